Context: an optimization exercise on an open-source flow, tuned for small area and a short achievable clock period. The choices shown serve that exercise and are no tape-out recipe.
RTL that was checked went through simulation tests only; none was proved equivalent to the original.
Runs are listed by start time; runs that overlapped did not see each other's results, and the first one shown may already differ from the original design.
Not every run is shown, and edits may drop behaviour that the tests do not exercise.
Function not checked in runs 2 to 15, 19, 24, 28 to 31, 33, 34, 36, 39, 40, 44 to 47, 49 to 52, 54 and 56 to 59: the RTL went through the layout flow alone.

$ cat flow/design.v
module ex2_1 (
	      input 		  clk, rst, validi,
	      input [31:0] 	  data_in,
	      output logic 	  valido, 
	      output logic [31:0] data_out
	      );
   enum 			  {S0, S1, S2} state, next;
   logic [31:0] 		  a;
   logic [31:0]                   b;
   always_ff @(posedge clk) begin
      a <= b;
      b <= data_in;
   end
   always_ff @(posedge clk or posedge rst) begin
      if (rst) begin
	 data_out <= 32'b0;
	 valido <= 1'b0;
	 state = S0;
	 next = S0;
      end
      else begin
	 case (state)
	   S0: begin
	      valido <= 1'b0;
	      if (validi) begin
		 next = S1;
	      end
	   end
	   S1: begin
	      if (validi) begin
		 next = S2;
	      end
	      else begin
		next = S0;
              end
	   end
	   S2: begin
	      if (validi) begin
		 data_out <= a * b + data_in;
		 valido <= 1'b1;
                 next = S2;
	      end
              else begin
                next = S0;
                valido <= 1'b0;
              end
	   end
	 endcase
	 state = next;
      end
   end
endmodule
$ cat flow/run.sh
#!/bin/bash
# synth_recipe.tcl (not shown) runs the flow's synth.tcl, then flattens the netlist and writes it again
# the make line also repeats each setting of config.mk as NAME=value (left out here)
make -C /OpenROAD-flow-scripts/flow DESIGN_CONFIG=/design/flow/config.mk WORK_HOME=/design/flow/orfs CLKGATE_MAP_FILE= SYNTH_SCRIPT=/design/flow/synth_recipe.tcl finish
$ cat flow/config.mk
export PLATFORM = sky130hd
export DESIGN_NAME = ex2_1
export DESIGN_NICKNAME = ex2_1
export VERILOG_FILES = /design/flow/design.v
export SDC_FILE = /design/flow/constraint.sdc
export NUM_CORES = 4
export LEC_CHECK = 0
export CAP_MARGIN = 20
export CORE_MARGIN = 2
export CORE_UTILIZATION = 40
export SLEW_MARGIN = 20
$ cat flow/constraint.sdc
create_clock -name core_clock -period 8.0 [get_ports {clk}]
set_input_delay 1.6000 -clock core_clock [delete_from_list [all_inputs] [get_ports {clk}]]
set_output_delay 1.6000 -clock core_clock [all_outputs]
set_load 0.01 [all_outputs]
==> results of run 1 <==
==> final cells by class <==
cell class	count	area share, %
inverter	488	8.41
clock buffer	11	1.21
sequential	99	9.90
clock inverter	5	0.178
tap	615	3.53
timing repair buffer	165	6.59
multi-input combinational	1381	70.2
==> through the flow <==
stage	setup WS [ns]	utilization, %	hold WS [ns]
2_1_floorplan	0.251	-	0.329
3_3_place_gp	-0.543	44.5	0.349
3_5_place_dp	-0.617	44.5	0.353
4_1_cts	0.0151	45.3	0.365
5_1_grt	0.00221	45.5	0.382
6_report	0.201	45.5	0.364
==> critical path: stages <==
cell             delay (ns)
clkdlybuf4s50_1        0.48
inv_1                  0.09
fa_1                   0.51
fa_1                   0.55
inv_1                  0.05
fa_1                   0.48
inv_1                  0.06
fa_1                   0.53
inv_1                  0.06
fa_1                   0.48
fa_1                   0.47
fa_1                   0.55
inv_1                  0.06
fa_1                   0.48
inv_1                  0.04
ha_2                   0.19
or3_4                  0.41
a311oi_4               0.29
buf_6                  0.16
o31ai_2                0.08
a2111oi_2              0.35
nand3b_1               0.15
==> cell families (layout without fill, tap and decap cells) <==
kind of cell | after synthesis | count (layout) | share of synthesized area [%]
and+or+nand+nor | 639 | 639 | 17.5
buffers and inverters | 580 | 669 | 11.2
adders and majority gates | 564 | 564 | 53.1
DFF | 99 | 99 | 11.1
AOI/OAI and AO/OA | 92 | 92 | 3.15
xor gates and xnor gates | 84 | 84 | 3.85
muxes | 2 | 2 | 0.109
==> cells in the final DEF (no fill, tap or decap), drive strengths merged, types with 3 or more instances in the layout <==
cell / n
nor3: 5
a21oi: 28
dfrtp: 35
dfxtp: 64
and2: 368
o21ai: 28
o21bai: 3
ha: 126
dlymetal6s2s: 5
nand3b: 3
xor2: 23
nand2: 222
nand2b: 3
buf: 98
xnor2: 60
clkbuf: 11
o22ai: 3
nand4: 3
a21o: 6
clkdlybuf4s50: 62
inv: 491
and3: 6
nor2: 12
nand3: 9
fa: 438
o31ai: 3
==> registers in the layout, indices dropped and copies added, names as in the netlist <==
register and count:
b 32, data_out 32, a 32, state 2
valido 1
==> how the worst min path moves through the flow <==
stage,startpoint,end
final,b[31],a[31]
after global placement,b[31],a[31]
after CTS,b[31],a[31]
after detailed placement,b[31],a[31]
after global routing,b[31],a[31]
after floorplan,b[22],a[22]
==> routing by layer <==
| layer | track usage (%) | up-vias |
|---|---|---|
| met5 | 0 | - |
| met4 | 6.62 | 0 |
| met3 | 4.17 | 73 |
| met2 | 36.3 | 426 |
| met1 | 32.8 | 7065 |
| li1 | - | 6093 |
==> timing repair <==
item | in CTS | in global routing
setup buffers | 1 | 1
gates resized for setup | 8 | 32
pin swaps | 7 | 18
endpoints found under the setup margin | 8 | 12
==> synthesized netlist by cell type, types with 2 or more instances <==
library cell  number  area [sq um]
o31ai_1            2          15.0
nor3_1             5          25.0
xnor2_1           60           526
a211oi_1           2          15.0
a221o_1            2          20.0
o2111ai_1          2          17.5
a21o_1             6          45.0
inv_1            488          1830
a31oi_1            2          12.5
o21bai_1           3          22.5
o21ai_0           26           130
clkbuf_1          91           342
nand3b_1           3          22.5
nor2_1            11          41.3
or4_1              2          15.0
o22ai_1            3          18.8
and2_1           366          2290
nand2_1          222           833
nand2b_1           3          18.8
or3_1              2          12.5
and3_1             6          37.5
nand4_1            3          18.8
a21oi_1           27           135
ha_1             126          1580
o211ai_1           2          15.0
nor2b_1            2          12.5
fa_1             438          8770
dfxtp_1           64          1280
nand3_1            9          45.0
xor2_1            23           201
o21a_1             2          15.0
dfrtp_1           35           876
==> impl_metrics.py, run 1 <==
metrics = {
    "cells_and_area": {
        "fill_cells": 4537,
        "final_cell_count_no_fill": 2764,
        "design_area_sq_um": 21800,
        "drive_above_1_share_pct": 7.17,
        "regArea_sq_um": 2160,
        "area_delta_synth_final_pct": 11.9,
        "fin_nets": 2743,
        "antenna_cells": 0,
        "multiInputGateArea_sq_um": 15300,
    },
    "global_route": {
        "grt_pass1_vias": 15451,
        "grt_use_total_pct": 23.1,
        "grt-ovfl-total": 0,
        "grt_first_pass_wirelength_mm": 87.7,
        "antenna_found_initial": 3,
        "grt_max_degree": 39,
    },
    "synth": {
        "synthFlopType": "dfxtp_1",
        "ys_ff_latch": 99,
        "syn-mean-instance-area_sq_um": 9.45,
        "ys_seq_area_share_pct": 11.1,
        "synth-edff-count": 0,
        "ys_warn_count": 1,
        "synthCells": 2060,
        "synthesis.area_sq_um": 19500,
        "yosysUniqueCellTypes": 54,
        "synth-async-reset-ratio_pct": 35.4,
    },
    "critical_path": {
        "reg2regPathDepth": 24,
        "critPathArrivalTime_ns": 8.12,
        "path_class": "in2reg",
        "required_ns": 8.32,
        "cp-endpoint": "data_out[26]",
        "crit_start": "data_in[22]",
        "cp-end-kind": "flop",
        "rr_startpoint": "b[2]",
        "r2r_slack_ns": 0.55,
        "r2r_end": "data_out[26]",
        "worstPathMaxFanout": 4,
        "crit_path_start_kind": "input port",
    },
    "timing": {
        "max-slew-margin-rel_pct": 27.2,
        "finalCritPeriodShare_pct": 97.5,
        "setup_viol": 0,
        "drv_slew": 0,
        "finalSetupTns_ns": 0,
        "max_freq_ghz": 0.128,
        "rsz0062_at_grt": "false",
        "hold_violations": 0,
        "period_minus_slack_ns": 7.80,
        "worst_pin_slew_ns": 1.09,
        "finClkSkew_ns": 0.00918,
    },
    "drt": {
        "routed.top_layer": "met4",
        "initialDrtViolationCount": 823,
        "drcViolationCount": 0,
        "via_count": 13657,
        "routedWlPerCell_um": 19.6,
        "dr_wl_met3_mm": 3.77,
        "ant_nets": 0,
        "vias_per_cell": 4.94,
        "dr.pass1.iters": 5,
        "wl_met1_mm": 24.2,
        "wl_mm": 54.0,
        "wl_met2_mm": 24.7,
    },
    "placement": {
        "port_buffers": 67,
        "dp_cells": 2746,
        "post_dp_cell_area_sq_um": 21300,
        "gp_congestion": 0.898,
        "dp_hpwl_mm": 44.1,
    },
    "clocking": {
        "clk_pin_slew_ns": 0.08,
        "numCtsBuffers": 9,
        "clockBufferDepth": 2,
        "htreeDepth": 3,
        "cts_root_buf": "clkbuf_16",
        "cts_hold_buf": 0,
        "cts_tree": "built",
        "clk_latency_ns": 0.39,
        "clock-sinks": 99,
    },
    "floorplan": {
        "initial_utilization_pct": 40.7,
        "die_area_sq_um": 50500,
        "core_area_sq_um": 47800,
        "die-width_um": 225,
        "pin_count": 68,
        "std_cell_rows": 80,
        "die_h_um": 225,
    },
    "hold_path": {
        "whs_path_depth": 0,
        "hold_path.class": "reg2reg",
    },
    "flow_run": {
        "cap_violations": 0,
    },
    "run_status": {
        "status": "finished clean",
    },
}
Power of run 1 is not shown: default switching activity piles up to over one toggle a cycle in this logic, so the estimate is an artifact.
## Run 2: large edit since run 1, in outline
flow/design.v: 52 -> 1692 lines; modules unchanged: 0
  ex2_1: edited, 52 -> 1692 lines, shown in part
==> module ex2_1, changes in run 2, first 46 of 1732 lines <==
@@ -1,52 +1,1692 @@
 module ex2_1 (
 	      input 		  clk, rst, validi,
 	      input [31:0] 	  data_in,
-	      output logic 	  valido, 
+	      output logic 	  valido,
 	      output logic [31:0] data_out
 	      );
-   enum 			  {S0, S1, S2} state, next;
-   logic [31:0] 		  a;
-   logic [31:0]                   b;
-   always_ff @(posedge clk) begin
-      a <= b;
-      b <= data_in;
-   end
+   logic [1:0] 			  cnt;
    always_ff @(posedge clk or posedge rst) begin
       if (rst) begin
-	 data_out <= 32'b0;
+	 cnt <= 2'b00;
 	 valido <= 1'b0;
-	 state = S0;
-	 next = S0;
       end
       else begin
-	 case (state)
-	   S0: begin
-	      valido <= 1'b0;
-	      if (validi) begin
-		 next = S1;
-	      end
-	   end
-	   S1: begin
-	      if (validi) begin
-		 next = S2;
-	      end
-	      else begin
-		next = S0;
-              end
-	   end
-	   S2: begin
-	      if (validi) begin
-		 data_out <= a * b + data_in;
-		 valido <= 1'b1;
-                 next = S2;
-	      end
==> run 2 against run 1 <==
Still clean on timing, DRC and antenna; hold slack better by 0.0039 ns; design area down 23%; global-route usage up 0.47 points; first-iteration DRC count grew 39%; clock-buffer cell count is 2 lower; clock skew is 0.0088 ns higher; die area is 22% lower; via count shrank 16%; final cell count decreased by 23%; fmax rose by 11%; critical endpoint is now data_out[31]; highest routed layer unchanged.
==> impl_metrics.py, run 2 <==
metrics = {
    "clocking": {
        "cts_root_buf": "clkbuf_16",
        "numCtsBuffers": 9,
        "cts_hold_buf": 0,
        "cts_resized": 0,
        "clk_pin_slew_ns": 0.09,
        "clk_latency_ns": 0.40,
        "cts_setup_buffers": 0,
        "clock-sinks": 99,
    },
    "cells_and_area": {
        "antenna_cells": 0,
        "reg_top3": "a (32), b (32), data_out (32)",
        "drive_above_1_share_pct": 6.20,
        "fin_nets": 1961,
    },
    "global_route": {
        "grt-ovfl-total": 0,
        "grt_max_degree": 48,
        "antenna_found_initial": 0,
        "grtUsageMet1_pct": 30.9,
        "top_usage_layer": "met2",
        "grt_first_pass_wirelength_mm": 69.7,
        "use_met2_pct": 38.1,
        "grt_use_met3_pct": 3.97,
        "grt_pass1_vias": 12133,
        "grt_use_total_pct": 23.6,
    },
    "synth": {
        "synth_top_area_cell": "fa_1",
        "yosysUniqueCellTypes": 53,
        "synthMuxAreaShare_pct": 0,
        "synthCells": 1617,
        "synth_common_cells": "260 x inv_1, 225 x a22oi_1, 225 x fa_1",
        "synth_compound_area_share_pct": 17.0,
        "synthFlopType": "dfxtp_1",
        "synthSimpleGateAreaFrac_pct": 4.25,
        "synth_area_leaders": "fa_1 30%, dfxtp_1 13%, xnor2_1 12%, a22oi_1 11%, xor2_1 7.6%",
        "synth_xor_area_share_pct": 19.4,
        "synth_top_family_by_area": "adder cells",
        "ys_warn_count": 1,
    },
    "flow_run": {
        "cap_violations": 0,
    },
    "critical_path": {
        "critPathArrivalTime_ns": 7.30,
        "required_ns": 8.27,
        "reg2regPathDepth": 23,
        "worstPathMaxFanout": 12,
        "crit_path_start_kind": "flop",
        "path_class": "reg2reg",
        "rr_startpoint": "a[9]",
        "r2r_slack_ns": 0.96,
    },
    "drt": {
        "via_count": 11480,
        "routedWlPerCell_um": 20.7,
        "initialDrtViolationCount": 1147,
        "ant_nets": 0,
        "dr.pass1.iters": 6,
    },
    "hold_path": {
        "holdPathEnd": "a[31]",
        "hold_path.class": "reg2reg",
        "hold_path.startpoint": "b[31]",
        "whs_path_depth": 0,
    },
    "timing": {
        "setup_viol": 0,
        "worst_pin_slew_ns": 0.990,
        "max-slew-margin-rel_pct": 33.9,
        "finalCritPeriodShare_pct": 88.0,
        "hold_ws_ns": 0.368,
        "worst_slack_ns": 0.961,
        "drv_slew": 0,
        "max_freq_ghz": 0.142,
        "finalSetupTns_ns": 0,
        "hold_violations": 0,
        "period_minus_slack_ns": 7.04,
        "finClkSkew_ns": 0.0180,
        "rsz0062_at_grt": "false",
    },
    "placement": {
        "dp_hpwl_mm": 34.2,
        "place_ws_ns": 0.975,
    },
    "run_status": {
        "status": "finished clean",
    },
    "floorplan": {
        "die_area_sq_um": 39400,
        "std_cell_rows": 71,
        "die_h_um": 199,
    },
}
==> run 2: how the worst max path moves through the flow <==
stage	startpoint	to	cells after the start
global placement	a[9]	data_out[31]	23
CTS	a[9]	data_out[31]	23
finish	a[9]	data_out[31]	23
global route	a[9]	data_out[31]	23
floorplan	a[1]	data_out[31]	23
detailed placement	a[9]	data_out[31]	23
==> run 2: kinds of logic after synthesis <==
| family | Yosys count |
|---|---|
| buf+inv | 395 |
| compound gates | 367 |
| flops | 99 |
| simple gates | 121 |
| fa+ha+maj | 302 |
| xor+xnor | 333 |
==> run 2: area by class of cell <==
cell class | count | area [sq um] | share of cell area, %
Timing Repair Buffer | 130 | 1140 | 6.84
Clock buffer | 9 | 225 | 1.35
Clock inverter | 7 | 78.8 | 0.472
Multi-Input combinational cell | 1123 | 11600 | 69.7
Inverter | 261 | 980 | 5.86
Sequential cell | 99 | 2000 | 12.0
Tap cell | 511 | 639 | 3.82
==> run 2: routing by layer <==
metal  up-vias  part of all wire (%)
met5         -                     0
met4         0                   4.1
met3        98                   7.2
met2       469                    47
met1      5673                    42
li1       5240                     -
==> run 2: critical path: stages (launching register included) <==
cell	delay, ns
dfxtp_1	0.42
ha_1	0.16
nand2b_1	0.55
inv_1	0.53
xnor2_1	0.30
fa_1	0.56
inv_1	0.06
fa_1	0.52
inv_1	0.05
fa_1	0.40
inv_1	0.08
fa_1	0.38
inv_1	0.08
fa_1	0.41
ha_1	0.29
ha_1	0.39
a21o_1	0.19
a21oi_1	0.18
o21ai_0	0.13
a21o_1	0.25
o41ai_2	0.40
o21ai_0	0.22
a31oi_1	0.24
xnor2_1	0.09
==> run 2: per-stage QoR <==
stage          cell area [sq um]  util [%]  cells
6_report                   16700      44.6   2140
3_5_place_dp               16400      43.8   2124
5_1_grt                    16700      44.6   2140
3_3_place_gp               16400      43.8   2124
2_1_floorplan              15100         -   1617
4_1_cts                    16700      44.6   2140
Power of run 2 is left out for the same reason.
## Run 3: large edit since run 2, in outline
flow/design.v: 1692 -> 1816 lines; modules unchanged: 0
  ex2_1: edited, 1692 -> 1816 lines, shown in part
==> module ex2_1, changes in run 3, first 68 of 1859 lines <==
@@ -16,7 +16,69 @@
       end
    end
    logic [31:0] a;
-   logic [31:0] b;
+   logic q0;
+   logic q1;
+   logic q2;
+   logic q3;
+   logic q4;
+   logic q5;
+   logic q6;
+   logic q7;
+   logic q8;
+   logic q9;
+   logic q10;
+   logic q11;
+   logic q12;
+   logic q13;
+   logic q14;
+   logic q15;
+   logic q16;
+   logic q17;
+   logic q18;
+   logic q19;
+   logic q20;
+   logic q21;
+   logic q22;
+   logic q23;
+   logic q24;
+   logic q25;
+   logic q26;
+   logic q27;
+   logic q28;
+   logic q29;
+   logic q30;
+   logic q31;
+   logic q32;
+   logic q33;
+   logic q34;
+   logic q35;
+   logic q36;
+   logic q37;
+   logic q38;
+   logic q39;
+   logic q40;
+   logic q41;
+   logic q42;
+   logic q43;
+   logic q44;
+   logic q45;
+   logic q46;
+   logic q47;
+   logic q48;
+   logic q49;
+   logic q50;
+   logic q51;
+   logic q52;
+   logic q53;
+   logic q54;
+   logic q55;
+   logic q56;
+   logic q57;
+   logic q58;
+   logic q59;
+   logic q60;
+   logic q61;
+   logic q62;
==> run 3 against run 2 <==
Hold slack gained 0.071 ns; clock-buffer cell count grew 10; routed wire length grew 11%; critical path depth shrank 9; worst setup slack gained 1.0 ns; non-clock buffer count shrank 11; die area grew 2.7%; sequential share of layout area grew 3.2 points; synthesized area grew 2.8%; via count grew 4.4%; critical endpoint is now q61; largest cell class unchanged.
==> impl_metrics.py, run 3 <==
metrics = {
    "timing": {
        "finClkSkew_ns": 0.0130,
        "worst_pin_slew_ns": 0.919,
        "rsz0062_at_grt": "false",
        "setup_viol": 0,
        "finalSetupTns_ns": 0,
        "hold_violations": 0,
        "worst_slack_ns": 1.97,
        "hold_ws_ns": 0.438,
        "period_minus_slack_ns": 6.03,
        "drv_slew": 0,
        "finalCritPeriodShare_pct": 75.4,
        "max_freq_ghz": 0.166,
    },
    "synth": {
        "synthCells": 1564,
        "synth_common_cells": "226 x fa_1, 223 x a22oi_1, 209 x xor2_1",
        "ys_warn_count": 1,
        "yosysMostFrequentCell": "fa_1",
        "ys_seq_area_share_pct": 16.8,
        "synth_top_area_share_pct": 29.1,
        "synth-async-reset-ratio_pct": 2.31,
        "synthesis.area_sq_um": 15600,
        "synth_top_area_cell": "fa_1",
        "synth_area_leaders": "fa_1 29%, dfxtp_1 16%, xor2_1 12%, a22oi_1 11%, xnor2_1 6.3%",
        "yosysUniqueCellTypes": 61,
    },
    "cells_and_area": {
        "final_core_util_pct": 45.0,
        "mostFrequentLayoutCell": "fa_1",
        "regArea_sq_um": 2620,
        "layout_common_cells": "226 x fa_1, 223 x a22oi_1, 209 x xor2_1, 129 x inv_1, 125 x dfxtp_1",
        "drive_above_1_share_pct": 7.05,
        "fin_nets": 1899,
        "design_area_sq_um": 17300,
        "area_delta_synth_final_pct": 11.2,
        "antenna_cells": 0,
        "multiInputGateArea_sq_um": 11900,
        "fill_cells": 3613,
    },
    "drt": {
        "dr.pass1.iters": 8,
        "via_count": 11986,
        "vias_per_cell": 5.73,
        "initialDrtViolationCount": 1316,
        "drcViolationCount": 0,
        "wl_mm": 49.4,
    },
    "flow_run": {
        "cap_violations": 0,
    },
    "hold_path": {
        "hold_path.class": "reg2reg",
        "whs_path_depth": 1,
        "holdPathEnd": "cnt[0]",
    },
    "critical_path": {
        "worstPathMaxFanout": 10,
        "required_ns": 8.33,
        "r2r_end": "q61",
        "crit_path_start_kind": "input port",
        "reg2regPathDepth": 17,
        "critPathArrivalTime_ns": 6.36,
    },
    "clocking": {
        "cts_setup_buffers": 0,
        "htreeDepth": 4,
        "cts_resized": 0,
        "cts_hold_buf": 0,
        "clockBufferDepth": 2,
        "clock-sinks": 130,
        "clk_latency_ns": 0.46,
    },
    "placement": {
        "dp_hpwl_mm": 35.8,
        "post_dp_cell_area_sq_um": 16700,
        "dp_cells": 2060,
        "gp_congestion": 0.922,
    },
    "floorplan": {
        "die_area_sq_um": 40500,
        "pin_count": 68,
        "std_cell_rows": 72,
        "die_h_um": 201,
    },
    "global_route": {
        "grt-ovfl-total": 0,
        "top_usage_layer": "met2",
        "grt_use_met3_pct": 5.51,
        "grt_first_pass_wirelength_mm": 75.9,
        "grt_pass1_vias": 12431,
    },
    "run_status": {
        "status": "finished clean",
    },
}
==> run 3: cell count changes after synthesis, moves of 5 or more <==
cell and delta:
o21ai_0 +9, o21bai_1 +5, nor2b_1 +7, xor2_1 +77, dfxtp_1 +31, nand3_1 +8, o211ai_1 +5, inv_1 -131
a21o_1 -7, nand3b_1 +6, xnor2_1 -87, nor2_1 +8
==> run 3: how the worst max path moves through the flow <==
stage,from,slack [ns],cells past startpoint,to
after floorplan,data_in[3],2.17,15,q61
after CTS,data_in[9],2.00,14,q61
final,data_in[9],1.97,14,q61
after global placement,data_in[9],1.53,14,q61
after detailed placement,data_in[9],1.54,14,q61
after global routing,data_in[9],1.79,14,q61
==> run 3: cell families (layout without fill, tap and decap cells) <==
group	after synthesis	in the layout	synth area share [%]
AOI/OAI and AO/OA	384	384	17.4
xor gates and xnor gates	323	323	18.4
adders and majority gates	303	303	35.3
buffers and inverters	271	281	6.77
and+or+nand+nor	152	152	5.28
DFF	130	130	16.8
muxes	1	1	0.0724
==> run 3: layout make-up <==
class | instances | area share, %
Multi-Input combinational cell | 1163 | 68.9
Sequential cell | 130 | 15.1
Timing Repair Buffer | 119 | 6.13
Tap cell | 518 | 3.75
Inverter | 130 | 2.82
Clock buffer | 19 | 2.50
Clock inverter | 13 | 0.745
==> run 3: per-layer routing <==
| layer | vias to the layer above | part of all wire (%) |
|---|---|---|
| met5 | - | 0 |
| met4 | 0 | 3.9 |
| met3 | 107 | 9.3 |
| met2 | 680 | 46 |
| met1 | 5961 | 41 |
| li1 | 5238 | - |
==> run 3: worst max-delay path, cell delays in order <==
cell and delay (ns):
clkdlybuf4s50_1 0.94, a22oi_1 0.21, xor2_1 0.21, fa_1 0.49, fa_1 0.48, fa_1 0.39, fa_1 0.39, fa_1 0.39
xnor2_1 0.22, xnor2_1 0.16, xnor2_1 0.16, xnor2_1 0.16, xnor2_1 0.14, xnor3_1 0.40
Power of run 3 is not shown: the default activity estimate is doubtful for this run.
==> run 4: changes to the inputs <==
==> flow/design.v: back to that of run 2 <==
--- a/flow/config.mk
+++ b/flow/config.mk
@@ -5,7 +5,9 @@
 export SDC_FILE = /design/flow/constraint.sdc
 export NUM_CORES = 4
 export LEC_CHECK = 0
+export ABC_CLOCK_PERIOD_IN_PS = 4000
 export CAP_MARGIN = 20
 export CORE_MARGIN = 2
 export CORE_UTILIZATION = 40
+export SETUP_SLACK_MARGIN = 3.5
 export SLEW_MARGIN = 20
==> run 4 against run 3 <==
Sequential share of layout area down 4.5 points; hold slack worse by 0.069 ns; fmax up 3.5%; design area up 13%; still clean; register-to-register slack worse by 0.24 ns.
==> impl_metrics.py, run 4 <==
metrics = {
    "run_status": {
        "status": "finished clean",
    },
    "floorplan": {
        "core_area_sq_um": 37500,
        "die_area_sq_um": 39400,
        "initial_utilization_pct": 40.4,
        "die-width_um": 199,
        "die_h_um": 199,
        "pin_count": 68,
        "std_cell_rows": 71,
    },
    "global_route": {
        "grt_pass1_vias": 13272,
        "grt-ovfl-total": 0,
        "grt_first_pass_wirelength_mm": 77.5,
        "grt_use_total_pct": 26.3,
        "grt_max_degree": 41,
        "antenna_found_initial": 0,
    },
    "drt": {
        "dr.pass1.iters": 6,
        "vias_per_cell": 5.51,
        "drcViolationCount": 0,
        "ant_nets": 0,
        "wl_mm": 50.2,
        "via_count": 12441,
        "initialDrtViolationCount": 1042,
        "routedWlPerCell_um": 22.3,
    },
    "synth": {
        "ys_warn_count": 1,
        "synth_top_area_share_pct": 29.8,
        "synth-async-reset-ratio_pct": 3.03,
        "synth_common_cells": "260 x inv_1, 225 x a22oi_1, 225 x fa_1",
        "yosysUniqueCellTypes": 53,
        "syn-mean-instance-area_sq_um": 9.36,
        "synth-edff-count": 0,
        "synthesis.area_sq_um": 15100,
        "synthCells": 1617,
        "synth_area_leaders": "fa_1 30%, dfxtp_1 13%, xnor2_1 12%, a22oi_1 11%, xor2_1 7.6%",
        "synth_top_area_cell": "fa_1",
        "ys_ff_latch": 99,
        "yosysMostFrequentCell": "inv_1",
        "synthFlopType": "dfxtp_1",
        "ys_seq_area_share_pct": 13.2,
    },
    "clocking": {
        "clk_pin_slew_ns": 0.07,
        "cts_root_buf": "clkbuf_16",
        "cts_tree": "built",
        "clk_latency_ns": 0.40,
        "clockBufferDepth": 2,
        "clock-sinks": 99,
        "numCtsBuffers": 9,
        "htreeDepth": 3,
    },
    "critical_path": {
        "path_class": "reg2reg",
        "worst-path-buf-inv": 7,
        "path_delay_family": "adder cells",
        "cp-end-kind": "flop",
        "critPathArrivalTime_ns": 6.10,
        "reg2regPathDepth": 25,
        "required_ns": 8.27,
        "worstPathMaxFanout": 5,
        "crit_path_start_kind": "flop",
        "cp_slowest_cell": "fa_2",
        "max_stage_delay_ns": 0.54,
        "crit_cells": 25,
    },
    "flow_run": {
        "cap_violations": 0,
    },
    "cells_and_area": {
        "area_delta_synth_final_pct": 28.6,
        "layout_common_cells": "232 x inv_1, 197 x a22oi_1, 192 x xnor2_1, 185 x fa_1, 128 x xor2_1",
        "mostFrequentLayoutCell": "inv_1",
        "drive_above_1_share_pct": 26.6,
        "fill_cells": 3364,
        "reg_top3": "a (32), b (32), data_out (32)",
        "antenna_cells": 0,
        "fin_nets": 2077,
    },
    "placement": {
        "dp_hpwl_mm": 33.3,
        "port_buffers": 67,
        "place_ws_ns": 1.16,
        "gp_congestion": 0.927,
    },
    "timing": {
        "finalSetupTns_ns": 0,
        "setup_viol": 0,
        "period_minus_slack_ns": 5.82,
        "max-slew-margin-rel_pct": 45.4,
        "hold_ws_ns": 0.369,
        "finClkSkew_ns": 0.0169,
        "hold_violations": 0,
        "rsz0062_at_grt": "true",
        "max_freq_ghz": 0.172,
        "worst_slack_ns": 2.18,
        "worst_pin_slew_ns": 0.818,
        "drv_slew": 0,
        "finalCritPeriodShare_pct": 72.8,
    },
    "hold_path": {
        "hold_path.class": "reg2reg",
        "whs_path_depth": 0,
    },
}
-- run 4: timing repair --
item	CTS	global route
buffers inserted	93	43
hold endpoints to repair	0	0
setup endpoints to repair	24	24
pin swaps	76	81
hold buffers	0	0
resized for setup	156	88
cloned	6	0
-- run 4: layer usage --
layer	vias to the layer above	wire length, um	global-route usage, %
li1	5483	-	-
met1	6313	20800	33.6
met2	512	23900	43.0
met3	133	3510	5.58
met4	0	2000	11.6
met5	-	0	0
-- run 4: cells by family after synthesis --
| group | synth area share [%] |
|---|---|
| XOR/XNOR | 19.4 |
| AO/OA/AOI/OAI | 17.0 |
| flip-flops | 13.2 |
| AND/OR/NAND/NOR | 4.25 |
| buffers and inverters | 9.97 |
| adder cells (fa/ha/maj) | 36.1 |
-- run 4: worst paths after layout --
path / startpoint / end / slack, ns
worst max register to register: a[3] / data_out[31] / 2.18
worst min register to register: b[31] / a[31] / 0.37
min in group asynchronous: rst / valido / 1.37
worst min-delay path: b[31] / a[31] / 0.37
worst max-delay path: a[3] / data_out[31] / 2.18
max in group asynchronous: rst / cnt[1] / 6.50
-- run 4: cell type report --
cell class                 count  area (sq um)  share of cell area, %
clock buffer                   9           225                   1.16
clock inverter                 7          63.8                  0.328
inverter                     261           983                   5.05
timing repair buffer         241          2310                   11.9
sequential                    99          2070                   10.6
tap                          511           639                   3.28
multi-input combinational   1128         13200                   67.7
-- run 4: through the flow --
stage               cells  cell area (sq um)  util (%)
finish               2256              19500      51.9
global route         2256              19500      51.9
CTS                  2213              18700      50.0
detailed placement   2098              16900      45.1
global placement     2098              16900      45.1
floorplan            1617              16100         -
Power of run 4 is left out: the tool's default activity adds up to more than one toggle a clock period on the data nets, which glitch-free logic cannot reach.
==> run 5: changes to the inputs <==
==> flow/design.v: back to that of run 3 <==
==> flow/config.mk (replaced) <==
export PLATFORM = sky130hd
export DESIGN_NAME = ex2_1
export DESIGN_NICKNAME = ex2_1
export VERILOG_FILES = /design/flow/design.v
export SDC_FILE = /design/flow/constraint.sdc
export NUM_CORES = 4
export LEC_CHECK = 0
export ABC_CLOCK_PERIOD_IN_PS = 3500
export CAP_MARGIN = 20
export CORE_MARGIN = 2
export CORE_UTILIZATION = 40
export SETUP_SLACK_MARGIN = 4.5
export SLEW_MARGIN = 20
==> run 5 against run 4 <==
Highest routed layer unchanged; largest cell class unchanged; design area is 4.1% higher; utilization is 0.73 points higher; fmax is 18% higher; critical path depth is 10 lower; synthesized cell count is 3.3% lower; final cell count is 2.7% lower; synthesized area is 2.8% higher; die area is 2.7% higher; non-clock buffer count is 18 lower; still clean on timing, DRC and antenna; sequential share of layout area is 2.3 points higher; first-iteration DRC count is 1.2% lower.
==> impl_metrics.py, run 5 <==
metrics = {
    "run_status": {
        "status": "finished clean",
    },
    "global_route": {
        "grt_first_pass_wirelength_mm": 79.1,
        "grt_use_met3_pct": 4.36,
        "grtUsageMet1_pct": 33.1,
        "grt_use_total_pct": 25.7,
        "grt_pass1_vias": 13287,
        "antenna_found_initial": 0,
        "grt_max_degree": 45,
        "grt-ovfl-total": 0,
        "use_met2_pct": 41.9,
    },
    "clocking": {
        "clk_pin_slew_ns": 0.06,
        "htreeDepth": 4,
        "clockBufferDepth": 2,
        "clk_latency_ns": 0.45,
        "cts_tree": "built",
        "clock-sinks": 130,
    },
    "synth": {
        "ys_seq_area_share_pct": 16.8,
        "synthesis.area_sq_um": 15600,
        "yosysMostFrequentCell": "fa_1",
        "synth_common_cells": "226 x fa_1, 223 x a22oi_1, 209 x xor2_1",
        "synthCells": 1564,
        "synth_top_area_cell": "fa_1",
        "synth-async-reset-ratio_pct": 2.31,
        "syn-mean-instance-area_sq_um": 9.94,
        "ys_ff_latch": 130,
        "yosysUniqueCellTypes": 61,
    },
    "cells_and_area": {
        "mostFrequentLayoutCell": "xor2_1",
        "reg_top3": "a (32), data_out (32), cnt (2)",
        "drive_above_1_share_pct": 33.0,
        "layout_common_cells": "188 x xor2_1, 151 x a22oi_1, 126 x fa_1, 125 x dfxtp_1, 107 x inv_1",
        "area_delta_synth_final_pct": 30.2,
        "antenna_cells": 0,
        "fill_cells": 3295,
    },
    "critical_path": {
        "path_delay_family": "adder cells",
        "worstPathMaxFanout": 7,
        "cp-end-kind": "flop",
        "path_cells": "buf_6 > buf_12 > a22oi_2 > xor2_1 > fa_1 > fa_2 > fa_2 > fa_2 > fa_2 > xnor2_2 > xnor2_2 > xnor2_2 > xnor2_2 > xnor2_1 > xnor3_1",
        "crit_cells": 15,
        "critPathArrivalTime_ns": 5.26,
        "path_class": "in2reg",
        "worst-path-buf-inv": 2,
    },
    "drt": {
        "via_count": 12471,
        "wl_mm": 51.0,
        "initialDrtViolationCount": 1029,
        "dr_wl_met3_mm": 3.81,
        "wl_met2_mm": 24.4,
        "dr.pass1.iters": 6,
        "routedWlPerCell_um": 23.2,
        "wl_met1_mm": 20.4,
        "vias_per_cell": 5.68,
        "drcViolationCount": 0,
    },
    "timing": {
        "worst_pin_slew_ns": 1.13,
        "hold_violations": 0,
        "period_minus_slack_ns": 4.93,
        "rsz0062_at_grt": "true",
        "setup_viol": 0,
        "max_freq_ghz": 0.203,
        "max-slew-margin-rel_pct": 24.7,
        "finalSetupTns_ns": 0,
        "drv_slew": 0,
        "finClkSkew_ns": 0.0104,
    },
    "placement": {
        "port_buffers": 67,
        "dp_hpwl_mm": 35.3,
        "gp_congestion": 0.923,
    },
    "floorplan": {
        "std_cell_rows": 72,
        "pin_count": 68,
        "core_area_sq_um": 38500,
        "die_area_sq_um": 40500,
        "die-width_um": 201,
        "die_h_um": 201,
    },
    "hold_path": {
        "hold_path.class": "reg2reg",
    },
}
run 5: what timing repair did:
action,CTS,global route
pin swaps,138,127
gates cloned,2,0
hold buffers,0,0
gates resized for setup,429,95
setup endpoints to repair,82,68
buffers inserted,68,29
run 5: final timing paths:
path | endpoint | start | slack (ns)
max | q61 | data_in[21] | 3.07
max in group asynchronous | cnt[0] | rst | 6.54
min reg2reg | cnt[0] | cnt[0] | 0.43
min | cnt[0] | cnt[0] | 0.43
min in group asynchronous | valido | rst | 1.33
max reg2reg | q61 | a[25] | 3.14
run 5: per-stage QoR:
stage	hold WS [ns]	cells	setup WS (ns)	instance area (sq um)	util, %
3_5_place_dp	0.425	2065	1.65	17300	45.0
4_1_cts	0.434	2167	3.15	19600	50.8
2_1_floorplan	0.353	1564	2.81	16400	-
5_1_grt	0.456	2196	2.96	20300	52.7
6_report	0.431	2196	3.07	20300	52.7
3_3_place_gp	0.418	2065	1.71	17300	45.0
run 5: worst register-to-register path, stage by stage, from the launching register on:
cell	delay, ns
dfxtp_1	0.36
ha_1	0.21
nor2b_1	0.86
xor2_2	0.24
fa_2	0.46
fa_2	0.41
fa_2	0.40
fa_2	0.35
fa_2	0.38
xnor2_2	0.16
xnor2_2	0.15
xnor2_2	0.22
xnor2_2	0.15
xnor2_1	0.15
xnor3_1	0.25
run 5: kinds of logic after synthesis:
logic type | Yosys count | synth area share, %
buffers and inverters | 271 | 6.77
xor gates and xnor gates | 323 | 18.4
AOI/OAI and AO/OA | 384 | 17.4
and+or+nand+nor | 152 | 5.28
adders and majority gates | 303 | 35.3
muxes | 1 | 0.0724
DFF | 130 | 16.8
run 5: area by class of cell:
cell class | count | area, sq um | area share (%)
flip-flops and latches | 130 | 2620 | 12.9
repair buffers | 223 | 2400 | 11.9
clock buffers | 18 | 439 | 2.17
inverters | 130 | 490 | 2.42
multi-input cells | 1163 | 13500 | 66.8
well taps | 518 | 648 | 3.20
clock inverters | 14 | 129 | 0.636
Power of run 5 is not shown: the default activity estimate is doubtful for this run.
==> run 6: too many edits to list; what changed since run 5 <==
flow/design.v: 1816 -> 1928 lines; modules unchanged: 0
  ex2_1: edited, 1816 -> 1928 lines, shown in part
==> module ex2_1, changes in run 6, first 65 of 1566 lines <==
@@ -79,6 +79,62 @@
    logic q60;
    logic q61;
    logic q62;
+   logic q63;
+   logic q64;
+   logic q65;
+   logic q66;
+   logic q67;
+   logic q68;
+   logic q69;
+   logic q70;
+   logic q71;
+   logic q72;
+   logic q73;
+   logic q74;
+   logic q75;
+   logic q76;
+   logic q77;
+   logic q78;
+   logic q79;
+   logic q80;
+   logic q81;
+   logic q82;
+   logic q83;
+   logic q84;
+   logic q85;
+   logic q86;
+   logic q87;
+   logic q88;
+   logic q89;
+   logic q90;
+   logic q91;
+   logic q92;
+   logic q93;
+   logic q94;
+   logic q95;
+   logic q96;
+   logic q97;
+   logic q98;
+   logic q99;
+   logic q100;
+   logic q101;
+   logic q102;
+   logic q103;
+   logic q104;
+   logic q105;
+   logic q106;
+   logic q107;
+   logic q108;
+   logic q109;
+   logic q110;
+   logic q111;
+   logic q112;
+   logic q113;
+   logic q114;
+   logic q115;
+   logic q116;
+   logic q117;
+   logic q118;
    wire bo0, bt0, bn0;
    wire pp1;
    wire pp2;
@@ -706,132 +762,132 @@
    wire s609;
==> run 6 against run 5 <==
First-iteration DRC count increased by 33%; clock-buffer cell count fell by 1; final cell count rose by 16%; utilization increased by 0.60 points; via count increased by 12%; critical path type unchanged; fmax grew 21%.
==> impl_metrics.py, run 6 <==
metrics = {
    "critical_path": {
        "crit_path_start_kind": "input port",
        "reg2regPathDepth": 14,
        "max_stage_delay_ns": 0.46,
        "r2r_slack_ns": 4.02,
        "cp_slowest_cell": "fa_2",
        "cp-endpoint": "q102",
        "path_cells": "buf_8 > buf_12 > buf_6 > buf_6 > buf_6 > buf_8 > buf_8 > a22oi_2 > xor2_2 > fa_2 > fa_2 > fa_2 > inv_2 > fa_1",
        "required_ns": 8.35,
        "critPathArrivalTime_ns": 4.43,
        "path_class": "in2reg",
    },
    "synth": {
        "synth_xor_area_share_pct": 16.6,
        "synthFlopType": "dfxtp_1",
        "synth-edff-count": 0,
        "ys_seq_area_share_pct": 21.5,
        "synth_compound_area_share_pct": 14.8,
        "ys_ff_latch": 186,
        "synth_top_family_by_area": "adder cells",
        "synth_top_area_share_pct": 26.0,
        "synthMuxAreaShare_pct": 0,
        "syn-mean-instance-area_sq_um": 9.48,
        "yosysUniqueCellTypes": 56,
        "ys_warn_count": 1,
        "synth_common_cells": "357 x inv_1, 226 x a22oi_1, 226 x fa_1",
        "synthesis.area_sq_um": 17400,
    },
    "clocking": {
        "clk_pin_slew_ns": 0.07,
        "clockBufferDepth": 2,
        "cts_hold_buf": 0,
        "numCtsBuffers": 17,
        "cts_tree": "built",
        "clk_latency_ns": 0.49,
        "clock-sinks": 186,
    },
    "cells_and_area": {
        "final_cell_count_no_fill": 2557,
        "mostFrequentLayoutCell": "inv_1",
        "drive_above_1_share_pct": 33.8,
        "fin_nets": 2296,
        "area_delta_synth_final_pct": 31.5,
    },
    "placement": {
        "dp_hpwl_mm": 37.4,
        "dp_cells": 2401,
    },
    "global_route": {
        "grt_first_pass_wirelength_mm": 89.1,
        "grt_pass1_vias": 14600,
        "grtUsageMet1_pct": 34.2,
        "grt_use_met3_pct": 6.10,
        "grt-ovfl-total": 0,
        "antenna_found_initial": 1,
        "grt_use_total_pct": 27.0,
        "use_met2_pct": 42.1,
        "top_usage_layer": "met2",
    },
    "flow_run": {
        "cap_violations": 0,
    },
    "run_status": {
        "status": "finished clean",
    },
    "floorplan": {
        "die_area_sq_um": 45200,
        "core_area_sq_um": 43000,
        "std_cell_rows": 76,
    },
    "timing": {
        "period_minus_slack_ns": 4.09,
        "worst_pin_slew_ns": 0.960,
        "finClkSkew_ns": 0.0268,
        "rsz0062_at_grt": "true",
        "hold_violations": 0,
        "drv_slew": 0,
        "max-slew-margin-rel_pct": 35.8,
        "finalCritPeriodShare_pct": 51.1,
        "setup_viol": 0,
    },
    "drt": {
        "vias_per_cell": 5.44,
        "via_count": 13907,
        "initialDrtViolationCount": 1365,
        "drcViolationCount": 0,
        "dr.pass1.iters": 6,
        "wl_mm": 58.9,
    },
    "hold_path": {
        "holdPathEnd": "cnt[0]",
        "hold_path.class": "reg2reg",
        "hold_path.startpoint": "cnt[0]",
        "whs_path_depth": 1,
    },
}
## run 6: cell types whose count changed in the layout (fill, tap and decap cells not counted), moves of 8 or more
| cell | previous run | this run |
|---|---|---|
| a22oi_2 | 72 | 89 |
| xnor2_1 | 97 | 170 |
| fa_1 | 126 | 146 |
| xnor2_2 | 14 | 22 |
| inv_2 | 22 | 84 |
| a21oi_1 | 57 | 39 |
| inv_1 | 107 | 273 |
| xor2_1 | 188 | 115 |
| a22oi_1 | 151 | 137 |
| fa_2 | 100 | 80 |
| dfxtp_1 | 125 | 173 |
| dfxtp_2 | 1 | 9 |
## run 6: final cells by class
type,instances,area [sq um]
clock inverter,15,220
antenna,1,2.50
multi-input combinational,1155,13700
sequential,186,3750
clock buffer,17,425
fill,3804,20100
tap,585,732
timing repair buffer,238,2710
inverter,360,1360
## run 6: cells by family (layout without fill, tap and decap cells)
logic type	count (synthesis)	after routing
buffers and inverters	495	630
AO/OA/AOI/OAI	370	370
XOR/XNOR	328	328
adder cells (fa/ha/maj)	303	303
flip-flops	186	186
AND/OR/NAND/NOR	154	154
other	0	1
## run 6: stage by stage
step	utilization, %	cell area [sq um]
after global routing	53.3	22900
after detailed placement	45.1	19400
after global placement	45.1	19400
after CTS	51.3	22100
final	53.3	22900
after floorplan	-	18700
## run 6: repair_timing
item,in CTS,in global routing
setup buffers,81,34
gates resized for setup,453,140
endpoints found under the setup margin,113,73
pin swaps,154,136
gates cloned,8,0
## run 6: layer usage
layer,vias up,share of wire [%]
met4,0,6.0
li1,6054,-
met3,179,9.0
met2,740,45
met1,6934,40
met5,-,0
## run 6: critical path: cells and delay by family
kind            cells  cell delay [ns]
buf+inv             8             0.86
xor+xnor            1             0.19
fa+ha+maj           4             1.58
compound gates      1             0.20
Power of run 6 is left out: the tool's default activity adds up to more than one toggle a clock period on the data nets, which glitch-free logic cannot reach.
--- run 7: outline of the changes from run 6 ---
flow/design.v: 1928 -> 1818 lines; modules unchanged: 0
  ex2_1: edited, 1928 -> 1818 lines, shown in part
==> module ex2_1, changes in run 7, first 65 of 2304 lines <==
@@ -80,61 +80,6 @@
    logic q61;
    logic q62;
    logic q63;
-   logic q64;
-   logic q65;
-   logic q66;
-   logic q67;
-   logic q68;
-   logic q69;
-   logic q70;
-   logic q71;
-   logic q72;
-   logic q73;
-   logic q74;
-   logic q75;
-   logic q76;
-   logic q77;
-   logic q78;
-   logic q79;
-   logic q80;
-   logic q81;
-   logic q82;
-   logic q83;
-   logic q84;
-   logic q85;
-   logic q86;
-   logic q87;
-   logic q88;
-   logic q89;
-   logic q90;
-   logic q91;
-   logic q92;
-   logic q93;
-   logic q94;
-   logic q95;
-   logic q96;
-   logic q97;
-   logic q98;
-   logic q99;
-   logic q100;
-   logic q101;
-   logic q102;
-   logic q103;
-   logic q104;
-   logic q105;
-   logic q106;
-   logic q107;
-   logic q108;
-   logic q109;
-   logic q110;
-   logic q111;
-   logic q112;
-   logic q113;
-   logic q114;
-   logic q115;
-   logic q116;
-   logic q117;
-   logic q118;
    wire bo0, bt0, bn0;
    wire pp1;
    wire pp2;
@@ -762,193 +707,193 @@
    wire s609;
    wire c610;
==> run 7 against run 6 <==
Critical path type unchanged; design area fell by 8.4%; fmax shrank 21%; register-to-register slack got worse by 0.62 ns; routed wire length shrank 15%; final cell count is 11% lower; utilization increased by 1.1 points; non-clock buffer count increased by 20; synthesized cell count decreased by 13%; worst setup slack worse by 1.1 ns; critical path depth rose by 5; via count fell by 10%; flip-flop and latch count decreased by 56.
==> impl_metrics.py, run 7 <==
metrics = {
    "critical_path": {
        "cp_slowest_cell": "fa_2",
        "path_cells": "buf_12 > nand3b_1 > o21ai_4 > buf_6 > buf_6 > buf_6 > buf_6 > buf_6 > buf_6 > a22oi_2 > xor2_2 > fa_2 > fa_2 > fa_2 > inv_2 > fa_2 > inv_2 > fa_2 > inv_1",
        "critPathArrivalTime_ns": 5.57,
        "path_delay_family": "adder cells",
        "cp-end-kind": "flop",
        "max_stage_delay_ns": 0.54,
        "worstPathMaxFanout": 7,
        "crit_path_start_kind": "input port",
        "required_ns": 8.36,
        "cp_common_cell": "buf_6",
        "worst-path-buf-inv": 10,
        "path_class": "in2reg",
    },
    "timing": {
        "finalCritPeriodShare_pct": 65.0,
        "worst_slack_ns": 2.80,
        "max-slew-margin-rel_pct": 33.1,
        "drv_slew": 0,
        "worst_pin_slew_ns": 1.00,
        "finalSetupTns_ns": 0,
        "max_freq_ghz": 0.192,
        "period_minus_slack_ns": 5.20,
        "hold_violations": 0,
        "rsz0062_at_grt": "true",
        "hold_ws_ns": 0.434,
        "finClkSkew_ns": 0.0139,
        "setup_viol": 0,
    },
    "clocking": {
        "clk_latency_ns": 0.47,
        "cts_root_buf": "clkbuf_16",
        "clockBufferDepth": 2,
        "cts_hold_buf": 0,
        "cts_tree": "built",
        "htreeDepth": 4,
        "clock-sinks": 130,
        "numCtsBuffers": 17,
        "clk_pin_slew_ns": 0.06,
    },
    "placement": {
        "port_buffers": 67,
        "dp_hpwl_mm": 34.5,
        "place_ws_ns": 1.34,
        "gp_congestion": 0.889,
        "dp_cells": 2094,
    },
    "cells_and_area": {
        "final_cell_count_no_fill": 2273,
        "mostFrequentLayoutCell": "xor2_1",
        "reg_top3": "a (32), data_out (32), cnt (2)",
        "layout_common_cells": "176 x xor2_1, 140 x a22oi_1, 136 x inv_1, 126 x dfxtp_1, 125 x xnor2_1",
        "drive_above_1_share_pct": 37.8,
        "area_delta_synth_final_pct": 34.7,
        "fin_nets": 2081,
    },
    "drt": {
        "dr.pass1.iters": 5,
        "vias_per_cell": 5.50,
        "wl_mm": 50.1,
        "ant_nets": 0,
        "initialDrtViolationCount": 1059,
        "via_count": 12512,
        "routedWlPerCell_um": 22.1,
        "drcViolationCount": 0,
    },
    "synth": {
        "syn-mean-instance-area_sq_um": 9.73,
        "synth_top_area_cell": "fa_1",
        "synthCells": 1601,
        "ys_ff_latch": 130,
        "synthFlopType": "dfxtp_1",
        "ys_warn_count": 1,
        "synth_top_area_share_pct": 29.1,
        "ys_seq_area_share_pct": 16.8,
        "synth_area_leaders": "fa_1 29%, dfxtp_1 16%, a22oi_1 11%, xor2_1 10%, xnor2_1 7.9%",
        "synth-async-reset-ratio_pct": 2.31,
        "yosysMostFrequentCell": "fa_1",
        "synth_common_cells": "226 x fa_1, 225 x a22oi_1, 191 x inv_1",
        "synth-edff-count": 0,
        "yosysUniqueCellTypes": 54,
        "synthesis.area_sq_um": 15600,
    },
    "run_status": {
        "status": "finished clean",
    },
    "flow_run": {
        "cap_violations": 0,
    },
    "global_route": {
        "grt_max_degree": 32,
        "grt-ovfl-total": 0,
        "grt_first_pass_wirelength_mm": 78.1,
        "antenna_found_initial": 0,
        "grt_use_total_pct": 25.5,
        "grt_pass1_vias": 12885,
    },
    "floorplan": {
        "initial_utilization_pct": 40.4,
        "die_h_um": 201,
        "die-width_um": 201,
        "std_cell_rows": 72,
        "pin_count": 68,
        "core_area_sq_um": 38600,
        "die_area_sq_um": 40500,
    },
    "hold_path": {
        "hold_path.class": "reg2reg",
    },
}
-- run 7: kinds of logic after synthesis --
group                    share of synthesized area [%]
XOR/XNOR                                          18.5
buffers and inverters                             7.95
flip-flops                                        16.8
AO/OA/AOI/OAI                                     16.7
AND/OR/NAND/NOR                                   4.82
adder cells (fa/ha/maj)                           35.2
-- run 7: per-stage QoR --
step	area (sq um)	util (%)
after global routing	21000	54.4
after detailed placement	17700	46.0
final	21000	54.4
after CTS	20600	53.4
after floorplan	17000	-
after global placement	17700	46.0
-- run 7: area by class of cell --
| class | instances | area, sq um |
|---|---|---|
| fillers | 3420 | 17600 |
| multi-input cells | 1143 | 13700 |
| repair buffers | 258 | 2660 |
| flip-flops and latches | 130 | 2620 |
| inverters | 192 | 726 |
| well taps | 518 | 648 |
| clock buffers | 20 | 478 |
| clock inverters | 10 | 124 |
| repair inverters | 1 | 5.00 |
| diodes | 1 | 2.50 |
-- run 7: path summary, 6_finish.rpt --
kind,start,end,slack (ns),cells after the start
max in group asynchronous,rst,valido,6.57,2
min in group asynchronous,rst,cnt[0],1.30,2
setup / recovery,data_in[5],q53,2.80,19
setup reg to reg,q3,data_out[29],3.40,17
hold / removal,cnt[0],cnt[0],0.43,1
hold reg to reg,cnt[0],cnt[0],0.43,1
-- run 7: per-layer routing --
metal / track usage, % / part of all wire, % / vias up / wire length [um]
li1: - / - / 5576 / -
met1: 35.0 / 44 / 6399 / 22000
met2: 41.3 / 47 / 448 / 23500
met3: 3.51 / 6.2 / 89 / 3120
met4: 9.11 / 3.1 / 0 / 1530
met5: 0 / 0 / - / 0
-- run 7: what timing repair did --
action                     CTS  global route
resized for setup          439            80
pin swaps                  153            69
buffers inserted           125            20
gates cloned                 3             0
setup endpoints to repair   79            72
Power of run 7 is not shown: the default activity estimate is doubtful for this run.
==> run 8: too many edits to list; what changed since run 7 <==
flow/design.v: 1818 -> 1876 lines; modules unchanged: 0
  ex2_1: edited, 1818 -> 1876 lines, shown in part
==> module ex2_1, changes in run 8, first 66 of 1617 lines <==
@@ -80,6 +80,35 @@
    logic q61;
    logic q62;
    logic q63;
+   logic q64;
+   logic q65;
+   logic q66;
+   logic q67;
+   logic q68;
+   logic q69;
+   logic q70;
+   logic q71;
+   logic q72;
+   logic q73;
+   logic q74;
+   logic q75;
+   logic q76;
+   logic q77;
+   logic q78;
+   logic q79;
+   logic q80;
+   logic q81;
+   logic q82;
+   logic q83;
+   logic q84;
+   logic q85;
+   logic q86;
+   logic q87;
+   logic q88;
+   logic q89;
+   logic q90;
+   logic q91;
+   logic q92;
    wire bo0, bt0, bn0;
    wire pp1;
    wire pp2;
@@ -707,193 +736,193 @@
    wire s609;
    wire c610;
    wire s611;
-   wire c612;
+   wire s612;
    wire s613;
-   wire c614;
+   wire s614;
    wire s615;
-   wire c616;
+   wire s616;
    wire s617;
-   wire c618;
+   wire s618;
    wire s619;
-   wire c620;
+   wire s620;
    wire s621;
-   wire c622;
+   wire s622;
    wire s623;
-   wire c624;
-   wire s625;
-   wire c626;
-   wire s627;
-   wire c628;
-   wire s629;
-   wire c630;
-   wire s631;
==> run 8 against run 7 <==
Flip-flop and latch count rose by 29; synthesized cell count rose by 5.2%; clock-buffer cell count fell by 1; critical path depth fell by 2; utilization rose by 1.2 points; synthesized area rose by 5.3%; clock skew rose by 0.0030 ns; routed wire length rose by 9.0%; global-route usage rose by 0.98 points; die area rose by 5.2%.
==> impl_metrics.py, run 8 <==
metrics = {
    "clocking": {
        "clk_pin_slew_ns": 0.07,
        "clk_latency_ns": 0.48,
        "clock-sinks": 159,
        "numCtsBuffers": 17,
        "cts_hold_buf": 0,
        "clockBufferDepth": 2,
    },
    "placement": {
        "dp_hpwl_mm": 35.5,
    },
    "flow_run": {
        "cap_violations": 0,
    },
    "critical_path": {
        "crit_cells": 17,
        "cp_common_cell": "xnor2_1",
        "reg2regPathDepth": 21,
        "worst-path-buf-inv": 3,
        "cp-end-kind": "flop",
        "crit_path_start_kind": "input port",
        "path_class": "in2reg",
        "r2r_slack_ns": 3.48,
        "path_cells": "buf_12 > nand2b_4 > o21ai_4 > a22oi_2 > xnor2_1 > fa_1 > inv_2 > fa_2 > inv_2 > fa_1 > fa_2 > xnor2_2 > xnor2_2 > xnor2_1 > xnor2_1 > xnor2_1 > xnor2_1",
        "worstPathMaxFanout": 4,
        "max_stage_delay_ns": 0.52,
        "critPathArrivalTime_ns": 5.16,
        "rr_startpoint": "q3",
        "path_delay_family": "adder cells",
        "cp-endpoint": "q92",
        "crit_start": "data_in[14]",
        "cp_slowest_cell": "fa_1",
    },
    "synth": {
        "syn-mean-instance-area_sq_um": 9.73,
        "synth_top_area_cell": "fa_1",
        "yosysMostFrequentCell": "inv_1",
        "synth_top_area_share_pct": 27.6,
        "synthFlopType": "dfxtp_1",
        "yosysUniqueCellTypes": 58,
        "ys_ff_latch": 159,
        "synthCells": 1685,
        "ys_warn_count": 1,
        "synth-edff-count": 0,
        "synth_area_leaders": "fa_1 28%, dfxtp_1 19%, xnor2_1 11%, a22oi_1 10%, xor2_1 6.6%",
        "synth-async-reset-ratio_pct": 1.89,
    },
    "timing": {
        "worst_pin_slew_ns": 0.996,
        "rsz0062_at_grt": "true",
        "max-slew-margin-rel_pct": 33.5,
        "finalCritPeriodShare_pct": 59.5,
        "hold_violations": 0,
        "finClkSkew_ns": 0.0169,
        "drv_slew": 0,
        "finalSetupTns_ns": 0,
        "period_minus_slack_ns": 4.76,
    },
    "run_status": {
        "status": "finished clean",
    },
    "drt": {
        "wl_mm": 54.7,
        "ant_nets": 0,
        "initialDrtViolationCount": 1192,
        "vias_per_cell": 5.53,
        "dr.pass1.iters": 5,
        "routedWlPerCell_um": 22.6,
    },
    "cells_and_area": {
        "antenna_cells": 0,
        "fin_nets": 2207,
        "fill_cells": 3422,
        "mostFrequentLayoutCell": "inv_1",
        "drive_above_1_share_pct": 38.0,
        "layout_common_cells": "181 x inv_1, 157 x xnor2_1, 154 x dfxtp_1, 130 x a22oi_1, 126 x buf_4",
    },
    "hold_path": {
        "whs_path_depth": 1,
        "hold_path.class": "reg2reg",
        "hold_path.startpoint": "cnt[0]",
    },
    "global_route": {
        "grt_use_total_pct": 26.5,
        "antenna_found_initial": 1,
        "grt_pass1_vias": 13602,
        "grt_first_pass_wirelength_mm": 83.2,
    },
    "floorplan": {
        "die_area_sq_um": 42600,
        "std_cell_rows": 74,
        "die_h_um": 206,
        "die-width_um": 206,
        "core_area_sq_um": 40600,
    },
}
-- run 8: cell types whose count changed in the layout (fill, tap and decap cells not counted), moves of 19 or more --
cell,previous run,this run
xnor2_2,16,41
dfxtp_1,126,154
inv_1,136,181
fa_1,106,125
fa_2,120,101
xor2_1,176,118
xnor2_1,125,157
-- run 8: routing by layer --
| layer | global-route usage [%] | share of wire, % |
|---|---|---|
| met1 | 35.7 | 41 |
| met2 | 41.7 | 47 |
| met3 | 4.49 | 7.5 |
| met4 | 11.9 | 4.4 |
| met5 | 0 | 0.016 |
-- run 8: metrics by stage --
step | setup WS (ns) | instance area, sq um | hold WS [ns] | util, % | std cells
after floorplan | 2.87 | 18000 | 0.409 | - | 1685
after global placement | 1.65 | 18600 | 0.419 | 45.7 | 2187
after detailed placement | 1.49 | 18600 | 0.422 | 45.7 | 2187
after CTS | 3.28 | 21900 | 0.442 | 53.8 | 2382
after global routing | 3.15 | 22600 | 0.493 | 55.6 | 2414
final | 3.24 | 22600 | 0.437 | 55.6 | 2414
-- run 8: layout make-up --
type / count / area [sq um] / share of cell area (%)
tap: 532 / 666 / 2.95
sequential: 159 / 3200 / 14.2
clock inverter: 13 / 129 / 0.571
timing repair buffer: 299 / 3280 / 14.5
multi-input combinational: 1156 / 14000 / 61.8
inverter: 236 / 912 / 4.04
clock buffer: 19 / 443 / 1.96
-- run 8: cell families after synthesis --
group	synth area share, %
AOI/OAI and AO/OA	15.8
muxes	0.0610
adders and majority gates	33.5
and+or+nand+nor	5.27
buffers and inverters	8.55
DFF	19.5
xor gates and xnor gates	17.4
-- run 8: repair_timing --
item	4_1_cts	5_1_grt
gates cloned	8	0
buffers inserted	155	32
gates resized for setup	484	104
endpoints found under the setup margin	100	91
pin swaps	205	91
Power of run 8 is left out: the tool's default activity adds up to more than one toggle a clock period on the data nets, which glitch-free logic cannot reach.
==> run 9: too many edits to list; what changed since run 8 <==
flow/design.v: 1876 -> 1930 lines; modules unchanged: 0
  ex2_1: edited, 1876 -> 1930 lines, shown in part
==> module ex2_1, changes in run 9, first 64 of 1686 lines <==
@@ -109,6 +109,33 @@
    logic q90;
    logic q91;
    logic q92;
+   logic q93;
+   logic q94;
+   logic q95;
+   logic q96;
+   logic q97;
+   logic q98;
+   logic q99;
+   logic q100;
+   logic q101;
+   logic q102;
+   logic q103;
+   logic q104;
+   logic q105;
+   logic q106;
+   logic q107;
+   logic q108;
+   logic q109;
+   logic q110;
+   logic q111;
+   logic q112;
+   logic q113;
+   logic q114;
+   logic q115;
+   logic q116;
+   logic q117;
+   logic q118;
+   logic q119;
    wire bo0, bt0, bn0;
    wire pp1;
    wire pp2;
@@ -686,17 +713,17 @@
    wire s559;
    wire c560;
    wire s561;
-   wire c562;
+   wire s562;
    wire s563;
-   wire c564;
+   wire s564;
    wire s565;
-   wire c566;
+   wire s566;
    wire s567;
-   wire c568;
+   wire s568;
    wire s569;
-   wire c570;
+   wire s570;
    wire s571;
-   wire c572;
+   wire s572;
    wire s573;
    wire c574;
    wire s575;
@@ -736,192 +763,192 @@
    wire s609;
    wire c610;
    wire s611;
-   wire s612;
+   wire c612;
==> run 9 against run 8 <==
Hold slack worse by 0.0070 ns; non-clock buffer count shrank 14; design area rose by 3.2%; largest cell class unchanged; critical path type is now reg2reg; final cell count increased by 3.3%; synthesized area is 4.8% higher; flip-flop and latch count rose by 27; register-to-register slack gained 0.21 ns.
==> impl_metrics.py, run 9 <==
metrics = {
    "floorplan": {
        "die-width_um": 211,
        "pin_count": 68,
        "core_area_sq_um": 42200,
        "std_cell_rows": 75,
    },
    "synth": {
        "synthCells": 1776,
        "synthesis.area_sq_um": 17200,
        "synth_fa_ha_area_share_pct": 31.9,
        "syn-mean-instance-area_sq_um": 9.68,
        "ys_ff_latch": 186,
        "synth_common_cells": "252 x inv_1, 226 x fa_1, 225 x a22oi_1",
        "synth_compound_area_share_pct": 15.1,
        "ys_seq_area_share_pct": 21.7,
        "synth_area_leaders": "fa_1 26%, dfxtp_1 21%, a22oi_1 9.8%, xnor2_1 9.1%, xor2_1 6.1%",
        "synthSimpleGateAreaFrac_pct": 6.54,
        "yosysMostFrequentCell": "inv_1",
        "synth_top_area_share_pct": 26.3,
        "synth_xor_area_share_pct": 15.3,
        "ys_warn_count": 1,
        "synthFlopType": "dfxtp_1",
    },
    "placement": {
        "gp_congestion": 0.842,
        "dp_cells": 2284,
    },
    "clocking": {
        "clockBufferDepth": 2,
        "cts_tree": "built",
        "clk_latency_ns": 0.48,
        "numCtsBuffers": 17,
        "htreeDepth": 4,
        "clk_pin_slew_ns": 0.07,
        "cts_hold_buf": 0,
        "cts_root_buf": "clkbuf_16",
    },
    "drt": {
        "drcViolationCount": 0,
        "routedWlPerCell_um": 23.0,
        "wl_mm": 57.3,
        "ant_nets": 0,
        "vias_per_cell": 5.53,
        "dr.pass1.iters": 5,
    },
    "critical_path": {
        "required_ns": 8.35,
        "path_cells": "inv_1 > fa_1 > inv_1 > fa_1 > fa_1 > ha_4 > ha_4 > or4_4 > a31oi_4 > o22ai_4 > o31a_1 > a221o_1 > xnor2_1",
        "path_delay_family": "adder cells",
        "worst-path-buf-inv": 2,
        "cp_slowest_cell": "fa_1",
        "critPathArrivalTime_ns": 4.65,
        "cp_common_cell": "fa_1",
        "cp-end-kind": "flop",
        "worstPathMaxFanout": 6,
    },
    "global_route": {
        "grt_use_met3_pct": 5.68,
        "grt_max_degree": 34,
        "grt_first_pass_wirelength_mm": 86.3,
        "grt-ovfl-total": 0,
        "antenna_found_initial": 1,
        "grtUsageMet1_pct": 32.5,
        "grt_pass1_vias": 14610,
        "use_met2_pct": 43.1,
    },
    "cells_and_area": {
        "final_cell_count_no_fill": 2494,
        "reg_top3": "a (32), data_out (32), cnt (2)",
        "final_core_util_pct": 55.2,
        "mostFrequentLayoutCell": "inv_1",
        "fill_cells": 3580,
        "fin_nets": 2280,
        "area_delta_synth_final_pct": 35.5,
        "antenna_cells": 0,
    },
    "timing": {
        "finClkSkew_ns": 0.0155,
        "max_freq_ghz": 0.232,
        "period_minus_slack_ns": 4.31,
        "hold_violations": 0,
        "finalSetupTns_ns": 0,
        "drv_slew": 0,
        "worst_pin_slew_ns": 0.957,
        "finalCritPeriodShare_pct": 53.9,
    },
    "flow_run": {
        "cap_violations": 0,
    },
    "run_status": {
        "status": "finished clean",
    },
    "hold_path": {
        "hold_path.class": "reg2reg",
    },
}
run 9: layout make-up:
| type | count | area, sq um | area share [%] |
|---|---|---|---|
| tap | 539 | 674 | 2.89 |
| timing repair buffer | 285 | 3140 | 13.5 |
| multi-input combinational | 1197 | 14200 | 61.0 |
| inverter | 254 | 971 | 4.17 |
| timing repair inverter | 1 | 11.3 | 0.0483 |
| clock inverter | 15 | 125 | 0.537 |
| sequential | 186 | 3740 | 16.1 |
| clock buffer | 17 | 425 | 1.83 |
run 9: cell families after synthesis:
group | Yosys count
AND/OR/NAND/NOR | 216
multiplexers | 8
XOR/XNOR | 298
flip-flops | 186
adder cells (fa/ha/maj) | 303
buffers and inverters | 393
AO/OA/AOI/OAI | 372
run 9: final timing paths:
kind | startpoint | to | slack, ns | depth (start not counted)
setup reg to reg | q68 | data_out[31] | 3.69 | 13
max in group asynchronous | rst | cnt[1] | 6.58 | 2
hold reg to reg | cnt[0] | cnt[0] | 0.43 | 1
min in group asynchronous | rst | cnt[0] | 1.29 | 2
hold / removal | cnt[0] | cnt[0] | 0.43 | 1
setup / recovery | q68 | data_out[31] | 3.69 | 13
run 9: through the flow:
| stage | cell area, sq um | setup slack (ns) | hold WS (ns) |
|---|---|---|---|
| final | 23300 | 3.69 | 0.430 |
| after global routing | 23300 | 3.58 | 0.449 |
| after CTS | 22500 | 3.67 | 0.434 |
| after detailed placement | 19100 | 2.25 | 0.424 |
| after global placement | 19100 | 2.26 | 0.418 |
| after floorplan | 18500 | 3.45 | 0.409 |
run 9: layer usage:
| metal | vias up | wire [um] |
|---|---|---|
| met5 | - | 0 |
| met4 | 0 | 2430 |
| met3 | 135 | 3960 |
| met2 | 510 | 27300 |
| met1 | 7025 | 23600 |
| li1 | 6112 | - |
run 9: timing repair:
action | CTS | global route
resized for setup | 532 | 111
buffers inserted | 139 | 31
cloned | 7 | 1
pin swaps | 194 | 105
endpoints found under the setup margin | 115 | 83
Power of run 9 is left out for the same reason.
--- run 10: outline of the changes from run 9 ---
flow/design.v: 1930 -> 1682 lines; modules unchanged: 0
  ex2_1: edited, 1930 -> 1674 lines, shown in part
  ex2_1_fa: new, 4 lines
  ex2_1_ha: new, 4 lines
==> module ex2_1 as of run 10, first 24 of 1674 lines <==
module ex2_1 (
	      input 		  clk, rst, validi,
	      input [31:0] 	  data_in,
	      output logic 	  valido,
	      output logic [31:0] data_out
	      );
   logic [1:0] 			  cnt;
   always_ff @(posedge clk or posedge rst) begin
      if (rst) begin
	 cnt <= 2'b00;
	 valido <= 1'b0;
      end
      else begin
	 cnt <= validi ? {cnt[1] | cnt[0], ~(cnt[1] | cnt[0])} : 2'b00;
	 valido <= validi & cnt[1];
      end
   end
   logic [31:0] a;
   logic q0;
   logic q1;
   logic q2;
   logic q3;
   logic q4;
   logic q5;
==> module ex2_1_fa as of run 10 <==
module ex2_1_fa (input a, b, c, output s, co);
   assign s = a ^ b ^ c;
   assign co = (a & b) | (c & (a ^ b));
endmodule
==> module ex2_1_ha as of run 10 <==
module ex2_1_ha (input a, b, output s, co);
   assign s = a ^ b;
   assign co = a & b;
endmodule
--- a/flow/config.mk
+++ b/flow/config.mk
@@ -11,3 +11,4 @@
 export CORE_UTILIZATION = 40
 export SETUP_SLACK_MARGIN = 4.5
 export SLEW_MARGIN = 20
+export SYNTH_HIERARCHICAL = 1
==> run 10 against run 9 <==
Still clean; register-to-register slack improved by 0.28 ns; routed wire length decreased by 3.8%; clock skew about the same; final cell count decreased by 11%; fmax about the same; global-route usage increased by 0.75 points; synthesized area decreased by 5.6%; first-iteration DRC count decreased by 10%; sequential share of layout area increased by 0.62 points; synthesized cell count decreased by 14%; critical path depth increased by 3.
==> impl_metrics.py, run 10 <==
metrics = {
    "cells_and_area": {
        "fin_nets": 2028,
        "final_cell_count_no_fill": 2228,
        "reg_top3": "a (32), data_out (32), cnt (2)",
        "mostFrequentLayoutCell": "xnor2_1",
        "area_delta_synth_final_pct": 38.1,
        "fill_cells": 3245,
        "layout_common_cells": "247 x xnor2_1, 181 x dfxtp_1, 141 x a22oi_1, 122 x buf_4, 115 x fa_2",
        "design_area_sq_um": 22400,
    },
    "drt": {
        "dr.pass1.iters": 5,
        "drcViolationCount": 0,
        "initialDrtViolationCount": 1045,
        "vias_per_cell": 5.71,
        "routedWlPerCell_um": 24.7,
        "wl_mm": 55.1,
    },
    "flow_run": {
        "cap_violations": 0,
    },
    "global_route": {
        "grt_use_total_pct": 26.8,
        "antenna_found_initial": 0,
        "grt-ovfl-total": 0,
        "grt_first_pass_wirelength_mm": 83.2,
        "grt_max_degree": 39,
    },
    "placement": {
        "post_dp_cell_area_sq_um": 18300,
        "gp_congestion": 0.875,
        "port_buffers": 67,
        "place_ws_ns": 2.04,
    },
    "synth": {
        "synthFlopType": "dfxtp_1",
        "synth-async-reset-ratio_pct": 1.61,
        "ys_warn_count": 7,
        "synth-edff-count": 0,
        "synth_top_area_share_pct": 27.9,
        "ys_ff_latch": 186,
        "syn-mean-instance-area_sq_um": 10.6,
        "ys_seq_area_share_pct": 23.0,
        "synth_top_area_cell": "fa_1",
    },
    "hold_path": {
        "hold_path.startpoint": "cnt[0]",
        "whs_path_depth": 1,
    },
    "timing": {
        "max-slew-margin-rel_pct": 32.2,
        "period_minus_slack_ns": 4.31,
        "setup_viol": 0,
        "hold_ws_ns": 0.437,
        "finalCritPeriodShare_pct": 53.9,
        "drv_slew": 0,
        "finClkSkew_ns": 0.0151,
        "rsz0062_at_grt": "true",
        "worst_slack_ns": 3.69,
        "hold_violations": 0,
        "max_freq_ghz": 0.232,
    },
    "clocking": {
        "clk_pin_slew_ns": 0.07,
        "cts_hold_buf": 0,
        "cts_root_buf": "clkbuf_16",
        "clock-sinks": 186,
        "clockBufferDepth": 2,
        "numCtsBuffers": 17,
        "cts_tree": "built",
        "clk_latency_ns": 0.48,
    },
    "critical_path": {
        "cp-end-kind": "flop",
        "critPathArrivalTime_ns": 4.71,
        "cp_common_cell": "xnor2_1",
        "required_ns": 8.40,
        "worst-path-buf-inv": 3,
        "path_cells": "buf_12 > nand3b_1 > o21ai_4 > buf_6 > buf_12 > a22oi_2 > xnor2_2 > fa_2 > fa_2 > fa_2 > xor2_1 > xnor2_1 > xnor2_1 > xnor2_1 > xnor2_1 > xnor2_1",
        "worstPathMaxFanout": 9,
        "path_class": "in2reg",
        "reg2regPathDepth": 14,
        "path_delay_family": "XOR/XNOR gates",
    },
    "floorplan": {
        "die_h_um": 205,
        "initial_utilization_pct": 40.7,
        "die-width_um": 205,
        "std_cell_rows": 73,
        "core_area_sq_um": 39900,
        "pin_count": 68,
    },
    "run_status": {
        "status": "finished clean",
    },
}
run 10: cell types whose count changed after synthesis, moves of 6 or more:
| cell | change |
|---|---|
| inv_1 | -210 |
| xnor2_1 | +122 |
| xor2_1 | -91 |
| a21oi_1 | +51 |
| nand3_1 | -32 |
| o21ai_0 | -28 |
| nand2_1 | -24 |
| nor2b_1 | -16 |
| nor2_1 | +12 |
| nand2b_1 | -11 |
| clkbuf_1 | -8 |
| inv_2 | +7 |
| mux2i_1 | -7 |
| buf_2 | -6 |
run 10: cell type report:
type / instances / area (sq um) / area share [%]
multi-input cells: 1170 / 14300 / 63.7
repair buffers: 260 / 2670 / 11.9
well taps: 525 / 657 / 2.93
repair inverters: 3 / 26.3 / 0.117
flip-flops and latches: 186 / 3740 / 16.7
clock inverters: 14 / 233 / 1.04
clock buffers: 18 / 439 / 1.96
inverters: 52 / 360 / 1.61
run 10: worst max path at each step:
stage               cells after the start   startpoint   end
finish                                 16   data_in[9]  q119
global route                           15  data_in[17]  q119
CTS                                    16   data_in[8]  q119
detailed placement                     14   data_in[3]  q119
global placement                       14   data_in[5]  q119
floorplan                              14  data_in[10]  q119
run 10: what timing repair did:
item / 4_1_cts / 5_1_grt
pin swaps: 179 / 105
endpoints found under the setup margin: 115 / 85
cloned: 7 / 1
gates resized for setup: 501 / 79
buffers inserted: 147 / 25
run 10: per-layer routing:
layer | vias to the layer above | track usage (%) | share of wire (%)
li1 | 5578 | - | -
met1 | 6515 | 35.7 | 42
met3 | 103 | 5.81 | 7.2
met5 | - | 0 | 0
met4 | 0 | 9.38 | 3.1
met2 | 528 | 43.2 | 47
run 10: cell families after synthesis:
logic type | share of synthesized area (%)
buf+inv | 4.09
mux | 0.131
fa+ha+maj | 33.8
simple gates | 4.33
xor+xnor | 17.7
flops | 23.0
compound gates | 16.9
Power of run 10 is left out for the same reason.
## Run 11: large edit since run 10, in outline
flow/design.v: 1682 -> 1628 lines; modules unchanged: 2
  ex2_1: edited, 1674 -> 1620 lines, shown in part
==> module ex2_1 as of run 11, first 59 of 1620 lines <==
module ex2_1 (
	      input 		  clk, rst, validi,
	      input [31:0] 	  data_in,
	      output logic 	  valido,
	      output logic [31:0] data_out
	      );
   logic [1:0] 			  cnt;
   always_ff @(posedge clk or posedge rst) begin
      if (rst) begin
	 cnt <= 2'b00;
	 valido <= 1'b0;
      end
      else begin
	 cnt <= validi ? {cnt[1] | cnt[0], ~(cnt[1] | cnt[0])} : 2'b00;
	 valido <= validi & cnt[1];
      end
   end
   logic [31:0] a;
   logic q0;
   logic q1;
   logic q2;
   logic q3;
   logic q4;
   logic q5;
   logic q6;
   logic q7;
   logic q8;
   logic q9;
   logic q10;
   logic q11;
   logic q12;
   logic q13;
   logic q14;
   logic q15;
   logic q16;
   logic q17;
   logic q18;
   logic q19;
   logic q20;
   logic q21;
   logic q22;
   logic q23;
   logic q24;
   logic q25;
   logic q26;
   logic q27;
   logic q28;
   logic q29;
   logic q30;
   logic q31;
   logic q32;
   logic q33;
   logic q34;
   logic q35;
   logic q36;
   logic q37;
   logic q38;
   logic q39;
   logic q40;
==> run 11 against run 10 <==
First-iteration DRC count up 8.9%; design area fell by 8.6%; largest cell class unchanged; hold slack got worse by 0.0025 ns; clock-buffer cell count decreased by 1; synthesized area fell by 2.8%; utilization shrank 3.3 points; flip-flop and latch count decreased by 26; routed wire length grew 2.0%; worst setup slack worse by 0.12 ns; non-clock buffer count decreased by 43; still clean on timing, DRC and antenna; fmax down 2.6%; critical path depth is 4 lower; critical path type unchanged.
==> impl_metrics.py, run 11 <==
metrics = {
    "clocking": {
        "cts_tree": "built",
        "numCtsBuffers": 17,
        "htreeDepth": 4,
        "clk_pin_slew_ns": 0.08,
        "cts_hold_buf": 0,
        "clock-sinks": 160,
        "clockBufferDepth": 2,
        "cts_root_buf": "clkbuf_16",
        "clk_latency_ns": 0.45,
    },
    "drt": {
        "wl_mm": 56.2,
        "initialDrtViolationCount": 1138,
        "dr.pass1.iters": 6,
        "routedWlPerCell_um": 26.2,
        "vias_per_cell": 5.94,
        "via_count": 12752,
        "drcViolationCount": 0,
        "ant_nets": 0,
    },
    "global_route": {
        "grt_pass1_vias": 13208,
        "grt_first_pass_wirelength_mm": 83.5,
        "antenna_found_initial": 0,
        "grt_max_degree": 39,
        "grt_use_total_pct": 27.4,
        "grt-ovfl-total": 0,
    },
    "timing": {
        "drv_slew": 0,
        "finalSetupTns_ns": 0,
        "finClkSkew_ns": 0.0150,
        "rsz0062_at_grt": "true",
        "period_minus_slack_ns": 4.43,
        "max-slew-margin-rel_pct": 36.0,
        "setup_viol": 0,
        "worst_pin_slew_ns": 0.954,
        "max_freq_ghz": 0.226,
        "hold_violations": 0,
        "finalCritPeriodShare_pct": 55.3,
    },
    "critical_path": {
        "path_cells": "buf_12 > a22oi_2 > xnor2_2 > fa_1 > fa_1 > fa_2 > fa_2 > xnor2_2 > xnor2_1 > xnor2_1 > xnor2_1 > xnor2_1",
        "path_class": "in2reg",
        "required_ns": 8.39,
        "cp_common_cell": "xnor2_1",
        "cp_slowest_cell": "fa_1",
        "crit_path_start_kind": "input port",
        "cp-end-kind": "flop",
        "max_stage_delay_ns": 0.58,
        "path_delay_family": "adder cells",
        "worstPathMaxFanout": 3,
        "r2r_slack_ns": 3.72,
        "worst-path-buf-inv": 1,
        "critPathArrivalTime_ns": 4.81,
    },
    "synth": {
        "yosysUniqueCellTypes": 58,
        "yosysMostFrequentCell": "xnor2_1",
        "synthFlopType": "dfxtp_1",
        "ys_warn_count": 7,
        "synthCells": 1510,
        "synth-async-reset-ratio_pct": 1.88,
        "synth_area_leaders": "fa_1 29%, dfxtp_1 20%, xnor2_1 16%, a22oi_1 11%, ha_1 6.1%",
        "synth_top_area_share_pct": 28.7,
        "ys_ff_latch": 160,
        "syn-mean-instance-area_sq_um": 10.4,
        "synthesis.area_sq_um": 15800,
        "synth-edff-count": 0,
        "synth_common_cells": "293 x xnor2_1, 226 x fa_1, 225 x a22oi_1",
        "synth_top_area_cell": "fa_1",
        "ys_seq_area_share_pct": 20.4,
    },
    "floorplan": {
        "core_area_sq_um": 38700,
        "pin_count": 68,
        "die-width_um": 203,
        "die_h_um": 203,
        "std_cell_rows": 72,
        "die_area_sq_um": 41000,
        "initial_utilization_pct": 40.7,
    },
    "cells_and_area": {
        "antenna_cells": 0,
        "drive_above_1_share_pct": 31.4,
        "layout_common_cells": "265 x xnor2_1, 154 x a22oi_1, 154 x dfxtp_1, 139 x fa_1, 98 x buf_4",
        "reg_top3": "a (32), data_out (32), cnt (2)",
        "fill_cells": 3289,
        "final_core_util_pct": 52.9,
        "mostFrequentLayoutCell": "xnor2_1",
        "fin_nets": 1954,
        "area_delta_synth_final_pct": 29.9,
    },
    "flow_run": {
        "cap_violations": 0,
    },
    "placement": {
        "gp_congestion": 0.887,
        "dp_hpwl_mm": 37.2,
        "port_buffers": 67,
    },
    "run_status": {
        "status": "finished clean",
    },
    "hold_path": {
        "hold_path.class": "reg2reg",
    },
}
-- run 11: repair_timing --
item,CTS,global route
gates resized for setup,389,102
pin swaps,88,86
setup buffers,62,37
endpoints found under the setup margin,99,73
cloned,7,0
-- run 11: layer usage --
layer	part of all wire, %	global-route usage, %	vias to the layer above
li1	-	-	5406
met1	40	36.3	6524
met2	46	43.2	674
met3	9.6	6.04	148
met4	4.3	12.0	0
met5	0	0	-
-- run 11: final timing paths --
kind                             startpoint  depth (start not counted)  endpoint
worst min register to register       cnt[0]                          1    cnt[0]
worst max register to register         a[3]                         13       q91
max in group asynchronous               rst                          2    valido
worst min-delay path                 cnt[0]                          1    cnt[0]
worst max-delay path            data_in[26]                         12       q91
min in group asynchronous               rst                          2    cnt[1]
-- run 11: per-module statistics from Yosys (local to each module, per instance) --
module    cells  cell area, sq um
ex2_1_fa      1              20.0
ex2_1      1254             10900
ex2_1_ha      1              12.5
-- run 11: kinds of logic (layout without fill, tap and decap cells) --
group,Yosys count,after routing,synth area share [%]
compound gates,410,410,17.7
xor+xnor,327,327,18.2
fa+ha+maj,303,303,34.8
buf+inv,186,304,4.51
flops,160,160,20.4
simple gates,124,124,4.29
-- run 11: cell type report --
type                       instances  area [sq um]  share of cell area, %
inverter                          56           231                   1.13
multi-input combinational       1164         13300                   65.0
tap                              518           648                   3.16
clock buffer                      17           425                   2.08
sequential                       160          3220                   15.7
clock inverter                    14           173                  0.843
timing repair buffer             217          2470                   12.1
-- run 11: through the flow --
stage	cell area [sq um]	setup slack [ns]	hold slack, ns	cells
after CTS	19700	3.57	0.433	2109
after global routing	20500	3.52	0.443	2146
after floorplan	16800	3.41	0.359	1510
after global placement	17500	2.38	0.421	2009
after detailed placement	17500	2.39	0.425	2009
final	20500	3.57	0.434	2146
Power of run 11 is left out for the same reason.
--- run 12: outline of the changes from run 11 ---
flow/design.v: 1628 -> 1682 lines; modules unchanged: 2
  ex2_1: edited, 1620 -> 1674 lines, shown in part
==> module ex2_1, changes in run 12, first 65 of 569 lines <==
@@ -109,6 +109,33 @@
    logic q90;
    logic q91;
    logic q92;
+   logic q93;
+   logic q94;
+   logic q95;
+   logic q96;
+   logic q97;
+   logic q98;
+   logic q99;
+   logic q100;
+   logic q101;
+   logic q102;
+   logic q103;
+   logic q104;
+   logic q105;
+   logic q106;
+   logic q107;
+   logic q108;
+   logic q109;
+   logic q110;
+   logic q111;
+   logic q112;
+   logic q113;
+   logic q114;
+   logic q115;
+   logic q116;
+   logic q117;
+   logic q118;
+   logic q119;
    wire bo0, bt0, bn0;
    wire pp1;
    wire pp2;
@@ -748,60 +775,60 @@
    wire s621;
    wire c622;
    wire s623;
-   wire s624;
-   wire c625;
-   wire s626;
-   wire c627;
-   wire s628;
-   wire c629;
-   wire s630;
-   wire c631;
-   wire s632;
-   wire c633;
-   wire s634;
-   wire c635;
-   wire s636;
-   wire c637;
-   wire s638;
-   wire c639;
-   wire s640;
-   wire c641;
-   wire s642;
-   wire c643;
-   wire s644;
-   wire c645;
-   wire s646;
-   wire c647;
-   wire s648;
-   wire c649;
-   wire s650;
==> run 12 against run 11 <==
Still clean on timing, DRC and antenna; clock skew up 0.0040 ns; flip-flop and latch count up 27; non-clock buffer count up 2; sequential share of layout area up 1.7 points.
==> impl_metrics.py, run 12 <==
metrics = {
    "clocking": {
        "cts_root_buf": "clkbuf_16",
        "clock-sinks": 187,
        "numCtsBuffers": 17,
        "clk_latency_ns": 0.47,
        "htreeDepth": 4,
        "cts_hold_buf": 0,
        "clk_pin_slew_ns": 0.07,
        "cts_tree": "built",
        "clockBufferDepth": 2,
    },
    "synth": {
        "synthMuxAreaShare_pct": 0.0610,
        "synthFlopType": "dfxtp_1",
        "yosysMostFrequentCell": "xnor2_1",
        "synthSimpleGateAreaFrac_pct": 4.44,
        "synth_common_cells": "291 x xnor2_1, 226 x fa_1, 225 x a22oi_1",
        "yosysUniqueCellTypes": 57,
        "synth-async-reset-ratio_pct": 1.60,
        "syn-mean-instance-area_sq_um": 10.6,
        "synth_compound_area_share_pct": 17.5,
        "synth_top_area_cell": "fa_1",
        "ys_seq_area_share_pct": 22.9,
        "ys_ff_latch": 187,
        "synth_top_area_share_pct": 27.6,
        "ys_warn_count": 7,
        "synthesis.area_sq_um": 16400,
        "synthCells": 1544,
        "synth_top_family_by_area": "adder cells",
        "synth_xor_area_share_pct": 17.4,
        "synth-edff-count": 0,
        "synth_area_leaders": "fa_1 28%, dfxtp_1 22%, xnor2_1 16%, a22oi_1 10%, ha_1 5.9%",
        "synth_fa_ha_area_share_pct": 33.4,
    },
    "placement": {
        "gp_congestion": 0.915,
        "post_dp_cell_area_sq_um": 18300,
        "dp_hpwl_mm": 37.0,
        "port_buffers": 67,
    },
    "timing": {
        "period_minus_slack_ns": 4.28,
        "finalSetupTns_ns": 0,
        "finClkSkew_ns": 0.0190,
        "max-slew-margin-rel_pct": 39.3,
        "rsz0062_at_grt": "true",
        "setup_viol": 0,
        "max_freq_ghz": 0.234,
        "hold_violations": 0,
        "finalCritPeriodShare_pct": 53.5,
        "worst_pin_slew_ns": 0.904,
        "drv_slew": 0,
    },
    "floorplan": {
        "core_area_sq_um": 40600,
        "die-width_um": 207,
        "initial_utilization_pct": 40.4,
        "std_cell_rows": 74,
        "pin_count": 68,
        "die_area_sq_um": 42700,
        "die_h_um": 207,
    },
    "hold_path": {
        "hold_path.class": "reg2reg",
    },
    "critical_path": {
        "crit_path_start_kind": "input port",
        "required_ns": 8.35,
        "path_class": "in2reg",
        "cp-end-kind": "flop",
        "critPathArrivalTime_ns": 4.63,
        "worstPathMaxFanout": 4,
    },
    "global_route": {
        "grt_max_degree": 41,
        "grt_first_pass_wirelength_mm": 87.1,
        "use_met2_pct": 44.5,
        "grt_use_total_pct": 28.2,
        "grt-ovfl-total": 0,
        "grt_use_met3_pct": 6.92,
        "antenna_found_initial": 0,
        "grtUsageMet1_pct": 37.2,
        "top_usage_layer": "met2",
        "grt_pass1_vias": 13449,
    },
    "cells_and_area": {
        "final_core_util_pct": 53.2,
        "design_area_sq_um": 21600,
        "mostFrequentLayoutCell": "xnor2_1",
        "area_delta_synth_final_pct": 31.9,
        "antenna_cells": 0,
        "fin_nets": 1989,
        "layout_common_cells": "242 x xnor2_1, 182 x dfxtp_1, 151 x fa_1, 137 x a22oi_1, 89 x buf_4",
        "reg_top3": "a (32), data_out (32), cnt (2)",
        "drive_above_1_share_pct": 32.6,
    },
    "drt": {
        "wl_mm": 58.9,
        "routed.top_layer": "met4",
        "dr.pass1.iters": 5,
        "routedWlPerCell_um": 26.8,
        "initialDrtViolationCount": 1300,
        "ant_nets": 0,
        "via_count": 12963,
        "wl_met2_mm": 27.1,
        "drcViolationCount": 0,
        "vias_per_cell": 5.90,
        "wl_met1_mm": 24.3,
        "dr_wl_met3_mm": 5.32,
    },
    "run_status": {
        "status": "finished clean",
    },
    "flow_run": {
        "cap_violations": 0,
    },
}
-- run 12: per-stage QoR --
step	worst slack [ns]	hold slack (ns)	std cells
2_1_floorplan	3.63	0.361	1544
3_3_place_gp	2.39	0.419	2056
3_5_place_dp	2.35	0.432	2056
4_1_cts	3.69	0.441	2171
5_1_grt	3.66	0.463	2196
6_report	3.72	0.439	2196
-- run 12: final cells by class --
type,count,area [sq um]
Fill cell,3450,19000
Multi-Input combinational cell,1174,13700
Sequential cell,187,3770
Timing Repair Buffer,219,2660
Tap cell,532,666
Clock buffer,19,443
Inverter,52,201
Clock inverter,13,190
-- run 12: timing repair --
item / CTS / global route
gates resized for setup: 410 / 95
cloned: 13 / 2
pin swaps: 176 / 146
endpoints found under the setup margin: 113 / 56
hold endpoints to repair: 0 / 0
setup buffers: 70 / 23
-- run 12: critical path, cell delays in order --
cell     delay (ns)
buf_8          0.10
buf_12         0.12
ha_4           0.15
fa_2           0.54
fa_1           0.45
ha_4           0.31
and3_4         0.20
and2_4         0.18
nand3_4        0.09
a211o_1        0.32
a31o_1         0.28
buf_4          0.15
xnor2_2        0.12
-- run 12: modules after synthesis, one instance, submodules excluded --
module    times used  cells inside  cell area (sq um)
ex2_1              1          1288              11500
ex2_1_ha          31             1               12.5
ex2_1_fa         225             1               20.0
-- run 12: path summary, 6_finish.rpt --
check | from | end | slack [ns] | cells past startpoint
setup / recovery | data_in[10] | data_out[26] | 3.72 | 13
hold / removal | cnt[0] | cnt[0] | 0.44 | 1
setup reg to reg | a[5] | q119 | 3.98 | 14
hold reg to reg | cnt[0] | cnt[0] | 0.44 | 1
max in group asynchronous | rst | valido | 6.57 | 2
min in group asynchronous | rst | cnt[1] | 1.31 | 2
Power of run 12 is left out for the same reason.
==> run 13: changes to the inputs <==
==> flow/config.mk (replaced) <==
export PLATFORM = sky130hd
export DESIGN_NAME = ex2_1
export DESIGN_NICKNAME = ex2_1
export VERILOG_FILES = /design/flow/design.v
export SDC_FILE = /design/flow/constraint.sdc
export NUM_CORES = 4
export LEC_CHECK = 0
export ABC_CLOCK_PERIOD_IN_PS = 4000
export CAP_MARGIN = 20
export CORE_MARGIN = 2
export CORE_UTILIZATION = 40
export SETUP_SLACK_MARGIN = 4.0
export SLEW_MARGIN = 20
export SYNTH_HIERARCHICAL = 1
==> run 13 against run 12 <==
Still clean; non-clock buffer count down 38; fmax down 0.94%; die area unchanged; critical endpoint is now data_out[27]; highest routed layer unchanged.
==> impl_metrics.py, run 13 <==
metrics = {
    "clocking": {
        "numCtsBuffers": 17,
        "clk_latency_ns": 0.47,
        "clk_pin_slew_ns": 0.06,
        "cts_tree": "built",
        "cts_root_buf": "clkbuf_16",
        "clockBufferDepth": 2,
        "htreeDepth": 4,
        "clock-sinks": 187,
    },
    "drt": {
        "routedWlPerCell_um": 27.0,
        "ant_nets": 0,
        "dr.pass1.iters": 6,
        "wl_mm": 58.3,
        "initialDrtViolationCount": 1235,
        "vias_per_cell": 5.93,
        "via_count": 12803,
        "drcViolationCount": 0,
    },
    "timing": {
        "setup_viol": 0,
        "finClkSkew_ns": 0.0178,
        "max_freq_ghz": 0.232,
        "worst_slack_ns": 3.68,
        "rsz0062_at_grt": "true",
        "max-slew-margin-rel_pct": 25.3,
        "finalSetupTns_ns": 0,
        "hold_violations": 0,
        "worst_pin_slew_ns": 1.12,
        "period_minus_slack_ns": 4.32,
        "drv_slew": 0,
        "finalCritPeriodShare_pct": 54.0,
        "hold_ws_ns": 0.432,
    },
    "placement": {
        "port_buffers": 67,
        "dp_cells": 2051,
        "dp_hpwl_mm": 36.7,
        "place_ws_ns": 2.44,
        "post_dp_cell_area_sq_um": 17900,
        "gp_congestion": 0.906,
    },
    "cells_and_area": {
        "reg_top3": "a (32), data_out (32), cnt (2)",
        "final_core_util_pct": 50.1,
        "mostFrequentLayoutCell": "xnor2_1",
        "design_area_sq_um": 20400,
        "area_delta_synth_final_pct": 24.1,
        "fin_nets": 1951,
        "drive_above_1_share_pct": 19.7,
        "layout_common_cells": "280 x xnor2_1, 216 x fa_1, 215 x a22oi_1, 182 x dfxtp_1, 75 x a21oi_1",
        "fill_cells": 3523,
        "final_cell_count_no_fill": 2158,
    },
    "critical_path": {
        "path_class": "in2reg",
        "cp_slowest_cell": "fa_1",
        "max_stage_delay_ns": 0.62,
        "crit_path_start_kind": "input port",
        "worstPathMaxFanout": 4,
        "critPathArrivalTime_ns": 4.63,
        "required_ns": 8.31,
        "cp-end-kind": "flop",
        "path_cells": "buf_12 > buf_12 > ha_4 > fa_1 > fa_1 > ha_4 > nand2_4 > nor3_4 > and3_4 > a221oi_4 > nand2_2 > a21oi_4 > a311oi_2",
    },
    "synth": {
        "synthFlopType": "dfxtp_1",
        "synth_area_leaders": "fa_1 28%, dfxtp_1 22%, xnor2_1 16%, a22oi_1 10%, ha_1 5.9%",
        "ys_warn_count": 7,
        "synthesis.area_sq_um": 16400,
        "yosysMostFrequentCell": "xnor2_1",
        "synth_top_area_cell": "fa_1",
        "synth-edff-count": 0,
        "synth-async-reset-ratio_pct": 1.60,
        "synthCells": 1544,
        "synth_top_area_share_pct": 27.6,
        "ys_seq_area_share_pct": 22.9,
        "syn-mean-instance-area_sq_um": 10.6,
        "synth_common_cells": "291 x xnor2_1, 226 x fa_1, 225 x a22oi_1",
        "ys_ff_latch": 187,
        "yosysUniqueCellTypes": 57,
    },
    "global_route": {
        "grt_use_total_pct": 28.3,
        "grt_pass1_vias": 13452,
        "grt-ovfl-total": 0,
        "antenna_found_initial": 1,
        "grt_first_pass_wirelength_mm": 87.0,
        "grt_max_degree": 34,
    },
    "floorplan": {
        "initial_utilization_pct": 40.4,
        "die_h_um": 207,
        "std_cell_rows": 74,
        "pin_count": 68,
        "core_area_sq_um": 40600,
        "die-width_um": 207,
        "die_area_sq_um": 42700,
    },
    "run_status": {
        "status": "finished clean",
    },
    "hold_path": {
        "hold_path.class": "reg2reg",
    },
    "flow_run": {
        "cap_violations": 0,
    },
}
[run 13: cells by family after synthesis]
family | after synthesis | synth area share [%]
AO/OA/AOI/OAI | 413 | 17.5
XOR/XNOR | 324 | 17.4
adder cells (fa/ha/maj) | 303 | 33.4
buffers and inverters | 183 | 4.23
flip-flops | 187 | 22.9
multiplexers | 1 | 0.0610
AND/OR/NAND/NOR | 133 | 4.44
[run 13: final timing paths]
kind	start	end	slack, ns	depth (start not counted)
setup reg to reg	a[3]	q119	3.96	13
hold / removal	cnt[0]	cnt[0]	0.43	1
max in group asynchronous	rst	valido	6.57	2
setup / recovery	data_in[13]	data_out[27]	3.68	13
hold reg to reg	cnt[0]	cnt[0]	0.43	1
min in group asynchronous	rst	cnt[1]	1.30	2
[run 13: per-module statistics from Yosys, one instance, submodules excluded]
module,flops+latches,area [sq um]
ex2_1_ha,0,12.5
ex2_1_fa,0,20.0
ex2_1,187,11500
[run 13: repair_timing]
action                     4_1_cts  5_1_grt
cloned                          13        0
resized for setup              295       57
pin swaps                       95       80
setup endpoints to repair       70       21
hold buffers                     0        0
buffers inserted                50       12
[run 13: area by class of cell]
type                       instances  area, sq um  share of cell area, %
antenna                            1         2.50                 0.0123
timing repair buffer             181         2160                   10.6
sequential                       187         3760                   18.5
tap                              532          666                   3.27
clock inverter                    13          214                   1.05
clock buffer                      18          429                   2.11
multi-input combinational       1174        12900                   63.5
inverter                          52          195                  0.958
[run 13: worst max-delay path: cells and delay by family]
kind                     cells  cell delay [ns]
AO/OA/AOI/OAI                3             0.83
adder cells (fa/ha/maj)      4             1.49
buffers and inverters        2             0.22
AND/OR/NAND/NOR              4             0.48
[run 13: metal layers]
metal  vias to the layer above  GRT usage [%]  share of wire (%)
li1                       5437              -                  -
met1                      6525           35.8                 39
met2                       701           46.7                 48
met3                       140           6.84                9.3
met4                         0           10.9                3.8
met5                         -              0                  0
Power of run 13 is left out for the same reason.
==> run 14: too many edits to list; what changed since run 13 <==
flow/design.v: 1682 -> 1648 lines; modules unchanged: 2
  ex2_1: edited, 1674 -> 1640 lines, shown in part
==> module ex2_1, changes in run 14, first 38 of 1354 lines <==
@@ -119,23 +119,6 @@
    logic q100;
    logic q101;
    logic q102;
-   logic q103;
-   logic q104;
-   logic q105;
-   logic q106;
-   logic q107;
-   logic q108;
-   logic q109;
-   logic q110;
-   logic q111;
-   logic q112;
-   logic q113;
-   logic q114;
-   logic q115;
-   logic q116;
-   logic q117;
-   logic q118;
-   logic q119;
    wire bo0, bt0, bn0;
    wire pp1;
    wire pp2;
@@ -443,197 +426,197 @@
    wire s289;
    wire c290;
    wire s291;
-   wire s292;
+   wire c292;
    wire s293;
-   wire s294;
-   wire c295;
-   wire s296;
-   wire c297;
-   wire s298;
-   wire c299;
-   wire s300;
==> flow/config.mk (replaced) <==
export PLATFORM = sky130hd
export DESIGN_NAME = ex2_1
export DESIGN_NICKNAME = ex2_1
export VERILOG_FILES = /design/flow/design.v
export SDC_FILE = /design/flow/constraint.sdc
export NUM_CORES = 4
export LEC_CHECK = 0
export ABC_CLOCK_PERIOD_IN_PS = 3500
export CAP_MARGIN = 20
export CORE_MARGIN = 2
export CORE_UTILIZATION = 40
export SETUP_SLACK_MARGIN = 4.5
export SLEW_MARGIN = 20
export SYNTH_HIERARCHICAL = 1
==> run 14 against run 13 <==
Critical path depth down 1; register-to-register slack got worse by 0.08 ns; highest routed layer unchanged; final cell count barely moved; die area decreased by 3.3%; largest cell class unchanged; design area is 5.2% higher; clock skew grew 0.0014 ns; non-clock buffer count up 42; hold slack better by 0.0050 ns; global-route usage grew 0.68 points; synthesized cell count shrank 2.1%; synthesized area down 3.4%; still clean; critical endpoint is now data_out[31].
==> impl_metrics.py, run 14 <==
metrics = {
    "run_status": {
        "status": "finished clean",
    },
    "critical_path": {
        "max_stage_delay_ns": 0.53,
        "crit_cells": 12,
        "crit_start": "data_in[13]",
        "cp-end-kind": "flop",
        "cp_slowest_cell": "fa_1",
        "r2r_end": "data_out[31]",
        "required_ns": 8.35,
        "critPathArrivalTime_ns": 4.52,
        "r2r_slack_ns": 3.88,
        "path_delay_family": "adder cells",
        "crit_path_start_kind": "input port",
        "worstPathMaxFanout": 5,
    },
    "synth": {
        "synth_area_leaders": "fa_1 29%, dfxtp_1 21%, xnor2_1 17%, a22oi_1 11%, ha_1 6.1%",
        "synthFlopType": "dfxtp_1",
        "synth_fa_ha_area_share_pct": 34.6,
        "synthesis.area_sq_um": 15900,
        "ys_ff_latch": 170,
        "synth_xor_area_share_pct": 18.3,
        "synth_common_cells": "303 x xnor2_1, 226 x fa_1, 225 x a22oi_1",
        "synth-async-reset-ratio_pct": 1.76,
        "synthCells": 1511,
        "synth_top_area_share_pct": 28.5,
        "ys_warn_count": 7,
        "yosysUniqueCellTypes": 54,
        "synth_top_family_by_area": "adder cells",
        "synth_compound_area_share_pct": 16.7,
        "ys_seq_area_share_pct": 21.6,
        "syn-mean-instance-area_sq_um": 10.5,
        "yosysMostFrequentCell": "xnor2_1",
        "synth_top_area_cell": "fa_1",
    },
    "placement": {
        "post_dp_cell_area_sq_um": 17700,
        "port_buffers": 67,
        "dp_hpwl_mm": 35.1,
        "place_ws_ns": 2.47,
        "gp_congestion": 0.900,
        "dp_cells": 2008,
    },
    "cells_and_area": {
        "final_cell_count_no_fill": 2157,
        "area_delta_synth_final_pct": 35.1,
        "design_area_sq_um": 21400,
        "drive_above_1_share_pct": 37.4,
        "reg_top3": "a (32), data_out (32), cnt (2)",
    },
    "hold_path": {
        "hold_path.class": "reg2reg",
        "hold_path.startpoint": "cnt[0]",
        "whs_path_depth": 1,
    },
    "floorplan": {
        "core_area_sq_um": 38900,
        "die-width_um": 203,
        "pin_count": 68,
    },
    "clocking": {
        "cts_tree": "built",
        "clk_pin_slew_ns": 0.07,
        "numCtsBuffers": 17,
        "htreeDepth": 4,
        "clock-sinks": 170,
    },
    "drt": {
        "ant_nets": 0,
        "vias_per_cell": 5.95,
        "wl_mm": 59.8,
        "via_count": 12840,
    },
    "timing": {
        "hold_ws_ns": 0.437,
        "drv_slew": 0,
        "finalSetupTns_ns": 0,
        "setup_viol": 0,
        "max-slew-margin-rel_pct": 37.2,
        "worst_pin_slew_ns": 0.936,
        "period_minus_slack_ns": 4.17,
        "rsz0062_at_grt": "true",
        "hold_violations": 0,
        "max_freq_ghz": 0.240,
        "worst_slack_ns": 3.83,
    },
    "global_route": {
        "grt_first_pass_wirelength_mm": 87.0,
        "grt_max_degree": 64,
        "grt_pass1_vias": 13298,
    },
}
run 14: changes by cell type after synthesis, sizes merged, moves of 6 or more:
cell | previous run | this run
nand2 | 34 | 42
and3 | 8 | 2
a21o | 22 | 6
clkbuf | 98 | 92
xnor2 | 291 | 303
inv | 50 | 57
dfxtp | 184 | 167
nor2 | 13 | 20
a211oi | 7 | 1
run 14: cells by family (layout without fill, tap and decap cells):
| group | count (synthesis) | after routing |
|---|---|---|
| AO/OA/AOI/OAI | 389 | 390 |
| flip-flops | 170 | 170 |
| AND/OR/NAND/NOR | 130 | 130 |
| XOR/XNOR | 331 | 331 |
| adder cells (fa/ha/maj) | 303 | 303 |
| other | 0 | 1 |
| buffers and inverters | 188 | 314 |
run 14: per-layer routing:
layer,global-route usage (%),wire length (um)
met3,7.56,6300
met2,45.4,27100
met1,38.1,23500
met5,0,0
met4,11.8,2870
run 14: cell type report:
| class | instances | area, sq um |
|---|---|---|
| diodes | 1 | 2.50 |
| clock buffers | 17 | 425 |
| clock inverters | 15 | 149 |
| fillers | 3233 | 17500 |
| inverters | 59 | 236 |
| multi-input cells | 1154 | 13800 |
| flip-flops and latches | 170 | 3430 |
| well taps | 518 | 648 |
| repair buffers | 223 | 2710 |
run 14: Yosys stat by module, one instance, submodules excluded:
| module | times used | flip-flops and latches | cell area (sq um) |
|---|---|---|---|
| ex2_1_ha | 31 | 0 | 12.5 |
| ex2_1 | 1 | 170 | 11000 |
| ex2_1_fa | 225 | 0 | 20.0 |
run 14: timing repair:
action / 4_1_cts / 5_1_grt
buffers inserted: 71 / 29
hold buffers: 0 / 0
endpoints found under the hold margin: 0 / 0
gates cloned: 14 / 2
pin swaps: 162 / 139
resized for setup: 421 / 140
endpoints found under the setup margin: 123 / 65
Power of run 14 is left out for the same reason.
==> run 15: too many edits to list; what changed since run 14 <==
flow/design.v: 1648 -> 1602 lines; modules unchanged: 2
  ex2_1: edited, 1640 -> 1594 lines, shown in part
==> module ex2_1, changes in run 15, first 65 of 803 lines <==
@@ -96,29 +96,6 @@
    logic q77;
    logic q78;
    logic q79;
-   logic q80;
-   logic q81;
-   logic q82;
-   logic q83;
-   logic q84;
-   logic q85;
-   logic q86;
-   logic q87;
-   logic q88;
-   logic q89;
-   logic q90;
-   logic q91;
-   logic q92;
-   logic q93;
-   logic q94;
-   logic q95;
-   logic q96;
-   logic q97;
-   logic q98;
-   logic q99;
-   logic q100;
-   logic q101;
-   logic q102;
    wire bo0, bt0, bn0;
    wire pp1;
    wire pp2;
@@ -738,15 +715,15 @@
    wire s601;
    wire c602;
    wire s603;
-   wire s604;
+   wire c604;
    wire s605;
-   wire s606;
+   wire c606;
    wire s607;
-   wire s608;
+   wire c608;
    wire s609;
-   wire s610;
+   wire c610;
    wire s611;
-   wire s612;
+   wire c612;
    wire s613;
    wire c614;
    wire s615;
@@ -776,17 +753,17 @@
    wire s639;
    wire c640;
    wire s641;
-   wire c642;
+   wire s642;
    wire s643;
-   wire c644;
+   wire s644;
    wire s645;
-   wire c646;
+   wire s646;
    wire s647;
-   wire c648;
==> run 15 against run 14 <==
Still clean on timing, DRC and antenna; design area decreased by 2.1%; routed wire length is 2.0% lower; via count fell by 0.56%; non-clock buffer count rose by 3; die area shrank 2.1%; highest routed layer unchanged.
==> impl_metrics.py, run 15 <==
metrics = {
    "timing": {
        "period_minus_slack_ns": 4.10,
        "rsz0062_at_grt": "true",
        "max_freq_ghz": 0.244,
        "finalSetupTns_ns": 0,
        "finClkSkew_ns": 0.0135,
        "finalCritPeriodShare_pct": 51.3,
        "worst_pin_slew_ns": 0.904,
        "setup_viol": 0,
        "drv_slew": 0,
        "max-slew-margin-rel_pct": 39.3,
        "hold_violations": 0,
    },
    "synth": {
        "synth_area_leaders": "fa_1 29%, dfxtp_1 19%, xnor2_1 17%, a22oi_1 11%, ha_1 6.2%",
        "yosysUniqueCellTypes": 59,
        "ys_ff_latch": 147,
        "synthesis.area_sq_um": 15500,
        "yosysMostFrequentCell": "xnor2_1",
        "ys_warn_count": 7,
        "synth-async-reset-ratio_pct": 2.04,
        "ys_seq_area_share_pct": 19.1,
        "synth_top_area_cell": "fa_1",
        "synth_top_area_share_pct": 29.2,
        "synth-edff-count": 0,
        "syn-mean-instance-area_sq_um": 10.4,
        "synthFlopType": "dfxtp_1",
        "synthCells": 1492,
        "synth_common_cells": "297 x xnor2_1, 226 x fa_1, 225 x a22oi_1",
    },
    "floorplan": {
        "pin_count": 68,
        "initial_utilization_pct": 40.3,
        "core_area_sq_um": 38500,
        "std_cell_rows": 72,
        "die_h_um": 201,
        "die-width_um": 201,
        "die_area_sq_um": 40400,
    },
    "hold_path": {
        "hold_path.class": "reg2reg",
        "hold_path.startpoint": "cnt[0]",
        "holdPathEnd": "cnt[0]",
        "whs_path_depth": 1,
    },
    "critical_path": {
        "crit_path_start_kind": "input port",
        "critPathArrivalTime_ns": 4.45,
        "r2r_end": "q79",
        "r2r_slack_ns": 3.94,
        "cp-endpoint": "q79",
        "path_class": "in2reg",
        "crit_start": "data_in[23]",
        "reg2regPathDepth": 13,
        "rr_startpoint": "a[7]",
        "cp-end-kind": "flop",
        "worstPathMaxFanout": 11,
        "required_ns": 8.35,
    },
    "cells_and_area": {
        "fin_nets": 1950,
        "reg_top3": "a (32), data_out (32), cnt (2)",
        "drive_above_1_share_pct": 39.0,
        "design_area_sq_um": 21000,
        "area_delta_synth_final_pct": 35.1,
        "layout_common_cells": "246 x xnor2_1, 148 x fa_2, 142 x dfxtp_1, 129 x a22oi_1, 96 x a22oi_2",
        "mostFrequentLayoutCell": "xnor2_1",
    },
    "drt": {
        "dr.pass1.iters": 5,
        "vias_per_cell": 5.96,
        "ant_nets": 0,
        "via_count": 12768,
        "drcViolationCount": 0,
        "routedWlPerCell_um": 27.3,
        "initialDrtViolationCount": 1330,
        "wl_mm": 58.6,
    },
    "flow_run": {
        "cap_violations": 0,
    },
    "clocking": {
        "numCtsBuffers": 17,
        "cts_setup_buffers": 83,
        "clk_latency_ns": 0.46,
        "cts_tree": "built",
        "cts_root_buf": "clkbuf_16",
        "clk_pin_slew_ns": 0.07,
        "htreeDepth": 4,
        "cts_hold_buf": 0,
        "cts_resized": 490,
        "clockBufferDepth": 2,
        "clock-sinks": 147,
    },
    "run_status": {
        "status": "finished clean",
    },
    "placement": {
        "post_dp_cell_area_sq_um": 17400,
        "port_buffers": 67,
        "gp_congestion": 0.905,
        "dp_hpwl_mm": 36.8,
    },
    "global_route": {
        "grt_max_degree": 64,
        "grt_pass1_vias": 13161,
        "grt_first_pass_wirelength_mm": 86.2,
        "grt-ovfl-total": 0,
        "grt_use_total_pct": 29.1,
        "antenna_found_initial": 0,
    },
}
run 15: cell types whose count changed after synthesis, moves of 8 or more:
| cell | before | now |
|---|---|---|
| inv_1 | 48 | 39 |
| a21o_1 | 6 | 16 |
| dfxtp_1 | 167 | 144 |
| a211oi_1 | 1 | 10 |
| nand2_1 | 42 | 34 |
| o21ai_0 | 22 | 12 |
run 15: worst max-delay path: stages:
cell and delay (ns):
buf_4 0.18, a22oi_2 0.24, xnor2_2 0.15, fa_2 0.48
fa_2 0.42, fa_2 0.41, xor2_2 0.16, xnor2_1 0.21
xnor2_1 0.17, xnor2_1 0.16, xnor2_1 0.16, xnor2_1 0.10
run 15: per-module statistics from Yosys (local to each module, per instance):
module    copies in the design  flops+latches  cells inside
ex2_1_fa                   225              0             1
ex2_1                        1            147          1236
ex2_1_ha                    31              0             1
run 15: cell type report:
cell class              count  area, sq um
diodes                      1         2.50
clock buffers              20          447
clock inverters            12          146
fillers                  3199        17500
inverters                  49          193
multi-input cells        1171        13800
flip-flops and latches    147         2960
well taps                 518          648
repair buffers            226         2740
run 15: cell families after synthesis:
group / Yosys count / synth area share, %
compound gates: 402 / 17.8
xor+xnor: 327 / 18.5
fa+ha+maj: 303 / 35.4
buf+inv: 174 / 4.34
flops: 147 / 19.1
mux: 1 / 0.0645
simple gates: 138 / 4.85
run 15: stage by stage:
stage / worst slack (ns) / util (%) / cells / hold WS [ns]
finish: 3.90 / 54.5 / 2144 / 0.433
global route: 3.82 / 54.5 / 2143 / 0.454
CTS: 3.99 / 53.0 / 2130 / 0.435
detailed placement: 2.52 / 45.3 / 2001 / 0.427
global placement: 2.47 / 45.3 / 2001 / 0.420
floorplan: 3.64 / - / 1492 / 0.361
run 15: per-layer routing:
layer	vias to the layer above	global-route usage, %	wire length [um]
met5	-	0	0
met4	0	15.6	3390
met2	791	45.6	26700
met1	6371	37.2	22700
met3	200	7.21	5870
li1	5406	-	-
Power of run 15 is not shown: the default activity estimate is doubtful for this run.
## Run 16: large edit since run 15, in outline
flow/design.v: 1602 -> 1682 lines; modules unchanged: 2
  ex2_1: edited, 1594 -> 1674 lines, shown in part
==> module ex2_1, changes in run 16, first 65 of 843 lines <==
@@ -96,6 +96,46 @@
    logic q77;
    logic q78;
    logic q79;
+   logic q80;
+   logic q81;
+   logic q82;
+   logic q83;
+   logic q84;
+   logic q85;
+   logic q86;
+   logic q87;
+   logic q88;
+   logic q89;
+   logic q90;
+   logic q91;
+   logic q92;
+   logic q93;
+   logic q94;
+   logic q95;
+   logic q96;
+   logic q97;
+   logic q98;
+   logic q99;
+   logic q100;
+   logic q101;
+   logic q102;
+   logic q103;
+   logic q104;
+   logic q105;
+   logic q106;
+   logic q107;
+   logic q108;
+   logic q109;
+   logic q110;
+   logic q111;
+   logic q112;
+   logic q113;
+   logic q114;
+   logic q115;
+   logic q116;
+   logic q117;
+   logic q118;
+   logic q119;
    wire bo0, bt0, bn0;
    wire pp1;
    wire pp2;
@@ -673,17 +713,17 @@
    wire s559;
    wire c560;
    wire s561;
-   wire c562;
+   wire s562;
    wire s563;
-   wire c564;
+   wire s564;
    wire s565;
-   wire c566;
+   wire s566;
    wire s567;
-   wire c568;
+   wire s568;
    wire s569;
-   wire c570;
+   wire s570;
==> run 16 against run 15 <==
Still clean on timing, DRC and antenna; die area grew 5.1%; via count fell by 0.94%; synthesized cell count is 2.7% higher; final cell count up 2.0%; non-clock buffer count decreased by 3; first-iteration DRC count is 13% lower; critical path depth grew 1; largest cell class unchanged; highest routed layer unchanged.
==> impl_metrics.py, run 16 <==
metrics = {
    "cells_and_area": {
        "final_core_util_pct": 53.3,
        "fill_cells": 3425,
        "drive_above_1_share_pct": 31.3,
        "mostFrequentLayoutCell": "xnor2_1",
        "antenna_cells": 0,
        "reg_top3": "a (32), data_out (32), cnt (2)",
        "final_cell_count_no_fill": 2187,
    },
    "timing": {
        "period_minus_slack_ns": 4.10,
        "finalCritPeriodShare_pct": 51.3,
        "worst_slack_ns": 3.90,
        "finClkSkew_ns": 0.0214,
        "max_freq_ghz": 0.244,
        "max-slew-margin-rel_pct": 39.4,
        "setup_viol": 0,
        "finalSetupTns_ns": 0,
        "worst_pin_slew_ns": 0.908,
    },
    "synth": {
        "synth_top_area_cell": "fa_1",
        "synth_area_leaders": "fa_1 28%, dfxtp_1 23%, xnor2_1 16%, a22oi_1 10%, ha_1 5.9%",
        "synthSimpleGateAreaFrac_pct": 4.61,
        "syn-mean-instance-area_sq_um": 10.7,
        "synthesis.area_sq_um": 16300,
        "synth_top_area_share_pct": 27.7,
        "synth-edff-count": 0,
        "synth_top_family_by_area": "adder cells",
        "yosysMostFrequentCell": "xnor2_1",
        "ys_ff_latch": 187,
        "synth_xor_area_share_pct": 17.6,
        "synth_compound_area_share_pct": 16.9,
        "ys_warn_count": 7,
        "yosysUniqueCellTypes": 59,
        "synth-async-reset-ratio_pct": 1.60,
    },
    "drt": {
        "via_count": 12648,
        "drcViolationCount": 0,
        "dr.pass1.iters": 5,
        "initialDrtViolationCount": 1153,
        "wl_mm": 54.0,
        "routedWlPerCell_um": 24.7,
    },
    "critical_path": {
        "cp-end-kind": "flop",
        "worstPathMaxFanout": 15,
        "cp_slowest_cell": "fa_1",
        "critPathArrivalTime_ns": 4.44,
        "worst-path-buf-inv": 3,
        "path_delay_family": "compound AO/OA/AOI/OAI gates",
        "path_cells": "buf_6 > buf_6 > fa_1 > ha_4 > ha_4 > a21o_1 > a2111oi_4 > a211oi_4 > o21ai_4 > buf_12 > a2bb2oi_4 > mux2i_1 > a211oi_2",
        "crit_path_start_kind": "input port",
        "required_ns": 8.34,
    },
    "clocking": {
        "htreeDepth": 4,
        "clk_latency_ns": 0.47,
        "clock-sinks": 187,
        "numCtsBuffers": 17,
        "cts_root_buf": "clkbuf_16",
        "cts_hold_buf": 0,
        "cts_tree": "built",
        "clk_pin_slew_ns": 0.07,
    },
    "global_route": {
        "grt_use_total_pct": 26.0,
        "grt_pass1_vias": 13128,
        "grt-ovfl-total": 0,
        "antenna_found_initial": 0,
    },
    "floorplan": {
        "die_h_um": 206,
        "pin_count": 68,
        "std_cell_rows": 73,
        "initial_utilization_pct": 40.8,
        "core_area_sq_um": 40000,
    },
    "placement": {
        "dp_hpwl_mm": 35.0,
        "dp_cells": 2044,
        "port_buffers": 67,
        "gp_congestion": 0.897,
        "post_dp_cell_area_sq_um": 18100,
        "place_ws_ns": 2.54,
    },
    "hold_path": {
        "hold_path.class": "reg2reg",
    },
    "run_status": {
        "status": "finished clean",
    },
}
[run 16: layout make-up]
| class | count | area (sq um) | area share [%] |
|---|---|---|---|
| multi-input combinational | 1171 | 13500 | 63.4 |
| sequential | 187 | 3770 | 17.7 |
| timing repair buffer | 223 | 2580 | 12.1 |
| tap | 525 | 657 | 3.08 |
| clock buffer | 20 | 478 | 2.24 |
| inverter | 49 | 188 | 0.880 |
| clock inverter | 12 | 148 | 0.692 |
[run 16: timing repair]
action | in CTS | in global routing
buffers inserted | 59 | 42
resized for setup | 403 | 99
cloned | 9 | 1
endpoints found under the setup margin | 99 | 53
pin swaps | 171 | 102
[run 16: modules after synthesis (local to each module, per instance)]
module | cells inside | flops+latches
ex2_1 | 1276 | 187
ex2_1_fa | 1 | 0
ex2_1_ha | 1 | 0
[run 16: logic make-up (layout without fill, tap and decap cells)]
kind of cell / count (synthesis) / count (layout)
simple gates: 138 / 138
fa+ha+maj: 303 / 303
compound gates: 402 / 402
flops: 187 / 187
xor+xnor: 327 / 327
buf+inv: 174 / 304
mux: 1 / 1
[run 16: per-layer routing]
layer	global-route usage, %	up-vias	wire length (um)
li1	-	5511	-
met1	35.4	6475	23100
met2	41.2	573	25000
met3	5.44	89	4600
met4	9.13	0	1330
met5	0	-	0
[run 16: path summary, 6_finish.rpt]
kind,slack (ns),cells after the start,start,end
worst max-delay path,3.90,13,data_in[9],data_out[24]
worst min-delay path,0.43,1,cnt[0],cnt[0]
worst max register to register,3.92,16,q3,data_out[24]
worst min register to register,0.43,1,cnt[0],cnt[0]
max in group asynchronous,6.58,2,rst,valido
min in group asynchronous,1.30,2,rst,cnt[0]
Power of run 16 is not shown: default switching activity piles up to over one toggle a cycle in this logic, so the estimate is an artifact.
==> run 17: changes to the inputs <==
--- a/flow/config.mk
+++ b/flow/config.mk
@@ -5,10 +5,10 @@
 export SDC_FILE = /design/flow/constraint.sdc
 export NUM_CORES = 4
 export LEC_CHECK = 0
-export ABC_CLOCK_PERIOD_IN_PS = 3500
 export CAP_MARGIN = 20
 export CORE_MARGIN = 2
 export CORE_UTILIZATION = 40
 export SETUP_SLACK_MARGIN = 4.5
 export SLEW_MARGIN = 20
 export SYNTH_HIERARCHICAL = 1
+export TNS_END_PERCENT = 0
==> run 17 against run 16 <==
Hold slack improved by 0.0062 ns; non-clock buffer count fell by 84; register-to-register slack got worse by 0.04 ns; largest cell class unchanged.
==> impl_metrics.py, run 17 <==
metrics = {
    "hold_path": {
        "hold_path.class": "reg2reg",
    },
    "synth": {
        "synthMuxAreaShare_pct": 0.0613,
        "ys_seq_area_share_pct": 23.0,
        "synthCells": 1532,
        "synth_compound_area_share_pct": 16.9,
        "synthesis.area_sq_um": 16300,
        "synth_top_area_share_pct": 27.7,
        "synthSimpleGateAreaFrac_pct": 4.61,
        "synthFlopType": "dfxtp_1",
        "synth-async-reset-ratio_pct": 1.60,
        "synth_xor_area_share_pct": 17.6,
        "yosysUniqueCellTypes": 59,
        "synth-edff-count": 0,
        "syn-mean-instance-area_sq_um": 10.7,
        "ys_warn_count": 7,
        "ys_ff_latch": 187,
        "synth_top_family_by_area": "adder cells",
        "synth_top_area_cell": "fa_1",
    },
    "cells_and_area": {
        "multi_input_area_share_pct": 65.0,
        "nonClkBufAreaFrac_pct": 7.83,
        "final_cell_count_no_fill": 2103,
        "area_delta_synth_final_pct": 16.5,
        "seq_cell_count": 187,
        "seq-cell-share_pct": 19.8,
        "n_all_inverters": 49,
        "mostFrequentLayoutCell": "xnor2_1",
        "antenna_cells": 0,
        "multi_input_cells": 1171,
        "layout_common_cells": "293 x xnor2_1, 214 x a22oi_1, 214 x fa_1, 181 x dfxtp_1, 88 x a21oi_1",
        "nNonClkBuffers": 139,
        "reg_top3": "a (32), data_out (32), cnt (2)",
        "largestClassByArea": "multi-input gates",
        "regArea_sq_um": 3760,
    },
    "timing": {
        "period_minus_slack_ns": 4.12,
        "hold_violations": 0,
        "setup_viol": 0,
        "max-slew-margin-rel_pct": 39.8,
        "drv_slew": 0,
        "max_freq_ghz": 0.243,
        "finalSetupTns_ns": 0,
        "finalCritPeriodShare_pct": 51.5,
        "worst_slack_ns": 3.88,
        "finClkSkew_ns": 0.0193,
    },
    "critical_path": {
        "crit_path_start_kind": "flop",
        "cp-end-kind": "flop",
        "r2r_slack_ns": 3.88,
        "worstPathMaxFanout": 7,
        "path_class": "reg2reg",
    },
    "floorplan": {
        "die_h_um": 206,
        "die_area_sq_um": 42400,
        "initial_utilization_pct": 40.8,
        "nWellTaps": 525,
        "pin_count": 68,
        "die-width_um": 206,
    },
    "placement": {
        "dp_hpwl_mm": 35.3,
        "port_buffers": 67,
        "place_ws_ns": 2.29,
    },
    "global_route": {
        "grt_max_degree": 41,
        "antenna_found_initial": 0,
        "grt_first_pass_wirelength_mm": 78.2,
        "grt-ovfl-total": 0,
    },
    "drt": {
        "initialDrtViolationCount": 1248,
        "drcViolationCount": 0,
        "ant_nets": 0,
        "via_count": 12171,
        "wl_mm": 51.1,
    },
    "clocking": {
        "cts_tree": "built",
        "cts_root_buf": "clkbuf_16",
        "numCtsBuffers": 17,
        "clockBufferDepth": 2,
    },
    "run_status": {
        "status": "finished clean",
    },
}
## run 17: logic make-up after synthesis
kind of cell / count (synthesis)
multiplexers: 1
buffers and inverters: 174
XOR/XNOR: 327
AND/OR/NAND/NOR: 138
AO/OA/AOI/OAI: 402
flip-flops: 187
adder cells (fa/ha/maj): 303
## run 17: critical path, cell delays in order (launching register included)
cell      delay [ns]
dfxtp_2         0.33
fa_2            0.39
fa_2            0.36
fa_1            0.44
ha_2            0.18
ha_1            0.17
ha_2            0.19
ha_4            0.30
ha_4            0.23
a211oi_2        0.19
o211a_1         0.22
a211oi_2        0.08
buf_4           0.16
o21ai_4         0.13
buf_12          0.14
o21ai_4         0.09
a311oi_2        0.30
xnor2_1         0.10
## run 17: Yosys stat by module, one instance, submodules excluded
module,times used,flops+latches
ex2_1,1,187
ex2_1_fa,225,0
ex2_1_ha,31,0
## run 17: worst paths after layout
check | from | endpoint | depth (start not counted)
max | q5 | data_out[30] | 17
min in group asynchronous | rst | cnt[0] | 2
min reg2reg | cnt[0] | cnt[0] | 1
max in group asynchronous | rst | valido | 2
max reg2reg | q5 | data_out[30] | 17
min | cnt[0] | cnt[0] | 1
## run 17: metrics by stage
step | hold WS (ns) | instance area, sq um
floorplan | 0.361 | 16500
global placement | 0.419 | 17500
detailed placement | 0.427 | 17500
CTS | 0.437 | 18900
global route | 0.473 | 19000
finish | 0.440 | 19000
## run 17: layer usage
metal  up-vias  wire length, um  global-route usage, %
li1       5325                -                      -
met1      6190            21500                   33.2
met2       564            24100                   40.3
met3        92             4090                   5.12
met4         0             1490                   8.42
met5         -                0                      0
## run 17: what timing repair did
action                                  CTS  global route
endpoints found under the setup margin  100            68
hold buffers                              0             0
cloned                                    7             0
buffers inserted                         23             0
pin swaps                                35            20
resized for setup                       225            26
Power of run 17 is left out for the same reason.
==> run 18: changes to the inputs <==
--- a/flow/config.mk
+++ b/flow/config.mk
@@ -8,7 +8,6 @@
 export CAP_MARGIN = 20
 export CORE_MARGIN = 2
 export CORE_UTILIZATION = 40
-export SETUP_SLACK_MARGIN = 4.5
+export SETUP_SLACK_MARGIN = 3.8
 export SLEW_MARGIN = 20
 export SYNTH_HIERARCHICAL = 1
-export TNS_END_PERCENT = 0
==> run 18 against run 17 <==
Still clean; register-to-register slack better by 0.03 ns; fmax down 0.30%; non-clock buffer count unchanged; sequential share of layout area about the same; die area unchanged; critical path depth down 3; first-iteration DRC count down 11%; synthesized area unchanged; clock-buffer cell count unchanged; worst setup slack worse by 0.012 ns; design area about the same; final cell count unchanged; critical endpoint unchanged; highest routed layer unchanged.
==> impl_metrics.py, run 18 <==
metrics = {
    "placement": {
        "dp_hpwl_mm": 35.3,
        "gp_congestion": 0.904,
    },
    "synth": {
        "ys_warn_count": 7,
        "synth_top_area_cell": "fa_1",
        "synth_top_family_by_area": "adder cells",
        "syn-mean-instance-area_sq_um": 10.7,
        "synthCells": 1532,
        "synth-async-reset-ratio_pct": 1.60,
        "yosysMostFrequentCell": "xnor2_1",
        "ys_ff_latch": 187,
        "synth_area_leaders": "fa_1 28%, dfxtp_1 23%, xnor2_1 16%, a22oi_1 10%, ha_1 5.9%",
        "synth-edff-count": 0,
        "synth_top_area_share_pct": 27.7,
        "synth_compound_area_share_pct": 16.9,
        "ys_seq_area_share_pct": 23.0,
        "synthSimpleGateAreaFrac_pct": 4.61,
        "synthesis.area_sq_um": 16300,
        "synthFlopType": "dfxtp_1",
    },
    "timing": {
        "period_minus_slack_ns": 4.13,
        "worst_pin_slew_ns": 0.917,
        "max_freq_ghz": 0.242,
        "drv_slew": 0,
        "finClkSkew_ns": 0.0157,
        "rsz0062_at_grt": "false",
        "max-slew-margin-rel_pct": 38.9,
        "hold_violations": 0,
    },
    "critical_path": {
        "r2r_slack_ns": 3.91,
        "critPathArrivalTime_ns": 4.49,
        "cp_slowest_cell": "fa_1",
        "r2r_end": "data_out[30]",
        "max_stage_delay_ns": 0.38,
        "cp_common_cell": "o21ai_4",
        "rr_startpoint": "q5",
        "cp-end-kind": "flop",
        "path_class": "in2reg",
        "reg2regPathDepth": 15,
        "path_cells": "buf_2 > buf_8 > fa_1 > ha_1 > ha_4 > a21o_1 > a2111oi_4 > a211oi_2 > buf_4 > o21ai_4 > buf_12 > o21ai_4 > a311oi_2 > xnor2_1",
    },
    "global_route": {
        "grtUsageMet1_pct": 32.8,
        "grt_use_total_pct": 24.7,
        "grt_use_met3_pct": 5.85,
        "grt_pass1_vias": 12632,
        "use_met2_pct": 40.0,
        "grt_first_pass_wirelength_mm": 77.6,
        "antenna_found_initial": 0,
        "top_usage_layer": "met2",
        "grt_max_degree": 41,
    },
    "hold_path": {
        "whs_path_depth": 1,
        "hold_path.startpoint": "cnt[0]",
        "hold_path.class": "reg2reg",
    },
    "floorplan": {
        "die_area_sq_um": 42400,
        "core_area_sq_um": 40000,
        "die_h_um": 206,
        "std_cell_rows": 73,
        "initial_utilization_pct": 40.8,
        "die-width_um": 206,
    },
    "drt": {
        "routedWlPerCell_um": 24.1,
        "drcViolationCount": 0,
        "vias_per_cell": 5.77,
        "ant_nets": 0,
        "via_count": 12135,
    },
    "clocking": {
        "clk_latency_ns": 0.47,
        "numCtsBuffers": 17,
        "clockBufferDepth": 2,
        "clk_pin_slew_ns": 0.07,
    },
    "cells_and_area": {
        "layout_common_cells": "292 x xnor2_1, 212 x fa_1, 211 x a22oi_1, 181 x dfxtp_1, 88 x a21oi_1",
        "design_area_sq_um": 19000,
        "mostFrequentLayoutCell": "xnor2_1",
        "area_delta_synth_final_pct": 16.6,
        "drive_above_1_share_pct": 14.3,
    },
    "run_status": {
        "status": "finished clean",
    },
    "flow_run": {
        "cap_violations": 0,
    },
}
==> run 18: cell counts after synthesis <==
Identical to the previous run, type by type.
==> run 18: layout make-up <==
type,instances,area [sq um],share of cell area (%)
Multi-Input combinational cell,1171,12400,65.1
Clock inverter,12,100,0.526
Sequential cell,187,3760,19.8
Inverter,49,190,1.00
Timing Repair Buffer,139,1480,7.77
Clock buffer,20,457,2.40
Tap cell,525,657,3.45
==> run 18: through the flow <==
stage | instances | hold WS (ns) | util (%) | setup slack (ns)
after CTS | 2095 | 0.437 | 47.1 | 3.81
after floorplan | 1532 | 0.361 | - | 3.64
after detailed placement | 2041 | 0.427 | 43.8 | 2.29
after global placement | 2041 | 0.419 | 43.8 | 2.34
after global routing | 2103 | 0.473 | 47.6 | 3.79
final | 2103 | 0.439 | 47.6 | 3.87
==> run 18: cells by family after synthesis <==
| family | Yosys count |
|---|---|
| xor+xnor | 327 |
| flops | 187 |
| buf+inv | 174 |
| compound gates | 402 |
| simple gates | 138 |
| fa+ha+maj | 303 |
| mux | 1 |
==> run 18: critical path: cells and delay by family <==
| family | cells | cell delay (ns) |
|---|---|---|
| adders and majority gates | 3 | 0.91 |
| buffers and inverters | 4 | 0.72 |
| AOI/OAI and AO/OA | 6 | 1.16 |
| xor gates and xnor gates | 1 | 0.10 |
==> run 18: Yosys stat by module, one instance, submodules excluded <==
module	copies in the design	flip-flops and latches	cell area [sq um]	cells inside
ex2_1	1	187	11400	1276
ex2_1_fa	225	0	20.0	1
ex2_1_ha	31	0	12.5	1
==> run 18: routing by layer <==
metal,vias up,part of all wire [%]
met5,-,0
met4,0,2.4
met3,82,8.4
met2,554,47
met1,6160,42
li1,5339,-
==> run 18: repair_timing <==
action / in CTS / in global routing
pin swaps: 22 / 35
endpoints found under the setup margin: 54 / 14
gates cloned: 7 / 0
gates resized for setup: 177 / 87
setup buffers: 15 / 8
Power of run 18 is left out for the same reason.
--- run 19: outline of the changes from run 18 ---
flow/design.v: 1682 -> 1602 lines; modules unchanged: 2
  ex2_1: edited, 1674 -> 1594 lines, shown in part
==> module ex2_1, changes in run 19, first 48 of 842 lines <==
@@ -96,46 +96,6 @@
    logic q77;
    logic q78;
    logic q79;
-   logic q80;
-   logic q81;
-   logic q82;
-   logic q83;
-   logic q84;
-   logic q85;
-   logic q86;
-   logic q87;
-   logic q88;
-   logic q89;
-   logic q90;
-   logic q91;
-   logic q92;
-   logic q93;
-   logic q94;
-   logic q95;
-   logic q96;
-   logic q97;
-   logic q98;
-   logic q99;
-   logic q100;
-   logic q101;
-   logic q102;
-   logic q103;
-   logic q104;
-   logic q105;
-   logic q106;
-   logic q107;
-   logic q108;
-   logic q109;
-   logic q110;
-   logic q111;
-   logic q112;
-   logic q113;
-   logic q114;
-   logic q115;
-   logic q116;
-   logic q117;
-   logic q118;
-   logic q119;
    wire bo0, bt0, bn0;
    wire pp1;
    wire pp2;
@@ -713,17 +673,17 @@
--- a/flow/config.mk
+++ b/flow/config.mk
@@ -8,6 +8,6 @@
 export CAP_MARGIN = 20
 export CORE_MARGIN = 2
 export CORE_UTILIZATION = 40
-export SETUP_SLACK_MARGIN = 3.8
+export SETUP_SLACK_MARGIN = 4.5
 export SLEW_MARGIN = 20
 export SYNTH_HIERARCHICAL = 1
==> run 19 against run 18 <==
Critical path type unchanged; critical endpoint is now q62; highest routed layer unchanged; still clean; hold slack worse by 0.0045 ns; clock skew down 0.00062 ns; die area down 4.4%; largest cell class unchanged.
==> impl_metrics.py, run 19 <==
metrics = {
    "floorplan": {
        "die_h_um": 201,
        "pin_count": 68,
        "die_area_sq_um": 40600,
        "std_cell_rows": 72,
        "die-width_um": 201,
        "core_area_sq_um": 38600,
        "initial_utilization_pct": 40.4,
    },
    "timing": {
        "drv_slew": 0,
        "finalCritPeriodShare_pct": 50.9,
        "hold_ws_ns": 0.435,
        "finClkSkew_ns": 0.0151,
        "max_freq_ghz": 0.246,
        "period_minus_slack_ns": 4.07,
        "rsz0062_at_grt": "true",
        "worst_pin_slew_ns": 0.919,
        "finalSetupTns_ns": 0,
        "setup_viol": 0,
        "hold_violations": 0,
        "max-slew-margin-rel_pct": 38.4,
    },
    "synth": {
        "synth_top_area_cell": "fa_1",
        "synth_area_leaders": "fa_1 29%, dfxtp_1 18%, xnor2_1 17%, a22oi_1 11%, ha_1 6.2%",
        "synthCells": 1494,
        "synth-async-reset-ratio_pct": 2.04,
        "ys_ff_latch": 147,
        "synthFlopType": "dfxtp_1",
        "yosysMostFrequentCell": "xnor2_1",
        "ys_seq_area_share_pct": 19.0,
        "synthesis.area_sq_um": 15600,
        "synth-edff-count": 0,
        "synth_common_cells": "294 x xnor2_1, 226 x fa_1, 225 x a22oi_1",
        "ys_warn_count": 7,
        "syn-mean-instance-area_sq_um": 10.4,
        "synth_top_area_share_pct": 29.0,
        "yosysUniqueCellTypes": 64,
    },
    "clocking": {
        "htreeDepth": 4,
        "clock-sinks": 147,
        "clk_latency_ns": 0.46,
        "cts_tree": "built",
        "cts_root_buf": "clkbuf_16",
        "clockBufferDepth": 2,
        "cts_hold_buf": 0,
        "numCtsBuffers": 17,
        "clk_pin_slew_ns": 0.07,
    },
    "cells_and_area": {
        "reg_top3": "a (32), data_out (32), cnt (2)",
        "multiInputGateArea_sq_um": 13900,
        "antenna_cells": 0,
        "area_delta_synth_final_pct": 34.7,
        "fin_nets": 1960,
        "drive_above_1_share_pct": 38.2,
        "mostFrequentLayoutCell": "xnor2_1",
        "fill_cells": 3240,
        "layout_common_cells": "249 x xnor2_1, 142 x dfxtp_1, 138 x a22oi_1, 130 x fa_2, 102 x buf_4",
        "regArea_sq_um": 2960,
    },
    "global_route": {
        "grt_pass1_vias": 13489,
        "grt_first_pass_wirelength_mm": 86.2,
        "grt-ovfl-total": 0,
        "antenna_found_initial": 0,
        "grt_max_degree": 64,
        "grt_use_total_pct": 28.5,
    },
    "critical_path": {
        "path_class": "in2reg",
        "worst-path-buf-inv": 3,
        "cp_common_cell": "fa_2",
        "required_ns": 8.33,
        "crit_path_start_kind": "input port",
        "max_stage_delay_ns": 0.56,
        "path_delay_family": "adder cells",
        "cp_slowest_cell": "fa_2",
        "cp-end-kind": "flop",
        "path_cells": "buf_12 > buf_8 > buf_4 > a22oi_2 > xnor2_1 > fa_2 > fa_2 > fa_2 > fa_2",
        "critPathArrivalTime_ns": 4.40,
        "worstPathMaxFanout": 7,
    },
    "drt": {
        "vias_per_cell": 6.01,
        "wl_mm": 58.0,
        "dr.pass1.iters": 5,
        "via_count": 12935,
        "routedWlPerCell_um": 26.9,
        "initialDrtViolationCount": 1290,
        "ant_nets": 0,
        "drcViolationCount": 0,
    },
    "placement": {
        "dp_hpwl_mm": 36.0,
        "port_buffers": 67,
        "gp_congestion": 0.890,
    },
    "flow_run": {
        "cap_violations": 0,
    },
    "run_status": {
        "status": "finished clean",
    },
    "hold_path": {
        "hold_path.class": "reg2reg",
    },
}
run 19: metrics by stage:
step	util (%)	instance area [sq um]	instances	setup slack (ns)
after floorplan	-	16500	1494	3.68
after global placement	44.6	17200	1995	2.48
after detailed placement	44.6	17200	1995	2.42
after CTS	52.2	20100	2120	4.02
after global routing	54.5	21000	2153	3.83
final	54.5	21000	2153	3.93
run 19: area by class of cell:
| cell class | instances | share of cell area (%) |
|---|---|---|
| clock buffer | 17 | 2.02 |
| clock inverter | 15 | 0.768 |
| multi-input combinational | 1164 | 66.0 |
| tap | 518 | 3.08 |
| inverter | 55 | 1.05 |
| timing repair buffer | 237 | 13.0 |
| sequential | 147 | 14.1 |
run 19: kinds of logic (layout without fill, tap and decap cells):
family | count (synthesis) | count (layout) | synth area share, %
compound gates | 391 | 391 | 17.8
xor+xnor | 330 | 330 | 18.6
fa+ha+maj | 303 | 303 | 35.2
buf+inv | 183 | 324 | 4.58
flops | 147 | 147 | 19.0
simple gates | 139 | 139 | 4.80
mux | 1 | 1 | 0.0642
run 19: path summary, 6_finish.rpt:
check,depth (start not counted),start,slack (ns),endpoint
worst max-delay path,9,data_in[11],3.93,q62
worst min-delay path,1,cnt[0],0.43,cnt[0]
worst max register to register,13,a[5],3.95,q78
worst min register to register,1,cnt[0],0.43,cnt[0]
max in group asynchronous,2,rst,6.56,cnt[1]
min in group asynchronous,2,rst,1.31,valido
run 19: routing by layer:
layer | global-route usage, % | share of wire (%) | wire length, um
met1 | 36.3 | 39 | 22600
met4 | 13.4 | 4.9 | 2830
met2 | 46.0 | 47 | 27100
met5 | 0 | 0 | 0
met3 | 6.30 | 9.2 | 5360
run 19: timing repair:
action                                  4_1_cts  5_1_grt
buffers inserted                             84       32
gates resized for setup                     481      131
gates cloned                                  9        1
endpoints found under the setup margin      104       74
pin swaps                                   184      128
Power of run 19 is not shown: the default activity estimate is doubtful for this run.
==> run 20: changes to the inputs <==
--- a/flow/design.v
+++ b/flow/design.v
@@ -847,70 +847,70 @@
    wire s733;
    wire c734;
    wire s735;
-   wire c736;
+   wire s736;
    wire s737;
-   wire c738;
-   wire s739;
-   wire c740;
-   wire s741;
-   wire c742;
-   wire s743;
-   wire c744;
-   wire s745;
-   wire c746;
-   wire s747;
-   wire c748;
-   wire s749;
-   wire c750;
-   wire s751;
-   wire c752;
-   wire s753;
-   wire c754;
-   wire s755;
-   wire c756;
-   wire s757;
-   wire c758;
-   wire s759;
-   wire c760;
-   wire s761;
-   wire c762;
-   wire s763;
-   wire c764;
-   wire s765;
-   wire c766;
-   wire s767;
-   wire c768;
-   wire s769;
-   wire c770;
-   wire s771;
-   wire c772;
-   wire s773;
-   wire c774;
-   wire s775;
-   wire c776;
-   wire s777;
-   wire c778;
-   wire s779;
-   wire c780;
-   wire s781;
-   wire c782;
-   wire s783;
-   wire c784;
-   wire s785;
-   wire c786;
-   wire s787;
-   wire c788;
-   wire s789;
-   wire c790;
-   wire s791;
-   wire c792;
-   wire s793;
-   wire c794;
-   wire s795;
-   wire c796;
-   wire s797;
+   wire s738;
+   wire c739;
+   wire s740;
+   wire c741;
+   wire s742;
+   wire c743;
+   wire s744;
+   wire c745;
+   wire s746;
+   wire c747;
+   wire s748;
+   wire c749;
+   wire s750;
+   wire c751;
+   wire s752;
+   wire c753;
+   wire s754;
+   wire c755;
+   wire s756;
+   wire c757;
+   wire s758;
+   wire c759;
+   wire s760;
+   wire c761;
+   wire s762;
+   wire c763;
+   wire s764;
+   wire c765;
+   wire s766;
+   wire c767;
+   wire s768;
+   wire c769;
+   wire s770;
+   wire c771;
+   wire s772;
+   wire c773;
+   wire s774;
+   wire c775;
+   wire s776;
+   wire c777;
+   wire s778;
+   wire c779;
+   wire s780;
+   wire c781;
+   wire s782;
+   wire c783;
+   wire s784;
+   wire c785;
+   wire s786;
+   wire c787;
+   wire s788;
+   wire c789;
+   wire s790;
+   wire c791;
+   wire s792;
+   wire c793;
+   wire s794;
+   wire c795;
+   wire s796;
+   wire c797;
    wire s798;
-   wire s799;
+   wire c799;
    wire s800;
    wire [31:0] ra, rb;
    always_ff @(posedge clk) begin
@@ -1513,84 +1513,84 @@
    assign s650 = c630 ^ s646 ^ s647;
    assign s651 = s648 ^ c632 ^ c634;
    assign s652 = s649 ^ s650 ^ c636;
-   ex2_1_ha us653 (.a(q0), .b(q1), .s(s653), .co(c654));
-   ex2_1_ha us655 (.a(q2), .b(c654), .s(s655), .co(c656));
-   ex2_1_ha us657 (.a(q3), .b(c656), .s(s657), .co(c658));
-   ex2_1_ha us659 (.a(q4), .b(c658), .s(s659), .co(c660));
-   ex2_1_ha us661 (.a(q5), .b(c660), .s(s661), .co(c662));
-   ex2_1_ha us663 (.a(q6), .b(c662), .s(s663), .co(c664));
-   ex2_1_fa us665 (.a(q7), .b(q8), .c(q9), .s(s665), .co(c666));
-   ex2_1_ha us667 (.a(s665), .b(data_in[6]), .s(s667), .co(c668));
-   ex2_1_fa us669 (.a(q10), .b(q11), .c(c666), .s(s669), .co(c670));
-   ex2_1_ha us671 (.a(s669), .b(data_in[7]), .s(s671), .co(c672));
-   ex2_1_fa us673 (.a(q12), .b(q13), .c(c670), .s(s673), .co(c674));
-   ex2_1_ha us675 (.a(data_in[8]), .b(c672), .s(s675), .co(c676));
-   ex2_1_fa us677 (.a(q14), .b(q15), .c(data_in[9]), .s(s677), .co(c678));
-   ex2_1_ha us679 (.a(c674), .b(c676), .s(s679), .co(c680));
-   ex2_1_fa us681 (.a(q16), .b(q17), .c(data_in[10]), .s(s681), .co(c682));
-   ex2_1_ha us683 (.a(c678), .b(s681), .s(s683), .co(c684));
-   ex2_1_fa us685 (.a(q18), .b(q19), .c(data_in[11]), .s(s685), .co(c686));
+   ex2_1_ha us653 (.a(q7), .b(q8), .s(s653), .co(c654));
+   ex2_1_ha us655 (.a(q10), .b(q11), .s(s655), .co(c656));
+   ex2_1_ha us657 (.a(q12), .b(q13), .s(s657), .co(c658));
+   ex2_1_ha us659 (.a(q14), .b(q15), .s(s659), .co(c660));
+   ex2_1_ha us661 (.a(q16), .b(q17), .s(s661), .co(c662));
+   ex2_1_ha us663 (.a(q18), .b(q19), .s(s663), .co(c664));
+   ex2_1_ha us665 (.a(q20), .b(q21), .s(s665), .co(c666));
+   ex2_1_ha us667 (.a(q22), .b(q23), .s(s667), .co(c668));
+   ex2_1_ha us669 (.a(q24), .b(q25), .s(s669), .co(c670));
+   ex2_1_ha us671 (.a(q26), .b(q27), .s(s671), .co(c672));
+   ex2_1_ha us673 (.a(q28), .b(q29), .s(s673), .co(c674));
+   ex2_1_ha us675 (.a(q30), .b(q31), .s(s675), .co(c676));
+   ex2_1_fa us677 (.a(q32), .b(q33), .c(q34), .s(s677), .co(c678));
+   ex2_1_ha us679 (.a(q35), .b(c676), .s(s679), .co(c680));
+   ex2_1_fa us681 (.a(q36), .b(q37), .c(q38), .s(s681), .co(c682));
+   ex2_1_ha us683 (.a(c680), .b(c678), .s(s683), .co(c684));
+   ex2_1_fa us685 (.a(q39), .b(q40), .c(q41), .s(s685), .co(c686));
    ex2_1_ha us687 (.a(c682), .b(s685), .s(s687), .co(c688));
-   ex2_1_fa us689 (.a(q20), .b(q21), .c(data_in[12]), .s(s689), .co(c690));
+   ex2_1_fa us689 (.a(q42), .b(q43), .c(q44), .s(s689), .co(c690));
    ex2_1_ha us691 (.a(c686), .b(s689), .s(s691), .co(c692));
-   ex2_1_fa us693 (.a(q22), .b(q23), .c(data_in[13]), .s(s693), .co(c694));
+   ex2_1_fa us693 (.a(q45), .b(q46), .c(q47), .s(s693), .co(c694));
    ex2_1_ha us695 (.a(c690), .b(s693), .s(s695), .co(c696));
-   ex2_1_fa us697 (.a(q24), .b(q25), .c(data_in[14]), .s(s697), .co(c698));
+   ex2_1_fa us697 (.a(q48), .b(q49), .c(q50), .s(s697), .co(c698));
    ex2_1_ha us699 (.a(c694), .b(s697), .s(s699), .co(c700));
-   ex2_1_fa us701 (.a(q26), .b(q27), .c(data_in[15]), .s(s701), .co(c702));
+   ex2_1_fa us701 (.a(q51), .b(q52), .c(q53), .s(s701), .co(c702));
    ex2_1_ha us703 (.a(c698), .b(s701), .s(s703), .co(c704));
-   ex2_1_fa us705 (.a(q28), .b(q29), .c(data_in[16]), .s(s705), .co(c706));
+   ex2_1_fa us705 (.a(q54), .b(q55), .c(q56), .s(s705), .co(c706));
    ex2_1_ha us707 (.a(c702), .b(s705), .s(s707), .co(c708));
-   ex2_1_fa us709 (.a(q30), .b(q31), .c(data_in[17]), .s(s709), .co(c710));
+   ex2_1_fa us709 (.a(q57), .b(q58), .c(q59), .s(s709), .co(c710));
    ex2_1_ha us711 (.a(c706), .b(s709), .s(s711), .co(c712));
-   ex2_1_fa us713 (.a(q32), .b(q33), .c(q34), .s(s713), .co(c714));
-   ex2_1_fa us715 (.a(q35), .b(s713), .c(data_in[18]), .s(s715), .co(c716));
-   ex2_1_ha us717 (.a(c710), .b(s715), .s(s717), .co(c718));
-   ex2_1_fa us719 (.a(q36), .b(q37), .c(q38), .s(s719), .co(c720));
-   ex2_1_fa us721 (.a(c714), .b(s719), .c(data_in[19]), .s(s721), .co(c722));
-   ex2_1_ha us723 (.a(c716), .b(s721), .s(s723), .co(c724));
-   ex2_1_fa us725 (.a(q39), .b(q40), .c(q41), .s(s725), .co(c726));
-   ex2_1_fa us727 (.a(c720), .b(s725), .c(data_in[20]), .s(s727), .co(c728));
-   ex2_1_ha us729 (.a(c722), .b(s727), .s(s729), .co(c730));
-   ex2_1_fa us731 (.a(q42), .b(q43), .c(q44), .s(s731), .co(c732));
-   ex2_1_fa us733 (.a(c726), .b(s731), .c(data_in[21]), .s(s733), .co(c734));
-   ex2_1_ha us735 (.a(c728), .b(s733), .s(s735), .co(c736));
-   ex2_1_fa us737 (.a(q45), .b(q46), .c(q47), .s(s737), .co(c738));
-   ex2_1_fa us739 (.a(c732), .b(s737), .c(data_in[22]), .s(s739), .co(c740));
-   ex2_1_ha us741 (.a(c734), .b(s739), .s(s741), .co(c742));
-   ex2_1_fa us743 (.a(q48), .b(q49), .c(q50), .s(s743), .co(c744));
-   ex2_1_fa us745 (.a(c738), .b(s743), .c(data_in[23]), .s(s745), .co(c746));
-   ex2_1_ha us747 (.a(c740), .b(s745), .s(s747), .co(c748));
-   ex2_1_fa us749 (.a(q51), .b(q52), .c(q53), .s(s749), .co(c750));
-   ex2_1_fa us751 (.a(c744), .b(s749), .c(data_in[24]), .s(s751), .co(c752));
-   ex2_1_ha us753 (.a(c746), .b(s751), .s(s753), .co(c754));
-   ex2_1_fa us755 (.a(q54), .b(q55), .c(q56), .s(s755), .co(c756));
-   ex2_1_fa us757 (.a(c750), .b(s755), .c(data_in[25]), .s(s757), .co(c758));
-   ex2_1_ha us759 (.a(c752), .b(s757), .s(s759), .co(c760));
-   ex2_1_fa us761 (.a(q57), .b(q58), .c(q59), .s(s761), .co(c762));
-   ex2_1_fa us763 (.a(c756), .b(s761), .c(data_in[26]), .s(s763), .co(c764));
-   ex2_1_ha us765 (.a(c758), .b(s763), .s(s765), .co(c766));
-   ex2_1_fa us767 (.a(q60), .b(q61), .c(q62), .s(s767), .co(c768));
-   ex2_1_fa us769 (.a(c762), .b(s767), .c(data_in[27]), .s(s769), .co(c770));
-   ex2_1_ha us771 (.a(c764), .b(s769), .s(s771), .co(c772));
-   ex2_1_fa us773 (.a(q63), .b(q64), .c(q65), .s(s773), .co(c774));
-   ex2_1_fa us775 (.a(q66), .b(q67), .c(c768), .s(s775), .co(c776));
-   ex2_1_fa us777 (.a(s773), .b(s775), .c(data_in[28]), .s(s777), .co(c778));
-   ex2_1_ha us779 (.a(c770), .b(s777), .s(s779), .co(c780));
-   ex2_1_fa us781 (.a(q68), .b(q69), .c(q70), .s(s781), .co(c782));
-   ex2_1_fa us783 (.a(q71), .b(c774), .c(s781), .s(s783), .co(c784));
-   ex2_1_fa us785 (.a(c776), .b(s783), .c(data_in[29]), .s(s785), .co(c786));
-   ex2_1_ha us787 (.a(c778), .b(s785), .s(s787), .co(c788));
-   ex2_1_fa us789 (.a(q72), .b(q73), .c(q74), .s(s789), .co(c790));
-   ex2_1_fa us791 (.a(q75), .b(c782), .c(s789), .s(s791), .co(c792));
-   ex2_1_fa us793 (.a(c784), .b(s791), .c(data_in[30]), .s(s793), .co(c794));
-   ex2_1_ha us795 (.a(c786), .b(s793), .s(s795), .co(c796));
-   assign s797 = q76 ^ q77 ^ q78;
-   assign s798 = q79 ^ c790 ^ s797;
-   assign s799 = s798 ^ c792 ^ data_in[31];
-   assign s800 = c794 ^ s799;
-   assign ra = {s800, c788, c780, c772, c766, c760, c754, c748, c742, c736, c730, c724, c718, c712, c708, c704, c700, c696, c692, c688, c684, c680, s677, s673, c668, c664, data_in[5], data_in[4], s659, s657, s655, s653};
-   assign rb = {c796, s795, s787, s779, s771, s765, s759, s753, s747, s741, s735, s729, s723, s717, s711, s707, s703, s699, s695, s691, s687, s683, s679, s675, s671, s667, s663, s661, data_in[3], data_in[2], data_in[1], data_in[0]};
+   ex2_1_fa us713 (.a(q60), .b(q61), .c(q62), .s(s713), .co(c714));
+   ex2_1_ha us715 (.a(c710), .b(s713), .s(s715), .co(c716));
+   ex2_1_fa us717 (.a(q63), .b(q64), .c(q65), .s(s717), .co(c718));
+   ex2_1_fa us719 (.a(q66), .b(q67), .c(c714), .s(s719), .co(c720));
+   ex2_1_ha us721 (.a(s717), .b(c716), .s(s721), .co(c722));
+   ex2_1_fa us723 (.a(q68), .b(q69), .c(q70), .s(s723), .co(c724));
+   ex2_1_fa us725 (.a(q71), .b(c718), .c(s723), .s(s725), .co(c726));
+   ex2_1_ha us727 (.a(c720), .b(c722), .s(s727), .co(c728));
+   ex2_1_fa us729 (.a(q72), .b(q73), .c(q74), .s(s729), .co(c730));
+   ex2_1_fa us731 (.a(q75), .b(c724), .c(s729), .s(s731), .co(c732));
+   ex2_1_ha us733 (.a(c726), .b(s731), .s(s733), .co(c734));
+   assign s735 = q76 ^ q77 ^ q78;
+   assign s736 = q79 ^ c730 ^ s735;
+   assign s737 = s736 ^ c732;
+   ex2_1_fa us738 (.a(q0), .b(q1), .c(data_in[0]), .s(s738), .co(c739));
+   ex2_1_ha us740 (.a(q2), .b(data_in[1]), .s(s740), .co(c741));
+   ex2_1_ha us742 (.a(q3), .b(data_in[2]), .s(s742), .co(c743));
+   ex2_1_ha us744 (.a(q4), .b(data_in[3]), .s(s744), .co(c745));
+   ex2_1_ha us746 (.a(q5), .b(data_in[4]), .s(s746), .co(c747));
+   ex2_1_ha us748 (.a(q6), .b(data_in[5]), .s(s748), .co(c749));
+   ex2_1_fa us750 (.a(q9), .b(s653), .c(data_in[6]), .s(s750), .co(c751));
+   ex2_1_fa us752 (.a(c654), .b(s655), .c(data_in[7]), .s(s752), .co(c753));
+   ex2_1_fa us754 (.a(c656), .b(s657), .c(data_in[8]), .s(s754), .co(c755));
+   ex2_1_fa us756 (.a(c658), .b(s659), .c(data_in[9]), .s(s756), .co(c757));
+   ex2_1_fa us758 (.a(c660), .b(s661), .c(data_in[10]), .s(s758), .co(c759));
+   ex2_1_fa us760 (.a(c662), .b(s663), .c(data_in[11]), .s(s760), .co(c761));
+   ex2_1_fa us762 (.a(c664), .b(s665), .c(data_in[12]), .s(s762), .co(c763));
+   ex2_1_fa us764 (.a(c666), .b(s667), .c(data_in[13]), .s(s764), .co(c765));
+   ex2_1_fa us766 (.a(c668), .b(s669), .c(data_in[14]), .s(s766), .co(c767));
+   ex2_1_fa us768 (.a(c670), .b(s671), .c(data_in[15]), .s(s768), .co(c769));
+   ex2_1_fa us770 (.a(c672), .b(s673), .c(data_in[16]), .s(s770), .co(c771));
+   ex2_1_fa us772 (.a(c674), .b(s675), .c(data_in[17]), .s(s772), .co(c773));
+   ex2_1_fa us774 (.a(s677), .b(s679), .c(data_in[18]), .s(s774), .co(c775));
+   ex2_1_fa us776 (.a(s681), .b(s683), .c(data_in[19]), .s(s776), .co(c777));
+   ex2_1_fa us778 (.a(c684), .b(s687), .c(data_in[20]), .s(s778), .co(c779));
+   ex2_1_fa us780 (.a(c688), .b(s691), .c(data_in[21]), .s(s780), .co(c781));
+   ex2_1_fa us782 (.a(c692), .b(s695), .c(data_in[22]), .s(s782), .co(c783));
+   ex2_1_fa us784 (.a(c696), .b(s699), .c(data_in[23]), .s(s784), .co(c785));
+   ex2_1_fa us786 (.a(c700), .b(s703), .c(data_in[24]), .s(s786), .co(c787));
+   ex2_1_fa us788 (.a(c704), .b(s707), .c(data_in[25]), .s(s788), .co(c789));
+   ex2_1_fa us790 (.a(c708), .b(s711), .c(data_in[26]), .s(s790), .co(c791));
+   ex2_1_fa us792 (.a(c712), .b(s715), .c(data_in[27]), .s(s792), .co(c793));
+   ex2_1_fa us794 (.a(s719), .b(s721), .c(data_in[28]), .s(s794), .co(c795));
+   ex2_1_fa us796 (.a(s725), .b(s727), .c(data_in[29]), .s(s796), .co(c797));
+   ex2_1_fa us798 (.a(c728), .b(s733), .c(data_in[30]), .s(s798), .co(c799));
+   assign s800 = s737 ^ c734 ^ data_in[31];
+   assign ra = {c799, c797, c795, c793, c791, c789, c787, c785, c783, c781, c779, c777, c775, c773, c771, c769, c767, c765, c763, c761, c759, c757, c755, c753, c751, c749, c747, c745, c743, c741, c739, s738};
+   assign rb = {s800, s798, s796, s794, s792, s790, s788, s786, s784, s782, s780, s778, s776, s774, s772, s770, s768, s766, s764, s762, s760, s758, s756, s754, s752, s750, s748, s746, s744, s742, s740, 1'b0};
 endmodule
 module ex2_1_fa (input a, b, c, output s, co);
    assign s = a ^ b ^ c;
==> run 20 against run 19 <==
Still clean; register-to-register slack better by 0.03 ns; via count fell by 2.4%; clock-buffer cell count is 1 higher; worst setup slack better by 0.014 ns; non-clock buffer count shrank 4; synthesized area decreased by 2.1%; final cell count fell by 2.0%; utilization is 0.41 points higher; die area down 2.1%; design area down 1.6%.
==> impl_metrics.py, run 20 <==
metrics = {
    "placement": {
        "dp_hpwl_mm": 35.5,
        "port_buffers": 67,
        "gp_congestion": 0.893,
    },
    "synth": {
        "synth-edff-count": 0,
        "synthCells": 1455,
        "synth_area_leaders": "fa_1 30%, dfxtp_1 19%, xnor2_1 17%, a22oi_1 11%, ha_1 6.1%",
        "syn-mean-instance-area_sq_um": 10.5,
        "synth-async-reset-ratio_pct": 2.04,
        "ys_ff_latch": 147,
        "synth_top_area_share_pct": 29.8,
        "synth_common_cells": "303 x xnor2_1, 227 x fa_1, 225 x a22oi_1",
        "synth_top_area_cell": "fa_1",
        "ys_warn_count": 7,
        "synthesis.area_sq_um": 15300,
        "ys_seq_area_share_pct": 19.4,
        "yosysMostFrequentCell": "xnor2_1",
    },
    "cells_and_area": {
        "fin_nets": 1923,
        "fill_cells": 3152,
        "area_delta_synth_final_pct": 35.5,
        "reg_top3": "a (32), data_out (32), cnt (2)",
        "mostFrequentLayoutCell": "xnor2_1",
    },
    "floorplan": {
        "std_cell_rows": 71,
        "core_area_sq_um": 37700,
        "pin_count": 68,
        "die_area_sq_um": 39700,
        "initial_utilization_pct": 40.5,
    },
    "drt": {
        "drcViolationCount": 0,
        "via_count": 12626,
        "routedWlPerCell_um": 27.3,
        "vias_per_cell": 5.98,
        "dr.pass1.iters": 7,
        "wl_mm": 57.6,
        "ant_nets": 0,
    },
    "run_status": {
        "status": "finished clean",
    },
    "hold_path": {
        "hold_path.startpoint": "cnt[0]",
        "hold_path.class": "reg2reg",
        "whs_path_depth": 1,
        "holdPathEnd": "cnt[0]",
    },
    "global_route": {
        "grt_max_degree": 64,
        "grt_pass1_vias": 12625,
        "grt_first_pass_wirelength_mm": 84.1,
    },
    "timing": {
        "rsz0062_at_grt": "true",
        "hold_violations": 0,
        "worst_pin_slew_ns": 1.01,
        "drv_slew": 0,
        "max-slew-margin-rel_pct": 32.0,
        "period_minus_slack_ns": 4.06,
        "finalCritPeriodShare_pct": 50.7,
        "setup_viol": 0,
    },
    "critical_path": {
        "r2r_end": "q78",
        "path_cells": "buf_6 > buf_12 > a22oi_2 > xnor2_1 > fa_1 > fa_2 > fa_2 > xnor2_2 > xnor2_2 > xnor2_2 > xnor2_1 > xnor2_1 > xnor2_1",
        "cp-end-kind": "flop",
        "path_delay_family": "adder cells",
        "reg2regPathDepth": 12,
        "path_class": "in2reg",
        "critPathArrivalTime_ns": 4.42,
        "r2r_slack_ns": 3.98,
        "cp_slowest_cell": "fa_1",
        "rr_startpoint": "a[13]",
        "worstPathMaxFanout": 4,
        "worst-path-buf-inv": 2,
        "cp_common_cell": "xnor2_1",
    },
    "clocking": {
        "clockBufferDepth": 2,
        "clk_pin_slew_ns": 0.07,
        "cts_tree": "built",
        "htreeDepth": 4,
        "cts_root_buf": "clkbuf_16",
        "clk_latency_ns": 0.44,
        "cts_hold_buf": 0,
        "clock-sinks": 147,
        "numCtsBuffers": 17,
    },
}
run 20: per-layer routing:
metal | track usage, % | share of wire [%] | wire length, um
met1 | 39.9 | 41 | 23600
met2 | 43.9 | 44 | 25100
met3 | 7.26 | 9.9 | 5690
met4 | 13.9 | 5.6 | 3200
met5 | 0 | 0 | 0
run 20: how the worst max path moves through the flow:
stage | slack [ns] | from | endpoint | depth (start not counted)
floorplan | 3.67 | data_in[15] | q78 | 13
global placement | 2.48 | data_in[11] | q78 | 12
detailed placement | 2.46 | data_in[11] | q78 | 12
CTS | 3.96 | data_in[7] | q78 | 13
global route | 3.83 | a[5] | q78 | 14
finish | 3.94 | data_in[6] | q78 | 13
run 20: repair_timing:
action                     4_1_cts  5_1_grt
gates resized for setup        415      144
pin swaps                      126      143
hold endpoints to repair         0        0
gates cloned                    13        0
setup endpoints to repair      100       76
buffers inserted                75       34
run 20: cell type report:
class,instances,area (sq um),area share (%)
multi-input cells,1136,13500,65.2
clock buffers,18,429,2.08
clock inverters,14,149,0.720
diodes,1,2.50,0.0121
flip-flops and latches,147,2960,14.3
well taps,511,639,3.09
repair buffers,233,2800,13.6
inverters,51,203,0.980
run 20: modules after synthesis (local to each module, per instance):
module    cell area, sq um  copies in the design
ex2_1_fa              20.0                   226
ex2_1_ha              12.5                    30
ex2_1                10400                     1
run 20: per-stage QoR:
step	utilization [%]	area [sq um]	hold WS, ns	worst slack (ns)	cells
final	54.9	20700	0.452	3.94	2111
after global routing	54.9	20700	0.473	3.83	2110
after CTS	52.5	19800	0.451	3.96	2076
after detailed placement	45.4	17100	0.442	2.46	1956
after global placement	45.4	17100	0.419	2.48	1956
after floorplan	-	16400	0.364	3.67	1455
run 20: kinds of logic after synthesis:
group | Yosys count | share of synthesized area [%]
flops | 147 | 19.4
buf+inv | 172 | 4.31
fa+ha+maj | 302 | 35.9
xor+xnor | 330 | 18.9
compound gates | 390 | 17.5
simple gates | 113 | 3.93
mux | 1 | 0.0656
Power of run 20 is not shown: the default activity estimate is doubtful for this run.
==> run 21: changes to the inputs <==
==> flow/design.v: back to that of run 16 <==
--- a/flow/config.mk
+++ b/flow/config.mk
@@ -8,6 +8,7 @@
 export CAP_MARGIN = 20
 export CORE_MARGIN = 2
 export CORE_UTILIZATION = 40
-export SETUP_SLACK_MARGIN = 4.5
+export SETUP_SLACK_MARGIN = 4.0
 export SLEW_MARGIN = 20
 export SYNTH_HIERARCHICAL = 1
+export TNS_END_PERCENT = 0
==> run 21 against run 20 <==
Still clean; flip-flop and latch count increased by 40; non-clock buffer count decreased by 94; design area decreased by 8.1%; final cell count decreased by 0.38%; largest cell class unchanged.
==> impl_metrics.py, run 21 <==
metrics = {
    "run_status": {
        "status": "finished clean",
    },
    "timing": {
        "hold_violations": 0,
        "max-slew-margin-rel_pct": 39.8,
        "max_freq_ghz": 0.243,
        "rsz0062_at_grt": "true",
        "finClkSkew_ns": 0.0193,
        "period_minus_slack_ns": 4.12,
        "drv_slew": 0,
        "hold_ws_ns": 0.440,
    },
    "clocking": {
        "clk_pin_slew_ns": 0.08,
        "clk_latency_ns": 0.47,
        "numCtsBuffers": 17,
        "htreeDepth": 4,
        "cts_tree": "built",
        "cts_root_buf": "clkbuf_16",
        "clock-sinks": 187,
    },
    "critical_path": {
        "r2r_slack_ns": 3.88,
        "r2r_end": "data_out[30]",
        "path_delay_family": "adder cells",
        "worstPathMaxFanout": 7,
        "crit_path_start_kind": "flop",
        "required_ns": 8.35,
        "reg2regPathDepth": 17,
        "cp-end-kind": "flop",
        "critPathArrivalTime_ns": 4.47,
        "path_class": "reg2reg",
        "worst-path-buf-inv": 2,
        "path_cells": "fa_2 > fa_2 > fa_1 > ha_2 > ha_1 > ha_2 > ha_4 > ha_4 > a211oi_2 > o211a_1 > a211oi_2 > buf_4 > o21ai_4 > buf_12 > o21ai_4 > a311oi_2 > xnor2_1",
    },
    "cells_and_area": {
        "layout_common_cells": "293 x xnor2_1, 214 x a22oi_1, 214 x fa_1, 181 x dfxtp_1, 88 x a21oi_1",
        "mostFrequentLayoutCell": "xnor2_1",
        "final_cell_count_no_fill": 2103,
        "drive_above_1_share_pct": 13.9,
        "area_delta_synth_final_pct": 16.5,
        "fin_nets": 1903,
        "fill_cells": 3659,
        "final_core_util_pct": 47.5,
        "reg_top3": "a (32), data_out (32), cnt (2)",
    },
    "floorplan": {
        "die_area_sq_um": 42400,
        "die-width_um": 206,
    },
    "synth": {
        "synth_top_area_share_pct": 27.7,
        "synth-async-reset-ratio_pct": 1.60,
        "ys_warn_count": 7,
        "synthFlopType": "dfxtp_1",
        "yosysMostFrequentCell": "xnor2_1",
        "synthesis.area_sq_um": 16300,
        "synth-edff-count": 0,
        "syn-mean-instance-area_sq_um": 10.7,
        "ys_seq_area_share_pct": 23.0,
        "synth_area_leaders": "fa_1 28%, dfxtp_1 23%, xnor2_1 16%, a22oi_1 10%, ha_1 5.9%",
        "synthCells": 1532,
        "synth_common_cells": "297 x xnor2_1, 226 x fa_1, 225 x a22oi_1",
    },
    "drt": {
        "drcViolationCount": 0,
        "vias_per_cell": 5.79,
        "wl_met2_mm": 24.1,
        "routedWlPerCell_um": 24.3,
        "via_count": 12171,
        "routed.top_layer": "met4",
        "wl_met1_mm": 21.5,
        "ant_nets": 0,
    },
    "placement": {
        "gp_congestion": 0.904,
    },
    "global_route": {
        "use_met2_pct": 40.3,
        "grtUsageMet1_pct": 33.2,
        "grt-ovfl-total": 0,
        "grt_use_total_pct": 24.9,
        "grt_max_degree": 41,
        "grt_first_pass_wirelength_mm": 78.2,
        "grt_use_met3_pct": 5.12,
        "grt_pass1_vias": 12706,
    },
    "hold_path": {
        "holdPathEnd": "cnt[0]",
        "hold_path.startpoint": "cnt[0]",
    },
    "flow_run": {
        "cap_violations": 0,
    },
}
==> run 21: changes by cell type after synthesis, sizes merged, moves of 5 or more <==
cell / delta
o21a: +5
dfxtp: +40
a211oi: +6
nor3: +7
xnor2: -6
==> run 21: final cells by class <==
class	instances	area, sq um	area share, %
sequential	187	3760	19.8
multi-input combinational	1171	12400	65.0
inverter	49	188	0.987
tap	525	657	3.46
clock inverter	12	100	0.527
timing repair buffer	139	1490	7.83
clock buffer	20	457	2.40
==> run 21: cells by family after synthesis <==
kind of cell	synth area share (%)
AOI/OAI and AO/OA	16.9
buffers and inverters	4.12
muxes	0.0613
and+or+nand+nor	4.61
xor gates and xnor gates	17.6
DFF	23.0
adders and majority gates	33.6
==> run 21: worst max-delay path by stage <==
| stage | cells after the start | slack (ns) | to | start |
|---|---|---|---|---|
| after global routing | 17 | 3.78 | data_out[30] | q5 |
| after floorplan | 13 | 3.64 | q119 | data_in[7] |
| after detailed placement | 11 | 2.29 | data_out[27] | data_in[8] |
| after CTS | 17 | 3.91 | data_out[30] | q5 |
| final | 17 | 3.88 | data_out[30] | q5 |
| after global placement | 11 | 2.34 | data_out[27] | data_in[8] |
==> run 21: repair_timing <==
item                                    4_1_cts  5_1_grt
pin swaps                                    35       20
cloned                                        7        0
buffers inserted                             23        0
endpoints found under the setup margin       69       28
resized for setup                           225       26
==> run 21: worst reg2reg max path: cells and delay by family, from the launching register on <==
family	cells	cell delay (ns)
AOI/OAI and AO/OA	6	1.01
buffers and inverters	2	0.30
adders and majority gates	8	2.26
xor gates and xnor gates	1	0.10
DFF	1	0.33
==> run 21: stage by stage <==
| stage | area, sq um | setup slack (ns) |
|---|---|---|
| after detailed placement | 17500 | 2.29 |
| after global placement | 17500 | 2.34 |
| after floorplan | 16500 | 3.64 |
| final | 19000 | 3.88 |
| after global routing | 19000 | 3.78 |
| after CTS | 18900 | 3.91 |
Power of run 21 is left out: the tool's default activity adds up to more than one toggle a clock period on the data nets, which glitch-free logic cannot reach.
==> run 22: changes to the inputs <==
--- a/flow/config.mk
+++ b/flow/config.mk
@@ -8,7 +8,7 @@
 export CAP_MARGIN = 20
 export CORE_MARGIN = 2
 export CORE_UTILIZATION = 40
-export SETUP_SLACK_MARGIN = 4.0
+export SETUP_SLACK_MARGIN = 3.5
 export SLEW_MARGIN = 20
 export SYNTH_HIERARCHICAL = 1
 export TNS_END_PERCENT = 0
==> run 22 against run 21 <==
Synthesized area is the same; final cell count grew 0.62%; via count grew 0.17%; clock skew shrank 0.0055 ns; routed wire length shrank 0.60%; worst setup slack lost 0.32 ns; register-to-register slack lost 0.29 ns; critical path depth shrank 8; synthesized cell count is the same; sequential share of layout area is essentially flat; design area is essentially flat; die area is the same.
==> impl_metrics.py, run 22 <==
metrics = {
    "run_status": {
        "status": "finished clean",
    },
    "critical_path": {
        "critPathArrivalTime_ns": 4.77,
        "r2r_slack_ns": 3.59,
        "worstPathMaxFanout": 13,
        "cp_common_cell": "fa_1",
        "required_ns": 8.33,
        "crit_path_start_kind": "input port",
        "path_cells": "clkdlybuf4s50_1 > buf_12 > buf_4 > a22oi_1 > xnor2_1 > fa_1 > fa_1 > fa_1 > fa_1",
        "path_class": "in2reg",
        "r2r_end": "data_out[30]",
    },
    "drt": {
        "wl_met2_mm": 23.6,
        "wl_met1_mm": 21.3,
        "initialDrtViolationCount": 1190,
        "wl_mm": 50.8,
        "routedWlPerCell_um": 24.0,
        "dr.pass1.iters": 6,
        "drcViolationCount": 0,
        "ant_nets": 0,
        "routed.top_layer": "met4",
        "vias_per_cell": 5.76,
    },
    "floorplan": {
        "initial_utilization_pct": 40.8,
        "core_area_sq_um": 40000,
        "nWellTaps": 525,
        "die_h_um": 206,
        "die-width_um": 206,
    },
    "synth": {
        "synth_top_area_share_pct": 27.7,
        "synth_area_leaders": "fa_1 28%, dfxtp_1 23%, xnor2_1 16%, a22oi_1 10%, ha_1 5.9%",
        "yosysUniqueCellTypes": 59,
        "yosysMostFrequentCell": "xnor2_1",
        "ys_warn_count": 7,
        "ys_ff_latch": 187,
        "synthFlopType": "dfxtp_1",
    },
    "cells_and_area": {
        "nonClkBufAreaFrac_pct": 8.73,
        "mostFrequentLayoutCell": "xnor2_1",
        "area_delta_synth_final_pct": 16.5,
        "final_core_util_pct": 47.5,
        "fill_cells": 3682,
        "multi_input_area_share_pct": 64.0,
        "seq_cell_count": 187,
        "layout_common_cells": "295 x xnor2_1, 222 x a22oi_1, 218 x fa_1, 182 x dfxtp_1, 91 x a21oi_1",
        "multiInputGateArea_sq_um": 12200,
        "clk_share_pct": 3.10,
        "largestClassByArea": "multi-input gates",
        "antenna_cells": 0,
        "seq-cell-share_pct": 19.8,
        "design_area_sq_um": 19000,
        "n_all_inverters": 49,
        "fin_nets": 1916,
        "regArea_sq_um": 3760,
    },
    "clocking": {
        "clockBufferDepth": 2,
        "numCtsBuffers": 17,
        "cts_root_buf": "clkbuf_16",
        "cts_tree": "built",
        "cts_hold_buf": 0,
    },
    "timing": {
        "setup_viol": 0,
        "hold_violations": 0,
        "period_minus_slack_ns": 4.44,
        "rsz0062_at_grt": "true",
        "finalSetupTns_ns": 0,
        "finalCritPeriodShare_pct": 55.5,
        "finClkSkew_ns": 0.0139,
    },
    "global_route": {
        "grt_first_pass_wirelength_mm": 76.0,
        "antenna_found_initial": 1,
        "grt-ovfl-total": 0,
        "grt_use_met3_pct": 6.18,
    },
    "placement": {
        "dp_hpwl_mm": 34.7,
        "post_dp_cell_area_sq_um": 17500,
        "port_buffers": 67,
    },
    "hold_path": {
        "hold_path.startpoint": "cnt[0]",
        "holdPathEnd": "cnt[0]",
    },
    "flow_run": {
        "cap_violations": 0,
    },
}
-- run 22: cell types whose count changed in the layout (fill, tap and decap cells not counted), sizes merged --
cell	before	now
bufbuf	7	4
clkinvlp	2	0
dlygate4sd2	0	6
clkdlybuf4s50	36	39
inv	54	56
clkdlybuf4s15	10	6
bufinv	0	1
clkbuf	24	27
dlymetal6s2s	0	10
buf	82	79
-- run 22: what timing repair did --
action                     in CTS  in global routing
setup endpoints to repair      24                 15
cloned                          4                  5
gates resized for setup        90                 51
pin swaps                       9                 28
setup buffers                   8                 23
-- run 22: worst max-delay path: cells and delay by family --
family / cells / cell delay, ns
AOI/OAI and AO/OA: 1 / 0.13
xor gates and xnor gates: 1 / 0.20
adders and majority gates: 4 / 1.95
buffers and inverters: 3 / 0.87
-- run 22: worst max path at each step --
stage                            from           end  slack [ns]  cells past startpoint
final                     data_in[15]          q111        3.56                      9
after global routing               q3  data_out[30]        3.45                     15
after CTS                 data_in[20]          q119        3.47                     13
after detailed placement   data_in[9]  data_out[30]        2.33                     11
after global placement     data_in[9]  data_out[30]        2.38                     11
after floorplan           data_in[15]          q119        3.51                     13
-- run 22: stage by stage --
step / hold WS (ns) / setup slack (ns) / std cells
after floorplan: 0.361 / 3.51 / 1532
after global placement: 0.418 / 2.38 / 2044
after detailed placement: 0.430 / 2.33 / 2044
after CTS: 0.440 / 3.47 / 2088
after global routing: 0.464 / 3.45 / 2116
final: 0.436 / 3.56 / 2116
-- run 22: logic make-up after synthesis --
kind of cell	Yosys count	synth area share, %
simple gates	138	4.61
mux	1	0.0613
buf+inv	174	4.12
xor+xnor	327	17.6
compound gates	402	16.9
flops	187	23.0
fa+ha+maj	303	33.6
-- run 22: per-module statistics from Yosys, one instance, submodules excluded --
| module | cell area (sq um) | flops+latches |
|---|---|---|
| ex2_1_ha | 12.5 | 0 |
| ex2_1 | 11400 | 187 |
| ex2_1_fa | 20.0 | 0 |
Power of run 22 is left out for the same reason.
==> run 23: changes to the inputs <==
==> flow/design.v: back to that of run 20 <==
--- a/flow/config.mk
+++ b/flow/config.mk
@@ -8,7 +8,7 @@
 export CAP_MARGIN = 20
 export CORE_MARGIN = 2
 export CORE_UTILIZATION = 40
-export SETUP_SLACK_MARGIN = 3.5
+export SETUP_SLACK_MARGIN = 4.0
 export SLEW_MARGIN = 20
 export SYNTH_HIERARCHICAL = 1
 export TNS_END_PERCENT = 0
==> run 23 against run 22 <==
Clock skew is 0.0043 ns higher; flip-flop and latch count decreased by 40; critical path depth rose by 4; final cell count shrank 4.1%; hold slack better by 0.011 ns; utilization increased by 0.71 points; clock-buffer cell count unchanged; sequential share of layout area down 3.5 points; still clean on timing, DRC and antenna; design area shrank 4.4%; synthesized cell count shrank 5.0%; non-clock buffer count up 1.
==> impl_metrics.py, run 23 <==
metrics = {
    "run_status": {
        "status": "finished clean",
    },
    "cells_and_area": {
        "mostFrequentLayoutCell": "xnor2_1",
        "multiInputGateArea_sq_um": 12000,
        "drive_above_1_share_pct": 16.0,
        "multi_input_cells": 1136,
        "final_core_util_pct": 48.2,
        "seq_cell_count": 147,
        "nonClkBufAreaFrac_pct": 9.41,
        "seq-cell-share_pct": 16.3,
        "n_all_inverters": 51,
        "fin_nets": 1843,
        "regArea_sq_um": 2960,
        "antenna_cells": 0,
        "area_delta_synth_final_pct": 19.0,
        "layout_common_cells": "291 x xnor2_1, 208 x fa_1, 205 x a22oi_1, 142 x dfxtp_1, 87 x a21oi_1",
    },
    "clocking": {
        "cts_tree": "built",
        "htreeDepth": 4,
        "clock-sinks": 147,
        "cts_root_buf": "clkbuf_16",
        "clockBufferDepth": 2,
        "clk_pin_slew_ns": 0.07,
    },
    "synth": {
        "synth_top_area_share_pct": 29.8,
        "ys_ff_latch": 147,
        "ys_warn_count": 7,
        "synth-async-reset-ratio_pct": 2.04,
        "synthFlopType": "dfxtp_1",
        "syn-mean-instance-area_sq_um": 10.5,
        "synth_area_leaders": "fa_1 30%, dfxtp_1 19%, xnor2_1 17%, a22oi_1 11%, ha_1 6.1%",
        "synth_top_area_cell": "fa_1",
        "synth-edff-count": 0,
        "yosysUniqueCellTypes": 52,
    },
    "floorplan": {
        "pin_count": 68,
        "std_cell_rows": 71,
        "nWellTaps": 511,
        "initial_utilization_pct": 40.5,
    },
    "global_route": {
        "antenna_found_initial": 1,
        "grt-ovfl-total": 0,
        "grt_first_pass_wirelength_mm": 77.3,
        "grt_pass1_vias": 12271,
        "grt_use_total_pct": 26.7,
        "grt_max_degree": 64,
    },
    "critical_path": {
        "rr_startpoint": "a[1]",
        "crit_cells": 13,
        "worstPathMaxFanout": 6,
        "max_stage_delay_ns": 0.38,
        "path_class": "in2reg",
        "crit_start": "data_in[0]",
        "cp_slowest_cell": "fa_2",
        "required_ns": 8.30,
        "worst-path-buf-inv": 2,
        "critPathArrivalTime_ns": 4.34,
    },
    "timing": {
        "finClkSkew_ns": 0.0182,
        "worst_pin_slew_ns": 1.08,
        "rsz0062_at_grt": "true",
        "setup_viol": 0,
        "finalSetupTns_ns": 0,
        "max_freq_ghz": 0.247,
        "max-slew-margin-rel_pct": 27.4,
    },
    "drt": {
        "routedWlPerCell_um": 25.3,
        "vias_per_cell": 5.86,
        "wl_mm": 51.4,
        "dr.pass1.iters": 7,
        "ant_nets": 0,
        "via_count": 11894,
        "initialDrtViolationCount": 1245,
        "drcViolationCount": 0,
    },
    "flow_run": {
        "cap_violations": 0,
    },
    "hold_path": {
        "hold_path.startpoint": "cnt[0]",
        "whs_path_depth": 1,
        "hold_path.class": "reg2reg",
    },
    "placement": {
        "dp_hpwl_mm": 33.6,
    },
}
run 23: changes by cell type after synthesis, sizes merged, moves of 3 or more:
cell / before / now
or3: 3 / 0
xnor2: 297 / 303
o21a: 8 / 3
o21ai: 25 / 28
a211oi: 10 / 4
clkbuf: 94 / 91
nor3: 10 / 3
nand2: 34 / 31
dfxtp: 184 / 144
o311ai: 3 / 0
and3: 5 / 2
run 23: repair_timing:
item,4_1_cts,5_1_grt
gates resized for setup,251,57
setup endpoints to repair,89,37
gates cloned,8,1
pin swaps,34,34
setup buffers,32,7
run 23: cells by family after synthesis:
group           Yosys count  synth area share (%)
simple gates            113                  3.93
buf+inv                 172                  4.31
mux                       1                0.0656
xor+xnor                330                  18.9
flops                   147                  19.4
fa+ha+maj               302                  35.9
compound gates          390                  17.5
run 23: per-stage QoR:
step           worst slack, ns  area, sq um  std cells  hold WS, ns
3_5_place_dp              2.40        16400       1950        0.437
5_1_grt                   3.82        18200       2030        0.458
3_3_place_gp              2.39        16400       1950        0.421
4_1_cts                   3.95        17900       2022        0.448
6_report                  3.95        18200       2030        0.447
2_1_floorplan             3.65        15400       1455        0.364
run 23: Yosys stat by module (local to each module, per instance):
| module | cells | flip-flops and latches | area [sq um] | copies in the design |
|---|---|---|---|---|
| ex2_1_ha | 1 | 0 | 12.5 | 30 |
| ex2_1 | 1199 | 147 | 10400 | 1 |
| ex2_1_fa | 1 | 0 | 20.0 | 226 |
run 23: routing by layer:
metal  vias up  global-route usage, %  share of wire [%]
met4         0                   11.5                4.0
met3       124                   6.99                 11
met2       683                   41.5                 45
met1      6008                   35.1                 40
met5         -                      0                  0
li1       5079                      -                  -
run 23: path summary, 6_finish.rpt:
check,endpoint,slack [ns]
max in group asynchronous,cnt[1],6.56
max,data_out[31],3.95
min,cnt[0],0.45
max reg2reg,q78,4.04
min reg2reg,cnt[0],0.45
min in group asynchronous,valido,1.31
Power of run 23 is not shown: the default activity estimate is doubtful for this run.
==> run 24: too many edits to list; what changed since run 23 <==
flow/design.v: 1602 -> 1640 lines; modules unchanged: 2
  ex2_1: edited, 1594 -> 1632 lines, shown in part
==> module ex2_1, changes in run 24, first 47 of 893 lines <==
@@ -96,6 +96,25 @@
    logic q77;
    logic q78;
    logic q79;
+   logic q80;
+   logic q81;
+   logic q82;
+   logic q83;
+   logic q84;
+   logic q85;
+   logic q86;
+   logic q87;
+   logic q88;
+   logic q89;
+   logic q90;
+   logic q91;
+   logic q92;
+   logic q93;
+   logic q94;
+   logic q95;
+   logic q96;
+   logic q97;
+   logic q98;
    wire bo0, bt0, bn0;
    wire pp1;
    wire pp2;
@@ -719,133 +738,133 @@
    wire s605;
    wire c606;
    wire s607;
-   wire c608;
+   wire s608;
    wire s609;
-   wire c610;
+   wire s610;
    wire s611;
-   wire c612;
+   wire s612;
    wire s613;
-   wire c614;
+   wire s614;
    wire s615;
-   wire c616;
+   wire s616;
    wire s617;
-   wire c618;
-   wire s619;
--- a/flow/config.mk
+++ b/flow/config.mk
@@ -8,7 +8,7 @@
 export CAP_MARGIN = 20
 export CORE_MARGIN = 2
 export CORE_UTILIZATION = 40
-export SETUP_SLACK_MARGIN = 4.0
+export SETUP_SLACK_MARGIN = 4.2
 export SLEW_MARGIN = 20
 export SYNTH_HIERARCHICAL = 1
 export TNS_END_PERCENT = 0
==> run 24 against run 23 <==
Clock skew fell by 0.0044 ns; final cell count rose by 1.5%; synthesized area rose by 2.4%; routed wire length fell by 0.32%; register-to-register slack improved by 0.12 ns; via count rose by 0.94%; design area rose by 4.3%; critical path type unchanged; critical endpoint is now data_out[23]; largest cell class unchanged.
==> impl_metrics.py, run 24 <==
metrics = {
    "run_status": {
        "status": "finished clean",
    },
    "cells_and_area": {
        "mostFrequentLayoutCell": "xnor2_1",
        "fin_nets": 1867,
        "design_area_sq_um": 18900,
        "final_cell_count_no_fill": 2060,
        "layout_common_cells": "295 x xnor2_1, 216 x fa_1, 215 x a22oi_1, 161 x dfxtp_1, 73 x a21oi_1",
        "reg_top3": "a (32), data_out (32), cnt (2)",
        "drive_above_1_share_pct": 16.8,
        "fill_cells": 3508,
    },
    "drt": {
        "dr_wl_met3_mm": 4.99,
        "vias_per_cell": 5.83,
        "drcViolationCount": 0,
        "via_count": 12006,
        "wl_met1_mm": 21.1,
        "routedWlPerCell_um": 24.9,
        "routed.top_layer": "met4",
        "ant_nets": 0,
        "initialDrtViolationCount": 1222,
        "dr.pass1.iters": 8,
        "wl_met2_mm": 23.1,
    },
    "floorplan": {
        "pin_count": 68,
        "std_cell_rows": 72,
        "core_area_sq_um": 38600,
        "die_h_um": 202,
        "die_area_sq_um": 40700,
        "initial_utilization_pct": 40.5,
    },
    "synth": {
        "yosysUniqueCellTypes": 57,
        "synth-async-reset-ratio_pct": 1.81,
        "synth_common_cells": "298 x xnor2_1, 227 x fa_1, 225 x a22oi_1",
        "ys_warn_count": 7,
        "syn-mean-instance-area_sq_um": 10.7,
        "ys_ff_latch": 166,
        "synth_area_leaders": "fa_1 29%, dfxtp_1 21%, xnor2_1 17%, a22oi_1 11%, ha_1 6.0%",
        "synth-edff-count": 0,
    },
    "clocking": {
        "clockBufferDepth": 2,
        "clk_pin_slew_ns": 0.06,
        "htreeDepth": 4,
        "clk_latency_ns": 0.46,
        "cts_root_buf": "clkbuf_16",
        "cts_tree": "built",
    },
    "placement": {
        "dp_hpwl_mm": 31.9,
        "gp_congestion": 0.897,
        "port_buffers": 67,
        "place_ws_ns": 2.47,
        "post_dp_cell_area_sq_um": 16800,
        "dp_cells": 1957,
    },
    "timing": {
        "hold_violations": 0,
        "worst_slack_ns": 4.05,
        "setup_viol": 0,
        "finalSetupTns_ns": 0,
        "drv_slew": 0,
        "max_freq_ghz": 0.253,
        "worst_pin_slew_ns": 1.18,
        "period_minus_slack_ns": 3.95,
        "hold_ws_ns": 0.434,
        "max-slew-margin-rel_pct": 21.1,
    },
    "flow_run": {
        "cap_violations": 0,
    },
    "critical_path": {
        "path_cells": "buf_8 > buf_12 > fa_2 > ha_4 > fa_2 > a21oi_2 > o21ai_2 > a21oi_4 > o311ai_4 > o31ai_4 > buf_12 > buf_4 > buf_4 > o21bai_1 > a21oi_2 > xnor2_1",
        "max_stage_delay_ns": 0.38,
        "cp_slowest_cell": "fa_2",
        "crit_path_start_kind": "input port",
        "critPathArrivalTime_ns": 4.33,
        "worstPathMaxFanout": 2,
        "path_delay_family": "compound AO/OA/AOI/OAI gates",
        "required_ns": 8.38,
        "worst-path-buf-inv": 5,
        "cp-end-kind": "flop",
    },
    "global_route": {
        "antenna_found_initial": 0,
        "grt_first_pass_wirelength_mm": 76.9,
        "grt_use_total_pct": 25.4,
        "grt-ovfl-total": 0,
    },
}
run 24: changes by cell type after synthesis, moves of 5 or more:
cell and delta:
xnor2_1 -5, o21ai_1 +6, dfxtp_1 +19, o21ai_0 -5, a21oi_1 -8
run 24: final timing paths:
path / start / endpoint / slack, ns / cells past startpoint
max: data_in[0] / data_out[23] / 4.05 / 16
min: cnt[0] / cnt[0] / 0.43 / 1
max reg2reg: q53 / data_out[29] / 4.16 / 14
min reg2reg: cnt[0] / cnt[0] / 0.43 / 1
max in group asynchronous: rst / cnt[0] / 6.57 / 2
min in group asynchronous: rst / valido / 1.30 / 2
run 24: cells by family after synthesis:
| logic type | after synthesis | synth area share (%) |
|---|---|---|
| xor+xnor | 328 | 18.4 |
| flops | 166 | 21.4 |
| simple gates | 110 | 3.80 |
| fa+ha+maj | 302 | 35.1 |
| compound gates | 377 | 17.0 |
| buf+inv | 174 | 4.26 |
| mux | 1 | 0.0641 |
run 24: layer usage:
layer  vias to the layer above  track usage, %
li1                       5141               -
met1                      6015            34.6
met2                       705            39.2
met3                       145            5.23
met4                         0            10.7
met5                         -               0
run 24: final cells by class:
| cell class | instances | area (sq um) | area share [%] |
|---|---|---|---|
| Timing Repair Buffer | 176 | 2060 | 10.9 |
| Inverter | 51 | 199 | 1.05 |
| Sequential cell | 166 | 3340 | 17.6 |
| Clock buffer | 19 | 453 | 2.39 |
| Multi-Input combinational cell | 1118 | 12100 | 63.9 |
| Clock inverter | 12 | 144 | 0.760 |
| Tap cell | 518 | 648 | 3.42 |
run 24: modules after synthesis, one instance, submodules excluded:
module,cells inside,times used,cell area (sq um),flip-flops and latches
ex2_1_fa,1,226,20.0,0
ex2_1_ha,1,30,12.5,0
ex2_1,1202,1,10700,166
run 24: timing repair:
action,in CTS,in global routing
hold buffers,0,0
setup buffers,42,14
gates cloned,13,3
pin swaps,34,43
resized for setup,175,63
endpoints found under the setup margin,93,56
Power of run 24 is left out: the tool's default activity adds up to more than one toggle a clock period on the data nets, which glitch-free logic cannot reach.
==> run 25: changes to the inputs <==
==> flow/design.v: back to that of run 20 <==
--- a/flow/config.mk
+++ b/flow/config.mk
@@ -8,7 +8,7 @@
 export CAP_MARGIN = 20
 export CORE_MARGIN = 2
 export CORE_UTILIZATION = 40
-export SETUP_SLACK_MARGIN = 4.2
+export SETUP_SLACK_MARGIN = 4.4
 export SLEW_MARGIN = 20
 export SYNTH_HIERARCHICAL = 1
 export TNS_END_PERCENT = 0
==> run 25 against run 24 <==
Sequential share of layout area shrank 1.4 points; design area shrank 3.9%; synthesized cell count shrank 0.21%; non-clock buffer count shrank 15; critical path depth shrank 7; highest routed layer is now met5.
==> impl_metrics.py, run 25 <==
metrics = {
    "run_status": {
        "status": "finished clean",
    },
    "critical_path": {
        "required_ns": 8.30,
        "critPathArrivalTime_ns": 4.35,
        "reg2regPathDepth": 14,
        "r2r_slack_ns": 4.04,
    },
    "clocking": {
        "cts_root_buf": "clkbuf_16",
        "cts_tree": "built",
        "numCtsBuffers": 17,
        "htreeDepth": 4,
        "cts_resized": 267,
        "clockBufferDepth": 2,
        "clk_pin_slew_ns": 0.07,
    },
    "timing": {
        "finClkSkew_ns": 0.0186,
        "worst_slack_ns": 3.96,
        "max-slew-margin-rel_pct": 26.1,
        "finalSetupTns_ns": 0,
        "max_freq_ghz": 0.247,
        "period_minus_slack_ns": 4.04,
        "hold_violations": 0,
        "rsz0062_at_grt": "true",
        "worst_pin_slew_ns": 1.10,
        "setup_viol": 0,
    },
    "synth": {
        "synth_common_cells": "303 x xnor2_1, 227 x fa_1, 225 x a22oi_1",
        "synthCells": 1455,
        "synth_area_leaders": "fa_1 30%, dfxtp_1 19%, xnor2_1 17%, a22oi_1 11%, ha_1 6.1%",
        "synthMuxAreaShare_pct": 0.0656,
        "ys_seq_area_share_pct": 19.4,
        "synth_top_area_cell": "fa_1",
        "synth_fa_ha_area_share_pct": 35.9,
        "synthFlopType": "dfxtp_1",
        "yosysUniqueCellTypes": 52,
        "ys_warn_count": 7,
        "synthSimpleGateAreaFrac_pct": 3.93,
        "synth_top_area_share_pct": 29.8,
    },
    "cells_and_area": {
        "area_delta_synth_final_pct": 19.2,
        "reg_top3": "a (32), data_out (32), cnt (2)",
        "layout_common_cells": "293 x xnor2_1, 209 x fa_1, 204 x a22oi_1, 142 x dfxtp_1, 88 x a21oi_1",
        "mostFrequentLayoutCell": "xnor2_1",
        "fin_nets": 1851,
        "antenna_cells": 0,
        "drive_above_1_share_pct": 16.2,
    },
    "hold_path": {
        "hold_path.class": "reg2reg",
        "hold_path.startpoint": "cnt[0]",
        "whs_path_depth": 1,
    },
    "drt": {
        "routedWlPerCell_um": 25.2,
        "vias_per_cell": 5.86,
        "drcViolationCount": 0,
        "wl_mm": 51.4,
        "ant_nets": 0,
        "dr_wl_met3_mm": 5.38,
        "routed.top_layer": "met5",
        "initialDrtViolationCount": 1237,
        "dr.pass1.iters": 6,
        "via_count": 11933,
        "wl_met2_mm": 23.1,
    },
    "flow_run": {
        "cap_violations": 0,
    },
    "floorplan": {
        "std_cell_rows": 71,
        "pin_count": 68,
        "die_h_um": 199,
        "die-width_um": 199,
        "core_area_sq_um": 37700,
        "die_area_sq_um": 39700,
    },
    "placement": {
        "place_ws_ns": 2.40,
        "port_buffers": 67,
        "dp_hpwl_mm": 33.6,
        "gp_congestion": 0.883,
        "dp_cells": 1950,
    },
    "global_route": {
        "grt_first_pass_wirelength_mm": 77.6,
        "grt_max_degree": 64,
        "grt-ovfl-total": 0,
        "grt_use_total_pct": 26.8,
    },
}
[run 25: cell count changes after synthesis, sizes merged, moves of 3 or more]
cell / delta
a21oi: +8
a21o: +4
nand3: +3
xor2: -3
xnor2: +5
nand2: +3
dfxtp: -19
[run 25: metrics by stage]
stage | cell area (sq um) | utilization, % | hold slack (ns)
floorplan | 15400 | - | 0.364
global placement | 16400 | 43.6 | 0.421
detailed placement | 16400 | 43.6 | 0.437
CTS | 18000 | 47.8 | 0.448
global route | 18200 | 48.3 | 0.458
finish | 18200 | 48.3 | 0.447
[run 25: cell families (layout without fill, tap and decap cells)]
family | after synthesis | in the layout
adders and majority gates | 302 | 302
muxes | 1 | 1
DFF | 147 | 147
and+or+nand+nor | 113 | 113
xor gates and xnor gates | 330 | 330
buffers and inverters | 172 | 244
AOI/OAI and AO/OA | 390 | 390
[run 25: cell type report]
type	count	area [sq um]
fillers	3452	19500
repair buffers	161	1780
inverters	51	228
clock buffers	19	443
flip-flops and latches	147	2960
well taps	511	639
multi-input cells	1136	12000
clock inverters	13	161
[run 25: metal layers]
metal  track usage [%]  vias up
met5                 0        -
met2              41.6      710
met1              35.6     5977
li1                  -     5099
met3              6.51      145
met4              11.7        2
[run 25: worst max path at each step]
stage | startpoint | end | slack, ns | depth (start not counted)
floorplan | data_in[12] | q78 | 3.65 | 13
global placement | data_in[8] | q78 | 2.39 | 13
detailed placement | data_in[8] | q78 | 2.40 | 13
CTS | data_in[7] | q78 | 3.99 | 13
global route | data_in[23] | q78 | 3.84 | 13
finish | data_in[13] | q29 | 3.96 | 9
[run 25: worst max-delay path, cell delays in order]
cell     delay, ns
buf_4         0.14
buf_12        0.14
buf_4         0.13
a22oi_1       0.21
xnor2_1       0.18
fa_1          0.46
fa_1          0.40
fa_1          0.59
fa_1          0.47
[run 25: Yosys stat by module (local to each module, per instance)]
module    flip-flops and latches  times used
ex2_1                        147           1
ex2_1_fa                       0         226
ex2_1_ha                       0          30
Power of run 25 is not shown: the default activity estimate is doubtful for this run.
==> run 26: changes to the inputs <==
--- a/flow/config.mk
+++ b/flow/config.mk
@@ -7,7 +7,7 @@
 export LEC_CHECK = 0
 export CAP_MARGIN = 20
 export CORE_MARGIN = 2
-export CORE_UTILIZATION = 40
+export CORE_UTILIZATION = 70
 export SETUP_SLACK_MARGIN = 4.4
 export SLEW_MARGIN = 20
 export SYNTH_HIERARCHICAL = 1
==> run 26 against run 25 <==
Utilization increased by 34 points; highest routed layer is now met4; routed wire length increased by 3.2%; largest cell class unchanged; hold slack got worse by 0.013 ns; clock-buffer cell count decreased by 2; global-route usage increased by 20 points.
==> impl_metrics.py, run 26 <==
metrics = {
    "run_status": {
        "status": "finished clean",
    },
    "critical_path": {
        "cp_common_cell": "xnor2_1",
        "worst-path-buf-inv": 2,
        "required_ns": 8.38,
        "worstPathMaxFanout": 6,
        "critPathArrivalTime_ns": 4.50,
        "cp_slowest_cell": "fa_2",
        "path_class": "in2reg",
        "path_delay_family": "adder cells",
    },
    "synth": {
        "ys_ff_latch": 147,
        "synthFlopType": "dfxtp_1",
        "ys_seq_area_share_pct": 19.4,
        "synth_top_area_share_pct": 29.8,
        "synth_area_leaders": "fa_1 30%, dfxtp_1 19%, xnor2_1 17%, a22oi_1 11%, ha_1 6.1%",
        "syn-mean-instance-area_sq_um": 10.5,
        "synthCells": 1455,
        "yosysMostFrequentCell": "xnor2_1",
        "synth_top_area_cell": "fa_1",
        "synth_common_cells": "303 x xnor2_1, 227 x fa_1, 225 x a22oi_1",
    },
    "cells_and_area": {
        "largestClassByArea": "multi-input gates",
        "n_all_inverters": 51,
        "final_cell_count_no_fill": 1790,
        "layout_common_cells": "294 x xnor2_1, 210 x a22oi_1, 208 x fa_1, 142 x dfxtp_1, 85 x a21oi_1",
        "multi_input_cells": 1136,
        "area_delta_synth_final_pct": 15.9,
        "multiInputGateArea_sq_um": 12000,
        "mostFrequentLayoutCell": "xnor2_1",
        "multi_input_area_share_pct": 67.5,
        "antenna_cells": 1,
        "clk_share_pct": 3.44,
        "nNonClkBuffers": 143,
        "regArea_sq_um": 2960,
        "nonClkBufAreaFrac_pct": 9.10,
        "drive_above_1_share_pct": 15.2,
        "nClkBuffers": 17,
    },
    "timing": {
        "max_freq_ghz": 0.242,
        "hold_ws_ns": 0.434,
        "finClkSkew_ns": 0.0151,
        "max-slew-margin-rel_pct": 47.6,
        "rsz0062_at_grt": "true",
        "finalSetupTns_ns": 0,
        "hold_violations": 0,
    },
    "floorplan": {
        "die_h_um": 152,
        "std_cell_rows": 54,
        "initial_utilization_pct": 70.6,
        "nWellTaps": 280,
        "core_area_sq_um": 21600,
        "die-width_um": 152,
        "pin_count": 68,
    },
    "clocking": {
        "clk_pin_slew_ns": 0.07,
        "htreeDepth": 4,
        "cts_root_buf": "clkbuf_16",
        "clock-sinks": 147,
        "cts_hold_buf": 0,
    },
    "global_route": {
        "antenna_found_initial": 1,
        "grt_use_total_pct": 46.6,
        "grt_pass1_vias": 12678,
        "grtUsageMet1_pct": 57.2,
        "grt_max_degree": 64,
        "use_met2_pct": 69.0,
    },
    "drt": {
        "drcViolationCount": 0,
        "dr.pass1.iters": 7,
        "initialDrtViolationCount": 2046,
        "dr_wl_met3_mm": 8.11,
        "vias_per_cell": 7.12,
        "routed.top_layer": "met4",
    },
    "placement": {
        "port_buffers": 67,
        "dp_cells": 1713,
        "gp_congestion": 0.963,
    },
    "hold_path": {
        "hold_path.class": "reg2reg",
    },
    "flow_run": {
        "cap_violations": 0,
    },
}
## run 26: worst register-to-register path, stage by stage, from the launching register on
cell and delay, ns:
dfxtp_1 0.52, ha_4 0.18, nand2b_1 0.42, inv_6 0.29
xnor2_2 0.33, fa_2 0.54, fa_2 0.39, fa_2 0.39
xnor2_2 0.16, xnor2_2 0.15, xnor2_1 0.22, xnor2_1 0.17
xnor2_1 0.16, xnor2_1 0.14
## run 26: cell families (layout without fill, tap and decap cells)
group                      count (synthesis)  after routing  synth area share [%]
adders and majority gates                302            302                  35.9
muxes                                      1              1                0.0656
AOI/OAI and AO/OA                        390            390                  17.5
DFF                                      147            147                  19.4
buffers and inverters                    172            226                  4.31
other                                      0              1                     0
xor gates and xnor gates                 330            330                  18.9
and+or+nand+nor                          113            113                  3.93
## run 26: final timing paths
| check | from | end | slack (ns) | cells past startpoint |
|---|---|---|---|---|
| max | data_in[28] | q78 | 3.87 | 13 |
| min | cnt[0] | cnt[0] | 0.43 | 1 |
| max reg2reg | a[3] | q78 | 3.88 | 13 |
| min reg2reg | cnt[0] | cnt[0] | 0.43 | 1 |
| max in group asynchronous | rst | valido | 6.57 | 2 |
| min in group asynchronous | rst | cnt[1] | 1.31 | 2 |
## run 26: through the flow
step | setup WS (ns) | area, sq um | util [%]
after floorplan | 3.65 | 15400 | -
after global placement | 2.61 | 16100 | 74.5
after detailed placement | 2.51 | 16100 | 74.5
after CTS | 3.96 | 17400 | 80.7
after global routing | 3.81 | 17700 | 81.8
final | 3.87 | 17700 | 81.8
## run 26: repair_timing
action | CTS | global route
endpoints found under the setup margin | 100 | 82
pin swaps | 28 | 22
resized for setup | 243 | 40
gates cloned | 9 | 0
buffers inserted | 20 | 15
hold endpoints to repair | 0 | 0
Power of run 26 is not shown: the default activity estimate is doubtful for this run.
==> run 27: changes to the inputs <==
--- a/flow/config.mk
+++ b/flow/config.mk
@@ -7,7 +7,7 @@
 export LEC_CHECK = 0
 export CAP_MARGIN = 20
 export CORE_MARGIN = 2
-export CORE_UTILIZATION = 70
+export CORE_UTILIZATION = 55
 export SETUP_SLACK_MARGIN = 4.4
 export SLEW_MARGIN = 20
 export SYNTH_HIERARCHICAL = 1
==> run 27 against run 26 <==
Still clean on timing, DRC and antenna; design area grew 1.0%; critical path depth decreased by 4; non-clock buffer count up 7; synthesized cell count unchanged; via count decreased by 5.5%; fmax is 1.2% higher; final cell count increased by 5.5%; die area grew 27%; synthesized area unchanged; critical path type unchanged; critical endpoint is now q50; highest routed layer unchanged.
==> impl_metrics.py, run 27 <==
metrics = {
    "run_status": {
        "status": "finished clean",
    },
    "timing": {
        "max-slew-margin-rel_pct": 40.5,
        "drv_slew": 0,
        "finalCritPeriodShare_pct": 51.0,
        "worst_pin_slew_ns": 0.892,
        "rsz0062_at_grt": "true",
        "finalSetupTns_ns": 0,
        "max_freq_ghz": 0.245,
        "period_minus_slack_ns": 4.08,
        "finClkSkew_ns": 0.0193,
        "setup_viol": 0,
    },
    "synth": {
        "ys_ff_latch": 147,
        "synthSimpleGateAreaFrac_pct": 3.93,
        "synth_xor_area_share_pct": 18.9,
        "synth_compound_area_share_pct": 17.5,
        "synth_common_cells": "303 x xnor2_1, 227 x fa_1, 225 x a22oi_1",
        "synthCells": 1455,
        "yosysUniqueCellTypes": 52,
        "synth_top_area_cell": "fa_1",
        "synth_top_area_share_pct": 29.8,
        "yosysMostFrequentCell": "xnor2_1",
        "synthMuxAreaShare_pct": 0.0656,
        "synthesis.area_sq_um": 15300,
        "ys_seq_area_share_pct": 19.4,
        "synth_top_family_by_area": "adder cells",
        "synth-async-reset-ratio_pct": 2.04,
    },
    "floorplan": {
        "die_h_um": 171,
        "initial_utilization_pct": 56.3,
        "pin_count": 68,
        "die-width_um": 171,
        "die_area_sq_um": 29100,
        "std_cell_rows": 60,
    },
    "global_route": {
        "grt-ovfl-total": 0,
        "grt_use_total_pct": 36.9,
        "grt_pass1_vias": 12007,
        "grt_max_degree": 64,
        "antenna_found_initial": 1,
    },
    "critical_path": {
        "path_delay_family": "adder cells",
        "cp_common_cell": "fa_1",
        "cp_slowest_cell": "fa_1",
        "worstPathMaxFanout": 9,
        "cp-end-kind": "flop",
        "path_cells": "buf_6 > buf_12 > buf_4 > a22oi_1 > xnor2_1 > fa_1 > fa_1 > fa_1 > fa_1",
        "max_stage_delay_ns": 0.49,
        "critPathArrivalTime_ns": 4.38,
    },
    "drt": {
        "vias_per_cell": 6.38,
        "routedWlPerCell_um": 27.6,
        "ant_nets": 0,
        "drcViolationCount": 0,
        "dr.pass1.iters": 6,
        "wl_mm": 52.1,
        "initialDrtViolationCount": 1468,
    },
    "cells_and_area": {
        "final_core_util_pct": 66.0,
        "layout_common_cells": "294 x xnor2_1, 208 x a22oi_1, 205 x fa_1, 141 x dfxtp_1, 88 x a21oi_1",
        "fill_cells": 2130,
        "mostFrequentLayoutCell": "xnor2_1",
        "regArea_sq_um": 2960,
        "fin_nets": 1840,
        "reg_top3": "a (32), data_out (32), cnt (2)",
        "area_delta_synth_final_pct": 17.1,
        "multiInputGateArea_sq_um": 12000,
    },
    "placement": {
        "dp_hpwl_mm": 34.2,
        "port_buffers": 67,
        "gp_congestion": 0.922,
    },
    "clocking": {
        "clk_pin_slew_ns": 0.07,
        "cts_hold_buf": 0,
        "clock-sinks": 147,
        "cts_tree": "built",
        "htreeDepth": 4,
        "clockBufferDepth": 2,
        "cts_root_buf": "clkbuf_16",
    },
}
-- run 27: final timing paths --
| path | startpoint | end | slack (ns) | cells after the start |
|---|---|---|---|---|
| min reg2reg | cnt[0] | cnt[0] | 0.44 | 1 |
| max in group asynchronous | rst | cnt[0] | 6.54 | 2 |
| max | data_in[10] | q50 | 3.92 | 9 |
| min in group asynchronous | rst | cnt[1] | 1.33 | 2 |
| max reg2reg | a[7] | q78 | 4.01 | 13 |
| min | cnt[0] | cnt[0] | 0.44 | 1 |
-- run 27: cell type report --
class | count | area share (%)
multi-input combinational | 1136 | 66.9
sequential | 147 | 16.6
timing repair buffer | 150 | 9.61
tap | 372 | 2.60
clock buffer | 18 | 2.40
inverter | 51 | 1.09
clock inverter | 14 | 0.812
antenna | 1 | 0.0140
-- run 27: timing repair --
action,in CTS,in global routing
gates cloned,7,1
setup endpoints to repair,103,73
setup buffers,27,7
resized for setup,291,18
pin swaps,40,17
-- run 27: kinds of logic (layout without fill, tap and decap cells) --
group	count (synthesis)	count (layout)
adders and majority gates	302	302
xor gates and xnor gates	330	330
buffers and inverters	172	233
and+or+nand+nor	113	113
AOI/OAI and AO/OA	390	390
other	0	1
muxes	1	1
DFF	147	147
-- run 27: through the flow --
stage | instance area (sq um) | worst slack (ns) | cells
2_1_floorplan | 15400 | 3.65 | 1455
3_3_place_gp | 16300 | 2.50 | 1814
3_5_place_dp | 16300 | 2.48 | 1814
4_1_cts | 17700 | 4.01 | 1880
5_1_grt | 17900 | 3.89 | 1888
6_report | 17900 | 3.92 | 1889
-- run 27: layer usage --
metal	vias to the layer above	track usage [%]	wire length, um
li1	5082	-	-
met1	6024	53.0	22000
met2	788	52.6	21800
met3	154	9.85	6080
met4	0	15.3	2270
met5	-	0	0
-- run 27: per-module statistics from Yosys, one instance, submodules excluded --
module | times used | area [sq um] | cells
ex2_1 | 1 | 10400 | 1199
ex2_1_ha | 30 | 12.5 | 1
ex2_1_fa | 226 | 20.0 | 1
Power of run 27 is not shown: the default activity estimate is doubtful for this run.
==> run 28: too many edits to list; what changed since run 27 <==
flow/design.v: 1602 -> 1838 lines; modules unchanged: 2
  ex2_1: edited, 1594 -> 1822 lines, not shown
  ex2_1_pgi: new, 4 lines
  ex2_1_pgn: new, 4 lines
==> module ex2_1_pgi as of run 28 <==
module ex2_1_pgi (input gh, ph, gl, pl, output gn, pn);
   assign gn = ~(gh | (ph & gl));
   assign pn = ~(ph & pl);
endmodule
==> module ex2_1_pgn as of run 28 <==
module ex2_1_pgn (input gnh, pnh, gnl, pnl, output g, p);
   assign g = ~(gnh & (pnh | gnl));
   assign p = ~(pnh | pnl);
endmodule
--- a/flow/config.mk
+++ b/flow/config.mk
@@ -7,7 +7,7 @@
 export LEC_CHECK = 0
 export CAP_MARGIN = 20
 export CORE_MARGIN = 2
-export CORE_UTILIZATION = 55
+export CORE_UTILIZATION = 40
 export SETUP_SLACK_MARGIN = 4.4
 export SLEW_MARGIN = 20
 export SYNTH_HIERARCHICAL = 1
==> run 28 against run 27 <==
Routed wire length fell by 2.8%; fmax fell by 0.50%; hold slack got worse by 0.0035 ns; first-iteration DRC count fell by 12%; sequential share of layout area fell by 0.12 points; largest cell class unchanged; utilization fell by 18 points.
==> impl_metrics.py, run 28 <==
metrics = {
    "cells_and_area": {
        "mostFrequentLayoutCell": "xnor2_1",
        "fin_nets": 1818,
        "antenna_cells": 0,
        "reg_top3": "a (32), data_out (32), cnt (2)",
        "drive_above_1_share_pct": 19.1,
        "area_delta_synth_final_pct": 16.9,
        "layout_common_cells": "279 x xnor2_1, 208 x fa_1, 203 x a22oi_1, 142 x dfxtp_1, 72 x ha_1",
    },
    "drt": {
        "via_count": 11620,
        "dr.pass1.iters": 6,
        "drcViolationCount": 0,
        "initialDrtViolationCount": 1285,
        "vias_per_cell": 5.79,
        "routedWlPerCell_um": 25.3,
        "wl_mm": 50.7,
        "ant_nets": 0,
    },
    "clocking": {
        "cts_setup_buffers": 34,
        "clock-sinks": 147,
        "cts_resized": 275,
        "cts_tree": "built",
        "cts_hold_buf": 0,
        "clockBufferDepth": 2,
        "numCtsBuffers": 17,
        "htreeDepth": 4,
        "cts_root_buf": "clkbuf_16",
        "clk_latency_ns": 0.46,
        "clk_pin_slew_ns": 0.08,
    },
    "synth": {
        "ys_warn_count": 7,
        "syn-mean-instance-area_sq_um": 10.7,
        "synthCells": 1438,
        "synthesis.area_sq_um": 15400,
    },
    "global_route": {
        "antenna_found_initial": 1,
        "grt_first_pass_wirelength_mm": 76.8,
        "grt_pass1_vias": 12024,
        "grt-ovfl-total": 0,
        "grt_max_degree": 64,
        "grt_use_total_pct": 25.6,
    },
    "floorplan": {
        "die-width_um": 200,
        "die_h_um": 200,
        "core_area_sq_um": 37800,
        "pin_count": 68,
        "initial_utilization_pct": 40.8,
        "std_cell_rows": 71,
        "die_area_sq_um": 40100,
    },
    "placement": {
        "gp_congestion": 0.928,
        "port_buffers": 67,
        "dp_hpwl_mm": 35.8,
    },
    "critical_path": {
        "reg2regPathDepth": 17,
        "crit_path_start_kind": "input port",
        "path_class": "in2reg",
        "r2r_end": "data_out[31]",
        "cp-end-kind": "flop",
        "worstPathMaxFanout": 15,
        "critPathArrivalTime_ns": 4.44,
        "r2r_slack_ns": 3.98,
        "rr_startpoint": "q57",
        "required_ns": 8.35,
    },
    "timing": {
        "setup_viol": 0,
        "hold_violations": 0,
        "drv_slew": 0,
        "finalSetupTns_ns": 0,
        "max-slew-margin-rel_pct": 42.7,
        "period_minus_slack_ns": 4.10,
        "worst_pin_slew_ns": 0.860,
        "max_freq_ghz": 0.244,
        "finClkSkew_ns": 0.0218,
        "finalCritPeriodShare_pct": 51.2,
        "rsz0062_at_grt": "true",
    },
    "flow_run": {
        "cap_violations": 0,
    },
    "hold_path": {
        "holdPathEnd": "cnt[0]",
        "hold_path.class": "reg2reg",
        "hold_path.startpoint": "cnt[0]",
        "whs_path_depth": 1,
    },
    "run_status": {
        "status": "finished clean",
    },
}
==> run 28: cell count changes in the layout (fill, tap and decap cells not counted), sizes merged, moves of 11 or more <==
| cell | before | now |
|---|---|---|
| a21o | 15 | 0 |
| xnor3 | 0 | 11 |
| xnor2 | 303 | 290 |
| nand2 | 31 | 55 |
| a21oi | 93 | 109 |
==> run 28: worst max-delay path by stage <==
stage,from,to,slack (ns)
finish,data_in[19],q78,3.90
detailed placement,data_in[18],q76,2.37
CTS,data_in[13],q78,3.94
global placement,data_in[18],q76,2.44
global route,data_in[13],q78,3.83
floorplan,data_in[6],q78,3.53
==> run 28: layer usage <==
metal	global-route usage, %	vias to the layer above	wire length [um]
met3	5.08	99	4330
met1	34.4	5920	20800
met4	10.3	0	1870
met2	40.7	614	23600
met5	0	-	0
li1	-	4987	-
==> run 28: area by class of cell <==
type,count,area [sq um]
Fill cell,3461,19800
Inverter,53,209
Clock inverter,13,134
Tap cell,511,639
Timing Repair Buffer,147,1530
Sequential cell,147,2960
Multi-Input combinational cell,1116,12100
Clock buffer,19,454
==> run 28: through the flow <==
step	cells	area, sq um	utilization, %	setup slack [ns]	hold slack, ns
finish	2006	18000	47.7	3.90	0.437
global route	2006	18000	47.7	3.83	0.464
CTS	2004	17900	47.5	3.94	0.439
detailed placement	1934	16600	44.0	2.37	0.431
global placement	1934	16600	44.0	2.44	0.418
floorplan	1438	15600	-	3.53	0.359
==> run 28: critical path: stages <==
cell	delay, ns
buf_6	0.15
a22oi_2	0.25
xnor2_2	0.15
fa_1	0.49
fa_2	0.41
fa_2	0.36
xnor2_2	0.16
xnor3_1	0.25
xnor3_1	0.21
xnor3_1	0.21
xnor3_1	0.18
Power of run 28 is not shown: the default activity estimate is doubtful for this run.
--- run 29: outline of the changes from run 28 ---
flow/design.v: 1838 -> 1876 lines; modules unchanged: 4
  ex2_1: edited, 1822 -> 1860 lines, shown in part
==> module ex2_1, changes in run 29, first 66 of 893 lines <==
@@ -96,6 +96,25 @@
    logic q77;
    logic q78;
    logic q79;
+   logic q80;
+   logic q81;
+   logic q82;
+   logic q83;
+   logic q84;
+   logic q85;
+   logic q86;
+   logic q87;
+   logic q88;
+   logic q89;
+   logic q90;
+   logic q91;
+   logic q92;
+   logic q93;
+   logic q94;
+   logic q95;
+   logic q96;
+   logic q97;
+   logic q98;
    wire bo0, bt0, bn0;
    wire pp1;
    wire pp2;
@@ -719,133 +738,133 @@
    wire s605;
    wire c606;
    wire s607;
-   wire c608;
+   wire s608;
    wire s609;
-   wire c610;
+   wire s610;
    wire s611;
-   wire c612;
+   wire s612;
    wire s613;
-   wire c614;
+   wire s614;
    wire s615;
-   wire c616;
+   wire s616;
    wire s617;
-   wire c618;
-   wire s619;
-   wire c620;
-   wire s621;
-   wire c622;
-   wire s623;
-   wire c624;
-   wire s625;
-   wire c626;
-   wire s627;
-   wire c628;
-   wire s629;
-   wire c630;
-   wire s631;
-   wire c632;
-   wire s633;
-   wire c634;
-   wire s635;
-   wire c636;
-   wire s637;
-   wire c638;
==> run 29 against run 28 <==
Still clean; fmax shrank 6.3%; worst setup slack got worse by 0.28 ns; flip-flop and latch count rose by 19; largest cell class unchanged.
==> impl_metrics.py, run 29 <==
metrics = {
    "clocking": {
        "cts_root_buf": "clkbuf_16",
        "htreeDepth": 4,
        "cts_tree": "built",
        "clock-sinks": 166,
        "numCtsBuffers": 17,
        "cts_hold_buf": 0,
        "clockBufferDepth": 2,
        "clk_pin_slew_ns": 0.08,
        "clk_latency_ns": 0.46,
    },
    "drt": {
        "ant_nets": 0,
        "routedWlPerCell_um": 25.4,
        "initialDrtViolationCount": 1388,
        "drcViolationCount": 0,
        "vias_per_cell": 5.84,
        "dr.pass1.iters": 5,
        "via_count": 11648,
        "wl_mm": 50.7,
    },
    "hold_path": {
        "hold_path.class": "reg2reg",
    },
    "critical_path": {
        "cp_slowest_cell": "fa_1",
        "worst-path-buf-inv": 2,
        "cp-end-kind": "flop",
        "required_ns": 8.34,
        "max_stage_delay_ns": 0.51,
        "path_class": "in2reg",
        "crit_path_start_kind": "input port",
        "critPathArrivalTime_ns": 4.72,
        "path_cells": "clkdlybuf4s50_1 > buf_6 > a22oi_2 > xnor2_1 > fa_1 > fa_2 > xnor2_1 > xnor3_1 > xnor3_1 > xnor3_1 > xnor3_1",
        "cp_common_cell": "xnor3_1",
        "worstPathMaxFanout": 18,
        "path_delay_family": "XOR/XNOR gates",
    },
    "timing": {
        "hold_violations": 0,
        "worst_pin_slew_ns": 1.23,
        "drv_slew": 0,
        "max-slew-margin-rel_pct": 17.9,
        "worst_slack_ns": 3.62,
        "max_freq_ghz": 0.229,
        "finalCritPeriodShare_pct": 54.7,
        "finalSetupTns_ns": 0,
        "period_minus_slack_ns": 4.38,
        "rsz0062_at_grt": "true",
        "finClkSkew_ns": 0.0175,
        "setup_viol": 0,
    },
    "global_route": {
        "grt_max_degree": 64,
        "grt_first_pass_wirelength_mm": 76.1,
        "grt-ovfl-total": 0,
        "grt_use_total_pct": 25.1,
        "antenna_found_initial": 0,
        "grt_pass1_vias": 11906,
    },
    "synth": {
        "synthCells": 1458,
        "ys_warn_count": 7,
        "synthesis.area_sq_um": 15800,
        "syn-mean-instance-area_sq_um": 10.8,
    },
    "cells_and_area": {
        "fin_nets": 1801,
        "layout_common_cells": "291 x xnor2_1, 221 x fa_1, 215 x a22oi_1, 160 x dfxtp_1, 70 x ha_1",
        "mostFrequentLayoutCell": "xnor2_1",
        "area_delta_synth_final_pct": 14.0,
        "antenna_cells": 0,
        "reg_top3": "a (32), data_out (32), cnt (2)",
        "drive_above_1_share_pct": 13.4,
    },
    "placement": {
        "place_ws_ns": 2.65,
        "port_buffers": 67,
        "gp_congestion": 0.908,
        "dp_hpwl_mm": 34.8,
    },
    "flow_run": {
        "cap_violations": 0,
    },
    "floorplan": {
        "die-width_um": 202,
        "core_area_sq_um": 38700,
        "die_area_sq_um": 41000,
        "die_h_um": 202,
        "initial_utilization_pct": 40.7,
        "std_cell_rows": 72,
        "pin_count": 68,
    },
    "run_status": {
        "status": "finished clean",
    },
}
run 29: cell types whose count changed in the layout (fill, tap and decap cells not counted), moves of 12 or more:
cell	delta
fa_1	+13
buf_4	-38
fa_2	-13
xnor2_1	+12
dfxtp_1	+18
dlygate4sd2_1	+12
a22oi_1	+12
buf_6	-19
run 29: final cells by class:
| cell class | instances | area [sq um] |
|---|---|---|
| flip-flops and latches | 166 | 3340 |
| clock inverters | 14 | 126 |
| repair buffers | 112 | 1270 |
| well taps | 518 | 648 |
| fillers | 3579 | 20800 |
| inverters | 51 | 191 |
| multi-input cells | 1117 | 11900 |
| clock buffers | 18 | 429 |
run 29: metal layers:
layer	share of wire (%)	vias to the layer above	global-route usage [%]
met5	0	-	0
met4	3.3	0	8.60
met3	9.8	93	5.41
met2	45	635	38.6
met1	42	5955	35.1
li1	-	4965	-
run 29: repair_timing:
item                                    4_1_cts  5_1_grt
endpoints found under the setup margin      117      102
setup buffers                                 2        2
hold endpoints to repair                      0        0
pin swaps                                    12       16
resized for setup                            81       16
cloned                                        5        1
run 29: per-stage QoR:
step	area, sq um	cells	hold WS, ns	utilization, %
global placement	16900	1954	0.418	43.7
finish	18000	1996	0.432	46.4
global route	18000	1996	0.450	46.4
CTS	17900	1993	0.434	46.1
detailed placement	16900	1954	0.426	43.7
floorplan	15900	1458	0.361	-
run 29: path summary, 6_finish.rpt:
path	start	endpoint	slack [ns]	depth (start not counted)
max	data_in[16]	q97	3.62	11
min	cnt[0]	cnt[0]	0.43	1
max reg2reg	q76	data_out[31]	3.64	18
min reg2reg	cnt[0]	cnt[0]	0.43	1
max in group asynchronous	rst	valido	6.56	2
min in group asynchronous	rst	cnt[0]	1.32	2
Power of run 29 is left out: the tool's default activity adds up to more than one toggle a clock period on the data nets, which glitch-free logic cannot reach.
## Run 30: large edit since run 29, in outline
flow/design.v: 1876 -> 1844 lines; modules unchanged: 4
  ex2_1: edited, 1860 -> 1822 lines, shown in part
  ex2_1_x: new, 3 lines
  ex2_1_xn: new, 3 lines
==> module ex2_1, changes in run 30, first 50 of 916 lines <==
@@ -96,25 +96,6 @@
    logic q77;
    logic q78;
    logic q79;
-   logic q80;
-   logic q81;
-   logic q82;
-   logic q83;
-   logic q84;
-   logic q85;
-   logic q86;
-   logic q87;
-   logic q88;
-   logic q89;
-   logic q90;
-   logic q91;
-   logic q92;
-   logic q93;
-   logic q94;
-   logic q95;
-   logic q96;
-   logic q97;
-   logic q98;
    wire bo0, bt0, bn0;
    wire pp1;
    wire pp2;
@@ -738,58 +719,58 @@
    wire s605;
    wire c606;
    wire s607;
-   wire s608;
+   wire c608;
    wire s609;
-   wire s610;
+   wire c610;
    wire s611;
-   wire s612;
+   wire c612;
    wire s613;
-   wire s614;
+   wire c614;
    wire s615;
-   wire s616;
+   wire c616;
    wire s617;
-   wire s618;
-   wire c619;
-   wire s620;
-   wire c621;
-   wire s622;
==> module ex2_1_x as of run 30 <==
module ex2_1_x (input a, b, output y);
   assign y = a ^ b;
endmodule
==> module ex2_1_xn as of run 30 <==
module ex2_1_xn (input a, b, output y);
   assign y = ~(a ^ b);
endmodule
==> run 30 against run 29 <==
Synthesized cell count is 1.1% lower; utilization up 1.9 points; first-iteration DRC count is 4.0% higher; final cell count grew 0.90%; fmax grew 4.6%; design area increased by 1.6%; critical endpoint is now q50; clock skew decreased by 0.0033 ns; critical path depth fell by 3; critical path type unchanged; still clean on timing, DRC and antenna; clock-buffer cell count increased by 3; sequential share of layout area is 2.4 points lower; synthesized area shrank 2.1%.
==> impl_metrics.py, run 30 <==
metrics = {
    "run_status": {
        "status": "finished clean",
    },
    "cells_and_area": {
        "antenna_cells": 0,
        "design_area_sq_um": 18200,
        "area_delta_synth_final_pct": 18.3,
        "drive_above_1_share_pct": 19.3,
        "reg_top3": "a (32), data_out (32), cnt (2)",
        "mostFrequentLayoutCell": "xnor2_1",
        "fin_nets": 1826,
        "final_cell_count_no_fill": 2014,
        "layout_common_cells": "277 x xnor2_1, 215 x fa_1, 199 x a22oi_1, 142 x dfxtp_1, 71 x ha_1",
    },
    "critical_path": {
        "rr_startpoint": "a[13]",
        "reg2regPathDepth": 11,
        "path_class": "in2reg",
        "crit_start": "data_in[1]",
        "cp-end-kind": "flop",
        "cp-endpoint": "q50",
        "r2r_end": "q78",
        "worstPathMaxFanout": 29,
        "critPathArrivalTime_ns": 4.50,
        "r2r_slack_ns": 3.87,
        "required_ns": 8.32,
        "crit_path_start_kind": "input port",
    },
    "global_route": {
        "grt_max_degree": 64,
        "grt_use_total_pct": 27.0,
        "antenna_found_initial": 0,
        "grt-ovfl-total": 0,
        "grt_first_pass_wirelength_mm": 80.3,
        "grt_pass1_vias": 12389,
    },
    "drt": {
        "routedWlPerCell_um": 26.8,
        "dr.pass1.iters": 9,
        "initialDrtViolationCount": 1444,
        "wl_mm": 54.0,
        "ant_nets": 0,
        "vias_per_cell": 6.00,
        "via_count": 12085,
        "drcViolationCount": 0,
    },
    "placement": {
        "place_ws_ns": 2.50,
        "gp_congestion": 0.909,
        "dp_cells": 1937,
        "port_buffers": 67,
        "post_dp_cell_area_sq_um": 16600,
        "dp_hpwl_mm": 35.8,
    },
    "timing": {
        "drv_slew": 0,
        "setup_viol": 0,
        "period_minus_slack_ns": 4.18,
        "finalCritPeriodShare_pct": 52.3,
        "rsz0062_at_grt": "true",
        "finalSetupTns_ns": 0,
        "worst_pin_slew_ns": 0.939,
        "max_freq_ghz": 0.239,
        "worst_slack_ns": 3.82,
        "hold_violations": 0,
        "finClkSkew_ns": 0.0141,
        "max-slew-margin-rel_pct": 37.4,
    },
    "floorplan": {
        "die_h_um": 200,
        "core_area_sq_um": 37800,
        "die_area_sq_um": 40100,
        "std_cell_rows": 71,
        "die-width_um": 200,
        "initial_utilization_pct": 40.8,
        "pin_count": 68,
    },
    "synth": {
        "synthesis.area_sq_um": 15400,
        "syn-mean-instance-area_sq_um": 10.7,
        "ys_warn_count": 7,
        "synthCells": 1442,
    },
    "clocking": {
        "clock-sinks": 147,
        "numCtsBuffers": 17,
        "cts_tree": "built",
        "htreeDepth": 4,
        "clockBufferDepth": 2,
        "clk_pin_slew_ns": 0.06,
        "clk_latency_ns": 0.45,
        "cts_root_buf": "clkbuf_16",
    },
    "flow_run": {
        "cap_violations": 0,
    },
    "hold_path": {
        "hold_path.class": "reg2reg",
    },
}
run 30: worst max-delay path, cell delays in order:
cell	delay [ns]
clkdlybuf4s15_2	0.34
buf_8	0.31
a22oi_1	0.13
xnor2_1	0.19
fa_1	0.48
fa_1	0.46
fa_1	0.48
fa_1	0.47
run 30: worst min-delay path by stage:
stage	startpoint	cells past startpoint	slack, ns	to
6_report	cnt[0]	1	0.43	cnt[0]
5_1_grt	cnt[0]	1	0.46	cnt[0]
4_1_cts	cnt[0]	1	0.44	cnt[0]
3_5_place_dp	cnt[0]	1	0.43	cnt[0]
3_3_place_gp	cnt[0]	1	0.42	cnt[0]
2_1_floorplan	a[1]	0	0.36	q0
run 30: layout make-up:
| cell class | instances | area [sq um] |
|---|---|---|
| clock inverter | 11 | 125 |
| tap | 511 | 639 |
| sequential | 147 | 2960 |
| inverter | 53 | 211 |
| multi-input combinational | 1121 | 12100 |
| clock buffer | 21 | 480 |
| fill | 3448 | 19600 |
| timing repair buffer | 150 | 1750 |
run 30: timing repair:
action	in CTS	in global routing
pin swaps	36	22
resized for setup	235	32
cloned	8	0
endpoints found under the setup margin	104	84
hold buffers	0	0
buffers inserted	33	4
run 30: metrics by stage:
stage | util [%] | hold slack [ns]
2_1_floorplan | - | 0.359
3_5_place_dp | 43.9 | 0.430
4_1_cts | 47.8 | 0.439
5_1_grt | 48.2 | 0.457
6_report | 48.2 | 0.435
3_3_place_gp | 43.9 | 0.420
run 30: per-layer routing:
| metal | track usage, % | up-vias | wire (um) |
|---|---|---|---|
| met2 | 42.5 | 816 | 24300 |
| met1 | 35.8 | 6085 | 21300 |
| met5 | 0 | - | 0 |
| met4 | 12.0 | 0 | 2600 |
| li1 | - | 5010 | - |
| met3 | 6.05 | 174 | 5760 |
Power of run 30 is not shown: the default activity estimate is doubtful for this run.
--- run 31: outline of the changes from run 30 ---
flow/design.v: 1844 -> 1906 lines; modules unchanged: 6
  ex2_1: edited, 1822 -> 1884 lines, shown in part
==> module ex2_1, changes in run 31, first 66 of 985 lines <==
@@ -96,6 +96,22 @@
    logic q77;
    logic q78;
    logic q79;
+   logic q80;
+   logic q81;
+   logic q82;
+   logic q83;
+   logic q84;
+   logic q85;
+   logic q86;
+   logic q87;
+   logic q88;
+   logic q89;
+   logic q90;
+   logic q91;
+   logic q92;
+   logic q93;
+   logic q94;
+   logic q95;
    wire bo0, bt0, bn0;
    wire pp1;
    wire pp2;
@@ -719,58 +735,58 @@
    wire s605;
    wire c606;
    wire s607;
-   wire c608;
+   wire s608;
    wire s609;
-   wire c610;
+   wire s610;
    wire s611;
-   wire c612;
+   wire s612;
    wire s613;
-   wire c614;
+   wire s614;
    wire s615;
-   wire c616;
+   wire s616;
    wire s617;
-   wire c618;
+   wire s618;
    wire s619;
-   wire c620;
+   wire s620;
    wire s621;
-   wire c622;
+   wire s622;
    wire s623;
-   wire c624;
+   wire s624;
    wire s625;
-   wire c626;
+   wire s626;
    wire s627;
-   wire c628;
+   wire s628;
    wire s629;
-   wire c630;
+   wire s630;
    wire s631;
-   wire c632;
-   wire s633;
-   wire c634;
==> run 31 against run 30 <==
Worst setup slack improved by 0.44 ns; clock skew grew 0.0057 ns; die area up 35%; still clean; routed wire length up 49%; global-route usage rose by 1.6 points.
==> impl_metrics.py, run 31 <==
metrics = {
    "timing": {
        "max-slew-margin-rel_pct": 33.4,
        "drv_slew": 0,
        "finalSetupTns_ns": 0,
        "hold_violations": 0,
        "finClkSkew_ns": 0.0198,
        "setup_viol": 0,
        "period_minus_slack_ns": 3.74,
        "finalCritPeriodShare_pct": 46.7,
        "worst_slack_ns": 4.26,
        "worst_pin_slew_ns": 0.999,
        "rsz0062_at_grt": "true",
        "max_freq_ghz": 0.267,
    },
    "synth": {
        "synthesis.area_sq_um": 20900,
        "ys_warn_count": 7,
        "synthCells": 2320,
        "syn-mean-instance-area_sq_um": 9.02,
    },
    "critical_path": {
        "crit_path_start_kind": "input port",
        "worstPathMaxFanout": 11,
        "path_class": "in2reg",
        "r2r_slack_ns": 4.37,
        "required_ns": 8.37,
        "reg2regPathDepth": 13,
        "rr_startpoint": "q80",
        "path_cells": "buf_2 > bufbuf_16 > o211a_1 > a211oi_4 > fa_2 > fa_1 > fa_1",
        "worst-path-buf-inv": 2,
        "max_stage_delay_ns": 0.55,
        "cp-end-kind": "flop",
        "cp_common_cell": "fa_1",
        "cp_slowest_cell": "fa_1",
        "critPathArrivalTime_ns": 4.11,
        "path_delay_family": "adder cells",
        "r2r_end": "data_out[31]",
    },
    "clocking": {
        "clockBufferDepth": 2,
        "clock-sinks": 163,
        "htreeDepth": 4,
        "numCtsBuffers": 17,
        "cts_root_buf": "clkbuf_16",
        "clk_latency_ns": 0.51,
        "cts_tree": "built",
        "clk_pin_slew_ns": 0.07,
    },
    "drt": {
        "initialDrtViolationCount": 2146,
        "ant_nets": 0,
        "via_count": 19238,
        "dr.pass1.iters": 6,
        "drcViolationCount": 0,
        "vias_per_cell": 6.71,
        "wl_mm": 80.2,
        "routedWlPerCell_um": 28.0,
    },
    "placement": {
        "place_ws_ns": 2.90,
        "dp_hpwl_mm": 46.3,
        "port_buffers": 67,
        "dp_cells": 2804,
        "gp_congestion": 0.870,
    },
    "cells_and_area": {
        "reg_top3": "a (32), data_out (32), cnt (2)",
        "area_delta_synth_final_pct": 12.6,
        "fin_nets": 2510,
        "drive_above_1_share_pct": 19.4,
        "final_cell_count_no_fill": 2869,
        "final_core_util_pct": 45.8,
        "mostFrequentLayoutCell": "a21oi_1",
        "layout_common_cells": "277 x a21oi_1, 218 x and3_1, 204 x fa_1, 189 x o211a_1, 162 x o21ai_1",
    },
    "global_route": {
        "grt_first_pass_wirelength_mm": 116,
        "grt_use_total_pct": 28.6,
        "grt-ovfl-total": 0,
        "grt_pass1_vias": 18298,
        "grt_max_degree": 78,
        "antenna_found_initial": 4,
    },
    "flow_run": {
        "cap_violations": 0,
    },
    "floorplan": {
        "initial_utilization_pct": 40.6,
        "std_cell_rows": 83,
        "die-width_um": 233,
        "die_area_sq_um": 54200,
        "pin_count": 68,
        "die_h_um": 233,
        "core_area_sq_um": 51500,
    },
    "hold_path": {
        "hold_path.startpoint": "cnt[0]",
        "hold_path.class": "reg2reg",
        "holdPathEnd": "cnt[0]",
        "whs_path_depth": 1,
    },
    "run_status": {
        "status": "finished clean",
    },
}
-- run 31: how the worst max path moves through the flow --
stage                            from           end  slack [ns]  depth (start not counted)
after floorplan            data_in[8]           q21        4.25                          7
after global routing      data_in[15]  data_out[31]        4.29                         12
final                      data_in[9]           q72        4.26                          7
after global placement    data_in[18]  data_out[31]        2.90                         11
after CTS                  data_in[6]  data_out[17]        4.33                         10
after detailed placement  data_in[11]  data_out[31]        2.90                         12
-- run 31: layer usage --
metal	share of wire, %	global-route usage (%)	routed length, um	up-vias
li1	-	-	-	8219
met1	40	37.3	32300	9662
met2	45	45.2	36100	1117
met3	9.3	5.33	7460	240
met4	5.4	14.9	4300	0
met5	0	0	0	-
-- run 31: area by class of cell --
cell class	count	area [sq um]
clock inverters	8	78.8
diodes	3	7.51
multi-input cells	1794	16700
inverters	47	176
fillers	4850	27900
repair buffers	151	1950
well taps	680	851
clock buffers	23	478
flip-flops and latches	163	3280
-- run 31: repair_timing --
| item | in CTS | in global routing |
|---|---|---|
| setup buffers | 3 | 6 |
| gates resized for setup | 192 | 67 |
| setup endpoints to repair | 108 | 68 |
| hold buffers | 0 | 0 |
| gates cloned | 14 | 6 |
| pin swaps | 24 | 28 |
-- run 31: worst register-to-register path, delay by kind of cell, from the launching register on --
| kind | cells | cell delay [ns] |
|---|---|---|
| buffers and inverters | 1 | 0.06 |
| adders and majority gates | 5 | 2.21 |
| DFF | 1 | 0.34 |
| xor gates and xnor gates | 1 | 0.14 |
| AOI/OAI and AO/OA | 6 | 0.79 |
-- run 31: metrics by stage --
step                      hold WS, ns  area (sq um)
after floorplan                 0.364         21400
after global placement          0.419         21700
after detailed placement        0.427         21700
after CTS                       0.436         23100
after global routing            0.454         23600
final                           0.429         23600
Power of run 31 is not shown: the default activity estimate is doubtful for this run.
--- run 32: outline of the changes from run 31 ---
flow/design.v: 1906 -> 1882 lines; modules unchanged: 6
  ex2_1: edited, 1884 -> 1860 lines, shown in part
==> module ex2_1, changes in run 32, first 65 of 526 lines <==
@@ -112,6 +112,9 @@
    logic q93;
    logic q94;
    logic q95;
+   logic q96;
+   logic q97;
+   logic q98;
    wire bo0, bt0, bn0;
    wire pp1;
    wire pp2;
@@ -746,19 +749,19 @@
    wire s616;
    wire s617;
    wire s618;
-   wire s619;
+   wire c619;
    wire s620;
-   wire s621;
+   wire c621;
    wire s622;
-   wire s623;
+   wire c623;
    wire s624;
-   wire s625;
+   wire c625;
    wire s626;
-   wire s627;
+   wire c627;
    wire s628;
-   wire s629;
+   wire c629;
    wire s630;
-   wire s631;
+   wire c631;
    wire s632;
    wire c633;
    wire s634;
@@ -776,7 +779,7 @@
    wire s646;
    wire c647;
    wire s648;
-   wire c649;
+   wire s649;
    wire s650;
    wire c651;
    wire s652;
@@ -814,57 +817,57 @@
    wire s684;
    wire c685;
    wire s686;
-   wire c687;
-   wire s688;
-   wire c689;
-   wire s690;
-   wire c691;
-   wire s692;
-   wire c693;
-   wire s694;
-   wire c695;
-   wire s696;
-   wire c697;
-   wire s698;
+   wire s687;
+   wire c688;
+   wire s689;
==> run 32 against run 31 <==
Non-clock buffer count is 12 lower; global-route usage is 1.7 points lower; still clean; largest cell class unchanged; design area shrank 22%; fmax fell by 2.2%; highest routed layer is now met5; final cell count down 30%; sequential share of layout area rose by 4.3 points; synthesized area is 25% lower; flip-flop and latch count grew 3.
==> impl_metrics.py, run 32 <==
metrics = {
    "cells_and_area": {
        "fin_nets": 1829,
        "fill_cells": 3605,
        "mostFrequentLayoutCell": "xnor2_1",
        "antenna_cells": 0,
        "reg_top3": "a (32), data_out (32), cnt (2)",
        "final_cell_count_no_fill": 2022,
        "drive_above_1_share_pct": 17.0,
        "design_area_sq_um": 18400,
        "multiInputGateArea_sq_um": 12000,
        "area_delta_synth_final_pct": 16.5,
        "layout_common_cells": "282 x xnor2_1, 222 x fa_1, 206 x a22oi_1, 161 x dfxtp_1, 72 x ha_1",
        "regArea_sq_um": 3340,
    },
    "synth": {
        "syn-mean-instance-area_sq_um": 10.8,
        "synthCells": 1458,
        "synthesis.area_sq_um": 15800,
        "ys_warn_count": 7,
    },
    "floorplan": {
        "std_cell_rows": 72,
        "pin_count": 68,
        "initial_utilization_pct": 40.7,
        "die-width_um": 203,
        "core_area_sq_um": 38700,
        "die_h_um": 203,
        "die_area_sq_um": 41000,
    },
    "critical_path": {
        "required_ns": 8.34,
        "worst-path-buf-inv": 2,
        "path_cells": "buf_8 > buf_12 > a22oi_2 > xnor2_2 > fa_1 > fa_2 > xnor2_2 > xnor3_1 > xnor3_1 > xnor3_1 > xnor3_1",
        "crit_path_start_kind": "input port",
        "path_class": "in2reg",
        "cp_slowest_cell": "fa_1",
        "worstPathMaxFanout": 4,
        "critPathArrivalTime_ns": 4.16,
        "path_delay_family": "XOR/XNOR gates",
        "cp_common_cell": "xnor3_1",
        "max_stage_delay_ns": 0.55,
        "cp-end-kind": "flop",
    },
    "clocking": {
        "cts_root_buf": "clkbuf_16",
        "clockBufferDepth": 2,
        "clk_pin_slew_ns": 0.07,
        "cts_tree": "built",
        "htreeDepth": 4,
        "clk_latency_ns": 0.46,
        "numCtsBuffers": 17,
        "clock-sinks": 166,
    },
    "global_route": {
        "grt_use_met3_pct": 6.98,
        "grt_pass1_vias": 12240,
        "top_usage_layer": "met2",
        "grt_max_degree": 64,
        "grt_first_pass_wirelength_mm": 81.0,
        "grtUsageMet1_pct": 36.8,
        "grt-ovfl-total": 0,
        "grt_use_total_pct": 26.9,
        "use_met2_pct": 41.2,
        "antenna_found_initial": 1,
    },
    "drt": {
        "drcViolationCount": 0,
        "vias_per_cell": 5.90,
        "wl_mm": 53.9,
        "ant_nets": 0,
        "via_count": 11922,
        "routedWlPerCell_um": 26.6,
        "dr.pass1.iters": 8,
        "initialDrtViolationCount": 1231,
    },
    "timing": {
        "worst_slack_ns": 4.18,
        "hold_violations": 0,
        "drv_slew": 0,
        "rsz0062_at_grt": "true",
        "max_freq_ghz": 0.262,
        "finalCritPeriodShare_pct": 47.8,
        "setup_viol": 0,
        "max-slew-margin-rel_pct": 45.8,
        "worst_pin_slew_ns": 0.814,
        "period_minus_slack_ns": 3.82,
        "finClkSkew_ns": 0.0120,
        "finalSetupTns_ns": 0,
    },
    "placement": {
        "place_ws_ns": 2.82,
        "dp_cells": 1958,
        "gp_congestion": 0.903,
        "port_buffers": 67,
        "dp_hpwl_mm": 35.7,
        "post_dp_cell_area_sq_um": 17000,
    },
    "hold_path": {
        "hold_path.class": "reg2reg",
    },
    "run_status": {
        "status": "finished clean",
    },
    "flow_run": {
        "cap_violations": 0,
    },
}
[run 32: cell types whose count changed in the layout (fill, tap and decap cells not counted), sizes merged, moves of 18 or more]
cell    delta
o21ai    -211
a21oi    -221
nand2b    +18
and4b     -29
a211oi   -218
xnor2    +220
and3     -218
a22oi    +222
o211a    -189
[run 32: path summary, 6_finish.rpt]
path | end | slack [ns] | from | cells past startpoint
max in group asynchronous | cnt[0] | 6.56 | rst | 2
hold reg to reg | cnt[0] | 0.44 | cnt[0] | 1
min in group asynchronous | valido | 1.32 | rst | 2
hold / removal | cnt[0] | 0.44 | cnt[0] | 1
setup reg to reg | q97 | 4.25 | a[15] | 10
setup / recovery | q97 | 4.18 | data_in[13] | 11
[run 32: final cells by class]
cell class              count  area share, %
clock buffers              21           2.57
clock inverters             9          0.504
inverters                  51           1.09
multi-input cells        1118           65.3
flip-flops and latches    166           18.2
well taps                 518           3.53
repair buffers            139           8.78
[run 32: repair_timing]
item | 4_1_cts | 5_1_grt
endpoints found under the setup margin | 123 | 49
setup buffers | 27 | 0
hold endpoints to repair | 0 | 0
gates cloned | 7 | 0
resized for setup | 251 | 18
pin swaps | 33 | 10
hold buffers | 0 | 0
[run 32: metrics by stage]
stage               hold slack, ns  util [%]
floorplan                    0.359         -
global placement             0.418      43.8
detailed placement           0.429      43.8
finish                       0.436      47.4
global route                 0.463      47.4
CTS                          0.438      47.2
[run 32: per-layer routing]
| layer | up-vias | part of all wire [%] |
|---|---|---|
| met3 | 133 | 11 |
| met1 | 6043 | 41 |
| met4 | 2 | 3.5 |
| met5 | - | 0.022 |
| li1 | 5025 | - |
| met2 | 719 | 44 |
Power of run 32 is not shown: default switching activity piles up to over one toggle a cycle in this logic, so the estimate is an artifact.
==> run 33: too many edits to list; what changed since run 32 <==
flow/design.v: 1882 -> 1906 lines; modules unchanged: 6
  ex2_1: edited, 1860 -> 1884 lines, shown in part
==> module ex2_1, changes in run 33, first 65 of 526 lines <==
@@ -112,9 +112,6 @@
    logic q93;
    logic q94;
    logic q95;
-   logic q96;
-   logic q97;
-   logic q98;
    wire bo0, bt0, bn0;
    wire pp1;
    wire pp2;
@@ -749,19 +746,19 @@
    wire s616;
    wire s617;
    wire s618;
-   wire c619;
+   wire s619;
    wire s620;
-   wire c621;
+   wire s621;
    wire s622;
-   wire c623;
+   wire s623;
    wire s624;
-   wire c625;
+   wire s625;
    wire s626;
-   wire c627;
+   wire s627;
    wire s628;
-   wire c629;
+   wire s629;
    wire s630;
-   wire c631;
+   wire s631;
    wire s632;
    wire c633;
    wire s634;
@@ -779,7 +776,7 @@
    wire s646;
    wire c647;
    wire s648;
-   wire s649;
+   wire c649;
    wire s650;
    wire c651;
    wire s652;
@@ -817,57 +814,57 @@
    wire s684;
    wire c685;
    wire s686;
-   wire s687;
-   wire c688;
-   wire s689;
-   wire c690;
-   wire s691;
-   wire c692;
-   wire s693;
-   wire c694;
-   wire s695;
-   wire c696;
-   wire s697;
-   wire c698;
+   wire c687;
+   wire s688;
+   wire c689;
==> run 33 against run 32 <==
Still clean on timing, DRC and antenna; clock skew increased by 0.0045 ns; non-clock buffer count rose by 20; clock-buffer cell count fell by 1; synthesized cell count down 0.14%; critical endpoint is now data_out[25]; largest cell class unchanged; highest routed layer is now met4.
==> impl_metrics.py, run 33 <==
metrics = {
    "timing": {
        "hold_violations": 0,
        "max_freq_ghz": 0.246,
        "setup_viol": 0,
        "finalCritPeriodShare_pct": 50.8,
        "finalSetupTns_ns": 0,
        "finClkSkew_ns": 0.0166,
        "period_minus_slack_ns": 4.06,
        "rsz0062_at_grt": "true",
        "worst_pin_slew_ns": 0.893,
        "drv_slew": 0,
        "max-slew-margin-rel_pct": 40.5,
    },
    "synth": {
        "synthCells": 1456,
        "synthesis.area_sq_um": 15700,
        "syn-mean-instance-area_sq_um": 10.8,
        "ys_warn_count": 7,
    },
    "floorplan": {
        "std_cell_rows": 72,
        "die-width_um": 202,
        "pin_count": 68,
        "die_h_um": 202,
        "core_area_sq_um": 38700,
        "die_area_sq_um": 40900,
        "initial_utilization_pct": 40.6,
    },
    "clocking": {
        "cts_tree": "built",
        "numCtsBuffers": 17,
        "cts_root_buf": "clkbuf_16",
        "clockBufferDepth": 2,
        "clock-sinks": 163,
        "htreeDepth": 4,
        "clk_latency_ns": 0.47,
        "clk_pin_slew_ns": 0.07,
    },
    "run_status": {
        "status": "finished clean",
    },
    "global_route": {
        "grt-ovfl-total": 0,
        "grt_pass1_vias": 12473,
        "grt_use_total_pct": 26.1,
        "antenna_found_initial": 0,
        "grt_first_pass_wirelength_mm": 78.9,
        "grt_max_degree": 64,
    },
    "critical_path": {
        "critPathArrivalTime_ns": 4.45,
        "path_class": "in2reg",
        "cp-end-kind": "flop",
        "crit_path_start_kind": "input port",
        "r2r_slack_ns": 4.02,
        "path_delay_family": "compound AO/OA/AOI/OAI gates",
        "cp_slowest_cell": "a21oi_2",
        "worstPathMaxFanout": 18,
        "max_stage_delay_ns": 0.40,
        "required_ns": 8.39,
        "worst-path-buf-inv": 4,
        "cp_common_cell": "a21oi_2",
        "path_cells": "dlygate4sd2_1 > buf_12 > fa_1 > ha_1 > a21oi_2 > o21ai_2 > a21oi_2 > inv_1 > a21oi_2 > inv_1 > a21oi_2 > xnor2_1",
    },
    "cells_and_area": {
        "area_delta_synth_final_pct": 18.0,
        "reg_top3": "a (32), data_out (32), cnt (2)",
        "antenna_cells": 0,
        "mostFrequentLayoutCell": "xnor2_1",
        "layout_common_cells": "278 x xnor2_1, 213 x fa_1, 200 x a22oi_1, 158 x dfxtp_1, 75 x ha_1",
        "drive_above_1_share_pct": 18.7,
        "fill_cells": 3517,
        "fin_nets": 1850,
    },
    "drt": {
        "routedWlPerCell_um": 25.5,
        "drcViolationCount": 0,
        "vias_per_cell": 5.83,
        "initialDrtViolationCount": 1289,
        "dr.pass1.iters": 6,
        "ant_nets": 0,
        "wl_mm": 52.2,
        "via_count": 11913,
    },
    "placement": {
        "port_buffers": 67,
        "dp_hpwl_mm": 34.9,
        "gp_congestion": 0.936,
    },
    "flow_run": {
        "cap_violations": 0,
    },
    "hold_path": {
        "hold_path.class": "reg2reg",
    },
}
## run 33: path summary, 6_finish.rpt
check,to,depth (start not counted),startpoint
max,data_out[25],12,data_in[0]
min,cnt[0],1,cnt[0]
max reg2reg,q94,13,a[13]
min reg2reg,cnt[0],1,cnt[0]
max in group asynchronous,cnt[1],2,rst
min in group asynchronous,valido,2,rst
## run 33: final cells by class
class	count	area, sq um	share of cell area, %
Inverter	54	211	1.14
Clock inverter	12	145	0.783
Tap cell	518	648	3.50
Clock buffer	20	447	2.41
Sequential cell	163	3280	17.7
Multi-Input combinational cell	1119	12000	64.8
Timing Repair Buffer	159	1790	9.66
## run 33: per-layer routing
metal  up-vias  global-route usage, %  share of wire, %
li1       5067                      -                 -
met1      6045                   34.6                41
met2       677                   40.8                45
met3       124                   5.64               9.3
met4         0                   12.0               4.7
met5         -                      0                 0
## run 33: metrics by stage
stage	worst slack (ns)	std cells	utilization [%]	cell area [sq um]	hold WS, ns
after floorplan	3.57	1457	-	15900	0.378
after global placement	2.64	1966	43.8	17000	0.420
after detailed placement	2.62	1966	43.8	17000	0.431
after CTS	3.97	2044	47.7	18500	0.439
after global routing	3.78	2045	47.8	18500	0.466
final	3.94	2045	47.8	18500	0.438
## run 33: what timing repair did
item,4_1_cts,5_1_grt
setup buffers,37,1
hold buffers,0,0
endpoints found under the hold margin,0,0
pin swaps,41,1
resized for setup,249,5
endpoints found under the setup margin,117,79
gates cloned,9,0
Power of run 33 is left out for the same reason.
--- run 34: outline of the changes from run 33 ---
flow/design.v: 1906 -> 1914 lines; modules unchanged: 6
  ex2_1: edited, 1884 -> 1892 lines, shown in part
==> module ex2_1, changes in run 34, first 63 of 769 lines <==
@@ -112,6 +112,10 @@
    logic q93;
    logic q94;
    logic q95;
+   logic q96;
+   logic q97;
+   logic q98;
+   logic q99;
    wire bo0, bt0, bn0;
    wire pp1;
    wire pp2;
@@ -731,9 +735,9 @@
    wire s601;
    wire c602;
    wire s603;
-   wire c604;
+   wire s604;
    wire s605;
-   wire c606;
+   wire s606;
    wire s607;
    wire s608;
    wire s609;
@@ -754,11 +758,11 @@
    wire s624;
    wire s625;
    wire s626;
-   wire s627;
+   wire c627;
    wire s628;
-   wire s629;
+   wire c629;
    wire s630;
-   wire s631;
+   wire c631;
    wire s632;
    wire c633;
    wire s634;
@@ -786,7 +790,7 @@
    wire s656;
    wire c657;
    wire s658;
-   wire c659;
+   wire s659;
    wire s660;
    wire c661;
    wire s662;
@@ -824,9 +828,9 @@
    wire s694;
    wire c695;
    wire s696;
-   wire c697;
+   wire s697;
    wire s698;
-   wire s699;
+   wire c699;
    wire s700;
    wire c701;
    wire s702;
@@ -1044,96 +1048,100 @@
       q3 <= s273;
       q4 <= s275;
       q5 <= s279;
==> run 34 against run 33 <==
Routed wire length grew 6.0%; design area up 3.2%; final cell count up 0.34%; synthesized cell count up 0.62%; non-clock buffer count down 3; hold slack worse by 0.0085 ns; clock-buffer cell count decreased by 2; sequential share of layout area fell by 0.13 points; die area up 0.71%; clock skew is 0.0021 ns lower; first-iteration DRC count fell by 7.6%; critical endpoint is now q62; highest routed layer unchanged.
==> impl_metrics.py, run 34 <==
metrics = {
    "global_route": {
        "grt_first_pass_wirelength_mm": 82.5,
        "grt_max_degree": 45,
        "grt_pass1_vias": 12857,
        "antenna_found_initial": 0,
        "grt_use_total_pct": 27.4,
        "grt-ovfl-total": 0,
    },
    "critical_path": {
        "cp-end-kind": "flop",
        "crit_path_start_kind": "input port",
        "crit_start": "data_in[19]",
        "rr_startpoint": "q81",
        "critPathArrivalTime_ns": 4.11,
        "worstPathMaxFanout": 6,
        "required_ns": 8.34,
        "path_class": "in2reg",
    },
    "floorplan": {
        "die-width_um": 203,
        "die_area_sq_um": 41200,
        "die_h_um": 203,
        "core_area_sq_um": 38800,
        "std_cell_rows": 72,
        "initial_utilization_pct": 40.8,
        "pin_count": 68,
    },
    "cells_and_area": {
        "area_delta_synth_final_pct": 20.9,
        "antenna_cells": 0,
        "drive_above_1_share_pct": 20.4,
        "mostFrequentLayoutCell": "xnor2_1",
        "reg_top3": "a (32), data_out (32), cnt (2)",
        "fin_nets": 1857,
        "layout_common_cells": "277 x xnor2_1, 217 x fa_1, 197 x a22oi_1, 161 x dfxtp_1, 66 x ha_1",
    },
    "timing": {
        "max-slew-margin-rel_pct": 31.8,
        "drv_slew": 0,
        "worst_pin_slew_ns": 1.02,
        "finalCritPeriodShare_pct": 47.0,
        "max_freq_ghz": 0.266,
        "hold_violations": 0,
        "finClkSkew_ns": 0.0145,
        "rsz0062_at_grt": "true",
        "period_minus_slack_ns": 3.76,
        "setup_viol": 0,
        "finalSetupTns_ns": 0,
    },
    "hold_path": {
        "hold_path.startpoint": "cnt[0]",
        "hold_path.class": "reg2reg",
    },
    "drt": {
        "wl_mm": 55.3,
        "vias_per_cell": 5.88,
        "dr.pass1.iters": 5,
        "ant_nets": 0,
        "drcViolationCount": 0,
        "initialDrtViolationCount": 1191,
        "routedWlPerCell_um": 27.0,
        "via_count": 12067,
    },
    "clocking": {
        "cts_tree": "built",
        "cts_root_buf": "clkbuf_16",
        "clockBufferDepth": 2,
        "clk_latency_ns": 0.47,
        "cts_hold_buf": 0,
        "clock-sinks": 167,
        "htreeDepth": 4,
        "clk_pin_slew_ns": 0.07,
        "numCtsBuffers": 17,
    },
    "synth": {
        "synthCells": 1465,
        "ys_warn_count": 7,
        "syn-mean-instance-area_sq_um": 10.8,
        "synthesis.area_sq_um": 15800,
    },
    "placement": {
        "port_buffers": 67,
        "dp_hpwl_mm": 35.3,
        "gp_congestion": 0.875,
    },
    "flow_run": {
        "cap_violations": 0,
    },
    "run_status": {
        "status": "finished clean",
    },
}
-- run 34: layout make-up --
cell class	count	area, sq um
Tap cell	518	648
Sequential cell	167	3360
Multi-Input combinational cell	1125	12300
Timing Repair Buffer	156	1960
Clock buffer	18	439
Inverter	54	215
Clock inverter	14	164
Fill cell	3436	19700
-- run 34: worst paths after layout --
check                               end  slack, ns  cells after the start
max                                 q62       4.24                      9
min                              cnt[0]       0.43                      1
max reg2reg                data_out[31]       4.25                     13
min reg2reg                      cnt[0]       0.43                      1
max in group asynchronous        cnt[0]       6.57                      2
min in group asynchronous        valido       1.30                      2
-- run 34: per-stage QoR --
stage                     worst slack, ns  instance area (sq um)  cells  util [%]  hold slack [ns]
after floorplan                      4.11                  16100   1466         -            0.378
after global placement               2.96                  17100   1965      44.0            0.419
after detailed placement             2.86                  17100   1965      44.0            0.425
after CTS                            4.25                  19000   2051      49.0            0.434
after global routing                 4.18                  19100   2052      49.3            0.455
final                                4.24                  19100   2052      49.3            0.429
-- run 34: critical path: stages --
cell and delay (ns):
dlygate4sd2_1 0.27, buf_12 0.16, buf_4 0.14, buf_4 0.16
a22oi_2 0.22, xnor2_2 0.15, fa_1 0.46, fa_1 0.53
fa_1 0.41
-- run 34: repair_timing --
item	in CTS	in global routing
endpoints found under the hold margin	0	0
buffers inserted	39	1
resized for setup	211	36
pin swaps	31	32
cloned	15	0
setup endpoints to repair	122	69
-- run 34: metal layers --
layer / vias up / global-route usage [%] / part of all wire (%)
li1: 5106 / - / -
met1: 6129 / 35.5 / 40
met2: 683 / 42.6 / 46
met3: 149 / 7.03 / 9.5
met4: 0 / 13.3 / 5.0
met5: - / 0 / 0
Power of run 34 is left out for the same reason.
==> run 35: changes to the inputs <==
==> flow/design.v: back to that of run 32 <==
==> flow/flow/run.sh (new file) <==
#!/bin/bash
# The standard layout, except that the port buffers are plain buf_4 cells rather
# than the delay cells buffer_ports picks by default. make's full output goes to flow_make.log.
set -euo pipefail
bash standard.sh "BUFFER_PORTS_ARGS=-buffer_cell sky130_fd_sc_hd__buf_4" finish > flow_make.log 2>&1
==> flow/standard.sh (new file) <==
#!/bin/bash
# synth_recipe.tcl (not shown) runs the flow's synth.tcl, then flattens the netlist and writes it again
# the make line also repeats each setting of config.mk as NAME=value (left out here)
make -C /OpenROAD-flow-scripts/flow DESIGN_CONFIG=/design/flow/config.mk WORK_HOME=/design/flow/orfs CLKGATE_MAP_FILE= SYNTH_SCRIPT=/design/flow/synth_recipe.tcl "${@:-finish}"
removed: flow/run.sh
==> run 35 against run 34 <==
Register-to-register slack better by 0.04 ns; clock-buffer cell count decreased by 1; critical path depth is 1 higher; hold slack improved by 0.022 ns; synthesized area is 0.36% lower; synthesized cell count is 0.48% lower.
==> impl_metrics.py, run 35 <==
metrics = {
    "cells_and_area": {
        "antenna_cells": 0,
        "design_area_sq_um": 17900,
        "fin_nets": 1792,
        "final_cell_count_no_fill": 1987,
        "layout_common_cells": "286 x xnor2_1, 222 x fa_1, 211 x a22oi_1, 161 x dfxtp_1, 73 x buf_4",
        "drive_above_1_share_pct": 17.5,
        "final_core_util_pct": 46.2,
        "reg_top3": "a (32), data_out (32), cnt (2)",
        "mostFrequentLayoutCell": "xnor2_1",
        "area_delta_synth_final_pct": 13.5,
    },
    "critical_path": {
        "path_cells": "buf_6 > a22oi_2 > xnor2_1 > fa_1 > fa_2 > xnor2_2 > xnor3_1 > xnor3_1 > xnor3_1 > xnor3_1",
        "crit_path_start_kind": "input port",
        "reg2regPathDepth": 13,
        "worstPathMaxFanout": 18,
        "required_ns": 8.35,
        "r2r_end": "data_out[31]",
        "cp_slowest_cell": "fa_1",
        "max_stage_delay_ns": 0.50,
        "r2r_slack_ns": 4.29,
        "rr_startpoint": "q81",
        "cp_common_cell": "xnor3_1",
        "cp-end-kind": "flop",
        "critPathArrivalTime_ns": 4.13,
        "path_class": "in2reg",
    },
    "drt": {
        "via_count": 11564,
        "wl_mm": 50.7,
        "drcViolationCount": 0,
        "ant_nets": 0,
        "routedWlPerCell_um": 25.5,
        "dr.pass1.iters": 6,
        "initialDrtViolationCount": 1403,
        "vias_per_cell": 5.82,
    },
    "timing": {
        "max-slew-margin-rel_pct": 45.1,
        "max_freq_ghz": 0.265,
        "hold_violations": 0,
        "period_minus_slack_ns": 3.78,
        "setup_viol": 0,
        "finalCritPeriodShare_pct": 47.2,
        "finalSetupTns_ns": 0,
        "worst_slack_ns": 4.22,
        "rsz0062_at_grt": "true",
        "worst_pin_slew_ns": 0.824,
        "finClkSkew_ns": 0.0102,
        "hold_ws_ns": 0.451,
        "drv_slew": 0,
    },
    "clocking": {
        "clk_pin_slew_ns": 0.08,
        "cts_tree": "built",
        "cts_root_buf": "clkbuf_16",
        "htreeDepth": 4,
        "clock-sinks": 166,
        "numCtsBuffers": 17,
        "clockBufferDepth": 2,
        "clk_latency_ns": 0.47,
    },
    "floorplan": {
        "initial_utilization_pct": 40.7,
        "die-width_um": 203,
        "std_cell_rows": 72,
        "pin_count": 68,
        "die_h_um": 203,
        "die_area_sq_um": 41000,
        "core_area_sq_um": 38700,
    },
    "synth": {
        "syn-mean-instance-area_sq_um": 10.8,
        "ys_warn_count": 7,
        "synthCells": 1458,
        "synthesis.area_sq_um": 15800,
    },
    "global_route": {
        "grt_use_total_pct": 24.5,
        "grt_first_pass_wirelength_mm": 74.5,
        "grt_pass1_vias": 11770,
        "grt_max_degree": 64,
        "grt-ovfl-total": 0,
        "antenna_found_initial": 0,
    },
    "placement": {
        "gp_congestion": 0.878,
        "port_buffers": 67,
        "dp_hpwl_mm": 35.0,
        "post_dp_cell_area_sq_um": 16600,
        "place_ws_ns": 3.55,
        "dp_cells": 1940,
    },
    "hold_path": {
        "hold_path.class": "reg2reg",
        "holdPathEnd": "cnt[0]",
        "hold_path.startpoint": "cnt[0]",
        "whs_path_depth": 1,
    },
    "flow_run": {
        "cap_violations": 0,
    },
    "run_status": {
        "status": "finished clean",
    },
}
[run 35: cell type report]
class / count / area (sq um)
multi-input combinational: 1118 / 12000
timing repair buffer: 102 / 1100
inverter: 51 / 206
clock inverter: 15 / 201
tap: 518 / 648
sequential: 166 / 3340
clock buffer: 17 / 425
fill: 3545 / 20800
[run 35: worst max-delay path: cells and delay by family]
family | cells | cell delay (ns)
XOR/XNOR | 6 | 1.23
adder cells (fa/ha/maj) | 2 | 0.90
buffers and inverters | 1 | 0.15
AO/OA/AOI/OAI | 1 | 0.23
[run 35: how the worst max path moves through the flow]
stage | slack, ns | endpoint | startpoint | cells after the start
3_5_place_dp | 3.55 | q97 | data_in[4] | 10
5_1_grt | 4.19 | q97 | data_in[16] | 10
6_report | 4.22 | q97 | data_in[16] | 10
2_1_floorplan | 3.86 | q97 | data_in[7] | 11
3_3_place_gp | 3.58 | q97 | data_in[4] | 10
4_1_cts | 4.29 | data_out[31] | q81 | 13
[run 35: what timing repair did]
action | in CTS | in global routing
cloned | 0 | 5
hold endpoints to repair | 0 | 0
buffers inserted | 2 | 8
pin swaps | 20 | 16
gates resized for setup | 72 | 27
hold buffers | 0 | 0
setup endpoints to repair | 25 | 17
[run 35: layer usage]
metal / up-vias / track usage (%) / wire, um
met4: 0 / 6.62 / 1410
met1: 5848 / 35.5 / 22000
met3: 94 / 5.84 / 5090
met5: - / 0 / 0
li1: 4949 / - / -
met2: 673 / 36.7 / 22200
Power of run 35 is left out for the same reason.
==> run 36: too many edits to list; what changed since run 35 <==
flow/design.v: 1882 -> 1988 lines; modules unchanged: 6
  ex2_1: edited, 1860 -> 1962 lines, shown in part
  ex2_1_cs: new, 4 lines
==> module ex2_1, changes in run 36, first 36 of 604 lines <==
@@ -112,9 +112,6 @@
    logic q93;
    logic q94;
    logic q95;
-   logic q96;
-   logic q97;
-   logic q98;
    wire bo0, bt0, bn0;
    wire pp1;
    wire pp2;
@@ -749,19 +746,19 @@
    wire s616;
    wire s617;
    wire s618;
-   wire c619;
+   wire s619;
    wire s620;
-   wire c621;
+   wire s621;
    wire s622;
-   wire c623;
+   wire s623;
    wire s624;
-   wire c625;
+   wire s625;
    wire s626;
-   wire c627;
+   wire s627;
    wire s628;
-   wire c629;
+   wire s629;
    wire s630;
-   wire c631;
+   wire s631;
    wire s632;
    wire c633;
==> module ex2_1_cs as of run 36 <==
module ex2_1_cs (input h, a, d, output s, co);
   assign s = h ^ d;
   assign co = a | (h & d);
endmodule
removed: flow/flow/run.sh
removed: flow/standard.sh
==> flow/run.sh (new file) <==
#!/bin/bash
# synth_recipe.tcl (not shown) runs the flow's synth.tcl, then flattens the netlist and writes it again
# the make line also repeats each setting of config.mk as NAME=value (left out here)
make -C /OpenROAD-flow-scripts/flow DESIGN_CONFIG=/design/flow/config.mk WORK_HOME=/design/flow/orfs CLKGATE_MAP_FILE= SYNTH_SCRIPT=/design/flow/synth_recipe.tcl finish
==> run 36 against run 35 <==
Still clean; final cell count rose by 5.5%; global-route usage increased by 2.1 points; utilization is 0.85 points higher; worst setup slack got worse by 0.31 ns; hold slack got worse by 0.010 ns; design area up 4.2%; critical path type unchanged; critical endpoint is now q94; largest cell class unchanged; highest routed layer unchanged.
==> impl_metrics.py, run 36 <==
metrics = {
    "run_status": {
        "status": "finished clean",
    },
    "timing": {
        "max-slew-margin-rel_pct": 44.4,
        "finalCritPeriodShare_pct": 51.0,
        "period_minus_slack_ns": 4.08,
        "setup_viol": 0,
        "drv_slew": 0,
        "rsz0062_at_grt": "true",
        "finClkSkew_ns": 0.0166,
        "worst_pin_slew_ns": 0.835,
        "finalSetupTns_ns": 0,
        "max_freq_ghz": 0.245,
        "hold_violations": 0,
    },
    "clocking": {
        "cts_setup_buffers": 31,
        "cts_resized": 237,
        "cts_tree": "built",
        "cts_hold_buf": 0,
        "clk_pin_slew_ns": 0.07,
        "clk_latency_ns": 0.46,
        "htreeDepth": 4,
        "cts_root_buf": "clkbuf_16",
        "clockBufferDepth": 2,
        "clock-sinks": 163,
        "numCtsBuffers": 17,
    },
    "global_route": {
        "grt_max_degree": 64,
        "grt-ovfl-total": 0,
        "grt_use_total_pct": 26.6,
        "grt_pass1_vias": 12444,
        "grt_first_pass_wirelength_mm": 80.7,
        "antenna_found_initial": 0,
    },
    "critical_path": {
        "critPathArrivalTime_ns": 4.43,
        "required_ns": 8.35,
        "reg2regPathDepth": 15,
        "worstPathMaxFanout": 4,
        "r2r_slack_ns": 4.02,
        "crit_path_start_kind": "input port",
        "r2r_end": "data_out[31]",
        "path_class": "in2reg",
        "rr_startpoint": "q73",
        "cp-end-kind": "flop",
    },
    "drt": {
        "via_count": 12175,
        "wl_mm": 53.8,
        "ant_nets": 0,
        "dr.pass1.iters": 6,
        "initialDrtViolationCount": 1338,
        "routedWlPerCell_um": 25.6,
        "drcViolationCount": 0,
        "vias_per_cell": 5.81,
    },
    "hold_path": {
        "hold_path.startpoint": "cnt[0]",
        "holdPathEnd": "cnt[0]",
        "whs_path_depth": 1,
        "hold_path.class": "reg2reg",
    },
    "synth": {
        "syn-mean-instance-area_sq_um": 10.6,
        "synthesis.area_sq_um": 16000,
        "ys_warn_count": 7,
        "synthCells": 1508,
    },
    "placement": {
        "port_buffers": 67,
        "gp_congestion": 0.911,
        "dp_hpwl_mm": 36.3,
    },
    "cells_and_area": {
        "reg_top3": "a (32), data_out (32), cnt (2)",
        "layout_common_cells": "280 x xnor2_1, 201 x a22oi_1, 189 x fa_1, 158 x dfxtp_1, 125 x ha_1",
        "fin_nets": 1920,
        "mostFrequentLayoutCell": "xnor2_1",
        "area_delta_synth_final_pct": 16.5,
        "antenna_cells": 0,
        "drive_above_1_share_pct": 18.0,
    },
    "floorplan": {
        "std_cell_rows": 73,
        "die_h_um": 204,
        "core_area_sq_um": 39600,
        "initial_utilization_pct": 40.4,
        "pin_count": 68,
        "die-width_um": 204,
        "die_area_sq_um": 41600,
    },
    "flow_run": {
        "cap_violations": 0,
    },
}
==> run 36: final cells by class <==
class / count / area, sq um
inverter: 54 / 209
sequential: 163 / 3280
clock inverter: 11 / 92.6
fill: 3693 / 21000
timing repair buffer: 151 / 1610
clock buffer: 21 / 470
tap: 525 / 657
multi-input combinational: 1171 / 12300
==> run 36: per-layer routing <==
| layer | routed length, um | vias up | GRT usage, % | share of wire (%) |
|---|---|---|---|---|
| met4 | 3030 | 0 | 15.1 | 5.6 |
| met3 | 4910 | 140 | 5.72 | 9.1 |
| li1 | - | 5263 | - | - |
| met2 | 23900 | 665 | 40.6 | 44 |
| met5 | 0 | - | 0 | 0 |
| met1 | 21900 | 6107 | 35.1 | 41 |
==> run 36: worst max path at each step <==
| stage | start | to | slack (ns) |
|---|---|---|---|
| 2_1_floorplan | data_in[6] | q94 | 3.59 |
| 3_3_place_gp | data_in[17] | q94 | 2.58 |
| 3_5_place_dp | data_in[17] | q94 | 2.53 |
| 4_1_cts | data_in[14] | q94 | 3.95 |
| 5_1_grt | data_in[10] | q94 | 3.83 |
| 6_report | data_in[10] | q94 | 3.92 |
==> run 36: worst max-delay path, cell delays in order <==
cell and delay [ns]:
buf_2 0.15, buf_12 0.15, a22oi_2 0.17, xnor2_1 0.13, fa_1 0.53, fa_2 0.38, fa_2 0.36, xnor2_2 0.14
xnor2_1 0.17, xnor3_1 0.24, xnor3_1 0.21, xnor3_1 0.20
==> run 36: metrics by stage <==
stage / setup WS, ns / hold slack (ns) / instance area (sq um) / cells / utilization [%]
after floorplan: 3.59 / 0.378 / 16300 / 1509 / -
after global placement: 2.58 / 0.418 / 17300 / 2022 / 43.7
after detailed placement: 2.53 / 0.436 / 17300 / 2022 / 43.7
after CTS: 3.95 / 0.445 / 18600 / 2093 / 46.9
after global routing: 3.83 / 0.468 / 18700 / 2096 / 47.1
final: 3.92 / 0.441 / 18700 / 2096 / 47.1
Power of run 36 is left out for the same reason.
==> run 37: changes to the inputs <==
==> flow/design.v: back to that of run 32 <==
==> flow/flow/run.sh (new file) <==
#!/bin/bash
# The standard layout, except that the port buffers are plain buf_2 cells rather
# than the delay cells buffer_ports picks by default. make's full output goes to flow_make.log.
set -euo pipefail
bash standard.sh "BUFFER_PORTS_ARGS=-buffer_cell sky130_fd_sc_hd__buf_2" finish > flow_make.log 2>&1
==> flow/standard.sh (new file) <==
#!/bin/bash
# synth_recipe.tcl (not shown) runs the flow's synth.tcl, then flattens the netlist and writes it again
# the make line also repeats each setting of config.mk as NAME=value (left out here)
make -C /OpenROAD-flow-scripts/flow DESIGN_CONFIG=/design/flow/config.mk WORK_HOME=/design/flow/orfs CLKGATE_MAP_FILE= SYNTH_SCRIPT=/design/flow/synth_recipe.tcl "${@:-finish}"
removed: flow/run.sh
==> run 37 against run 36 <==
Hold slack improved by 0.0062 ns; worst setup slack improved by 0.33 ns; sequential share of layout area increased by 1.4 points; still clean; critical path depth decreased by 2; final cell count decreased by 5.6%; largest cell class unchanged; utilization decreased by 1.6 points; synthesized area decreased by 1.5%; highest routed layer is now met5; critical path type unchanged; die area decreased by 1.5%; global-route usage decreased by 2.5 points.
==> impl_metrics.py, run 37 <==
metrics = {
    "global_route": {
        "grt_use_total_pct": 24.1,
        "grt_max_degree": 49,
        "grt-ovfl-total": 0,
        "grt_first_pass_wirelength_mm": 73.5,
        "antenna_found_initial": 2,
        "grt_pass1_vias": 11817,
    },
    "drt": {
        "wl_mm": 48.9,
        "via_count": 11306,
        "ant_nets": 0,
        "routedWlPerCell_um": 24.7,
        "vias_per_cell": 5.71,
        "dr.pass1.iters": 6,
        "initialDrtViolationCount": 1050,
        "drcViolationCount": 0,
    },
    "critical_path": {
        "crit_start": "data_in[6]",
        "worstPathMaxFanout": 28,
        "crit_path_start_kind": "input port",
        "cp-end-kind": "flop",
        "cp_slowest_cell": "fa_1",
        "path_class": "in2reg",
        "max_stage_delay_ns": 0.52,
        "rr_startpoint": "a[11]",
        "cp_common_cell": "xnor3_1",
        "required_ns": 8.34,
        "critPathArrivalTime_ns": 4.09,
        "path_cells": "buf_12 > a22oi_2 > xnor2_2 > fa_1 > fa_2 > xnor2_2 > xnor3_1 > xnor3_1 > xnor3_1 > xnor3_1",
    },
    "timing": {
        "period_minus_slack_ns": 3.75,
        "finalCritPeriodShare_pct": 46.9,
        "finalSetupTns_ns": 0,
        "drv_slew": 0,
        "worst_pin_slew_ns": 0.801,
        "max_freq_ghz": 0.266,
        "hold_violations": 0,
        "max-slew-margin-rel_pct": 46.5,
        "rsz0062_at_grt": "true",
        "setup_viol": 0,
        "finClkSkew_ns": 0.0157,
    },
    "clocking": {
        "clock-sinks": 166,
        "numCtsBuffers": 17,
        "cts_tree": "built",
        "cts_root_buf": "clkbuf_16",
        "clk_latency_ns": 0.46,
        "clk_pin_slew_ns": 0.07,
        "htreeDepth": 4,
        "clockBufferDepth": 2,
        "cts_hold_buf": 0,
    },
    "floorplan": {
        "std_cell_rows": 72,
        "core_area_sq_um": 38700,
        "initial_utilization_pct": 40.7,
        "die_h_um": 203,
        "pin_count": 68,
        "die-width_um": 203,
        "die_area_sq_um": 41000,
    },
    "cells_and_area": {
        "final_cell_count_no_fill": 1979,
        "design_area_sq_um": 17600,
        "mostFrequentLayoutCell": "xnor2_1",
        "final_core_util_pct": 45.4,
        "antenna_cells": 0,
        "drive_above_1_share_pct": 16.8,
        "reg_top3": "a (32), data_out (32), cnt (2)",
        "fill_cells": 3623,
        "layout_common_cells": "284 x xnor2_1, 221 x fa_1, 211 x a22oi_1, 161 x dfxtp_1, 71 x ha_1",
        "fin_nets": 1784,
        "area_delta_synth_final_pct": 11.5,
    },
    "synth": {
        "syn-mean-instance-area_sq_um": 10.8,
        "synthCells": 1458,
        "synthesis.area_sq_um": 15800,
        "ys_warn_count": 7,
    },
    "hold_path": {
        "hold_path.startpoint": "cnt[0]",
        "hold_path.class": "reg2reg",
    },
    "run_status": {
        "status": "finished clean",
    },
    "placement": {
        "dp_cells": 1942,
        "port_buffers": 67,
        "dp_hpwl_mm": 34.6,
        "post_dp_cell_area_sq_um": 16500,
        "gp_congestion": 0.891,
    },
    "flow_run": {
        "cap_violations": 0,
    },
}
-- run 37: cell count changes in the layout (fill, tap and decap cells not counted), moves of 8 or more --
cell and delta:
clkdlybuf4s50_1 -36, a22oi_1 +10, ha_1 -54, buf_2 +30, bufbuf_16 -8, or2_1 -26, a22oi_2 -9, fa_1 +32
buf_4 -46
-- run 37: per-layer routing --
metal	share of wire (%)	track usage, %	vias to the layer above
li1	-	-	4930
met1	43	33.6	5767
met2	45	37.0	528
met3	9.1	5.75	79
met4	2.6	7.74	2
met5	0.016	0	-
-- run 37: what timing repair did --
| item | CTS | global route |
|---|---|---|
| setup buffers | 1 | 3 |
| endpoints found under the setup margin | 65 | 16 |
| pin swaps | 17 | 3 |
| cloned | 0 | 1 |
| gates resized for setup | 109 | 9 |
| endpoints found under the hold margin | 0 | 0 |
-- run 37: path summary, 6_finish.rpt --
check / endpoint / slack, ns / depth (start not counted)
max in group asynchronous: cnt[0] / 6.87 / 2
worst max register to register: q97 / 4.27 / 11
worst max-delay path: q97 / 4.25 / 10
worst min register to register: cnt[0] / 0.45 / 1
min in group asynchronous: valido / 1.00 / 2
worst min-delay path: cnt[0] / 0.45 / 1
-- run 37: metrics by stage --
stage | setup WS (ns) | hold WS (ns)
final | 4.25 | 0.447
after detailed placement | 3.32 | 0.440
after CTS | 4.29 | 0.449
after global placement | 3.36 | 0.418
after global routing | 4.21 | 0.478
after floorplan | 3.86 | 0.359
-- run 37: worst max-delay path, delay by kind of cell --
family,cells,cell delay [ns]
AOI/OAI and AO/OA,1,0.24
xor gates and xnor gates,6,1.13
adders and majority gates,2,0.94
buffers and inverters,1,0.14
-- run 37: layout make-up --
class | instances | area (sq um) | share of cell area, %
multi-input cells | 1118 | 12000 | 68.1
flip-flops and latches | 166 | 3340 | 19.0
repair buffers | 94 | 852 | 4.84
well taps | 518 | 648 | 3.68
clock buffers | 19 | 443 | 2.52
inverters | 51 | 196 | 1.12
clock inverters | 13 | 135 | 0.768
Power of run 37 is left out for the same reason.
==> run 38: changes to the inputs <==
==> flow/flow/run.sh (replaced) <==
#!/bin/bash
# The standard layout, except that the port buffers are plain buf_1 cells rather
# than the delay cells buffer_ports picks by default. make's full output goes to flow_make.log.
set -euo pipefail
bash standard.sh "BUFFER_PORTS_ARGS=-buffer_cell sky130_fd_sc_hd__buf_1" finish > flow_make.log 2>&1
==> run 38 against run 37 <==
Fmax decreased by 1.9%; synthesized area unchanged; register-to-register slack got worse by 0.03 ns; still clean on timing, DRC and antenna; utilization increased by 2.1 points; flip-flop and latch count unchanged; critical path depth increased by 1; critical path type unchanged; sequential share of layout area decreased by 0.85 points.
==> impl_metrics.py, run 38 <==
metrics = {
    "drt": {
        "drcViolationCount": 0,
        "initialDrtViolationCount": 1348,
        "routedWlPerCell_um": 27.7,
        "via_count": 12213,
        "wl_mm": 56.7,
        "dr.pass1.iters": 8,
        "vias_per_cell": 5.96,
        "ant_nets": 0,
    },
    "clocking": {
        "clock-sinks": 166,
        "cts_tree": "built",
        "clockBufferDepth": 2,
        "cts_root_buf": "clkbuf_16",
        "clk_latency_ns": 0.47,
        "clk_pin_slew_ns": 0.07,
        "numCtsBuffers": 17,
        "cts_hold_buf": 0,
        "htreeDepth": 4,
    },
    "critical_path": {
        "rr_startpoint": "q73",
        "cp-end-kind": "flop",
        "crit_path_start_kind": "input port",
        "reg2regPathDepth": 13,
        "r2r_slack_ns": 4.24,
        "required_ns": 8.34,
        "crit_start": "data_in[16]",
        "path_class": "in2reg",
        "critPathArrivalTime_ns": 4.17,
        "cp-endpoint": "data_out[18]",
        "r2r_end": "data_out[31]",
        "worstPathMaxFanout": 7,
    },
    "timing": {
        "finClkSkew_ns": 0.0112,
        "rsz0062_at_grt": "true",
        "period_minus_slack_ns": 3.83,
        "hold_violations": 0,
        "worst_pin_slew_ns": 0.968,
        "max-slew-margin-rel_pct": 35.4,
        "setup_viol": 0,
        "max_freq_ghz": 0.261,
        "finalCritPeriodShare_pct": 47.8,
        "finalSetupTns_ns": 0,
        "drv_slew": 0,
    },
    "floorplan": {
        "pin_count": 68,
        "core_area_sq_um": 38700,
        "die-width_um": 203,
        "die_h_um": 203,
        "std_cell_rows": 72,
        "initial_utilization_pct": 40.7,
        "die_area_sq_um": 41000,
    },
    "cells_and_area": {
        "layout_common_cells": "278 x xnor2_1, 222 x fa_1, 207 x a22oi_1, 161 x dfxtp_1, 72 x ha_1",
        "fin_nets": 1855,
        "reg_top3": "a (32), data_out (32), cnt (2)",
        "multiInputGateArea_sq_um": 12000,
        "fill_cells": 3549,
        "area_delta_synth_final_pct": 16.8,
        "drive_above_1_share_pct": 18.4,
        "regArea_sq_um": 3340,
        "mostFrequentLayoutCell": "xnor2_1",
        "antenna_cells": 0,
    },
    "placement": {
        "dp_hpwl_mm": 35.3,
        "gp_congestion": 0.856,
        "port_buffers": 67,
    },
    "synth": {
        "ys_warn_count": 7,
        "synthesis.area_sq_um": 15800,
        "syn-mean-instance-area_sq_um": 10.8,
        "synthCells": 1458,
    },
    "global_route": {
        "grt_pass1_vias": 12721,
        "grt_first_pass_wirelength_mm": 83.8,
        "antenna_found_initial": 0,
        "grt_use_total_pct": 28.1,
        "grt_max_degree": 64,
        "grt-ovfl-total": 0,
    },
    "hold_path": {
        "hold_path.class": "reg2reg",
        "whs_path_depth": 1,
    },
    "flow_run": {
        "cap_violations": 0,
    },
    "run_status": {
        "status": "finished clean",
    },
}
run 38: how the worst min path moves through the flow:
stage / startpoint / endpoint / slack [ns]
floorplan: a[1] / q0 / 0.36
global placement: cnt[0] / cnt[0] / 0.42
detailed placement: cnt[0] / cnt[0] / 0.44
CTS: cnt[0] / cnt[0] / 0.45
global route: cnt[0] / cnt[0] / 0.48
finish: cnt[0] / cnt[0] / 0.45
run 38: final cells by class:
class                           instances  share of cell area (%)
Tap cell                              518                    3.52
Sequential cell                       166                    18.2
Clock inverter                         14                   0.632
Clock buffer                           18                    2.39
Inverter                               51                    1.06
Multi-Input combinational cell       1118                    65.3
Timing Repair Buffer                  165                    8.98
run 38: through the flow:
stage | setup WS [ns] | hold WS (ns) | util, % | area [sq um] | cells
6_report | 4.17 | 0.447 | 47.5 | 18400 | 2050
5_1_grt | 4.14 | 0.480 | 47.5 | 18400 | 2050
4_1_cts | 4.27 | 0.447 | 47.3 | 18300 | 2050
3_5_place_dp | 3.19 | 0.438 | 42.8 | 16600 | 1962
3_3_place_gp | 3.25 | 0.418 | 42.8 | 16600 | 1962
2_1_floorplan | 3.86 | 0.359 | - | 15900 | 1459
run 38: worst max-delay path, cell delays in order:
cell	delay, ns
buf_1	0.12
buf_12	0.12
buf_4	0.21
fa_1	0.45
ha_1	0.36
nand2_1	0.19
nor2_1	0.32
nand2_1	0.16
nor2_1	0.16
a21oi_2	0.12
xnor2_1	0.35
run 38: metal layers:
| layer | part of all wire [%] | global-route usage (%) |
|---|---|---|
| met5 | 0 | 0 |
| met4 | 4.6 | 12.5 |
| met3 | 10 | 6.50 |
| met2 | 44 | 43.7 |
| met1 | 41 | 37.4 |
run 38: what timing repair did:
| item | in CTS | in global routing |
|---|---|---|
| pin swaps | 29 | 7 |
| gates cloned | 11 | 0 |
| endpoints found under the setup margin | 95 | 60 |
| resized for setup | 132 | 14 |
| setup buffers | 45 | 0 |
Power of run 38 is left out for the same reason.
--- run 39: outline of the changes from run 38 ---
flow/design.v: 1882 -> 1894 lines; modules unchanged: 6
  ex2_1: edited, 1860 -> 1872 lines, shown in part
==> module ex2_1, changes in run 39, first 49 of 996 lines <==
@@ -115,6 +115,8 @@
    logic q96;
    logic q97;
    logic q98;
+   logic q99;
+   logic q100;
    wire bo0, bt0, bn0;
    wire pp1;
    wire pp2;
@@ -734,9 +736,9 @@
    wire s601;
    wire c602;
    wire s603;
-   wire c604;
+   wire s604;
    wire s605;
-   wire c606;
+   wire s606;
    wire s607;
    wire s608;
    wire s609;
@@ -745,9 +747,9 @@
    wire s612;
    wire s613;
    wire s614;
-   wire s615;
+   wire c615;
    wire s616;
-   wire s617;
+   wire c617;
    wire s618;
    wire c619;
    wire s620;
@@ -777,45 +779,45 @@
    wire s644;
    wire c645;
    wire s646;
-   wire c647;
+   wire s647;
    wire s648;
    wire s649;
-   wire s650;
-   wire c651;
-   wire s652;
-   wire c653;
-   wire s654;
-   wire c655;
-   wire s656;
-   wire c657;
==> flow/flow/run.sh (replaced) <==
#!/bin/bash
# The standard layout, except that the port buffers are plain buf_2 cells rather
# than the delay cells buffer_ports picks by default. make's full output goes to flow_make.log.
set -euo pipefail
bash standard.sh "BUFFER_PORTS_ARGS=-buffer_cell sky130_fd_sc_hd__buf_2" finish > flow_make.log 2>&1
==> run 39 against run 38 <==
Utilization shrank 3.8 points; final cell count shrank 3.4%; register-to-register slack gained 0.03 ns; global-route usage shrank 4.9 points; highest routed layer unchanged.
==> impl_metrics.py, run 39 <==
metrics = {
    "floorplan": {
        "std_cell_rows": 73,
        "core_area_sq_um": 39500,
        "pin_count": 68,
        "die_h_um": 203,
        "initial_utilization_pct": 40.3,
        "die-width_um": 203,
        "die_area_sq_um": 41400,
    },
    "synth": {
        "ys_warn_count": 7,
        "synthCells": 1464,
        "syn-mean-instance-area_sq_um": 10.9,
        "synthesis.area_sq_um": 15900,
    },
    "drt": {
        "vias_per_cell": 5.52,
        "dr.pass1.iters": 6,
        "wl_mm": 46.3,
        "ant_nets": 0,
        "via_count": 10939,
        "drcViolationCount": 0,
        "routedWlPerCell_um": 23.4,
        "initialDrtViolationCount": 777,
    },
    "flow_run": {
        "cap_violations": 0,
    },
    "global_route": {
        "grt_use_total_pct": 23.2,
        "antenna_found_initial": 0,
        "grt_pass1_vias": 11665,
        "grt_max_degree": 51,
        "grt_first_pass_wirelength_mm": 71.5,
        "grt-ovfl-total": 0,
    },
    "critical_path": {
        "worstPathMaxFanout": 19,
        "r2r_end": "data_out[31]",
        "rr_startpoint": "q81",
        "critPathArrivalTime_ns": 4.12,
        "r2r_slack_ns": 4.27,
        "crit_start": "data_in[15]",
        "reg2regPathDepth": 13,
        "crit_path_start_kind": "input port",
        "cp-end-kind": "flop",
        "required_ns": 8.39,
        "cp-endpoint": "data_out[27]",
        "path_class": "in2reg",
    },
    "timing": {
        "period_minus_slack_ns": 3.73,
        "setup_viol": 0,
        "finalSetupTns_ns": 0,
        "max-slew-margin-rel_pct": 26.9,
        "finalCritPeriodShare_pct": 46.7,
        "drv_slew": 0,
        "rsz0062_at_grt": "true",
        "worst_pin_slew_ns": 1.09,
        "max_freq_ghz": 0.268,
        "hold_violations": 0,
        "finClkSkew_ns": 0.0248,
    },
    "cells_and_area": {
        "reg_top3": "a (32), data_out (32), cnt (2)",
        "fin_nets": 1788,
        "layout_common_cells": "289 x xnor2_1, 227 x fa_1, 205 x a22oi_1, 163 x dfxtp_1, 73 x ha_1",
        "area_delta_synth_final_pct": 8.54,
        "final_core_util_pct": 43.8,
        "mostFrequentLayoutCell": "xnor2_1",
        "drive_above_1_share_pct": 16.4,
    },
    "placement": {
        "dp_hpwl_mm": 34.0,
        "gp_congestion": 0.903,
        "port_buffers": 67,
    },
    "clocking": {
        "clk_pin_slew_ns": 0.06,
        "cts_root_buf": "clkbuf_16",
        "clk_latency_ns": 0.48,
        "clock-sinks": 168,
        "cts_hold_buf": 0,
        "numCtsBuffers": 17,
        "cts_tree": "built",
        "cts_setup_buffers": 0,
        "htreeDepth": 4,
        "clockBufferDepth": 2,
    },
    "hold_path": {
        "hold_path.startpoint": "cnt[0]",
        "hold_path.class": "reg2reg",
        "whs_path_depth": 1,
    },
    "run_status": {
        "status": "finished clean",
    },
}
## run 39: final cells by class
class,instances,area (sq um)
clock inverter,12,143
timing repair buffer,79,470
clock buffer,20,437
fill,3784,22200
multi-input combinational,1119,12000
inverter,56,213
antenna,1,2.50
sequential,168,3380
tap,525,657
## run 39: routing by layer
| layer | global-route usage, % | share of wire, % | vias up |
|---|---|---|---|
| met5 | 0 | 0 | - |
| met4 | 7.27 | 2.4 | 0 |
| met3 | 4.28 | 5.7 | 44 |
| met2 | 38.2 | 48 | 361 |
| met1 | 30.9 | 44 | 5634 |
| li1 | - | - | 4900 |
## run 39: worst min path at each step
stage / endpoint
4_1_cts: cnt[0]
5_1_grt: cnt[0]
3_3_place_gp: cnt[0]
3_5_place_dp: cnt[0]
2_1_floorplan: q0
6_report: cnt[0]
## run 39: through the flow
step                      instances  cell area [sq um]  worst slack (ns)  hold slack [ns]
after detailed placement       1947              16600              3.44            0.425
after global placement         1947              16600              3.46            0.419
final                          1980              17300              4.27            0.430
after CTS                      1979              17200              4.23            0.434
after floorplan                1465              16200              4.30            0.363
after global routing           1979              17300              4.17            0.465
## run 39: repair_timing
| action | 4_1_cts | 5_1_grt |
|---|---|---|
| pin swaps | 4 | 8 |
| endpoints found under the setup margin | 71 | 55 |
| resized for setup | 29 | 9 |
## run 39: worst max-delay path: stages
cell	delay (ns)
buf_2	0.41
fa_1	0.53
ha_1	0.34
a21oi_2	0.21
o21ai_2	0.10
a21oi_2	0.22
o21ai_2	0.10
a21oi_2	0.26
inv_1	0.09
a21oi_2	0.13
xnor2_1	0.12
Power of run 39 is left out for the same reason.
==> run 40: too many edits to list; what changed since run 39 <==
flow/design.v: 1894 -> 1922 lines; modules unchanged: 6
  ex2_1: edited, 1872 -> 1900 lines, shown in part
==> module ex2_1, changes in run 40, first 65 of 1117 lines <==
@@ -117,6 +117,19 @@
    logic q98;
    logic q99;
    logic q100;
+   logic q101;
+   logic q102;
+   logic q103;
+   logic q104;
+   logic q105;
+   logic q106;
+   logic q107;
+   logic q108;
+   logic q109;
+   logic q110;
+   logic q111;
+   logic q112;
+   logic q113;
    wire bo0, bt0, bn0;
    wire pp1;
    wire pp2;
@@ -714,15 +727,15 @@
    wire s579;
    wire c580;
    wire s581;
-   wire c582;
+   wire s582;
    wire s583;
-   wire c584;
+   wire s584;
    wire s585;
-   wire c586;
+   wire s586;
    wire s587;
-   wire c588;
+   wire s588;
    wire s589;
-   wire c590;
+   wire s590;
    wire s591;
    wire c592;
    wire s593;
@@ -730,22 +743,22 @@
    wire s595;
    wire c596;
    wire s597;
-   wire c598;
-   wire s599;
-   wire c600;
-   wire s601;
-   wire c602;
-   wire s603;
+   wire s598;
+   wire c599;
+   wire s600;
+   wire c601;
+   wire s602;
+   wire c603;
    wire s604;
-   wire s605;
+   wire c605;
    wire s606;
-   wire s607;
+   wire c607;
    wire s608;
-   wire s609;
==> run 40 against run 39 <==
Routed wire length up 2.9%; via count up 2.0%; synthesized area up 1.6%; sequential share of layout area up 1.2 points; non-clock buffer count down 1; hold slack better by 0.016 ns; design area up 1.7%; first-iteration DRC count up 9.0%; utilization up 0.33 points.
==> impl_metrics.py, run 40 <==
metrics = {
    "timing": {
        "setup_viol": 0,
        "finClkSkew_ns": 0.0240,
        "rsz0062_at_grt": "true",
        "drv_slew": 0,
        "worst_pin_slew_ns": 1.10,
        "hold_violations": 0,
        "max-slew-margin-rel_pct": 26.6,
        "finalSetupTns_ns": 0,
        "finalCritPeriodShare_pct": 48.8,
        "period_minus_slack_ns": 3.91,
        "max_freq_ghz": 0.256,
        "hold_ws_ns": 0.446,
    },
    "floorplan": {
        "std_cell_rows": 73,
        "die_area_sq_um": 42000,
        "die_h_um": 205,
        "die-width_um": 205,
        "initial_utilization_pct": 40.6,
        "pin_count": 68,
        "core_area_sq_um": 39800,
    },
    "cells_and_area": {
        "drive_above_1_share_pct": 17.1,
        "fin_nets": 1800,
        "mostFrequentLayoutCell": "xnor2_1",
        "design_area_sq_um": 17600,
        "final_cell_count_no_fill": 1991,
        "antenna_cells": 0,
        "reg_top3": "a (32), data_out (32), cnt (2)",
        "layout_common_cells": "291 x xnor2_1, 215 x fa_1, 206 x a22oi_1, 174 x dfxtp_1, 71 x ha_1",
        "area_delta_synth_final_pct": 8.60,
    },
    "clocking": {
        "numCtsBuffers": 17,
        "clk_pin_slew_ns": 0.07,
        "clock-sinks": 181,
        "cts_tree": "built",
        "clk_latency_ns": 0.48,
        "cts_root_buf": "clkbuf_16",
        "clockBufferDepth": 2,
        "htreeDepth": 4,
    },
    "global_route": {
        "grt-ovfl-total": 0,
        "antenna_found_initial": 1,
        "grt_max_degree": 64,
        "grt_pass1_vias": 11907,
        "grt_use_total_pct": 23.7,
        "grt_first_pass_wirelength_mm": 73.3,
    },
    "synth": {
        "synthesis.area_sq_um": 16200,
        "ys_warn_count": 7,
        "syn-mean-instance-area_sq_um": 10.9,
        "synthCells": 1478,
    },
    "drt": {
        "initialDrtViolationCount": 847,
        "routed.top_layer": "met5",
        "ant_nets": 0,
        "vias_per_cell": 5.60,
        "wl_mm": 47.7,
        "wl_met2_mm": 22.4,
        "via_count": 11155,
        "dr.pass1.iters": 7,
        "drcViolationCount": 0,
        "wl_met1_mm": 20.3,
        "routedWlPerCell_um": 23.9,
        "dr_wl_met3_mm": 3.46,
    },
    "critical_path": {
        "worstPathMaxFanout": 3,
        "r2r_slack_ns": 4.09,
        "rr_startpoint": "q90",
        "reg2regPathDepth": 14,
        "crit_start": "q90",
        "cp-end-kind": "flop",
        "critPathArrivalTime_ns": 4.31,
        "path_class": "reg2reg",
        "required_ns": 8.41,
        "r2r_end": "data_out[31]",
        "crit_path_start_kind": "flop",
    },
    "placement": {
        "dp_cells": 1959,
        "port_buffers": 67,
        "gp_congestion": 0.843,
        "dp_hpwl_mm": 34.9,
        "post_dp_cell_area_sq_um": 16800,
    },
    "hold_path": {
        "whs_path_depth": 1,
        "holdPathEnd": "cnt[0]",
        "hold_path.class": "reg2reg",
        "hold_path.startpoint": "cnt[0]",
    },
    "flow_run": {
        "cap_violations": 0,
    },
    "run_status": {
        "status": "finished clean",
    },
}
[run 40: changes by cell type in the layout (fill, tap and decap cells not counted), sizes merged]
cell,change
clkinv,+1
xnor2,+2
inv,+1
diode,-1
clkbuf,+4
buf,-7
fa,-1
dfxtp,+13
bufinv,-1
[run 40: per-stage QoR]
step / utilization (%) / setup WS [ns]
global placement: 42.3 / 3.46
finish: 44.1 / 4.09
floorplan: - / 4.37
CTS: 43.9 / 3.97
detailed placement: 42.3 / 3.41
global route: 44.1 / 3.97
[run 40: worst max path at each step]
| stage | slack (ns) | endpoint | depth (start not counted) |
|---|---|---|---|
| after floorplan | 4.37 | q16 | 7 |
| after global placement | 3.46 | data_out[25] | 11 |
| after detailed placement | 3.41 | data_out[25] | 11 |
| after CTS | 3.97 | data_out[31] | 14 |
| after global routing | 3.97 | data_out[31] | 14 |
| final | 4.09 | data_out[31] | 14 |
[run 40: worst max-delay path, stage by stage, from the launching register on]
cell     delay, ns
dfxtp_2       0.33
ha_4          0.24
fa_2          0.35
fa_1          0.50
fa_1          0.45
fa_1          0.58
ha_4          0.24
a21oi_4       0.25
o21ai_2       0.10
a21oi_2       0.13
o21ai_2       0.09
a21oi_4       0.25
inv_2         0.06
a21oi_2       0.13
xnor2_1       0.12
[run 40: repair_timing]
item                       CTS  global route
pin swaps                    4             8
setup endpoints to repair  106           100
gates resized for setup     16            13
hold buffers                 0             0
setup buffers                0             1
[run 40: per-layer routing]
metal,global-route usage [%],up-vias
li1,-,4929
met5,0,-
met1,31.3,5724
met4,9.12,2
met2,37.5,433
met3,5.74,67
[run 40: cell type report]
type,instances,area [sq um]
Multi-Input combinational cell,1120,12000
Sequential cell,181,3650
Fill cell,3829,22300
Clock inverter,13,145
Tap cell,525,657
Inverter,56,215
Clock buffer,18,439
Timing Repair Buffer,78,464
Power of run 40 is left out for the same reason.
## Run 41: large edit since run 40, in outline
flow/design.v: 1922 -> 1890 lines; modules unchanged: 6
  ex2_1: edited, 1900 -> 1868 lines, shown in part
==> module ex2_1, changes in run 41, first 41 of 1171 lines <==
@@ -115,21 +115,6 @@
    logic q96;
    logic q97;
    logic q98;
-   logic q99;
-   logic q100;
-   logic q101;
-   logic q102;
-   logic q103;
-   logic q104;
-   logic q105;
-   logic q106;
-   logic q107;
-   logic q108;
-   logic q109;
-   logic q110;
-   logic q111;
-   logic q112;
-   logic q113;
    wire bo0, bt0, bn0;
    wire pp1;
    wire pp2;
@@ -727,15 +712,15 @@
    wire s579;
    wire c580;
    wire s581;
-   wire s582;
+   wire c582;
    wire s583;
-   wire s584;
+   wire c584;
    wire s585;
-   wire s586;
+   wire c586;
    wire s587;
-   wire s588;
+   wire c588;
    wire s589;
-   wire s590;
+   wire c590;
    wire s591;
==> flow/flow/run.sh (replaced) <==
#!/bin/bash
# The standard layout, with two changes: the port buffers are plain buf_2 cells rather
# than the delay cells buffer_ports picks by default, and timing repair may resize a cell to
# any drive strength (MATCH_CELL_FOOTPRINT=0), not only to cells of the same footprint.
# make's full output goes to flow_make.log.
set -euo pipefail
bash standard.sh "BUFFER_PORTS_ARGS=-buffer_cell sky130_fd_sc_hd__buf_2" MATCH_CELL_FOOTPRINT=0 finish > flow_make.log 2>&1
==> run 41 against run 40 <==
Still clean; die area down 1.8%; clock-buffer cell count up 2; fmax up 5.7%; sequential share of layout area down 1.5 points; synthesized cell count down 1.1%; flip-flop and latch count down 15; routed wire length up 0.65%; register-to-register slack better by 0.22 ns; first-iteration DRC count up 30%; critical path type is now in2reg.
==> impl_metrics.py, run 41 <==
metrics = {
    "global_route": {
        "top_usage_layer": "met2",
        "grt_pass1_vias": 11693,
        "grt_use_total_pct": 24.0,
        "grt_max_degree": 64,
        "antenna_found_initial": 1,
        "use_met2_pct": 37.3,
        "grt_use_met3_pct": 5.53,
        "grtUsageMet1_pct": 33.5,
        "grt_first_pass_wirelength_mm": 73.7,
        "grt-ovfl-total": 0,
    },
    "timing": {
        "hold_violations": 0,
        "finalCritPeriodShare_pct": 46.2,
        "drv_slew": 0,
        "finalSetupTns_ns": 0,
        "finClkSkew_ns": 0.0129,
        "rsz0062_at_grt": "true",
        "worst_pin_slew_ns": 1.08,
        "setup_viol": 0,
        "max-slew-margin-rel_pct": 28.3,
        "hold_ws_ns": 0.440,
        "period_minus_slack_ns": 3.70,
        "max_freq_ghz": 0.270,
    },
    "run_status": {
        "status": "finished clean",
    },
    "cells_and_area": {
        "reg_top3": "a (32), data_out (32), cnt (2)",
        "area_delta_synth_final_pct": 9.29,
        "design_area_sq_um": 17300,
        "mostFrequentLayoutCell": "xnor2_1",
        "fill_cells": 3666,
        "drive_above_1_share_pct": 16.4,
        "multiInputGateArea_sq_um": 12000,
        "layout_common_cells": "288 x xnor2_1, 230 x fa_1, 213 x a22oi_1, 161 x dfxtp_1, 72 x ha_1",
        "regArea_sq_um": 3340,
        "fin_nets": 1789,
    },
    "placement": {
        "port_buffers": 67,
        "gp_congestion": 0.857,
        "dp_hpwl_mm": 34.3,
        "post_dp_cell_area_sq_um": 16500,
    },
    "synth": {
        "synthCells": 1462,
        "synthesis.area_sq_um": 15900,
        "syn-mean-instance-area_sq_um": 10.9,
        "ys_warn_count": 7,
    },
    "drt": {
        "routedWlPerCell_um": 24.3,
        "via_count": 11237,
        "ant_nets": 0,
        "wl_mm": 48.0,
        "dr.pass1.iters": 6,
        "initialDrtViolationCount": 1099,
        "drcViolationCount": 0,
        "vias_per_cell": 5.69,
    },
    "flow_run": {
        "cap_violations": 0,
    },
    "clocking": {
        "clock-sinks": 166,
        "numCtsBuffers": 17,
        "cts_tree": "built",
        "clockBufferDepth": 2,
        "cts_root_buf": "clkbuf_16",
        "htreeDepth": 4,
        "clk_pin_slew_ns": 0.07,
        "clk_latency_ns": 0.46,
    },
    "floorplan": {
        "std_cell_rows": 72,
        "core_area_sq_um": 38900,
        "die_h_um": 203,
        "die-width_um": 203,
        "initial_utilization_pct": 40.8,
        "pin_count": 68,
        "die_area_sq_um": 41300,
    },
    "critical_path": {
        "cp-end-kind": "flop",
        "worstPathMaxFanout": 32,
        "path_class": "in2reg",
        "required_ns": 8.34,
        "critPathArrivalTime_ns": 4.03,
        "crit_path_start_kind": "input port",
    },
    "hold_path": {
        "hold_path.class": "reg2reg",
    },
}
[run 41: what timing repair did]
action | in CTS | in global routing
pin swaps | 2 | 0
setup endpoints to repair | 87 | 71
setup buffers | 1 | 0
hold buffers | 0 | 0
gates resized for setup | 45 | 16
[run 41: per-stage QoR]
stage	worst slack [ns]	instances	utilization, %
after global placement	3.56	1939	42.4
after CTS	4.32	1973	44.4
after global routing	4.21	1973	44.6
after detailed placement	3.56	1940	42.4
final	4.30	1974	44.6
after floorplan	4.25	1463	-
[run 41: routing by layer]
layer  part of all wire, %  vias up
met1                    44     5709
met2                    45      560
li1                      -     4899
met5                     0        -
met4                   1.8        0
met3                   9.2       69
[run 41: worst paths after layout]
kind | startpoint | endpoint | slack (ns) | cells past startpoint
max | data_in[2] | q43 | 4.30 | 7
min | cnt[0] | cnt[0] | 0.44 | 1
max reg2reg | q79 | data_out[31] | 4.31 | 13
min reg2reg | cnt[0] | cnt[0] | 0.44 | 1
max in group asynchronous | rst | cnt[1] | 6.87 | 2
min in group asynchronous | rst | cnt[0] | 1.00 | 2
[run 41: area by class of cell]
cell class	instances	area share (%)
Timing Repair Buffer	82	3.08
Antenna cell	1	0.0144
Clock inverter	12	0.815
Sequential cell	166	19.3
Multi-Input combinational cell	1119	69.1
Clock buffer	20	2.69
Inverter	56	1.25
Tap cell	518	3.74
[run 41: critical path, cell delays in order]
cell	delay, ns
buf_4	0.43
a22oi_2	0.18
xnor2_2	0.20
fa_2	0.42
fa_2	0.40
fa_2	0.36
fa_1	0.43
Power of run 41 is left out for the same reason.
==> run 42: changes to the inputs <==
==> flow/flow/run.sh (replaced) <==
#!/bin/bash
# The standard layout, except that the port buffers are plain buf_2 cells rather
# than the delay cells buffer_ports picks by default. make's full output goes to flow_make.log.
set -euo pipefail
bash standard.sh "BUFFER_PORTS_ARGS=-buffer_cell sky130_fd_sc_hd__buf_2" finish > flow_make.log 2>&1
==> run 42 against run 41 <==
Still clean on timing, DRC and antenna; clock-buffer cell count increased by 1; routed wire length is essentially flat; via count grew 0.44%; first-iteration DRC count increased by 4.4%; non-clock buffer count decreased by 2; flip-flop and latch count is the same; global-route usage barely moved; design area about the same; utilization hardly changed; die area unchanged; worst setup slack gained 0.015 ns; synthesized area stayed put; critical path type unchanged; critical endpoint is now q6.
==> impl_metrics.py, run 42 <==
metrics = {
    "placement": {
        "dp_cells": 1938,
        "post_dp_cell_area_sq_um": 16500,
        "port_buffers": 67,
        "dp_hpwl_mm": 34.0,
        "gp_congestion": 0.885,
    },
    "cells_and_area": {
        "area_delta_synth_final_pct": 9.29,
        "layout_common_cells": "287 x xnor2_1, 229 x fa_1, 217 x a22oi_1, 160 x dfxtp_1, 72 x ha_1",
        "final_cell_count_no_fill": 1971,
        "antenna_cells": 0,
        "reg_top3": "a (32), data_out (32), cnt (2)",
        "drive_above_1_share_pct": 16.5,
        "mostFrequentLayoutCell": "xnor2_1",
        "final_core_util_pct": 44.6,
        "fin_nets": 1787,
        "fill_cells": 3667,
        "design_area_sq_um": 17300,
    },
    "hold_path": {
        "hold_path.class": "reg2reg",
        "hold_path.startpoint": "cnt[0]",
        "whs_path_depth": 1,
        "holdPathEnd": "cnt[0]",
    },
    "timing": {
        "finalCritPeriodShare_pct": 46.0,
        "finClkSkew_ns": 0.0141,
        "max-slew-margin-rel_pct": 26.3,
        "drv_slew": 0,
        "rsz0062_at_grt": "true",
        "max_freq_ghz": 0.272,
        "finalSetupTns_ns": 0,
        "period_minus_slack_ns": 3.68,
        "worst_pin_slew_ns": 1.11,
        "hold_violations": 0,
        "setup_viol": 0,
    },
    "floorplan": {
        "die_area_sq_um": 41300,
        "core_area_sq_um": 38900,
        "pin_count": 68,
        "std_cell_rows": 72,
        "die-width_um": 203,
        "die_h_um": 203,
        "initial_utilization_pct": 40.8,
    },
    "flow_run": {
        "cap_violations": 0,
    },
    "critical_path": {
        "reg2regPathDepth": 13,
        "critPathArrivalTime_ns": 4.01,
        "r2r_end": "data_out[31]",
        "crit_path_start_kind": "input port",
        "cp_common_cell": "fa_1",
        "worst-path-buf-inv": 2,
        "path_cells": "buf_4 > inv_1 > a21oi_1 > a21oi_1 > fa_1 > fa_1 > fa_2 > fa_1",
        "worstPathMaxFanout": 34,
        "path_delay_family": "adder cells",
        "path_class": "in2reg",
        "cp-end-kind": "flop",
        "rr_startpoint": "q79",
        "cp_slowest_cell": "fa_1",
        "r2r_slack_ns": 4.34,
        "max_stage_delay_ns": 0.46,
        "required_ns": 8.33,
    },
    "drt": {
        "vias_per_cell": 5.73,
        "routedWlPerCell_um": 24.3,
        "ant_nets": 0,
        "via_count": 11287,
        "wl_mm": 48.0,
        "initialDrtViolationCount": 1147,
        "drcViolationCount": 0,
        "dr.pass1.iters": 6,
    },
    "global_route": {
        "grt-ovfl-total": 0,
        "grt_max_degree": 65,
        "antenna_found_initial": 2,
        "grt_use_total_pct": 24.0,
        "grt_pass1_vias": 11586,
        "grt_first_pass_wirelength_mm": 73.4,
    },
    "synth": {
        "synthCells": 1462,
        "syn-mean-instance-area_sq_um": 10.9,
        "ys_warn_count": 7,
        "synthesis.area_sq_um": 15900,
    },
    "clocking": {
        "clock-sinks": 166,
        "numCtsBuffers": 17,
        "clk_latency_ns": 0.46,
        "cts_tree": "built",
        "clk_pin_slew_ns": 0.07,
        "htreeDepth": 4,
        "cts_root_buf": "clkbuf_16",
        "clockBufferDepth": 2,
    },
    "run_status": {
        "status": "finished clean",
    },
}
-- run 42: worst max path at each step --
stage	slack, ns	cells past startpoint	start	to
final	4.32	8	data_in[1]	q6
after global routing	4.26	8	data_in[1]	q6
after CTS	4.27	13	q79	data_out[31]
after detailed placement	3.54	7	data_in[2]	q43
after global placement	3.56	11	data_in[7]	data_out[31]
after floorplan	4.24	8	data_in[6]	q43
-- run 42: worst register-to-register path: stages (launching register included) --
cell and delay, ns:
dfxtp_2 0.35, fa_2 0.40, fa_1 0.51, fa_1 0.44, fa_1 0.58, ha_4 0.24, a21oi_4 0.18, o21ai_2 0.08
a21oi_2 0.17, o21ai_2 0.10, a21oi_4 0.20, inv_1 0.08, a21oi_2 0.13, xnor2_1 0.08
-- run 42: repair_timing --
action | 4_1_cts | 5_1_grt
gates resized for setup | 26 | 38
hold buffers | 0 | 0
setup endpoints to repair | 83 | 70
buffers inserted | 0 | 1
pin swaps | 2 | 5
cloned | 0 | 0
-- run 42: per-stage QoR --
stage / hold slack [ns] / worst slack (ns)
4_1_cts: 0.443 / 4.27
3_3_place_gp: 0.419 / 3.56
6_report: 0.438 / 4.32
3_5_place_dp: 0.424 / 3.54
2_1_floorplan: 0.363 / 4.24
5_1_grt: 0.466 / 4.26
-- run 42: layout make-up --
class / count / area [sq um] / area share, %
inverter: 56 / 218 / 1.26
clock inverter: 11 / 134 / 0.772
tap: 518 / 648 / 3.74
clock buffer: 21 / 482 / 2.78
timing repair buffer: 80 / 513 / 2.96
sequential: 166 / 3340 / 19.3
multi-input combinational: 1119 / 12000 / 69.2
-- run 42: routing by layer --
metal,vias to the layer above,wire length (um),GRT usage (%),share of wire [%]
li1,4878,-,-,-
met4,2,1060,7.43,2.2
met2,566,21600,36.3,45
met1,5760,20600,33.9,43
met3,81,4660,5.93,9.7
met5,-,13,0,0.027
Power of run 42 is left out for the same reason.
==> run 43: changes to the inputs <==
==> flow/flow/run.sh (replaced) <==
#!/bin/bash
# The standard layout, with two changes: the port buffers are plain buf_2 cells rather
# than the delay cells buffer_ports picks by default, and timing repair may resize a cell to
# any drive strength (MATCH_CELL_FOOTPRINT=0), not only to cells of the same footprint.
# make's full output goes to flow_make.log.
set -euo pipefail
bash standard.sh "BUFFER_PORTS_ARGS=-buffer_cell sky130_fd_sc_hd__buf_2" MATCH_CELL_FOOTPRINT=0 finish > flow_make.log 2>&1
--- a/flow/config.mk
+++ b/flow/config.mk
@@ -8,7 +8,7 @@
 export CAP_MARGIN = 20
 export CORE_MARGIN = 2
 export CORE_UTILIZATION = 40
-export SETUP_SLACK_MARGIN = 4.4
+export SETUP_SLACK_MARGIN = 4.8
 export SLEW_MARGIN = 20
 export SYNTH_HIERARCHICAL = 1
 export TNS_END_PERCENT = 0
==> run 43 against run 42 <==
Global-route usage barely moved; synthesized cell count did not move; hold slack improved by 0.0028 ns; highest routed layer is now met4.
==> impl_metrics.py, run 43 <==
metrics = {
    "cells_and_area": {
        "layout_common_cells": "288 x xnor2_1, 230 x fa_1, 213 x a22oi_1, 161 x dfxtp_1, 72 x ha_1",
        "multiInputGateArea_sq_um": 12000,
        "reg_top3": "a (32), data_out (32), cnt (2)",
        "fill_cells": 3666,
        "regArea_sq_um": 3340,
        "mostFrequentLayoutCell": "xnor2_1",
        "fin_nets": 1789,
        "drive_above_1_share_pct": 16.4,
        "area_delta_synth_final_pct": 9.29,
    },
    "global_route": {
        "grt_max_degree": 64,
        "antenna_found_initial": 1,
        "grt_pass1_vias": 11693,
        "grt-ovfl-total": 0,
        "grt_use_total_pct": 24.0,
        "grt_first_pass_wirelength_mm": 73.7,
    },
    "floorplan": {
        "die_h_um": 203,
        "die_area_sq_um": 41300,
        "initial_utilization_pct": 40.8,
        "core_area_sq_um": 38900,
        "die-width_um": 203,
        "pin_count": 68,
        "std_cell_rows": 72,
    },
    "critical_path": {
        "cp_slowest_cell": "buf_4",
        "max_stage_delay_ns": 0.43,
        "crit_start": "data_in[2]",
        "path_class": "in2reg",
        "worstPathMaxFanout": 32,
        "r2r_slack_ns": 4.31,
        "rr_startpoint": "q79",
        "cp-end-kind": "flop",
        "cp-endpoint": "q43",
        "critPathArrivalTime_ns": 4.03,
        "cp_common_cell": "fa_2",
        "r2r_end": "data_out[31]",
        "reg2regPathDepth": 13,
        "crit_path_start_kind": "input port",
        "required_ns": 8.34,
        "path_cells": "buf_4 > a22oi_2 > xnor2_2 > fa_2 > fa_2 > fa_2 > fa_1",
    },
    "timing": {
        "finalCritPeriodShare_pct": 46.2,
        "max_freq_ghz": 0.270,
        "hold_violations": 0,
        "finalSetupTns_ns": 0,
        "period_minus_slack_ns": 3.70,
        "setup_viol": 0,
        "worst_slack_ns": 4.30,
        "max-slew-margin-rel_pct": 28.3,
        "rsz0062_at_grt": "true",
        "worst_pin_slew_ns": 1.08,
        "drv_slew": 0,
        "finClkSkew_ns": 0.0129,
    },
    "synth": {
        "syn-mean-instance-area_sq_um": 10.9,
        "synthCells": 1462,
        "synthesis.area_sq_um": 15900,
        "ys_warn_count": 7,
    },
    "clocking": {
        "clk_latency_ns": 0.46,
        "clock-sinks": 166,
        "clk_pin_slew_ns": 0.07,
        "numCtsBuffers": 17,
        "cts_tree": "built",
        "cts_root_buf": "clkbuf_16",
        "cts_hold_buf": 0,
        "clockBufferDepth": 2,
        "htreeDepth": 4,
    },
    "placement": {
        "place_ws_ns": 3.56,
        "port_buffers": 67,
        "gp_congestion": 0.857,
        "dp_hpwl_mm": 34.3,
    },
    "drt": {
        "wl_met1_mm": 21.0,
        "dr.pass1.iters": 6,
        "drcViolationCount": 0,
        "vias_per_cell": 5.69,
        "routedWlPerCell_um": 24.3,
        "wl_met2_mm": 21.7,
        "wl_mm": 48.0,
        "routed.top_layer": "met4",
        "dr_wl_met3_mm": 4.42,
        "via_count": 11237,
        "initialDrtViolationCount": 1099,
        "ant_nets": 0,
    },
    "run_status": {
        "status": "finished clean",
    },
    "hold_path": {
        "hold_path.class": "reg2reg",
    },
    "flow_run": {
        "cap_violations": 0,
    },
}
==> run 43: area by class of cell <==
cell class | instances | area share, %
clock inverter | 12 | 0.815
multi-input combinational | 1119 | 69.1
clock buffer | 20 | 2.69
inverter | 56 | 1.25
tap | 518 | 3.74
sequential | 166 | 19.3
antenna | 1 | 0.0144
timing repair buffer | 82 | 3.08
==> run 43: stage by stage <==
step	std cells	area (sq um)	util, %	hold slack, ns
finish	1974	17300	44.6	0.440
global route	1973	17300	44.6	0.471
CTS	1973	17300	44.4	0.444
detailed placement	1940	16500	42.4	0.435
global placement	1939	16500	42.4	0.418
floorplan	1463	16100	-	0.363
==> run 43: metal layers <==
metal,track usage [%],vias to the layer above
met3,5.53,69
met5,0,-
met4,6.60,0
met1,33.5,5709
li1,-,4899
met2,37.3,560
==> run 43: how the worst min path moves through the flow <==
stage / start / to / slack [ns] / depth (start not counted)
2_1_floorplan: a[1] / q0 / 0.36 / 0
3_3_place_gp: cnt[0] / cnt[0] / 0.42 / 1
3_5_place_dp: cnt[0] / cnt[0] / 0.43 / 1
4_1_cts: cnt[0] / cnt[0] / 0.44 / 1
5_1_grt: cnt[0] / cnt[0] / 0.47 / 1
6_report: cnt[0] / cnt[0] / 0.44 / 1
==> run 43: critical path: cells and delay by family <==
family	cells	cell delay, ns
adder cells (fa/ha/maj)	4	1.61
AO/OA/AOI/OAI	1	0.18
buffers and inverters	1	0.43
XOR/XNOR	1	0.20
==> run 43: what timing repair did <==
item                       in CTS  in global routing
gates resized for setup        45                 16
setup endpoints to repair     114                106
buffers inserted                1                  0
pin swaps                       2                  0
Power of run 43 is left out for the same reason.
==> run 44: too many edits to list; what changed since run 43 <==
flow/design.v: 1890 -> 1979 lines; modules unchanged: 6
  ex2_1: edited, 1868 -> 1957 lines, shown in part
==> module ex2_1, changes in run 44, first 23 of 403 lines <==
@@ -984,7 +984,7 @@
    wire xg45, xp45;
    wire xg46, xp46;
    wire xg47, xp47;
-   wire gi48, pi48;
+   wire xg48, xp48;
    wire xg49, xp49;
    wire xg50, xp50;
    wire xg51, xp51;
@@ -998,7 +998,7 @@
    wire xg59, xp59;
    wire xg60, xp60;
    wire xg61, xp61;
-   wire gi62, pi62;
+   wire xg62, xp62;
    wire xg63, xp63;
    wire gi64, pi64;
    wire xg65, xp65;
@@ -1014,20 +1014,66 @@
    wire xg75, xp75;
    wire xg76, xp76;
    wire xg77, xp77;
-   wire gi78, pi78;
==> flow/flow/run.sh (replaced) <==
#!/bin/bash
# The standard layout, except that the port buffers are plain buf_2 cells rather
# than the delay cells buffer_ports picks by default. make's full output goes to flow_make.log.
set -euo pipefail
bash standard.sh "BUFFER_PORTS_ARGS=-buffer_cell sky130_fd_sc_hd__buf_2" finish > flow_make.log 2>&1
--- a/flow/config.mk
+++ b/flow/config.mk
@@ -8,7 +8,7 @@
 export CAP_MARGIN = 20
 export CORE_MARGIN = 2
 export CORE_UTILIZATION = 40
-export SETUP_SLACK_MARGIN = 4.8
+export SETUP_SLACK_MARGIN = 4.4
 export SLEW_MARGIN = 20
 export SYNTH_HIERARCHICAL = 1
 export TNS_END_PERCENT = 0
==> run 44 against run 43 <==
Still clean on timing, DRC and antenna; first-iteration DRC count is 12% higher; flip-flop and latch count unchanged; die area rose by 3.7%; hold slack got worse by 0.0082 ns; critical path type unchanged; highest routed layer is now met5.
==> impl_metrics.py, run 44 <==
metrics = {
    "clocking": {
        "clock-sinks": 166,
        "cts_root_buf": "clkbuf_16",
        "clk_pin_slew_ns": 0.06,
        "cts_tree": "built",
        "clk_latency_ns": 0.46,
        "numCtsBuffers": 17,
        "htreeDepth": 4,
        "clockBufferDepth": 2,
    },
    "synth": {
        "ys_warn_count": 7,
        "synthesis.area_sq_um": 16500,
        "synthCells": 1557,
        "syn-mean-instance-area_sq_um": 10.6,
    },
    "critical_path": {
        "worstPathMaxFanout": 22,
        "required_ns": 8.32,
        "worst-path-buf-inv": 1,
        "cp_slowest_cell": "fa_1",
        "crit_path_start_kind": "input port",
        "cp-end-kind": "flop",
        "path_class": "in2reg",
        "path_cells": "buf_4 > a22oi_1 > xnor2_1 > fa_1 > fa_1 > fa_1",
        "r2r_slack_ns": 4.46,
        "cp_common_cell": "fa_1",
        "critPathArrivalTime_ns": 3.92,
        "max_stage_delay_ns": 0.57,
        "path_delay_family": "adder cells",
    },
    "cells_and_area": {
        "fill_cells": 3878,
        "area_delta_synth_final_pct": 8.37,
        "multiInputGateArea_sq_um": 12500,
        "fin_nets": 1887,
        "regArea_sq_um": 3340,
        "reg_top3": "a (32), data_out (32), cnt (2)",
        "mostFrequentLayoutCell": "xnor2_1",
        "layout_common_cells": "282 x xnor2_1, 227 x fa_1, 219 x a22oi_1, 161 x dfxtp_1, 71 x nand2_1",
        "drive_above_1_share_pct": 18.2,
    },
    "timing": {
        "finalCritPeriodShare_pct": 45.0,
        "max-slew-margin-rel_pct": 26.8,
        "setup_viol": 0,
        "finalSetupTns_ns": 0,
        "finClkSkew_ns": 0.00951,
        "hold_violations": 0,
        "worst_pin_slew_ns": 1.10,
        "rsz0062_at_grt": "true",
        "period_minus_slack_ns": 3.60,
        "drv_slew": 0,
        "max_freq_ghz": 0.278,
    },
    "floorplan": {
        "die-width_um": 207,
        "die_h_um": 207,
        "die_area_sq_um": 42800,
        "std_cell_rows": 74,
        "pin_count": 68,
        "initial_utilization_pct": 40.4,
        "core_area_sq_um": 40700,
    },
    "global_route": {
        "grt_first_pass_wirelength_mm": 75.9,
        "antenna_found_initial": 3,
        "grt_max_degree": 59,
        "grt_use_total_pct": 23.9,
        "grt-ovfl-total": 0,
        "grt_pass1_vias": 12585,
    },
    "drt": {
        "dr_wl_met3_mm": 4.46,
        "ant_nets": 0,
        "vias_per_cell": 5.74,
        "drcViolationCount": 0,
        "dr.pass1.iters": 8,
        "wl_met2_mm": 23.1,
        "initialDrtViolationCount": 1235,
        "wl_met1_mm": 20.6,
        "via_count": 11966,
        "routedWlPerCell_um": 23.7,
        "routed.top_layer": "met5",
        "wl_mm": 49.3,
    },
    "flow_run": {
        "cap_violations": 0,
    },
    "placement": {
        "gp_congestion": 0.888,
        "dp_hpwl_mm": 35.2,
        "port_buffers": 67,
    },
    "run_status": {
        "status": "finished clean",
    },
    "hold_path": {
        "hold_path.class": "reg2reg",
    },
}
==> run 44: final cells by class <==
class	count	share of cell area (%)
diodes	1	0.0140
clock buffers	19	2.54
clock inverters	12	0.680
inverters	52	1.11
multi-input cells	1221	70.2
flip-flops and latches	166	18.7
well taps	532	3.73
repair buffers	82	2.98
==> run 44: path summary, 6_finish.rpt <==
| kind | to | startpoint | depth (start not counted) |
|---|---|---|---|
| min | cnt[0] | cnt[0] | 1 |
| max reg2reg | data_out[30] | q79 | 11 |
| max | q72 | data_in[12] | 6 |
| max in group asynchronous | cnt[1] | rst | 2 |
| min in group asynchronous | valido | rst | 2 |
| min reg2reg | cnt[0] | cnt[0] | 1 |
==> run 44: through the flow <==
step | setup slack, ns | hold slack [ns] | instance area, sq um | std cells | util [%]
detailed placement | 3.67 | 0.430 | 17100 | 2051 | 41.9
floorplan | 4.24 | 0.363 | 16600 | 1561 | -
global placement | 3.67 | 0.418 | 17100 | 2051 | 41.9
CTS | 4.31 | 0.439 | 17700 | 2082 | 43.5
global route | 4.36 | 0.466 | 17900 | 2084 | 43.8
finish | 4.40 | 0.432 | 17900 | 2085 | 43.8
==> run 44: layer usage <==
layer	global-route usage (%)	vias up
met2	38.1	594
met5	0	-
met4	8.51	6
met1	32.0	6038
li1	-	5243
met3	5.38	85
==> run 44: timing repair <==
item / in CTS / in global routing
hold buffers: 0 / 0
endpoints found under the setup margin: 62 / 57
gates resized for setup: 17 / 29
buffers inserted: 0 / 1
pin swaps: 0 / 8
Power of run 44 is left out for the same reason.
==> run 45: too many edits to list; what changed since run 44 <==
flow/design.v: 1979 -> 1972 lines; modules unchanged: 6
  ex2_1: edited, 1957 -> 1946 lines, shown in part
  ex2_1_cs: new, 4 lines
==> module ex2_1, changes in run 45, first 57 of 563 lines <==
@@ -934,7 +934,59 @@
    wire s801;
    wire c802;
    wire s803;
-   wire s804;
+   wire c804;
+   wire s805;
+   wire c806;
+   wire s807;
+   wire c808;
+   wire s809;
+   wire c810;
+   wire s811;
+   wire c812;
+   wire s813;
+   wire c814;
+   wire s815;
+   wire c816;
+   wire s817;
+   wire c818;
+   wire s819;
+   wire c820;
+   wire s821;
+   wire c822;
+   wire s823;
+   wire c824;
+   wire s825;
+   wire c826;
+   wire s827;
+   wire c828;
+   wire s829;
+   wire c830;
+   wire s831;
+   wire c832;
+   wire s833;
+   wire c834;
+   wire s835;
+   wire c836;
+   wire s837;
+   wire c838;
+   wire s839;
+   wire c840;
+   wire s841;
+   wire c842;
+   wire s843;
+   wire c844;
+   wire s845;
+   wire c846;
+   wire s847;
+   wire c848;
+   wire s849;
+   wire c850;
+   wire s851;
+   wire c852;
+   wire s853;
+   wire c854;
+   wire s855;
==> module ex2_1_cs as of run 45 <==
module ex2_1_cs (input h, a, d, output s, co);
   assign s = h ^ d;
   assign co = a | (h & d);
endmodule
==> run 45 against run 44 <==
Non-clock buffer count grew 10; design area shrank 0.90%; routed wire length shrank 3.1%; utilization grew 0.60 points; critical path depth grew 3; critical path type is now reg2reg; fmax shrank 6.4%.
==> impl_metrics.py, run 45 <==
metrics = {
    "floorplan": {
        "die_h_um": 205,
        "initial_utilization_pct": 40.6,
        "pin_count": 68,
        "core_area_sq_um": 39800,
        "std_cell_rows": 73,
        "die-width_um": 205,
        "die_area_sq_um": 42000,
    },
    "critical_path": {
        "path_class": "reg2reg",
        "required_ns": 8.32,
        "crit_path_start_kind": "flop",
        "worstPathMaxFanout": 12,
        "reg2regPathDepth": 9,
        "rr_startpoint": "a[9]",
        "r2r_end": "q43",
        "critPathArrivalTime_ns": 4.17,
        "r2r_slack_ns": 4.15,
        "cp-end-kind": "flop",
    },
    "clocking": {
        "clock-sinks": 166,
        "clk_latency_ns": 0.46,
        "cts_tree": "built",
        "cts_root_buf": "clkbuf_16",
        "cts_hold_buf": 0,
        "numCtsBuffers": 17,
        "clockBufferDepth": 2,
        "htreeDepth": 4,
        "clk_pin_slew_ns": 0.07,
    },
    "timing": {
        "worst_pin_slew_ns": 1.20,
        "finClkSkew_ns": 0.0123,
        "finalCritPeriodShare_pct": 48.1,
        "rsz0062_at_grt": "true",
        "max-slew-margin-rel_pct": 19.7,
        "setup_viol": 0,
        "period_minus_slack_ns": 3.85,
        "finalSetupTns_ns": 0,
        "drv_slew": 0,
        "hold_violations": 0,
        "max_freq_ghz": 0.260,
    },
    "drt": {
        "dr.pass1.iters": 6,
        "routedWlPerCell_um": 23.4,
        "drcViolationCount": 0,
        "wl_mm": 47.8,
        "vias_per_cell": 5.69,
        "initialDrtViolationCount": 1105,
        "ant_nets": 0,
        "via_count": 11598,
    },
    "global_route": {
        "grt_pass1_vias": 11739,
        "grt_use_met3_pct": 4.69,
        "top_usage_layer": "met2",
        "grt-ovfl-total": 0,
        "antenna_found_initial": 0,
        "grt_first_pass_wirelength_mm": 72.7,
        "grtUsageMet1_pct": 31.2,
        "use_met2_pct": 36.8,
        "grt_use_total_pct": 23.4,
        "grt_max_degree": 40,
    },
    "placement": {
        "gp_congestion": 0.874,
        "port_buffers": 67,
        "dp_hpwl_mm": 34.6,
    },
    "synth": {
        "ys_warn_count": 7,
        "synthesis.area_sq_um": 16200,
        "synthCells": 1514,
        "syn-mean-instance-area_sq_um": 10.7,
    },
    "hold_path": {
        "whs_path_depth": 1,
        "holdPathEnd": "cnt[0]",
        "hold_path.class": "reg2reg",
        "hold_path.startpoint": "cnt[0]",
    },
    "run_status": {
        "status": "finished clean",
    },
    "cells_and_area": {
        "antenna_cells": 0,
        "final_core_util_pct": 44.4,
        "area_delta_synth_final_pct": 9.47,
        "layout_common_cells": "289 x xnor2_1, 217 x a22oi_1, 204 x fa_1, 160 x dfxtp_1, 119 x ha_1",
        "multiInputGateArea_sq_um": 12300,
        "regArea_sq_um": 3340,
        "reg_top3": "a (32), data_out (32), cnt (2)",
        "fin_nets": 1877,
        "mostFrequentLayoutCell": "xnor2_1",
        "fill_cells": 3831,
        "drive_above_1_share_pct": 16.2,
    },
    "flow_run": {
        "cap_violations": 0,
    },
}
==> run 45: critical path, stage by stage (launching register included) <==
cell and delay, ns:
dfxtp_1 0.43, nand2b_1 0.08, o21ai_1 0.91, buf_4 0.39, a22oi_2 0.09, xnor2_1 0.21, fa_2 0.39, fa_2 0.37
fa_2 0.39, fa_1 0.45
==> run 45: through the flow <==
step	hold slack, ns	std cells	area, sq um	setup WS [ns]
after global routing	0.452	2040	17700	4.09
after floorplan	0.363	1515	16300	4.24
after CTS	0.438	2038	17700	4.20
final	0.433	2040	17700	4.15
after detailed placement	0.430	1998	16800	3.33
after global placement	0.421	1998	16800	3.32
==> run 45: layer usage <==
| layer | wire, um | share of wire, % |
|---|---|---|
| met3 | 3820 | 8.0 |
| met5 | 0 | 0 |
| met4 | 1760 | 3.7 |
| met2 | 22300 | 47 |
| met1 | 19900 | 42 |
==> run 45: worst max-delay path by stage <==
stage,start,end,slack [ns],cells past startpoint
floorplan,data_in[6],q43,4.24,8
global placement,data_in[1],data_out[25],3.32,11
detailed placement,data_in[3],data_out[25],3.33,11
CTS,q73,data_out[31],4.20,15
global route,q73,data_out[31],4.09,15
finish,a[9],q43,4.15,9
==> run 45: area by class of cell <==
class	instances	area share, %
clock buffers	20	2.64
clock inverters	10	0.827
inverters	56	1.20
multi-input cells	1171	69.5
flip-flops and latches	166	18.9
well taps	525	3.71
repair buffers	92	3.20
==> run 45: what timing repair did <==
action,in CTS,in global routing
pin swaps,15,0
endpoints found under the setup margin,106,72
gates resized for setup,44,3
setup buffers,10,2
Power of run 45 is left out for the same reason.
--- run 46: outline of the changes from run 45 ---
flow/design.v: 1972 -> 1983 lines; modules unchanged: 6
  ex2_1: edited, 1946 -> 1961 lines, shown in part
  removed: ex2_1_cs
==> module ex2_1, changes in run 46, first 65 of 1292 lines <==
@@ -115,6 +115,8 @@
    logic q96;
    logic q97;
    logic q98;
+   logic q99;
+   logic q100;
    wire bo0, bt0, bn0;
    wire pp1;
    wire pp2;
@@ -734,9 +736,9 @@
    wire s601;
    wire c602;
    wire s603;
-   wire c604;
+   wire s604;
    wire s605;
-   wire c606;
+   wire s606;
    wire s607;
    wire s608;
    wire s609;
@@ -745,9 +747,9 @@
    wire s612;
    wire s613;
    wire s614;
-   wire s615;
+   wire c615;
    wire s616;
-   wire s617;
+   wire c617;
    wire s618;
    wire c619;
    wire s620;
@@ -777,10 +779,10 @@
    wire s644;
    wire c645;
    wire s646;
-   wire c647;
+   wire s647;
    wire s648;
    wire s649;
-   wire s650;
+   wire c650;
    wire s651;
    wire c652;
    wire s653;
@@ -816,9 +818,9 @@
    wire s683;
    wire c684;
    wire s685;
-   wire c686;
+   wire s686;
    wire s687;
-   wire s688;
+   wire c688;
    wire s689;
    wire c690;
    wire s691;
@@ -934,59 +936,7 @@
    wire s801;
    wire c802;
    wire s803;
-   wire c804;
-   wire s805;
-   wire c806;
==> run 46 against run 45 <==
Synthesized area rose by 2.2%; critical path type is now in2reg; clock skew rose by 0.00073 ns; design area rose by 1.8%; still clean; sequential share of layout area fell by 0.13 points.
==> impl_metrics.py, run 46 <==
metrics = {
    "synth": {
        "synthCells": 1559,
        "syn-mean-instance-area_sq_um": 10.6,
        "ys_warn_count": 7,
        "synthesis.area_sq_um": 16500,
    },
    "clocking": {
        "htreeDepth": 4,
        "cts_tree": "built",
        "clk_pin_slew_ns": 0.07,
        "clock-sinks": 168,
        "clk_latency_ns": 0.47,
        "numCtsBuffers": 17,
        "cts_root_buf": "clkbuf_16",
        "clockBufferDepth": 2,
    },
    "global_route": {
        "grt_pass1_vias": 12693,
        "antenna_found_initial": 0,
        "grt_first_pass_wirelength_mm": 78.4,
        "grt_max_degree": 54,
        "top_usage_layer": "met2",
        "grt_use_total_pct": 24.0,
        "grt_use_met3_pct": 4.80,
        "grt-ovfl-total": 0,
        "use_met2_pct": 38.9,
        "grtUsageMet1_pct": 32.1,
    },
    "drt": {
        "routedWlPerCell_um": 24.5,
        "wl_mm": 51.2,
        "ant_nets": 0,
        "drcViolationCount": 0,
        "initialDrtViolationCount": 1034,
        "dr.pass1.iters": 5,
        "via_count": 11936,
        "vias_per_cell": 5.71,
    },
    "cells_and_area": {
        "drive_above_1_share_pct": 18.8,
        "area_delta_synth_final_pct": 9.07,
        "final_cell_count_no_fill": 2089,
        "reg_top3": "a (32), data_out (32), cnt (2)",
        "antenna_cells": 0,
        "fin_nets": 1891,
        "design_area_sq_um": 18000,
        "mostFrequentLayoutCell": "xnor2_1",
        "fill_cells": 3842,
        "layout_common_cells": "284 x xnor2_1, 230 x fa_1, 211 x a22oi_1, 162 x dfxtp_1, 72 x nand2_1",
    },
    "floorplan": {
        "die_h_um": 207,
        "initial_utilization_pct": 40.5,
        "core_area_sq_um": 40800,
        "die-width_um": 207,
        "pin_count": 68,
        "die_area_sq_um": 42900,
        "std_cell_rows": 74,
    },
    "placement": {
        "dp_cells": 2056,
        "port_buffers": 67,
        "post_dp_cell_area_sq_um": 17200,
        "dp_hpwl_mm": 35.7,
        "gp_congestion": 0.848,
    },
    "timing": {
        "hold_violations": 0,
        "hold_ws_ns": 0.438,
        "finClkSkew_ns": 0.0131,
        "max-slew-margin-rel_pct": 23.9,
        "max_freq_ghz": 0.278,
        "worst_pin_slew_ns": 1.14,
        "period_minus_slack_ns": 3.59,
        "finalSetupTns_ns": 0,
        "finalCritPeriodShare_pct": 44.9,
        "setup_viol": 0,
        "rsz0062_at_grt": "true",
        "drv_slew": 0,
    },
    "flow_run": {
        "cap_violations": 0,
    },
    "critical_path": {
        "critPathArrivalTime_ns": 3.93,
        "worstPathMaxFanout": 28,
        "required_ns": 8.34,
        "path_class": "in2reg",
        "crit_path_start_kind": "input port",
        "cp-end-kind": "flop",
    },
    "hold_path": {
        "hold_path.class": "reg2reg",
    },
    "run_status": {
        "status": "finished clean",
    },
}
[run 46: cell count changes in the layout (fill, tap and decap cells not counted), moves of 8 or more]
cell	previous run	this run
or2_1	26	0
nor2_1	17	39
nand2_1	42	72
ha_1	119	67
a21oi_2	40	70
a21oi_4	10	2
buf_6	0	11
buf_4	33	18
o21ai_2	29	58
fa_1	204	230
[run 46: cell type report]
cell class                 count  area, sq um  share of cell area, %
clock buffer                  18          439                   2.44
clock inverter                14          186                   1.03
tap                          532          666                   3.69
multi-input combinational   1222        12600                   69.9
timing repair buffer          83          547                   3.03
inverter                      52          209                   1.16
sequential                   168         3380                   18.8
[run 46: critical path, cell delays in order]
cell     delay [ns]
buf_4          0.37
a22oi_2        0.16
xnor2_1        0.27
fa_1           0.51
fa_1           0.56
fa_1           0.44
[run 46: repair_timing]
item,in CTS,in global routing
setup buffers,0,0
endpoints found under the setup margin,96,46
hold buffers,0,0
endpoints found under the hold margin,0,0
resized for setup,27,28
cloned,0,1
pin swaps,0,5
[run 46: path summary, 6_finish.rpt]
| check | startpoint | to | slack, ns | depth (start not counted) |
|---|---|---|---|---|
| worst min register to register | cnt[0] | cnt[0] | 0.44 | 1 |
| worst max register to register | a[5] | q38 | 4.43 | 7 |
| min in group asynchronous | rst | cnt[0] | 0.98 | 2 |
| max in group asynchronous | rst | cnt[1] | 6.89 | 2 |
| worst min-delay path | cnt[0] | cnt[0] | 0.44 | 1 |
| worst max-delay path | data_in[6] | q74 | 4.41 | 6 |
[run 46: per-layer routing]
layer	vias up	routed length, um
met3	63	4180
li1	5246	-
met5	-	0
met2	573	24100
met1	6054	21800
met4	0	1120
[run 46: metrics by stage]
stage | util (%) | worst slack, ns
final | 44.1 | 4.41
after global routing | 44.1 | 4.38
after CTS | 43.9 | 4.37
after detailed placement | 42.1 | 3.66
after global placement | 42.1 | 3.65
after floorplan | - | 4.28
Power of run 46 is left out for the same reason.
--- run 47: outline of the changes from run 46 ---
flow/design.v: 1983 -> 1890 lines; modules unchanged: 6
  ex2_1: edited, 1961 -> 1868 lines, shown in part
==> module ex2_1, changes in run 47, first 65 of 1359 lines <==
@@ -115,8 +115,6 @@
    logic q96;
    logic q97;
    logic q98;
-   logic q99;
-   logic q100;
    wire bo0, bt0, bn0;
    wire pp1;
    wire pp2;
@@ -736,9 +734,9 @@
    wire s601;
    wire c602;
    wire s603;
-   wire s604;
+   wire c604;
    wire s605;
-   wire s606;
+   wire c606;
    wire s607;
    wire s608;
    wire s609;
@@ -747,9 +745,9 @@
    wire s612;
    wire s613;
    wire s614;
-   wire c615;
+   wire s615;
    wire s616;
-   wire c617;
+   wire s617;
    wire s618;
    wire c619;
    wire s620;
@@ -779,98 +777,98 @@
    wire s644;
    wire c645;
    wire s646;
-   wire s647;
+   wire c647;
    wire s648;
-   wire s649;
-   wire c650;
-   wire s651;
-   wire c652;
-   wire s653;
-   wire c654;
-   wire s655;
-   wire c656;
-   wire s657;
-   wire c658;
-   wire s659;
-   wire c660;
-   wire s661;
-   wire c662;
-   wire s663;
-   wire c664;
-   wire s665;
-   wire c666;
-   wire s667;
-   wire c668;
-   wire s669;
-   wire c670;
-   wire s671;
-   wire c672;
-   wire s673;
==> run 47 against run 46 <==
Clock-buffer cell count is 1 higher; flip-flop and latch count is 2 lower; sequential share of layout area is 0.71 points higher; synthesized area is 3.9% lower; critical path type is now reg2reg.
==> impl_metrics.py, run 47 <==
metrics = {
    "clocking": {
        "clk_pin_slew_ns": 0.06,
        "clock-sinks": 166,
        "clockBufferDepth": 2,
        "clk_latency_ns": 0.47,
        "cts_root_buf": "clkbuf_16",
        "cts_hold_buf": 0,
        "numCtsBuffers": 17,
        "htreeDepth": 4,
        "cts_tree": "built",
    },
    "global_route": {
        "grt_first_pass_wirelength_mm": 73.1,
        "grt-ovfl-total": 0,
        "grt_max_degree": 44,
        "antenna_found_initial": 0,
        "grt_pass1_vias": 11852,
        "grt_use_total_pct": 23.9,
    },
    "timing": {
        "finalSetupTns_ns": 0,
        "max_freq_ghz": 0.254,
        "finClkSkew_ns": 0.0134,
        "period_minus_slack_ns": 3.94,
        "worst_pin_slew_ns": 1.09,
        "hold_ws_ns": 0.434,
        "drv_slew": 0,
        "max-slew-margin-rel_pct": 27.0,
        "worst_slack_ns": 4.06,
        "finalCritPeriodShare_pct": 49.2,
        "setup_viol": 0,
        "hold_violations": 0,
        "rsz0062_at_grt": "true",
    },
    "synth": {
        "syn-mean-instance-area_sq_um": 10.9,
        "ys_warn_count": 7,
        "synthCells": 1462,
        "synthesis.area_sq_um": 15900,
    },
    "drt": {
        "dr_wl_met3_mm": 3.16,
        "initialDrtViolationCount": 942,
        "wl_met2_mm": 22.4,
        "ant_nets": 0,
        "via_count": 11236,
        "routed.top_layer": "met4",
        "routedWlPerCell_um": 24.1,
        "drcViolationCount": 0,
        "dr.pass1.iters": 6,
        "wl_mm": 47.6,
        "vias_per_cell": 5.70,
        "wl_met1_mm": 20.0,
    },
    "cells_and_area": {
        "layout_common_cells": "288 x xnor2_1, 229 x fa_1, 217 x a22oi_1, 159 x dfxtp_1, 71 x ha_1",
        "drive_above_1_share_pct": 15.8,
        "antenna_cells": 0,
        "area_delta_synth_final_pct": 8.21,
        "mostFrequentLayoutCell": "xnor2_1",
        "fin_nets": 1787,
        "reg_top3": "a (32), data_out (32), cnt (2)",
    },
    "placement": {
        "gp_congestion": 0.896,
        "dp_hpwl_mm": 34.3,
        "place_ws_ns": 3.33,
        "port_buffers": 67,
    },
    "floorplan": {
        "die-width_um": 203,
        "die_area_sq_um": 41300,
        "pin_count": 68,
        "std_cell_rows": 72,
        "die_h_um": 203,
        "initial_utilization_pct": 40.8,
        "core_area_sq_um": 38900,
    },
    "flow_run": {
        "cap_violations": 0,
    },
    "critical_path": {
        "worstPathMaxFanout": 3,
        "required_ns": 8.40,
        "crit_path_start_kind": "flop",
        "cp-end-kind": "flop",
        "path_class": "reg2reg",
        "critPathArrivalTime_ns": 4.34,
    },
    "hold_path": {
        "hold_path.class": "reg2reg",
    },
    "run_status": {
        "status": "finished clean",
    },
}
run 47: worst max-delay path: stages (launching register included):
cell and delay, ns:
dfxtp_2 0.33, fa_1 0.49, fa_1 0.53, ha_2 0.28, fa_1 0.52, ha_1 0.37, a21oi_2 0.32, o21ai_2 0.10
a21oi_2 0.13, o21ai_2 0.07, a21oi_2 0.35, inv_1 0.11, a21oi_2 0.15, xnor2_1 0.12
run 47: path summary, 6_finish.rpt:
| kind | startpoint | to | slack [ns] | cells past startpoint |
|---|---|---|---|---|
| min in group asynchronous | rst | cnt[1] | 0.99 | 2 |
| setup reg to reg | q75 | data_out[29] | 4.06 | 13 |
| setup / recovery | q75 | data_out[29] | 4.06 | 13 |
| hold reg to reg | cnt[0] | cnt[0] | 0.43 | 1 |
| max in group asynchronous | rst | valido | 6.89 | 2 |
| hold / removal | cnt[0] | cnt[0] | 0.43 | 1 |
run 47: area by class of cell:
class / count / area, sq um
Clock buffer: 19 / 443
Clock inverter: 12 / 140
Fill cell: 3676 / 21700
Inverter: 56 / 213
Multi-Input combinational cell: 1119 / 11900
Sequential cell: 166 / 3350
Tap cell: 518 / 648
Timing Repair Buffer: 80 / 470
run 47: repair_timing:
action / CTS / global route
pin swaps: 8 / 10
endpoints found under the setup margin: 107 / 92
hold endpoints to repair: 0 / 0
resized for setup: 25 / 10
setup buffers: 1 / 0
run 47: through the flow:
stage          cell area [sq um]  utilization [%]  cells
3_5_place_dp               16400             42.3   1938
4_1_cts                    17100             44.1   1970
2_1_floorplan              16000                -   1463
6_report                   17200             44.1   1970
3_3_place_gp               16400             42.3   1938
5_1_grt                    17200             44.1   1970
run 47: metal layers:
layer | GRT usage (%) | vias up
met3 | 4.33 | 100
met1 | 31.2 | 5781
met2 | 38.2 | 477
li1 | - | 4878
met4 | 11.5 | 0
met5 | 0 | -
Power of run 47 is left out for the same reason.
==> run 48: changes to the inputs <==
==> flow/design.v: back to that of run 41 <==
--- a/flow/config.mk
+++ b/flow/config.mk
@@ -8,6 +8,8 @@
 export CAP_MARGIN = 20
 export CORE_MARGIN = 2
 export CORE_UTILIZATION = 40
+export GPL_ROUTABILITY_DRIVEN = 0
+export PLACE_DENSITY = 0.8
 export SETUP_SLACK_MARGIN = 4.4
 export SLEW_MARGIN = 20
 export SYNTH_HIERARCHICAL = 1
==> run 48 against run 47 <==
Die area unchanged; critical path depth down 2; clock-buffer cell count unchanged; largest cell class unchanged.
==> impl_metrics.py, run 48 <==
metrics = {
    "floorplan": {
        "core_area_sq_um": 38900,
        "die-width_um": 203,
        "die_h_um": 203,
        "initial_utilization_pct": 40.8,
        "std_cell_rows": 72,
        "pin_count": 68,
        "die_area_sq_um": 41300,
    },
    "flow_run": {
        "cap_violations": 0,
    },
    "cells_and_area": {
        "mostFrequentLayoutCell": "xnor2_1",
        "drive_above_1_share_pct": 15.7,
        "fin_nets": 1789,
        "regArea_sq_um": 3340,
        "fill_cells": 3501,
        "antenna_cells": 0,
        "reg_top3": "a (32), data_out (32), cnt (2)",
        "multiInputGateArea_sq_um": 11900,
        "layout_common_cells": "289 x xnor2_1, 230 x fa_1, 217 x a22oi_1, 161 x dfxtp_1, 72 x ha_1",
        "design_area_sq_um": 17300,
        "area_delta_synth_final_pct": 8.82,
    },
    "global_route": {
        "grt_use_total_pct": 22.2,
        "grt_first_pass_wirelength_mm": 69.8,
        "grt-ovfl-total": 0,
        "grt_max_degree": 68,
        "antenna_found_initial": 0,
        "grt_pass1_vias": 11980,
    },
    "clocking": {
        "cts_root_buf": "clkbuf_16",
        "clock-sinks": 166,
        "cts_tree": "built",
        "numCtsBuffers": 17,
        "clk_latency_ns": 0.46,
        "clk_pin_slew_ns": 0.07,
        "htreeDepth": 4,
        "clockBufferDepth": 2,
    },
    "critical_path": {
        "critPathArrivalTime_ns": 4.15,
        "cp_slowest_cell": "fa_1",
        "path_class": "in2reg",
        "required_ns": 8.38,
        "cp-end-kind": "flop",
        "worstPathMaxFanout": 35,
        "path_cells": "buf_4 > fa_1 > ha_1 > a21oi_4 > o21ai_2 > a21oi_2 > inv_1 > a21oi_4 > inv_1 > a21oi_2 > xnor2_1",
        "crit_path_start_kind": "input port",
        "max_stage_delay_ns": 0.45,
    },
    "timing": {
        "worst_pin_slew_ns": 1.10,
        "period_minus_slack_ns": 3.77,
        "rsz0062_at_grt": "true",
        "drv_slew": 0,
        "finalCritPeriodShare_pct": 47.1,
        "max-slew-margin-rel_pct": 26.0,
        "finalSetupTns_ns": 0,
        "max_freq_ghz": 0.265,
        "finClkSkew_ns": 0.0130,
        "hold_violations": 0,
        "setup_viol": 0,
    },
    "drt": {
        "drcViolationCount": 0,
        "initialDrtViolationCount": 1273,
        "dr.pass1.iters": 7,
        "ant_nets": 0,
        "vias_per_cell": 5.76,
        "wl_mm": 44.7,
        "via_count": 11357,
        "routedWlPerCell_um": 22.6,
    },
    "hold_path": {
        "hold_path.class": "reg2reg",
    },
    "synth": {
        "synthesis.area_sq_um": 15900,
        "ys_warn_count": 7,
        "synthCells": 1462,
        "syn-mean-instance-area_sq_um": 10.9,
    },
    "placement": {
        "dp_hpwl_mm": 32.5,
        "post_dp_cell_area_sq_um": 16400,
        "port_buffers": 67,
    },
    "run_status": {
        "status": "finished clean",
    },
}
-- run 48: timing repair --
item                       4_1_cts  5_1_grt
cloned                           1        0
resized for setup               27       15
pin swaps                        4        6
buffers inserted                 1        1
setup endpoints to repair      101       72
hold buffers                     0        0
-- run 48: final cells by class --
class	instances	share of cell area, %
Clock buffer	19	2.56
Clock inverter	13	0.935
Inverter	56	1.23
Multi-Input combinational cell	1120	69.0
Sequential cell	166	19.3
Tap cell	518	3.75
Timing Repair Buffer	81	3.14
-- run 48: routing by layer --
layer	global-route usage (%)	up-vias	share of wire, %
met5	0	-	0
met3	4.57	95	9.2
met4	9.59	0	3.6
met2	35.9	704	48
met1	28.8	5668	40
li1	-	4890	-
-- run 48: path summary, 6_finish.rpt --
path                       startpoint           end  slack (ns)  cells after the start
min in group asynchronous         rst        cnt[1]        0.99                      2
hold reg to reg                cnt[0]        cnt[0]        0.43                      1
setup reg to reg                 a[3]           q43        4.24                      8
setup / recovery           data_in[0]  data_out[25]        4.23                     11
max in group asynchronous         rst        cnt[0]        6.89                      2
hold / removal                 cnt[0]        cnt[0]        0.43                      1
-- run 48: through the flow --
step | utilization (%) | hold slack (ns) | cells | worst slack, ns
global placement | 42.2 | 0.419 | 1937 | 3.47
detailed placement | 42.2 | 0.425 | 1937 | 3.35
CTS | 44.2 | 0.435 | 1971 | 4.25
floorplan | - | 0.363 | 1463 | 4.24
global route | 44.4 | 0.476 | 1973 | 4.16
finish | 44.4 | 0.434 | 1973 | 4.23
-- run 48: worst max-delay path: cells and delay by family --
family,cells,cell delay [ns]
AO/OA/AOI/OAI,5,1.17
adder cells (fa/ha/maj),2,0.69
XOR/XNOR,1,0.13
buffers and inverters,3,0.52
Power of run 48 is left out for the same reason.
## Run 49: large edit since run 48, in outline
flow/design.v: 1890 -> 1892 lines; modules unchanged: 6
  ex2_1: edited, 1868 -> 1870 lines, shown in part
==> module ex2_1, changes in run 49, first 46 of 1388 lines <==
@@ -115,6 +115,7 @@
    logic q96;
    logic q97;
    logic q98;
+   logic q99;
    wire bo0, bt0, bn0;
    wire pp1;
    wire pp2;
@@ -736,7 +737,7 @@
    wire s603;
    wire c604;
    wire s605;
-   wire c606;
+   wire s606;
    wire s607;
    wire s608;
    wire s609;
@@ -747,7 +748,7 @@
    wire s614;
    wire s615;
    wire s616;
-   wire s617;
+   wire c617;
    wire s618;
    wire c619;
    wire s620;
@@ -777,10 +778,10 @@
    wire s644;
    wire c645;
    wire s646;
-   wire c647;
+   wire s647;
    wire s648;
    wire s649;
-   wire s650;
+   wire c650;
    wire s651;
    wire c652;
    wire s653;
@@ -816,9 +817,9 @@
    wire s683;
    wire c684;
    wire s685;
-   wire c686;
+   wire s686;
    wire s687;
--- a/flow/config.mk
+++ b/flow/config.mk
@@ -8,8 +8,6 @@
 export CAP_MARGIN = 20
 export CORE_MARGIN = 2
 export CORE_UTILIZATION = 40
-export GPL_ROUTABILITY_DRIVEN = 0
-export PLACE_DENSITY = 0.8
 export SETUP_SLACK_MARGIN = 4.4
 export SLEW_MARGIN = 20
 export SYNTH_HIERARCHICAL = 1
==> run 49 against run 48 <==
Hold slack better by 0.0044 ns; via count grew 0.85%; clock skew shrank 0.0024 ns; synthesized cell count unchanged; highest routed layer unchanged; flip-flop and latch count unchanged; critical path type unchanged; sequential share of layout area down 0.92 points.
==> impl_metrics.py, run 49 <==
metrics = {
    "run_status": {
        "status": "finished clean",
    },
    "critical_path": {
        "cp-end-kind": "flop",
        "worst-path-buf-inv": 3,
        "path_delay_family": "adder cells",
        "required_ns": 8.34,
        "max_stage_delay_ns": 0.51,
        "path_class": "in2reg",
        "critPathArrivalTime_ns": 4.26,
        "crit_path_start_kind": "input port",
        "path_cells": "buf_12 > buf_4 > ha_4 > buf_4 > a22oi_1 > xnor2_1 > fa_1 > fa_1 > fa_1",
        "cp_slowest_cell": "fa_1",
        "cp_common_cell": "fa_1",
        "r2r_slack_ns": 4.22,
        "worstPathMaxFanout": 12,
    },
    "clocking": {
        "clockBufferDepth": 2,
        "clk_latency_ns": 0.46,
        "clk_pin_slew_ns": 0.07,
        "cts_root_buf": "clkbuf_16",
        "clock-sinks": 166,
        "cts_tree": "built",
        "numCtsBuffers": 17,
        "htreeDepth": 4,
    },
    "placement": {
        "port_buffers": 67,
        "gp_congestion": 0.868,
        "dp_hpwl_mm": 32.6,
    },
    "cells_and_area": {
        "reg_top3": "a (32), data_out (32), cnt (2)",
        "mostFrequentLayoutCell": "xnor2_1",
        "drive_above_1_share_pct": 19.9,
        "multiInputGateArea_sq_um": 12100,
        "regArea_sq_um": 3340,
        "fin_nets": 1839,
        "antenna_cells": 0,
        "layout_common_cells": "287 x xnor2_1, 229 x fa_1, 216 x a22oi_1, 159 x dfxtp_1, 65 x ha_1",
        "area_delta_synth_final_pct": 14.4,
        "fill_cells": 3614,
    },
    "flow_run": {
        "cap_violations": 0,
    },
    "drt": {
        "ant_nets": 0,
        "dr.pass1.iters": 7,
        "routedWlPerCell_um": 23.9,
        "drcViolationCount": 0,
        "wl_mm": 48.4,
        "initialDrtViolationCount": 1111,
        "via_count": 11453,
        "vias_per_cell": 5.66,
    },
    "timing": {
        "finalSetupTns_ns": 0,
        "worst_pin_slew_ns": 1.11,
        "hold_violations": 0,
        "drv_slew": 0,
        "finClkSkew_ns": 0.0107,
        "finalCritPeriodShare_pct": 49.1,
        "setup_viol": 0,
        "max-slew-margin-rel_pct": 26.0,
        "rsz0062_at_grt": "true",
        "max_freq_ghz": 0.255,
        "period_minus_slack_ns": 3.93,
    },
    "floorplan": {
        "std_cell_rows": 72,
        "die_h_um": 203,
        "initial_utilization_pct": 40.8,
        "pin_count": 68,
        "die_area_sq_um": 41300,
        "die-width_um": 203,
        "core_area_sq_um": 38900,
    },
    "global_route": {
        "grt_use_total_pct": 23.6,
        "grt_max_degree": 66,
        "grt-ovfl-total": 0,
        "grt_first_pass_wirelength_mm": 72.4,
        "grt_pass1_vias": 11972,
        "antenna_found_initial": 0,
    },
    "hold_path": {
        "hold_path.class": "reg2reg",
    },
    "synth": {
        "synthCells": 1462,
        "syn-mean-instance-area_sq_um": 10.9,
        "synthesis.area_sq_um": 15900,
        "ys_warn_count": 7,
    },
}
[run 49: cell type report]
cell class / count / share of cell area, %
well taps: 518 / 3.57
multi-input cells: 1119 / 66.8
inverters: 56 / 1.45
clock buffers: 17 / 2.34
flip-flops and latches: 166 / 18.4
repair buffers: 131 / 6.46
clock inverters: 15 / 0.917
repair inverters: 1 / 0.0483
[run 49: path summary, 6_finish.rpt]
| path | from | endpoint | cells after the start |
|---|---|---|---|
| worst max-delay path | data_in[1] | q57 | 9 |
| min in group asynchronous | rst | cnt[1] | 2 |
| worst max register to register | q77 | data_out[31] | 13 |
| max in group asynchronous | rst | valido | 2 |
| worst min-delay path | cnt[0] | cnt[0] | 1 |
| worst min register to register | cnt[0] | cnt[0] | 1 |
[run 49: per-stage QoR]
stage          area [sq um]  hold WS (ns)  setup slack [ns]  util, %  cells
3_3_place_gp          16500         0.418              2.97     42.4   1944
3_5_place_dp          16500         0.429              2.93     42.4   1944
4_1_cts               17800         0.439              4.10     45.8   2010
6_report              18100         0.438              4.07     46.6   2023
5_1_grt               18100         0.465              4.03     46.6   2023
2_1_floorplan         16000         0.409              3.95        -   1463
[run 49: layer usage]
layer	part of all wire, %	vias up	track usage (%)
met4	4.0	0	10.5
met1	41	5821	31.1
li1	-	4988	-
met2	47	549	37.1
met3	8.5	95	5.39
met5	0	-	0
[run 49: worst reg2reg max path: stages, from the launching register on]
cell and delay (ns):
dfxtp_1 0.31, ha_1 0.30, fa_1 0.51, fa_1 0.43, fa_1 0.47, ha_1 0.37
a21oi_4 0.29, o21ai_2 0.18, a21oi_2 0.15, o21ai_2 0.08, a21oi_4 0.26, inv_1 0.09
a21oi_2 0.14, xnor2_1 0.08
[run 49: repair_timing]
| item | in CTS | in global routing |
|---|---|---|
| gates resized for setup | 77 | 31 |
| setup buffers | 28 | 12 |
| endpoints found under the setup margin | 110 | 86 |
| pin swaps | 41 | 33 |
| hold buffers | 0 | 0 |
| cloned | 6 | 1 |
Power of run 49 is left out for the same reason.
## Run 50: large edit since run 49, in outline
flow/design.v: 1892 -> 1850 lines; modules unchanged: 6
  ex2_1: edited, 1870 -> 1828 lines, shown in part
==> module ex2_1, changes in run 50, first 66 of 1785 lines <==
@@ -96,26 +96,6 @@
    logic q77;
    logic q78;
    logic q79;
-   logic q80;
-   logic q81;
-   logic q82;
-   logic q83;
-   logic q84;
-   logic q85;
-   logic q86;
-   logic q87;
-   logic q88;
-   logic q89;
-   logic q90;
-   logic q91;
-   logic q92;
-   logic q93;
-   logic q94;
-   logic q95;
-   logic q96;
-   logic q97;
-   logic q98;
-   logic q99;
    wire bo0, bt0, bn0;
    wire pp1;
    wire pp2;
@@ -737,53 +717,53 @@
    wire s603;
    wire c604;
    wire s605;
-   wire s606;
+   wire c606;
    wire s607;
-   wire s608;
+   wire c608;
    wire s609;
-   wire s610;
+   wire c610;
    wire s611;
-   wire s612;
+   wire c612;
    wire s613;
-   wire s614;
+   wire c614;
    wire s615;
-   wire s616;
-   wire c617;
-   wire s618;
-   wire c619;
-   wire s620;
-   wire c621;
-   wire s622;
-   wire c623;
-   wire s624;
-   wire c625;
-   wire s626;
-   wire c627;
-   wire s628;
-   wire c629;
-   wire s630;
-   wire c631;
-   wire s632;
-   wire c633;
-   wire s634;
-   wire c635;
==> run 50 against run 49 <==
Hold slack worse by 0.0032 ns; global-route usage grew 1.2 points; design area is 2.0% higher; clock skew grew 0.0086 ns; largest cell class unchanged; highest routed layer unchanged.
==> impl_metrics.py, run 50 <==
metrics = {
    "run_status": {
        "status": "finished clean",
    },
    "global_route": {
        "grt_use_total_pct": 24.8,
        "grt_first_pass_wirelength_mm": 74.3,
        "grt_pass1_vias": 11925,
        "grt-ovfl-total": 0,
        "grt_max_degree": 64,
        "antenna_found_initial": 0,
    },
    "cells_and_area": {
        "fin_nets": 1800,
        "multiInputGateArea_sq_um": 12600,
        "layout_common_cells": "265 x xnor2_1, 180 x fa_1, 164 x a22oi_1, 141 x dfxtp_1, 67 x ha_1",
        "regArea_sq_um": 2960,
        "drive_above_1_share_pct": 27.2,
        "design_area_sq_um": 18500,
        "antenna_cells": 0,
        "reg_top3": "a (32), data_out (32), cnt (2)",
        "area_delta_synth_final_pct": 19.5,
        "mostFrequentLayoutCell": "xnor2_1",
        "fill_cells": 3471,
    },
    "hold_path": {
        "hold_path.class": "reg2reg",
    },
    "synth": {
        "synthCells": 1442,
        "synthesis.area_sq_um": 15500,
        "syn-mean-instance-area_sq_um": 10.7,
        "ys_warn_count": 7,
    },
    "floorplan": {
        "die-width_um": 201,
        "die_h_um": 201,
        "initial_utilization_pct": 40.3,
        "die_area_sq_um": 40300,
        "pin_count": 68,
        "std_cell_rows": 72,
        "core_area_sq_um": 38500,
    },
    "timing": {
        "hold_violations": 0,
        "finalCritPeriodShare_pct": 46.7,
        "rsz0062_at_grt": "true",
        "worst_pin_slew_ns": 0.744,
        "finClkSkew_ns": 0.0193,
        "max_freq_ghz": 0.268,
        "finalSetupTns_ns": 0,
        "setup_viol": 0,
        "max-slew-margin-rel_pct": 50.3,
        "drv_slew": 0,
        "period_minus_slack_ns": 3.73,
    },
    "drt": {
        "ant_nets": 0,
        "routedWlPerCell_um": 25.4,
        "wl_mm": 50.5,
        "initialDrtViolationCount": 1351,
        "drcViolationCount": 0,
        "dr.pass1.iters": 6,
        "vias_per_cell": 5.81,
        "via_count": 11530,
    },
    "placement": {
        "port_buffers": 67,
        "gp_congestion": 0.899,
        "post_dp_cell_area_sq_um": 16200,
        "dp_hpwl_mm": 32.7,
    },
    "critical_path": {
        "worstPathMaxFanout": 15,
        "cp-end-kind": "flop",
        "required_ns": 8.33,
        "path_class": "in2reg",
        "crit_path_start_kind": "input port",
        "critPathArrivalTime_ns": 4.06,
    },
    "clocking": {
        "cts_root_buf": "clkbuf_16",
        "clk_latency_ns": 0.46,
        "numCtsBuffers": 17,
        "clockBufferDepth": 2,
        "clock-sinks": 147,
        "cts_tree": "built",
        "htreeDepth": 4,
        "clk_pin_slew_ns": 0.06,
    },
    "flow_run": {
        "cap_violations": 0,
    },
}
[run 50: layout make-up]
type                            instances  share of cell area [%]
Clock buffer                           20                    2.41
Clock inverter                         12                   0.838
Inverter                               56                    1.28
Multi-Input combinational cell       1118                    68.0
Sequential cell                       147                    16.0
Tap cell                              518                    3.50
Timing Repair Buffer                  112                    7.93
[run 50: timing repair]
action | 4_1_cts | 5_1_grt
gates resized for setup | 177 | 98
hold buffers | 0 | 0
pin swaps | 48 | 59
buffers inserted | 13 | 6
setup endpoints to repair | 98 | 48
cloned | 7 | 6
[run 50: per-stage QoR]
step / utilization [%] / instances / setup slack, ns / hold slack (ns)
5_1_grt: 48.1 / 1983 / 4.29 / 0.452
6_report: 48.1 / 1983 / 4.27 / 0.435
3_5_place_dp: 42.0 / 1919 / 3.26 / 0.429
2_1_floorplan: - / 1443 / 3.91 / 0.363
3_3_place_gp: 42.0 / 1919 / 3.31 / 0.418
4_1_cts: 46.5 / 1971 / 4.36 / 0.437
[run 50: path summary, 6_finish.rpt]
kind                             start      to  slack, ns  cells after the start
max                        data_in[19]     q62       4.27                      7
min                             cnt[0]  cnt[0]       0.44                      1
max reg2reg                       a[5]     q62       4.43                      8
min reg2reg                     cnt[0]  cnt[0]       0.44                      1
max in group asynchronous          rst  cnt[0]       6.86                      2
min in group asynchronous          rst  valido       1.01                      2
[run 50: critical path: stages]
cell	delay, ns
buf_6	0.21
a22oi_2	0.10
xnor2_1	0.27
fa_1	0.52
fa_2	0.37
fa_1	0.56
fa_1	0.40
[run 50: layer usage]
metal / wire length [um] / track usage (%)
met1: 20200 / 32.6
met2: 22800 / 37.5
met3: 5660 / 8.33
met4: 1820 / 9.95
met5: 0 / 0
Power of run 50 is not shown: the default activity estimate is doubtful for this run.
==> run 51: too many edits to list; what changed since run 50 <==
flow/design.v: 1850 -> 1846 lines; modules unchanged: 6
  ex2_1: edited, 1828 -> 1824 lines, shown in part
==> module ex2_1, changes in run 51, first 63 of 692 lines <==
@@ -94,8 +94,6 @@
    logic q75;
    logic q76;
    logic q77;
-   logic q78;
-   logic q79;
    wire bo0, bt0, bn0;
    wire pp1;
    wire pp2;
@@ -753,9 +751,9 @@
    wire s639;
    wire c640;
    wire s641;
-   wire s642;
+   wire c642;
    wire s643;
-   wire s644;
+   wire c644;
    wire s645;
    wire s646;
    wire s647;
@@ -765,16 +763,16 @@
    wire s651;
    wire s652;
    wire s653;
-   wire c654;
+   wire s654;
    wire s655;
-   wire c656;
+   wire s656;
    wire s657;
    wire c658;
    wire s659;
-   wire s660;
-   wire c661;
-   wire s662;
-   wire c663;
+   wire c660;
+   wire s661;
+   wire c662;
+   wire s663;
    wire s664;
    wire c665;
    wire s666;
@@ -798,9 +796,9 @@
    wire s684;
    wire c685;
    wire s686;
-   wire s687;
+   wire c687;
    wire s688;
-   wire c689;
+   wire s689;
    wire s690;
    wire c691;
    wire s692;
@@ -1017,79 +1015,77 @@
       q4 <= s275;
       q5 <= s279;
       q6 <= s283;
-      q7 <= s285;
-      q8 <= s287;
-      q9 <= c284;
==> run 51 against run 50 <==
First-iteration DRC count down 1.8%; synthesized area down 0.26%; clock-buffer cell count up 1; critical path depth unchanged; fmax up 1.4%; still clean on timing, DRC and antenna; global-route usage down 0.70 points; clock skew up 0.0039 ns; sequential share of layout area down 0.51 points; design area up 1.9%; register-to-register slack worse by 0.08 ns; worst setup slack better by 0.051 ns; non-clock buffer count up 3; largest cell class unchanged.
==> impl_metrics.py, run 51 <==
metrics = {
    "critical_path": {
        "r2r_end": "q57",
        "critPathArrivalTime_ns": 4.02,
        "worstPathMaxFanout": 17,
        "cp_common_cell": "fa_1",
        "max_stage_delay_ns": 0.57,
        "path_class": "in2reg",
        "cp-endpoint": "q32",
        "r2r_slack_ns": 4.35,
        "cp_slowest_cell": "fa_1",
        "reg2regPathDepth": 8,
        "required_ns": 8.34,
        "cp-end-kind": "flop",
        "crit_path_start_kind": "input port",
        "crit_start": "data_in[1]",
        "path_cells": "buf_16 > a22oi_2 > xnor2_2 > fa_1 > fa_2 > fa_1 > fa_1",
        "rr_startpoint": "a[19]",
    },
    "cells_and_area": {
        "drive_above_1_share_pct": 28.1,
        "area_delta_synth_final_pct": 22.1,
        "fin_nets": 1802,
        "final_core_util_pct": 49.8,
        "fill_cells": 3352,
        "design_area_sq_um": 18900,
        "reg_top3": "a (32), data_out (32), cnt (2)",
        "final_cell_count_no_fill": 1979,
        "layout_common_cells": "257 x xnor2_1, 184 x fa_1, 155 x a22oi_1, 137 x dfxtp_1, 69 x a22oi_2",
        "mostFrequentLayoutCell": "xnor2_1",
    },
    "global_route": {
        "antenna_found_initial": 1,
        "grt_max_degree": 38,
        "grt_pass1_vias": 11588,
        "grt_use_total_pct": 24.0,
        "grt_first_pass_wirelength_mm": 72.7,
        "grt-ovfl-total": 0,
    },
    "run_status": {
        "status": "finished clean",
    },
    "timing": {
        "max-slew-margin-rel_pct": 38.9,
        "max_freq_ghz": 0.271,
        "period_minus_slack_ns": 3.68,
        "worst_slack_ns": 4.32,
        "hold_violations": 0,
        "finalSetupTns_ns": 0,
        "finClkSkew_ns": 0.0232,
        "drv_slew": 0,
        "rsz0062_at_grt": "true",
        "hold_ws_ns": 0.450,
        "setup_viol": 0,
        "worst_pin_slew_ns": 0.916,
        "finalCritPeriodShare_pct": 46.0,
    },
    "drt": {
        "routedWlPerCell_um": 26.7,
        "via_count": 11786,
        "initialDrtViolationCount": 1327,
        "drcViolationCount": 0,
        "dr.pass1.iters": 8,
        "ant_nets": 0,
        "wl_mm": 52.8,
        "vias_per_cell": 5.96,
    },
    "floorplan": {
        "initial_utilization_pct": 40.8,
        "core_area_sq_um": 37800,
        "pin_count": 68,
        "std_cell_rows": 71,
        "die-width_um": 201,
        "die_area_sq_um": 40200,
        "die_h_um": 201,
    },
    "flow_run": {
        "cap_violations": 0,
    },
    "placement": {
        "post_dp_cell_area_sq_um": 16100,
        "place_ws_ns": 3.26,
        "dp_hpwl_mm": 32.3,
        "gp_congestion": 0.868,
        "dp_cells": 1909,
        "port_buffers": 67,
    },
    "synth": {
        "syn-mean-instance-area_sq_um": 10.7,
        "synthCells": 1440,
        "synthesis.area_sq_um": 15500,
        "ys_warn_count": 7,
    },
    "clocking": {
        "htreeDepth": 4,
        "cts_root_buf": "clkbuf_16",
        "numCtsBuffers": 17,
        "clockBufferDepth": 2,
        "cts_tree": "built",
        "clk_latency_ns": 0.47,
        "clk_pin_slew_ns": 0.07,
        "clock-sinks": 145,
    },
    "hold_path": {
        "hold_path.class": "reg2reg",
    },
}
==> run 51: cell types whose count changed in the layout (fill, tap and decap cells not counted), sizes merged <==
| cell | delta |
|---|---|
| clkbuf | +18 |
| buf | -12 |
| clkinvlp | -3 |
| bufbuf | -2 |
| dfxtp | -2 |
| clkinv | +1 |
| diode | +1 |
| inv | +1 |
| o21ai | +1 |
==> run 51: final cells by class <==
cell class / instances / area [sq um] / area share, %
Inverter: 56 / 234 / 1.24
Tap cell: 511 / 639 / 3.39
Multi-Input combinational cell: 1119 / 12700 / 67.2
Clock inverter: 11 / 155 / 0.823
Antenna cell: 1 / 2.50 / 0.0133
Clock buffer: 21 / 440 / 2.33
Timing Repair Buffer: 115 / 1790 / 9.48
Sequential cell: 145 / 2920 / 15.5
==> run 51: worst min path at each step <==
| stage | from | to | slack, ns | depth (start not counted) |
|---|---|---|---|---|
| 2_1_floorplan | a[1] | q0 | 0.36 | 0 |
| 3_3_place_gp | cnt[0] | cnt[0] | 0.42 | 1 |
| 3_5_place_dp | cnt[0] | cnt[0] | 0.44 | 1 |
| 4_1_cts | cnt[0] | cnt[0] | 0.45 | 1 |
| 5_1_grt | cnt[0] | cnt[0] | 0.47 | 1 |
| 6_report | cnt[0] | cnt[0] | 0.45 | 1 |
==> run 51: critical path, delay by kind of cell <==
family          cells  cell delay [ns]
compound gates      1             0.24
xor+xnor            1             0.15
fa+ha+maj           4             1.86
buf+inv             1             0.14
==> run 51: layer usage <==
layer | vias up | global-route usage (%) | routed length, um
met3 | 177 | 6.38 | 6100
met5 | - | 0 | 0
met1 | 5905 | 32.5 | 20400
li1 | 4919 | - | -
met4 | 0 | 7.96 | 2500
met2 | 785 | 37.4 | 23800
==> run 51: repair_timing <==
action,4_1_cts,5_1_grt
setup endpoints to repair,86,46
pin swaps,20,84
hold buffers,0,0
gates cloned,5,24
buffers inserted,2,6
gates resized for setup,141,161
Power of run 51 is not shown: the default activity estimate is doubtful for this run.
==> run 52: changes to the inputs <==
==> flow/design.v: back to that of run 50 <==
--- a/flow/config.mk
+++ b/flow/config.mk
@@ -8,7 +8,7 @@
 export CAP_MARGIN = 20
 export CORE_MARGIN = 2
 export CORE_UTILIZATION = 40
-export SETUP_SLACK_MARGIN = 4.4
+export SETUP_SLACK_MARGIN = 4.0
 export SLEW_MARGIN = 20
 export SYNTH_HIERARCHICAL = 1
 export TNS_END_PERCENT = 0
==> run 52 against run 51 <==
Critical path depth did not move; clock-buffer cell count decreased by 1; synthesized cell count grew 0.14%; die area rose by 0.25%; critical path type unchanged; synthesized area rose by 0.26%; design area decreased by 10%; routed wire length decreased by 13%; sequential share of layout area up 2.0 points; worst setup slack got worse by 0.30 ns; flip-flop and latch count grew 2; hold slack worse by 0.015 ns; still clean on timing, DRC and antenna; register-to-register slack worse by 0.32 ns.
==> impl_metrics.py, run 52 <==
metrics = {
    "run_status": {
        "status": "finished clean",
    },
    "timing": {
        "finalSetupTns_ns": 0,
        "rsz0062_at_grt": "true",
        "hold_violations": 0,
        "finClkSkew_ns": 0.0186,
        "worst_pin_slew_ns": 1.10,
        "finalCritPeriodShare_pct": 49.8,
        "setup_viol": 0,
        "drv_slew": 0,
        "period_minus_slack_ns": 3.99,
        "max_freq_ghz": 0.251,
        "max-slew-margin-rel_pct": 26.4,
    },
    "critical_path": {
        "worst-path-buf-inv": 1,
        "cp-end-kind": "flop",
        "cp_slowest_cell": "fa_1",
        "cp_common_cell": "fa_1",
        "required_ns": 8.33,
        "worstPathMaxFanout": 15,
        "path_delay_family": "adder cells",
        "critPathArrivalTime_ns": 4.32,
        "max_stage_delay_ns": 0.58,
        "path_cells": "buf_2 > a22oi_1 > xnor2_1 > fa_1 > fa_2 > fa_1 > fa_1",
        "crit_path_start_kind": "input port",
        "path_class": "in2reg",
    },
    "clocking": {
        "clock-sinks": 147,
        "htreeDepth": 4,
        "cts_hold_buf": 0,
        "clk_latency_ns": 0.46,
        "cts_resized": 24,
        "cts_setup_buffers": 0,
        "cts_tree": "built",
        "clockBufferDepth": 2,
        "clk_pin_slew_ns": 0.07,
        "numCtsBuffers": 17,
        "cts_root_buf": "clkbuf_16",
    },
    "cells_and_area": {
        "drive_above_1_share_pct": 17.2,
        "layout_common_cells": "286 x xnor2_1, 217 x fa_1, 208 x a22oi_1, 142 x dfxtp_1, 74 x ha_1",
        "area_delta_synth_final_pct": 8.99,
        "antenna_cells": 0,
        "mostFrequentLayoutCell": "xnor2_1",
        "reg_top3": "a (32), data_out (32), cnt (2)",
        "fin_nets": 1769,
    },
    "global_route": {
        "antenna_found_initial": 0,
        "grt_pass1_vias": 11614,
        "grt_first_pass_wirelength_mm": 71.1,
        "grt_max_degree": 64,
        "grt-ovfl-total": 0,
        "grt_use_total_pct": 23.4,
    },
    "placement": {
        "dp_hpwl_mm": 32.7,
        "gp_congestion": 0.899,
        "port_buffers": 67,
    },
    "drt": {
        "routedWlPerCell_um": 23.6,
        "via_count": 11043,
        "ant_nets": 0,
        "wl_mm": 46.0,
        "drcViolationCount": 0,
        "vias_per_cell": 5.66,
        "dr.pass1.iters": 6,
        "initialDrtViolationCount": 1032,
    },
    "floorplan": {
        "die_area_sq_um": 40300,
        "pin_count": 68,
        "core_area_sq_um": 38500,
        "std_cell_rows": 72,
        "die-width_um": 201,
        "initial_utilization_pct": 40.3,
        "die_h_um": 201,
    },
    "synth": {
        "ys_warn_count": 7,
        "synthCells": 1442,
        "synthesis.area_sq_um": 15500,
        "syn-mean-instance-area_sq_um": 10.7,
    },
    "hold_path": {
        "hold_path.class": "reg2reg",
    },
    "flow_run": {
        "cap_violations": 0,
    },
}
run 52: cell types whose count changed in the layout (fill, tap and decap cells not counted), moves of 12 or more:
cell,previous run,this run
a22oi_1,155,208
buf_16,19,0
buf_4,14,26
xnor2_2,30,1
clkbuf_16,41,17
xnor2_1,257,286
a22oi_2,69,16
fa_1,184,217
fa_2,54,21
run 52: final timing paths:
kind                       cells past startpoint     end        start  slack, ns
max in group asynchronous                      2  cnt[0]          rst       6.87
hold reg to reg                                1  cnt[0]       cnt[0]       0.44
min in group asynchronous                      2  valido          rst       1.01
hold / removal                                 1  cnt[0]       cnt[0]       0.44
setup reg to reg                              10     q50         a[1]       4.03
setup / recovery                               7     q59  data_in[19]       4.01
run 52: metal layers:
| metal | global-route usage (%) | up-vias | part of all wire [%] |
|---|---|---|---|
| met2 | 36.0 | 522 | 45 |
| met4 | 7.80 | 0 | 2.6 |
| met5 | 0 | - | 0 |
| met3 | 6.70 | 73 | 9.3 |
| met1 | 31.9 | 5625 | 43 |
| li1 | - | 4823 | - |
run 52: area by class of cell:
| type | count | area [sq um] |
|---|---|---|
| Clock buffer | 20 | 447 |
| Clock inverter | 12 | 155 |
| Fill cell | 3633 | 21600 |
| Inverter | 56 | 215 |
| Multi-Input combinational cell | 1118 | 11900 |
| Sequential cell | 147 | 2960 |
| Tap cell | 518 | 648 |
| Timing Repair Buffer | 81 | 510 |
run 52: metrics by stage:
step           utilization [%]  cells  worst slack, ns  hold slack (ns)  instance area, sq um
3_3_place_gp              42.0   1919             3.31            0.418                 16200
5_1_grt                   43.9   1952             3.93            0.452                 16900
2_1_floorplan                -   1443             3.91            0.363                 15700
4_1_cts                   43.7   1951             3.99            0.437                 16800
3_5_place_dp              42.0   1919             3.26            0.429                 16200
6_report                  43.9   1952             4.01            0.435                 16900
Power of run 52 is not shown: the default activity estimate is doubtful for this run.
==> run 53: changes to the inputs <==
==> flow/design.v: back to that of run 41 <==
--- a/flow/config.mk
+++ b/flow/config.mk
@@ -8,7 +8,7 @@
 export CAP_MARGIN = 20
 export CORE_MARGIN = 2
 export CORE_UTILIZATION = 40
-export SETUP_SLACK_MARGIN = 4.0
+export SETUP_SLACK_MARGIN = 4.2
 export SLEW_MARGIN = 20
 export SYNTH_HIERARCHICAL = 1
 export TNS_END_PERCENT = 0
==> run 53 against run 52 <==
Critical path depth rose by 4; via count rose by 1.4%; global-route usage fell by 0.078 points; still clean; sequential share of layout area rose by 1.9 points; first-iteration DRC count rose by 1.7%; synthesized area rose by 2.4%; design area rose by 1.9%; highest routed layer unchanged; routed wire length rose by 1.8%; utilization rose by 0.33 points; register-to-register slack improved by 0.26 ns; hold slack got worse by 0.00057 ns.
==> impl_metrics.py, run 53 <==
metrics = {
    "timing": {
        "drv_slew": 0,
        "hold_violations": 0,
        "finalSetupTns_ns": 0,
        "finClkSkew_ns": 0.0181,
        "max_freq_ghz": 0.265,
        "setup_viol": 0,
        "finalCritPeriodShare_pct": 47.2,
        "worst_pin_slew_ns": 1.09,
        "max-slew-margin-rel_pct": 27.7,
        "rsz0062_at_grt": "true",
        "period_minus_slack_ns": 3.78,
    },
    "global_route": {
        "grt_max_degree": 64,
        "top_usage_layer": "met2",
        "grtUsageMet1_pct": 33.2,
        "grt-ovfl-total": 0,
        "grt_use_total_pct": 23.4,
        "grt_pass1_vias": 11730,
        "grt_first_pass_wirelength_mm": 72.2,
        "grt_use_met3_pct": 4.28,
        "antenna_found_initial": 0,
        "use_met2_pct": 36.5,
    },
    "placement": {
        "dp_hpwl_mm": 32.8,
        "gp_congestion": 0.865,
        "port_buffers": 67,
    },
    "critical_path": {
        "crit_path_start_kind": "input port",
        "worst-path-buf-inv": 2,
        "path_cells": "buf_4 > fa_1 > ha_1 > nand2_1 > nor2_1 > nand2_1 > o21ai_2 > a21oi_2 > inv_1 > a21oi_2 > xnor2_1",
        "r2r_slack_ns": 4.29,
        "worstPathMaxFanout": 25,
        "max_stage_delay_ns": 0.49,
        "cp_slowest_cell": "fa_1",
        "cp-end-kind": "flop",
        "critPathArrivalTime_ns": 4.11,
        "required_ns": 8.33,
        "path_delay_family": "adder cells",
        "path_class": "in2reg",
    },
    "clocking": {
        "cts_tree": "built",
        "htreeDepth": 4,
        "clockBufferDepth": 2,
        "clock-sinks": 166,
        "cts_root_buf": "clkbuf_16",
        "clk_pin_slew_ns": 0.06,
        "clk_latency_ns": 0.46,
        "cts_hold_buf": 0,
        "numCtsBuffers": 17,
    },
    "drt": {
        "dr.pass1.iters": 5,
        "dr_wl_met3_mm": 4.10,
        "routedWlPerCell_um": 23.7,
        "wl_met2_mm": 21.5,
        "routed.top_layer": "met4",
        "initialDrtViolationCount": 1050,
        "ant_nets": 0,
        "vias_per_cell": 5.67,
        "wl_met1_mm": 20.3,
        "wl_mm": 46.8,
        "drcViolationCount": 0,
        "via_count": 11197,
    },
    "synth": {
        "synthCells": 1462,
        "synthesis.area_sq_um": 15900,
        "ys_warn_count": 7,
        "syn-mean-instance-area_sq_um": 10.9,
    },
    "hold_path": {
        "hold_path.class": "reg2reg",
    },
    "cells_and_area": {
        "reg_top3": "a (32), data_out (32), cnt (2)",
        "area_delta_synth_final_pct": 8.45,
        "fill_cells": 3654,
        "layout_common_cells": "289 x xnor2_1, 233 x fa_1, 222 x a22oi_1, 161 x dfxtp_1, 74 x ha_1",
        "fin_nets": 1792,
        "antenna_cells": 0,
        "mostFrequentLayoutCell": "xnor2_1",
        "drive_above_1_share_pct": 15.1,
    },
    "floorplan": {
        "initial_utilization_pct": 40.8,
        "die_h_um": 203,
        "pin_count": 68,
        "core_area_sq_um": 38900,
        "std_cell_rows": 72,
        "die_area_sq_um": 41300,
        "die-width_um": 203,
    },
    "flow_run": {
        "cap_violations": 0,
    },
    "run_status": {
        "status": "finished clean",
    },
}
run 53: changes by cell type in the layout (fill, tap and decap cells not counted), moves of 2 or more:
cell / before / now
clkbuf_1: 2 / 0
clkbuf_4: 0 / 5
clkinv_2: 2 / 0
xnor2_1: 286 / 289
a22oi_2: 16 / 2
fa_2: 21 / 4
fa_1: 217 / 233
dfxtp_1: 142 / 161
buf_2: 50 / 47
buf_4: 26 / 31
a22oi_1: 208 / 222
buf_6: 4 / 0
run 53: through the flow:
stage / setup slack (ns) / utilization, % / cells / hold slack (ns) / area [sq um]
after floorplan: 4.15 / - / 1463 / 0.363 / 15900
after global placement: 3.40 / 42.2 / 1937 / 0.419 / 16400
after detailed placement: 3.37 / 42.2 / 1937 / 0.430 / 16400
after CTS: 4.16 / 44.0 / 1969 / 0.439 / 17100
after global routing: 4.15 / 44.2 / 1975 / 0.459 / 17200
final: 4.22 / 44.2 / 1975 / 0.434 / 17200
run 53: final timing paths:
| kind | from | end | depth (start not counted) |
|---|---|---|---|
| setup / recovery | data_in[9] | data_out[29] | 11 |
| hold / removal | cnt[0] | cnt[0] | 1 |
| setup reg to reg | q79 | data_out[31] | 13 |
| hold reg to reg | cnt[0] | cnt[0] | 1 |
| max in group asynchronous | rst | cnt[0] | 2 |
| min in group asynchronous | rst | cnt[1] | 2 |
run 53: area by class of cell:
type / count / area, sq um / share of cell area (%)
repair buffers: 84 / 526 / 3.05
multi-input cells: 1120 / 11900 / 68.8
inverters: 56 / 213 / 1.24
flip-flops and latches: 166 / 3340 / 19.4
clock inverters: 13 / 196 / 1.14
clock buffers: 18 / 439 / 2.55
well taps: 518 / 648 / 3.77
run 53: timing repair:
action,CTS,global route
setup buffers,0,6
endpoints found under the hold margin,0,0
pin swaps,1,3
endpoints found under the setup margin,49,45
gates resized for setup,18,11
gates cloned,1,0
Power of run 53 is not shown: default switching activity piles up to over one toggle a cycle in this logic, so the estimate is an artifact.
## Run 54: large edit since run 53, in outline
flow/design.v: 1890 -> 1926 lines; modules unchanged: 6
  ex2_1: edited, 1868 -> 1900 lines, shown in part
  ex2_1_gt: new, 4 lines
==> module ex2_1, changes in run 54, first 11 of 292 lines <==
@@ -937,6 +937,7 @@
    wire s804;
    wire [31:0] ra, rb;
    wire [31:0] g0, p0, sum;
+   wire [31:0] gn0, tn0;
    wire xg1, xp1;
    wire xg2, xp2;
    wire xg3, xp3;
@@ -1729,140 +1730,171 @@
    assign s804 = c738 ^ s803;
    assign ra = {c802, c800, c798, c796, c794, c792, c790, c788, c786, c784, c782, c780, c778, c776, c774, c772, c770, c768, c766, c764, c762, c760, c758, c756, c754, c752, c750, c748, c746, c744, c742, s741};
==> module ex2_1_gt as of run 54 <==
module ex2_1_gt (input a, b, output gn, tn);
   assign gn = ~(a & b);
   assign tn = ~(a | b);
endmodule
--- a/flow/config.mk
+++ b/flow/config.mk
@@ -8,7 +8,7 @@
 export CAP_MARGIN = 20
 export CORE_MARGIN = 2
 export CORE_UTILIZATION = 40
-export SETUP_SLACK_MARGIN = 4.2
+export SETUP_SLACK_MARGIN = 4.4
 export SLEW_MARGIN = 20
 export SYNTH_HIERARCHICAL = 1
 export TNS_END_PERCENT = 0
==> run 54 against run 53 <==
Critical endpoint is now q43; non-clock buffer count up 2; clock-buffer cell count grew 1; highest routed layer unchanged; final cell count grew 3.5%.
==> impl_metrics.py, run 54 <==
metrics = {
    "global_route": {
        "grt_max_degree": 67,
        "grt-ovfl-total": 0,
        "antenna_found_initial": 0,
        "grt_pass1_vias": 11878,
        "grt_first_pass_wirelength_mm": 73.1,
        "grt_use_total_pct": 23.6,
    },
    "hold_path": {
        "hold_path.class": "reg2reg",
    },
    "clocking": {
        "clk_latency_ns": 0.47,
        "clock-sinks": 166,
        "cts_hold_buf": 0,
        "clk_pin_slew_ns": 0.07,
        "clockBufferDepth": 2,
        "htreeDepth": 4,
        "cts_tree": "built",
        "numCtsBuffers": 17,
        "cts_root_buf": "clkbuf_16",
    },
    "synth": {
        "synthesis.area_sq_um": 16000,
        "synthCells": 1523,
        "ys_warn_count": 7,
        "syn-mean-instance-area_sq_um": 10.5,
    },
    "critical_path": {
        "crit_cells": 7,
        "cp-end-kind": "flop",
        "reg2regPathDepth": 14,
        "worst-path-buf-inv": 1,
        "crit_path_start_kind": "input port",
        "path_cells": "buf_4 > a22oi_2 > xnor2_2 > fa_2 > fa_2 > fa_2 > fa_1",
        "path_delay_family": "adder cells",
        "r2r_end": "data_out[31]",
        "rr_startpoint": "q79",
        "required_ns": 8.35,
        "cp_slowest_cell": "fa_2",
        "worstPathMaxFanout": 32,
        "path_class": "in2reg",
        "cp_common_cell": "fa_2",
        "r2r_slack_ns": 4.44,
        "cp-endpoint": "q43",
        "max_stage_delay_ns": 0.44,
        "critPathArrivalTime_ns": 3.96,
        "crit_start": "data_in[2]",
    },
    "timing": {
        "finalSetupTns_ns": 0,
        "rsz0062_at_grt": "true",
        "finalCritPeriodShare_pct": 45.2,
        "drv_slew": 0,
        "period_minus_slack_ns": 3.61,
        "setup_viol": 0,
        "max_freq_ghz": 0.277,
        "worst_slack_ns": 4.39,
        "hold_violations": 0,
        "max-slew-margin-rel_pct": 29.9,
        "finClkSkew_ns": 0.0113,
        "worst_pin_slew_ns": 1.05,
    },
    "flow_run": {
        "cap_violations": 0,
    },
    "cells_and_area": {
        "regArea_sq_um": 3340,
        "reg_top3": "a (32), data_out (32), cnt (2)",
        "multiInputGateArea_sq_um": 12200,
        "antenna_cells": 0,
        "fin_nets": 1824,
        "drive_above_1_share_pct": 17.9,
        "area_delta_synth_final_pct": 9.53,
        "fill_cells": 3800,
        "mostFrequentLayoutCell": "xnor2_1",
        "layout_common_cells": "269 x xnor2_1, 226 x fa_1, 205 x a22oi_1, 160 x dfxtp_1, 72 x xor2_1",
    },
    "placement": {
        "port_buffers": 67,
        "gp_congestion": 0.904,
        "place_ws_ns": 3.64,
        "dp_hpwl_mm": 33.9,
    },
    "floorplan": {
        "core_area_sq_um": 39600,
        "pin_count": 68,
        "die-width_um": 204,
        "die_h_um": 204,
        "std_cell_rows": 73,
        "die_area_sq_um": 41600,
        "initial_utilization_pct": 40.4,
    },
    "drt": {
        "initialDrtViolationCount": 995,
        "drcViolationCount": 0,
        "routedWlPerCell_um": 23.1,
        "via_count": 11463,
        "ant_nets": 0,
        "dr.pass1.iters": 8,
        "wl_mm": 47.3,
        "vias_per_cell": 5.61,
    },
    "run_status": {
        "status": "finished clean",
    },
}
## run 54: worst min path at each step
stage	start	endpoint	slack, ns	cells after the start
after floorplan	a[1]	q0	0.36	0
after detailed placement	cnt[0]	cnt[0]	0.44	1
after global routing	cnt[0]	cnt[0]	0.46	1
after global placement	cnt[0]	cnt[0]	0.42	1
after CTS	cnt[0]	cnt[0]	0.45	1
final	cnt[0]	cnt[0]	0.43	1
## run 54: timing repair
action	in CTS	in global routing
setup endpoints to repair	50	61
cloned	0	1
pin swaps	3	12
resized for setup	27	52
setup buffers	2	4
## run 54: final cells by class
| class | count | area share, % |
|---|---|---|
| Tap cell | 525 | 3.75 |
| Sequential cell | 166 | 19.1 |
| Clock buffer | 19 | 2.53 |
| Clock inverter | 13 | 0.635 |
| Inverter | 56 | 1.22 |
| Multi-Input combinational cell | 1180 | 69.6 |
| Timing Repair Buffer | 86 | 3.20 |
## run 54: layer usage
metal | vias to the layer above | part of all wire (%) | GRT usage (%)
met3 | 67 | 6.6 | 5.01
li1 | 5061 | - | -
met2 | 460 | 48 | 38.4
met4 | 0 | 2.8 | 8.02
met1 | 5875 | 43 | 31.2
met5 | - | 0 | 0
## run 54: stage by stage
stage | instance area (sq um) | hold slack [ns] | std cells | utilization, %
CTS | 17300 | 0.445 | 2040 | 43.7
global placement | 16700 | 0.418 | 2006 | 42.0
global route | 17500 | 0.457 | 2045 | 44.2
detailed placement | 16700 | 0.436 | 2006 | 42.0
floorplan | 16200 | 0.363 | 1523 | -
finish | 17500 | 0.435 | 2045 | 44.2
Power of run 54 is left out for the same reason.
## Run 55: large edit since run 54, in outline
flow/design.v: 1926 -> 1930 lines; modules unchanged: 7
  ex2_1: edited, 1900 -> 1904 lines, shown in part
==> module ex2_1, changes in run 55, first 63 of 745 lines <==
@@ -115,6 +115,8 @@
    logic q96;
    logic q97;
    logic q98;
+   logic q99;
+   logic q100;
    wire bo0, bt0, bn0;
    wire pp1;
    wire pp2;
@@ -734,9 +736,9 @@
    wire s601;
    wire c602;
    wire s603;
-   wire c604;
+   wire s604;
    wire s605;
-   wire c606;
+   wire s606;
    wire s607;
    wire s608;
    wire s609;
@@ -745,9 +747,9 @@
    wire s612;
    wire s613;
    wire s614;
-   wire s615;
+   wire c615;
    wire s616;
-   wire s617;
+   wire c617;
    wire s618;
    wire c619;
    wire s620;
@@ -777,10 +779,10 @@
    wire s644;
    wire c645;
    wire s646;
-   wire c647;
+   wire s647;
    wire s648;
    wire s649;
-   wire s650;
+   wire c650;
    wire s651;
    wire c652;
    wire s653;
@@ -816,9 +818,9 @@
    wire s683;
    wire c684;
    wire s685;
-   wire c686;
+   wire s686;
    wire s687;
-   wire s688;
+   wire c688;
    wire s689;
    wire c690;
    wire s691;
@@ -1037,99 +1039,101 @@
       q3 <= s273;
       q4 <= s275;
       q5 <= s279;
-      q6 <= s283;
==> run 55 against run 54 <==
Global-route usage about the same; register-to-register slack got worse by 0.02 ns; clock-buffer cell count grew 1; die area increased by 0.25%; sequential share of layout area up 0.21 points; flip-flop and latch count grew 2; final cell count about the same; highest routed layer unchanged.
==> impl_metrics.py, run 55 <==
metrics = {
    "critical_path": {
        "cp_slowest_cell": "fa_1",
        "path_class": "reg2reg",
        "critPathArrivalTime_ns": 3.92,
        "crit_path_start_kind": "flop",
        "required_ns": 8.34,
        "cp-end-kind": "flop",
        "max_stage_delay_ns": 0.52,
        "reg2regPathDepth": 13,
        "path_cells": "fa_1 > fa_1 > fa_1 > fa_1 > buf_4 > nand2_1 > o21ai_2 > a21oi_2 > o21ai_2 > a21oi_2 > o21ai_4 > buf_4 > xor2_1",
        "cp_common_cell": "fa_1",
        "r2r_slack_ns": 4.42,
        "rr_startpoint": "q75",
        "r2r_end": "data_out[30]",
        "worstPathMaxFanout": 2,
    },
    "timing": {
        "max-slew-margin-rel_pct": 27.4,
        "finalCritPeriodShare_pct": 44.7,
        "finClkSkew_ns": 0.0147,
        "setup_viol": 0,
        "period_minus_slack_ns": 3.58,
        "drv_slew": 0,
        "max_freq_ghz": 0.280,
        "hold_violations": 0,
        "finalSetupTns_ns": 0,
        "rsz0062_at_grt": "true",
        "worst_pin_slew_ns": 1.08,
    },
    "global_route": {
        "grt_max_degree": 67,
        "grt_pass1_vias": 11907,
        "grt_first_pass_wirelength_mm": 73.2,
        "grt_use_total_pct": 23.6,
        "antenna_found_initial": 0,
        "grt-ovfl-total": 0,
    },
    "drt": {
        "wl_mm": 47.7,
        "ant_nets": 0,
        "vias_per_cell": 5.59,
        "routedWlPerCell_um": 23.3,
        "via_count": 11429,
        "dr.pass1.iters": 6,
        "drcViolationCount": 0,
        "initialDrtViolationCount": 1048,
    },
    "floorplan": {
        "die_area_sq_um": 41700,
        "die_h_um": 204,
        "initial_utilization_pct": 40.5,
        "core_area_sq_um": 39600,
        "std_cell_rows": 73,
        "die-width_um": 204,
        "pin_count": 68,
    },
    "cells_and_area": {
        "mostFrequentLayoutCell": "xnor2_1",
        "final_core_util_pct": 44.3,
        "drive_above_1_share_pct": 17.3,
        "fill_cells": 3804,
        "reg_top3": "a (32), data_out (32), cnt (2)",
        "fin_nets": 1825,
        "area_delta_synth_final_pct": 9.30,
        "layout_common_cells": "270 x xnor2_1, 227 x fa_1, 211 x a22oi_1, 163 x dfxtp_1, 72 x xor2_1",
        "antenna_cells": 0,
    },
    "placement": {
        "dp_hpwl_mm": 33.9,
        "port_buffers": 67,
        "gp_congestion": 0.900,
    },
    "hold_path": {
        "hold_path.class": "reg2reg",
        "whs_path_depth": 1,
        "hold_path.startpoint": "cnt[0]",
        "holdPathEnd": "cnt[0]",
    },
    "synth": {
        "synthesis.area_sq_um": 16000,
        "syn-mean-instance-area_sq_um": 10.5,
        "ys_warn_count": 7,
        "synthCells": 1525,
    },
    "clocking": {
        "numCtsBuffers": 17,
        "clk_latency_ns": 0.47,
        "clock-sinks": 168,
        "clk_pin_slew_ns": 0.07,
        "cts_tree": "built",
        "htreeDepth": 4,
        "cts_root_buf": "clkbuf_16",
        "clockBufferDepth": 2,
    },
    "flow_run": {
        "cap_violations": 0,
    },
    "run_status": {
        "status": "finished clean",
    },
}
==> run 55: worst max path at each step <==
stage	to	depth (start not counted)	startpoint	slack (ns)
detailed placement	data_out[29]	11	data_in[6]	3.67
finish	data_out[30]	13	q75	4.42
global route	data_out[23]	13	q42	4.32
floorplan	q70	7	data_in[14]	4.26
global placement	data_out[29]	11	data_in[5]	3.70
CTS	data_out[29]	13	q55	4.35
==> run 55: layout make-up <==
type                    count  area [sq um]  share of cell area, %
repair buffers             86           551                   3.14
flip-flops and latches    168          3380                   19.3
well taps                 525           657                   3.74
clock inverters            10           146                  0.835
inverters                  56           218                   1.24
clock buffers              20           467                   2.66
multi-input cells        1179         12100                   69.1
==> run 55: repair_timing <==
action,CTS,global route
pin swaps,5,15
hold buffers,0,0
setup buffers,3,5
resized for setup,40,36
setup endpoints to repair,57,59
==> run 55: per-stage QoR <==
| step | hold WS [ns] | setup WS, ns | cells | area (sq um) |
|---|---|---|---|---|
| after global placement | 0.419 | 3.70 | 2006 | 16600 |
| after floorplan | 0.363 | 4.26 | 1525 | 16200 |
| after detailed placement | 0.433 | 3.67 | 2006 | 16600 |
| after global routing | 0.477 | 4.32 | 2044 | 17500 |
| final | 0.436 | 4.42 | 2044 | 17500 |
| after CTS | 0.442 | 4.35 | 2039 | 17400 |
==> run 55: per-layer routing <==
metal,track usage (%),vias to the layer above,routed length [um]
met4,7.92,0,1430
met3,3.70,72,3240
met5,0,-,0
met2,38.4,461,22800
met1,32.0,5843,20300
li1,-,5053,-
==> run 55: worst max-delay path: cells and delay by family (launching register included) <==
kind,cells,cell delay (ns)
adder cells (fa/ha/maj),4,1.91
AO/OA/AOI/OAI,5,0.65
flip-flops,1,0.32
buffers and inverters,2,0.32
XOR/XNOR,1,0.15
AND/OR/NAND/NOR,1,0.10
Power of run 55 is left out for the same reason.
--- run 56: outline of the changes from run 55 ---
flow/design.v: 1930 -> 2019 lines; modules unchanged: 7
  ex2_1: edited, 1904 -> 1993 lines, shown in part
==> module ex2_1, changes in run 56, first 48 of 403 lines <==
@@ -987,7 +987,7 @@
    wire xg45, xp45;
    wire xg46, xp46;
    wire xg47, xp47;
-   wire gi48, pi48;
+   wire xg48, xp48;
    wire xg49, xp49;
    wire xg50, xp50;
    wire xg51, xp51;
@@ -1001,7 +1001,7 @@
    wire xg59, xp59;
    wire xg60, xp60;
    wire xg61, xp61;
-   wire gi62, pi62;
+   wire xg62, xp62;
    wire xg63, xp63;
    wire gi64, pi64;
    wire xg65, xp65;
@@ -1017,20 +1017,66 @@
    wire xg75, xp75;
    wire xg76, xp76;
    wire xg77, xp77;
-   wire gi78, pi78;
+   wire xg78, xp78;
    wire xg79, xp79;
-   wire gi80, pi80;
+   wire xg80, xp80;
    wire xg81, xp81;
-   wire gi82, pi82;
+   wire xg82, xp82;
    wire xg83, xp83;
-   wire gi84, pi84;
+   wire xg84, xp84;
    wire xg85, xp85;
-   wire gi86, pi86;
+   wire xg86, xp86;
    wire xg87, xp87;
-   wire gi88, pi88;
+   wire xg88, xp88;
    wire xg89, xp89;
-   wire gi90, pi90;
+   wire xg90, xp90;
    wire xg91, xp91;
+   wire xg92, xp92;
+   wire xg93, xp93;
+   wire gi94, pi94;
+   wire xg95, xp95;
+   wire gi96, pi96;
==> run 56 against run 55 <==
Fmax fell by 1.2%; clock-buffer cell count fell by 2; critical endpoint is now q66; sequential share of layout area decreased by 0.47 points.
==> impl_metrics.py, run 56 <==
metrics = {
    "timing": {
        "drv_slew": 0,
        "setup_viol": 0,
        "worst_pin_slew_ns": 1.03,
        "worst_slack_ns": 4.38,
        "period_minus_slack_ns": 3.62,
        "finalCritPeriodShare_pct": 45.2,
        "hold_violations": 0,
        "max_freq_ghz": 0.276,
        "max-slew-margin-rel_pct": 31.3,
        "finClkSkew_ns": 0.0138,
        "rsz0062_at_grt": "true",
        "finalSetupTns_ns": 0,
    },
    "cells_and_area": {
        "reg_top3": "a (32), data_out (32), cnt (2)",
        "final_cell_count_no_fill": 2150,
        "area_delta_synth_final_pct": 6.58,
        "fin_nets": 1915,
        "final_core_util_pct": 43.0,
        "drive_above_1_share_pct": 17.5,
        "antenna_cells": 0,
        "fill_cells": 3911,
        "mostFrequentLayoutCell": "xnor2_1",
        "layout_common_cells": "275 x xnor2_1, 233 x fa_1, 210 x a22oi_1, 163 x dfxtp_1, 93 x nand2_1",
    },
    "global_route": {
        "grt_use_total_pct": 23.5,
        "grt_first_pass_wirelength_mm": 77.5,
        "grt_max_degree": 64,
        "antenna_found_initial": 2,
        "grt_pass1_vias": 12859,
        "grt-ovfl-total": 0,
    },
    "critical_path": {
        "crit_path_start_kind": "input port",
        "worstPathMaxFanout": 18,
        "path_class": "in2reg",
        "critPathArrivalTime_ns": 3.95,
        "required_ns": 8.34,
        "cp-end-kind": "flop",
    },
    "floorplan": {
        "pin_count": 68,
        "initial_utilization_pct": 40.4,
        "die_area_sq_um": 43800,
        "std_cell_rows": 75,
        "die_h_um": 209,
        "die-width_um": 209,
        "core_area_sq_um": 41800,
    },
    "placement": {
        "place_ws_ns": 3.69,
        "gp_congestion": 0.889,
        "port_buffers": 67,
        "dp_hpwl_mm": 35.8,
        "dp_cells": 2117,
    },
    "clocking": {
        "clk_pin_slew_ns": 0.07,
        "cts_root_buf": "clkbuf_16",
        "clock-sinks": 168,
        "clk_latency_ns": 0.47,
        "cts_tree": "built",
        "numCtsBuffers": 17,
        "htreeDepth": 4,
        "clockBufferDepth": 2,
    },
    "synth": {
        "ys_warn_count": 7,
        "syn-mean-instance-area_sq_um": 10.4,
        "synthesis.area_sq_um": 16900,
        "synthCells": 1620,
    },
    "drt": {
        "routedWlPerCell_um": 23.6,
        "dr.pass1.iters": 6,
        "ant_nets": 0,
        "initialDrtViolationCount": 1357,
        "vias_per_cell": 5.73,
        "wl_mm": 50.7,
        "via_count": 12315,
        "drcViolationCount": 0,
    },
    "run_status": {
        "status": "finished clean",
    },
    "flow_run": {
        "cap_violations": 0,
    },
    "hold_path": {
        "hold_path.class": "reg2reg",
    },
}
==> run 56: cell count changes in the layout (fill, tap and decap cells not counted), sizes merged <==
cell / previous run / this run
a21oi: 86 / 113
nor2: 56 / 83
o21ai: 66 / 89
nand2: 71 / 93
inv: 52 / 60
buf: 83 / 78
clkinv: 9 / 4
xnor2: 270 / 275
xor2: 72 / 67
clkbuf: 23 / 20
bufinv: 3 / 2
clkinvlp: 2 / 1
==> run 56: through the flow <==
step           hold WS (ns)  cell area [sq um]
2_1_floorplan         0.374              17000
3_3_place_gp          0.419              17300
3_5_place_dp          0.428              17300
4_1_cts               0.437              17900
5_1_grt               0.454              18000
6_report              0.432              18000
==> run 56: final timing paths <==
check                            start     end  slack, ns  cells past startpoint
setup reg to reg                  a[1]     q22       4.51                      9
hold reg to reg                 cnt[0]  cnt[0]       0.43                      1
max in group asynchronous          rst  valido       6.88                      2
min in group asynchronous          rst  cnt[0]       0.99                      2
hold / removal                  cnt[0]  cnt[0]       0.43                      1
setup / recovery           data_in[16]     q66       4.38                      6
==> run 56: per-layer routing <==
layer	GRT usage, %	vias up	share of wire, %
met2	38.0	627	47
met1	32.3	6207	43
li1	-	5394	-
met4	6.80	2	2.0
met3	4.37	85	8.3
met5	0	-	0.022
==> run 56: timing repair <==
item                       4_1_cts  5_1_grt
pin swaps                        0        1
setup endpoints to repair       45       39
setup buffers                    0        0
gates resized for setup         13       12
cloned                           0        1
hold buffers                     0        0
==> run 56: critical path, stage by stage <==
cell	delay, ns
buf_2	0.43
a22oi_2	0.16
xnor2_1	0.34
fa_1	0.49
fa_1	0.51
fa_1	0.40
==> run 56: area by class of cell <==
cell class,instances,area (sq um),share of cell area (%)
Multi-Input combinational cell,1278,12600,70.3
Clock inverter,14,176,0.981
Clock buffer,18,439,2.44
Inverter,53,205,1.14
Sequential cell,168,3380,18.8
Tap cell,539,674,3.75
Timing Repair Buffer,80,470,2.62
Power of run 56 is left out for the same reason.
## Run 57: large edit since run 56, in outline
flow/design.v: 2019 -> 1992 lines; modules unchanged: 7
  ex2_1: edited, 1993 -> 1966 lines, shown in part
==> module ex2_1, changes in run 57, first 64 of 1367 lines <==
@@ -117,6 +117,35 @@
    logic q98;
    logic q99;
    logic q100;
+   logic q101;
+   logic q102;
+   logic q103;
+   logic q104;
+   logic q105;
+   logic q106;
+   logic q107;
+   logic q108;
+   logic q109;
+   logic q110;
+   logic q111;
+   logic q112;
+   logic q113;
+   logic q114;
+   logic q115;
+   logic q116;
+   logic q117;
+   logic q118;
+   logic q119;
+   logic q120;
+   logic q121;
+   logic q122;
+   logic q123;
+   logic q124;
+   logic q125;
+   logic q126;
+   logic q127;
+   logic q128;
+   logic q129;
    wire bo0, bt0, bn0;
    wire pp1;
    wire pp2;
@@ -686,35 +715,35 @@
    wire s551;
    wire c552;
    wire s553;
-   wire c554;
+   wire s554;
    wire s555;
-   wire c556;
+   wire s556;
    wire s557;
-   wire c558;
+   wire s558;
    wire s559;
-   wire c560;
+   wire s560;
    wire s561;
-   wire c562;
-   wire s563;
-   wire c564;
-   wire s565;
-   wire c566;
-   wire s567;
-   wire c568;
-   wire s569;
-   wire c570;
-   wire s571;
-   wire c572;
-   wire s573;
==> run 57 against run 56 <==
Hold slack worse by 0.0023 ns; clock skew is 0.0028 ns lower; global-route usage decreased by 0.19 points; non-clock buffer count grew 30; fmax fell by 4.3%; via count fell by 3.8%; design area increased by 1.6%; still clean; critical path type is now reg2reg; die area decreased by 1.4%; flip-flop and latch count increased by 29; critical endpoint is now data_out[31].
==> impl_metrics.py, run 57 <==
metrics = {
    "run_status": {
        "status": "finished clean",
    },
    "clocking": {
        "htreeDepth": 4,
        "numCtsBuffers": 17,
        "clockBufferDepth": 2,
        "clk_pin_slew_ns": 0.08,
        "clock-sinks": 197,
        "cts_tree": "built",
        "cts_root_buf": "clkbuf_16",
        "cts_hold_buf": 0,
        "clk_latency_ns": 0.48,
    },
    "synth": {
        "syn-mean-instance-area_sq_um": 10.7,
        "ys_warn_count": 7,
        "synthesis.area_sq_um": 16600,
        "synthCells": 1556,
    },
    "cells_and_area": {
        "area_delta_synth_final_pct": 9.83,
        "regArea_sq_um": 3970,
        "antenna_cells": 0,
        "reg_top3": "a (32), data_out (32), cnt (2)",
        "mostFrequentLayoutCell": "xnor2_1",
        "layout_common_cells": "274 x xnor2_1, 225 x fa_1, 223 x a22oi_1, 187 x dfxtp_1, 72 x xor2_1",
        "fill_cells": 3884,
        "multiInputGateArea_sq_um": 12200,
        "drive_above_1_share_pct": 18.7,
        "fin_nets": 1878,
    },
    "global_route": {
        "grt_use_total_pct": 23.3,
        "grt_max_degree": 47,
        "grt_pass1_vias": 12472,
        "grt-ovfl-total": 0,
        "grt_first_pass_wirelength_mm": 76.1,
        "antenna_found_initial": 0,
    },
    "placement": {
        "dp_hpwl_mm": 35.8,
        "place_ws_ns": 3.65,
        "port_buffers": 67,
        "gp_congestion": 0.903,
    },
    "drt": {
        "dr.pass1.iters": 8,
        "drcViolationCount": 0,
        "initialDrtViolationCount": 1105,
        "routedWlPerCell_um": 23.3,
        "wl_mm": 49.2,
        "via_count": 11841,
        "vias_per_cell": 5.62,
        "ant_nets": 0,
    },
    "timing": {
        "worst_pin_slew_ns": 1.00,
        "max_freq_ghz": 0.264,
        "period_minus_slack_ns": 3.78,
        "rsz0062_at_grt": "true",
        "worst_slack_ns": 4.22,
        "drv_slew": 0,
        "finClkSkew_ns": 0.0110,
        "finalSetupTns_ns": 0,
        "finalCritPeriodShare_pct": 47.3,
        "max-slew-margin-rel_pct": 32.7,
        "setup_viol": 0,
        "hold_violations": 0,
    },
    "floorplan": {
        "pin_count": 68,
        "core_area_sq_um": 40900,
        "die_h_um": 208,
        "die_area_sq_um": 43200,
        "std_cell_rows": 74,
        "initial_utilization_pct": 40.6,
        "die-width_um": 208,
    },
    "critical_path": {
        "path_delay_family": "adder cells",
        "cp-end-kind": "flop",
        "worst-path-buf-inv": 2,
        "rr_startpoint": "q96",
        "cp_common_cell": "fa_1",
        "path_class": "reg2reg",
        "worstPathMaxFanout": 2,
        "path_cells": "ha_1 > fa_1 > fa_1 > fa_1 > fa_1 > nor2_4 > nor2_4 > buf_4 > a21oi_2 > o21ai_2 > a21oi_2 > o21ai_4 > inv_2 > o21ai_2 > xor2_1",
        "r2r_slack_ns": 4.22,
        "required_ns": 8.36,
        "reg2regPathDepth": 15,
        "cp_slowest_cell": "fa_1",
        "max_stage_delay_ns": 0.55,
        "r2r_end": "data_out[31]",
        "crit_path_start_kind": "flop",
        "critPathArrivalTime_ns": 4.14,
    },
    "flow_run": {
        "cap_violations": 0,
    },
    "hold_path": {
        "whs_path_depth": 1,
        "hold_path.startpoint": "cnt[0]",
        "hold_path.class": "reg2reg",
        "holdPathEnd": "cnt[0]",
    },
}
==> run 57: metrics by stage <==
stage               area, sq um  utilization (%)  hold slack (ns)  instances
floorplan                 16600                -            0.363       1556
global placement          17200             42.1            0.419       2057
detailed placement        17200             42.1            0.426       2057
CTS                       18200             44.4            0.438       2107
global route              18300             44.6            0.458       2108
finish                    18300             44.6            0.430       2108
==> run 57: worst max-delay path by stage <==
| stage | startpoint | to | slack [ns] | cells after the start |
|---|---|---|---|---|
| floorplan | data_in[16] | q50 | 4.36 | 7 |
| global placement | data_in[7] | data_out[27] | 3.69 | 11 |
| detailed placement | data_in[7] | data_out[27] | 3.65 | 11 |
| CTS | q78 | data_out[27] | 4.21 | 14 |
| global route | q79 | data_out[27] | 4.13 | 14 |
| finish | q96 | data_out[31] | 4.22 | 15 |
==> run 57: what timing repair did <==
action                                  CTS  global route
pin swaps                                38            21
resized for setup                        67            22
setup buffers                            18             1
endpoints found under the setup margin   21            29
==> run 57: per-layer routing <==
| layer | wire (um) | GRT usage, % | vias up |
|---|---|---|---|
| met2 | 23500 | 38.0 | 517 |
| met5 | 0 | 0 | - |
| li1 | - | - | 5204 |
| met1 | 20700 | 31.2 | 6044 |
| met4 | 1350 | 8.54 | 0 |
| met3 | 3640 | 4.08 | 76 |
==> run 57: cell type report <==
cell class / count / share of cell area, %
multi-input combinational: 1181 / 66.7
timing repair buffer: 110 / 3.69
tap: 532 / 3.65
sequential: 197 / 21.7
inverter: 56 / 1.16
clock buffer: 20 / 2.56
clock inverter: 12 / 0.535
Power of run 57 is left out for the same reason.
## Run 58: large edit since run 57, in outline
flow/design.v: 1992 -> 2045 lines; modules unchanged: 7
  ex2_1: edited, 1966 -> 2016 lines, shown in part
  ex2_1_ao: new, 3 lines
==> module ex2_1, changes in run 58, first 56 of 1072 lines <==
@@ -117,35 +117,6 @@
    logic q98;
    logic q99;
    logic q100;
-   logic q101;
-   logic q102;
-   logic q103;
-   logic q104;
-   logic q105;
-   logic q106;
-   logic q107;
-   logic q108;
-   logic q109;
-   logic q110;
-   logic q111;
-   logic q112;
-   logic q113;
-   logic q114;
-   logic q115;
-   logic q116;
-   logic q117;
-   logic q118;
-   logic q119;
-   logic q120;
-   logic q121;
-   logic q122;
-   logic q123;
-   logic q124;
-   logic q125;
-   logic q126;
-   logic q127;
-   logic q128;
-   logic q129;
    wire bo0, bt0, bn0;
    wire pp1;
    wire pp2;
@@ -715,35 +686,35 @@
    wire s551;
    wire c552;
    wire s553;
-   wire s554;
+   wire c554;
    wire s555;
-   wire s556;
+   wire c556;
    wire s557;
-   wire s558;
+   wire c558;
    wire s559;
-   wire s560;
+   wire c560;
    wire s561;
-   wire s562;
-   wire c563;
-   wire s564;
-   wire c565;
==> module ex2_1_ao as of run 58 <==
module ex2_1_ao (input a, b, c, output y);
   assign y = a | (b & c);
endmodule
==> run 58 against run 57 <==
Final cell count barely moved; routed wire length fell by 2.9%; utilization rose by 0.76 points; clock-buffer cell count fell by 1; hold slack barely moved; synthesized cell count rose by 1.5%; synthesized area fell by 1.9%; sequential share of layout area fell by 3.1 points; register-to-register slack improved by 0.23 ns; design area fell by 0.57%; worst setup slack improved by 0.16 ns; still clean.
==> impl_metrics.py, run 58 <==
metrics = {
    "clocking": {
        "htreeDepth": 4,
        "clk_pin_slew_ns": 0.07,
        "numCtsBuffers": 17,
        "clock-sinks": 168,
        "cts_root_buf": "clkbuf_16",
        "cts_tree": "built",
        "cts_hold_buf": 0,
        "clk_latency_ns": 0.47,
        "clockBufferDepth": 2,
    },
    "cells_and_area": {
        "reg_top3": "a (32), data_out (32), cnt (2)",
        "area_delta_synth_final_pct": 11.3,
        "mostFrequentLayoutCell": "xnor2_1",
        "layout_common_cells": "265 x xnor2_1, 205 x a22oi_1, 205 x fa_1, 162 x dfxtp_1, 96 x xor2_1",
        "fin_nets": 1882,
        "antenna_cells": 0,
        "drive_above_1_share_pct": 18.2,
        "fill_cells": 3802,
    },
    "timing": {
        "finalCritPeriodShare_pct": 45.3,
        "max_freq_ghz": 0.276,
        "max-slew-margin-rel_pct": 24.9,
        "period_minus_slack_ns": 3.62,
        "finalSetupTns_ns": 0,
        "finClkSkew_ns": 0.0129,
        "rsz0062_at_grt": "true",
        "drv_slew": 0,
        "hold_violations": 0,
        "worst_pin_slew_ns": 1.12,
        "setup_viol": 0,
    },
    "floorplan": {
        "initial_utilization_pct": 40.8,
        "core_area_sq_um": 40000,
        "std_cell_rows": 73,
        "die-width_um": 206,
        "die_h_um": 206,
        "die_area_sq_um": 42400,
        "pin_count": 68,
    },
    "critical_path": {
        "cp-end-kind": "flop",
        "crit_start": "data_in[22]",
        "rr_startpoint": "q75",
        "required_ns": 8.35,
        "critPathArrivalTime_ns": 3.97,
        "worstPathMaxFanout": 13,
        "crit_path_start_kind": "input port",
        "path_class": "in2reg",
    },
    "hold_path": {
        "hold_path.class": "reg2reg",
        "hold_path.startpoint": "cnt[0]",
    },
    "synth": {
        "synthCells": 1580,
        "synthesis.area_sq_um": 16300,
        "syn-mean-instance-area_sq_um": 10.3,
        "ys_warn_count": 7,
    },
    "drt": {
        "ant_nets": 0,
        "dr.pass1.iters": 5,
        "routedWlPerCell_um": 22.6,
        "vias_per_cell": 5.61,
        "drcViolationCount": 0,
        "wl_mm": 47.7,
        "via_count": 11823,
        "initialDrtViolationCount": 1083,
    },
    "flow_run": {
        "cap_violations": 0,
    },
    "placement": {
        "dp_hpwl_mm": 34.5,
        "port_buffers": 67,
        "gp_congestion": 0.873,
    },
    "global_route": {
        "antenna_found_initial": 0,
        "grt_max_degree": 40,
        "grt-ovfl-total": 0,
        "grt_first_pass_wirelength_mm": 72.7,
        "grt_pass1_vias": 12098,
        "grt_use_total_pct": 23.1,
    },
    "run_status": {
        "status": "finished clean",
    },
}
-- run 58: final cells by class --
| class | instances | area, sq um | share of cell area, % |
|---|---|---|---|
| Multi-Input combinational cell | 1238 | 12600 | 69.7 |
| Sequential cell | 168 | 3380 | 18.6 |
| Tap cell | 525 | 657 | 3.62 |
| Timing Repair Buffer | 92 | 639 | 3.52 |
| Clock buffer | 19 | 464 | 2.56 |
| Inverter | 52 | 196 | 1.08 |
| Clock inverter | 13 | 165 | 0.910 |
-- run 58: per-layer routing --
metal	global-route usage [%]	routed length, um
met5	0	0
met4	9.64	1710
met1	30.5	20100
met3	3.91	3240
met2	37.6	22700
-- run 58: timing repair --
action	CTS	global route
resized for setup	44	58
setup buffers	5	8
pin swaps	7	18
endpoints found under the setup margin	99	64
-- run 58: worst paths after layout --
kind                                 to  slack (ns)  cells past startpoint
hold / removal                   cnt[0]        0.43                      1
setup reg to reg           data_out[30]        4.45                     13
max in group asynchronous        cnt[0]        6.89                      2
setup / recovery                    q70        4.38                      6
hold reg to reg                  cnt[0]        0.43                      1
min in group asynchronous        valido        0.98                      2
-- run 58: per-stage QoR --
stage,utilization (%),worst slack (ns),area (sq um),hold slack (ns),std cells
2_1_floorplan,-,4.26,16500,0.350,1580
3_3_place_gp,42.2,3.68,16900,0.418,2061
3_5_place_dp,42.3,3.58,16900,0.424,2062
4_1_cts,44.5,4.30,17800,0.435,2099
5_1_grt,45.4,4.33,18200,0.454,2107
6_report,45.4,4.38,18200,0.430,2107
-- run 58: worst max-delay path: stages --
cell and delay (ns):
buf_2 0.35, a22oi_1 0.14, xnor2_1 0.42, fa_1 0.51
fa_1 0.52, fa_1 0.41
Power of run 58 is left out for the same reason.
==> run 59: too many edits to list; what changed since run 58 <==
flow/design.v: 2045 -> 2107 lines; modules unchanged: 8
  ex2_1: edited, 2016 -> 2078 lines, shown in part
==> module ex2_1, changes in run 59, first 64 of 1080 lines <==
@@ -117,6 +117,35 @@
    logic q98;
    logic q99;
    logic q100;
+   logic q101;
+   logic q102;
+   logic q103;
+   logic q104;
+   logic q105;
+   logic q106;
+   logic q107;
+   logic q108;
+   logic q109;
+   logic q110;
+   logic q111;
+   logic q112;
+   logic q113;
+   logic q114;
+   logic q115;
+   logic q116;
+   logic q117;
+   logic q118;
+   logic q119;
+   logic q120;
+   logic q121;
+   logic q122;
+   logic q123;
+   logic q124;
+   logic q125;
+   logic q126;
+   logic q127;
+   logic q128;
+   logic q129;
    wire bo0, bt0, bn0;
    wire pp1;
    wire pp2;
@@ -686,35 +715,35 @@
    wire s551;
    wire c552;
    wire s553;
-   wire c554;
+   wire s554;
    wire s555;
-   wire c556;
+   wire s556;
    wire s557;
-   wire c558;
+   wire s558;
    wire s559;
-   wire c560;
+   wire s560;
    wire s561;
-   wire c562;
-   wire s563;
-   wire c564;
-   wire s565;
-   wire c566;
-   wire s567;
-   wire c568;
-   wire s569;
-   wire c570;
-   wire s571;
-   wire c572;
-   wire s573;
==> run 59 against run 58 <==
Sequential share of layout area grew 2.7 points; first-iteration DRC count increased by 3.4%; flip-flop and latch count increased by 29; final cell count grew 2.8%; non-clock buffer count grew 13; critical endpoint is now data_out[31].
==> impl_metrics.py, run 59 <==
metrics = {
    "run_status": {
        "status": "finished clean",
    },
    "floorplan": {
        "pin_count": 68,
        "core_area_sq_um": 41800,
        "die-width_um": 209,
        "std_cell_rows": 75,
        "die_h_um": 209,
        "die_area_sq_um": 43900,
        "initial_utilization_pct": 40.4,
    },
    "global_route": {
        "grt_max_degree": 60,
        "grt_use_total_pct": 23.9,
        "grt_first_pass_wirelength_mm": 78.3,
        "antenna_found_initial": 0,
        "grt_pass1_vias": 12804,
        "grt-ovfl-total": 0,
    },
    "synth": {
        "syn-mean-instance-area_sq_um": 10.5,
        "synthesis.area_sq_um": 16900,
        "ys_warn_count": 7,
        "synthCells": 1611,
    },
    "timing": {
        "finalSetupTns_ns": 0,
        "rsz0062_at_grt": "true",
        "finalCritPeriodShare_pct": 47.2,
        "period_minus_slack_ns": 3.78,
        "max-slew-margin-rel_pct": 30.5,
        "setup_viol": 0,
        "drv_slew": 0,
        "finClkSkew_ns": 0.0119,
        "max_freq_ghz": 0.265,
        "hold_violations": 0,
        "worst_pin_slew_ns": 1.04,
    },
    "flow_run": {
        "cap_violations": 0,
    },
    "critical_path": {
        "crit_start": "q96",
        "path_class": "reg2reg",
        "path_delay_family": "adder cells",
        "crit_path_start_kind": "flop",
        "max_stage_delay_ns": 0.59,
        "path_cells": "ha_4 > fa_2 > fa_1 > fa_1 > ha_4 > a21o_4 > nor2_4 > nor2_4 > buf_6 > a21oi_4 > o21ai_2 > a21oi_2 > o21ai_4 > inv_2 > o21ai_2 > xor2_1",
        "worst-path-buf-inv": 2,
        "cp-end-kind": "flop",
        "critPathArrivalTime_ns": 4.13,
        "worstPathMaxFanout": 3,
        "rr_startpoint": "q96",
        "required_ns": 8.36,
        "cp_slowest_cell": "fa_1",
    },
    "drt": {
        "routedWlPerCell_um": 23.5,
        "ant_nets": 0,
        "via_count": 12211,
        "dr.pass1.iters": 6,
        "drcViolationCount": 0,
        "wl_mm": 50.9,
        "vias_per_cell": 5.64,
        "initialDrtViolationCount": 1120,
    },
    "cells_and_area": {
        "layout_common_cells": "270 x xnor2_1, 214 x a22oi_1, 206 x fa_1, 191 x dfxtp_1, 97 x xor2_1",
        "reg_top3": "a (32), data_out (32), cnt (2)",
        "area_delta_synth_final_pct": 10.3,
        "fin_nets": 1924,
        "antenna_cells": 0,
        "drive_above_1_share_pct": 17.7,
        "mostFrequentLayoutCell": "xnor2_1",
    },
    "clocking": {
        "clock-sinks": 197,
        "clockBufferDepth": 2,
        "cts_root_buf": "clkbuf_16",
        "cts_tree": "built",
        "numCtsBuffers": 17,
        "htreeDepth": 4,
        "clk_pin_slew_ns": 0.07,
        "clk_latency_ns": 0.47,
    },
    "placement": {
        "dp_hpwl_mm": 35.8,
        "port_buffers": 67,
        "gp_congestion": 0.893,
    },
    "hold_path": {
        "hold_path.class": "reg2reg",
        "hold_path.startpoint": "cnt[0]",
    },
}
[run 59: worst register-to-register path, cell delays in order, from the launching register on]
cell and delay (ns):
dfxtp_1 0.37, ha_4 0.22, fa_2 0.39, fa_1 0.48, fa_1 0.59, ha_4 0.24
a21o_4 0.22, nor2_4 0.14, nor2_4 0.08, buf_6 0.12, a21oi_4 0.17, o21ai_2 0.08
a21oi_2 0.16, o21ai_4 0.12, inv_2 0.08, o21ai_2 0.05, xor2_1 0.15
[run 59: layer usage]
layer	share of wire, %	global-route usage [%]
met1	43	32.5
met2	48	39.4
met3	6.5	3.44
met4	2.6	7.78
met5	0	0
[run 59: area by class of cell]
cell class,count,area (sq um)
Sequential cell,197,3970
Multi-Input combinational cell,1240,12500
Timing Repair Buffer,105,649
Clock buffer,17,425
Clock inverter,15,171
Fill cell,3898,23100
Tap cell,539,674
Inverter,52,195
[run 59: what timing repair did]
action / 4_1_cts / 5_1_grt
resized for setup: 57 / 27
endpoints found under the setup margin: 37 / 45
pin swaps: 20 / 19
hold buffers: 0 / 0
setup buffers: 11 / 3
endpoints found under the hold margin: 0 / 0
[run 59: path summary, 6_finish.rpt]
| kind | to | slack [ns] | depth (start not counted) |
|---|---|---|---|
| max | data_out[31] | 4.22 | 16 |
| min | cnt[0] | 0.45 | 1 |
| max reg2reg | data_out[31] | 4.22 | 16 |
| min reg2reg | cnt[0] | 0.45 | 1 |
| max in group asynchronous | valido | 6.88 | 2 |
| min in group asynchronous | cnt[0] | 0.99 | 2 |
[run 59: metrics by stage]
step           util (%)  setup WS, ns  hold slack [ns]  std cells  cell area (sq um)
6_report           44.6          4.22            0.447       2165              18600
3_3_place_gp       42.0          3.65            0.419       2119              17500
3_5_place_dp       42.0          3.64            0.441       2119              17500
5_1_grt            44.6          4.11            0.460       2165              18600
4_1_cts            44.3          4.17            0.451       2162              18500
2_1_floorplan         -          4.38            0.350       1611              16900
Power of run 59 is left out for the same reason.
==> run 60: changes to the inputs <==
==> flow/design.v: back to that of run 55 <==
--- a/flow/config.mk
+++ b/flow/config.mk
@@ -8,7 +8,7 @@
 export CAP_MARGIN = 20
 export CORE_MARGIN = 2
 export CORE_UTILIZATION = 40
-export SETUP_SLACK_MARGIN = 4.4
+export SETUP_SLACK_MARGIN = 4.6
 export SLEW_MARGIN = 20
 export SYNTH_HIERARCHICAL = 1
 export TNS_END_PERCENT = 0
==> run 60 against run 59 <==
Hold slack worse by 0.011 ns; die area down 4.8%; worst setup slack better by 0.26 ns; critical path depth down 3; still clean on timing, DRC and antenna; highest routed layer unchanged; sequential share of layout area down 2.4 points; clock-buffer cell count up 3; routed wire length down 4.7%; flip-flop and latch count down 29; via count down 5.4%; design area down 4.0%; final cell count down 5.1%; fmax up 7.4%.
==> impl_metrics.py, run 60 <==
metrics = {
    "clocking": {
        "clockBufferDepth": 2,
        "cts_root_buf": "clkbuf_16",
        "cts_hold_buf": 0,
        "htreeDepth": 4,
        "cts_tree": "built",
        "cts_setup_buffers": 9,
        "numCtsBuffers": 17,
        "clock-sinks": 168,
        "clk_latency_ns": 0.47,
        "cts_resized": 72,
        "clk_pin_slew_ns": 0.06,
    },
    "run_status": {
        "status": "finished clean",
    },
    "timing": {
        "worst_pin_slew_ns": 1.07,
        "rsz0062_at_grt": "true",
        "finClkSkew_ns": 0.0156,
        "max_freq_ghz": 0.285,
        "setup_viol": 0,
        "hold_violations": 0,
        "finalSetupTns_ns": 0,
        "period_minus_slack_ns": 3.51,
        "drv_slew": 0,
        "max-slew-margin-rel_pct": 28.3,
        "finalCritPeriodShare_pct": 43.9,
    },
    "critical_path": {
        "r2r_end": "data_out[30]",
        "max_stage_delay_ns": 0.53,
        "path_delay_family": "adder cells",
        "worst-path-buf-inv": 2,
        "crit_path_start_kind": "flop",
        "reg2regPathDepth": 13,
        "cp-end-kind": "flop",
        "required_ns": 8.34,
        "path_cells": "fa_2 > fa_1 > fa_1 > fa_2 > buf_4 > nand2_4 > o21ai_4 > a21oi_2 > o21ai_2 > a21oi_2 > o21ai_4 > buf_4 > xor2_2",
        "path_class": "reg2reg",
        "r2r_slack_ns": 4.49,
        "worstPathMaxFanout": 2,
        "rr_startpoint": "q75",
        "critPathArrivalTime_ns": 3.85,
        "cp_slowest_cell": "fa_1",
    },
    "cells_and_area": {
        "antenna_cells": 0,
        "area_delta_synth_final_pct": 11.4,
        "final_core_util_pct": 45.1,
        "fill_cells": 3773,
        "layout_common_cells": "270 x xnor2_1, 224 x fa_1, 211 x a22oi_1, 160 x dfxtp_1, 71 x xor2_1",
        "fin_nets": 1835,
        "reg_top3": "a (32), data_out (32), cnt (2)",
        "drive_above_1_share_pct": 19.6,
        "mostFrequentLayoutCell": "xnor2_1",
    },
    "global_route": {
        "grt_max_degree": 67,
        "grt_first_pass_wirelength_mm": 73.7,
        "grt_use_total_pct": 23.7,
        "antenna_found_initial": 0,
        "grt-ovfl-total": 0,
        "grt_pass1_vias": 11955,
    },
    "drt": {
        "initialDrtViolationCount": 1048,
        "vias_per_cell": 5.62,
        "ant_nets": 0,
        "wl_mm": 48.6,
        "drcViolationCount": 0,
        "via_count": 11553,
        "routedWlPerCell_um": 23.6,
        "dr.pass1.iters": 6,
    },
    "synth": {
        "ys_warn_count": 7,
        "syn-mean-instance-area_sq_um": 10.5,
        "synthCells": 1525,
        "synthesis.area_sq_um": 16000,
    },
    "floorplan": {
        "die_h_um": 204,
        "pin_count": 68,
        "die-width_um": 204,
        "std_cell_rows": 73,
        "core_area_sq_um": 39600,
        "die_area_sq_um": 41700,
        "initial_utilization_pct": 40.5,
    },
    "placement": {
        "port_buffers": 67,
        "gp_congestion": 0.900,
        "dp_hpwl_mm": 33.9,
    },
    "hold_path": {
        "hold_path.class": "reg2reg",
        "whs_path_depth": 1,
        "holdPathEnd": "cnt[0]",
        "hold_path.startpoint": "cnt[0]",
    },
    "flow_run": {
        "cap_violations": 0,
    },
}
[run 60: changes by cell type in the layout (fill, tap and decap cells not counted), sizes merged, moves of 7 or more]
cell | before | now
xor2 | 107 | 72
dfxtp | 194 | 165
fa | 208 | 237
a21o | 27 | 0
ha | 68 | 45
a21oi | 78 | 86
buf | 98 | 91
[run 60: worst max path at each step]
stage / to / cells after the start / startpoint
2_1_floorplan: q70 / 7 / data_in[14]
3_3_place_gp: data_out[29] / 11 / data_in[5]
3_5_place_dp: data_out[29] / 11 / data_in[6]
4_1_cts: data_out[30] / 12 / q75
5_1_grt: data_out[31] / 13 / q75
6_report: data_out[30] / 13 / q75
[run 60: layer usage]
metal	track usage (%)	vias to the layer above	part of all wire, %
met1	32.0	5916	42
met3	3.70	63	7.1
met4	8.10	0	2.7
met5	0	-	0
met2	38.8	497	48
li1	-	5077	-
[run 60: worst register-to-register path, delay by kind of cell, from the launching register on]
kind	cells	cell delay, ns
fa+ha+maj	4	1.88
xor+xnor	1	0.16
simple gates	1	0.07
buf+inv	2	0.34
compound gates	5	0.63
flops	1	0.32
[run 60: metrics by stage]
stage	setup WS, ns	hold WS (ns)	cell area (sq um)	cells
6_report	4.49	0.436	17900	2054
5_1_grt	4.43	0.477	17900	2054
4_1_cts	4.47	0.442	17500	2045
3_5_place_dp	3.67	0.433	16600	2006
3_3_place_gp	3.70	0.419	16600	2006
2_1_floorplan	4.26	0.363	16200	1525
[run 60: area by class of cell]
| type | instances | area, sq um | share of cell area (%) |
|---|---|---|---|
| clock inverter | 10 | 146 | 0.819 |
| timing repair inverter | 1 | 7.51 | 0.0420 |
| multi-input combinational | 1180 | 12300 | 69.0 |
| tap | 525 | 657 | 3.67 |
| sequential | 168 | 3380 | 18.9 |
| inverter | 56 | 224 | 1.25 |
| timing repair buffer | 94 | 652 | 3.64 |
| clock buffer | 20 | 467 | 2.61 |
Power of run 60 is left out for the same reason.
==> run 61: changes to the inputs <==
--- a/flow/config.mk
+++ b/flow/config.mk
@@ -7,8 +7,8 @@
 export LEC_CHECK = 0
 export CAP_MARGIN = 20
 export CORE_MARGIN = 2
-export CORE_UTILIZATION = 40
-export SETUP_SLACK_MARGIN = 4.6
+export CORE_UTILIZATION = 50
+export SETUP_SLACK_MARGIN = 4.4
 export SLEW_MARGIN = 20
 export SYNTH_HIERARCHICAL = 1
 export TNS_END_PERCENT = 0
==> run 61 against run 60 <==
Design area is 2.4% lower; fmax is 3.1% lower; routed wire length is 3.5% lower; hold slack worse by 0.0015 ns; final cell count is 6.0% lower; via count is 0.46% lower; sequential share of layout area is 0.45 points higher; highest routed layer unchanged.
==> impl_metrics.py, run 61 <==
metrics = {
    "run_status": {
        "status": "finished clean",
    },
    "floorplan": {
        "die_area_sq_um": 33500,
        "die_h_um": 183,
        "die-width_um": 183,
        "std_cell_rows": 65,
        "initial_utilization_pct": 50.9,
        "pin_count": 68,
        "core_area_sq_um": 31600,
    },
    "flow_run": {
        "cap_violations": 0,
    },
    "cells_and_area": {
        "mostFrequentLayoutCell": "xnor2_1",
        "area_delta_synth_final_pct": 8.81,
        "antenna_cells": 0,
        "drive_above_1_share_pct": 17.0,
        "fill_cells": 2847,
        "regArea_sq_um": 3380,
        "multiInputGateArea_sq_um": 12100,
        "fin_nets": 1832,
        "layout_common_cells": "270 x xnor2_1, 233 x fa_1, 211 x a22oi_1, 163 x dfxtp_1, 71 x xor2_1",
        "reg_top3": "a (32), data_out (32), cnt (2)",
    },
    "critical_path": {
        "cp-end-kind": "flop",
        "critPathArrivalTime_ns": 3.97,
        "required_ns": 8.34,
        "worstPathMaxFanout": 29,
        "crit_path_start_kind": "input port",
        "path_class": "in2reg",
    },
    "global_route": {
        "grt_max_degree": 36,
        "grt_use_total_pct": 28.9,
        "grt_first_pass_wirelength_mm": 71.8,
        "grt_pass1_vias": 11759,
        "grt-ovfl-total": 0,
        "antenna_found_initial": 0,
    },
    "timing": {
        "hold_ws_ns": 0.435,
        "finalSetupTns_ns": 0,
        "rsz0062_at_grt": "true",
        "period_minus_slack_ns": 3.63,
        "max-slew-margin-rel_pct": 25.4,
        "finClkSkew_ns": 0.0124,
        "worst_pin_slew_ns": 1.11,
        "finalCritPeriodShare_pct": 45.3,
        "setup_viol": 0,
        "drv_slew": 0,
        "hold_violations": 0,
        "max_freq_ghz": 0.276,
    },
    "placement": {
        "port_buffers": 67,
        "gp_congestion": 0.875,
        "dp_hpwl_mm": 33.0,
    },
    "drt": {
        "vias_per_cell": 5.96,
        "dr.pass1.iters": 6,
        "wl_met1_mm": 20.1,
        "drcViolationCount": 0,
        "dr_wl_met3_mm": 3.71,
        "routedWlPerCell_um": 24.3,
        "wl_met2_mm": 21.6,
        "wl_mm": 46.9,
        "ant_nets": 0,
        "initialDrtViolationCount": 1008,
        "via_count": 11500,
        "routed.top_layer": "met4",
    },
    "synth": {
        "ys_warn_count": 7,
        "synthesis.area_sq_um": 16000,
        "synthCells": 1525,
        "syn-mean-instance-area_sq_um": 10.5,
    },
    "clocking": {
        "clk_pin_slew_ns": 0.07,
        "cts_tree": "built",
        "numCtsBuffers": 17,
        "clock-sinks": 168,
        "htreeDepth": 4,
        "clockBufferDepth": 2,
        "clk_latency_ns": 0.46,
        "cts_root_buf": "clkbuf_16",
    },
    "hold_path": {
        "hold_path.class": "reg2reg",
    },
}
[run 61: metal layers]
layer / GRT usage [%] / vias to the layer above
li1: - / 5076
met1: 39.9 / 5831
met2: 44.7 / 518
met3: 5.74 / 75
met4: 11.9 / 0
met5: 0 / -
[run 61: critical path, cell delays in order]
cell     delay [ns]
buf_4          0.37
fa_1           0.55
nor2_1         0.23
nor2_2         0.09
a21oi_2        0.21
o21ai_2        0.11
a21oi_2        0.27
o21ai_4        0.11
buf_12         0.14
buf_4          0.13
xor2_1         0.15
[run 61: repair_timing]
item,CTS,global route
hold buffers,0,0
setup buffers,4,8
pin swaps,9,6
cloned,1,0
endpoints found under the setup margin,86,52
resized for setup,46,19
[run 61: worst paths after layout]
kind / slack, ns / cells after the start / start / endpoint
min reg2reg: 0.43 / 1 / cnt[0] / cnt[0]
min in group asynchronous: 1.01 / 2 / rst / cnt[0]
max: 4.37 / 11 / data_in[5] / data_out[26]
max reg2reg: 4.43 / 13 / q75 / data_out[31]
min: 0.43 / 1 / cnt[0] / cnt[0]
max in group asynchronous: 6.86 / 2 / rst / cnt[1]
[run 61: layout make-up]
cell class / count / area share, %
Clock buffer: 21 / 2.69
Clock inverter: 11 / 0.645
Inverter: 56 / 1.24
Multi-Input combinational cell: 1180 / 69.6
Sequential cell: 168 / 19.4
Tap cell: 402 / 2.88
Timing Repair Buffer: 92 / 3.60
[run 61: through the flow]
step / setup WS [ns] / std cells / util, % / cell area, sq um
after floorplan: 4.26 / 1525 / - / 16200
after global placement: 3.57 / 1884 / 52.3 / 16500
after detailed placement: 3.55 / 1884 / 52.3 / 16500
final: 4.37 / 1930 / 55.3 / 17500
after global routing: 4.28 / 1930 / 55.3 / 17500
after CTS: 4.35 / 1921 / 54.7 / 17300
Power of run 61 is left out for the same reason.
==> run 62: changes to the inputs <==
--- a/flow/design.v
+++ b/flow/design.v
@@ -1009,28 +1009,31 @@
    wire xg67, xp67;
    wire xg68, xp68;
    wire xg69, xp69;
+   wire gq2, tq2;
    wire xg70, xp70;
    wire xg71, xp71;
+   wire gq6, tq6;
    wire xg72, xp72;
+   wire gq8, tq8;
    wire xg73, xp73;
    wire xg74, xp74;
    wire xg75, xp75;
    wire xg76, xp76;
    wire xg77, xp77;
-   wire gi78, pi78;
+   wire gq18, tq18;
+   wire xg78, xp78;
+   wire gq20, tq20;
    wire xg79, xp79;
-   wire gi80, pi80;
+   wire gq22, tq22;
+   wire xg80, xp80;
+   wire gq24, tq24;
    wire xg81, xp81;
-   wire gi82, pi82;
+   wire gq26, tq26;
+   wire xg82, xp82;
+   wire gq28, tq28;
    wire xg83, xp83;
-   wire gi84, pi84;
-   wire xg85, xp85;
-   wire gi86, pi86;
-   wire xg87, xp87;
-   wire gi88, pi88;
-   wire xg89, xp89;
-   wire gi90, pi90;
-   wire xg91, xp91;
+   wire gq30, tq30;
+   wire xg84, xp84;
    always_ff @(posedge clk) begin
       a <= data_in;
       q0 <= bn0;
@@ -1840,45 +1843,41 @@
    ex2_1_pgn ug67 (.gnh(xg57), .pnh(xp57), .gnl(xg49), .pnl(1'b0), .g(xg67), .p(xp67));
    ex2_1_pgn ug68 (.gnh(xg58), .pnh(xp58), .gnl(xg50), .pnl(1'b0), .g(xg68), .p(xp68));
    ex2_1_pgn ug69 (.gnh(xg59), .pnh(xp59), .gnl(xg51), .pnl(1'b0), .g(xg69), .p(xp69));
-   ex2_1_pgn ug70 (.gnh(gn0[2]), .pnh(tn0[2]), .gnl(gi32), .pnl(1'b0), .g(xg70), .p(xp70));
+   ex2_1_gtp ugq2 (.a(ra[2]), .b(rb[2]), .g(gq2), .t(tq2));
+   ex2_1_pgi ug70 (.gh(gq2), .ph(tq2), .gl(xg1), .pl(1'b1), .gn(xg70), .pn(xp70));
    ex2_1_pgn ug71 (.gnh(gn0[4]), .pnh(tn0[4]), .gnl(xg17), .pnl(1'b0), .g(xg71), .p(xp71));
-   ex2_1_pgn ug72 (.gnh(gn0[6]), .pnh(tn0[6]), .gnl(gi62), .pnl(1'b0), .g(xg72), .p(xp72));
-   ex2_1_pgn ug73 (.gnh(gn0[8]), .pnh(tn0[8]), .gnl(gi64), .pnl(1'b0), .g(xg73), .p(xp73));
+   ex2_1_gtp ugq6 (.a(ra[6]), .b(rb[6]), .g(gq6), .t(tq6));
+   ex2_1_pgi ug72 (.gh(gq6), .ph(tq6), .gl(xg33), .pl(1'b1), .gn(xg72), .pn(xp72));
+   ex2_1_gtp ugq8 (.a(ra[8]), .b(rb[8]), .g(gq8), .t(tq8));
+   ex2_1_pgi ug73 (.gh(gq8), .ph(tq8), .gl(xg34), .pl(1'b1), .gn(xg73), .pn(xp73));
    ex2_1_pgn ug74 (.gnh(gn0[10]), .pnh(tn0[10]), .gnl(xg47), .pnl(1'b0), .g(xg74), .p(xp74));
    ex2_1_pgn ug75 (.gnh(gn0[12]), .pnh(tn0[12]), .gnl(xg49), .pnl(1'b0), .g(xg75), .p(xp75));
    ex2_1_pgn ug76 (.gnh(gn0[14]), .pnh(tn0[14]), .gnl(xg50), .pnl(1'b0), .g(xg76), .p(xp76));
    ex2_1_pgn ug77 (.gnh(gn0[16]), .pnh(tn0[16]), .gnl(xg51), .pnl(1'b0), .g(xg77), .p(xp77));
-   assign gi78 = ~xg60;
-   assign pi78 = ~xp60;
-   ex2_1_pgn ug79 (.gnh(gn0[18]), .pnh(tn0[18]), .gnl(gi78), .pnl(1'b0), .g(xg79), .p(xp79));
-   assign gi80 = ~xg61;
-   assign pi80 = ~xp61;
-   ex2_1_pgn ug81 (.gnh(gn0[20]), .pnh(tn0[20]), .gnl(gi80), .pnl(1'b0), .g(xg81), .p(xp81));
-   assign gi82 = ~xg63;
-   assign pi82 = ~xp63;
-   ex2_1_pgn ug83 (.gnh(gn0[22]), .pnh(tn0[22]), .gnl(gi82), .pnl(1'b0), .g(xg83), .p(xp83));
-   assign gi84 = ~xg65;
-   assign pi84 = ~xp65;
-   ex2_1_pgn ug85 (.gnh(gn0[24]), .pnh(tn0[24]), .gnl(gi84), .pnl(1'b0), .g(xg85), .p(xp85));
-   assign gi86 = ~xg66;
-   assign pi86 = ~xp66;
-   ex2_1_pgn ug87 (.gnh(gn0[26]), .pnh(tn0[26]), .gnl(gi86), .pnl(1'b0), .g(xg87), .p(xp87));
-   assign gi88 = ~xg67;
-   assign pi88 = ~xp67;
-   ex2_1_pgn ug89 (.gnh(gn0[28]), .pnh(tn0[28]), .gnl(gi88), .pnl(1'b0), .g(xg89), .p(xp89));
-   assign gi90 = ~xg68;
-   assign pi90 = ~xp68;
-   ex2_1_pgn ug91 (.gnh(gn0[30]), .pnh(tn0[30]), .gnl(gi90), .pnl(1'b0), .g(xg91), .p(xp91));
+   ex2_1_gtp ugq18 (.a(ra[18]), .b(rb[18]), .g(gq18), .t(tq18));
+   ex2_1_pgi ug78 (.gh(gq18), .ph(tq18), .gl(xg60), .pl(1'b1), .gn(xg78), .pn(xp78));
+   ex2_1_gtp ugq20 (.a(ra[20]), .b(rb[20]), .g(gq20), .t(tq20));
+   ex2_1_pgi ug79 (.gh(gq20), .ph(tq20), .gl(xg61), .pl(1'b1), .gn(xg79), .pn(xp79));
+   ex2_1_gtp ugq22 (.a(ra[22]), .b(rb[22]), .g(gq22), .t(tq22));
+   ex2_1_pgi ug80 (.gh(gq22), .ph(tq22), .gl(xg63), .pl(1'b1), .gn(xg80), .pn(xp80));
+   ex2_1_gtp ugq24 (.a(ra[24]), .b(rb[24]), .g(gq24), .t(tq24));
+   ex2_1_pgi ug81 (.gh(gq24), .ph(tq24), .gl(xg65), .pl(1'b1), .gn(xg81), .pn(xp81));
+   ex2_1_gtp ugq26 (.a(ra[26]), .b(rb[26]), .g(gq26), .t(tq26));
+   ex2_1_pgi ug82 (.gh(gq26), .ph(tq26), .gl(xg66), .pl(1'b1), .gn(xg82), .pn(xp82));
+   ex2_1_gtp ugq28 (.a(ra[28]), .b(rb[28]), .g(gq28), .t(tq28));
+   ex2_1_pgi ug83 (.gh(gq28), .ph(tq28), .gl(xg67), .pl(1'b1), .gn(xg83), .pn(xp83));
+   ex2_1_gtp ugq30 (.a(ra[30]), .b(rb[30]), .g(gq30), .t(tq30));
+   ex2_1_pgi ug84 (.gh(gq30), .ph(tq30), .gl(xg68), .pl(1'b1), .gn(xg84), .pn(xp84));
    assign sum[0] = p0[0];
    ex2_1_xn us1 (.a(p0[1]), .b(gn0[0]), .y(sum[1]));
    ex2_1_x us2 (.a(p0[2]), .b(xg1), .y(sum[2]));
-   ex2_1_x us3 (.a(p0[3]), .b(xg70), .y(sum[3]));
+   ex2_1_xn us3 (.a(p0[3]), .b(xg70), .y(sum[3]));
    ex2_1_xn us4 (.a(p0[4]), .b(xg17), .y(sum[4]));
    ex2_1_x us5 (.a(p0[5]), .b(xg71), .y(sum[5]));
    ex2_1_x us6 (.a(p0[6]), .b(xg33), .y(sum[6]));
-   ex2_1_x us7 (.a(p0[7]), .b(xg72), .y(sum[7]));
+   ex2_1_xn us7 (.a(p0[7]), .b(xg72), .y(sum[7]));
    ex2_1_x us8 (.a(p0[8]), .b(xg34), .y(sum[8]));
-   ex2_1_x us9 (.a(p0[9]), .b(xg73), .y(sum[9]));
+   ex2_1_xn us9 (.a(p0[9]), .b(xg73), .y(sum[9]));
    ex2_1_xn us10 (.a(p0[10]), .b(xg47), .y(sum[10]));
    ex2_1_x us11 (.a(p0[11]), .b(xg74), .y(sum[11]));
    ex2_1_xn us12 (.a(p0[12]), .b(xg49), .y(sum[12]));
@@ -1888,19 +1887,19 @@
    ex2_1_xn us16 (.a(p0[16]), .b(xg51), .y(sum[16]));
    ex2_1_x us17 (.a(p0[17]), .b(xg77), .y(sum[17]));
    ex2_1_x us18 (.a(p0[18]), .b(xg60), .y(sum[18]));
-   ex2_1_x us19 (.a(p0[19]), .b(xg79), .y(sum[19]));
+   ex2_1_xn us19 (.a(p0[19]), .b(xg78), .y(sum[19]));
    ex2_1_x us20 (.a(p0[20]), .b(xg61), .y(sum[20]));
-   ex2_1_x us21 (.a(p0[21]), .b(xg81), .y(sum[21]));
+   ex2_1_xn us21 (.a(p0[21]), .b(xg79), .y(sum[21]));
    ex2_1_x us22 (.a(p0[22]), .b(xg63), .y(sum[22]));
-   ex2_1_x us23 (.a(p0[23]), .b(xg83), .y(sum[23]));
+   ex2_1_xn us23 (.a(p0[23]), .b(xg80), .y(sum[23]));
    ex2_1_x us24 (.a(p0[24]), .b(xg65), .y(sum[24]));
-   ex2_1_x us25 (.a(p0[25]), .b(xg85), .y(sum[25]));
+   ex2_1_xn us25 (.a(p0[25]), .b(xg81), .y(sum[25]));
    ex2_1_x us26 (.a(p0[26]), .b(xg66), .y(sum[26]));
-   ex2_1_x us27 (.a(p0[27]), .b(xg87), .y(sum[27]));
+   ex2_1_xn us27 (.a(p0[27]), .b(xg82), .y(sum[27]));
    ex2_1_x us28 (.a(p0[28]), .b(xg67), .y(sum[28]));
-   ex2_1_x us29 (.a(p0[29]), .b(xg89), .y(sum[29]));
+   ex2_1_xn us29 (.a(p0[29]), .b(xg83), .y(sum[29]));
    ex2_1_x us30 (.a(p0[30]), .b(xg68), .y(sum[30]));
-   ex2_1_x us31 (.a(p0[31]), .b(xg91), .y(sum[31]));
+   ex2_1_xn us31 (.a(p0[31]), .b(xg84), .y(sum[31]));
 endmodule
 module ex2_1_fa (input a, b, c, output s, co);
    assign s = a ^ b ^ c;
@@ -1918,6 +1917,13 @@
    assign g = ~(gnh & (pnh | gnl));
    assign p = ~(pnh | pnl);
 endmodule
+module ex2_1_ao (input a, b, c, output y);
+   assign y = a | (b & c);
+endmodule
+module ex2_1_gtp (input a, b, output g, t);
+   assign g = a & b;
+   assign t = a | b;
+endmodule
 module ex2_1_gt (input a, b, output gn, tn);
    assign gn = ~(a & b);
    assign tn = ~(a | b);
--- a/flow/config.mk
+++ b/flow/config.mk
@@ -7,7 +7,7 @@
 export LEC_CHECK = 0
 export CAP_MARGIN = 20
 export CORE_MARGIN = 2
-export CORE_UTILIZATION = 50
+export CORE_UTILIZATION = 40
 export SETUP_SLACK_MARGIN = 4.4
 export SLEW_MARGIN = 20
 export SYNTH_HIERARCHICAL = 1
==> run 62 against run 61 <==
Still clean; via count fell by 0.88%; sequential share of layout area is 0.19 points lower; flip-flop and latch count unchanged.
==> impl_metrics.py, run 62 <==
metrics = {
    "run_status": {
        "status": "finished clean",
    },
    "critical_path": {
        "required_ns": 8.36,
        "critPathArrivalTime_ns": 3.92,
        "cp-end-kind": "flop",
        "reg2regPathDepth": 13,
        "worstPathMaxFanout": 5,
        "path_class": "reg2reg",
        "crit_path_start_kind": "flop",
    },
    "timing": {
        "finalCritPeriodShare_pct": 44.6,
        "drv_slew": 0,
        "hold_ws_ns": 0.436,
        "max-slew-margin-rel_pct": 30.0,
        "rsz0062_at_grt": "true",
        "max_freq_ghz": 0.280,
        "period_minus_slack_ns": 3.57,
        "hold_violations": 0,
        "finClkSkew_ns": 0.0134,
        "worst_pin_slew_ns": 1.05,
        "finalSetupTns_ns": 0,
        "setup_viol": 0,
    },
    "cells_and_area": {
        "reg_top3": "a (32), data_out (32), cnt (2)",
        "final_cell_count_no_fill": 2056,
        "mostFrequentLayoutCell": "xnor2_1",
        "fin_nets": 1836,
        "drive_above_1_share_pct": 17.0,
        "layout_common_cells": "280 x xnor2_1, 231 x fa_1, 213 x a22oi_1, 163 x dfxtp_1, 65 x nand2_1",
        "antenna_cells": 0,
        "fill_cells": 3803,
        "final_core_util_pct": 44.3,
        "area_delta_synth_final_pct": 9.12,
    },
    "hold_path": {
        "whs_path_depth": 1,
        "hold_path.class": "reg2reg",
    },
    "floorplan": {
        "initial_utilization_pct": 40.6,
        "pin_count": 68,
        "core_area_sq_um": 39800,
        "die-width_um": 205,
        "die_area_sq_um": 42000,
        "die_h_um": 205,
        "std_cell_rows": 73,
    },
    "placement": {
        "port_buffers": 67,
        "gp_congestion": 0.867,
        "dp_hpwl_mm": 33.1,
        "dp_cells": 2018,
    },
    "clocking": {
        "clock-sinks": 168,
        "numCtsBuffers": 17,
        "clk_pin_slew_ns": 0.07,
        "clockBufferDepth": 2,
        "cts_tree": "built",
        "cts_root_buf": "clkbuf_16",
        "clk_latency_ns": 0.47,
        "htreeDepth": 4,
    },
    "drt": {
        "dr.pass1.iters": 5,
        "initialDrtViolationCount": 831,
        "drcViolationCount": 0,
        "routedWlPerCell_um": 22.3,
        "via_count": 11399,
        "wl_mm": 45.9,
        "ant_nets": 0,
        "vias_per_cell": 5.54,
    },
    "global_route": {
        "grt_pass1_vias": 11480,
        "grt-ovfl-total": 0,
        "grt_use_total_pct": 22.6,
        "antenna_found_initial": 0,
        "grt_first_pass_wirelength_mm": 70.4,
        "grt_max_degree": 67,
    },
    "synth": {
        "synthCells": 1536,
        "synthesis.area_sq_um": 16200,
        "ys_warn_count": 7,
        "syn-mean-instance-area_sq_um": 10.5,
    },
    "flow_run": {
        "cap_violations": 0,
    },
}
run 62: worst max-delay path, cell delays in order (launching register included):
cell and delay (ns):
dfxtp_1 0.32, fa_2 0.39, fa_1 0.48, fa_1 0.51, fa_2 0.52, nor2_1 0.23
nor2_4 0.10, buf_4 0.14, a21oi_2 0.16, o21ai_2 0.08, a21oi_2 0.15, o21ai_4 0.13
a21oi_2 0.17, xnor2_1 0.09
run 62: metal layers:
metal	vias up	wire length, um	share of wire [%]	track usage (%)
met5	-	0	0	0
met4	0	1340	2.9	8.71
met1	5832	19200	42	29.9
met3	58	3090	6.7	3.96
met2	412	22200	48	36.8
li1	5097	-	-	-
run 62: timing repair:
action	CTS	global route
endpoints found under the setup margin	45	68
hold endpoints to repair	0	0
buffers inserted	0	7
pin swaps	0	13
hold buffers	0	0
resized for setup	10	58
run 62: cell type report:
| type | count | area (sq um) | area share [%] |
|---|---|---|---|
| sequential | 168 | 3380 | 19.2 |
| inverter | 49 | 190 | 1.08 |
| tap | 525 | 657 | 3.73 |
| clock inverter | 8 | 111 | 0.632 |
| clock buffer | 23 | 488 | 2.77 |
| timing repair buffer | 86 | 548 | 3.11 |
| multi-input combinational | 1197 | 12300 | 69.5 |
run 62: worst paths after layout:
path	start	to	slack, ns
worst max-delay path	q75	data_out[31]	4.43
worst min-delay path	cnt[0]	cnt[0]	0.44
worst max register to register	q75	data_out[31]	4.43
worst min register to register	cnt[0]	cnt[0]	0.44
max in group asynchronous	rst	cnt[1]	6.88
min in group asynchronous	rst	cnt[0]	0.99
run 62: metrics by stage:
step / setup WS, ns / cell area [sq um]
after global placement: 3.74 / 16700
after CTS: 4.24 / 17400
final: 4.43 / 17600
after floorplan: 4.27 / 16300
after global routing: 4.37 / 17600
after detailed placement: 3.68 / 16700
Power of run 62 is left out for the same reason.
==> run 63: changes to the inputs <==
==> flow/flow/run.sh (replaced) <==
#!/bin/bash
# The standard layout, with two changes: the port buffers are plain buf_2 cells rather
# than the delay cells buffer_ports picks by default, and timing repair may resize a cell to
# any drive strength (MATCH_CELL_FOOTPRINT=0), not only to cells of the same footprint.
# make's full output goes to flow_make.log.
set -euo pipefail
bash standard.sh "BUFFER_PORTS_ARGS=-buffer_cell sky130_fd_sc_hd__buf_2" MATCH_CELL_FOOTPRINT=0 finish > flow_make.log 2>&1
--- a/flow/config.mk
+++ b/flow/config.mk
@@ -8,7 +8,7 @@
 export CAP_MARGIN = 20
 export CORE_MARGIN = 2
 export CORE_UTILIZATION = 40
-export SETUP_SLACK_MARGIN = 4.4
+export SETUP_SLACK_MARGIN = 4.6
 export SLEW_MARGIN = 20
 export SYNTH_HIERARCHICAL = 1
 export TNS_END_PERCENT = 0
==> run 63 against run 62 <==
Flip-flop and latch count is the same; via count is 2.1% higher; die area stayed put; non-clock buffer count is 6 higher; critical path type is now in2reg.
==> impl_metrics.py, run 63 <==
metrics = {
    "drt": {
        "routedWlPerCell_um": 22.9,
        "dr_wl_met3_mm": 3.35,
        "wl_met2_mm": 22.8,
        "via_count": 11634,
        "wl_met1_mm": 19.8,
        "vias_per_cell": 5.64,
        "dr.pass1.iters": 5,
        "routed.top_layer": "met4",
        "wl_mm": 47.3,
        "initialDrtViolationCount": 996,
        "ant_nets": 0,
        "drcViolationCount": 0,
    },
    "timing": {
        "setup_viol": 0,
        "hold_violations": 0,
        "max-slew-margin-rel_pct": 38.3,
        "finalCritPeriodShare_pct": 44.1,
        "period_minus_slack_ns": 3.53,
        "hold_ws_ns": 0.441,
        "drv_slew": 0,
        "finClkSkew_ns": 0.0117,
        "rsz0062_at_grt": "true",
        "worst_pin_slew_ns": 0.924,
        "max_freq_ghz": 0.283,
        "finalSetupTns_ns": 0,
    },
    "global_route": {
        "grt_max_degree": 45,
        "grt_first_pass_wirelength_mm": 72.6,
        "grt_use_total_pct": 23.1,
        "grt_pass1_vias": 12044,
        "antenna_found_initial": 0,
        "grt-ovfl-total": 0,
    },
    "placement": {
        "port_buffers": 67,
        "dp_hpwl_mm": 33.9,
        "gp_congestion": 0.879,
    },
    "critical_path": {
        "r2r_slack_ns": 4.51,
        "worstPathMaxFanout": 15,
        "max_stage_delay_ns": 0.67,
        "path_class": "in2reg",
        "cp_slowest_cell": "fa_1",
        "cp-end-kind": "flop",
        "path_cells": "clkbuf_4 > a22oi_1 > xnor2_1 > fa_1 > fa_1 > fa_1",
        "crit_path_start_kind": "input port",
        "critPathArrivalTime_ns": 3.86,
        "required_ns": 8.33,
        "cp_common_cell": "fa_1",
    },
    "hold_path": {
        "hold_path.class": "reg2reg",
    },
    "synth": {
        "syn-mean-instance-area_sq_um": 10.5,
        "ys_warn_count": 7,
        "synthCells": 1536,
        "synthesis.area_sq_um": 16200,
    },
    "cells_and_area": {
        "layout_common_cells": "280 x xnor2_1, 221 x fa_1, 211 x a22oi_1, 160 x dfxtp_1, 62 x xor2_1",
        "mostFrequentLayoutCell": "xnor2_1",
        "area_delta_synth_final_pct": 10.6,
        "fill_cells": 3801,
        "antenna_cells": 0,
        "fin_nets": 1843,
        "reg_top3": "a (32), data_out (32), cnt (2)",
        "drive_above_1_share_pct": 19.7,
    },
    "clocking": {
        "htreeDepth": 4,
        "clock-sinks": 168,
        "cts_tree": "built",
        "cts_root_buf": "clkbuf_16",
        "clk_pin_slew_ns": 0.07,
        "clockBufferDepth": 2,
        "numCtsBuffers": 17,
        "clk_latency_ns": 0.46,
    },
    "floorplan": {
        "std_cell_rows": 73,
        "core_area_sq_um": 39800,
        "pin_count": 68,
        "die_area_sq_um": 42000,
        "initial_utilization_pct": 40.6,
        "die-width_um": 205,
        "die_h_um": 205,
    },
    "run_status": {
        "status": "finished clean",
    },
    "flow_run": {
        "cap_violations": 0,
    },
}
## run 63: stage by stage
| step | area (sq um) | setup WS [ns] | util, % | std cells |
|---|---|---|---|---|
| 2_1_floorplan | 16300 | 4.26 | - | 1536 |
| 3_3_place_gp | 16700 | 3.72 | 42.0 | 2018 |
| 3_5_place_dp | 16700 | 3.68 | 42.0 | 2018 |
| 4_1_cts | 17500 | 4.45 | 44.0 | 2054 |
| 5_1_grt | 17900 | 4.46 | 44.8 | 2064 |
| 6_report | 17900 | 4.47 | 44.8 | 2064 |
## run 63: path summary, 6_finish.rpt
kind,endpoint,from,cells after the start
setup / recovery,q100,data_in[19],6
hold reg to reg,cnt[0],cnt[0],1
min in group asynchronous,cnt[1],rst,2
setup reg to reg,data_out[29],q51,12
hold / removal,cnt[0],cnt[0],1
max in group asynchronous,valido,rst,2
## run 63: cell type report
cell class                      count  area (sq um)  area share [%]
Clock buffer                       20           467            2.61
Clock inverter                     12           115           0.645
Inverter                           49           198            1.11
Multi-Input combinational cell   1198         12400            69.4
Sequential cell                   168          3390            19.0
Tap cell                          525           657            3.68
Timing Repair Buffer               92           639            3.58
## run 63: per-layer routing
layer	vias to the layer above	GRT usage, %
li1	5112	-
met1	5960	31.2
met2	498	37.6
met3	64	3.55
met4	0	8.14
met5	-	0
## run 63: what timing repair did
action	4_1_cts	5_1_grt
setup buffers	4	9
pin swaps	8	28
resized for setup	58	84
setup endpoints to repair	106	79
hold buffers	0	0
cloned	0	1
## run 63: critical path, delay by kind of cell
family,cells,cell delay [ns]
adders and majority gates,3,1.59
buffers and inverters,1,0.30
xor gates and xnor gates,1,0.21
AOI/OAI and AO/OA,1,0.16
Power of run 63 is left out for the same reason.
==> run 64: changes to the inputs <==
==> flow/flow/run.sh (replaced) <==
#!/bin/bash
# The standard layout, except that the port buffers are plain buf_2 cells rather
# than the delay cells buffer_ports picks by default. make's full output goes to flow_make.log.
set -euo pipefail
bash standard.sh "BUFFER_PORTS_ARGS=-buffer_cell sky130_fd_sc_hd__buf_2" finish > flow_make.log 2>&1
==> run 64 against run 63 <==
Synthesized area unchanged; via count decreased by 1.6%; clock-buffer cell count is 3 higher; register-to-register slack better by 0.04 ns; global-route usage shrank 0.46 points; synthesized cell count unchanged; fmax up 1.2%; highest routed layer unchanged.
==> impl_metrics.py, run 64 <==
metrics = {
    "cells_and_area": {
        "area_delta_synth_final_pct": 10.6,
        "drive_above_1_share_pct": 18.8,
        "reg_top3": "a (32), data_out (32), cnt (2)",
        "antenna_cells": 0,
        "fin_nets": 1842,
        "final_core_util_pct": 44.9,
        "mostFrequentLayoutCell": "xnor2_1",
        "layout_common_cells": "280 x xnor2_1, 225 x fa_1, 213 x a22oi_1, 163 x dfxtp_1, 62 x xor2_1",
    },
    "global_route": {
        "antenna_found_initial": 0,
        "grt_first_pass_wirelength_mm": 70.5,
        "grt_pass1_vias": 11551,
        "grt-ovfl-total": 0,
        "grt_max_degree": 67,
        "grt_use_total_pct": 22.6,
    },
    "floorplan": {
        "std_cell_rows": 73,
        "die-width_um": 205,
        "die_area_sq_um": 42000,
        "core_area_sq_um": 39800,
        "pin_count": 68,
        "die_h_um": 205,
        "initial_utilization_pct": 40.6,
    },
    "synth": {
        "synthesis.area_sq_um": 16200,
        "syn-mean-instance-area_sq_um": 10.5,
        "synthCells": 1536,
        "ys_warn_count": 7,
    },
    "critical_path": {
        "crit_path_start_kind": "input port",
        "path_cells": "buf_4 > a22oi_2 > xnor2_1 > fa_2 > fa_1 > fa_1",
        "cp-end-kind": "flop",
        "cp_common_cell": "fa_1",
        "worst-path-buf-inv": 1,
        "critPathArrivalTime_ns": 3.84,
        "path_class": "in2reg",
        "worstPathMaxFanout": 28,
        "max_stage_delay_ns": 0.57,
        "required_ns": 8.35,
        "cp_slowest_cell": "fa_1",
        "path_delay_family": "adder cells",
    },
    "clocking": {
        "clock-sinks": 168,
        "cts_hold_buf": 0,
        "numCtsBuffers": 17,
        "clockBufferDepth": 2,
        "cts_tree": "built",
        "cts_root_buf": "clkbuf_16",
        "clk_pin_slew_ns": 0.07,
        "clk_latency_ns": 0.47,
        "htreeDepth": 4,
    },
    "flow_run": {
        "cap_violations": 0,
    },
    "timing": {
        "rsz0062_at_grt": "true",
        "drv_slew": 0,
        "max_freq_ghz": 0.287,
        "setup_viol": 0,
        "finalCritPeriodShare_pct": 43.6,
        "max-slew-margin-rel_pct": 41.3,
        "hold_violations": 0,
        "finalSetupTns_ns": 0,
        "finClkSkew_ns": 0.0135,
        "hold_ws_ns": 0.436,
        "worst_pin_slew_ns": 0.880,
        "worst_slack_ns": 4.51,
        "period_minus_slack_ns": 3.49,
    },
    "drt": {
        "dr.pass1.iters": 6,
        "wl_mm": 46.6,
        "initialDrtViolationCount": 794,
        "via_count": 11447,
        "ant_nets": 0,
        "routedWlPerCell_um": 22.6,
        "drcViolationCount": 0,
        "vias_per_cell": 5.55,
    },
    "placement": {
        "dp_hpwl_mm": 33.1,
        "port_buffers": 67,
        "gp_congestion": 0.867,
        "place_ws_ns": 3.68,
    },
    "hold_path": {
        "hold_path.class": "reg2reg",
    },
    "run_status": {
        "status": "finished clean",
    },
}
[run 64: per-layer routing]
metal	up-vias	routed length, um	track usage [%]	part of all wire [%]
met5	-	0	0	0
met4	0	1460	8.76	3.1
met3	69	3190	3.87	6.8
met2	427	22500	37.0	48
met1	5834	19500	30.0	42
li1	5117	-	-	-
[run 64: metrics by stage]
step | std cells | cell area [sq um]
floorplan | 1536 | 16300
global placement | 2018 | 16700
detailed placement | 2018 | 16700
CTS | 2053 | 17500
global route | 2062 | 17900
finish | 2062 | 17900
[run 64: cell type report]
class	count	area [sq um]
fillers	3784	22000
well taps	525	657
clock buffers	23	488
clock inverters	8	111
flip-flops and latches	168	3380
inverters	49	195
multi-input cells	1198	12400
repair buffers	91	641
[run 64: worst paths after layout]
path | start | end | slack [ns] | cells after the start
worst min register to register | cnt[0] | cnt[0] | 0.44 | 1
worst min-delay path | cnt[0] | cnt[0] | 0.44 | 1
min in group asynchronous | rst | cnt[0] | 0.99 | 2
worst max-delay path | data_in[6] | q70 | 4.51 | 6
max in group asynchronous | rst | cnt[1] | 6.88 | 2
worst max register to register | q75 | data_out[30] | 4.55 | 13
[run 64: worst reg2reg max path, cell delays in order, from the launching register on]
cell     delay [ns]
dfxtp_1        0.32
fa_2           0.39
fa_1           0.49
fa_2           0.59
fa_1           0.46
buf_6          0.15
nand2_2        0.07
o21ai_4        0.09
a21oi_2        0.14
o21ai_2        0.08
a21oi_2        0.15
o21ai_4        0.13
buf_6          0.14
xor2_1         0.14
[run 64: what timing repair did]
item / 4_1_cts / 5_1_grt
setup endpoints to repair: 90 / 79
cloned: 0 / 1
gates resized for setup: 48 / 69
setup buffers: 4 / 8
pin swaps: 9 / 30
Power of run 64 is left out for the same reason.

[afterwards: timing with drivers on the ports]
Ports are ideal in the flow. The routed layouts listed here were re-timed in OpenROAD. Step 1: set_driving_cell puts a clkbuf_16 on clk and a buf_2 on each other input, an assumption about the parent block. Step 2 moves the port delays by t, midway between the first and last clock arrival at a register: inputs arrive t later, outputs are due t later. That takes back most of the time a late clock gives input paths. Slacks: no drivers / after step 1 / after step 2; pairs: no drivers / after step 1.
run | t, ns | setup WS [ns] | latest minus earliest clock arrival (ns) | worst data-port slew with drivers (ns)
run 1 | 0.444 | 0.201 / 0.224 / -0.219 | 0.009 / 0.009 | 0.04
run 2 | 0.450 | 0.961 / 0.961 / 0.961 | 0.019 / 0.019 | 0.05
run 3 | 0.506 | 1.971 / 1.998 / 1.492 | 0.013 / 0.013 | 0.07
run 4 | 0.446 | 2.176 / 2.176 / 1.833 | 0.017 / 0.017 | 0.04
run 5 | 0.497 | 3.071 / 3.046 / 2.548 | 0.011 / 0.011 | 0.09
run 6 | 0.530 | 3.912 / 3.930 / 3.399 | 0.027 / 0.027 | 0.06
run 7 | 0.519 | 2.797 / 2.788 / 2.269 | 0.014 / 0.014 | 0.07
run 8 | 0.522 | 3.239 / 3.242 / 2.720 | 0.018 / 0.018 | 0.07
run 9 | 0.533 | 3.692 / 3.692 / 3.208 | 0.016 / 0.016 | 0.07
run 10 | 0.531 | 3.689 / 3.662 / 3.131 | 0.016 / 0.016 | 0.19
run 11 | 0.497 | 3.573 / 3.569 / 3.072 | 0.015 / 0.015 | 0.10
run 12 | 0.521 | 3.721 / 3.743 / 3.222 | 0.020 / 0.020 | 0.06
run 13 | 0.521 | 3.681 / 3.691 / 3.170 | 0.018 / 0.018 | 0.10
run 14 | 0.525 | 3.829 / 3.863 / 3.338 | 0.020 / 0.020 | 0.09
run 15 | 0.512 | 3.897 / 3.870 / 3.359 | 0.015 / 0.015 | 0.11
run 16 | 0.518 | 3.898 / 3.915 / 3.398 | 0.023 / 0.023 | 0.06
run 17 | 0.513 | 3.879 / 3.879 / 3.395 | 0.020 / 0.020 | 0.04
run 18 | 0.518 | 3.866 / 3.900 / 3.382 | 0.017 / 0.017 | 0.05
run 19 | 0.512 | 3.928 / 3.925 / 3.412 | 0.016 / 0.017 | 0.09
run 20 | 0.493 | 3.942 / 3.958 / 3.465 | 0.021 / 0.021 | 0.08
run 21 | 0.513 | 3.879 / 3.879 / 3.395 | 0.020 / 0.020 | 0.04
run 22 | 0.504 | 3.563 / 3.586 / 3.087 | 0.014 / 0.013 | 0.04
run 23 | 0.492 | 3.954 / 3.982 / 3.490 | 0.018 / 0.018 | 0.11
run 24 | 0.508 | 4.055 / 4.068 / 3.560 | 0.014 / 0.014 | 0.05
run 25 | 0.495 | 3.957 / 3.989 / 3.494 | 0.019 / 0.019 | 0.10
run 26 | 0.499 | 3.873 / 3.877 / 3.377 | 0.016 / 0.015 | 0.08
run 27 | 0.484 | 3.921 / 3.938 / 3.454 | 0.020 / 0.020 | 0.07
run 28 | 0.506 | 3.901 / 3.915 / 3.409 | 0.022 / 0.022 | 0.07
run 29 | 0.502 | 3.624 / 3.643 / 3.149 | 0.017 / 0.017 | 0.04
run 30 | 0.497 | 3.817 / 3.828 / 3.331 | 0.015 / 0.015 | 0.09
run 31 | 0.560 | 4.261 / 4.296 / 3.736 | 0.020 / 0.020 | 0.09
run 32 | 0.508 | 4.177 / 4.190 / 3.682 | 0.014 / 0.014 | 0.06
run 33 | 0.514 | 3.939 / 3.958 / 3.444 | 0.017 / 0.017 | 0.06
run 34 | 0.514 | 4.237 / 4.249 / 3.755 | 0.015 / 0.015 | 0.04
run 35 | 0.512 | 4.222 / 4.127 / 3.615 | 0.010 / 0.010 | 0.22
run 36 | 0.513 | 3.917 / 3.949 / 3.436 | 0.017 / 0.016 | 0.06
run 37 | 0.508 | 4.245 / 4.239 / 3.731 | 0.015 / 0.016 | 0.08
run 38 | 0.514 | 4.173 / 4.201 / 3.687 | 0.011 / 0.011 | 0.06
run 39 | 0.516 | 4.266 / 4.267 / 3.767 | 0.027 / 0.027 | 0.05
run 40 | 0.520 | 4.093 / 4.093 / 3.661 | 0.024 / 0.024 | 0.05
run 41 | 0.506 | 4.302 / 4.310 / 3.817 | 0.013 / 0.013 | 0.06
run 42 | 0.503 | 4.317 / 4.337 / 3.843 | 0.015 / 0.016 | 0.05
run 43 | 0.506 | 4.302 / 4.310 / 3.817 | 0.013 / 0.013 | 0.06
run 44 | 0.510 | 4.399 / 4.408 / 3.899 | 0.011 / 0.011 | 0.07
run 45 | 0.512 | 4.153 / 4.153 / 3.689 | 0.014 / 0.014 | 0.04
run 46 | 0.522 | 4.408 / 4.429 / 3.923 | 0.013 / 0.013 | 0.04
run 47 | 0.516 | 4.064 / 4.064 / 3.588 | 0.013 / 0.013 | 0.04
run 48 | 0.512 | 4.233 / 4.241 / 3.753 | 0.013 / 0.013 | 0.06
run 49 | 0.506 | 4.071 / 4.073 / 3.566 | 0.010 / 0.011 | 0.06
run 50 | 0.502 | 4.266 / 4.217 / 3.716 | 0.019 / 0.019 | 0.20
run 51 | 0.512 | 4.317 / 4.195 / 3.683 | 0.024 / 0.023 | 0.25
run 52 | 0.500 | 4.014 / 4.018 / 3.518 | 0.019 / 0.019 | 0.04
run 53 | 0.502 | 4.222 / 4.252 / 3.750 | 0.020 / 0.019 | 0.05
run 54 | 0.513 | 4.387 / 4.409 / 3.896 | 0.012 / 0.012 | 0.04
run 55 | 0.518 | 4.424 / 4.424 / 3.948 | 0.015 / 0.015 | 0.04
run 56 | 0.514 | 4.382 / 4.398 / 3.885 | 0.014 / 0.013 | 0.05
run 57 | 0.528 | 4.218 / 4.218 / 3.758 | 0.011 / 0.011 | 0.05
run 58 | 0.516 | 4.376 / 4.400 / 3.884 | 0.013 / 0.014 | 0.04
run 59 | 0.518 | 4.225 / 4.225 / 3.742 | 0.012 / 0.012 | 0.05
run 60 | 0.510 | 4.485 / 4.485 / 3.998 | 0.016 / 0.016 | 0.04
run 61 | 0.504 | 4.374 / 4.402 / 3.898 | 0.014 / 0.013 | 0.04
run 62 | 0.514 | 4.434 / 4.434 / 3.945 | 0.015 / 0.016 | 0.04
run 63 | 0.501 | 4.471 / 4.489 / 3.988 | 0.012 / 0.012 | 0.05
run 64 | 0.512 | 4.514 / 4.539 / 4.026 | 0.015 / 0.015 | 0.05
Met with ideal ports but missed after step 2: setup timing in run 1. The setup slack of run 51, which loses most, moves by -0.122 ns with the drivers and by -0.634 ns with both steps.
